Background: an optimization exercise with open tools, aiming at small area, a short achievable clock period and few clock cycles. Do not read the settings as production practice.
Function was checked by simulation only, so behaviour that the tests miss may differ from the original.
Order is by start time. A run may have started before the one above it ended, and the first run may already hold edits.
Some runs may be left out. An edit can pass the tests and still lose a function that they never use.

==> flow/design.v <==
`timescale 1ns/100ps
`default_nettype none
module M1 (
		input logic clk,                  
        input logic reset,
        input logic M1_start,
        input logic [15:0] SRAM_read_data,
        output logic [17:0] M1_SRAM_Address,
        output logic [15:0] M1_SRAM_write_data,
        output logic M1_Status,
        output logic M1_SRAM_we_n
);
typedef enum logic [3:0] {
	M1_S_IDLE,
	M1_LI_0,
	M1_LI_1,
	M1_LI_2,
	M1_LI_3,
	M1_LI_4,
	M1_LI_5,
	M1_LI_6,
	M1_LI_7,
	M1_LI_8,
	M1_CC_0,
	M1_CC_1,
	M1_CC_2,
	M1_CC_3,
	M1_CC_4,
	M1_CC_5
} M1_state_type;
localparam
	Y_START_ADDRESS = 0,
	U_START_ADDRESS = 38400,
	V_START_ADDRESS = 57600,
	RGB_START_ADDRESS = 146944;
M1_state_type M1_state;
logic signed [31:0] R_Initial[1:0];
logic signed [31:0] G_Initial[1:0];
logic signed [31:0] B_Initial[1:0];
logic [7:0] r[1:0];
logic [7:0] g[1:0];
logic [7:0] b[1:0];
logic signed [31:0] Y_Register[1:0];
logic signed [31:0] U_Register;
logic signed [31:0] V_Register[1:0];
logic [47:0] U_Shift_Register;
logic [47:0] V_Shift_Register;
logic [7:0] U_buff;
logic [7:0] V_buff;
logic [17:0] Y_Counter, X_counter, Y_Address, U_Address, V_Address, RGB_Address;
logic signed [31:0] Product[3:0];
logic signed [31:0] Op0[3:0];
logic signed [31:0] Op1[3:0];
logic eol;
always @(posedge clk or negedge reset) begin
    if (~reset)begin
        M1_state <= M1_S_IDLE;
        M1_SRAM_we_n <= 1'b1;
        M1_Status <= 1'b0;
        M1_SRAM_Address <= 18'd0;
        M1_SRAM_write_data <= 16'd0;
        Y_Register[0] <= 16'd0;
        Y_Register[1] <= 16'd0;
        U_Register <= 16'd0;
        V_Register[0] <= 16'd0;
        V_Register[1] <= 16'd0;
        U_Shift_Register <= 48'd0;
        V_Shift_Register <= 48'd0;
        U_buff <= 8'd0;
        V_buff <= 8'd0;
        X_counter <= 18'd0;
        Y_Counter <= 18'd0;
        eol <= 1'b0;
        Op0[0] <= 32'd0;
        Op0[1] <= 32'd0;
        Op0[2] <= 32'd0;
        Op0[3] <= 32'd0;
        Op1[0] <= 32'd0;
        Op1[1] <= 32'd0;
        Op1[2] <= 32'd0;
        Op1[3] <= 32'd0;
        R_Initial[0] <= 32'd0;
        R_Initial[1] <= 32'd0;
        G_Initial[0] <= 32'd0;
        G_Initial[1] <= 32'd0;
        B_Initial[0] <= 32'd0;
        B_Initial[1] <= 32'd0;
        Y_Address <= Y_START_ADDRESS;
        U_Address <= U_START_ADDRESS;
        V_Address <= V_START_ADDRESS;
        RGB_Address <= RGB_START_ADDRESS;
        end else begin
            case(M1_state)
            M1_S_IDLE: begin
                M1_Status <= 1'b0;
                if(M1_start) begin
                    M1_state <= M1_LI_0;
                    M1_SRAM_we_n <= 1'b1;
						  M1_Status <= 1'b0;
						  Y_Register[0] <= 16'd0;
						  Y_Register[1] <= 16'd0;
						  U_Register <= 16'd0;
						  V_Register[0] <= 16'd0;
						  V_Register[1] <= 16'd0;
						  U_Shift_Register <= 48'd0;
						  V_Shift_Register <= 48'd0;
						  U_buff <= 8'd0;
						  V_buff <= 8'd0;
                            X_counter <= 18'd0;
                            Y_Counter <= 18'd0;
                            eol <= 1'b0;
                            Op0[0] <= 32'd0;
                            Op0[1] <= 32'd0;
                            Op0[2] <= 32'd0;
                            Op0[3] <= 32'd0;
                            Op1[0] <= 32'd0;
                            Op1[1] <= 32'd0;
                            Op1[2] <= 32'd0;
                            Op1[3] <= 32'd0;
                            R_Initial[0] <= 32'd0;
                            R_Initial[1] <= 32'd0;
                            G_Initial[0] <= 32'd0;
                            G_Initial[1] <= 32'd0;
                            B_Initial[0] <= 32'd0;
                            B_Initial[1] <= 32'd0;
						  Y_Address <= Y_START_ADDRESS;
						  U_Address <= U_START_ADDRESS;
						  V_Address <= V_START_ADDRESS;
						  RGB_Address <= RGB_START_ADDRESS;
                end
            end
        M1_LI_0: begin
            M1_SRAM_Address  <= Y_Address;
            Y_Address <= Y_Address + 1'b1;
            X_counter <= X_counter + 2'd2;
            Y_Counter <= Y_Counter + 1'd1;
            M1_state <= M1_LI_1;
        end
        M1_LI_1: begin
            M1_SRAM_Address  <= V_Address;
            V_Address <= V_Address + 1'b1;
            M1_state <= M1_LI_2;
        end
        M1_LI_2: begin
            M1_SRAM_Address  <= U_Address;
            U_Address <= U_Address + 1'b1;
            M1_state <= M1_LI_3;
        end
        M1_LI_3: begin
            M1_SRAM_Address  <= V_Address;
            V_Address <= V_Address + 1'b1;
            Op0[0] <= {24'd0, (SRAM_read_data[15:8] - 16)};
            Op1[0] <= 32'sd76284;
            Op0[1] <= {24'd0, (SRAM_read_data[7:0] - 16)};
            Op1[1] <= 32'sd76284;
            M1_state <= M1_LI_4;
        end
        M1_LI_4: begin
            M1_SRAM_Address  <= U_Address;
            U_Address <= U_Address + 1'b1;
            V_Shift_Register[47:40] <= SRAM_read_data[15:8];  
            V_Shift_Register[39:32] <= SRAM_read_data[15:8];  
            V_Shift_Register[31:24] <= SRAM_read_data[15:8];  
            V_Shift_Register[23:16] <= SRAM_read_data[7:0];   
            Y_Register[0] <= Product[0];
            Y_Register[1] <= Product[1];
            M1_state <= M1_LI_5;
        end
        M1_LI_5: begin
            U_Shift_Register[47:40] <= SRAM_read_data[15:8];  
            U_Shift_Register[39:32] <= SRAM_read_data[15:8];  
            U_Shift_Register[31:24] <= SRAM_read_data[15:8];  
            U_Shift_Register[23:16] <= SRAM_read_data[7:0];   
            Op0[0] <= {24'd0, V_Shift_Register[31:24] - 128};
            Op1[0] <= 32'sd104595;
            Op0[1] <= {24'd0, V_Shift_Register[31:24] - 128};
            Op1[1] <= -32'sd53281;
            Op0[2] <= {24'd0, V_Shift_Register[47:40]};
            Op1[2] <= 32'sd21;
            Op0[3] <= {24'd0, V_Shift_Register[39:32]};
            Op1[3] <= 32'sd52;
            X_counter <= X_counter + 2'd2;
            M1_state <= M1_LI_6;
        end
        M1_LI_6: begin
            V_Shift_Register[15:8] <= SRAM_read_data[15:8];
            V_Shift_Register[7:0] <= SRAM_read_data[7:0];
            Op0[0] <= {24'd0, U_Shift_Register[31:24] - 128};
            Op1[0] <= -32'sd25624;
            Op0[1] <= {24'd0, U_Shift_Register[31:24] - 128};
            Op1[1] <= 32'sd132251;
            Op0[2] <= {24'd0, U_Shift_Register[47:40]};
            Op1[2] <= 32'sd21;
            Op0[3] <= {24'd0, U_Shift_Register[39:32]};
            Op1[3] <= 32'sd52;
            R_Initial[0] <= Y_Register[0] + Product[0]; 
            V_Register[0] <= Product[1];
            V_Register[1] <= (Product[2] - Product[3]);
            M1_state <= M1_LI_7;
        end
        M1_LI_7: begin
            M1_SRAM_Address  <= Y_Address;
            Y_Address <= Y_Address + 1'b1;
            U_Shift_Register[15:8] <= SRAM_read_data[15:8] ;
            U_Shift_Register[7:0] <= SRAM_read_data[7:0];
            Op0[0] <= {24'd0, V_Shift_Register[31:24]};
            Op1[0] <= 32'sd159;
            Op0[1] <= {24'd0, V_Shift_Register[23:16]};
            Op1[1] <= 32'sd159;
            Op0[2] <= {24'd0, V_Shift_Register[15:8]};
            Op1[2] <= 32'sd52;
            Op0[3] <= {24'd0, V_Shift_Register[7:0]};
            Op1[3] <= 32'sd21;
            G_Initial[0] <= (Y_Register[0] + V_Register[0] + Product[0]);
            B_Initial[0] <= (Y_Register[0] + Product[1]);
            U_Register <= (Product[2] - Product[3]);
            M1_state <= M1_LI_8;
        end
        M1_LI_8: begin
            if (X_counter < 8'd162) begin
                M1_SRAM_Address  <= V_Address;
                V_Address <= V_Address + 1'b1;
            end
            Op0[0] <= {24'd0, U_Shift_Register[31:24]};
            Op1[0] <= 32'sd159;
            Op0[1] <= {24'd0, U_Shift_Register[23:16]};
            Op1[1] <= 32'sd159;
            Op0[2] <= {24'd0, U_Shift_Register[15:8]};
            Op1[2] <= 32'sd52;
            Op0[3] <= {24'd0, U_Shift_Register[7:0]};
            Op1[3] <= 32'sd21;
            V_Register[1] <= (((V_Register[1] + Product[0] + Product[1] - Product[2] + Product[3] + 8'd128) >>> 8) - 8'd128);
            M1_state <= M1_CC_0;
        end
        M1_CC_0: begin
            if (X_counter < 8'd160) begin
                if (eol == 1'b0) begin
                    M1_SRAM_Address  <= U_Address;
                    U_Address <= U_Address + 1'b1;
                end
            end
            Op0[0] <= {16'd0, (V_Register[1])};
            Op1[0] <= 32'sd104595;
            Op0[1] <= {16'd0, (V_Register[1])};
            Op1[1] <= -32'sd53281;
            U_Register <= (((U_Register + Product[0] + Product[1] - Product[2] + Product[3] + 8'd128) >>> 8) - 8'd128);
            V_Shift_Register <= V_Shift_Register << 8;
            U_Shift_Register <= U_Shift_Register << 8;
            M1_state <= M1_CC_1;
            if (Y_Counter > 240) begin
                M1_Status <= 1'b1;
            end
        end
        M1_CC_1: begin
            M1_SRAM_we_n <= 1'b0;
            M1_SRAM_Address  <= RGB_Address;
            RGB_Address <= RGB_Address + 1'b1;
            M1_SRAM_write_data <= {r[0], g[0]};
            Op0[0] <= {24'd0, (SRAM_read_data[15:8] - 16)};
            Op1[0] <= 32'sd76284;
            Op0[1] <= {24'd0, (SRAM_read_data[7:0] - 16)};
            Op1[1] <= 32'sd76284;
            Op0[2] <= {16'd0, (U_Register )};
            Op1[2] <= -32'sd25624;
            Op0[3] <= {16'd0, (U_Register )};
            Op1[3] <= 32'sd132251;
            R_Initial[1] <= Y_Register[1] + Product[0];
            G_Initial[1] <= Y_Register[1] + Product[1];
            if (eol == 1'b1) begin
                U_Shift_Register[7:0] <= U_buff;
                V_Shift_Register[7:0] <= V_buff;
            end
            M1_state <= M1_CC_2;
        end
        M1_CC_2: begin
            M1_SRAM_we_n <= 1'b0;
            M1_SRAM_Address  <= RGB_Address;
            RGB_Address <= RGB_Address + 1'b1;
            M1_SRAM_write_data <= {b[0], r[1]};
            Op0[0] <= {24'd0, V_Shift_Register[31:24]-128};
            Op1[0] <= 32'sd104595;
            Op0[1] <= {24'd0, V_Shift_Register[31:24]-128};
            Op1[1] <= -32'sd53281;
            Op0[2] <= {24'd0, V_Shift_Register[47:40]};
            Op1[2] <= 32'sd21;
            Op0[3] <= {24'd0, V_Shift_Register[39:32]};
            Op1[3] <= 32'sd52;
            G_Initial[1] <= G_Initial[1] + Product[2];
            B_Initial[1] <= Y_Register[1] + Product[3];
            Y_Register[0] <= Product[0];
            Y_Register[1] <= Product[1];
            if (eol == 1'b0) begin
                if (X_counter > 8'd159) begin
                    V_Shift_Register[7:0] <= V_Shift_Register[15:8];
                    V_buff <= V_Shift_Register[15:8];
                end else begin
                    V_Shift_Register[7:0] <= SRAM_read_data[15:8];
                    V_buff <= SRAM_read_data[7:0];   
                end
            end
            M1_state <= M1_CC_3;
        end
        M1_CC_3: begin
            M1_SRAM_we_n <= 1'b0;
            M1_SRAM_Address  <= RGB_Address;
            RGB_Address <= RGB_Address + 1'b1;
            M1_SRAM_write_data <= {g[1], b[1]};
            Op0[0] <= {24'd0, U_Shift_Register[31:24]-128};
            Op1[0] <= 32'sd132251;
            Op0[1] <= {24'd0, U_Shift_Register[31:24]-128};
            Op1[1] <= -32'sd25624;
            Op0[2] <= {24'd0, U_Shift_Register[47:40]};
            Op1[2] <= 32'sd21;
            Op0[3] <= {24'd0, U_Shift_Register[39:32]};
            Op1[3] <= 32'sd52;
            R_Initial[0] <= Y_Register[0] + Product[0]; 
            V_Register[0] <= Product[1];
            V_Register[1] <= (Product[2] - Product[3]);
            if (eol == 1'b0) begin
                if (X_counter > 8'd159) begin
                    U_Shift_Register[7:0] <= U_Shift_Register[15:8];
                    U_buff <= U_Shift_Register[15:8];
                end else begin
                    U_Shift_Register[7:0] <= SRAM_read_data[15:8];
                    U_buff <= SRAM_read_data[7:0];   
                end
            end
            M1_state <= M1_CC_4;
        end
        M1_CC_4: begin
            M1_SRAM_we_n <= 1'b1;
            if (X_counter < 8'd162) begin
                M1_SRAM_Address  <= Y_Address;
                Y_Address <= Y_Address + 1'b1;
            end
            eol <= ~eol;
            Op0[0] <= {24'd0, V_Shift_Register[31:24]};
            Op1[0] <= 32'sd159;
            Op0[1] <= {24'd0, V_Shift_Register[23:16]};
            Op1[1] <= 32'sd159;
            Op0[2] <= {24'd0, V_Shift_Register[15:8]};
            Op1[2] <= 32'sd52;
            Op0[3] <= {24'd0, V_Shift_Register[7:0]};
            Op1[3] <= 32'sd21;
            U_Register <= (Product[2] - Product[3]);
            G_Initial[0] <= (Y_Register[0] + V_Register[0] + Product[1]);
            B_Initial[0] <= (Y_Register[0] + Product[0]);
            X_counter <= X_counter + 1'd1;
            M1_state <= M1_CC_5;
        end
        M1_CC_5: begin
            M1_SRAM_we_n <= 1'b1;
            if (X_counter < 8'd160) begin
                if (eol == 1'b0) begin
                    M1_SRAM_Address  <= V_Address;
                    V_Address <= V_Address + 1'b1;
                end
            end
            Op0[0] <= {24'd0, U_Shift_Register[31:24]};
            Op1[0] <= 32'sd159;
            Op0[1] <= {24'd0, U_Shift_Register[23:16]};
            Op1[1] <= 32'sd159;
            Op0[2] <= {24'd0, U_Shift_Register[15:8]};
            Op1[2] <= 32'sd52;
            Op0[3] <= {24'd0, U_Shift_Register[7:0]};
            Op1[3] <= 32'sd21;
            V_Register[1] <= (((V_Register[1] + Product[0] + Product[1] - Product[2] + Product[3] + 8'd128) >>> 8) - 8'd128);
                if(X_counter > 163)begin
						  M1_SRAM_we_n <= 1'b1;
						  M1_Status <= 1'b0;
						  Y_Register[0] <= 16'd0;
						  Y_Register[1] <= 16'd0;
						  U_Register <= 16'd0;
						  V_Register[0] <= 16'd0;
						  V_Register[1] <= 16'd0;
						  U_Shift_Register <= 48'd0;
						  V_Shift_Register <= 48'd0;
						  U_buff <= 8'd0;
						  V_buff <= 8'd0;
						  X_counter <= 18'd0;
						  eol <= 1'b0;
                            Op0[0] <= 32'd0;
                            Op0[1] <= 32'd0;
                            Op0[2] <= 32'd0;
                            Op0[3] <= 32'd0;
                            Op1[0] <= 32'd0;
                            Op1[1] <= 32'd0;
                            Op1[2] <= 32'd0;
                            Op1[3] <= 32'd0;
                            R_Initial[0] <= 32'd0;
                            R_Initial[1] <= 32'd0;
                            G_Initial[0] <= 32'd0;
                            G_Initial[1] <= 32'd0;
                            B_Initial[0] <= 32'd0;
                            B_Initial[1] <= 32'd0;  
                    M1_state <= M1_LI_0;
                end else begin
                    M1_state <= M1_CC_0;
                end
        end
            endcase
        end       
end
assign Product[0] = Op0[0] * Op1[0];
assign Product[1] = Op0[1] * Op1[1];
assign Product[2] = Op0[2] * Op1[2];
assign Product[3] = Op0[3] * Op1[3];
assign r[0] = (R_Initial[0][31]) ? 8'd0 : (|R_Initial[0][30:24]) ? 8'd255 : R_Initial[0][23:16];
assign g[0] = (G_Initial[0][31]) ? 8'd0 : (|G_Initial[0][30:24]) ? 8'd255 : G_Initial[0][23:16];
assign b[0] = (B_Initial[0][31]) ? 8'd0 : (|B_Initial[0][30:24]) ? 8'd255 : B_Initial[0][23:16];
assign r[1] = (R_Initial[1][31]) ? 8'd0 : (|R_Initial[1][30:24]) ? 8'd255 : R_Initial[1][23:16];
assign g[1] = (G_Initial[1][31]) ? 8'd0 : (|G_Initial[1][30:24]) ? 8'd255 : G_Initial[1][23:16];
assign b[1] = (B_Initial[1][31]) ? 8'd0 : (|B_Initial[1][30:24]) ? 8'd255 : B_Initial[1][23:16];
endmodule
==> flow/run.sh <==
#!/bin/bash
# synth_recipe.tcl (not shown) runs the flow's synth.tcl, then flattens the netlist and writes it again
# the make line also repeats each setting of config.mk as NAME=value (left out here)
make -C /OpenROAD-flow-scripts/flow DESIGN_CONFIG=/design/flow/config.mk WORK_HOME=/design/flow/orfs CLKGATE_MAP_FILE= SYNTH_SCRIPT=/design/flow/synth_recipe.tcl finish
==> flow/config.mk <==
export PLATFORM = sky130hd
export DESIGN_NAME = M1
export DESIGN_NICKNAME = M1
export VERILOG_FILES = /design/flow/design.v
export SDC_FILE = /design/flow/constraint.sdc
export NUM_CORES = 4
export LEC_CHECK = 0
export CAP_MARGIN = 20
export CORE_MARGIN = 2
export CORE_UTILIZATION = 40
export SLEW_MARGIN = 20
==> flow/constraint.sdc <==
create_clock -name core_clock -period 13.0 [get_ports {clk}]
set_input_delay 2.6000 -clock core_clock [delete_from_list [all_inputs] [get_ports {clk}]]
set_output_delay 2.6000 -clock core_clock [all_outputs]
set_load 0.01 [all_outputs]
==> results by group, run 1 <==
Run status
  – Status: complete, no violations

Drt
  – Routed length per instance: between 20 and 25 um
  – Initial DRC count: between 7000 and 8000
  – Post-Route WL: between 300000 and 400000 um
  – Vias: 74301
  – DRC violations left: 0
  – DR pass1 iterations: 9
  – Vias per cell: between 5 and 6
  – Post-route ant nets: 0

Die
  – Starting Density: between 40% and 50%
  – Die area: about 240000 um2
  – Cell Rows: approximately 180
  – Die width: 491.0 um
  – Die Ht: between 400 and 500 um
  – IO Pins: 55
  – Core Footprint: between 200000 and 250000 um2

STA
  – Final setup margin: 0.6631 ns
  – RSZ-0062 raised after global routing: no
  – Final setup viols: 0
  – Setup TNS: 0 ns
  – Final-report hold violation count: 0
  – Worst slew pin tran: between 1 and 1.5 ns
  – Relative max-transition margin: around 23%
  – Fmax: 0.08106 GHz
  – Post-layout min period: around 12 ns
  – Fin Clk Skew: 0.07193 ns
  – Fin. max-slew vios: 0
  – Tcrit/Tclk final: a little over nine tenths

Synthesis
  – Area leader, netlist: fa_1
  – Synthesized area: between 90000 and 100000 um2
  – Post-synth ARST share: 100.0%
  – Top_reg_cell synth: dfrtp_1
  – Yosys Warn Count: 12
  – Dominant cell by count in the synthesized netlist: inv_1
  – Average cell area after synthesis: between 9 and 10 um2
  – Syn Inst Count: around 10000
  – Sequential share of the synthesized area: about 17%
  – Yosys cell types: a little under 90
  – Seq cells post-synth: ~660
  – Most frequent cells after synthesis: 1950 x inv_1, 1360 x fa_1, 1057 x ha_1, 861 x nand2_1, 647 x dfrtp_1
  – Synth top area cells: fa_1 29%, dfrtp_1 17%, ha_1 14%
  – Net Count, Synth: approximately 13000
  – Post-synth EDFFs: 0
  – Top cell type's share of synthesized area: between 20% and 30%

Layout
  – Layout cells sized above 1: 4.366%
  – Area growth from synthesis to layout: 8.426%
  – Layout net count: between 10000 and 15000
  – Non-filler cells, final: 13358

Clocking
  – Post-CTS sizing: 0
  – Post-CTS Setup Bufs: 0
  – # clock sinks: about 660
  – CTS Buf Count: 87
  – Worst-path clk slew: 0.06 ns
  – Hold Buf Count CTS: 0
  – Clock Latency Late Sink: 0.77 ns
  – H-tree depth: 3
  – CTS Buffer Depth: 3
  – CTS Root Buffer Type: clkbuf_16
  – CTS tree: done

Setup path
  – WP buf/inv: 9
  – Reg2Reg Depth: 39
  – CP arrival: ~13 ns
  – Most frequent CP cell: fa_1
  – CP top delay family: adder cells
  – CP Launch Type: register
  – CP Data Required Time: about 14 ns
  – Largest stage delay on the critical path: between 0.9 and 1 ns
  – CP endpoint kind: register
  – Critical path peak fanout: 17
  – Kind of critical path: register to register
  – Slowest cell on crit path: a2111oi_0
  – WP depth: 39

Placement
  – Placer congestion estimate: approximately 0.97
  – IO Port Bufs: 54
  – DP Cell Count: 13182
  – DPL Wire Length: ~260000 um
  – Dpl ws: ~0.58 ns

GRT
  – First-pass GRT wire length: roughly 500000 um
  – Overflow left after global routing: 0
  – Antenna violations before repair: 34
  – Gr usage total: 26.79%
  – Largest net degree at the start of global routing: 157
  – Vias in the first global route: 76019

Min path
  – Hold Path Depth: 1
  – HP Class: register to register

Flow run
  – Max Cap Viol: 0
-- cell usage in the layout, fill, tap and decap left out, types with 145 or more instances in the layout --
cell and instances:
buf_4 189, nand3_1 219, nand2_1 857, dfrtp_1 644, a221o_1 145, o21ai_0 382
nor2_1 327, xnor2_1 400, inv_1 1950, a21oi_1 364, fa_1 1360, a21o_1 150
xor2_1 228, and2_1 444, ha_1 1057
-- kinds of logic (layout without fill, tap and decap cells) --
| family | count (synthesis) | in the layout | share of synthesized area, % |
|---|---|---|---|
| fa+ha+maj | 2417 | 2417 | 42.65 |
| simple gates | 2300 | 2300 | 11.69 |
| buf+inv | 2300 | 2359 | 9.104 |
| compound gates | 1787 | 1787 | 12.79 |
| flops | 662 | 662 | 17.48 |
| xor+xnor | 639 | 639 | 5.960 |
| mux | 29 | 29 | 0.3245 |
| other cells | 0 | 15 | 0 |
-- metrics by stage --
step | util, % | hold slack [ns] | cell area [um2]
2_1_floorplan | - | 0.4432 | 94850
3_3_place_gp | 42.36 | 0.4601 | 99710
3_5_place_dp | 42.36 | 0.4651 | 99720
4_1_cts | 43.66 | 0.4814 | 102800
5_1_grt | 43.67 | 0.5004 | 102800
6_report | 43.69 | 0.4781 | 102800
-- worst paths after layout --
path | start | end | slack (ns)
setup / recovery | Op1[0][3] | V_Register[1][23] | 0.66
hold / removal | M1_SRAM_write_data[12] | M1_SRAM_write_data[12] | 0.48
setup reg to reg | Op1[0][3] | V_Register[1][23] | 0.66
hold reg to reg | M1_SRAM_write_data[12] | M1_SRAM_write_data[12] | 0.48
max in group asynchronous | reset | V_Register[1][24] | 8.79
min in group asynchronous | reset | V_Address[16] | 1.91
-- flip-flops by register name, indices dropped and copies added (netlist names), 25 cells and up --
register and count:
G_Initial 48, Y_Register 64, Op0 104, V_Shift_Register 48, Op1 25, U_Shift_Register 48
B_Initial 32, R_Initial 32, V_Register 64, U_Register 32
-- layer usage --
layer  global-route usage (%)  wire, um  vias to the layer above
li1                         -         -                    33076
met1                    37.32    139600                    37546
met2                    40.19    138700                     3096
met3                    6.675     29750                      541
met4                    9.749     13960                       42
met5                        0       272                        -
-- final cells by class --
cell class	instances	area (um2)
diodes	15	37.54
clock buffers	126	2524
clock inverters	35	546.8
fillers	22794	132600
inverters	1953	7331
multi-input cells	7172	69870
flip-flops and latches	662	16590
well taps	3150	3941
repair buffers	245	2004
Testbench counts, summed over its fixed seeds: cycles 1,395,426.
Power of run 1 is left out: the tool's default activity adds up to more than one toggle a clock period on the data nets, which glitch-free logic cannot reach.
==> inputs of run 2 (changes only) <==
==> flow/design.v (replaced) <==
`timescale 1ns/100ps
`default_nettype none
module M1 (
		input logic clk,
		input logic reset,
		input logic M1_start,
		input logic [15:0] SRAM_read_data,
		output logic [17:0] M1_SRAM_Address,
		output logic [15:0] M1_SRAM_write_data,
		output logic M1_Status,
		output logic M1_SRAM_we_n
);
localparam logic [1:0] S_IDLE = 2'd0, S_RUN = 2'd1, S_LEAD = 2'd2, S_DONE = 2'd3;
localparam logic [17:0] U_START_ADDRESS = 18'd38400, V_START_ADDRESS = 18'd57600,
                        RGB_START_ADDRESS = 18'd146944;
logic [1:0]  mode;
logic        dummy;       
logic [3:0]  ph;          
logic [6:0]  k;           
logic [15:0] yc;          
logic [14:0] wc;          
logic [17:0] ra;          
logic [7:0]  wu0, wu1, wu2, wu3, wu4, wu5, bufu;
logic [7:0]  wv0, wv1, wv2, wv3, wv4, wv5, bufv;
logic [15:0] py_r;
logic [9:0]  puf, pvf;    
logic [23:0] res;         
logic [7:0]  b0h;
wire run  = (mode == S_RUN);
wire lead = (mode == S_LEAD);
wire p0 = ph == 4'd0, p1 = ph == 4'd1, p2 = ph == 4'd2, p3 = ph == 4'd3, p4 = ph == 4'd4;
wire p5 = ph == 4'd5, p6 = ph == 4'd6, p7 = ph == 4'd7, p8 = ph == 4'd8, p9 = ph == 4'd9;
wire inrow = (k <= 7'd77);      
wire last_row = (yc >= 16'd38400);
wire rd_u = run ? p0 : (lead & (p0 | p4));
wire rd_v = run ? p9 : (lead & (p1 | p5 | p8));
wire rd_y = run & (p1 | p6);
wire wr   = run & ~dummy & (p2 | p3 | p4 | p5 | p7 | p8);
always_comb begin
	if (rd_y)      M1_SRAM_Address = {2'b00, yc};
	else if (rd_u) M1_SRAM_Address = U_START_ADDRESS + {3'd0, wc};
	else if (rd_v) M1_SRAM_Address = V_START_ADDRESS + {3'd0, wc};
	else           M1_SRAM_Address = ra;
end
assign M1_SRAM_we_n = ~wr;
assign M1_SRAM_write_data = (p2 | p5) ? res[23:8] : (p3 | p7) ? {b0h, res[23:16]} : res[15:0];
always_ff @(posedge clk or negedge reset) begin
	if (~reset) begin
		mode <= S_IDLE; dummy <= 1'b0; ph <= 4'd0; k <= 7'd0;
		yc <= 16'd0; wc <= 15'd0; ra <= RGB_START_ADDRESS; M1_Status <= 1'b0;
	end else begin
		case (mode)
		S_IDLE: if (M1_start) begin
			mode <= S_RUN; dummy <= 1'b1; ph <= 4'd6; k <= 7'd0;
			yc <= 16'd0; wc <= 15'd0; ra <= RGB_START_ADDRESS; M1_Status <= 1'b0;
		end
		S_RUN: begin
			if (rd_y) yc <= yc + 16'd1;
			if (p0 & inrow) wc <= wc + 15'd1;
			if (wr) ra <= ra + 18'd1;
			if (p7 & (k == 7'd79) & last_row) M1_Status <= 1'b1;
			if (p8 & (k == 7'd79) & last_row) mode <= S_DONE;
			if (p9) begin
				ph <= 4'd0;
				if (dummy | (k == 7'd79)) begin
					mode <= S_LEAD; dummy <= 1'b0; k <= 7'd0;
				end else k <= k + 7'd1;
			end else ph <= ph + 4'd1;
		end
		S_LEAD: begin
			if (p1 | p5) wc <= wc + 15'd1;
			if (p8) begin mode <= S_RUN; ph <= 4'd0; end
			else ph <= ph + 4'd1;
		end
		default: ;
		endcase
	end
end
wire shu     = run ? (p2 | p6) : (lead & (p2 | p3 | p4 | p5 | p6 | p7));
wire shu_bus = run ? (p2 & inrow) : (lead & (p2 | p6));
wire shu_buf = run ? (p6 & inrow) : (lead & (p5 | p7));
wire shv     = run ? (p1 | p6) : (lead & (p3 | p4 | p5 | p6 | p7 | p8));
wire shv_bus = run ? (p1 & inrow) : (lead & (p3 | p7));
wire shv_buf = run ? (p6 & inrow) : (lead & (p6 | p8));
wire [7:0] nu = shu_bus ? SRAM_read_data[15:8] : shu_buf ? bufu : wu5;
wire [7:0] nv = shv_bus ? SRAM_read_data[15:8] : shv_buf ? bufv : wv5;
always_ff @(posedge clk) begin
	if (shu) begin wu0 <= wu1; wu1 <= wu2; wu2 <= wu3; wu3 <= wu4; wu4 <= wu5; wu5 <= nu; end
	if (shu_bus) bufu <= SRAM_read_data[7:0];
	if (shv) begin wv0 <= wv1; wv1 <= wv2; wv2 <= wv3; wv3 <= wv4; wv4 <= wv5; wv5 <= nv; end
	if (shv_bus) bufv <= SRAM_read_data[7:0];
end
wire chv = p1 | p4;
wire [7:0] fa = chv ? wv0 : wu0;
wire [7:0] fb = chv ? wv1 : wu1;
wire [7:0] fc = chv ? wv2 : wu2;
wire [7:0] fd = chv ? wv3 : wu3;
wire [7:0] fe = chv ? wv4 : wu4;
wire [7:0] ff = chv ? wv5 : wu5;
    wire fs_1 = fa[5] ^ fa[3] ^ fa[1];
    wire fs_2 = (fa[5] & fa[3]) | (fa[5] & fa[1]) | (fa[3] & fa[1]);
    wire fs_3 = ff[5] ^ ff[3] ^ ff[1];
    wire fs_4 = (ff[5] & ff[3]) | (ff[5] & ff[1]) | (ff[3] & ff[1]);
    wire fs_5 = fa[6] ^ fa[4] ^ fa[2];
    wire fs_6 = (fa[6] & fa[4]) | (fa[6] & fa[2]) | (fa[4] & fa[2]);
    wire fs_7 = ff[6] ^ ff[4] ^ ff[2];
    wire fs_8 = (ff[6] & ff[4]) | (ff[6] & ff[2]) | (ff[4] & ff[2]);
    wire fs_9 = ~fb[4] ^ ~fb[2] ^ ~fb[1];
    wire fs_10 = (~fb[4] & ~fb[2]) | (~fb[4] & ~fb[1]) | (~fb[2] & ~fb[1]);
    wire fs_11 = fa[7] ^ fa[5] ^ fa[3];
    wire fs_12 = (fa[7] & fa[5]) | (fa[7] & fa[3]) | (fa[5] & fa[3]);
    wire fs_13 = ff[7] ^ ff[5] ^ ff[3];
    wire fs_14 = (ff[7] & ff[5]) | (ff[7] & ff[3]) | (ff[5] & ff[3]);
    wire fs_15 = ~fb[5] ^ ~fb[3] ^ ~fb[2];
    wire fs_16 = (~fb[5] & ~fb[3]) | (~fb[5] & ~fb[2]) | (~fb[3] & ~fb[2]);
    wire fs_17 = ~fe[5] ^ ~fe[3] ^ ~fe[2];
    wire fs_18 = (~fe[5] & ~fe[3]) | (~fe[5] & ~fe[2]) | (~fe[3] & ~fe[2]);
    wire fs_19 = ~fc[7] ^ fc[2];
    wire fs_20 = ~fc[7] & fc[2];
    wire fs_21 = fa[6] ^ fa[4] ^ ff[6];
    wire fs_22 = (fa[6] & fa[4]) | (fa[6] & ff[6]) | (fa[4] & ff[6]);
    wire fs_23 = ff[4] ^ ~fb[6] ^ ~fb[4];
    wire fs_24 = (ff[4] & ~fb[6]) | (ff[4] & ~fb[4]) | (~fb[6] & ~fb[4]);
    wire fs_25 = ~fb[3] ^ ~fe[6] ^ ~fe[4];
    wire fs_26 = (~fb[3] & ~fe[6]) | (~fb[3] & ~fe[4]) | (~fe[6] & ~fe[4]);
    wire fs_27 = fa[7] ^ fa[5] ^ ff[7];
    wire fs_28 = (fa[7] & fa[5]) | (fa[7] & ff[7]) | (fa[5] & ff[7]);
    wire fs_29 = ff[5] ^ ~fb[7] ^ ~fb[5];
    wire fs_30 = (ff[5] & ~fb[7]) | (ff[5] & ~fb[5]) | (~fb[7] & ~fb[5]);
    wire fs_31 = ~fb[4] ^ ~fe[7];
    wire fs_32 = ~fb[4] & ~fe[7];
    wire fs_33 = fa[6] ^ ff[6];
    wire fs_34 = fa[6] & ff[6];
    wire fs_35 = fa[4] ^ fa[2] ^ fa[0];
    wire fs_36 = (fa[4] & fa[2]) | (fa[4] & fa[0]) | (fa[2] & fa[0]);
    wire fs_37 = ff[4] ^ ff[2];
    wire fs_38 = ff[4] & ff[2];
    wire fs_39 = ~fb[3] ^ ~fb[1] ^ ~fb[0];
    wire fs_40 = (~fb[3] & ~fb[1]) | (~fb[3] & ~fb[0]) | (~fb[1] & ~fb[0]);
    wire fs_41 = ~fe[3] ^ ~fe[1] ^ ~fe[0];
    wire fs_42 = (~fe[3] & ~fe[1]) | (~fe[3] & ~fe[0]) | (~fe[1] & ~fe[0]);
    wire fs_43 = ~fc[5] ^ fc[0] ^ ~fd[5];
    wire fs_44 = (~fc[5] & fc[0]) | (~fc[5] & ~fd[5]) | (fc[0] & ~fd[5]);
    wire fs_45 = ~fe[4] ^ ~fe[2] ^ ~fe[1];
    wire fs_46 = (~fe[4] & ~fe[2]) | (~fe[4] & ~fe[1]) | (~fe[2] & ~fe[1]);
    wire fs_47 = ~fc[6] ^ fc[1] ^ ~fd[6];
    wire fs_48 = (~fc[6] & fc[1]) | (~fc[6] & ~fd[6]) | (fc[1] & ~fd[6]);
    wire fs_49 = ~(fd[1] ^ fs_2);
    wire fs_50 = fd[1] | fs_2;
    wire fs_51 = fs_4 ^ fs_5;
    wire fs_52 = fs_4 & fs_5;
    wire fs_53 = fc[0] ^ ~fd[7] ^ fd[2];
    wire fs_54 = (fc[0] & ~fd[7]) | (fc[0] & fd[2]) | (~fd[7] & fd[2]);
    wire fs_55 = ~(fd[0] ^ fs_6);
    wire fs_56 = fd[0] | fs_6;
    wire fs_57 = fs_8 ^ fs_10 ^ fs_11;
    wire fs_58 = (fs_8 & fs_10) | (fs_8 & fs_11) | (fs_10 & fs_11);
    wire fs_59 = fs_13 ^ fs_15 ^ fs_17;
    wire fs_60 = (fs_13 & fs_15) | (fs_13 & fs_17) | (fs_15 & fs_17);
    wire fs_61 = ~fe[3] ^ fc[3] ^ fc[1];
    wire fs_62 = (~fe[3] & fc[3]) | (~fe[3] & fc[1]) | (fc[3] & fc[1]);
    wire fs_63 = fd[3] ^ fd[1] ^ fs_12;
    wire fs_64 = (fd[3] & fd[1]) | (fd[3] & fs_12) | (fd[1] & fs_12);
    wire fs_65 = fs_14 ^ fs_16 ^ fs_18;
    wire fs_66 = (fs_14 & fs_16) | (fs_14 & fs_18) | (fs_16 & fs_18);
    wire fs_67 = fs_20 ^ fs_21 ^ fs_23;
    wire fs_68 = (fs_20 & fs_21) | (fs_20 & fs_23) | (fs_21 & fs_23);
    wire fs_69 = ~fe[5] ^ ~fe[4] ^ fc[4];
    wire fs_70 = (~fe[5] & ~fe[4]) | (~fe[5] & fc[4]) | (~fe[4] & fc[4]);
    wire fs_71 = fc[2] ^ fd[4] ^ fd[2];
    wire fs_72 = (fc[2] & fd[4]) | (fc[2] & fd[2]) | (fd[4] & fd[2]);
    wire fs_73 = ~(fs_22 ^ fs_24);
    wire fs_74 = fs_22 | fs_24;
    wire fs_75 = fs_26 ^ fs_27 ^ fs_29;
    wire fs_76 = (fs_26 & fs_27) | (fs_26 & fs_29) | (fs_27 & fs_29);
    wire fs_77 = ~fb[6] ^ ~fb[5] ^ ~fe[6];
    wire fs_78 = (~fb[6] & ~fb[5]) | (~fb[6] & ~fe[6]) | (~fb[5] & ~fe[6]);
    wire fs_79 = ~fe[5] ^ fc[5] ^ fc[3];
    wire fs_80 = (~fe[5] & fc[5]) | (~fe[5] & fc[3]) | (fc[5] & fc[3]);
    wire fs_81 = ~(fd[5] ^ fd[3]);
    wire fs_82 = fd[5] | fd[3];
    wire fs_83 = fs_28 ^ fs_30 ^ fs_32;
    wire fs_84 = (fs_28 & fs_30) | (fs_28 & fs_32) | (fs_30 & fs_32);
    wire fs_85 = fa[7] ^ ff[7] ^ ~fb[7];
    wire fs_86 = (fa[7] & ff[7]) | (fa[7] & ~fb[7]) | (ff[7] & ~fb[7]);
    wire fs_87 = ~fb[6] ^ ~fe[7] ^ ~fe[6];
    wire fs_88 = (~fb[6] & ~fe[7]) | (~fb[6] & ~fe[6]) | (~fe[7] & ~fe[6]);
    wire fs_89 = fc[6] ^ fc[4] ^ fd[6];
    wire fs_90 = (fc[6] & fc[4]) | (fc[6] & fd[6]) | (fc[4] & fd[6]);
    wire fs_91 = ~fb[7] ^ ~fe[7];
    wire fs_92 = ~fb[7] & ~fe[7];
    wire fs_93 = fa[2] ^ fa[0] ^ ff[2];
    wire fs_94 = (fa[2] & fa[0]) | (fa[2] & ff[2]) | (fa[0] & ff[2]);
    wire fs_95 = fa[3] ^ fa[1] ^ ff[3];
    wire fs_96 = (fa[3] & fa[1]) | (fa[3] & ff[3]) | (fa[1] & ff[3]);
    wire fs_97 = ff[1] ^ ~fb[1] ^ ~fe[1];
    wire fs_98 = (ff[1] & ~fb[1]) | (ff[1] & ~fe[1]) | (~fb[1] & ~fe[1]);
    wire fs_99 = ff[0] ^ ~fb[2] ^ ~fb[0];
    wire fs_100 = (ff[0] & ~fb[2]) | (ff[0] & ~fb[0]) | (~fb[2] & ~fb[0]);
    wire fs_101 = ~fe[2] ^ ~fe[0] ^ ~fc[4];
    wire fs_102 = (~fe[2] & ~fe[0]) | (~fe[2] & ~fc[4]) | (~fe[0] & ~fc[4]);
    wire fs_103 = ~fd[4] ^ fs_35;
    wire fs_104 = ~fd[4] & fs_35;
    wire fs_105 = ~(fd[0] ^ fs_1);
    wire fs_106 = fd[0] | fs_1;
    wire fs_107 = fs_3 ^ fs_36 ^ fs_38;
    wire fs_108 = (fs_3 & fs_36) | (fs_3 & fs_38) | (fs_36 & fs_38);
    wire fs_109 = fs_39 ^ fs_41 ^ fs_43;
    wire fs_110 = (fs_39 & fs_41) | (fs_39 & fs_43) | (fs_41 & fs_43);
    wire fs_111 = fs_7 ^ fs_9 ^ fs_40;
    wire fs_112 = (fs_7 & fs_9) | (fs_7 & fs_40) | (fs_9 & fs_40);
    wire fs_113 = fs_42 ^ fs_44 ^ fs_45;
    wire fs_114 = (fs_42 & fs_44) | (fs_42 & fs_45) | (fs_44 & fs_45);
    wire fs_115 = fs_47 ^ fs_49 ^ fs_51;
    wire fs_116 = (fs_47 & fs_49) | (fs_47 & fs_51) | (fs_49 & fs_51);
    wire fs_117 = fs_19 ^ fs_46 ^ fs_48;
    wire fs_118 = (fs_19 & fs_46) | (fs_19 & fs_48) | (fs_46 & fs_48);
    wire fs_119 = fs_50 ^ fs_52 ^ fs_53;
    wire fs_120 = (fs_50 & fs_52) | (fs_50 & fs_53) | (fs_52 & fs_53);
    wire fs_121 = fs_55 ^ fs_57 ^ fs_59;
    wire fs_122 = (fs_55 & fs_57) | (fs_55 & fs_59) | (fs_57 & fs_59);
    wire fs_123 = fs_25 ^ fs_54 ^ fs_56;
    wire fs_124 = (fs_25 & fs_54) | (fs_25 & fs_56) | (fs_54 & fs_56);
    wire fs_125 = fs_58 ^ fs_60 ^ fs_61;
    wire fs_126 = (fs_58 & fs_60) | (fs_58 & fs_61) | (fs_60 & fs_61);
    wire fs_127 = fs_63 ^ fs_65 ^ fs_67;
    wire fs_128 = (fs_63 & fs_65) | (fs_63 & fs_67) | (fs_65 & fs_67);
    wire fs_129 = fs_31 ^ fs_62 ^ fs_64;
    wire fs_130 = (fs_31 & fs_62) | (fs_31 & fs_64) | (fs_62 & fs_64);
    wire fs_131 = fs_66 ^ fs_68 ^ fs_69;
    wire fs_132 = (fs_66 & fs_68) | (fs_66 & fs_69) | (fs_68 & fs_69);
    wire fs_133 = fs_71 ^ fs_73 ^ fs_75;
    wire fs_134 = (fs_71 & fs_73) | (fs_71 & fs_75) | (fs_73 & fs_75);
    wire fs_135 = fs_33 ^ fs_70 ^ fs_72;
    wire fs_136 = (fs_33 & fs_70) | (fs_33 & fs_72) | (fs_70 & fs_72);
    wire fs_137 = fs_74 ^ fs_76 ^ fs_77;
    wire fs_138 = (fs_74 & fs_76) | (fs_74 & fs_77) | (fs_76 & fs_77);
    wire fs_139 = fs_79 ^ fs_81 ^ fs_83;
    wire fs_140 = (fs_79 & fs_81) | (fs_79 & fs_83) | (fs_81 & fs_83);
    wire fs_141 = fd[4] ^ fs_34 ^ fs_78;
    wire fs_142 = (fd[4] & fs_34) | (fd[4] & fs_78) | (fs_34 & fs_78);
    wire fs_143 = fs_80 ^ fs_82 ^ fs_84;
    wire fs_144 = (fs_80 & fs_82) | (fs_80 & fs_84) | (fs_82 & fs_84);
    wire fs_145 = fs_85 ^ fs_87 ^ fs_89;
    wire fs_146 = (fs_85 & fs_87) | (fs_85 & fs_89) | (fs_87 & fs_89);
    wire fs_147 = fc[7] ^ fc[5] ^ fd[7];
    wire fs_148 = (fc[7] & fc[5]) | (fc[7] & fd[7]) | (fc[5] & fd[7]);
    wire fs_149 = ~(fd[5] ^ fs_86);
    wire fs_150 = fd[5] | fs_86;
    wire fs_151 = fs_88 ^ fs_90 ^ fs_91;
    wire fs_152 = (fs_88 & fs_90) | (fs_88 & fs_91) | (fs_90 & fs_91);
    wire fs_153 = fa[1] ^ ff[1];
    wire fs_154 = fa[1] & ff[1];
    wire fs_155 = ff[0] ^ ~fb[0] ^ ~fe[0];
    wire fs_156 = (ff[0] & ~fb[0]) | (ff[0] & ~fe[0]) | (~fb[0] & ~fe[0]);
    wire fs_157 = ~fc[2] ^ ~fd[2];
    wire fs_158 = ~fc[2] & ~fd[2];
    wire fs_159 = ~(~fc[3] ^ ~fd[3]);
    wire fs_160 = ~fc[3] | ~fd[3];
    wire fs_161 = fs_94 ^ fs_95 ^ fs_97;
    wire fs_162 = (fs_94 & fs_95) | (fs_94 & fs_97) | (fs_95 & fs_97);
    wire fs_163 = fs_37 ^ fs_96 ^ fs_98;
    wire fs_164 = (fs_37 & fs_96) | (fs_37 & fs_98) | (fs_96 & fs_98);
    wire fs_165 = fs_99 ^ fs_101 ^ fs_103;
    wire fs_166 = (fs_99 & fs_101) | (fs_99 & fs_103) | (fs_101 & fs_103);
    wire fs_167 = fs_100 ^ fs_102 ^ fs_104;
    wire fs_168 = (fs_100 & fs_102) | (fs_100 & fs_104) | (fs_102 & fs_104);
    wire fs_169 = fs_105 ^ fs_107 ^ fs_109;
    wire fs_170 = (fs_105 & fs_107) | (fs_105 & fs_109) | (fs_107 & fs_109);
    wire fs_171 = fs_106 ^ fs_108 ^ fs_110;
    wire fs_172 = (fs_106 & fs_108) | (fs_106 & fs_110) | (fs_108 & fs_110);
    wire fs_173 = fs_111 ^ fs_113 ^ fs_115;
    wire fs_174 = (fs_111 & fs_113) | (fs_111 & fs_115) | (fs_113 & fs_115);
    wire fs_175 = fs_112 ^ fs_114 ^ fs_116;
    wire fs_176 = (fs_112 & fs_114) | (fs_112 & fs_116) | (fs_114 & fs_116);
    wire fs_177 = fs_117 ^ fs_119 ^ fs_121;
    wire fs_178 = (fs_117 & fs_119) | (fs_117 & fs_121) | (fs_119 & fs_121);
    wire fs_179 = fs_118 ^ fs_120 ^ fs_122;
    wire fs_180 = (fs_118 & fs_120) | (fs_118 & fs_122) | (fs_120 & fs_122);
    wire fs_181 = fs_123 ^ fs_125 ^ fs_127;
    wire fs_182 = (fs_123 & fs_125) | (fs_123 & fs_127) | (fs_125 & fs_127);
    wire fs_183 = fs_124 ^ fs_126 ^ fs_128;
    wire fs_184 = (fs_124 & fs_126) | (fs_124 & fs_128) | (fs_126 & fs_128);
    wire fs_185 = fs_129 ^ fs_131 ^ fs_133;
    wire fs_186 = (fs_129 & fs_131) | (fs_129 & fs_133) | (fs_131 & fs_133);
    wire fs_187 = fs_130 ^ fs_132 ^ fs_134;
    wire fs_188 = (fs_130 & fs_132) | (fs_130 & fs_134) | (fs_132 & fs_134);
    wire fs_189 = fs_135 ^ fs_137 ^ fs_139;
    wire fs_190 = (fs_135 & fs_137) | (fs_135 & fs_139) | (fs_137 & fs_139);
    wire fs_191 = fs_136 ^ fs_138 ^ fs_140;
    wire fs_192 = (fs_136 & fs_138) | (fs_136 & fs_140) | (fs_138 & fs_140);
    wire fs_193 = fs_141 ^ fs_143 ^ fs_145;
    wire fs_194 = (fs_141 & fs_143) | (fs_141 & fs_145) | (fs_143 & fs_145);
    wire fs_195 = fs_142 ^ fs_144 ^ fs_146;
    wire fs_196 = (fs_142 & fs_144) | (fs_142 & fs_146) | (fs_144 & fs_146);
    wire fs_197 = fs_147 ^ fs_149 ^ fs_151;
    wire fs_198 = (fs_147 & fs_149) | (fs_147 & fs_151) | (fs_149 & fs_151);
    wire fs_199 = fc[6] ^ fd[6] ^ fs_92;
    wire fs_200 = (fc[6] & fd[6]) | (fc[6] & fs_92) | (fd[6] & fs_92);
    wire fs_201 = fs_148 ^ fs_150 ^ fs_152;
    wire fs_202 = (fs_148 & fs_150) | (fs_148 & fs_152) | (fs_150 & fs_152);
    wire fs_203 = fa[0] ^ ff[0];
    wire fs_204 = fa[0] & ff[0];
    wire fs_205 = ~(~fc[1] ^ ~fd[1]);
    wire fs_206 = ~fc[1] | ~fd[1];
    wire fs_207 = fs_93 ^ fs_154 ^ fs_155;
    wire fs_208 = (fs_93 & fs_154) | (fs_93 & fs_155) | (fs_154 & fs_155);
    wire fs_209 = fs_156 ^ fs_158 ^ fs_159;
    wire fs_210 = (fs_156 & fs_158) | (fs_156 & fs_159) | (fs_158 & fs_159);
    wire fs_211 = fs_160 ^ fs_162 ^ fs_163;
    wire fs_212 = (fs_160 & fs_162) | (fs_160 & fs_163) | (fs_162 & fs_163);
    wire fs_213 = fs_164 ^ fs_166 ^ fs_167;
    wire fs_214 = (fs_164 & fs_166) | (fs_164 & fs_167) | (fs_166 & fs_167);
    wire fs_215 = fs_168 ^ fs_170 ^ fs_171;
    wire fs_216 = (fs_168 & fs_170) | (fs_168 & fs_171) | (fs_170 & fs_171);
    wire fs_217 = fs_172 ^ fs_174 ^ fs_175;
    wire fs_218 = (fs_172 & fs_174) | (fs_172 & fs_175) | (fs_174 & fs_175);
    wire fs_219 = fs_176 ^ fs_178 ^ fs_179;
    wire fs_220 = (fs_176 & fs_178) | (fs_176 & fs_179) | (fs_178 & fs_179);
    wire fs_221 = fs_180 ^ fs_182 ^ fs_183;
    wire fs_222 = (fs_180 & fs_182) | (fs_180 & fs_183) | (fs_182 & fs_183);
    wire fs_223 = fs_184 ^ fs_186 ^ fs_187;
    wire fs_224 = (fs_184 & fs_186) | (fs_184 & fs_187) | (fs_186 & fs_187);
    wire fs_225 = fs_188 ^ fs_190 ^ fs_191;
    wire fs_226 = (fs_188 & fs_190) | (fs_188 & fs_191) | (fs_190 & fs_191);
    wire fs_227 = fs_192 ^ fs_194 ^ fs_195;
    wire fs_228 = (fs_192 & fs_194) | (fs_192 & fs_195) | (fs_194 & fs_195);
    wire fs_229 = fs_196 ^ fs_198 ^ fs_199;
    wire fs_230 = (fs_196 & fs_198) | (fs_196 & fs_199) | (fs_198 & fs_199);
    wire fs_231 = fc[7] ^ fd[7] ^ fs_200;
    wire fs_232 = (fc[7] & fd[7]) | (fc[7] & fs_200) | (fd[7] & fs_200);
    wire fs_233 = ~fc[0] ^ ~fd[0];
    wire fs_234 = ~fc[0] & ~fd[0];
    wire fs_235 = fs_153 ^ fs_204 ^ fs_205;
    wire fs_236 = (fs_153 & fs_204) | (fs_153 & fs_205) | (fs_204 & fs_205);
    wire fs_237 = fs_157 ^ fs_206 ^ fs_207;
    wire fs_238 = (fs_157 & fs_206) | (fs_157 & fs_207) | (fs_206 & fs_207);
    wire fs_239 = fs_161 ^ fs_208 ^ fs_209;
    wire fs_240 = (fs_161 & fs_208) | (fs_161 & fs_209) | (fs_208 & fs_209);
    wire fs_241 = fs_165 ^ fs_210 ^ fs_211;
    wire fs_242 = (fs_165 & fs_210) | (fs_165 & fs_211) | (fs_210 & fs_211);
    wire fs_243 = fs_169 ^ fs_212 ^ fs_213;
    wire fs_244 = (fs_169 & fs_212) | (fs_169 & fs_213) | (fs_212 & fs_213);
    wire fs_245 = fs_173 ^ fs_214 ^ fs_215;
    wire fs_246 = (fs_173 & fs_214) | (fs_173 & fs_215) | (fs_214 & fs_215);
    wire fs_247 = fs_177 ^ fs_216 ^ fs_217;
    wire fs_248 = (fs_177 & fs_216) | (fs_177 & fs_217) | (fs_216 & fs_217);
    wire fs_249 = fs_181 ^ fs_218 ^ fs_219;
    wire fs_250 = (fs_181 & fs_218) | (fs_181 & fs_219) | (fs_218 & fs_219);
    wire fs_251 = fs_185 ^ fs_220 ^ fs_221;
    wire fs_252 = (fs_185 & fs_220) | (fs_185 & fs_221) | (fs_220 & fs_221);
    wire fs_253 = fs_189 ^ fs_222 ^ fs_223;
    wire fs_254 = (fs_189 & fs_222) | (fs_189 & fs_223) | (fs_222 & fs_223);
    wire fs_255 = fs_193 ^ fs_224 ^ fs_225;
    wire fs_256 = (fs_193 & fs_224) | (fs_193 & fs_225) | (fs_224 & fs_225);
    wire fs_257 = fs_197 ^ fs_226 ^ fs_227;
    wire fs_258 = (fs_197 & fs_226) | (fs_197 & fs_227) | (fs_226 & fs_227);
    wire fs_259 = fs_201 ^ fs_228 ^ fs_229;
    wire fs_260 = (fs_201 & fs_228) | (fs_201 & fs_229) | (fs_228 & fs_229);
    wire fs_261 = fs_202 ^ fs_230 ^ fs_231;
    wire fs_262 = (fs_202 & fs_230) | (fs_202 & fs_231) | (fs_230 & fs_231);
    wire fs_263 = ~fs_232;
    wire fs_264 = fs_232;
    wire [17:0] fs_ra = {1'b1, 1'b1, fs_262, fs_260, fs_258, fs_256, fs_254, fs_252, fs_250, fs_248, fs_246, fs_244, fs_242, fs_240, fs_238, fs_236, fs_234, fs_203};
    wire [17:0] fs_rb = {1'b0, fs_264, fs_263, fs_261, fs_259, fs_257, fs_255, fs_253, fs_251, fs_249, fs_247, fs_245, fs_243, fs_241, fs_239, fs_237, fs_235, fs_233};
    wire [17:0] fir_s = fs_ra + fs_rb;
    wire sr_1 = py[6] ^ py[4] ^ py[2];
    wire sr_2 = (py[6] & py[4]) | (py[6] & py[2]) | (py[4] & py[2]);
    wire sr_3 = py[7] ^ py[5] ^ py[3];
    wire sr_4 = (py[7] & py[5]) | (py[7] & py[3]) | (py[5] & py[3]);
    wire sr_5 = py[0] ^ ~pv[5];
    wire sr_6 = py[0] & ~pv[5];
    wire sr_7 = py[6] ^ py[4] ^ py[1];
    wire sr_8 = (py[6] & py[4]) | (py[6] & py[1]) | (py[4] & py[1]);
    wire sr_9 = ~pv[6] ^ pv[4];
    wire sr_10 = ~pv[6] & pv[4];
    wire sr_11 = py[7] ^ py[5] ^ py[2];
    wire sr_12 = (py[7] & py[5]) | (py[7] & py[2]) | (py[5] & py[2]);
    wire sr_13 = ~pv[7] ^ pv[5];
    wire sr_14 = ~pv[7] & pv[5];
    wire sr_15 = py[6] ^ py[3] ^ ~pv[8];
    wire sr_16 = (py[6] & py[3]) | (py[6] & ~pv[8]) | (py[3] & ~pv[8]);
    wire sr_17 = py[7] ^ py[4];
    wire sr_18 = py[7] & py[4];
    wire sr_19 = ~py[4] ^ ~pv[6];
    wire sr_20 = ~py[4] & ~pv[6];
    wire sr_21 = ~py[5] ^ ~pv[7] ^ pv[5];
    wire sr_22 = (~py[5] & ~pv[7]) | (~py[5] & pv[5]) | (~pv[7] & pv[5]);
    wire sr_23 = pv[3] ^ pv[0];
    wire sr_24 = pv[3] & pv[0];
    wire sr_25 = ~py[6] ^ ~pv[8] ^ pv[6];
    wire sr_26 = (~py[6] & ~pv[8]) | (~py[6] & pv[6]) | (~pv[8] & pv[6]);
    wire sr_27 = pv[4] ^ pv[1];
    wire sr_28 = pv[4] & pv[1];
    wire sr_29 = ~py[7] ^ py[0] ^ pv[7];
    wire sr_30 = (~py[7] & py[0]) | (~py[7] & pv[7]) | (py[0] & pv[7]);
    wire sr_31 = pv[5] ^ pv[2];
    wire sr_32 = pv[5] & pv[2];
    wire sr_33 = py[1] ^ pv[8] ^ pv[6];
    wire sr_34 = (py[1] & pv[8]) | (py[1] & pv[6]) | (pv[8] & pv[6]);
    wire sr_35 = py[2] ^ py[0] ^ pv[7];
    wire sr_36 = (py[2] & py[0]) | (py[2] & pv[7]) | (py[0] & pv[7]);
    wire sr_37 = pv[4] ^ ~pv[0];
    wire sr_38 = pv[4] & ~pv[0];
    wire sr_39 = py[3] ^ py[1] ^ pv[8];
    wire sr_40 = (py[3] & py[1]) | (py[3] & pv[8]) | (py[1] & pv[8]);
    wire sr_41 = ~(pv[5] ^ ~pv[1]);
    wire sr_42 = pv[5] | ~pv[1];
    wire sr_43 = py[4] ^ py[2] ^ py[0];
    wire sr_44 = (py[4] & py[2]) | (py[4] & py[0]) | (py[2] & py[0]);
    wire sr_45 = pv[6] ^ ~pv[2] ^ pv[0];
    wire sr_46 = (pv[6] & ~pv[2]) | (pv[6] & pv[0]) | (~pv[2] & pv[0]);
    wire sr_47 = py[5] ^ py[3] ^ py[1];
    wire sr_48 = (py[5] & py[3]) | (py[5] & py[1]) | (py[3] & py[1]);
    wire sr_49 = pv[7] ^ ~pv[3] ^ pv[1];
    wire sr_50 = (pv[7] & ~pv[3]) | (pv[7] & pv[1]) | (~pv[3] & pv[1]);
    wire sr_51 = pv[8] ^ ~pv[4] ^ pv[2];
    wire sr_52 = (pv[8] & ~pv[4]) | (pv[8] & pv[2]) | (~pv[4] & pv[2]);
    wire sr_53 = ~(~pv[0] ^ sr_1);
    wire sr_54 = ~pv[0] | sr_1;
    wire sr_55 = ~(pv[3] ^ ~pv[1]);
    wire sr_56 = pv[3] | ~pv[1];
    wire sr_57 = sr_2 ^ sr_3 ^ sr_5;
    wire sr_58 = (sr_2 & sr_3) | (sr_2 & sr_5) | (sr_3 & sr_5);
    wire sr_59 = ~pv[2] ^ pv[0] ^ sr_4;
    wire sr_60 = (~pv[2] & pv[0]) | (~pv[2] & sr_4) | (pv[0] & sr_4);
    wire sr_61 = sr_6 ^ sr_7 ^ sr_9;
    wire sr_62 = (sr_6 & sr_7) | (sr_6 & sr_9) | (sr_7 & sr_9);
    wire sr_63 = ~pv[3] ^ pv[1] ^ sr_8;
    wire sr_64 = (~pv[3] & pv[1]) | (~pv[3] & sr_8) | (pv[1] & sr_8);
    wire sr_65 = sr_10 ^ sr_11 ^ sr_13;
    wire sr_66 = (sr_10 & sr_11) | (sr_10 & sr_13) | (sr_11 & sr_13);
    wire sr_67 = pv[6] ^ ~pv[4] ^ pv[2];
    wire sr_68 = (pv[6] & ~pv[4]) | (pv[6] & pv[2]) | (~pv[4] & pv[2]);
    wire sr_69 = sr_12 ^ sr_14 ^ sr_15;
    wire sr_70 = (sr_12 & sr_14) | (sr_12 & sr_15) | (sr_14 & sr_15);
    wire sr_71 = pv[7] ^ ~pv[5] ^ pv[3];
    wire sr_72 = (pv[7] & ~pv[5]) | (pv[7] & pv[3]) | (~pv[5] & pv[3]);
    wire sr_73 = ~(sr_16 ^ sr_17);
    wire sr_74 = sr_16 | sr_17;
    wire sr_75 = py[5] ^ pv[8] ^ ~pv[6];
    wire sr_76 = (py[5] & pv[8]) | (py[5] & ~pv[6]) | (pv[8] & ~pv[6]);
    wire sr_77 = pv[4] ^ sr_18;
    wire sr_78 = pv[4] & sr_18;
    wire sr_79 = py[6] ^ ~pv[7];
    wire sr_80 = py[6] & ~pv[7];
    wire sr_81 = ~py[0] ^ ~pv[2];
    wire sr_82 = ~py[0] & ~pv[2];
    wire sr_83 = ~py[1] ^ ~pv[3];
    wire sr_84 = ~py[1] & ~pv[3];
    wire sr_85 = ~py[2] ^ ~pv[4] ^ pv[2];
    wire sr_86 = (~py[2] & ~pv[4]) | (~py[2] & pv[2]) | (~pv[4] & pv[2]);
    wire sr_87 = ~py[3] ^ ~pv[5] ^ pv[3];
    wire sr_88 = (~py[3] & ~pv[5]) | (~py[3] & pv[3]) | (~pv[5] & pv[3]);
    wire sr_89 = ~(pv[4] ^ pv[2]);
    wire sr_90 = pv[4] | pv[2];
    wire sr_91 = ~(sr_20 ^ sr_21);
    wire sr_92 = sr_20 | sr_21;
    wire sr_93 = sr_22 ^ sr_24 ^ sr_25;
    wire sr_94 = (sr_22 & sr_24) | (sr_22 & sr_25) | (sr_24 & sr_25);
    wire sr_95 = sr_26 ^ sr_28 ^ sr_29;
    wire sr_96 = (sr_26 & sr_28) | (sr_26 & sr_29) | (sr_28 & sr_29);
    wire sr_97 = pv[3] ^ sr_30 ^ sr_32;
    wire sr_98 = (pv[3] & sr_30) | (pv[3] & sr_32) | (sr_30 & sr_32);
    wire sr_99 = ~(sr_34 ^ sr_35);
    wire sr_100 = sr_34 | sr_35;
    wire sr_101 = sr_36 ^ sr_38 ^ sr_39;
    wire sr_102 = (sr_36 & sr_38) | (sr_36 & sr_39) | (sr_38 & sr_39);
    wire sr_103 = sr_40 ^ sr_42 ^ sr_43;
    wire sr_104 = (sr_40 & sr_42) | (sr_40 & sr_43) | (sr_42 & sr_43);
    wire sr_105 = sr_44 ^ sr_46 ^ sr_47;
    wire sr_106 = (sr_44 & sr_46) | (sr_44 & sr_47) | (sr_46 & sr_47);
    wire sr_107 = sr_48 ^ sr_50 ^ sr_51;
    wire sr_108 = (sr_48 & sr_50) | (sr_48 & sr_51) | (sr_50 & sr_51);
    wire sr_109 = sr_52 ^ sr_54 ^ sr_55;
    wire sr_110 = (sr_52 & sr_54) | (sr_52 & sr_55) | (sr_54 & sr_55);
    wire sr_111 = sr_56 ^ sr_58 ^ sr_59;
    wire sr_112 = (sr_56 & sr_58) | (sr_56 & sr_59) | (sr_58 & sr_59);
    wire sr_113 = sr_60 ^ sr_62 ^ sr_63;
    wire sr_114 = (sr_60 & sr_62) | (sr_60 & sr_63) | (sr_62 & sr_63);
    wire sr_115 = sr_64 ^ sr_66 ^ sr_67;
    wire sr_116 = (sr_64 & sr_66) | (sr_64 & sr_67) | (sr_66 & sr_67);
    wire sr_117 = sr_68 ^ sr_70 ^ sr_71;
    wire sr_118 = (sr_68 & sr_70) | (sr_68 & sr_71) | (sr_70 & sr_71);
    wire sr_119 = sr_72 ^ sr_74 ^ sr_75;
    wire sr_120 = (sr_72 & sr_74) | (sr_72 & sr_75) | (sr_74 & sr_75);
    wire sr_121 = pv[5] ^ sr_76 ^ sr_78;
    wire sr_122 = (pv[5] & sr_76) | (pv[5] & sr_78) | (sr_76 & sr_78);
    wire sr_123 = py[7] ^ ~pv[8] ^ pv[6];
    wire sr_124 = (py[7] & ~pv[8]) | (py[7] & pv[6]) | (~pv[8] & pv[6]);
    wire sr_125 = ~pv[0];
    wire sr_126 = pv[0];
    wire sr_127 = pv[1] ^ sr_82 ^ sr_83;
    wire sr_128 = (pv[1] & sr_82) | (pv[1] & sr_83) | (sr_82 & sr_83);
    wire sr_129 = pv[0] ^ sr_84 ^ sr_85;
    wire sr_130 = (pv[0] & sr_84) | (pv[0] & sr_85) | (sr_84 & sr_85);
    wire sr_131 = pv[1] ^ sr_86 ^ sr_87;
    wire sr_132 = (pv[1] & sr_86) | (pv[1] & sr_87) | (sr_86 & sr_87);
    wire sr_133 = sr_19 ^ sr_88 ^ sr_89;
    wire sr_134 = (sr_19 & sr_88) | (sr_19 & sr_89) | (sr_88 & sr_89);
    wire sr_135 = sr_23 ^ sr_90 ^ sr_91;
    wire sr_136 = (sr_23 & sr_90) | (sr_23 & sr_91) | (sr_90 & sr_91);
    wire sr_137 = sr_27 ^ sr_92 ^ sr_93;
    wire sr_138 = (sr_27 & sr_92) | (sr_27 & sr_93) | (sr_92 & sr_93);
    wire sr_139 = sr_31 ^ sr_94 ^ sr_95;
    wire sr_140 = (sr_31 & sr_94) | (sr_31 & sr_95) | (sr_94 & sr_95);
    wire sr_141 = sr_33 ^ sr_96 ^ sr_97;
    wire sr_142 = (sr_33 & sr_96) | (sr_33 & sr_97) | (sr_96 & sr_97);
    wire sr_143 = sr_37 ^ sr_98 ^ sr_99;
    wire sr_144 = (sr_37 & sr_98) | (sr_37 & sr_99) | (sr_98 & sr_99);
    wire sr_145 = sr_41 ^ sr_100 ^ sr_101;
    wire sr_146 = (sr_41 & sr_100) | (sr_41 & sr_101) | (sr_100 & sr_101);
    wire sr_147 = sr_45 ^ sr_102 ^ sr_103;
    wire sr_148 = (sr_45 & sr_102) | (sr_45 & sr_103) | (sr_102 & sr_103);
    wire sr_149 = sr_49 ^ sr_104 ^ sr_105;
    wire sr_150 = (sr_49 & sr_104) | (sr_49 & sr_105) | (sr_104 & sr_105);
    wire sr_151 = sr_53 ^ sr_106 ^ sr_107;
    wire sr_152 = (sr_53 & sr_106) | (sr_53 & sr_107) | (sr_106 & sr_107);
    wire sr_153 = sr_57 ^ sr_108 ^ sr_109;
    wire sr_154 = (sr_57 & sr_108) | (sr_57 & sr_109) | (sr_108 & sr_109);
    wire sr_155 = sr_61 ^ sr_110 ^ sr_111;
    wire sr_156 = (sr_61 & sr_110) | (sr_61 & sr_111) | (sr_110 & sr_111);
    wire sr_157 = sr_65 ^ sr_112 ^ sr_113;
    wire sr_158 = (sr_65 & sr_112) | (sr_65 & sr_113) | (sr_112 & sr_113);
    wire sr_159 = sr_69 ^ sr_114 ^ sr_115;
    wire sr_160 = (sr_69 & sr_114) | (sr_69 & sr_115) | (sr_114 & sr_115);
    wire sr_161 = sr_73 ^ sr_116 ^ sr_117;
    wire sr_162 = (sr_73 & sr_116) | (sr_73 & sr_117) | (sr_116 & sr_117);
    wire sr_163 = sr_77 ^ sr_118 ^ sr_119;
    wire sr_164 = (sr_77 & sr_118) | (sr_77 & sr_119) | (sr_118 & sr_119);
    wire sr_165 = sr_79 ^ sr_120 ^ sr_121;
    wire sr_166 = (sr_79 & sr_120) | (sr_79 & sr_121) | (sr_120 & sr_121);
    wire sr_167 = sr_80 ^ sr_122 ^ sr_123;
    wire sr_168 = (sr_80 & sr_122) | (sr_80 & sr_123) | (sr_122 & sr_123);
    wire sr_169 = pv[7] ^ sr_124;
    wire sr_170 = pv[7] & sr_124;
    wire sr_171 = ~pv[8];
    wire sr_172 = pv[8];
    wire [27:0] sr_ra = {1'b1, 1'b1, sr_170, sr_168, sr_166, sr_164, sr_162, sr_160, sr_158, sr_156, sr_154, sr_152, sr_150, sr_148, sr_146, sr_144, sr_142, sr_140, sr_138, sr_136, sr_134, sr_132, sr_130, sr_128, sr_126, sr_81, ~pv[1], ~pv[0]};
    wire [27:0] sr_rb = {1'b0, sr_172, sr_171, sr_169, sr_167, sr_165, sr_163, sr_161, sr_159, sr_157, sr_155, sr_153, sr_151, sr_149, sr_147, sr_145, sr_143, sr_141, sr_139, sr_137, sr_135, sr_133, sr_131, sr_129, sr_127, sr_125, 1'b0, 1'b1};
    wire [27:0] sum_r = sr_ra + sr_rb;
    wire sg_1 = py[7] ^ py[5];
    wire sg_2 = py[7] & py[5];
    wire sg_3 = py[6] ^ py[4];
    wire sg_4 = py[6] & py[4];
    wire sg_5 = py[7] ^ py[5];
    wire sg_6 = py[7] & py[5];
    wire sg_7 = py[2] ^ py[0];
    wire sg_8 = py[2] & py[0];
    wire sg_9 = py[3] ^ py[1];
    wire sg_10 = py[3] & py[1];
    wire sg_11 = py[4] ^ py[2] ^ py[0];
    wire sg_12 = (py[4] & py[2]) | (py[4] & py[0]) | (py[2] & py[0]);
    wire sg_13 = ~pu[8] ^ ~pu[3];
    wire sg_14 = ~pu[8] & ~pu[3];
    wire sg_15 = py[5] ^ py[3] ^ py[1];
    wire sg_16 = (py[5] & py[3]) | (py[5] & py[1]) | (py[3] & py[1]);
    wire sg_17 = ~pu[4] ^ pu[1];
    wire sg_18 = ~pu[4] & pu[1];
    wire sg_19 = py[6] ^ py[4] ^ py[2];
    wire sg_20 = (py[6] & py[4]) | (py[6] & py[2]) | (py[4] & py[2]);
    wire sg_21 = ~pu[5] ^ pu[2] ^ ~pu[0];
    wire sg_22 = (~pu[5] & pu[2]) | (~pu[5] & ~pu[0]) | (pu[2] & ~pu[0]);
    wire sg_23 = ~pv[3] ^ pv[1];
    wire sg_24 = ~pv[3] & pv[1];
    wire sg_25 = py[3] ^ py[0] ^ ~pu[6];
    wire sg_26 = (py[3] & py[0]) | (py[3] & ~pu[6]) | (py[0] & ~pu[6]);
    wire sg_27 = pu[3] ^ ~pu[1] ^ ~pv[4];
    wire sg_28 = (pu[3] & ~pu[1]) | (pu[3] & ~pv[4]) | (~pu[1] & ~pv[4]);
    wire sg_29 = pv[2] ^ ~pv[0] ^ sg_1;
    wire sg_30 = (pv[2] & ~pv[0]) | (pv[2] & sg_1) | (~pv[0] & sg_1);
    wire sg_31 = py[1] ^ ~pu[7] ^ pu[4];
    wire sg_32 = (py[1] & ~pu[7]) | (py[1] & pu[4]) | (~pu[7] & pu[4]);
    wire sg_33 = ~pu[2] ^ ~pv[5] ^ pv[3];
    wire sg_34 = (~pu[2] & ~pv[5]) | (~pu[2] & pv[3]) | (~pv[5] & pv[3]);
    wire sg_35 = ~pv[1] ^ sg_2 ^ sg_3;
    wire sg_36 = (~pv[1] & sg_2) | (~pv[1] & sg_3) | (sg_2 & sg_3);
    wire sg_37 = py[2] ^ ~pu[8] ^ pu[5];
    wire sg_38 = (py[2] & ~pu[8]) | (py[2] & pu[5]) | (~pu[8] & pu[5]);
    wire sg_39 = ~pu[3] ^ ~pv[6] ^ pv[4];
    wire sg_40 = (~pu[3] & ~pv[6]) | (~pu[3] & pv[4]) | (~pv[6] & pv[4]);
    wire sg_41 = ~pv[2] ^ sg_4 ^ sg_5;
    wire sg_42 = (~pv[2] & sg_4) | (~pv[2] & sg_5) | (sg_4 & sg_5);
    wire sg_43 = py[6] ^ py[3] ^ pu[6];
    wire sg_44 = (py[6] & py[3]) | (py[6] & pu[6]) | (py[3] & pu[6]);
    wire sg_45 = ~pu[4] ^ ~pv[7] ^ pv[5];
    wire sg_46 = (~pu[4] & ~pv[7]) | (~pu[4] & pv[5]) | (~pv[7] & pv[5]);
    wire sg_47 = ~pv[3] ^ sg_6;
    wire sg_48 = ~pv[3] & sg_6;
    wire sg_49 = py[7] ^ py[4] ^ pu[7];
    wire sg_50 = (py[7] & py[4]) | (py[7] & pu[7]) | (py[4] & pu[7]);
    wire sg_51 = ~pu[5] ^ ~pv[8] ^ pv[6];
    wire sg_52 = (~pu[5] & ~pv[8]) | (~pu[5] & pv[6]) | (~pv[8] & pv[6]);
    wire sg_53 = py[5] ^ pu[8] ^ ~pu[6];
    wire sg_54 = (py[5] & pu[8]) | (py[5] & ~pu[6]) | (pu[8] & ~pu[6]);
    wire sg_55 = ~py[3] ^ pu[2];
    wire sg_56 = ~py[3] & pu[2];
    wire sg_57 = ~py[4] ^ pu[3] ^ ~pu[1];
    wire sg_58 = (~py[4] & pu[3]) | (~py[4] & ~pu[1]) | (pu[3] & ~pu[1]);
    wire sg_59 = ~py[5] ^ pu[4] ^ ~pu[2];
    wire sg_60 = (~py[5] & pu[4]) | (~py[5] & ~pu[2]) | (pu[4] & ~pu[2]);
    wire sg_61 = ~py[6] ^ pu[5] ^ ~pu[3];
    wire sg_62 = (~py[6] & pu[5]) | (~py[6] & ~pu[3]) | (pu[5] & ~pu[3]);
    wire sg_63 = ~pv[8] ^ ~pv[3];
    wire sg_64 = ~pv[8] & ~pv[3];
    wire sg_65 = ~py[7] ^ py[0] ^ pu[6];
    wire sg_66 = (~py[7] & py[0]) | (~py[7] & pu[6]) | (py[0] & pu[6]);
    wire sg_67 = ~(~pu[4] ^ ~pv[4]);
    wire sg_68 = ~pu[4] | ~pv[4];
    wire sg_69 = py[1] ^ pu[7] ^ ~pu[5];
    wire sg_70 = (py[1] & pu[7]) | (py[1] & ~pu[5]) | (pu[7] & ~pu[5]);
    wire sg_71 = ~pu[0] ^ ~pv[5];
    wire sg_72 = ~pu[0] & ~pv[5];
    wire sg_73 = pu[8] ^ ~pu[6] ^ ~pu[1];
    wire sg_74 = (pu[8] & ~pu[6]) | (pu[8] & ~pu[1]) | (~pu[6] & ~pu[1]);
    wire sg_75 = ~(~pv[6] ^ sg_7);
    wire sg_76 = ~pv[6] | sg_7;
    wire sg_77 = ~pu[7] ^ ~pu[2] ^ ~pv[7];
    wire sg_78 = (~pu[7] & ~pu[2]) | (~pu[7] & ~pv[7]) | (~pu[2] & ~pv[7]);
    wire sg_79 = ~pv[0] ^ sg_8 ^ sg_9;
    wire sg_80 = (~pv[0] & sg_8) | (~pv[0] & sg_9) | (sg_8 & sg_9);
    wire sg_81 = pu[0] ^ ~pv[8] ^ ~pv[1];
    wire sg_82 = (pu[0] & ~pv[8]) | (pu[0] & ~pv[1]) | (~pv[8] & ~pv[1]);
    wire sg_83 = sg_10 ^ sg_11 ^ sg_13;
    wire sg_84 = (sg_10 & sg_11) | (sg_10 & sg_13) | (sg_11 & sg_13);
    wire sg_85 = ~pv[2] ^ pv[0] ^ sg_12;
    wire sg_86 = (~pv[2] & pv[0]) | (~pv[2] & sg_12) | (pv[0] & sg_12);
    wire sg_87 = sg_14 ^ sg_15 ^ sg_17;
    wire sg_88 = (sg_14 & sg_15) | (sg_14 & sg_17) | (sg_15 & sg_17);
    wire sg_89 = ~(sg_16 ^ sg_18);
    wire sg_90 = sg_16 | sg_18;
    wire sg_91 = sg_19 ^ sg_21 ^ sg_23;
    wire sg_92 = (sg_19 & sg_21) | (sg_19 & sg_23) | (sg_21 & sg_23);
    wire sg_93 = sg_20 ^ sg_22 ^ sg_24;
    wire sg_94 = (sg_20 & sg_22) | (sg_20 & sg_24) | (sg_22 & sg_24);
    wire sg_95 = sg_25 ^ sg_27 ^ sg_29;
    wire sg_96 = (sg_25 & sg_27) | (sg_25 & sg_29) | (sg_27 & sg_29);
    wire sg_97 = sg_26 ^ sg_28 ^ sg_30;
    wire sg_98 = (sg_26 & sg_28) | (sg_26 & sg_30) | (sg_28 & sg_30);
    wire sg_99 = sg_31 ^ sg_33 ^ sg_35;
    wire sg_100 = (sg_31 & sg_33) | (sg_31 & sg_35) | (sg_33 & sg_35);
    wire sg_101 = sg_32 ^ sg_34 ^ sg_36;
    wire sg_102 = (sg_32 & sg_34) | (sg_32 & sg_36) | (sg_34 & sg_36);
    wire sg_103 = sg_37 ^ sg_39 ^ sg_41;
    wire sg_104 = (sg_37 & sg_39) | (sg_37 & sg_41) | (sg_39 & sg_41);
    wire sg_105 = sg_38 ^ sg_40 ^ sg_42;
    wire sg_106 = (sg_38 & sg_40) | (sg_38 & sg_42) | (sg_40 & sg_42);
    wire sg_107 = sg_43 ^ sg_45 ^ sg_47;
    wire sg_108 = (sg_43 & sg_45) | (sg_43 & sg_47) | (sg_45 & sg_47);
    wire sg_109 = ~pv[4] ^ sg_44 ^ sg_46;
    wire sg_110 = (~pv[4] & sg_44) | (~pv[4] & sg_46) | (sg_44 & sg_46);
    wire sg_111 = sg_48 ^ sg_49 ^ sg_51;
    wire sg_112 = (sg_48 & sg_49) | (sg_48 & sg_51) | (sg_49 & sg_51);
    wire sg_113 = ~(pv[7] ^ ~pv[5]);
    wire sg_114 = pv[7] | ~pv[5];
    wire sg_115 = sg_50 ^ sg_52 ^ sg_53;
    wire sg_116 = (sg_50 & sg_52) | (sg_50 & sg_53) | (sg_52 & sg_53);
    wire sg_117 = py[6] ^ ~pu[7] ^ pv[8];
    wire sg_118 = (py[6] & ~pu[7]) | (py[6] & pv[8]) | (~pu[7] & pv[8]);
    wire sg_119 = ~(~pv[6] ^ sg_54);
    wire sg_120 = ~pv[6] | sg_54;
    wire sg_121 = py[7] ^ ~pu[8];
    wire sg_122 = py[7] & ~pu[8];
    wire sg_123 = ~pu[0] ^ ~pv[5];
    wire sg_124 = ~pu[0] & ~pv[5];
    wire sg_125 = ~pv[6] ^ ~pv[1] ^ sg_56;
    wire sg_126 = (~pv[6] & ~pv[1]) | (~pv[6] & sg_56) | (~pv[1] & sg_56);
    wire sg_127 = ~pv[7] ^ ~pv[2] ^ sg_58;
    wire sg_128 = (~pv[7] & ~pv[2]) | (~pv[7] & sg_58) | (~pv[2] & sg_58);
    wire sg_129 = ~(sg_60 ^ sg_61);
    wire sg_130 = sg_60 | sg_61;
    wire sg_131 = sg_62 ^ sg_64 ^ sg_65;
    wire sg_132 = (sg_62 & sg_64) | (sg_62 & sg_65) | (sg_64 & sg_65);
    wire sg_133 = sg_66 ^ sg_68 ^ sg_69;
    wire sg_134 = (sg_66 & sg_68) | (sg_66 & sg_69) | (sg_68 & sg_69);
    wire sg_135 = sg_70 ^ sg_72 ^ sg_73;
    wire sg_136 = (sg_70 & sg_72) | (sg_70 & sg_73) | (sg_72 & sg_73);
    wire sg_137 = sg_74 ^ sg_76 ^ sg_77;
    wire sg_138 = (sg_74 & sg_76) | (sg_74 & sg_77) | (sg_76 & sg_77);
    wire sg_139 = sg_78 ^ sg_80 ^ sg_81;
    wire sg_140 = (sg_78 & sg_80) | (sg_78 & sg_81) | (sg_80 & sg_81);
    wire sg_141 = sg_82 ^ sg_84 ^ sg_85;
    wire sg_142 = (sg_82 & sg_84) | (sg_82 & sg_85) | (sg_84 & sg_85);
    wire sg_143 = sg_86 ^ sg_88 ^ sg_89;
    wire sg_144 = (sg_86 & sg_88) | (sg_86 & sg_89) | (sg_88 & sg_89);
    wire sg_145 = sg_90 ^ sg_92 ^ sg_93;
    wire sg_146 = (sg_90 & sg_92) | (sg_90 & sg_93) | (sg_92 & sg_93);
    wire sg_147 = sg_94 ^ sg_96 ^ sg_97;
    wire sg_148 = (sg_94 & sg_96) | (sg_94 & sg_97) | (sg_96 & sg_97);
    wire sg_149 = sg_98 ^ sg_100 ^ sg_101;
    wire sg_150 = (sg_98 & sg_100) | (sg_98 & sg_101) | (sg_100 & sg_101);
    wire sg_151 = sg_102 ^ sg_104 ^ sg_105;
    wire sg_152 = (sg_102 & sg_104) | (sg_102 & sg_105) | (sg_104 & sg_105);
    wire sg_153 = sg_106 ^ sg_108 ^ sg_109;
    wire sg_154 = (sg_106 & sg_108) | (sg_106 & sg_109) | (sg_108 & sg_109);
    wire sg_155 = sg_110 ^ sg_112 ^ sg_113;
    wire sg_156 = (sg_110 & sg_112) | (sg_110 & sg_113) | (sg_112 & sg_113);
    wire sg_157 = sg_114 ^ sg_116 ^ sg_117;
    wire sg_158 = (sg_114 & sg_116) | (sg_114 & sg_117) | (sg_116 & sg_117);
    wire sg_159 = ~pv[7] ^ sg_118 ^ sg_120;
    wire sg_160 = (~pv[7] & sg_118) | (~pv[7] & sg_120) | (sg_118 & sg_120);
    wire sg_161 = ~~pv[8];
    wire sg_162 = ~pv[8];
    wire sg_163 = ~py[0] ^ ~pv[2];
    wire sg_164 = ~py[0] & ~pv[2];
    wire sg_165 = ~py[1] ^ pu[0] ^ ~pv[3];
    wire sg_166 = (~py[1] & pu[0]) | (~py[1] & ~pv[3]) | (pu[0] & ~pv[3]);
    wire sg_167 = ~py[2] ^ pu[1] ^ ~pv[4];
    wire sg_168 = (~py[2] & pu[1]) | (~py[2] & ~pv[4]) | (pu[1] & ~pv[4]);
    wire sg_169 = ~pv[0] ^ sg_55 ^ sg_123;
    wire sg_170 = (~pv[0] & sg_55) | (~pv[0] & sg_123) | (sg_55 & sg_123);
    wire sg_171 = sg_57 ^ sg_124 ^ sg_125;
    wire sg_172 = (sg_57 & sg_124) | (sg_57 & sg_125) | (sg_124 & sg_125);
    wire sg_173 = sg_59 ^ sg_126 ^ sg_127;
    wire sg_174 = (sg_59 & sg_126) | (sg_59 & sg_127) | (sg_126 & sg_127);
    wire sg_175 = sg_63 ^ sg_128 ^ sg_129;
    wire sg_176 = (sg_63 & sg_128) | (sg_63 & sg_129) | (sg_128 & sg_129);
    wire sg_177 = sg_67 ^ sg_130 ^ sg_131;
    wire sg_178 = (sg_67 & sg_130) | (sg_67 & sg_131) | (sg_130 & sg_131);
    wire sg_179 = sg_71 ^ sg_132 ^ sg_133;
    wire sg_180 = (sg_71 & sg_132) | (sg_71 & sg_133) | (sg_132 & sg_133);
    wire sg_181 = sg_75 ^ sg_134 ^ sg_135;
    wire sg_182 = (sg_75 & sg_134) | (sg_75 & sg_135) | (sg_134 & sg_135);
    wire sg_183 = sg_79 ^ sg_136 ^ sg_137;
    wire sg_184 = (sg_79 & sg_136) | (sg_79 & sg_137) | (sg_136 & sg_137);
    wire sg_185 = sg_83 ^ sg_138 ^ sg_139;
    wire sg_186 = (sg_83 & sg_138) | (sg_83 & sg_139) | (sg_138 & sg_139);
    wire sg_187 = sg_87 ^ sg_140 ^ sg_141;
    wire sg_188 = (sg_87 & sg_140) | (sg_87 & sg_141) | (sg_140 & sg_141);
    wire sg_189 = sg_91 ^ sg_142 ^ sg_143;
    wire sg_190 = (sg_91 & sg_142) | (sg_91 & sg_143) | (sg_142 & sg_143);
    wire sg_191 = sg_95 ^ sg_144 ^ sg_145;
    wire sg_192 = (sg_95 & sg_144) | (sg_95 & sg_145) | (sg_144 & sg_145);
    wire sg_193 = sg_99 ^ sg_146 ^ sg_147;
    wire sg_194 = (sg_99 & sg_146) | (sg_99 & sg_147) | (sg_146 & sg_147);
    wire sg_195 = sg_103 ^ sg_148 ^ sg_149;
    wire sg_196 = (sg_103 & sg_148) | (sg_103 & sg_149) | (sg_148 & sg_149);
    wire sg_197 = sg_107 ^ sg_150 ^ sg_151;
    wire sg_198 = (sg_107 & sg_150) | (sg_107 & sg_151) | (sg_150 & sg_151);
    wire sg_199 = sg_111 ^ sg_152 ^ sg_153;
    wire sg_200 = (sg_111 & sg_152) | (sg_111 & sg_153) | (sg_152 & sg_153);
    wire sg_201 = sg_115 ^ sg_154 ^ sg_155;
    wire sg_202 = (sg_115 & sg_154) | (sg_115 & sg_155) | (sg_154 & sg_155);
    wire sg_203 = sg_119 ^ sg_156 ^ sg_157;
    wire sg_204 = (sg_119 & sg_156) | (sg_119 & sg_157) | (sg_156 & sg_157);
    wire sg_205 = sg_121 ^ sg_158 ^ sg_159;
    wire sg_206 = (sg_121 & sg_158) | (sg_121 & sg_159) | (sg_158 & sg_159);
    wire sg_207 = sg_122 ^ sg_160 ^ sg_161;
    wire sg_208 = (sg_122 & sg_160) | (sg_122 & sg_161) | (sg_160 & sg_161);
    wire [27:0] sg_ra = {1'b1, 1'b1, sg_162, sg_206, sg_204, sg_202, sg_200, sg_198, sg_196, sg_194, sg_192, sg_190, sg_188, sg_186, sg_184, sg_182, sg_180, sg_178, sg_176, sg_174, sg_172, sg_170, sg_168, sg_166, sg_164, 1'b1, ~pv[1], ~pv[0]};
    wire [27:0] sg_rb = {1'b0, 1'b0, sg_208, sg_207, sg_205, sg_203, sg_201, sg_199, sg_197, sg_195, sg_193, sg_191, sg_189, sg_187, sg_185, sg_183, sg_181, sg_179, sg_177, sg_175, sg_173, sg_171, sg_169, sg_167, sg_165, sg_163, 1'b0, 1'b1};
    wire [27:0] sum_g = sg_ra + sg_rb;
    wire sb_1 = ~py[4] ^ ~pu[6];
    wire sb_2 = ~py[4] & ~pu[6];
    wire sb_3 = ~py[5] ^ ~pu[7] ^ ~pu[5];
    wire sb_4 = (~py[5] & ~pu[7]) | (~py[5] & ~pu[5]) | (~pu[7] & ~pu[5]);
    wire sb_5 = pu[2] ^ pu[0];
    wire sb_6 = pu[2] & pu[0];
    wire sb_7 = ~py[6] ^ ~pu[8] ^ ~pu[6];
    wire sb_8 = (~py[6] & ~pu[8]) | (~py[6] & ~pu[6]) | (~pu[8] & ~pu[6]);
    wire sb_9 = pu[3] ^ pu[1];
    wire sb_10 = pu[3] & pu[1];
    wire sb_11 = ~py[7] ^ py[0] ^ ~pu[7];
    wire sb_12 = (~py[7] & py[0]) | (~py[7] & ~pu[7]) | (py[0] & ~pu[7]);
    wire sb_13 = pu[4] ^ pu[2];
    wire sb_14 = pu[4] & pu[2];
    wire sb_15 = py[1] ^ ~pu[8] ^ pu[5];
    wire sb_16 = (py[1] & ~pu[8]) | (py[1] & pu[5]) | (~pu[8] & pu[5]);
    wire sb_17 = ~(pu[3] ^ pu[0]);
    wire sb_18 = pu[3] | pu[0];
    wire sb_19 = py[2] ^ py[0] ^ pu[6];
    wire sb_20 = (py[2] & py[0]) | (py[2] & pu[6]) | (py[0] & pu[6]);
    wire sb_21 = pu[4] ^ pu[1];
    wire sb_22 = pu[4] & pu[1];
    wire sb_23 = py[3] ^ py[1] ^ pu[7];
    wire sb_24 = (py[3] & py[1]) | (py[3] & pu[7]) | (py[1] & pu[7]);
    wire sb_25 = pu[5] ^ pu[2];
    wire sb_26 = pu[5] & pu[2];
    wire sb_27 = py[4] ^ py[2] ^ py[0];
    wire sb_28 = (py[4] & py[2]) | (py[4] & py[0]) | (py[2] & py[0]);
    wire sb_29 = pu[8] ^ pu[6] ^ pu[3];
    wire sb_30 = (pu[8] & pu[6]) | (pu[8] & pu[3]) | (pu[6] & pu[3]);
    wire sb_31 = py[5] ^ py[3] ^ py[1];
    wire sb_32 = (py[5] & py[3]) | (py[5] & py[1]) | (py[3] & py[1]);
    wire sb_33 = pu[7] ^ pu[4];
    wire sb_34 = pu[7] & pu[4];
    wire sb_35 = py[6] ^ py[4] ^ py[2];
    wire sb_36 = (py[6] & py[4]) | (py[6] & py[2]) | (py[4] & py[2]);
    wire sb_37 = pu[8] ^ pu[5];
    wire sb_38 = pu[8] & pu[5];
    wire sb_39 = py[7] ^ py[5] ^ py[3];
    wire sb_40 = (py[7] & py[5]) | (py[7] & py[3]) | (py[5] & py[3]);
    wire sb_41 = ~(py[0] ^ pu[6]);
    wire sb_42 = py[0] | pu[6];
    wire sb_43 = py[6] ^ py[4] ^ py[1];
    wire sb_44 = (py[6] & py[4]) | (py[6] & py[1]) | (py[4] & py[1]);
    wire sb_45 = ~(pu[7] ^ pu[0]);
    wire sb_46 = pu[7] | pu[0];
    wire sb_47 = py[7] ^ py[5] ^ py[2];
    wire sb_48 = (py[7] & py[5]) | (py[7] & py[2]) | (py[5] & py[2]);
    wire sb_49 = pu[8] ^ pu[1];
    wire sb_50 = pu[8] & pu[1];
    wire sb_51 = py[6] ^ py[3] ^ pu[2];
    wire sb_52 = (py[6] & py[3]) | (py[6] & pu[2]) | (py[3] & pu[2]);
    wire sb_53 = ~py[1] ^ ~pu[3];
    wire sb_54 = ~py[1] & ~pu[3];
    wire sb_55 = ~py[2] ^ ~pu[4];
    wire sb_56 = ~py[2] & ~pu[4];
    wire sb_57 = ~py[3] ^ ~pu[5] ^ ~pu[3];
    wire sb_58 = (~py[3] & ~pu[5]) | (~py[3] & ~pu[3]) | (~pu[5] & ~pu[3]);
    wire sb_59 = ~(~pu[4] ^ pu[1]);
    wire sb_60 = ~pu[4] | pu[1];
    wire sb_61 = ~(sb_2 ^ sb_3);
    wire sb_62 = sb_2 | sb_3;
    wire sb_63 = sb_4 ^ sb_6 ^ sb_7;
    wire sb_64 = (sb_4 & sb_6) | (sb_4 & sb_7) | (sb_6 & sb_7);
    wire sb_65 = sb_8 ^ sb_10 ^ sb_11;
    wire sb_66 = (sb_8 & sb_10) | (sb_8 & sb_11) | (sb_10 & sb_11);
    wire sb_67 = sb_12 ^ sb_14 ^ sb_15;
    wire sb_68 = (sb_12 & sb_14) | (sb_12 & sb_15) | (sb_14 & sb_15);
    wire sb_69 = sb_16 ^ sb_18 ^ sb_19;
    wire sb_70 = (sb_16 & sb_18) | (sb_16 & sb_19) | (sb_18 & sb_19);
    wire sb_71 = sb_20 ^ sb_22 ^ sb_23;
    wire sb_72 = (sb_20 & sb_22) | (sb_20 & sb_23) | (sb_22 & sb_23);
    wire sb_73 = sb_24 ^ sb_26 ^ sb_27;
    wire sb_74 = (sb_24 & sb_26) | (sb_24 & sb_27) | (sb_26 & sb_27);
    wire sb_75 = sb_28 ^ sb_30 ^ sb_31;
    wire sb_76 = (sb_28 & sb_30) | (sb_28 & sb_31) | (sb_30 & sb_31);
    wire sb_77 = sb_32 ^ sb_34 ^ sb_35;
    wire sb_78 = (sb_32 & sb_34) | (sb_32 & sb_35) | (sb_34 & sb_35);
    wire sb_79 = sb_36 ^ sb_38 ^ sb_39;
    wire sb_80 = (sb_36 & sb_38) | (sb_36 & sb_39) | (sb_38 & sb_39);
    wire sb_81 = sb_40 ^ sb_42 ^ sb_43;
    wire sb_82 = (sb_40 & sb_42) | (sb_40 & sb_43) | (sb_42 & sb_43);
    wire sb_83 = sb_44 ^ sb_46 ^ sb_47;
    wire sb_84 = (sb_44 & sb_46) | (sb_44 & sb_47) | (sb_46 & sb_47);
    wire sb_85 = ~(sb_48 ^ sb_50);
    wire sb_86 = sb_48 | sb_50;
    wire sb_87 = py[7] ^ py[4] ^ pu[3];
    wire sb_88 = (py[7] & py[4]) | (py[7] & pu[3]) | (py[4] & pu[3]);
    wire sb_89 = py[5] ^ pu[4];
    wire sb_90 = py[5] & pu[4];
    wire sb_91 = py[6] ^ pu[5];
    wire sb_92 = py[6] & pu[5];
    wire sb_93 = py[7] ^ pu[6];
    wire sb_94 = py[7] & pu[6];
    wire sb_95 = ~py[0] ^ ~pu[2];
    wire sb_96 = ~py[0] & ~pu[2];
    wire sb_97 = ~(~pu[1] ^ sb_53);
    wire sb_98 = ~pu[1] | sb_53;
    wire sb_99 = ~pu[2] ^ sb_54 ^ sb_55;
    wire sb_100 = (~pu[2] & sb_54) | (~pu[2] & sb_55) | (sb_54 & sb_55);
    wire sb_101 = pu[0] ^ sb_56 ^ sb_57;
    wire sb_102 = (pu[0] & sb_56) | (pu[0] & sb_57) | (sb_56 & sb_57);
    wire sb_103 = sb_1 ^ sb_58 ^ sb_59;
    wire sb_104 = (sb_1 & sb_58) | (sb_1 & sb_59) | (sb_58 & sb_59);
    wire sb_105 = sb_5 ^ sb_60 ^ sb_61;
    wire sb_106 = (sb_5 & sb_60) | (sb_5 & sb_61) | (sb_60 & sb_61);
    wire sb_107 = sb_9 ^ sb_62 ^ sb_63;
    wire sb_108 = (sb_9 & sb_62) | (sb_9 & sb_63) | (sb_62 & sb_63);
    wire sb_109 = sb_13 ^ sb_64 ^ sb_65;
    wire sb_110 = (sb_13 & sb_64) | (sb_13 & sb_65) | (sb_64 & sb_65);
    wire sb_111 = sb_17 ^ sb_66 ^ sb_67;
    wire sb_112 = (sb_17 & sb_66) | (sb_17 & sb_67) | (sb_66 & sb_67);
    wire sb_113 = sb_21 ^ sb_68 ^ sb_69;
    wire sb_114 = (sb_21 & sb_68) | (sb_21 & sb_69) | (sb_68 & sb_69);
    wire sb_115 = sb_25 ^ sb_70 ^ sb_71;
    wire sb_116 = (sb_25 & sb_70) | (sb_25 & sb_71) | (sb_70 & sb_71);
    wire sb_117 = sb_29 ^ sb_72 ^ sb_73;
    wire sb_118 = (sb_29 & sb_72) | (sb_29 & sb_73) | (sb_72 & sb_73);
    wire sb_119 = sb_33 ^ sb_74 ^ sb_75;
    wire sb_120 = (sb_33 & sb_74) | (sb_33 & sb_75) | (sb_74 & sb_75);
    wire sb_121 = sb_37 ^ sb_76 ^ sb_77;
    wire sb_122 = (sb_37 & sb_76) | (sb_37 & sb_77) | (sb_76 & sb_77);
    wire sb_123 = sb_41 ^ sb_78 ^ sb_79;
    wire sb_124 = (sb_41 & sb_78) | (sb_41 & sb_79) | (sb_78 & sb_79);
    wire sb_125 = sb_45 ^ sb_80 ^ sb_81;
    wire sb_126 = (sb_45 & sb_80) | (sb_45 & sb_81) | (sb_80 & sb_81);
    wire sb_127 = sb_49 ^ sb_82 ^ sb_83;
    wire sb_128 = (sb_49 & sb_82) | (sb_49 & sb_83) | (sb_82 & sb_83);
    wire sb_129 = sb_51 ^ sb_84 ^ sb_85;
    wire sb_130 = (sb_51 & sb_84) | (sb_51 & sb_85) | (sb_84 & sb_85);
    wire sb_131 = sb_52 ^ sb_86 ^ sb_87;
    wire sb_132 = (sb_52 & sb_86) | (sb_52 & sb_87) | (sb_86 & sb_87);
    wire sb_133 = ~(sb_88 ^ sb_89);
    wire sb_134 = sb_88 | sb_89;
    wire sb_135 = ~(sb_90 ^ sb_91);
    wire sb_136 = sb_90 | sb_91;
    wire sb_137 = ~(sb_92 ^ sb_93);
    wire sb_138 = sb_92 | sb_93;
    wire sb_139 = pu[7] ^ sb_94;
    wire sb_140 = pu[7] & sb_94;
    wire sb_141 = ~pu[8];
    wire sb_142 = pu[8];
    wire [27:0] sb_ra = {1'b1, 1'b1, sb_140, sb_138, sb_136, sb_134, sb_132, sb_130, sb_128, sb_126, sb_124, sb_122, sb_120, sb_118, sb_116, sb_114, sb_112, sb_110, sb_108, sb_106, sb_104, sb_102, sb_100, sb_98, sb_96, ~pu[0], ~pu[1], ~pu[0]};
    wire [27:0] sb_rb = {1'b0, sb_142, sb_141, sb_139, sb_137, sb_135, sb_133, sb_131, sb_129, sb_127, sb_125, sb_123, sb_121, sb_119, sb_117, sb_115, sb_113, sb_111, sb_109, sb_107, sb_105, sb_103, sb_101, sb_99, sb_97, sb_95, 1'b0, 1'b1};
    wire [27:0] sum_b = sb_ra + sb_rb;
always_ff @(posedge clk) begin
	if (run & (p0 | p3)) puf <= fir_s[17:8];
	if (run & (p1 | p4)) pvf <= fir_s[17:8];
	if (run & (p3 | p8)) py_r <= SRAM_read_data;
end
wire odd = p2 | p5;
wire [7:0] py = odd ? py_r[7:0] : py_r[15:8];
wire [8:0] pu = odd ? puf[8:0] : {1'b0, wu2};
wire [8:0] pv = odd ? pvf[8:0] : {1'b0, wv2};
wire qu = odd & puf[9];
wire qv = odd & pvf[9];
function automatic [7:0] clip(input [27:0] s);
	clip = s[27] ? 8'd0 : (|s[26:24]) ? 8'd255 : s[23:16];
endfunction
always_ff @(posedge clk) begin
	if (run & (p0 | p2 | p4 | p5))
		res <= {qv ? 8'd0 : clip(sum_r), (qu | qv) ? 8'd0 : clip(sum_g), qu ? 8'd0 : clip(sum_b)};
	if (run & (p1 | p5)) b0h <= res[7:0];
end
endmodule
==> run 2 against run 1 <==
Against the previous run:
- die area down 76%
- first-iteration DRC count down 88%
- highest routed layer unchanged
- critical endpoint is now puf[8]
- critical path type unchanged
- via count shrank 79%
- maximum frequency increased by 48%
- flip-flop and latch count fell by 418
- still clean on timing, DRC and antenna
- routed wire length decreased by 81%
- synthesized cell count is 78% lower
- utilization increased by 1.2 points
- non-clock buffer count fell by 156
- final cell count is 77% lower
- worst setup slack better by 4.0 ns
==> results by group, run 2 <==
Clocking
  – Post-CTS Setup Bufs: 0 (unchanged)
  – CTS Root Buffer Type: clkbuf_16
  – Post-CTS sizing: 0 (unchanged)
  – Clock Latency Late Sink: 0.58 ns (-0.19 ns)
  – CTS tree: done
  – # clock sinks: 244 (-63%)
  – CTS Buf Count: 26 (-70%)
  – Worst-path clk slew: 0.06 ns (about the same)
  – CTS Buffer Depth: 3 (unchanged)
  – H-tree depth: 1 (-2)
  – Hold Buf Count CTS: 0 (unchanged)

Drt
  – Vias: 15695 (-79%)
  – Post-Route WL: 59820 um (-81%)
  – Post-route ant nets: 0 (unchanged)
  – DR pass1 iterations: 5 (-4)
  – WL met3: 2944 um (-90%)
  – Routed length per instance: 19.64 um (-19%)
  – Initial DRC count: 934 (-88%)
  – Top Layer Used: met5
  – Vias per cell: 5.153 (-7.4%)
  – DRC violations left: 0 (unchanged)
  – Met1 WL: 25920 um (-81%)
  – Routed wl met2: 29340 um (-79%)

Synthesis
  – Most frequent cells after synthesis: 483 x inv_1, 263 x fa_1, 214 x ha_1, 180 x edfxtp_1, 147 x nand2_1
  – Sequential share of the synthesized area: 30.71% (+13 points)
  – Area leader, netlist: edfxtp_1
  – Dominant cell by count in the synthesized netlist: inv_1
  – Syn Inst Count: 2189 (-78%)
  – Average cell area after synthesis: 10.43 um2 (+11%)
  – Synthesized area: 22840 um2 (-76%)
  – Top_reg_cell synth: edfxtp_1
  – Yosys cell types: 71 (-20%)
  – Seq cells post-synth: 244 (-63%)
  – Post-synth EDFFs: 180 (+180)
  – Yosys Warn Count: 1 (-11)
  – Top cell type's share of synthesized area: 23.66% (-5.0 points)
  – Post-synth ARST share: 26.23% (-74 points)
  – Net Count, Synth: 2685 (-79%)
  – Synth top area cells: edfxtp_1 24%, fa_1 23%, ha_1 12%

Layout
  – Filler cell count: 5392 (-76%)
  – Max reg flops: 24 (-77%)
  – Most frequent cells in the layout: 483 x inv_1, 263 x fa_1, 214 x ha_1
  – Regs by FF count: res (24), ra (18)
  – Area growth from synthesis to layout: 10.83%
  – Largest Register: res
  – Layout cells sized above 1: 5.646% (+1.3 points)
  – Layout net count: 2761 (-78%)
  – Most common cell after layout, fill and taps aside: inv_1

STA
  – Setup TNS: 0 ns (unchanged)
  – Post-layout min period: 8.309 ns (-4.028 ns)
  – RSZ-0062 raised after global routing: no
  – Relative max-transition margin: 24.94% (+2.1 points)
  – Tcrit/Tclk final: 63.91% (-31 points)
  – Fin Clk Skew: 0.03417 ns (-0.03777 ns)
  – Final-report hold violation count: 0 (unchanged)
  – Final setup viols: 0 (unchanged)
  – Fin. max-slew vios: 0 (unchanged)
  – Fmax: 0.1204 GHz (+48%)
  – Worst slew pin tran: 1.114 ns (-0.04332 ns)

Min path
  – Hold_sp: wu3[6]
  – Hold EP: wu2[6]
  – HP Class: register to register
  – Hold Path Depth: 0 (-1)

Setup path
  – Largest stage delay on the critical path: 0.86 ns (-0.06 ns)
  – Reg2reg end: puf[8]
  – CP Launch Type: register
  – CP arrival: 8.59 ns (-4.34 ns)
  – Slowest cell on crit path: o21ai_0
  – Reg2Reg Depth: 25 (-36%)
  – Kind of critical path: register to register
  – CP Data Required Time: 13.29 ns (-0.31 ns)
  – Critical path peak fanout: 51 (+34)
  – Crit Reg-Reg Startpoint: ph[1]
  – Most frequent CP cell: fa_1
  – R2R setup slack: 4.69 ns (+4.03 ns)
  – CP endpoint kind: register

Die
  – Die Ht: 243.0 um (-51%)
  – Cell Rows: 87 (-51%)
  – IO Pins: 55 (unchanged)
  – Die area: 59030 um2 (-76%)
  – Core Footprint: 56390 um2 (-76%)
  – Die width: 243.0 um (-51%)
  – Starting Density: 40.51% (+0.21 points)

Run status
  – Status: complete, no violations

Placement
  – IO Port Bufs: 54 (unchanged)
  – DPL Wire Length: 48390 um (-82%)
  – Placer congestion estimate: 0.9429 (-2.7%)

GRT
  – Largest net degree at the start of global routing: 65 (-59%)
  – Overflow left after global routing: 0 (unchanged)
  – First-pass GRT wire length: 93720 um (-81%)
  – Gr usage total: 20.52% (-6.3 points)
  – Antenna violations before repair: 6 (-82%)
  – Vias in the first global route: 16521 (-78%)

Flow run
  – Max Cap Viol: 0 (unchanged)
run 2: final cells by class:
cell class | instances | area [um2] | area share, %
clock inverters | 18 | 176.4 | 0.6969
well taps | 756 | 945.9 | 3.737
multi-input cells | 1418 | 13880 | 54.82
flip-flops and latches | 244 | 7014 | 27.71
clock buffers | 30 | 665.6 | 2.629
inverters | 486 | 1824 | 7.206
diodes | 5 | 12.51 | 0.04943
repair buffers | 89 | 798.3 | 3.153
run 2: logic make-up after synthesis:
kind of cell	after synthesis	synth area share (%)
AO/OA/AOI/OAI	317	8.628
multiplexers	104	4.667
flip-flops	244	30.71
buffers and inverters	527	8.699
XOR/XNOR	101	3.873
AND/OR/NAND/NOR	412	8.343
adder cells (fa/ha/maj)	484	35.08
run 2: how the worst max path moves through the flow:
| stage | cells past startpoint | endpoint | slack, ns | startpoint |
|---|---|---|---|---|
| global route | 26 | puf[8] | 4.23 | ph[1] |
| detailed placement | 25 | pvf[8] | 4.76 | ph[1] |
| finish | 25 | puf[8] | 4.69 | ph[1] |
| floorplan | 26 | puf[8] | 5.73 | ph[1] |
| global placement | 25 | puf[8] | 4.97 | ph[1] |
| CTS | 25 | puf[8] | 4.73 | ph[1] |
run 2: through the flow:
| stage | utilization (%) | hold WS, ns | setup slack [ns] | std cells | cell area [um2] |
|---|---|---|---|---|---|
| floorplan | - | 0.4204 | 5.730 | 2189 | 22840 |
| global placement | 43.38 | 0.4264 | 4.974 | 2993 | 24460 |
| detailed placement | 43.38 | 0.4339 | 4.761 | 2993 | 24460 |
| CTS | 44.87 | 0.4484 | 4.728 | 3041 | 25300 |
| global route | 44.89 | 0.4606 | 4.232 | 3046 | 25310 |
| finish | 44.89 | 0.4474 | 4.691 | 3046 | 25310 |
run 2: worst max-delay path: cells and delay by family (launching register included):
kind	cells	cell delay (ns)
adder cells (fa/ha/maj)	8	3.59
AO/OA/AOI/OAI	5	1.43
buffers and inverters	5	0.95
multiplexers	1	0.63
AND/OR/NAND/NOR	4	0.60
flip-flops	1	0.43
XOR/XNOR	2	0.32
run 2: metal layers:
metal	vias to the layer above	global-route usage (%)
met5	-	0
met4	8	5.558
met3	97	2.908
met2	379	35.18
met1	7911	27.19
li1	7300	-
Testbench counts for the RTL of run 2, summed over its fixed seeds: cycles 1,164,978.
Power of run 2 is left out for the same reason.
==> run 3: too many edits to list; what changed since run 2 <==
flow/design.v: 917 -> 920 lines; modules unchanged: 0
  M1: edited, 915 -> 918 lines, shown in part
==> module M1, changes in run 3, first 45 of 1734 lines <==
@@ -16,58 +16,602 @@
 logic [3:0]  ph;          
 logic [6:0]  k;           
 logic [15:0] yc;          
-logic [14:0] wc;          
 logic [17:0] ra;          
+logic        chv;         
 logic [7:0]  wu0, wu1, wu2, wu3, wu4, wu5, bufu;
 logic [7:0]  wv0, wv1, wv2, wv3, wv4, wv5, bufv;
-logic [15:0] py_r;
-logic [9:0]  puf, pvf;    
+logic [7:0]  py, yl;
+logic [9:0]  pu, pv;      
 logic [23:0] res;         
-logic [7:0]  b0h;
 wire run  = (mode == S_RUN);
 wire lead = (mode == S_LEAD);
 wire p0 = ph == 4'd0, p1 = ph == 4'd1, p2 = ph == 4'd2, p3 = ph == 4'd3, p4 = ph == 4'd4;
 wire p5 = ph == 4'd5, p6 = ph == 4'd6, p7 = ph == 4'd7, p8 = ph == 4'd8, p9 = ph == 4'd9;
 wire inrow = (k <= 7'd77);      
+wire last_grp = (k == 7'd79);
 wire last_row = (yc >= 16'd38400);
-wire rd_u = run ? p0 : (lead & (p0 | p4));
-wire rd_v = run ? p9 : (lead & (p1 | p5 | p8));
-wire rd_y = run & (p1 | p6);
-wire wr   = run & ~dummy & (p2 | p3 | p4 | p5 | p7 | p8);
-always_comb begin
-	if (rd_y)      M1_SRAM_Address = {2'b00, yc};
-	else if (rd_u) M1_SRAM_Address = U_START_ADDRESS + {3'd0, wc};
-	else if (rd_v) M1_SRAM_Address = V_START_ADDRESS + {3'd0, wc};
-	else           M1_SRAM_Address = ra;
+wire to_lead = dummy | last_grp;
+wire sr_1 = py[6] ^ py[4] ^ py[2];
+wire sr_2 = (py[6] & py[4]) | (py[6] & py[2]) | (py[4] & py[2]);
+wire sr_3 = py[7] ^ py[5] ^ py[3];
+wire sr_4 = (py[7] & py[5]) | (py[7] & py[3]) | (py[5] & py[3]);
+wire sr_5 = py[0] ^ ~pv[5];
+wire sr_6 = py[0] & ~pv[5];
+wire sr_7 = py[6] ^ py[4] ^ py[1];
+wire sr_8 = (py[6] & py[4]) | (py[6] & py[1]) | (py[4] & py[1]);
+wire sr_9 = ~pv[6] ^ pv[4];
+wire sr_10 = ~pv[6] & pv[4];
+wire sr_11 = py[7] ^ py[5] ^ py[2];
+wire sr_12 = (py[7] & py[5]) | (py[7] & py[2]) | (py[5] & py[2]);
+wire sr_13 = ~pv[7] ^ pv[5];
==> run 3 against run 2 <==
Against the previous run:
- synthesized cell count rose by 2.7%
- non-clock buffer count down 19
- worst setup slack improved by 1.0 ns
- via count increased by 0.25%
- critical path type unchanged
- highest routed layer is now met4
==> results by group, run 3 <==
Setup path
  – CP Data Required Time: 13.30 ns (about the same)
  – Critical path peak fanout: 48 (-5.9%)
  – CP arrival: 7.57 ns (-1.02 ns)
  – R2R setup slack: 5.73 ns (+1.04 ns)
  – Crit Reg-Reg Startpoint: chv
  – Reg2Reg Depth: 21 (-16%)
  – CP Launch Type: register
  – Reg2reg end: pu[7]
  – Kind of critical path: register to register
  – CP endpoint kind: register

Placement
  – Placer congestion estimate: 0.9194 (-2.5%)
  – Cell Area, Placed: 24710 um2 (+1.0%)
  – Dpl ws: 5.699 ns (+0.9388 ns)
  – DPL Wire Length: 47220 um (-2.4%)
  – IO Port Bufs: 54 (unchanged)

Drt
  – DRC violations left: 0 (unchanged)
  – Met1 WL: 26250 um (+1.3%)
  – Post-Route WL: 58760 um (-1.8%)
  – Vias per cell: 5.105 (-0.92%)
  – Vias: 15735 (+0.25%)
  – WL met3: 2722 um (-7.5%)
  – Routed length per instance: 19.06 um (-2.9%)
  – Top Layer Used: met4
  – Post-route ant nets: 0 (unchanged)
  – Routed wl met2: 28090 um (-4.3%)
  – DR pass1 iterations: 5 (unchanged)
  – Initial DRC count: 979 (+4.8%)

GRT
  – First-pass GRT wire length: 93440 um (-0.29%)
  – Largest net degree at the start of global routing: 52 (-20%)
  – Vias in the first global route: 16646 (+0.76%)
  – Overflow left after global routing: 0 (unchanged)
  – Antenna violations before repair: 0 (-6)
  – Gr usage total: 20.02% (-0.50 points)

STA
  – Fin. max-slew vios: 0 (unchanged)
  – Fin Clk Skew: 0.01588 ns (-0.01828 ns)
  – Tcrit/Tclk final: 55.91% (-8.0 points)
  – Worst slew pin tran: 1.003 ns (-0.1108 ns)
  – Final setup margin: 5.732 ns (+1.041 ns)
  – Fmax: 0.1376 GHz (+14%)
  – Setup TNS: 0 ns (unchanged)
  – Final-report hold violation count: 0 (unchanged)
  – Post-layout min period: 7.268 ns (-1.041 ns)
  – RSZ-0062 raised after global routing: no
  – Relative max-transition margin: 33.04% (+8.1 points)
  – Final setup viols: 0 (unchanged)

Flow run
  – Max Cap Viol: 0 (unchanged)

Synthesis
  – Net Count, Synth: 2761 (+2.8%)
  – Post-synth EDFFs: 168 (-6.7%)
  – Dominant cell by count in the synthesized netlist: inv_1
  – Post-synth ARST share: 19.84% (-6.4 points)
  – Top cell type's share of synthesized area: 24.88% (+1.2 points)
  – Top_reg_cell synth: edfxtp_1
  – Synth top area cells: fa_1 25%, edfxtp_1 22%, ha_1 11%
  – Most frequent cells after synthesis: 500 x inv_1, 289 x fa_1, 204 x ha_1, 168 x edfxtp_1, 136 x nor2_1
  – Synthesized area: 23260 um2 (+1.8%)
  – Average cell area after synthesis: 10.34 um2 (-0.90%)
  – Syn Inst Count: 2249 (+2.7%)
  – Yosys Warn Count: 1 (unchanged)
  – Sequential share of the synthesized area: 30.49% (-0.22 points)
  – Area leader, netlist: fa_1
  – Yosys cell types: 78 (+9.9%)
  – Seq cells post-synth: 257 (+5.3%)

Clocking
  – Post-CTS sizing: 0 (unchanged)
  – H-tree depth: 1 (unchanged)
  – Hold Buf Count CTS: 0 (unchanged)
  – Post-CTS Setup Bufs: 0 (unchanged)
  – CTS Buf Count: 27 (+3.8%)
  – Clock Latency Late Sink: 0.55 ns (-0.03 ns)
  – Worst-path clk slew: 0.07 ns (about the same)
  – CTS Root Buffer Type: clkbuf_16
  – CTS Buffer Depth: 3 (unchanged)
  – CTS tree: done
  – # clock sinks: 257 (+5.3%)

Die
  – Core Footprint: 57590 um2 (+2.1%)
  – Die width: 245.1 um (+0.89%)
  – Die area: 60080 um2 (+1.8%)
  – Starting Density: 40.39% (-0.12 points)
  – Cell Rows: 88 (+1.1%)
  – Die Ht: 245.1 um (+0.89%)
  – IO Pins: 55 (unchanged)

Min path
  – HP Class: register to register
  – Hold EP: wu0[4]
  – Hold_sp: wu1[4]
  – Hold Path Depth: 0 (unchanged)

Layout
  – Area growth from synthesis to layout: 9.943%
  – Most frequent cells in the layout: 500 x inv_1, 289 x fa_1, 204 x ha_1
  – Max reg flops: 24 (unchanged)
  – Most common cell after layout, fill and taps aside: inv_1
  – Regs by FF count: res (24), M1_SRAM_Address (18), ra (18)
  – Diode count: 0 (-5)
  – Post-route cell area: 25570 um2 (+1.0%)
  – Largest Register: res
  – Layout cells sized above 1: 4.834% (-0.81 points)
  – Layout net count: 2810 (+1.8%)

Run status
  – Status: complete, no violations
-- run 3: changes by cell type after synthesis, sizes merged, moves of 14 or more --
cell	change
xnor2	-28
nor3	+23
nor2	+32
inv	+16
dfrtp	-14
dfxtp	+38
o21ai	-20
fa	+26
mux2i	-34
a21oi	+18
-- run 3: how the worst max path moves through the flow --
stage / from / to / slack [ns] / cells after the start
after floorplan: chv / pu[7] / 5.98 / 23
after global placement: chv / pv[7] / 5.77 / 20
after detailed placement: chv / pu[7] / 5.70 / 21
after CTS: chv / pu[7] / 5.70 / 21
after global routing: chv / pu[7] / 5.36 / 21
final: chv / pu[7] / 5.73 / 21
-- run 3: metal layers --
metal,up-vias,global-route usage [%]
li1,7416,-
met1,7858,27.09
met2,375,33.82
met3,86,2.449
met4,0,5.613
met5,-,0
-- run 3: worst max-delay path, cell delays in order, from the launching register on --
cell and delay, ns:
dfrtp_2 0.34, buf_4 0.65, mux2i_1 0.46, inv_1 0.12, fa_1 0.48, fa_1 0.55
inv_1 0.05, fa_1 0.43, fa_1 0.55, inv_1 0.06, fa_1 0.52, inv_1 0.05
fa_1 0.53, inv_1 0.04, ha_1 0.31, and3_1 0.19, a2111oi_0 0.42, nor3_1 0.19
a41oi_1 0.43, and2b_1 0.24, xnor2_1 0.09, mux2_2 0.26
-- run 3: stage by stage --
stage | cells | utilization, % | hold slack (ns)
after floorplan | 2249 | - | 0.4204
after global placement | 3034 | 42.90 | 0.4318
after detailed placement | 3034 | 42.90 | 0.4351
after CTS | 3082 | 44.40 | 0.4291
after global routing | 3082 | 44.40 | 0.4462
final | 3082 | 44.40 | 0.4329
-- run 3: cell families (layout without fill, tap and decap cells) --
| logic type | after synthesis | count (layout) | share of synthesized area (%) |
|---|---|---|---|
| xor+xnor | 78 | 78 | 2.938 |
| buf+inv | 550 | 618 | 8.926 |
| simple gates | 453 | 453 | 9.039 |
| fa+ha+maj | 494 | 494 | 35.90 |
| compound gates | 336 | 336 | 9.060 |
| mux | 81 | 81 | 3.653 |
| flops | 257 | 257 | 30.49 |
-- run 3: cell type report --
type | count | area [um2]
Clock buffer | 36 | 760.7
Inverter | 500 | 1877
Sequential cell | 257 | 7092
Clock inverter | 12 | 101.3
Multi-Input combinational cell | 1442 | 14120
Fill cell | 5441 | 32020
Timing Repair Buffer | 70 | 655.6
Tap cell | 765 | 957.2
Testbench counts for the RTL of run 3, summed over its fixed seeds: cycles 1,166,424.
Power of run 3 is not shown: the default activity estimate is doubtful for this run.
==> inputs of run 4 (changes only) <==
--- a/flow/config.mk
+++ b/flow/config.mk
@@ -7,5 +7,5 @@
 export LEC_CHECK = 0
 export CAP_MARGIN = 20
 export CORE_MARGIN = 2
-export CORE_UTILIZATION = 40
+export CORE_UTILIZATION = 60
 export SLEW_MARGIN = 20
==> run 4 against run 3 <==
Against the previous run:
- final cell count shrank 7.9%
- critical endpoint is now pv[7]
- hold slack gained 0.016 ns
- still clean
- synthesized cell count unchanged
- first-iteration DRC count is 22% higher
- synthesized area is the same
- critical path depth unchanged
- global-route usage up 9.6 points
- routed wire length fell by 2.4%
- utilization grew 22 points
- sequential share of layout area increased by 0.16 points
- clock skew hardly changed
- flip-flop and latch count is the same
==> results by group, run 4 <==
Run status
  – Status: complete, no violations

GRT
  – Antenna violations before repair: 1 (+1)
  – GR Util met1: 39.66% (+13 points)
  – Busiest layer in global routing: met2
  – Vias in the first global route: 16791 (+0.87%)
  – Gr usage total: 29.59% (+9.6 points)
  – Overflow left after global routing: 0 (unchanged)
  – Largest net degree at the start of global routing: 52 (unchanged)
  – Met2 Use GR: 50.47% (+17 points)
  – First-pass GRT wire length: 92160 um (-1.4%)
  – GR met3 Demand/Resource: 2.987% (+0.54 points)

Synthesis
  – Area leader, netlist: fa_1
  – Yosys Warn Count: 1 (unchanged)
  – Most frequent cells after synthesis: 500 x inv_1, 289 x fa_1, 204 x ha_1, 168 x edfxtp_1, 136 x nor2_1
  – Top_reg_cell synth: edfxtp_1
  – Seq cells post-synth: 257 (unchanged)
  – Dominant cell by count in the synthesized netlist: inv_1
  – Top cell type's share of synthesized area: 24.88% (unchanged)
  – Synthesized area: 23260 um2 (unchanged)
  – Post-synth ARST share: 19.84% (unchanged)
  – Synth top area cells: fa_1 25%, edfxtp_1 22%, ha_1 11%
  – Net Count, Synth: 2761 (unchanged)
  – Yosys cell types: 78 (unchanged)
  – Post-synth EDFFs: 168 (unchanged)
  – Average cell area after synthesis: 10.34 um2 (unchanged)
  – Syn Inst Count: 2249 (unchanged)
  – Sequential share of the synthesized area: 30.49% (unchanged)

Setup path
  – CP Launch Type: register
  – CP Data Required Time: 13.31 ns (about the same)
  – Slowest cell on crit path: buf_4
  – Most frequent CP cell: fa_1
  – Largest stage delay on the critical path: 0.64 ns (about the same)
  – CP arrival: 7.68 ns (+0.11 ns)
  – Critical path peak fanout: 48 (unchanged)
  – Critical path, cell by cell: buf_4 > mux2i_1 > inv_1 > fa_1 > inv_1 > fa_1 > fa_1 > fa_1 > inv_1 > fa_1 > inv_1 > fa_1 > inv_1 > ha_1 > and3_1 > a2111oi_0 > nor3_1 > a41oi_1 > and2b_1 > xnor2_1 > mux2_2
  – Kind of critical path: register to register
  – CP endpoint kind: register

Drt
  – Post-Route WL: 57360 um (-2.4%)
  – DRC violations left: 0 (unchanged)
  – Post-route ant nets: 0 (unchanged)
  – Vias per cell: 5.612 (+9.9%)
  – Vias: 15932 (+1.3%)
  – Routed length per instance: 20.21 um (+6.0%)
  – Initial DRC count: 1198 (+22%)
  – DR pass1 iterations: 7 (+2)

Layout
  – Regs by FF count: res (24), M1_SRAM_Address (18), ra (18)
  – Max reg flops: 24 (unchanged)
  – Diode count: 0 (unchanged)
  – Most common cell after layout, fill and taps aside: inv_1
  – Layout cells sized above 1: 5.256% (+0.42 points)
  – Largest Register: res
  – Most frequent cells in the layout: 500 x inv_1, 289 x fa_1, 204 x ha_1
  – Area growth from synthesis to layout: 9.307%
  – Layout net count: 2812 (+0.071%)
  – Filler cell count: 3128 (-43%)

Clocking
  – CTS Buffer Depth: 3 (unchanged)
  – CTS Root Buffer Type: clkbuf_16
  – Worst-path clk slew: 0.07 ns (about the same)
  – H-tree depth: 1 (unchanged)
  – Clock Latency Late Sink: 0.56 ns (about the same)
  – # clock sinks: 257 (unchanged)
  – Hold Buf Count CTS: 0 (unchanged)
  – Post-CTS sizing: 0 (unchanged)
  – CTS tree: done
  – CTS Buf Count: 27 (unchanged)
  – Post-CTS Setup Bufs: 0 (unchanged)

STA
  – Final-report hold violation count: 0 (unchanged)
  – Worst slew pin tran: 0.9079 ns (-0.09539 ns)
  – Tcrit/Tclk final: 56.69% (+0.78 points)
  – Fin Clk Skew: 0.01599 ns (+0.0001121 ns)
  – Post-layout min period: 7.369 ns (+0.1011 ns)
  – Setup TNS: 0 ns (unchanged)
  – Relative max-transition margin: 39.01% (+6.0 points)
  – RSZ-0062 raised after global routing: no
  – Fin. max-slew vios: 0 (unchanged)
  – Final setup viols: 0 (unchanged)
  – Final setup margin: 5.631 ns (-0.1011 ns)
  – Fmax: 0.1357 GHz (-1.4%)

Die
  – IO Pins: 55 (unchanged)
  – Core Footprint: 38470 um2 (-33%)
  – Starting Density: 60.46% (+20 points)
  – Die Ht: 200.9 um (-18%)
  – Die area: 40350 um2 (-33%)
  – Die width: 200.9 um (-18%)
  – Cell Rows: 72 (-18%)

Placement
  – Placer congestion estimate: 0.9266 (+0.78%)
  – DPL Wire Length: 45930 um (-2.7%)
  – Dpl ws: 5.665 ns (-0.03394 ns)
  – IO Port Bufs: 54 (unchanged)

Flow run
  – Max Cap Viol: 0 (unchanged)

Min path
  – HP Class: register to register
## run 4: cell type report
| type | count | area [um2] | share of cell area (%) |
|---|---|---|---|
| inverters | 500 | 1877 | 7.383 |
| repair buffers | 72 | 670.6 | 2.638 |
| well taps | 518 | 648.1 | 2.550 |
| clock buffers | 30 | 716.9 | 2.820 |
| flip-flops and latches | 257 | 7092 | 27.90 |
| multi-input cells | 1442 | 14130 | 55.58 |
| clock inverters | 20 | 287.8 | 1.132 |
## run 4: per-layer routing
layer	share of wire, %	wire length, um
met3	4.6	2622
met2	49	28260
met5	0.023	13
met4	3.8	2205
met1	42	24270
## run 4: worst max-delay path, delay by kind of cell (launching register included)
family | cells | cell delay, ns
simple gates | 3 | 1.09
fa+ha+maj | 7 | 3.37
compound gates | 2 | 0.42
buf+inv | 6 | 0.98
xor+xnor | 1 | 0.14
mux | 2 | 0.76
flops | 1 | 0.34
## run 4: stage by stage
step	utilization [%]	hold slack [ns]	instance area, um2	instances
6_report	66.08	0.4490	25420	2839
5_1_grt	66.08	0.4563	25420	2839
2_1_floorplan	-	0.4204	23260	2249
3_3_place_gp	63.46	0.4335	24410	2789
3_5_place_dp	63.46	0.4324	24410	2789
4_1_cts	66.07	0.4479	25410	2839
## run 4: path summary, 6_finish.rpt
path                       startpoint     end  slack, ns  cells after the start
max in group asynchronous       reset     chv      10.33                      2
setup reg to reg                  chv   pv[7]       5.63                     21
setup / recovery                  chv   pv[7]       5.63                     21
min in group asynchronous       reset   ra[0]       2.16                      2
hold / removal                 wu3[2]  wu2[2]       0.45                      0
hold reg to reg                wu3[2]  wu2[2]       0.45                      0
## run 4: kinds of logic after synthesis
logic type	count (synthesis)	share of synthesized area (%)
fa+ha+maj	494	35.90
buf+inv	550	8.926
flops	257	30.49
mux	81	3.653
simple gates	453	9.039
xor+xnor	78	2.938
compound gates	336	9.060
Power of run 4 is not shown: the default activity estimate is doubtful for this run.
==> inputs of run 5 (changes only) <==
==> flow/design.v (replaced) <==
`timescale 1ns/100ps
`default_nettype none
module M1 (
		input logic clk,
		input logic reset,
		input logic M1_start,
		input logic [15:0] SRAM_read_data,
		output logic [17:0] M1_SRAM_Address,
		output logic [15:0] M1_SRAM_write_data,
		output logic M1_Status,
		output logic M1_SRAM_we_n
);
localparam logic [1:0] S_IDLE = 2'd0, S_RUN = 2'd1, S_LEAD = 2'd2, S_DONE = 2'd3;
localparam logic [17:0] U_START_ADDRESS = 18'd38400, V_START_ADDRESS = 18'd57600,
                        RGB_START_ADDRESS = 18'd146944;
logic [1:0]  mode;
logic        dummy;       
logic        first;       
logic [3:0]  ph;          
logic [6:0]  k;           
logic [15:0] yc;          
logic [17:0] ra;          
logic        chv;         
logic [7:0]  wu0, wu1, wu2, wu3, wu4, wu5, bufu;
logic [7:0]  wv0, wv1, wv2, wv3, wv4, wv5, bufv;
logic [15:0] yw;          
logic [22:0] yt;          
logic [8:0]  pu, pv;      
logic        qu, qv;      
logic [8:0]  pa, pb, pc;  
logic [37:0] res;         
logic [7:0]  b0h;
wire run  = (mode == S_RUN);
wire lead = (mode == S_LEAD);
wire p0 = ph == 4'd0, p1 = ph == 4'd1, p2 = ph == 4'd2, p3 = ph == 4'd3, p4 = ph == 4'd4;
wire p5 = ph == 4'd5, p6 = ph == 4'd6, p7 = ph == 4'd7, p8 = ph == 4'd8, p9 = ph == 4'd9;
wire inrow = (k <= 7'd77);      
wire last_grp = (k == 7'd79);
wire tail = (k == 7'd80);
wire last_row = (yc >= 16'd38400);
wire to_lead = dummy | (last_grp & ~last_row);
wire ys_1 = ysel[7] ^ ysel[5];
wire ys_2 = ysel[7] & ysel[5];
wire ys_3 = ysel[6] ^ ysel[4];
wire ys_4 = ysel[6] & ysel[4];
wire ys_5 = ysel[7] ^ ysel[5];
wire ys_6 = ysel[7] & ysel[5];
wire ys_7 = ysel[4] ^ ysel[2];
wire ys_8 = ysel[4] & ysel[2];
wire ys_9 = ysel[5] ^ ysel[3] ^ ysel[1];
wire ys_10 = (ysel[5] & ysel[3]) | (ysel[5] & ysel[1]) | (ysel[3] & ysel[1]);
wire ys_11 = ysel[6] ^ ysel[4] ^ ysel[2];
wire ys_12 = (ysel[6] & ysel[4]) | (ysel[6] & ysel[2]) | (ysel[4] & ysel[2]);
wire ys_13 = ~(ysel[3] ^ ysel[0]);
wire ys_14 = ysel[3] | ysel[0];
wire ys_15 = ~(ysel[1] ^ ys_2);
wire ys_16 = ysel[1] | ys_2;
wire ys_17 = ~(ysel[2] ^ ys_4);
wire ys_18 = ysel[2] | ys_4;
wire ys_19 = ~(ysel[6] ^ ysel[3]);
wire ys_20 = ysel[6] | ysel[3];
wire ys_21 = ysel[7] ^ ysel[4];
wire ys_22 = ysel[7] & ysel[4];
wire ys_23 = ysel[2] ^ ysel[0];
wire ys_24 = ysel[2] & ysel[0];
wire ys_25 = ~(ysel[3] ^ ysel[1]);
wire ys_26 = ysel[3] | ysel[1];
wire ys_27 = ~(ysel[0] ^ ys_7);
wire ys_28 = ysel[0] | ys_7;
wire ys_29 = ~(ys_8 ^ ys_9);
wire ys_30 = ys_8 | ys_9;
wire ys_31 = ~(ys_10 ^ ys_11);
wire ys_32 = ys_10 | ys_11;
wire ys_33 = ys_1 ^ ys_12 ^ ys_13;
wire ys_34 = (ys_1 & ys_12) | (ys_1 & ys_13) | (ys_12 & ys_13);
wire ys_35 = ys_3 ^ ys_14 ^ ys_15;
wire ys_36 = (ys_3 & ys_14) | (ys_3 & ys_15) | (ys_14 & ys_15);
wire ys_37 = ys_5 ^ ys_16 ^ ys_17;
wire ys_38 = (ys_5 & ys_16) | (ys_5 & ys_17) | (ys_16 & ys_17);
wire ys_39 = ys_6 ^ ys_18 ^ ys_19;
wire ys_40 = (ys_6 & ys_18) | (ys_6 & ys_19) | (ys_18 & ys_19);
wire ys_41 = ~(ys_20 ^ ys_21);
wire ys_42 = ys_20 | ys_21;
wire ys_43 = ~(ysel[5] ^ ys_22);
wire ys_44 = ysel[5] | ys_22;
wire ys_45 = ~(ysel[6]);
wire ys_46 = ysel[6];
wire ys_47 = ~(ysel[7]);
wire ys_48 = ysel[7];
wire [24:0] ys_ra = {1'b1, ys_46, ys_44, ys_42, ys_40, ys_38, ys_36, ys_34, ys_32, ys_30, ys_28, ys_26, ys_24, 1'b1, ysel[1], ~ysel[7], ~ysel[6], ~ysel[5], ~ysel[4], ~ysel[3], ~ysel[2], ~ysel[1], ~ysel[0], 1'b0, 1'b0};
wire [24:0] ys_rb = {ys_48, ys_47, ys_45, ys_43, ys_41, ys_39, ys_37, ys_35, ys_33, ys_31, ys_29, ys_27, ys_25, ys_23, 1'b1, ysel[0], 1'b0, 1'b0, 1'b0, 1'b0, 1'b0, 1'b0, 1'b1, 1'b0, 1'b0};
wire [24:0] yt_s = ys_ra + ys_rb;
wire sr_1 = yt[4] ^ ~pv[6];
wire sr_2 = yt[4] & ~pv[6];
wire sr_3 = yt[5] ^ ~pv[7] ^ pv[5];
wire sr_4 = (yt[5] & ~pv[7]) | (yt[5] & pv[5]) | (~pv[7] & pv[5]);
wire sr_5 = pv[3] ^ pv[0];
wire sr_6 = pv[3] & pv[0];
wire sr_7 = yt[6] ^ ~pv[8] ^ pv[6];
wire sr_8 = (yt[6] & ~pv[8]) | (yt[6] & pv[6]) | (~pv[8] & pv[6]);
wire sr_9 = pv[4] ^ pv[1];
wire sr_10 = pv[4] & pv[1];
wire sr_11 = yt[7] ^ pv[7] ^ pv[5];
wire sr_12 = (yt[7] & pv[7]) | (yt[7] & pv[5]) | (pv[7] & pv[5]);
wire sr_13 = yt[8] ^ pv[8] ^ pv[6];
wire sr_14 = (yt[8] & pv[8]) | (yt[8] & pv[6]) | (pv[8] & pv[6]);
wire sr_15 = yt[9] ^ pv[7] ^ pv[4];
wire sr_16 = (yt[9] & pv[7]) | (yt[9] & pv[4]) | (pv[7] & pv[4]);
wire sr_17 = yt[10] ^ pv[8] ^ pv[5];
wire sr_18 = (yt[10] & pv[8]) | (yt[10] & pv[5]) | (pv[8] & pv[5]);
wire sr_19 = yt[11] ^ pv[6];
wire sr_20 = yt[11] & pv[6];
wire sr_21 = yt[12] ^ pv[7];
wire sr_22 = yt[12] & pv[7];
wire sr_23 = yt[13] ^ pv[8] ^ ~pv[4];
wire sr_24 = (yt[13] & pv[8]) | (yt[13] & ~pv[4]) | (pv[8] & ~pv[4]);
wire sr_25 = pv[2] ^ ~pv[0];
wire sr_26 = pv[2] & ~pv[0];
wire sr_27 = yt[14] ^ ~pv[5] ^ pv[3];
wire sr_28 = (yt[14] & ~pv[5]) | (yt[14] & pv[3]) | (~pv[5] & pv[3]);
wire sr_29 = ~(~pv[1]);
wire sr_30 = ~pv[1];
wire sr_31 = yt[15] ^ ~pv[6] ^ pv[4];
wire sr_32 = (yt[15] & ~pv[6]) | (yt[15] & pv[4]) | (~pv[6] & pv[4]);
wire sr_33 = ~pv[2] ^ pv[0];
wire sr_34 = ~pv[2] & pv[0];
wire sr_35 = yt[16] ^ ~pv[7] ^ pv[5];
wire sr_36 = (yt[16] & ~pv[7]) | (yt[16] & pv[5]) | (~pv[7] & pv[5]);
wire sr_37 = ~pv[3] ^ pv[1];
wire sr_38 = ~pv[3] & pv[1];
wire sr_39 = yt[17] ^ ~pv[8] ^ pv[6];
wire sr_40 = (yt[17] & ~pv[8]) | (yt[17] & pv[6]) | (~pv[8] & pv[6]);
wire sr_41 = ~pv[4] ^ pv[2];
wire sr_42 = ~pv[4] & pv[2];
wire sr_43 = yt[18] ^ pv[7] ^ ~pv[5];
wire sr_44 = (yt[18] & pv[7]) | (yt[18] & ~pv[5]) | (pv[7] & ~pv[5]);
wire sr_45 = ~(pv[3]);
wire sr_46 = pv[3];
wire sr_47 = yt[19] ^ pv[8] ^ ~pv[6];
wire sr_48 = (yt[19] & pv[8]) | (yt[19] & ~pv[6]) | (pv[8] & ~pv[6]);
wire sr_49 = yt[2] ^ ~pv[4];
wire sr_50 = yt[2] & ~pv[4];
wire sr_51 = yt[3] ^ ~pv[5] ^ pv[3];
wire sr_52 = (yt[3] & ~pv[5]) | (yt[3] & pv[3]) | (~pv[5] & pv[3]);
wire sr_53 = ~(pv[4] ^ pv[2]);
wire sr_54 = pv[4] | pv[2];
wire sr_55 = ~(sr_2 ^ sr_3);
wire sr_56 = sr_2 | sr_3;
wire sr_57 = sr_4 ^ sr_6 ^ sr_7;
wire sr_58 = (sr_4 & sr_6) | (sr_4 & sr_7) | (sr_6 & sr_7);
wire sr_59 = pv[2] ^ sr_8 ^ sr_10;
wire sr_60 = (pv[2] & sr_8) | (pv[2] & sr_10) | (sr_8 & sr_10);
wire sr_61 = ~(pv[3] ^ sr_12);
wire sr_62 = pv[3] | sr_12;
wire sr_63 = ~(~pv[0] ^ sr_14);
wire sr_64 = ~pv[0] | sr_14;
wire sr_65 = ~(~pv[1] ^ sr_16);
wire sr_66 = ~pv[1] | sr_16;
wire sr_67 = ~pv[2] ^ pv[0] ^ sr_18;
wire sr_68 = (~pv[2] & pv[0]) | (~pv[2] & sr_18) | (pv[0] & sr_18);
wire sr_69 = ~pv[3] ^ pv[1] ^ sr_20;
wire sr_70 = (~pv[3] & pv[1]) | (~pv[3] & sr_20) | (pv[1] & sr_20);
wire sr_71 = ~(sr_22 ^ sr_23);
wire sr_72 = sr_22 | sr_23;
wire sr_73 = sr_24 ^ sr_26 ^ sr_27;
wire sr_74 = (sr_24 & sr_26) | (sr_24 & sr_27) | (sr_26 & sr_27);
wire sr_75 = sr_28 ^ sr_30 ^ sr_31;
wire sr_76 = (sr_28 & sr_30) | (sr_28 & sr_31) | (sr_30 & sr_31);
wire sr_77 = sr_32 ^ sr_34 ^ sr_35;
wire sr_78 = (sr_32 & sr_34) | (sr_32 & sr_35) | (sr_34 & sr_35);
wire sr_79 = sr_36 ^ sr_38 ^ sr_39;
wire sr_80 = (sr_36 & sr_38) | (sr_36 & sr_39) | (sr_38 & sr_39);
wire sr_81 = sr_40 ^ sr_42 ^ sr_43;
wire sr_82 = (sr_40 & sr_42) | (sr_40 & sr_43) | (sr_42 & sr_43);
wire sr_83 = pv[4] ^ sr_44 ^ sr_46;
wire sr_84 = (pv[4] & sr_44) | (pv[4] & sr_46) | (sr_44 & sr_46);
wire sr_85 = yt[20] ^ ~pv[7] ^ pv[5];
wire sr_86 = (yt[20] & ~pv[7]) | (yt[20] & pv[5]) | (~pv[7] & pv[5]);
wire sr_87 = yt[21] ^ ~pv[8];
wire sr_88 = yt[21] & ~pv[8];
wire sr_89 = yt[0] ^ ~pv[2];
wire sr_90 = yt[0] & ~pv[2];
wire sr_91 = yt[1] ^ ~pv[3] ^ pv[1];
wire sr_92 = (yt[1] & ~pv[3]) | (yt[1] & pv[1]) | (~pv[3] & pv[1]);
wire sr_93 = pv[2] ^ pv[0] ^ sr_49;
wire sr_94 = (pv[2] & pv[0]) | (pv[2] & sr_49) | (pv[0] & sr_49);
wire sr_95 = pv[1] ^ sr_50 ^ sr_51;
wire sr_96 = (pv[1] & sr_50) | (pv[1] & sr_51) | (sr_50 & sr_51);
wire sr_97 = sr_1 ^ sr_52 ^ sr_53;
wire sr_98 = (sr_1 & sr_52) | (sr_1 & sr_53) | (sr_52 & sr_53);
wire sr_99 = sr_5 ^ sr_54 ^ sr_55;
wire sr_100 = (sr_5 & sr_54) | (sr_5 & sr_55) | (sr_54 & sr_55);
wire sr_101 = sr_9 ^ sr_56 ^ sr_57;
wire sr_102 = (sr_9 & sr_56) | (sr_9 & sr_57) | (sr_56 & sr_57);
wire sr_103 = sr_11 ^ sr_58 ^ sr_59;
wire sr_104 = (sr_11 & sr_58) | (sr_11 & sr_59) | (sr_58 & sr_59);
wire sr_105 = sr_13 ^ sr_60 ^ sr_61;
wire sr_106 = (sr_13 & sr_60) | (sr_13 & sr_61) | (sr_60 & sr_61);
wire sr_107 = sr_15 ^ sr_62 ^ sr_63;
wire sr_108 = (sr_15 & sr_62) | (sr_15 & sr_63) | (sr_62 & sr_63);
wire sr_109 = sr_17 ^ sr_64 ^ sr_65;
wire sr_110 = (sr_17 & sr_64) | (sr_17 & sr_65) | (sr_64 & sr_65);
wire sr_111 = sr_19 ^ sr_66 ^ sr_67;
wire sr_112 = (sr_19 & sr_66) | (sr_19 & sr_67) | (sr_66 & sr_67);
wire sr_113 = sr_21 ^ sr_68 ^ sr_69;
wire sr_114 = (sr_21 & sr_68) | (sr_21 & sr_69) | (sr_68 & sr_69);
wire sr_115 = sr_25 ^ sr_70 ^ sr_71;
wire sr_116 = (sr_25 & sr_70) | (sr_25 & sr_71) | (sr_70 & sr_71);
wire sr_117 = sr_29 ^ sr_72 ^ sr_73;
wire sr_118 = (sr_29 & sr_72) | (sr_29 & sr_73) | (sr_72 & sr_73);
wire sr_119 = sr_33 ^ sr_74 ^ sr_75;
wire sr_120 = (sr_33 & sr_74) | (sr_33 & sr_75) | (sr_74 & sr_75);
wire sr_121 = sr_37 ^ sr_76 ^ sr_77;
wire sr_122 = (sr_37 & sr_76) | (sr_37 & sr_77) | (sr_76 & sr_77);
wire sr_123 = sr_41 ^ sr_78 ^ sr_79;
wire sr_124 = (sr_41 & sr_78) | (sr_41 & sr_79) | (sr_78 & sr_79);
wire sr_125 = sr_45 ^ sr_80 ^ sr_81;
wire sr_126 = (sr_45 & sr_80) | (sr_45 & sr_81) | (sr_80 & sr_81);
wire sr_127 = sr_47 ^ sr_82 ^ sr_83;
wire sr_128 = (sr_47 & sr_82) | (sr_47 & sr_83) | (sr_82 & sr_83);
wire sr_129 = sr_48 ^ sr_84 ^ sr_85;
wire sr_130 = (sr_48 & sr_84) | (sr_48 & sr_85) | (sr_84 & sr_85);
wire sr_131 = pv[6] ^ sr_86 ^ sr_87;
wire sr_132 = (pv[6] & sr_86) | (pv[6] & sr_87) | (sr_86 & sr_87);
wire sr_133 = yt[22] ^ pv[7] ^ sr_88;
wire sr_134 = (yt[22] & pv[7]) | (yt[22] & sr_88) | (pv[7] & sr_88);
wire sr_135 = ~(pv[8]);
wire sr_136 = pv[8];
wire [27:0] sr_ra = {1'b1, 1'b1, sr_134, sr_132, sr_130, sr_128, sr_126, sr_124, sr_122, sr_120, sr_118, sr_116, sr_114, sr_112, sr_110, sr_108, sr_106, sr_104, sr_102, sr_100, sr_98, sr_96, sr_94, sr_92, sr_90, pv[0], ~pv[1], ~pv[0]};
wire [27:0] sr_rb = {1'b0, sr_136, sr_135, sr_133, sr_131, sr_129, sr_127, sr_125, sr_123, sr_121, sr_119, sr_117, sr_115, sr_113, sr_111, sr_109, sr_107, sr_105, sr_103, sr_101, sr_99, sr_97, sr_95, sr_93, sr_91, sr_89, 1'b0, 1'b1};
wire [27:0] sum_r = sr_ra + sr_rb;
wire sg_1 = yt[13] ^ ~pu[5];
wire sg_2 = yt[13] & ~pu[5];
wire sg_3 = yt[14] ^ ~pu[6] ^ pu[3];
wire sg_4 = (yt[14] & ~pu[6]) | (yt[14] & pu[3]) | (~pu[6] & pu[3]);
wire sg_5 = yt[15] ^ ~pu[7] ^ pu[4];
wire sg_6 = (yt[15] & ~pu[7]) | (yt[15] & pu[4]) | (~pu[7] & pu[4]);
wire sg_7 = yt[16] ^ ~pu[8] ^ pu[5];
wire sg_8 = (yt[16] & ~pu[8]) | (yt[16] & pu[5]) | (~pu[8] & pu[5]);
wire sg_9 = yt[17] ^ pu[6];
wire sg_10 = yt[17] & pu[6];
wire sg_11 = yt[18] ^ pu[7];
wire sg_12 = yt[18] & pu[7];
wire sg_13 = yt[19] ^ pu[8];
wire sg_14 = yt[19] & pu[8];
wire sg_15 = yt[3] ^ pu[2];
wire sg_16 = yt[3] & pu[2];
wire sg_17 = yt[4] ^ pu[3] ^ ~pu[1];
wire sg_18 = (yt[4] & pu[3]) | (yt[4] & ~pu[1]) | (pu[3] & ~pu[1]);
wire sg_19 = yt[5] ^ pu[4] ^ ~pu[2];
wire sg_20 = (yt[5] & pu[4]) | (yt[5] & ~pu[2]) | (pu[4] & ~pu[2]);
wire sg_21 = yt[6] ^ pu[5] ^ ~pu[3];
wire sg_22 = (yt[6] & pu[5]) | (yt[6] & ~pu[3]) | (pu[5] & ~pu[3]);
wire sg_23 = ~pv[8] ^ ~pv[3];
wire sg_24 = ~pv[8] & ~pv[3];
wire sg_25 = yt[7] ^ pu[6] ^ ~pu[4];
wire sg_26 = (yt[7] & pu[6]) | (yt[7] & ~pu[4]) | (pu[6] & ~pu[4]);
wire sg_27 = ~(~pv[4]);
wire sg_28 = ~pv[4];
wire sg_29 = yt[8] ^ pu[7] ^ ~pu[5];
wire sg_30 = (yt[8] & pu[7]) | (yt[8] & ~pu[5]) | (pu[7] & ~pu[5]);
wire sg_31 = ~(~pu[0] ^ ~pv[5]);
wire sg_32 = ~pu[0] | ~pv[5];
wire sg_33 = yt[9] ^ pu[8] ^ ~pu[6];
wire sg_34 = (yt[9] & pu[8]) | (yt[9] & ~pu[6]) | (pu[8] & ~pu[6]);
wire sg_35 = ~(~pu[1] ^ ~pv[6]);
wire sg_36 = ~pu[1] | ~pv[6];
wire sg_37 = yt[10] ^ ~pu[7] ^ ~pu[2];
wire sg_38 = (yt[10] & ~pu[7]) | (yt[10] & ~pu[2]) | (~pu[7] & ~pu[2]);
wire sg_39 = ~pv[7] ^ ~pv[0];
wire sg_40 = ~pv[7] & ~pv[0];
wire sg_41 = yt[11] ^ ~pu[8] ^ ~pu[3];
wire sg_42 = (yt[11] & ~pu[8]) | (yt[11] & ~pu[3]) | (~pu[8] & ~pu[3]);
wire sg_43 = pu[0] ^ ~pv[8] ^ ~pv[1];
wire sg_44 = (pu[0] & ~pv[8]) | (pu[0] & ~pv[1]) | (~pv[8] & ~pv[1]);
wire sg_45 = yt[12] ^ ~pu[4] ^ pu[1];
wire sg_46 = (yt[12] & ~pu[4]) | (yt[12] & pu[1]) | (~pu[4] & pu[1]);
wire sg_47 = ~pv[2] ^ pv[0];
wire sg_48 = ~pv[2] & pv[0];
wire sg_49 = pu[2] ^ ~pu[0] ^ ~pv[3];
wire sg_50 = (pu[2] & ~pu[0]) | (pu[2] & ~pv[3]) | (~pu[0] & ~pv[3]);
wire sg_51 = ~(pv[1] ^ sg_1);
wire sg_52 = pv[1] | sg_1;
wire sg_53 = ~pu[1] ^ ~pv[4] ^ pv[2];
wire sg_54 = (~pu[1] & ~pv[4]) | (~pu[1] & pv[2]) | (~pv[4] & pv[2]);
wire sg_55 = ~pv[0] ^ sg_2 ^ sg_3;
wire sg_56 = (~pv[0] & sg_2) | (~pv[0] & sg_3) | (sg_2 & sg_3);
wire sg_57 = ~pu[2] ^ ~pv[5] ^ pv[3];
wire sg_58 = (~pu[2] & ~pv[5]) | (~pu[2] & pv[3]) | (~pv[5] & pv[3]);
wire sg_59 = ~pv[1] ^ sg_4 ^ sg_5;
wire sg_60 = (~pv[1] & sg_4) | (~pv[1] & sg_5) | (sg_4 & sg_5);
wire sg_61 = ~pu[3] ^ ~pv[6] ^ pv[4];
wire sg_62 = (~pu[3] & ~pv[6]) | (~pu[3] & pv[4]) | (~pv[6] & pv[4]);
wire sg_63 = ~pv[2] ^ sg_6 ^ sg_7;
wire sg_64 = (~pv[2] & sg_6) | (~pv[2] & sg_7) | (sg_6 & sg_7);
wire sg_65 = ~pu[4] ^ ~pv[7] ^ pv[5];
wire sg_66 = (~pu[4] & ~pv[7]) | (~pu[4] & pv[5]) | (~pv[7] & pv[5]);
wire sg_67 = ~pv[3] ^ sg_8 ^ sg_9;
wire sg_68 = (~pv[3] & sg_8) | (~pv[3] & sg_9) | (sg_8 & sg_9);
wire sg_69 = ~pu[5] ^ ~pv[8] ^ pv[6];
wire sg_70 = (~pu[5] & ~pv[8]) | (~pu[5] & pv[6]) | (~pv[8] & pv[6]);
wire sg_71 = ~pv[4] ^ sg_10 ^ sg_11;
wire sg_72 = (~pv[4] & sg_10) | (~pv[4] & sg_11) | (sg_10 & sg_11);
wire sg_73 = ~pu[6] ^ pv[7] ^ ~pv[5];
wire sg_74 = (~pu[6] & pv[7]) | (~pu[6] & ~pv[5]) | (pv[7] & ~pv[5]);
wire sg_75 = ~(sg_12 ^ sg_13);
wire sg_76 = sg_12 | sg_13;
wire sg_77 = yt[20] ^ ~pu[7] ^ pv[8];
wire sg_78 = (yt[20] & ~pu[7]) | (yt[20] & pv[8]) | (~pu[7] & pv[8]);
wire sg_79 = ~(~pv[6] ^ sg_14);
wire sg_80 = ~pv[6] | sg_14;
wire sg_81 = yt[21] ^ ~pu[8];
wire sg_82 = yt[21] & ~pu[8];
wire sg_83 = ~pu[0] ^ ~pv[5];
wire sg_84 = ~pu[0] & ~pv[5];
wire sg_85 = ~pv[6] ^ ~pv[1] ^ sg_16;
wire sg_86 = (~pv[6] & ~pv[1]) | (~pv[6] & sg_16) | (~pv[1] & sg_16);
wire sg_87 = ~pv[7] ^ ~pv[2] ^ sg_18;
wire sg_88 = (~pv[7] & ~pv[2]) | (~pv[7] & sg_18) | (~pv[2] & sg_18);
wire sg_89 = ~(sg_20 ^ sg_21);
wire sg_90 = sg_20 | sg_21;
wire sg_91 = sg_22 ^ sg_24 ^ sg_25;
wire sg_92 = (sg_22 & sg_24) | (sg_22 & sg_25) | (sg_24 & sg_25);
wire sg_93 = sg_26 ^ sg_28 ^ sg_29;
wire sg_94 = (sg_26 & sg_28) | (sg_26 & sg_29) | (sg_28 & sg_29);
wire sg_95 = sg_30 ^ sg_32 ^ sg_33;
wire sg_96 = (sg_30 & sg_32) | (sg_30 & sg_33) | (sg_32 & sg_33);
wire sg_97 = sg_34 ^ sg_36 ^ sg_37;
wire sg_98 = (sg_34 & sg_36) | (sg_34 & sg_37) | (sg_36 & sg_37);
wire sg_99 = sg_38 ^ sg_40 ^ sg_41;
wire sg_100 = (sg_38 & sg_40) | (sg_38 & sg_41) | (sg_40 & sg_41);
wire sg_101 = sg_42 ^ sg_44 ^ sg_45;
wire sg_102 = (sg_42 & sg_44) | (sg_42 & sg_45) | (sg_44 & sg_45);
wire sg_103 = sg_46 ^ sg_48 ^ sg_49;
wire sg_104 = (sg_46 & sg_48) | (sg_46 & sg_49) | (sg_48 & sg_49);
wire sg_105 = sg_50 ^ sg_52 ^ sg_53;
wire sg_106 = (sg_50 & sg_52) | (sg_50 & sg_53) | (sg_52 & sg_53);
wire sg_107 = sg_54 ^ sg_56 ^ sg_57;
wire sg_108 = (sg_54 & sg_56) | (sg_54 & sg_57) | (sg_56 & sg_57);
wire sg_109 = sg_58 ^ sg_60 ^ sg_61;
wire sg_110 = (sg_58 & sg_60) | (sg_58 & sg_61) | (sg_60 & sg_61);
wire sg_111 = sg_62 ^ sg_64 ^ sg_65;
wire sg_112 = (sg_62 & sg_64) | (sg_62 & sg_65) | (sg_64 & sg_65);
wire sg_113 = sg_66 ^ sg_68 ^ sg_69;
wire sg_114 = (sg_66 & sg_68) | (sg_66 & sg_69) | (sg_68 & sg_69);
wire sg_115 = sg_70 ^ sg_72 ^ sg_73;
wire sg_116 = (sg_70 & sg_72) | (sg_70 & sg_73) | (sg_72 & sg_73);
wire sg_117 = sg_74 ^ sg_76 ^ sg_77;
wire sg_118 = (sg_74 & sg_76) | (sg_74 & sg_77) | (sg_76 & sg_77);
wire sg_119 = ~pv[7] ^ sg_78 ^ sg_80;
wire sg_120 = (~pv[7] & sg_78) | (~pv[7] & sg_80) | (sg_78 & sg_80);
wire sg_121 = ~(yt[22] ^ ~pv[8]);
wire sg_122 = yt[22] | ~pv[8];
wire sg_123 = yt[1] ^ pu[0];
wire sg_124 = yt[1] & pu[0];
wire sg_125 = yt[2] ^ pu[1] ^ ~pv[4];
wire sg_126 = (yt[2] & pu[1]) | (yt[2] & ~pv[4]) | (pu[1] & ~pv[4]);
wire sg_127 = ~pv[0] ^ sg_15 ^ sg_83;
wire sg_128 = (~pv[0] & sg_15) | (~pv[0] & sg_83) | (sg_15 & sg_83);
wire sg_129 = sg_17 ^ sg_84 ^ sg_85;
wire sg_130 = (sg_17 & sg_84) | (sg_17 & sg_85) | (sg_84 & sg_85);
wire sg_131 = sg_19 ^ sg_86 ^ sg_87;
wire sg_132 = (sg_19 & sg_86) | (sg_19 & sg_87) | (sg_86 & sg_87);
wire sg_133 = sg_23 ^ sg_88 ^ sg_89;
wire sg_134 = (sg_23 & sg_88) | (sg_23 & sg_89) | (sg_88 & sg_89);
wire sg_135 = sg_27 ^ sg_90 ^ sg_91;
wire sg_136 = (sg_27 & sg_90) | (sg_27 & sg_91) | (sg_90 & sg_91);
wire sg_137 = sg_31 ^ sg_92 ^ sg_93;
wire sg_138 = (sg_31 & sg_92) | (sg_31 & sg_93) | (sg_92 & sg_93);
wire sg_139 = sg_35 ^ sg_94 ^ sg_95;
wire sg_140 = (sg_35 & sg_94) | (sg_35 & sg_95) | (sg_94 & sg_95);
wire sg_141 = sg_39 ^ sg_96 ^ sg_97;
wire sg_142 = (sg_39 & sg_96) | (sg_39 & sg_97) | (sg_96 & sg_97);
wire sg_143 = sg_43 ^ sg_98 ^ sg_99;
wire sg_144 = (sg_43 & sg_98) | (sg_43 & sg_99) | (sg_98 & sg_99);
wire sg_145 = sg_47 ^ sg_100 ^ sg_101;
wire sg_146 = (sg_47 & sg_100) | (sg_47 & sg_101) | (sg_100 & sg_101);
wire sg_147 = sg_51 ^ sg_102 ^ sg_103;
wire sg_148 = (sg_51 & sg_102) | (sg_51 & sg_103) | (sg_102 & sg_103);
wire sg_149 = sg_55 ^ sg_104 ^ sg_105;
wire sg_150 = (sg_55 & sg_104) | (sg_55 & sg_105) | (sg_104 & sg_105);
wire sg_151 = sg_59 ^ sg_106 ^ sg_107;
wire sg_152 = (sg_59 & sg_106) | (sg_59 & sg_107) | (sg_106 & sg_107);
wire sg_153 = sg_63 ^ sg_108 ^ sg_109;
wire sg_154 = (sg_63 & sg_108) | (sg_63 & sg_109) | (sg_108 & sg_109);
wire sg_155 = sg_67 ^ sg_110 ^ sg_111;
wire sg_156 = (sg_67 & sg_110) | (sg_67 & sg_111) | (sg_110 & sg_111);
wire sg_157 = sg_71 ^ sg_112 ^ sg_113;
wire sg_158 = (sg_71 & sg_112) | (sg_71 & sg_113) | (sg_112 & sg_113);
wire sg_159 = sg_75 ^ sg_114 ^ sg_115;
wire sg_160 = (sg_75 & sg_114) | (sg_75 & sg_115) | (sg_114 & sg_115);
wire sg_161 = sg_79 ^ sg_116 ^ sg_117;
wire sg_162 = (sg_79 & sg_116) | (sg_79 & sg_117) | (sg_116 & sg_117);
wire sg_163 = sg_81 ^ sg_118 ^ sg_119;
wire sg_164 = (sg_81 & sg_118) | (sg_81 & sg_119) | (sg_118 & sg_119);
wire sg_165 = sg_82 ^ sg_120 ^ sg_121;
wire sg_166 = (sg_82 & sg_120) | (sg_82 & sg_121) | (sg_120 & sg_121);
wire [27:0] sg_ra = {1'b1, 1'b1, sg_122, sg_164, sg_162, sg_160, sg_158, sg_156, sg_154, sg_152, sg_150, sg_148, sg_146, sg_144, sg_142, sg_140, sg_138, sg_136, sg_134, sg_132, sg_130, sg_128, sg_126, sg_124, ~pv[3], yt[0], ~pv[1], ~pv[0]};
wire [27:0] sg_rb = {1'b0, 1'b0, sg_166, sg_165, sg_163, sg_161, sg_159, sg_157, sg_155, sg_153, sg_151, sg_149, sg_147, sg_145, sg_143, sg_141, sg_139, sg_137, sg_135, sg_133, sg_131, sg_129, sg_127, sg_125, sg_123, ~pv[2], 1'b0, 1'b1};
wire [27:0] sum_g = sg_ra + sg_rb;
wire sb_1 = yt[4] ^ ~pu[6];
wire sb_2 = yt[4] & ~pu[6];
wire sb_3 = yt[5] ^ ~pu[7] ^ ~pu[5];
wire sb_4 = (yt[5] & ~pu[7]) | (yt[5] & ~pu[5]) | (~pu[7] & ~pu[5]);
wire sb_5 = pu[2] ^ pu[0];
wire sb_6 = pu[2] & pu[0];
wire sb_7 = yt[6] ^ ~pu[8] ^ ~pu[6];
wire sb_8 = (yt[6] & ~pu[8]) | (yt[6] & ~pu[6]) | (~pu[8] & ~pu[6]);
wire sb_9 = pu[3] ^ pu[1];
wire sb_10 = pu[3] & pu[1];
wire sb_11 = yt[7] ^ ~pu[7] ^ pu[4];
wire sb_12 = (yt[7] & ~pu[7]) | (yt[7] & pu[4]) | (~pu[7] & pu[4]);
wire sb_13 = yt[8] ^ ~pu[8] ^ pu[5];
wire sb_14 = (yt[8] & ~pu[8]) | (yt[8] & pu[5]) | (~pu[8] & pu[5]);
wire sb_15 = yt[9] ^ pu[6] ^ pu[4];
wire sb_16 = (yt[9] & pu[6]) | (yt[9] & pu[4]) | (pu[6] & pu[4]);
wire sb_17 = yt[10] ^ pu[7];
wire sb_18 = yt[10] & pu[7];
wire sb_19 = yt[11] ^ pu[8];
wire sb_20 = yt[11] & pu[8];
wire sb_21 = yt[0] ^ ~pu[2];
wire sb_22 = yt[0] & ~pu[2];
wire sb_23 = yt[1] ^ ~pu[3];
wire sb_24 = yt[1] & ~pu[3];
wire sb_25 = yt[2] ^ ~pu[4];
wire sb_26 = yt[2] & ~pu[4];
wire sb_27 = yt[3] ^ ~pu[5] ^ ~pu[3];
wire sb_28 = (yt[3] & ~pu[5]) | (yt[3] & ~pu[3]) | (~pu[5] & ~pu[3]);
wire sb_29 = ~(~pu[4] ^ pu[1]);
wire sb_30 = ~pu[4] | pu[1];
wire sb_31 = ~(sb_2 ^ sb_3);
wire sb_32 = sb_2 | sb_3;
wire sb_33 = sb_4 ^ sb_6 ^ sb_7;
wire sb_34 = (sb_4 & sb_6) | (sb_4 & sb_7) | (sb_6 & sb_7);
wire sb_35 = pu[2] ^ sb_8 ^ sb_10;
wire sb_36 = (pu[2] & sb_8) | (pu[2] & sb_10) | (sb_8 & sb_10);
wire sb_37 = pu[3] ^ pu[0] ^ sb_12;
wire sb_38 = (pu[3] & pu[0]) | (pu[3] & sb_12) | (pu[0] & sb_12);
wire sb_39 = ~(pu[1] ^ sb_14);
wire sb_40 = pu[1] | sb_14;
wire sb_41 = pu[5] ^ pu[2] ^ sb_16;
wire sb_42 = (pu[5] & pu[2]) | (pu[5] & sb_16) | (pu[2] & sb_16);
wire sb_43 = pu[6] ^ pu[3] ^ sb_18;
wire sb_44 = (pu[6] & pu[3]) | (pu[6] & sb_18) | (pu[3] & sb_18);
wire sb_45 = yt[12] ^ pu[7] ^ pu[4];
wire sb_46 = (yt[12] & pu[7]) | (yt[12] & pu[4]) | (pu[7] & pu[4]);
wire sb_47 = yt[13] ^ pu[8];
wire sb_48 = yt[13] & pu[8];
wire sb_49 = yt[14] ^ pu[6];
wire sb_50 = yt[14] & pu[6];
wire sb_51 = yt[15] ^ pu[7] ^ pu[0];
wire sb_52 = (yt[15] & pu[7]) | (yt[15] & pu[0]) | (pu[7] & pu[0]);
wire sb_53 = yt[16] ^ pu[8];
wire sb_54 = yt[16] & pu[8];
wire sb_55 = yt[17] ^ pu[2];
wire sb_56 = yt[17] & pu[2];
wire sb_57 = ~(~pu[0]);
wire sb_58 = ~pu[0];
wire sb_59 = ~pu[1] ^ sb_22 ^ sb_23;
wire sb_60 = (~pu[1] & sb_22) | (~pu[1] & sb_23) | (sb_22 & sb_23);
wire sb_61 = ~pu[2] ^ sb_24 ^ sb_25;
wire sb_62 = (~pu[2] & sb_24) | (~pu[2] & sb_25) | (sb_24 & sb_25);
wire sb_63 = pu[0] ^ sb_26 ^ sb_27;
wire sb_64 = (pu[0] & sb_26) | (pu[0] & sb_27) | (sb_26 & sb_27);
wire sb_65 = sb_1 ^ sb_28 ^ sb_29;
wire sb_66 = (sb_1 & sb_28) | (sb_1 & sb_29) | (sb_28 & sb_29);
wire sb_67 = sb_5 ^ sb_30 ^ sb_31;
wire sb_68 = (sb_5 & sb_30) | (sb_5 & sb_31) | (sb_30 & sb_31);
wire sb_69 = sb_9 ^ sb_32 ^ sb_33;
wire sb_70 = (sb_9 & sb_32) | (sb_9 & sb_33) | (sb_32 & sb_33);
wire sb_71 = sb_11 ^ sb_34 ^ sb_35;
wire sb_72 = (sb_11 & sb_34) | (sb_11 & sb_35) | (sb_34 & sb_35);
wire sb_73 = sb_13 ^ sb_36 ^ sb_37;
wire sb_74 = (sb_13 & sb_36) | (sb_13 & sb_37) | (sb_36 & sb_37);
wire sb_75 = sb_15 ^ sb_38 ^ sb_39;
wire sb_76 = (sb_15 & sb_38) | (sb_15 & sb_39) | (sb_38 & sb_39);
wire sb_77 = sb_17 ^ sb_40 ^ sb_41;
wire sb_78 = (sb_17 & sb_40) | (sb_17 & sb_41) | (sb_40 & sb_41);
wire sb_79 = sb_19 ^ sb_42 ^ sb_43;
wire sb_80 = (sb_19 & sb_42) | (sb_19 & sb_43) | (sb_42 & sb_43);
wire sb_81 = sb_20 ^ sb_44 ^ sb_45;
wire sb_82 = (sb_20 & sb_44) | (sb_20 & sb_45) | (sb_44 & sb_45);
wire sb_83 = pu[5] ^ sb_46 ^ sb_47;
wire sb_84 = (pu[5] & sb_46) | (pu[5] & sb_47) | (sb_46 & sb_47);
wire sb_85 = ~(sb_48 ^ sb_49);
wire sb_86 = sb_48 | sb_49;
wire sb_87 = ~(sb_50 ^ sb_51);
wire sb_88 = sb_50 | sb_51;
wire sb_89 = pu[1] ^ sb_52 ^ sb_53;
wire sb_90 = (pu[1] & sb_52) | (pu[1] & sb_53) | (sb_52 & sb_53);
wire sb_91 = ~(sb_54 ^ sb_55);
wire sb_92 = sb_54 | sb_55;
wire sb_93 = yt[18] ^ pu[3] ^ sb_56;
wire sb_94 = (yt[18] & pu[3]) | (yt[18] & sb_56) | (pu[3] & sb_56);
wire sb_95 = ~(yt[19] ^ pu[4]);
wire sb_96 = yt[19] | pu[4];
wire sb_97 = ~(yt[20] ^ pu[5]);
wire sb_98 = yt[20] | pu[5];
wire sb_99 = ~(yt[21] ^ pu[6]);
wire sb_100 = yt[21] | pu[6];
wire sb_101 = yt[22] ^ pu[7];
wire sb_102 = yt[22] & pu[7];
wire sb_103 = ~(pu[8]);
wire sb_104 = pu[8];
wire [27:0] sb_ra = {1'b1, 1'b1, sb_102, sb_100, sb_98, sb_96, sb_94, sb_92, sb_90, sb_88, sb_86, sb_84, sb_82, sb_80, sb_78, sb_76, sb_74, sb_72, sb_70, sb_68, sb_66, sb_64, sb_62, sb_60, sb_58, sb_21, ~pu[1], ~pu[0]};
wire [27:0] sb_rb = {1'b0, sb_104, sb_103, sb_101, sb_99, sb_97, sb_95, sb_93, sb_91, sb_89, sb_87, sb_85, sb_83, sb_81, sb_79, sb_77, sb_75, sb_73, sb_71, sb_69, sb_67, sb_65, sb_63, sb_61, sb_59, sb_57, 1'b0, 1'b1};
wire [27:0] sum_b = sb_ra + sb_rb;
wire fs_1 = pa[7] ^ pa[5];
wire fs_2 = pa[7] & pa[5];
wire fs_3 = pa[8] ^ pa[6];
wire fs_4 = pa[8] & pa[6];
wire fs_5 = pa[4] ^ pa[2];
wire fs_6 = pa[4] & pa[2];
wire fs_7 = pa[5] ^ pa[3] ^ pa[1];
wire fs_8 = (pa[5] & pa[3]) | (pa[5] & pa[1]) | (pa[3] & pa[1]);
wire fs_9 = ~pb[3] ^ ~pb[1] ^ ~pb[0];
wire fs_10 = (~pb[3] & ~pb[1]) | (~pb[3] & ~pb[0]) | (~pb[1] & ~pb[0]);
wire fs_11 = pa[6] ^ pa[4] ^ pa[2];
wire fs_12 = (pa[6] & pa[4]) | (pa[6] & pa[2]) | (pa[4] & pa[2]);
wire fs_13 = ~pb[4] ^ ~pb[2] ^ ~pb[1];
wire fs_14 = (~pb[4] & ~pb[2]) | (~pb[4] & ~pb[1]) | (~pb[2] & ~pb[1]);
wire fs_15 = pa[3] ^ ~pb[5] ^ ~pb[3];
wire fs_16 = (pa[3] & ~pb[5]) | (pa[3] & ~pb[3]) | (~pb[5] & ~pb[3]);
wire fs_17 = ~pb[2] ^ ~pc[7] ^ pc[2];
wire fs_18 = (~pb[2] & ~pc[7]) | (~pb[2] & pc[2]) | (~pc[7] & pc[2]);
wire fs_19 = ~(pc[0]);
wire fs_20 = pc[0];
wire fs_21 = pa[4] ^ ~pb[6] ^ ~pb[4];
wire fs_22 = (pa[4] & ~pb[6]) | (pa[4] & ~pb[4]) | (~pb[6] & ~pb[4]);
wire fs_23 = ~pb[3] ^ ~pc[8] ^ pc[3];
wire fs_24 = (~pb[3] & ~pc[8]) | (~pb[3] & pc[3]) | (~pc[8] & pc[3]);
wire fs_25 = pc[1] ^ fs_2 ^ fs_3;
wire fs_26 = (pc[1] & fs_2) | (pc[1] & fs_3) | (fs_2 & fs_3);
wire fs_27 = pa[7] ^ pa[5] ^ ~pb[7];
wire fs_28 = (pa[7] & pa[5]) | (pa[7] & ~pb[7]) | (pa[5] & ~pb[7]);
wire fs_29 = ~pb[5] ^ ~pb[4] ^ pc[4];
wire fs_30 = (~pb[5] & ~pb[4]) | (~pb[5] & pc[4]) | (~pb[4] & pc[4]);
wire fs_31 = ~(pc[2] ^ fs_4);
wire fs_32 = pc[2] | fs_4;
wire fs_33 = pa[8] ^ pa[6] ^ ~pb[8];
wire fs_34 = (pa[8] & pa[6]) | (pa[8] & ~pb[8]) | (pa[6] & ~pb[8]);
wire fs_35 = ~pb[6] ^ ~pb[5] ^ pc[5];
wire fs_36 = (~pb[6] & ~pb[5]) | (~pb[6] & pc[5]) | (~pb[5] & pc[5]);
wire fs_37 = ~(pc[3]);
wire fs_38 = pc[3];
wire fs_39 = pa[7] ^ ~pb[7] ^ ~pb[6];
wire fs_40 = (pa[7] & ~pb[7]) | (pa[7] & ~pb[6]) | (~pb[7] & ~pb[6]);
wire fs_41 = pa[8] ^ ~pb[8];
wire fs_42 = pa[8] & ~pb[8];
wire fs_43 = pa[2] ^ pa[0];
wire fs_44 = pa[2] & pa[0];
wire fs_45 = pa[3] ^ pa[1];
wire fs_46 = pa[3] & pa[1];
wire fs_47 = pa[0] ^ ~pb[2] ^ ~pb[0];
wire fs_48 = (pa[0] & ~pb[2]) | (pa[0] & ~pb[0]) | (~pb[2] & ~pb[0]);
wire fs_49 = ~(~pc[4]);
wire fs_50 = ~pc[4];
wire fs_51 = ~(~pc[5] ^ pc[0]);
wire fs_52 = ~pc[5] | pc[0];
wire fs_53 = fs_6 ^ fs_7 ^ fs_9;
wire fs_54 = (fs_6 & fs_7) | (fs_6 & fs_9) | (fs_7 & fs_9);
wire fs_55 = ~pc[6] ^ pc[1] ^ fs_8;
wire fs_56 = (~pc[6] & pc[1]) | (~pc[6] & fs_8) | (pc[1] & fs_8);
wire fs_57 = fs_10 ^ fs_11 ^ fs_13;
wire fs_58 = (fs_10 & fs_11) | (fs_10 & fs_13) | (fs_11 & fs_13);
wire fs_59 = fs_1 ^ fs_12 ^ fs_14;
wire fs_60 = (fs_1 & fs_12) | (fs_1 & fs_14) | (fs_12 & fs_14);
wire fs_61 = fs_15 ^ fs_17 ^ fs_19;
wire fs_62 = (fs_15 & fs_17) | (fs_15 & fs_19) | (fs_17 & fs_19);
wire fs_63 = fs_16 ^ fs_18 ^ fs_20;
wire fs_64 = (fs_16 & fs_18) | (fs_16 & fs_20) | (fs_18 & fs_20);
wire fs_65 = fs_21 ^ fs_23 ^ fs_25;
wire fs_66 = (fs_21 & fs_23) | (fs_21 & fs_25) | (fs_23 & fs_25);
wire fs_67 = fs_22 ^ fs_24 ^ fs_26;
wire fs_68 = (fs_22 & fs_24) | (fs_22 & fs_26) | (fs_24 & fs_26);
wire fs_69 = fs_27 ^ fs_29 ^ fs_31;
wire fs_70 = (fs_27 & fs_29) | (fs_27 & fs_31) | (fs_29 & fs_31);
wire fs_71 = fs_28 ^ fs_30 ^ fs_32;
wire fs_72 = (fs_28 & fs_30) | (fs_28 & fs_32) | (fs_30 & fs_32);
wire fs_73 = fs_33 ^ fs_35 ^ fs_37;
wire fs_74 = (fs_33 & fs_35) | (fs_33 & fs_37) | (fs_35 & fs_37);
wire fs_75 = pc[6] ^ pc[4] ^ fs_34;
wire fs_76 = (pc[6] & pc[4]) | (pc[6] & fs_34) | (pc[4] & fs_34);
wire fs_77 = fs_36 ^ fs_38 ^ fs_39;
wire fs_78 = (fs_36 & fs_38) | (fs_36 & fs_39) | (fs_38 & fs_39);
wire fs_79 = ~pb[7] ^ pc[7] ^ pc[5];
wire fs_80 = (~pb[7] & pc[7]) | (~pb[7] & pc[5]) | (pc[7] & pc[5]);
wire fs_81 = ~(fs_40 ^ fs_41);
wire fs_82 = fs_40 | fs_41;
wire fs_83 = ~pb[8] ^ pc[8] ^ pc[6];
wire fs_84 = (~pb[8] & pc[8]) | (~pb[8] & pc[6]) | (pc[8] & pc[6]);
wire fs_85 = ~pb[0] ^ ~pc[2];
wire fs_86 = ~pb[0] & ~pc[2];
wire fs_87 = ~pb[1] ^ ~pc[3] ^ fs_44;
wire fs_88 = (~pb[1] & ~pc[3]) | (~pb[1] & fs_44) | (~pc[3] & fs_44);
wire fs_89 = fs_5 ^ fs_46 ^ fs_47;
wire fs_90 = (fs_5 & fs_46) | (fs_5 & fs_47) | (fs_46 & fs_47);
wire fs_91 = fs_48 ^ fs_50 ^ fs_51;
wire fs_92 = (fs_48 & fs_50) | (fs_48 & fs_51) | (fs_50 & fs_51);
wire fs_93 = fs_52 ^ fs_54 ^ fs_55;
wire fs_94 = (fs_52 & fs_54) | (fs_52 & fs_55) | (fs_54 & fs_55);
wire fs_95 = fs_56 ^ fs_58 ^ fs_59;
wire fs_96 = (fs_56 & fs_58) | (fs_56 & fs_59) | (fs_58 & fs_59);
wire fs_97 = fs_60 ^ fs_62 ^ fs_63;
wire fs_98 = (fs_60 & fs_62) | (fs_60 & fs_63) | (fs_62 & fs_63);
wire fs_99 = fs_64 ^ fs_66 ^ fs_67;
wire fs_100 = (fs_64 & fs_66) | (fs_64 & fs_67) | (fs_66 & fs_67);
wire fs_101 = fs_68 ^ fs_70 ^ fs_71;
wire fs_102 = (fs_68 & fs_70) | (fs_68 & fs_71) | (fs_70 & fs_71);
wire fs_103 = fs_72 ^ fs_74 ^ fs_75;
wire fs_104 = (fs_72 & fs_74) | (fs_72 & fs_75) | (fs_74 & fs_75);
wire fs_105 = fs_76 ^ fs_78 ^ fs_79;
wire fs_106 = (fs_76 & fs_78) | (fs_76 & fs_79) | (fs_78 & fs_79);
wire fs_107 = fs_42 ^ fs_80 ^ fs_82;
wire fs_108 = (fs_42 & fs_80) | (fs_42 & fs_82) | (fs_80 & fs_82);
wire fs_109 = pa[0] ^ ~pc[0];
wire fs_110 = pa[0] & ~pc[0];
wire fs_111 = pa[1] ^ ~pc[1];
wire fs_112 = pa[1] & ~pc[1];
wire fs_113 = ~(fs_43 ^ fs_85);
wire fs_114 = fs_43 | fs_85;
wire fs_115 = fs_45 ^ fs_86 ^ fs_87;
wire fs_116 = (fs_45 & fs_86) | (fs_45 & fs_87) | (fs_86 & fs_87);
wire fs_117 = fs_49 ^ fs_88 ^ fs_89;
wire fs_118 = (fs_49 & fs_88) | (fs_49 & fs_89) | (fs_88 & fs_89);
wire fs_119 = fs_53 ^ fs_90 ^ fs_91;
wire fs_120 = (fs_53 & fs_90) | (fs_53 & fs_91) | (fs_90 & fs_91);
wire fs_121 = fs_57 ^ fs_92 ^ fs_93;
wire fs_122 = (fs_57 & fs_92) | (fs_57 & fs_93) | (fs_92 & fs_93);
wire fs_123 = fs_61 ^ fs_94 ^ fs_95;
wire fs_124 = (fs_61 & fs_94) | (fs_61 & fs_95) | (fs_94 & fs_95);
wire fs_125 = fs_65 ^ fs_96 ^ fs_97;
wire fs_126 = (fs_65 & fs_96) | (fs_65 & fs_97) | (fs_96 & fs_97);
wire fs_127 = fs_69 ^ fs_98 ^ fs_99;
wire fs_128 = (fs_69 & fs_98) | (fs_69 & fs_99) | (fs_98 & fs_99);
wire fs_129 = fs_73 ^ fs_100 ^ fs_101;
wire fs_130 = (fs_73 & fs_100) | (fs_73 & fs_101) | (fs_100 & fs_101);
wire fs_131 = fs_77 ^ fs_102 ^ fs_103;
wire fs_132 = (fs_77 & fs_102) | (fs_77 & fs_103) | (fs_102 & fs_103);
wire fs_133 = fs_81 ^ fs_104 ^ fs_105;
wire fs_134 = (fs_81 & fs_104) | (fs_81 & fs_105) | (fs_104 & fs_105);
wire fs_135 = fs_83 ^ fs_106 ^ fs_107;
wire fs_136 = (fs_83 & fs_106) | (fs_83 & fs_107) | (fs_106 & fs_107);
wire fs_137 = pc[7] ^ fs_84 ^ fs_108;
wire fs_138 = (pc[7] & fs_84) | (pc[7] & fs_108) | (fs_84 & fs_108);
wire fs_139 = ~(pc[8]);
wire fs_140 = pc[8];
wire [17:0] fs_ra = {1'b1, 1'b1, fs_138, fs_136, fs_134, fs_132, fs_130, fs_128, fs_126, fs_124, fs_122, fs_120, fs_118, fs_116, fs_114, fs_112, fs_110, 1'b1};
wire [17:0] fs_rb = {1'b0, fs_140, fs_139, fs_137, fs_135, fs_133, fs_131, fs_129, fs_127, fs_125, fs_123, fs_121, fs_119, fs_117, fs_115, fs_113, fs_111, fs_109};
wire [17:0] fir_s = fs_ra + fs_rb;
function automatic [7:0] clip(input [11:0] s);
	clip = s[11] ? 8'd0 : (|s[10:8]) ? 8'd255 : s[7:0];
endfunction
wire rq_u = res[1], rq_v = res[0];
wire [7:0] c_r = rq_v ? 8'd0 : clip(res[37:26]);
wire [7:0] c_g = (rq_u | rq_v) ? 8'd0 : clip(res[25:14]);
wire [7:0] c_b = rq_u ? 8'd0 : clip(res[13:2]);
wire nx_rd_y = run & (p2 | p6);
wire nx_rd_u = (run & (p0 | (p9 & to_lead))) | (lead & p3);
wire nx_rd_v = (run & p1) | (lead & (p0 | p4));
wire nx_wr_cur  = run & ~dummy & ~tail & (p5 | p7 | p8);
wire nx_wr_prev = ~first & ((run & ((p9 & ~to_lead) | p3 | p4)) | (lead & p8));
wire nx_wr   = nx_wr_cur | nx_wr_prev;
wire [1:0] uv_d = lead ? {1'b0, p3 | p4} : (p9 ? 2'd0 : 2'd2);
wire [14:0] uvw = yc[15:1] + {13'd0, uv_d};
wire [17:0] nx_uva = (nx_rd_u ? U_START_ADDRESS : V_START_ADDRESS) + {3'd0, uvw};
always_ff @(posedge clk) begin
	if (nx_rd_y)                  M1_SRAM_Address <= {2'b00, yc};
	else if (nx_rd_u | nx_rd_v)   M1_SRAM_Address <= nx_uva;
	else                          M1_SRAM_Address <= ra;
	if (run & (p3 | p7))      M1_SRAM_write_data <= {b0h, c_r};
	else if (run & (p4 | p8)) M1_SRAM_write_data <= {c_g, c_b};
	else                  M1_SRAM_write_data <= {c_r, c_g};
end
always_ff @(posedge clk or negedge reset) begin
	if (~reset) begin
		mode <= S_IDLE; dummy <= 1'b0; first <= 1'b0; ph <= 4'd0; k <= 7'd0; chv <= 1'b0;
		yc <= 16'd0; ra <= RGB_START_ADDRESS; M1_Status <= 1'b0; M1_SRAM_we_n <= 1'b1;
	end else begin
		M1_SRAM_we_n <= ~nx_wr;
		chv <= run & (p3 | p7);
		case (mode)
		S_IDLE: if (M1_start) begin
			mode <= S_RUN; dummy <= 1'b1; first <= 1'b1; ph <= 4'd6; k <= 7'd0;
			yc <= 16'd0; ra <= RGB_START_ADDRESS; M1_Status <= 1'b0;
		end
		S_RUN: begin
			if (nx_rd_y) yc <= yc + 16'd1;
			if (nx_wr) ra <= ra + 18'd1;
			if (p5 & ~dummy) first <= 1'b0;
			if (p4 & tail) M1_Status <= 1'b1;
			if (p5 & tail) mode <= S_DONE;
			if (p9) begin
				ph <= 4'd0;
				if (to_lead) begin
					mode <= S_LEAD; dummy <= 1'b0; k <= 7'd0;
				end else k <= k + 7'd1;
			end else ph <= ph + 4'd1;
		end
		S_LEAD: begin
			if (nx_wr) ra <= ra + 18'd1;
			if (p8) begin mode <= S_RUN; ph <= 4'd0; end
			else ph <= ph + 4'd1;
		end
		default: ;
		endcase
	end
end
wire shu     = run ? (p3 | p9) : (lead & (p2 | p3 | p4 | p5 | p6 | p7));
wire shu_bus = run ? (p3 & inrow) : (lead & (p2 | p6));
wire shu_buf = run ? (p9 & inrow) : (lead & (p5 | p7));
wire shv     = run ? (p4 | p9) : (lead & (p3 | p4 | p5 | p6 | p7 | p8));
wire shv_bus = run ? (p4 & inrow) : (lead & (p3 | p7));
wire shv_buf = run ? (p9 & inrow) : (lead & (p6 | p8));
wire [7:0] nu = shu_bus ? SRAM_read_data[15:8] : shu_buf ? bufu : wu5;
wire [7:0] nv = shv_bus ? SRAM_read_data[15:8] : shv_buf ? bufv : wv5;
always_ff @(posedge clk) begin
	if (shu) begin wu0 <= wu1; wu1 <= wu2; wu2 <= wu3; wu3 <= wu4; wu4 <= wu5; wu5 <= nu; end
	if (shu_bus) bufu <= SRAM_read_data[7:0];
	if (shv) begin wv0 <= wv1; wv1 <= wv2; wv2 <= wv3; wv3 <= wv4; wv4 <= wv5; wv5 <= nv; end
	if (shv_bus) bufv <= SRAM_read_data[7:0];
end
wire [7:0] fa = chv ? wv0 : wu0;
wire [7:0] fb = chv ? wv1 : wu1;
wire [7:0] fc = chv ? wv2 : wu2;
wire [7:0] fd = chv ? wv3 : wu3;
wire [7:0] fe = chv ? wv4 : wu4;
wire [7:0] ff = chv ? wv5 : wu5;
always_ff @(posedge clk) begin
	pa <= {1'b0, fa} + {1'b0, ff};
	pb <= {1'b0, fb} + {1'b0, fe};
	pc <= {1'b0, fc} + {1'b0, fd};
end
wire ld_even = run & (p0 | p6);
wire [7:0] ysel = (p3 | p7) ? yw[15:8] : yw[7:0];
always_ff @(posedge clk) begin
	if (ld_even)            begin pu <= {1'b0, wu2}; qu <= 1'b0; end
	else if (run & (p4 | p8)) begin pu <= fir_s[16:8]; qu <= fir_s[17]; end
	if (ld_even)            begin pv <= {1'b0, wv2}; qv <= 1'b0; end
	else if (run & (p5 | p9)) begin pv <= fir_s[16:8]; qv <= fir_s[17]; end
	if (run & (p5 | p9)) yw <= SRAM_read_data;
	if (run & (p3 | p5 | p7 | p9)) yt <= yt_s[24:2];
	if (run & (p0 | p4 | p6 | p8)) res <= {sum_r[27:16], sum_g[27:16], sum_b[27:16], qu, qv};
	if (run & (p5 | p9)) b0h <= c_b;
end
endmodule
--- a/flow/config.mk
+++ b/flow/config.mk
@@ -7,5 +7,5 @@
 export LEC_CHECK = 0
 export CAP_MARGIN = 20
 export CORE_MARGIN = 2
-export CORE_UTILIZATION = 60
+export CORE_UTILIZATION = 50
 export SLEW_MARGIN = 20
==> run 5 against run 4 <==
Against the previous run:
- still clean on timing, DRC and antenna
- non-clock buffer count fell by 6
- synthesized area up 5.8%
- first-iteration DRC count down 9.9%
- register-to-register slack better by 2.3 ns
- sequential share of layout area rose by 5.3 points
- worst setup slack better by 2.3 ns
- count of clock-buffer cells in the layout rose by 15
- via count grew 2.6%
- synthesized cell count grew 2.4%
- clock skew grew 0.013 ns
- hold slack got worse by 0.0082 ns
- critical path depth decreased by 7
- critical path type unchanged
- largest cell class unchanged
- highest routed layer is now met4
==> results by group, run 5 <==
Run status
  – Status: complete, no violations

Clocking
  – CTS Buffer Depth: 3 (unchanged)
  – CTS Root Buffer Type: clkbuf_16
  – Post-CTS sizing: 0 (unchanged)
  – Hold Buf Count CTS: 0 (unchanged)
  – Clock Latency Late Sink: 0.57 ns (about the same)
  – CTS tree: done
  – Post-CTS Setup Bufs: 0 (unchanged)
  – H-tree depth: 2 (+1)
  – # clock sinks: 330 (+28%)
  – Worst-path clk slew: 0.06 ns (about the same)
  – CTS Buf Count: 39 (+44%)

Layout
  – Non-filler cells, final: 3055 (+7.6%)
  – Multi-input gate area in the final layout: 13750 um2 (-2.7%)
  – Largest Register: res
  – Filler cell count: 4263 (+36%)
  – Reg area: 9009 um2 (+27%)
  – Area growth from synthesis to layout: 10.26%
  – Layout net count: 2823 (+0.39%)
  – Most common cell after layout, fill and taps aside: inv_1
  – Post-Route Utilization: 55.64% (-10 points)
  – Max reg flops: 38 (+58%)
  – Layout cells sized above 1: 7.110% (+1.9 points)
  – Diode count: 0 (unchanged)
  – Most frequent cells in the layout: 445 x inv_1, 241 x ha_1, 213 x edfxtp_1
  – Regs by FF count: res (38), yt (23)

STA
  – Tcrit/Tclk final: 39.21% (-17 points)
  – Final setup margin: 7.903 ns (+2.272 ns)
  – Fin. max-slew vios: 0 (unchanged)
  – RSZ-0062 raised after global routing: no
  – Relative max-transition margin: 27.89% (-11 points)
  – Worst slew pin tran: 1.079 ns (+0.1714 ns)
  – Fmax: 0.1962 GHz (+45%)
  – Post-layout min period: 5.097 ns (-2.272 ns)
  – Final-report hold violation count: 0 (unchanged)
  – Setup TNS: 0 ns (unchanged)
  – Fin Clk Skew: 0.02947 ns (+0.01347 ns)
  – Final setup viols: 0 (unchanged)

Synthesis
  – Area leader, netlist: edfxtp_1
  – Synthesized area: 24600 um2 (+5.8%)
  – Most frequent cells after synthesis: 445 x inv_1, 241 x ha_1, 213 x edfxtp_1, 203 x fa_1, 154 x nand2_1
  – Post-synth EDFFs: 213 (+27%)
  – Dominant cell by count in the synthesized netlist: inv_1
  – Yosys Warn Count: 1 (unchanged)
  – Sequential share of the synthesized area: 36.62% (+6.1 points)
  – Top cell type's share of synthesized area: 26.00% (+1.1 points)
  – Yosys cell types: 82 (+5.1%)
  – Seq cells post-synth: 330 (+28%)
  – Synth top area cells: edfxtp_1 26%, fa_1 17%, ha_1 12%
  – Net Count, Synth: 2767 (+0.22%)
  – Syn Inst Count: 2304 (+2.4%)
  – Average cell area after synthesis: 10.68 um2 (+3.3%)
  – Top_reg_cell synth: edfxtp_1
  – Post-synth ARST share: 15.76% (-4.1 points)

Drt
  – Post-Route WL: 59320 um (+3.4%)
  – Vias per cell: 5.353 (-4.6%)
  – Routed length per instance: 19.42 um (-3.9%)
  – DRC violations left: 0 (unchanged)
  – Vias: 16354 (+2.6%)
  – Post-route ant nets: 0 (unchanged)
  – DR pass1 iterations: 5 (-2)
  – Initial DRC count: 1079 (-9.9%)

Die
  – IO Pins: 55 (unchanged)
  – Die Ht: 225.8 um (+12%)
  – Starting Density: 50.46% (-10 points)
  – Die width: 225.8 um (+12%)
  – Core Footprint: 48750 um2 (+27%)
  – Die area: 50990 um2 (+26%)
  – Cell Rows: 81 (+13%)

GRT
  – Antenna violations before repair: 0 (-1)
  – Vias in the first global route: 16893 (+0.61%)
  – Largest net degree at the start of global routing: 53 (+1.9%)
  – First-pass GRT wire length: 94880 um (+2.9%)
  – Overflow left after global routing: 0 (unchanged)
  – Gr usage total: 24.19% (-5.4 points)

Setup path
  – Critical path, cell by cell: inv_1 > fa_1 > fa_1 > fa_1 > inv_1 > ha_1 > a21oi_1 > o21ai_0 > a2111oi_0 > o211ai_1 > a31oi_1 > o21a_1 > or4b_1 > o311ai_1
  – Kind of critical path: register to register
  – Most frequent CP cell: fa_1
  – CP Data Required Time: 13.36 ns (+0.05 ns)
  – CP arrival: 5.46 ns (-2.22 ns)
  – Largest stage delay on the critical path: 0.81 ns (+0.17 ns)
  – Slowest cell on crit path: edfxtp_1
  – WP buf/inv: 2 (-4)
  – Critical path peak fanout: 10 (-79%)
  – CP top delay family: adder cells
  – CP Launch Type: register
  – CP endpoint kind: register

Placement
  – DP Cell Count: 2982 (+6.9%)
  – IO Port Bufs: 54 (unchanged)
  – Dpl ws: 7.868 ns (+2.203 ns)
  – Placer congestion estimate: 0.9277 (+0.12%)
  – DPL Wire Length: 46980 um (+2.3%)

Min path
  – HP Class: register to register

Flow run
  – Max Cap Viol: 0 (unchanged)
==> run 5: cell count changes after synthesis, moves of 19 or more <==
cell / delta
mux2i_1: -22
edfxtp_1: +45
inv_1: -55
ha_1: +37
fa_1: -86
o21ai_1: +29
dfxtp_1: +27
mux2_2: +38
xnor2_1: +26
nand2_1: +19
nor2_1: -40
==> run 5: path summary, 6_finish.rpt <==
| kind | start | endpoint | slack [ns] | depth (start not counted) |
|---|---|---|---|---|
| max | pv[5] | res[33] | 7.90 | 14 |
| min | wv3[7] | wv2[7] | 0.44 | 0 |
| max reg2reg | pv[5] | res[33] | 7.90 | 14 |
| min reg2reg | wv3[7] | wv2[7] | 0.44 | 0 |
| max in group asynchronous | reset | chv | 10.29 | 2 |
| min in group asynchronous | reset | ra[14] | 2.17 | 2 |
==> run 5: worst register-to-register path, stage by stage (launching register included) <==
cell	delay [ns]
edfxtp_1	0.81
inv_1	0.37
fa_1	0.51
fa_1	0.50
fa_1	0.49
inv_1	0.04
ha_1	0.32
a21oi_1	0.15
o21ai_0	0.09
a2111oi_0	0.41
o211ai_1	0.16
a31oi_1	0.30
o21a_1	0.22
or4b_1	0.45
o311ai_1	0.11
==> run 5: logic make-up (layout without fill, tap and decap cells) <==
family | Yosys count | in the layout | synth area share (%)
flops | 330 | 330 | 36.62
compound gates | 392 | 392 | 10.23
xor+xnor | 98 | 98 | 3.489
fa+ha+maj | 444 | 444 | 28.78
buf+inv | 498 | 585 | 7.736
simple gates | 445 | 445 | 8.850
mux | 97 | 97 | 4.298
==> run 5: metrics by stage <==
| step | hold WS, ns | cell area [um2] |
|---|---|---|
| after floorplan | 0.4081 | 24600 |
| after global placement | 0.4216 | 25870 |
| after detailed placement | 0.4299 | 25870 |
| after CTS | 0.4402 | 27110 |
| after global routing | 0.4524 | 27120 |
| final | 0.4408 | 27120 |
==> run 5: layer usage <==
| layer | GRT usage, % | part of all wire (%) | vias to the layer above |
|---|---|---|---|
| met2 | 39.16 | 46 | 319 |
| met4 | 5.512 | 1.8 | 0 |
| met3 | 2.875 | 3.6 | 70 |
| met5 | 0 | 0 | - |
| met1 | 34.93 | 48 | 8097 |
| li1 | - | - | 7868 |
==> run 5: area by class of cell <==
class	count	area share [%]
Multi-Input combinational cell	1476	50.68
Tap cell	664	3.063
Timing Repair Buffer	66	2.297
Clock inverter	27	0.8764
Sequential cell	330	33.21
Inverter	447	6.186
Clock buffer	45	3.681
Testbench counts for the RTL of run 5, summed over its fixed seeds: cycles 1,165,020.
Power of run 5 is not shown: the default activity estimate is doubtful for this run.
==> inputs of run 6 (changes only) <==
==> flow/design.v (replaced) <==
`timescale 1ns/100ps
`default_nettype none
module M1 (
		input logic clk,
		input logic reset,
		input logic M1_start,
		input logic [15:0] SRAM_read_data,
		output logic [17:0] M1_SRAM_Address,
		output logic [15:0] M1_SRAM_write_data,
		output logic M1_Status,
		output logic M1_SRAM_we_n
);
localparam logic [1:0] S_IDLE = 2'd0, S_RUN = 2'd1, S_LEAD = 2'd2, S_DONE = 2'd3;
localparam logic [17:0] U_START_ADDRESS = 18'd38400, V_START_ADDRESS = 18'd57600,
                        RGB_START_ADDRESS = 18'd146944;
logic [1:0]  mode;
logic        dummy;       
logic        first;       
logic [3:0]  ph;          
logic [6:0]  k;           
logic [15:0] yc;          
logic [17:0] ra;          
logic        chv;         
logic [7:0]  wu0, wu1, wu2, wu3, wu4, wu5, bufu;
logic [7:0]  wv0, wv1, wv2, wv3, wv4, wv5, bufv;
logic [15:0] yw;          
logic [22:0] yt;          
logic        start_r;
logic [8:0]  pu, pv;      
logic [10:0] pu3, pv3;    
logic [9:0]  ft;          
logic        qu, qv;      
logic [8:0]  pa, pb, pc;  
logic [37:0] res;         
logic [7:0]  b0h;
wire run  = (mode == S_RUN);
wire lead = (mode == S_LEAD);
wire p0 = ph == 4'd0, p1 = ph == 4'd1, p2 = ph == 4'd2, p3 = ph == 4'd3, p4 = ph == 4'd4;
wire p5 = ph == 4'd5, p6 = ph == 4'd6, p7 = ph == 4'd7, p8 = ph == 4'd8, p9 = ph == 4'd9;
wire inrow = (k <= 7'd77);      
wire last_grp = (k == 7'd79);
wire tail = (k == 7'd80);
wire last_row = (yc >= 16'd38400);
wire to_lead = dummy | (last_grp & ~last_row);
wire ys_1 = ysel[7] ^ ysel[5];
wire ys_2 = ysel[7] & ysel[5];
wire ys_3 = ysel[6] ^ ysel[4];
wire ys_4 = ysel[6] & ysel[4];
wire ys_5 = ysel[7] ^ ysel[5];
wire ys_6 = ysel[7] & ysel[5];
wire ys_7 = ysel[4] ^ ysel[2];
wire ys_8 = ysel[4] & ysel[2];
wire ys_9 = ysel[5] ^ ysel[3] ^ ysel[1];
wire ys_10 = (ysel[5] & ysel[3]) | (ysel[5] & ysel[1]) | (ysel[3] & ysel[1]);
wire ys_11 = ysel[6] ^ ysel[4] ^ ysel[2];
wire ys_12 = (ysel[6] & ysel[4]) | (ysel[6] & ysel[2]) | (ysel[4] & ysel[2]);
wire ys_13 = ~(ysel[3] ^ ysel[0]);
wire ys_14 = ysel[3] | ysel[0];
wire ys_15 = ~(ysel[1] ^ ys_2);
wire ys_16 = ysel[1] | ys_2;
wire ys_17 = ~(ysel[2] ^ ys_4);
wire ys_18 = ysel[2] | ys_4;
wire ys_19 = ~(ysel[6] ^ ysel[3]);
wire ys_20 = ysel[6] | ysel[3];
wire ys_21 = ysel[7] ^ ysel[4];
wire ys_22 = ysel[7] & ysel[4];
wire ys_23 = ysel[2] ^ ysel[0];
wire ys_24 = ysel[2] & ysel[0];
wire ys_25 = ~(ysel[3] ^ ysel[1]);
wire ys_26 = ysel[3] | ysel[1];
wire ys_27 = ~(ysel[0] ^ ys_7);
wire ys_28 = ysel[0] | ys_7;
wire ys_29 = ~(ys_8 ^ ys_9);
wire ys_30 = ys_8 | ys_9;
wire ys_31 = ~(ys_10 ^ ys_11);
wire ys_32 = ys_10 | ys_11;
wire ys_33 = ys_1 ^ ys_12 ^ ys_13;
wire ys_34 = (ys_1 & ys_12) | (ys_1 & ys_13) | (ys_12 & ys_13);
wire ys_35 = ys_3 ^ ys_14 ^ ys_15;
wire ys_36 = (ys_3 & ys_14) | (ys_3 & ys_15) | (ys_14 & ys_15);
wire ys_37 = ys_5 ^ ys_16 ^ ys_17;
wire ys_38 = (ys_5 & ys_16) | (ys_5 & ys_17) | (ys_16 & ys_17);
wire ys_39 = ys_6 ^ ys_18 ^ ys_19;
wire ys_40 = (ys_6 & ys_18) | (ys_6 & ys_19) | (ys_18 & ys_19);
wire ys_41 = ~(ys_20 ^ ys_21);
wire ys_42 = ys_20 | ys_21;
wire ys_43 = ~(ysel[5] ^ ys_22);
wire ys_44 = ysel[5] | ys_22;
wire ys_45 = ~(ysel[6]);
wire ys_46 = ysel[6];
wire ys_47 = ~(ysel[7]);
wire ys_48 = ysel[7];
wire [24:0] ys_ra = {1'b1, ys_46, ys_44, ys_42, ys_40, ys_38, ys_36, ys_34, ys_32, ys_30, ys_28, ys_26, ys_24, 1'b1, ysel[1], ~ysel[7], ~ysel[6], ~ysel[5], ~ysel[4], ~ysel[3], ~ysel[2], ~ysel[1], ~ysel[0], 1'b0, 1'b0};
wire [24:0] ys_rb = {ys_48, ys_47, ys_45, ys_43, ys_41, ys_39, ys_37, ys_35, ys_33, ys_31, ys_29, ys_27, ys_25, ys_23, 1'b1, ysel[0], 1'b0, 1'b0, 1'b0, 1'b0, 1'b0, 1'b0, 1'b1, 1'b0, 1'b0};
wire [24:0] yt_s = ys_ra + ys_rb;
wire sr_1 = yt[5] ^ pv[0];
wire sr_2 = yt[5] & pv[0];
wire sr_3 = yt[6] ^ pv[1];
wire sr_4 = yt[6] & pv[1];
wire sr_5 = yt[7] ^ pv[2] ^ pv[5];
wire sr_6 = (yt[7] & pv[2]) | (yt[7] & pv[5]) | (pv[2] & pv[5]);
wire sr_7 = yt[8] ^ pv[3] ^ pv[6];
wire sr_8 = (yt[8] & pv[3]) | (yt[8] & pv[6]) | (pv[3] & pv[6]);
wire sr_9 = yt[9] ^ pv3[0];
wire sr_10 = yt[9] & pv3[0];
wire sr_11 = yt[10] ^ pv3[1] ^ pv[5];
wire sr_12 = (yt[10] & pv3[1]) | (yt[10] & pv[5]) | (pv3[1] & pv[5]);
wire sr_13 = yt[4] ^ pv[2];
wire sr_14 = yt[4] & pv[2];
wire sr_15 = ~(pv[3] ^ pv3[7]);
wire sr_16 = pv[3] | pv3[7];
wire sr_17 = pv[4] ^ pv3[8] ^ sr_2;
wire sr_18 = (pv[4] & pv3[8]) | (pv[4] & sr_2) | (pv3[8] & sr_2);
wire sr_19 = ~(pv3[9] ^ sr_4);
wire sr_20 = pv3[9] | sr_4;
wire sr_21 = ~(pv3[10] ^ sr_6);
wire sr_22 = pv3[10] | sr_6;
wire sr_23 = pv[4] ^ pv[7] ^ sr_8;
wire sr_24 = (pv[4] & pv[7]) | (pv[4] & sr_8) | (pv[7] & sr_8);
wire sr_25 = ~(pv[8] ^ sr_10);
wire sr_26 = pv[8] | sr_10;
wire sr_27 = yt[11] ^ pv3[2] ^ pv[6];
wire sr_28 = (yt[11] & pv3[2]) | (yt[11] & pv[6]) | (pv3[2] & pv[6]);
wire sr_29 = yt[12] ^ pv3[3];
wire sr_30 = yt[12] & pv3[3];
wire sr_31 = yt[13] ^ pv3[0] ^ pv3[4];
wire sr_32 = (yt[13] & pv3[0]) | (yt[13] & pv3[4]) | (pv3[0] & pv3[4]);
wire sr_33 = yt[14] ^ pv3[1] ^ pv3[5];
wire sr_34 = (yt[14] & pv3[1]) | (yt[14] & pv3[5]) | (pv3[1] & pv3[5]);
wire sr_35 = yt[15] ^ pv3[2];
wire sr_36 = yt[15] & pv3[2];
wire sr_37 = yt[16] ^ pv3[3];
wire sr_38 = yt[16] & pv3[3];
wire sr_39 = yt[17] ^ pv3[4];
wire sr_40 = yt[17] & pv3[4];
wire sr_41 = yt[18] ^ pv3[5];
wire sr_42 = yt[18] & pv3[5];
wire sr_43 = yt[19] ^ pv3[6] ^ pv3[10];
wire sr_44 = (yt[19] & pv3[6]) | (yt[19] & pv3[10]) | (pv3[6] & pv3[10]);
wire sr_45 = yt[2] ^ pv[0];
wire sr_46 = yt[2] & pv[0];
wire sr_47 = yt[3] ^ pv[1] ^ pv3[5];
wire sr_48 = (yt[3] & pv[1]) | (yt[3] & pv3[5]) | (pv[1] & pv3[5]);
wire sr_49 = ~(pv3[6] ^ sr_13);
wire sr_50 = pv3[6] | sr_13;
wire sr_51 = sr_1 ^ sr_14 ^ sr_15;
wire sr_52 = (sr_1 & sr_14) | (sr_1 & sr_15) | (sr_14 & sr_15);
wire sr_53 = sr_3 ^ sr_16 ^ sr_17;
wire sr_54 = (sr_3 & sr_16) | (sr_3 & sr_17) | (sr_16 & sr_17);
wire sr_55 = sr_5 ^ sr_18 ^ sr_19;
wire sr_56 = (sr_5 & sr_18) | (sr_5 & sr_19) | (sr_18 & sr_19);
wire sr_57 = sr_7 ^ sr_20 ^ sr_21;
wire sr_58 = (sr_7 & sr_20) | (sr_7 & sr_21) | (sr_20 & sr_21);
wire sr_59 = sr_9 ^ sr_22 ^ sr_23;
wire sr_60 = (sr_9 & sr_22) | (sr_9 & sr_23) | (sr_22 & sr_23);
wire sr_61 = sr_11 ^ sr_24 ^ sr_25;
wire sr_62 = (sr_11 & sr_24) | (sr_11 & sr_25) | (sr_24 & sr_25);
wire sr_63 = sr_12 ^ sr_26 ^ sr_27;
wire sr_64 = (sr_12 & sr_26) | (sr_12 & sr_27) | (sr_26 & sr_27);
wire sr_65 = pv[7] ^ sr_28 ^ sr_29;
wire sr_66 = (pv[7] & sr_28) | (pv[7] & sr_29) | (sr_28 & sr_29);
wire sr_67 = pv[8] ^ sr_30 ^ sr_31;
wire sr_68 = (pv[8] & sr_30) | (pv[8] & sr_31) | (sr_30 & sr_31);
wire sr_69 = ~(sr_32 ^ sr_33);
wire sr_70 = sr_32 | sr_33;
wire sr_71 = pv3[6] ^ sr_34 ^ sr_35;
wire sr_72 = (pv3[6] & sr_34) | (pv3[6] & sr_35) | (sr_34 & sr_35);
wire sr_73 = pv3[7] ^ sr_36 ^ sr_37;
wire sr_74 = (pv3[7] & sr_36) | (pv3[7] & sr_37) | (sr_36 & sr_37);
wire sr_75 = pv3[8] ^ sr_38 ^ sr_39;
wire sr_76 = (pv3[8] & sr_38) | (pv3[8] & sr_39) | (sr_38 & sr_39);
wire sr_77 = pv3[9] ^ sr_40 ^ sr_41;
wire sr_78 = (pv3[9] & sr_40) | (pv3[9] & sr_41) | (sr_40 & sr_41);
wire sr_79 = ~(sr_42 ^ sr_43);
wire sr_80 = sr_42 | sr_43;
wire sr_81 = yt[20] ^ pv3[7] ^ sr_44;
wire sr_82 = (yt[20] & pv3[7]) | (yt[20] & sr_44) | (pv3[7] & sr_44);
wire sr_83 = yt[21] ^ pv3[8];
wire sr_84 = yt[21] & pv3[8];
wire sr_85 = ~(yt[22] ^ pv3[9]);
wire sr_86 = yt[22] | pv3[9];
wire sr_87 = ~(pv3[10]);
wire sr_88 = pv3[10];
wire [27:0] sr_ra = {1'b1, 1'b1, sr_86, sr_84, sr_82, sr_80, sr_78, sr_76, sr_74, sr_72, sr_70, sr_68, sr_66, sr_64, sr_62, sr_60, sr_58, sr_56, sr_54, sr_52, sr_50, sr_48, sr_46, pv3[4], yt[1], yt[0], pv3[1], pv3[0]};
wire [27:0] sr_rb = {1'b0, sr_88, sr_87, sr_85, sr_83, sr_81, sr_79, sr_77, sr_75, sr_73, sr_71, sr_69, sr_67, sr_65, sr_63, sr_61, sr_59, sr_57, sr_55, sr_53, sr_51, sr_49, sr_47, sr_45, pv3[3], pv3[2], 1'b0, 1'b0};
wire [27:0] sum_r = sr_ra + sr_rb;
wire sg_1 = yt[11] ^ ~pu3[0];
wire sg_2 = yt[11] & ~pu3[0];
wire sg_3 = yt[12] ^ ~pu3[1];
wire sg_4 = yt[12] & ~pu3[1];
wire sg_5 = yt[3] ^ ~pu3[2];
wire sg_6 = yt[3] & ~pu3[2];
wire sg_7 = yt[4] ^ ~pu3[3] ^ ~pv[1];
wire sg_8 = (yt[4] & ~pu3[3]) | (yt[4] & ~pv[1]) | (~pu3[3] & ~pv[1]);
wire sg_9 = yt[5] ^ ~pu3[4] ^ ~pv[2];
wire sg_10 = (yt[5] & ~pu3[4]) | (yt[5] & ~pv[2]) | (~pu3[4] & ~pv[2]);
wire sg_11 = yt[6] ^ ~pu3[5];
wire sg_12 = yt[6] & ~pu3[5];
wire sg_13 = yt[7] ^ ~pu3[6];
wire sg_14 = yt[7] & ~pu3[6];
wire sg_15 = yt[8] ^ ~pu[0] ^ ~pu3[7];
wire sg_16 = (yt[8] & ~pu[0]) | (yt[8] & ~pu3[7]) | (~pu[0] & ~pu3[7]);
wire sg_17 = yt[9] ^ ~pu[1] ^ ~pu3[8];
wire sg_18 = (yt[9] & ~pu[1]) | (yt[9] & ~pu3[8]) | (~pu[1] & ~pu3[8]);
wire sg_19 = yt[10] ^ ~pu[2] ^ ~pu3[9];
wire sg_20 = (yt[10] & ~pu[2]) | (yt[10] & ~pu3[9]) | (~pu[2] & ~pu3[9]);
wire sg_21 = ~pu[3] ^ ~pu3[10] ^ ~pv[1];
wire sg_22 = (~pu[3] & ~pu3[10]) | (~pu[3] & ~pv[1]) | (~pu3[10] & ~pv[1]);
wire sg_23 = ~(~pv[8]);
wire sg_24 = ~pv[8];
wire sg_25 = ~pu[4] ^ ~pv3[0] ^ ~pv[2];
wire sg_26 = (~pu[4] & ~pv3[0]) | (~pu[4] & ~pv[2]) | (~pv3[0] & ~pv[2]);
wire sg_27 = ~(sg_2 ^ sg_3);
wire sg_28 = sg_2 | sg_3;
wire sg_29 = yt[13] ^ ~pu3[2] ^ ~pu[5];
wire sg_30 = (yt[13] & ~pu3[2]) | (yt[13] & ~pu[5]) | (~pu3[2] & ~pu[5]);
wire sg_31 = ~pv3[1] ^ ~pv[3] ^ sg_4;
wire sg_32 = (~pv3[1] & ~pv[3]) | (~pv3[1] & sg_4) | (~pv[3] & sg_4);
wire sg_33 = yt[14] ^ ~pu3[3] ^ ~pu[6];
wire sg_34 = (yt[14] & ~pu3[3]) | (yt[14] & ~pu[6]) | (~pu3[3] & ~pu[6]);
wire sg_35 = ~(~pv3[2] ^ ~pv[4]);
wire sg_36 = ~pv3[2] | ~pv[4];
wire sg_37 = yt[15] ^ ~pu3[4] ^ ~pu[7];
wire sg_38 = (yt[15] & ~pu3[4]) | (yt[15] & ~pu[7]) | (~pu3[4] & ~pu[7]);
wire sg_39 = ~(~pv3[3] ^ ~pv[5]);
wire sg_40 = ~pv3[3] | ~pv[5];
wire sg_41 = yt[16] ^ ~pu3[5] ^ ~pu[8];
wire sg_42 = (yt[16] & ~pu3[5]) | (yt[16] & ~pu[8]) | (~pu3[5] & ~pu[8]);
wire sg_43 = ~(~pv3[4] ^ ~pv[6]);
wire sg_44 = ~pv3[4] | ~pv[6];
wire sg_45 = yt[17] ^ ~pu3[6] ^ ~pv3[5];
wire sg_46 = (yt[17] & ~pu3[6]) | (yt[17] & ~pv3[5]) | (~pu3[6] & ~pv3[5]);
wire sg_47 = ~(~pv[7]);
wire sg_48 = ~pv[7];
wire sg_49 = yt[18] ^ ~pu3[7] ^ ~pv3[6];
wire sg_50 = (yt[18] & ~pu3[7]) | (yt[18] & ~pv3[6]) | (~pu3[7] & ~pv3[6]);
wire sg_51 = ~(~pv[8]);
wire sg_52 = ~pv[8];
wire sg_53 = yt[19] ^ ~pu3[8];
wire sg_54 = yt[19] & ~pu3[8];
wire sg_55 = yt[20] ^ ~pu3[9];
wire sg_56 = yt[20] & ~pu3[9];
wire sg_57 = yt[1] ^ ~pu3[0];
wire sg_58 = yt[1] & ~pu3[0];
wire sg_59 = yt[2] ^ ~pu3[1];
wire sg_60 = yt[2] & ~pu3[1];
wire sg_61 = ~(~pv[0] ^ ~pv[5]);
wire sg_62 = ~pv[0] | ~pv[5];
wire sg_63 = ~(~pv[6] ^ sg_6);
wire sg_64 = ~pv[6] | sg_6;
wire sg_65 = ~(~pv[7] ^ sg_8);
wire sg_66 = ~pv[7] | sg_8;
wire sg_67 = ~pv[3] ^ ~pv[8] ^ sg_10;
wire sg_68 = (~pv[3] & ~pv[8]) | (~pv[3] & sg_10) | (~pv[8] & sg_10);
wire sg_69 = ~(~pv[4] ^ sg_12);
wire sg_70 = ~pv[4] | sg_12;
wire sg_71 = ~(~pv[5] ^ sg_14);
wire sg_72 = ~pv[5] | sg_14;
wire sg_73 = ~(~pv[6] ^ sg_16);
wire sg_74 = ~pv[6] | sg_16;
wire sg_75 = ~pv[0] ^ ~pv[7] ^ sg_18;
wire sg_76 = (~pv[0] & ~pv[7]) | (~pv[0] & sg_18) | (~pv[7] & sg_18);
wire sg_77 = sg_1 ^ sg_20 ^ sg_21;
wire sg_78 = (sg_1 & sg_20) | (sg_1 & sg_21) | (sg_20 & sg_21);
wire sg_79 = sg_22 ^ sg_24 ^ sg_25;
wire sg_80 = (sg_22 & sg_24) | (sg_22 & sg_25) | (sg_24 & sg_25);
wire sg_81 = sg_26 ^ sg_28 ^ sg_29;
wire sg_82 = (sg_26 & sg_28) | (sg_26 & sg_29) | (sg_28 & sg_29);
wire sg_83 = sg_30 ^ sg_32 ^ sg_33;
wire sg_84 = (sg_30 & sg_32) | (sg_30 & sg_33) | (sg_32 & sg_33);
wire sg_85 = sg_34 ^ sg_36 ^ sg_37;
wire sg_86 = (sg_34 & sg_36) | (sg_34 & sg_37) | (sg_36 & sg_37);
wire sg_87 = sg_38 ^ sg_40 ^ sg_41;
wire sg_88 = (sg_38 & sg_40) | (sg_38 & sg_41) | (sg_40 & sg_41);
wire sg_89 = sg_42 ^ sg_44 ^ sg_45;
wire sg_90 = (sg_42 & sg_44) | (sg_42 & sg_45) | (sg_44 & sg_45);
wire sg_91 = sg_46 ^ sg_48 ^ sg_49;
wire sg_92 = (sg_46 & sg_48) | (sg_46 & sg_49) | (sg_48 & sg_49);
wire sg_93 = ~pv3[7] ^ sg_50 ^ sg_52;
wire sg_94 = (~pv3[7] & sg_50) | (~pv3[7] & sg_52) | (sg_50 & sg_52);
wire sg_95 = ~(~pv3[8] ^ sg_54);
wire sg_96 = ~pv3[8] | sg_54;
wire sg_97 = yt[21] ^ ~pu3[10] ^ ~pv3[9];
wire sg_98 = (yt[21] & ~pu3[10]) | (yt[21] & ~pv3[9]) | (~pu3[10] & ~pv3[9]);
wire sg_99 = yt[22] ^ ~pv3[10];
wire sg_100 = yt[22] & ~pv3[10];
wire sg_101 = ~(~pv[3]);
wire sg_102 = ~pv[3];
wire sg_103 = ~pv[4] ^ sg_58 ^ sg_59;
wire sg_104 = (~pv[4] & sg_58) | (~pv[4] & sg_59) | (sg_58 & sg_59);
wire sg_105 = sg_5 ^ sg_60 ^ sg_61;
wire sg_106 = (sg_5 & sg_60) | (sg_5 & sg_61) | (sg_60 & sg_61);
wire sg_107 = sg_7 ^ sg_62 ^ sg_63;
wire sg_108 = (sg_7 & sg_62) | (sg_7 & sg_63) | (sg_62 & sg_63);
wire sg_109 = sg_9 ^ sg_64 ^ sg_65;
wire sg_110 = (sg_9 & sg_64) | (sg_9 & sg_65) | (sg_64 & sg_65);
wire sg_111 = sg_11 ^ sg_66 ^ sg_67;
wire sg_112 = (sg_11 & sg_66) | (sg_11 & sg_67) | (sg_66 & sg_67);
wire sg_113 = sg_13 ^ sg_68 ^ sg_69;
wire sg_114 = (sg_13 & sg_68) | (sg_13 & sg_69) | (sg_68 & sg_69);
wire sg_115 = sg_15 ^ sg_70 ^ sg_71;
wire sg_116 = (sg_15 & sg_70) | (sg_15 & sg_71) | (sg_70 & sg_71);
wire sg_117 = sg_17 ^ sg_72 ^ sg_73;
wire sg_118 = (sg_17 & sg_72) | (sg_17 & sg_73) | (sg_72 & sg_73);
wire sg_119 = sg_19 ^ sg_74 ^ sg_75;
wire sg_120 = (sg_19 & sg_74) | (sg_19 & sg_75) | (sg_74 & sg_75);
wire sg_121 = sg_23 ^ sg_76 ^ sg_77;
wire sg_122 = (sg_23 & sg_76) | (sg_23 & sg_77) | (sg_76 & sg_77);
wire sg_123 = sg_27 ^ sg_78 ^ sg_79;
wire sg_124 = (sg_27 & sg_78) | (sg_27 & sg_79) | (sg_78 & sg_79);
wire sg_125 = sg_31 ^ sg_80 ^ sg_81;
wire sg_126 = (sg_31 & sg_80) | (sg_31 & sg_81) | (sg_80 & sg_81);
wire sg_127 = sg_35 ^ sg_82 ^ sg_83;
wire sg_128 = (sg_35 & sg_82) | (sg_35 & sg_83) | (sg_82 & sg_83);
wire sg_129 = sg_39 ^ sg_84 ^ sg_85;
wire sg_130 = (sg_39 & sg_84) | (sg_39 & sg_85) | (sg_84 & sg_85);
wire sg_131 = sg_43 ^ sg_86 ^ sg_87;
wire sg_132 = (sg_43 & sg_86) | (sg_43 & sg_87) | (sg_86 & sg_87);
wire sg_133 = sg_47 ^ sg_88 ^ sg_89;
wire sg_134 = (sg_47 & sg_88) | (sg_47 & sg_89) | (sg_88 & sg_89);
wire sg_135 = sg_51 ^ sg_90 ^ sg_91;
wire sg_136 = (sg_51 & sg_90) | (sg_51 & sg_91) | (sg_90 & sg_91);
wire sg_137 = sg_53 ^ sg_92 ^ sg_93;
wire sg_138 = (sg_53 & sg_92) | (sg_53 & sg_93) | (sg_92 & sg_93);
wire sg_139 = sg_55 ^ sg_94 ^ sg_95;
wire sg_140 = (sg_55 & sg_94) | (sg_55 & sg_95) | (sg_94 & sg_95);
wire sg_141 = sg_56 ^ sg_96 ^ sg_97;
wire sg_142 = (sg_56 & sg_96) | (sg_56 & sg_97) | (sg_96 & sg_97);
wire sg_143 = ~(sg_98 ^ sg_99);
wire sg_144 = sg_98 | sg_99;
wire [27:0] sg_ra = {1'b1, 1'b1, sg_100, sg_142, sg_140, sg_138, sg_136, sg_134, sg_132, sg_130, sg_128, sg_126, sg_124, sg_122, sg_120, sg_118, sg_116, sg_114, sg_112, sg_110, sg_108, sg_106, sg_104, sg_102, sg_57, yt[0], ~pv[1], ~pv[0]};
wire [27:0] sg_rb = {1'b0, 1'b0, sg_144, sg_143, sg_141, sg_139, sg_137, sg_135, sg_133, sg_131, sg_129, sg_127, sg_125, sg_123, sg_121, sg_119, sg_117, sg_115, sg_113, sg_111, sg_109, sg_107, sg_105, sg_103, sg_101, ~pv[2], 1'b0, 1'b1};
wire [27:0] sum_g = sg_ra + sg_rb;
wire sb_1 = yt[5] ^ pu[0];
wire sb_2 = yt[5] & pu[0];
wire sb_3 = yt[6] ^ pu[1];
wire sb_4 = yt[6] & pu[1];
wire sb_5 = yt[7] ^ pu[2] ^ pu3[6];
wire sb_6 = (yt[7] & pu[2]) | (yt[7] & pu3[6]) | (pu[2] & pu3[6]);
wire sb_7 = yt[8] ^ pu[0] ^ pu[3];
wire sb_8 = (yt[8] & pu[0]) | (yt[8] & pu[3]) | (pu[0] & pu[3]);
wire sb_9 = yt[9] ^ pu[1];
wire sb_10 = yt[9] & pu[1];
wire sb_11 = yt[10] ^ pu[2] ^ pu[5];
wire sb_12 = (yt[10] & pu[2]) | (yt[10] & pu[5]) | (pu[2] & pu[5]);
wire sb_13 = yt[11] ^ pu[3];
wire sb_14 = yt[11] & pu[3];
wire sb_15 = yt[4] ^ pu3[3];
wire sb_16 = yt[4] & pu3[3];
wire sb_17 = ~(pu3[4] ^ pu3[7]);
wire sb_18 = pu3[4] | pu3[7];
wire sb_19 = pu3[5] ^ pu3[8] ^ sb_2;
wire sb_20 = (pu3[5] & pu3[8]) | (pu3[5] & sb_2) | (pu3[8] & sb_2);
wire sb_21 = ~(pu3[9] ^ sb_4);
wire sb_22 = pu3[9] | sb_4;
wire sb_23 = pu3[7] ^ pu3[10] ^ sb_6;
wire sb_24 = (pu3[7] & pu3[10]) | (pu3[7] & sb_6) | (pu3[10] & sb_6);
wire sb_25 = pu[4] ^ pu3[8] ^ sb_8;
wire sb_26 = (pu[4] & pu3[8]) | (pu[4] & sb_8) | (pu3[8] & sb_8);
wire sb_27 = ~(pu3[9] ^ sb_10);
wire sb_28 = pu3[9] | sb_10;
wire sb_29 = pu[6] ^ pu3[10] ^ sb_12;
wire sb_30 = (pu[6] & pu3[10]) | (pu[6] & sb_12) | (pu3[10] & sb_12);
wire sb_31 = yt[12] ^ pu[4] ^ pu[7];
wire sb_32 = (yt[12] & pu[4]) | (yt[12] & pu[7]) | (pu[4] & pu[7]);
wire sb_33 = yt[13] ^ pu[5];
wire sb_34 = yt[13] & pu[5];
wire sb_35 = yt[14] ^ pu[6];
wire sb_36 = yt[14] & pu[6];
wire sb_37 = yt[15] ^ pu[0] ^ pu[7];
wire sb_38 = (yt[15] & pu[0]) | (yt[15] & pu[7]) | (pu[0] & pu[7]);
wire sb_39 = yt[16] ^ pu[1];
wire sb_40 = yt[16] & pu[1];
wire sb_41 = yt[17] ^ pu[2];
wire sb_42 = yt[17] & pu[2];
wire sb_43 = yt[1] ^ pu3[0];
wire sb_44 = yt[1] & pu3[0];
wire sb_45 = yt[2] ^ pu3[1] ^ pu3[4];
wire sb_46 = (yt[2] & pu3[1]) | (yt[2] & pu3[4]) | (pu3[1] & pu3[4]);
wire sb_47 = yt[3] ^ pu3[2] ^ pu3[5];
wire sb_48 = (yt[3] & pu3[2]) | (yt[3] & pu3[5]) | (pu3[2] & pu3[5]);
wire sb_49 = ~(pu3[6] ^ sb_15);
wire sb_50 = pu3[6] | sb_15;
wire sb_51 = sb_1 ^ sb_16 ^ sb_17;
wire sb_52 = (sb_1 & sb_16) | (sb_1 & sb_17) | (sb_16 & sb_17);
wire sb_53 = sb_3 ^ sb_18 ^ sb_19;
wire sb_54 = (sb_3 & sb_18) | (sb_3 & sb_19) | (sb_18 & sb_19);
wire sb_55 = sb_5 ^ sb_20 ^ sb_21;
wire sb_56 = (sb_5 & sb_20) | (sb_5 & sb_21) | (sb_20 & sb_21);
wire sb_57 = sb_7 ^ sb_22 ^ sb_23;
wire sb_58 = (sb_7 & sb_22) | (sb_7 & sb_23) | (sb_22 & sb_23);
wire sb_59 = sb_9 ^ sb_24 ^ sb_25;
wire sb_60 = (sb_9 & sb_24) | (sb_9 & sb_25) | (sb_24 & sb_25);
wire sb_61 = sb_11 ^ sb_26 ^ sb_27;
wire sb_62 = (sb_11 & sb_26) | (sb_11 & sb_27) | (sb_26 & sb_27);
wire sb_63 = sb_13 ^ sb_28 ^ sb_29;
wire sb_64 = (sb_13 & sb_28) | (sb_13 & sb_29) | (sb_28 & sb_29);
wire sb_65 = sb_14 ^ sb_30 ^ sb_31;
wire sb_66 = (sb_14 & sb_30) | (sb_14 & sb_31) | (sb_30 & sb_31);
wire sb_67 = pu[8] ^ sb_32 ^ sb_33;
wire sb_68 = (pu[8] & sb_32) | (pu[8] & sb_33) | (sb_32 & sb_33);
wire sb_69 = ~(sb_34 ^ sb_35);
wire sb_70 = sb_34 | sb_35;
wire sb_71 = ~(sb_36 ^ sb_37);
wire sb_72 = sb_36 | sb_37;
wire sb_73 = pu[8] ^ sb_38 ^ sb_39;
wire sb_74 = (pu[8] & sb_38) | (pu[8] & sb_39) | (sb_38 & sb_39);
wire sb_75 = ~(sb_40 ^ sb_41);
wire sb_76 = sb_40 | sb_41;
wire sb_77 = yt[18] ^ pu[3] ^ sb_42;
wire sb_78 = (yt[18] & pu[3]) | (yt[18] & sb_42) | (pu[3] & sb_42);
wire sb_79 = ~(yt[19] ^ pu[4]);
wire sb_80 = yt[19] | pu[4];
wire sb_81 = ~(yt[20] ^ pu[5]);
wire sb_82 = yt[20] | pu[5];
wire sb_83 = ~(yt[21] ^ pu[6]);
wire sb_84 = yt[21] | pu[6];
wire sb_85 = yt[22] ^ pu[7];
wire sb_86 = yt[22] & pu[7];
wire sb_87 = ~(pu[8]);
wire sb_88 = pu[8];
wire [27:0] sb_ra = {1'b1, 1'b1, sb_86, sb_84, sb_82, sb_80, sb_78, sb_76, sb_74, sb_72, sb_70, sb_68, sb_66, sb_64, sb_62, sb_60, sb_58, sb_56, sb_54, sb_52, sb_50, sb_48, sb_46, sb_44, pu3[3], yt[0], pu3[1], pu3[0]};
wire [27:0] sb_rb = {1'b0, sb_88, sb_87, sb_85, sb_83, sb_81, sb_79, sb_77, sb_75, sb_73, sb_71, sb_69, sb_67, sb_65, sb_63, sb_61, sb_59, sb_57, sb_55, sb_53, sb_51, sb_49, sb_47, sb_45, sb_43, pu3[2], 1'b0, 1'b0};
wire [27:0] sum_b = sb_ra + sb_rb;
wire fs_1 = pa[7] ^ pa[5];
wire fs_2 = pa[7] & pa[5];
wire fs_3 = pa[8] ^ pa[6];
wire fs_4 = pa[8] & pa[6];
wire fs_5 = pa[4] ^ pa[2];
wire fs_6 = pa[4] & pa[2];
wire fs_7 = pa[5] ^ pa[3] ^ pa[1];
wire fs_8 = (pa[5] & pa[3]) | (pa[5] & pa[1]) | (pa[3] & pa[1]);
wire fs_9 = ~pb[3] ^ ~pb[1] ^ ~pb[0];
wire fs_10 = (~pb[3] & ~pb[1]) | (~pb[3] & ~pb[0]) | (~pb[1] & ~pb[0]);
wire fs_11 = pa[6] ^ pa[4] ^ pa[2];
wire fs_12 = (pa[6] & pa[4]) | (pa[6] & pa[2]) | (pa[4] & pa[2]);
wire fs_13 = ~pb[4] ^ ~pb[2] ^ ~pb[1];
wire fs_14 = (~pb[4] & ~pb[2]) | (~pb[4] & ~pb[1]) | (~pb[2] & ~pb[1]);
wire fs_15 = pa[3] ^ ~pb[5] ^ ~pb[3];
wire fs_16 = (pa[3] & ~pb[5]) | (pa[3] & ~pb[3]) | (~pb[5] & ~pb[3]);
wire fs_17 = ~pb[2] ^ ~pc[7] ^ pc[2];
wire fs_18 = (~pb[2] & ~pc[7]) | (~pb[2] & pc[2]) | (~pc[7] & pc[2]);
wire fs_19 = ~(pc[0]);
wire fs_20 = pc[0];
wire fs_21 = pa[4] ^ ~pb[6] ^ ~pb[4];
wire fs_22 = (pa[4] & ~pb[6]) | (pa[4] & ~pb[4]) | (~pb[6] & ~pb[4]);
wire fs_23 = ~pb[3] ^ ~pc[8] ^ pc[3];
wire fs_24 = (~pb[3] & ~pc[8]) | (~pb[3] & pc[3]) | (~pc[8] & pc[3]);
wire fs_25 = pc[1] ^ fs_2 ^ fs_3;
wire fs_26 = (pc[1] & fs_2) | (pc[1] & fs_3) | (fs_2 & fs_3);
wire fs_27 = pa[7] ^ pa[5] ^ ~pb[7];
wire fs_28 = (pa[7] & pa[5]) | (pa[7] & ~pb[7]) | (pa[5] & ~pb[7]);
wire fs_29 = ~pb[5] ^ ~pb[4] ^ pc[4];
wire fs_30 = (~pb[5] & ~pb[4]) | (~pb[5] & pc[4]) | (~pb[4] & pc[4]);
wire fs_31 = ~(pc[2] ^ fs_4);
wire fs_32 = pc[2] | fs_4;
wire fs_33 = pa[8] ^ pa[6] ^ ~pb[8];
wire fs_34 = (pa[8] & pa[6]) | (pa[8] & ~pb[8]) | (pa[6] & ~pb[8]);
wire fs_35 = ~pb[6] ^ ~pb[5] ^ pc[5];
wire fs_36 = (~pb[6] & ~pb[5]) | (~pb[6] & pc[5]) | (~pb[5] & pc[5]);
wire fs_37 = ~(pc[3]);
wire fs_38 = pc[3];
wire fs_39 = pa[7] ^ ~pb[7] ^ ~pb[6];
wire fs_40 = (pa[7] & ~pb[7]) | (pa[7] & ~pb[6]) | (~pb[7] & ~pb[6]);
wire fs_41 = pa[8] ^ ~pb[8];
wire fs_42 = pa[8] & ~pb[8];
wire fs_43 = pa[2] ^ pa[0];
wire fs_44 = pa[2] & pa[0];
wire fs_45 = pa[3] ^ pa[1];
wire fs_46 = pa[3] & pa[1];
wire fs_47 = pa[0] ^ ~pb[2] ^ ~pb[0];
wire fs_48 = (pa[0] & ~pb[2]) | (pa[0] & ~pb[0]) | (~pb[2] & ~pb[0]);
wire fs_49 = ~(~pc[4]);
wire fs_50 = ~pc[4];
wire fs_51 = ~(~pc[5] ^ pc[0]);
wire fs_52 = ~pc[5] | pc[0];
wire fs_53 = fs_6 ^ fs_7 ^ fs_9;
wire fs_54 = (fs_6 & fs_7) | (fs_6 & fs_9) | (fs_7 & fs_9);
wire fs_55 = ~pc[6] ^ pc[1] ^ fs_8;
wire fs_56 = (~pc[6] & pc[1]) | (~pc[6] & fs_8) | (pc[1] & fs_8);
wire fs_57 = fs_10 ^ fs_11 ^ fs_13;
wire fs_58 = (fs_10 & fs_11) | (fs_10 & fs_13) | (fs_11 & fs_13);
wire fs_59 = fs_1 ^ fs_12 ^ fs_14;
wire fs_60 = (fs_1 & fs_12) | (fs_1 & fs_14) | (fs_12 & fs_14);
wire fs_61 = fs_15 ^ fs_17 ^ fs_19;
wire fs_62 = (fs_15 & fs_17) | (fs_15 & fs_19) | (fs_17 & fs_19);
wire fs_63 = fs_16 ^ fs_18 ^ fs_20;
wire fs_64 = (fs_16 & fs_18) | (fs_16 & fs_20) | (fs_18 & fs_20);
wire fs_65 = fs_21 ^ fs_23 ^ fs_25;
wire fs_66 = (fs_21 & fs_23) | (fs_21 & fs_25) | (fs_23 & fs_25);
wire fs_67 = fs_22 ^ fs_24 ^ fs_26;
wire fs_68 = (fs_22 & fs_24) | (fs_22 & fs_26) | (fs_24 & fs_26);
wire fs_69 = fs_27 ^ fs_29 ^ fs_31;
wire fs_70 = (fs_27 & fs_29) | (fs_27 & fs_31) | (fs_29 & fs_31);
wire fs_71 = fs_28 ^ fs_30 ^ fs_32;
wire fs_72 = (fs_28 & fs_30) | (fs_28 & fs_32) | (fs_30 & fs_32);
wire fs_73 = fs_33 ^ fs_35 ^ fs_37;
wire fs_74 = (fs_33 & fs_35) | (fs_33 & fs_37) | (fs_35 & fs_37);
wire fs_75 = pc[6] ^ pc[4] ^ fs_34;
wire fs_76 = (pc[6] & pc[4]) | (pc[6] & fs_34) | (pc[4] & fs_34);
wire fs_77 = fs_36 ^ fs_38 ^ fs_39;
wire fs_78 = (fs_36 & fs_38) | (fs_36 & fs_39) | (fs_38 & fs_39);
wire fs_79 = ~pb[7] ^ pc[7] ^ pc[5];
wire fs_80 = (~pb[7] & pc[7]) | (~pb[7] & pc[5]) | (pc[7] & pc[5]);
wire fs_81 = ~(fs_40 ^ fs_41);
wire fs_82 = fs_40 | fs_41;
wire fs_83 = ~pb[8] ^ pc[8] ^ pc[6];
wire fs_84 = (~pb[8] & pc[8]) | (~pb[8] & pc[6]) | (pc[8] & pc[6]);
wire fs_85 = ~pb[0] ^ ~pc[2];
wire fs_86 = ~pb[0] & ~pc[2];
wire fs_87 = ~pb[1] ^ ~pc[3] ^ fs_44;
wire fs_88 = (~pb[1] & ~pc[3]) | (~pb[1] & fs_44) | (~pc[3] & fs_44);
wire fs_89 = fs_5 ^ fs_46 ^ fs_47;
wire fs_90 = (fs_5 & fs_46) | (fs_5 & fs_47) | (fs_46 & fs_47);
wire fs_91 = fs_48 ^ fs_50 ^ fs_51;
wire fs_92 = (fs_48 & fs_50) | (fs_48 & fs_51) | (fs_50 & fs_51);
wire fs_93 = fs_52 ^ fs_54 ^ fs_55;
wire fs_94 = (fs_52 & fs_54) | (fs_52 & fs_55) | (fs_54 & fs_55);
wire fs_95 = fs_56 ^ fs_58 ^ fs_59;
wire fs_96 = (fs_56 & fs_58) | (fs_56 & fs_59) | (fs_58 & fs_59);
wire fs_97 = fs_60 ^ fs_62 ^ fs_63;
wire fs_98 = (fs_60 & fs_62) | (fs_60 & fs_63) | (fs_62 & fs_63);
wire fs_99 = fs_64 ^ fs_66 ^ fs_67;
wire fs_100 = (fs_64 & fs_66) | (fs_64 & fs_67) | (fs_66 & fs_67);
wire fs_101 = fs_68 ^ fs_70 ^ fs_71;
wire fs_102 = (fs_68 & fs_70) | (fs_68 & fs_71) | (fs_70 & fs_71);
wire fs_103 = fs_72 ^ fs_74 ^ fs_75;
wire fs_104 = (fs_72 & fs_74) | (fs_72 & fs_75) | (fs_74 & fs_75);
wire fs_105 = fs_76 ^ fs_78 ^ fs_79;
wire fs_106 = (fs_76 & fs_78) | (fs_76 & fs_79) | (fs_78 & fs_79);
wire fs_107 = fs_42 ^ fs_80 ^ fs_82;
wire fs_108 = (fs_42 & fs_80) | (fs_42 & fs_82) | (fs_80 & fs_82);
wire fs_109 = pa[0] ^ ~pc[0];
wire fs_110 = pa[0] & ~pc[0];
wire fs_111 = pa[1] ^ ~pc[1];
wire fs_112 = pa[1] & ~pc[1];
wire fs_113 = ~(fs_43 ^ fs_85);
wire fs_114 = fs_43 | fs_85;
wire fs_115 = fs_45 ^ fs_86 ^ fs_87;
wire fs_116 = (fs_45 & fs_86) | (fs_45 & fs_87) | (fs_86 & fs_87);
wire fs_117 = fs_49 ^ fs_88 ^ fs_89;
wire fs_118 = (fs_49 & fs_88) | (fs_49 & fs_89) | (fs_88 & fs_89);
wire fs_119 = fs_53 ^ fs_90 ^ fs_91;
wire fs_120 = (fs_53 & fs_90) | (fs_53 & fs_91) | (fs_90 & fs_91);
wire fs_121 = fs_57 ^ fs_92 ^ fs_93;
wire fs_122 = (fs_57 & fs_92) | (fs_57 & fs_93) | (fs_92 & fs_93);
wire fs_123 = fs_61 ^ fs_94 ^ fs_95;
wire fs_124 = (fs_61 & fs_94) | (fs_61 & fs_95) | (fs_94 & fs_95);
wire fs_125 = fs_65 ^ fs_96 ^ fs_97;
wire fs_126 = (fs_65 & fs_96) | (fs_65 & fs_97) | (fs_96 & fs_97);
wire fs_127 = fs_69 ^ fs_98 ^ fs_99;
wire fs_128 = (fs_69 & fs_98) | (fs_69 & fs_99) | (fs_98 & fs_99);
wire fs_129 = fs_73 ^ fs_100 ^ fs_101;
wire fs_130 = (fs_73 & fs_100) | (fs_73 & fs_101) | (fs_100 & fs_101);
wire fs_131 = fs_77 ^ fs_102 ^ fs_103;
wire fs_132 = (fs_77 & fs_102) | (fs_77 & fs_103) | (fs_102 & fs_103);
wire fs_133 = fs_81 ^ fs_104 ^ fs_105;
wire fs_134 = (fs_81 & fs_104) | (fs_81 & fs_105) | (fs_104 & fs_105);
wire fs_135 = fs_83 ^ fs_106 ^ fs_107;
wire fs_136 = (fs_83 & fs_106) | (fs_83 & fs_107) | (fs_106 & fs_107);
wire fs_137 = pc[7] ^ fs_84 ^ fs_108;
wire fs_138 = (pc[7] & fs_84) | (pc[7] & fs_108) | (fs_84 & fs_108);
wire fs_139 = ~(pc[8]);
wire fs_140 = pc[8];
wire [17:0] fs_ra = {1'b1, 1'b1, fs_138, fs_136, fs_134, fs_132, fs_130, fs_128, fs_126, fs_124, fs_122, fs_120, fs_118, fs_116, fs_114, fs_112, fs_110, 1'b1};
wire [17:0] fs_rb = {1'b0, fs_140, fs_139, fs_137, fs_135, fs_133, fs_131, fs_129, fs_127, fs_125, fs_123, fs_121, fs_119, fs_117, fs_115, fs_113, fs_111, fs_109};
wire [17:0] fir_s = fs_ra + fs_rb;
function automatic [7:0] clip(input [11:0] s);
	clip = s[11] ? 8'd0 : (|s[10:8]) ? 8'd255 : s[7:0];
endfunction
wire rq_u = res[1], rq_v = res[0];
wire [7:0] c_r = rq_v ? 8'd0 : clip(res[37:26]);
wire [7:0] c_g = (rq_u | rq_v) ? 8'd0 : clip(res[25:14]);
wire [7:0] c_b = rq_u ? 8'd0 : clip(res[13:2]);
wire nx_rd_y = run & (p2 | p6);
wire nx_rd_u = (run & (p0 | (p9 & to_lead))) | (lead & p3);
wire nx_rd_v = (run & p1) | (lead & (p0 | p4));
wire nx_wr_cur  = run & ~dummy & ~tail & (p5 | p7 | p8);
wire nx_wr_prev = ~first & ((run & ((p9 & ~to_lead) | p3 | p4)) | (lead & p8));
wire nx_wr   = nx_wr_cur | nx_wr_prev;
wire [1:0] uv_d = lead ? {1'b0, p3 | p4} : (p9 ? 2'd0 : 2'd2);
wire [14:0] uvw = yc[15:1] + {13'd0, uv_d};
wire [17:0] nx_uva = (nx_rd_u ? U_START_ADDRESS : V_START_ADDRESS) + {3'd0, uvw};
always_ff @(posedge clk) begin
	if (nx_rd_y)                  M1_SRAM_Address <= {2'b00, yc};
	else if (nx_rd_u | nx_rd_v)   M1_SRAM_Address <= nx_uva;
	else                          M1_SRAM_Address <= ra;
	if (run & (p3 | p7))      M1_SRAM_write_data <= {b0h, c_r};
	else if (run & (p4 | p8)) M1_SRAM_write_data <= {c_g, c_b};
	else                  M1_SRAM_write_data <= {c_r, c_g};
end
always_ff @(posedge clk or negedge reset) begin
	if (~reset) begin
		start_r <= 1'b0;
		mode <= S_IDLE; dummy <= 1'b0; first <= 1'b0; ph <= 4'd0; k <= 7'd0; chv <= 1'b0;
		yc <= 16'd0; ra <= RGB_START_ADDRESS; M1_Status <= 1'b0; M1_SRAM_we_n <= 1'b1;
	end else begin
		M1_SRAM_we_n <= ~nx_wr;
		start_r <= M1_start;
		chv <= run & (p2 | p6);
		case (mode)
		S_IDLE: if (start_r) begin
			mode <= S_RUN; dummy <= 1'b1; first <= 1'b1; ph <= 4'd6; k <= 7'd0;
			yc <= 16'd0; ra <= RGB_START_ADDRESS; M1_Status <= 1'b0;
		end
		S_RUN: begin
			if (nx_rd_y) yc <= yc + 16'd1;
			if (nx_wr) ra <= ra + 18'd1;
			if (p5 & ~dummy) first <= 1'b0;
			if (p4 & tail) M1_Status <= 1'b1;
			if (p5 & tail) mode <= S_DONE;
			if (p9) begin
				ph <= 4'd0;
				if (to_lead) begin
					mode <= S_LEAD; dummy <= 1'b0; k <= 7'd0;
				end else k <= k + 7'd1;
			end else ph <= ph + 4'd1;
		end
		S_LEAD: begin
			if (nx_wr) ra <= ra + 18'd1;
			if (p8) begin mode <= S_RUN; ph <= 4'd0; end
			else ph <= ph + 4'd1;
		end
		default: ;
		endcase
	end
end
wire shu     = run ? (p3 | p9) : (lead & (p2 | p3 | p4 | p5 | p6 | p7));
wire shu_bus = run ? (p3 & inrow) : (lead & (p2 | p6));
wire shu_buf = run ? (p9 & inrow) : (lead & (p5 | p7));
wire shv     = run ? (p4 | p9) : (lead & (p3 | p4 | p5 | p6 | p7 | p8));
wire shv_bus = run ? (p4 & inrow) : (lead & (p3 | p7));
wire shv_buf = run ? (p9 & inrow) : (lead & (p6 | p8));
wire [7:0] nu = shu_bus ? SRAM_read_data[15:8] : shu_buf ? bufu : wu5;
wire [7:0] nv = shv_bus ? SRAM_read_data[15:8] : shv_buf ? bufv : wv5;
always_ff @(posedge clk) begin
	if (shu) begin wu0 <= wu1; wu1 <= wu2; wu2 <= wu3; wu3 <= wu4; wu4 <= wu5; wu5 <= nu; end
	if (shu_bus) bufu <= SRAM_read_data[7:0];
	if (shv) begin wv0 <= wv1; wv1 <= wv2; wv2 <= wv3; wv3 <= wv4; wv4 <= wv5; wv5 <= nv; end
	if (shv_bus) bufv <= SRAM_read_data[7:0];
end
wire [7:0] fa = chv ? wv0 : wu0;
wire [7:0] fb = chv ? wv1 : wu1;
wire [7:0] fc = chv ? wv2 : wu2;
wire [7:0] fd = chv ? wv3 : wu3;
wire [7:0] fe = chv ? wv4 : wu4;
wire [7:0] ff = chv ? wv5 : wu5;
always_ff @(posedge clk) begin
	pa <= {1'b0, fa} + {1'b0, ff};
	pb <= {1'b0, fb} + {1'b0, fe};
	pc <= {1'b0, fc} + {1'b0, fd};
end
wire ld_even = run & (p0 | p6);
wire [8:0] nu9 = ld_even ? {1'b0, wu2} : ft[8:0];
wire [8:0] nv9 = ld_even ? {1'b0, wv2} : ft[8:0];
wire [7:0] ysel = (p3 | p7) ? yw[15:8] : yw[7:0];
always_ff @(posedge clk) begin
	ft <= fir_s[17:8];
	if (ld_even | (run & (p4 | p8))) begin pu <= nu9; pu3 <= nu9 + {nu9, 1'b0}; qu <= ~ld_even & ft[9]; end
	if (ld_even | (run & (p5 | p9))) begin pv <= nv9; pv3 <= nv9 + {nv9, 1'b0}; qv <= ~ld_even & ft[9]; end
	if (run & (p5 | p9)) yw <= SRAM_read_data;
	if (run & (p3 | p5 | p7 | p9)) yt <= yt_s[24:2];
	if (run & (p0 | p4 | p6 | p8)) res <= {sum_r[27:16], sum_g[27:16], sum_b[27:16], qu, qv};
	if (run & (p5 | p9)) b0h <= c_b;
end
endmodule
==> run 6 against run 5 <==
Against the previous run:
- worst setup slack better by 0.21 ns
- non-clock buffer count is 2 lower
- clock skew increased by 0.0077 ns
- first-iteration DRC count down 19%
- utilization grew 0.66 points
- flip-flop and latch count rose by 31
- global-route usage decreased by 1.4 points
- final cell count decreased by 0.85%
==> results by group, run 6 <==
Drt
  – Routed length per instance: 18.39 um (-5.3%)
  – Vias: 15719 (-3.9%)
  – Post-route ant nets: 0 (unchanged)
  – DRC violations left: 0 (unchanged)
  – Vias per cell: 5.190 (-3.1%)
  – Post-Route WL: 55690 um (-6.1%)
  – DR pass1 iterations: 5 (unchanged)
  – Initial DRC count: 869 (-19%)

STA
  – RSZ-0062 raised after global routing: no
  – Worst slew pin tran: 1.105 ns (+0.02571 ns)
  – Tcrit/Tclk final: 37.60% (-1.6 points)
  – Fin. max-slew vios: 0 (unchanged)
  – Fmax: 0.2046 GHz (+4.3%)
  – Setup TNS: 0 ns (unchanged)
  – Hold WS: 0.4304 ns (-0.01039 ns)
  – Fin Clk Skew: 0.03713 ns (+0.007666 ns)
  – Final setup viols: 0 (unchanged)
  – Post-layout min period: 4.888 ns (-0.2091 ns)
  – Relative max-transition margin: 26.33% (-1.6 points)
  – Final-report hold violation count: 0 (unchanged)

Layout
  – Diode count: 0 (unchanged)
  – Regs by FF count: res (38), yt (23)
  – Most frequent cells in the layout: 431 x inv_1, 259 x ha_1, 237 x edfxtp_1
  – Post-Route Utilization: 56.30% (+0.66 points)
  – Area growth from synthesis to layout: 11.42%
  – Most common cell after layout, fill and taps aside: inv_1
  – Post-route cell area: 27450 um2 (+1.2%)
  – Largest Register: res
  – Layout net count: 2766 (-2.0%)
  – Max reg flops: 38 (unchanged)
  – Layout cells sized above 1: 7.611% (+0.50 points)

Synthesis
  – Adder-Cell Fraction of Synth Area: 25.91% (-2.9 points)
  – Post-synthesis xor/xnor area fraction: 4.302% (+0.81 points)
  – Mux cell area share after synthesis: 4.292% (-0.0059 points)
  – Post-Synth Simple-Gate Area: 7.888% (-0.96 points)
  – Combinational family with the most area after synthesis: adder cells
  – Most frequent cells after synthesis: 432 x inv_1, 259 x ha_1, 237 x edfxtp_1, 157 x fa_1, 117 x nand2_1
  – Dominant cell by count in the synthesized netlist: inv_1
  – Net Count, Synth: 2705 (-2.2%)
  – Post-synth EDFFs: 237 (+11%)
  – Syn Inst Count: 2270 (-1.5%)
  – Synth top area cells: edfxtp_1 29%, ha_1 13%, fa_1 13%
  – Top cell type's share of synthesized area: 28.89% (+2.9 points)
  – Post-synth ARST share: 14.68% (-1.1 points)
  – Area leader, netlist: edfxtp_1
  – Compound-Gate Fraction of Synth Area: 10.06% (-0.18 points)
  – Synthesized area: 24630 um2 (+0.14%)
  – Top_reg_cell synth: edfxtp_1
  – Sequential share of the synthesized area: 40.08% (+3.5 points)
  – Yosys Warn Count: 1 (unchanged)
  – Seq cells post-synth: 361 (+9.4%)
  – Yosys cell types: 75 (-8.5%)
  – Average cell area after synthesis: 10.85 um2 (+1.6%)

GRT
  – Gr usage total: 22.81% (-1.4 points)
  – Antenna violations before repair: 0 (unchanged)
  – Overflow left after global routing: 0 (unchanged)
  – Vias in the first global route: 16046 (-5.0%)
  – Largest net degree at the start of global routing: 54 (+1.9%)
  – First-pass GRT wire length: 88590 um (-6.6%)

Clocking
  – CTS tree: done
  – CTS Root Buffer Type: clkbuf_16
  – Clock Latency Late Sink: 0.60 ns (+0.03 ns)
  – # clock sinks: 361 (+9.4%)
  – CTS Buffer Depth: 3 (unchanged)
  – H-tree depth: 2 (unchanged)
  – Post-CTS Setup Bufs: 0 (unchanged)
  – CTS Buf Count: 42 (+7.7%)
  – Worst-path clk slew: 0.06 ns (about the same)
  – Hold Buf Count CTS: 0 (unchanged)
  – Post-CTS sizing: 0 (unchanged)

Die
  – Cell Rows: 81 (unchanged)
  – Core Footprint: 48750 um2 (unchanged)
  – Starting Density: 50.53% (+0.069 points)
  – Die area: 51060 um2 (+0.13%)
  – Die width: 226.0 um (about the same)
  – Die Ht: 226.0 um (about the same)
  – IO Pins: 55 (unchanged)

Placement
  – Placer congestion estimate: 0.9123 (-1.7%)
  – IO Port Bufs: 54 (unchanged)
  – DPL Wire Length: 44630 um (-5.0%)
  – Cell Area, Placed: 25900 um2 (+0.11%)

Flow run
  – Max Cap Viol: 0 (unchanged)

Setup path
  – Kind of critical path: register to register
  – Critical path peak fanout: 14 (+4)
  – CP endpoint kind: register
  – CP Launch Type: register
  – CP arrival: 5.22 ns (-0.24 ns)
  – CP Data Required Time: 13.33 ns (-0.03 ns)

Min path
  – HP Class: register to register

Run status
  – Status: complete, no violations
-- run 6: cell types whose count changed in the layout (fill, tap and decap cells not counted), moves of 24 or more --
cell	previous run	this run
fa_1	203	157
o21ai_0	66	108
o21ai_1	40	1
nand2_1	154	117
edfxtp_1	213	237
-- run 6: layout make-up --
type	count	area, um2
clock inverter	24	327.8
tap	664	830.8
fill	4182	21300
sequential	361	9874
multi-input combinational	1426	12960
inverter	436	1639
clock buffer	54	1200
timing repair buffer	64	618.1
-- run 6: worst paths after layout --
kind	start	end	slack [ns]	depth (start not counted)
max	ph[0]	yt[21]	8.11	18
min	qv	res[0]	0.43	0
max reg2reg	ph[0]	yt[21]	8.11	18
min reg2reg	qv	res[0]	0.43	0
max in group asynchronous	reset	chv	10.34	2
min in group asynchronous	reset	ra[8]	2.15	2
-- run 6: routing by layer --
metal / vias up / part of all wire, % / global-route usage, %
met3: 82 / 3.6 / 3.149
li1: 7764 / - / -
met1: 7595 / 46 / 30.68
met5: - / 0 / 0
met4: 0 / 2.7 / 6.623
met2: 278 / 48 / 38.54
-- run 6: kinds of logic after synthesis --
group / after synthesis
XOR/XNOR: 121
AND/OR/NAND/NOR: 403
adder cells (fa/ha/maj): 416
flip-flops: 361
AO/OA/AOI/OAI: 390
multiplexers: 96
buffers and inverters: 483
-- run 6: worst max-delay path: stages (launching register included) --
cell and delay [ns]:
dfrtp_1 0.41, ha_1 0.37, nor2b_1 0.18, buf_4 0.26
mux2i_1 0.46, inv_1 0.17, ha_1 0.27, inv_1 0.07
ha_1 0.23, fa_1 0.48, inv_1 0.04, ha_1 0.34
and3_1 0.21, o21ai_0 0.09, a21o_1 0.19, a31oi_1 0.24
a2111oi_0 0.16, a311o_1 0.35, xnor2_1 0.12
-- run 6: stage by stage --
| step | worst slack (ns) | std cells |
|---|---|---|
| finish | 8.112 | 3029 |
| global route | 7.812 | 3029 |
| global placement | 8.215 | 2950 |
| floorplan | 8.197 | 2270 |
| detailed placement | 8.122 | 2950 |
| CTS | 8.120 | 3028 |
Testbench counts for the RTL of run 6, summed over its fixed seeds: cycles 1,165,026.
Power of run 6 is left out: the tool's default activity adds up to more than one toggle a clock period on the data nets, which glitch-free logic cannot reach.
==> inputs of run 7 (changes only) <==
--- a/flow/design.v
+++ b/flow/design.v
@@ -28,10 +28,11 @@
 logic        start_r;
 logic [8:0]  pu, pv;      
 logic [10:0] pu3, pv3;    
-logic [9:0]  ft;          
+logic [20:0] ft;          
+logic        ysel_hi;
 logic        qu, qv;      
 logic [8:0]  pa, pb, pc;  
-logic [37:0] res;         
+logic [76:0] res;         
 logic [7:0]  b0h;
 wire run  = (mode == S_RUN);
 wire lead = (mode == S_LEAD);
@@ -183,7 +184,6 @@
 wire sr_88 = pv3[10];
 wire [27:0] sr_ra = {1'b1, 1'b1, sr_86, sr_84, sr_82, sr_80, sr_78, sr_76, sr_74, sr_72, sr_70, sr_68, sr_66, sr_64, sr_62, sr_60, sr_58, sr_56, sr_54, sr_52, sr_50, sr_48, sr_46, pv3[4], yt[1], yt[0], pv3[1], pv3[0]};
 wire [27:0] sr_rb = {1'b0, sr_88, sr_87, sr_85, sr_83, sr_81, sr_79, sr_77, sr_75, sr_73, sr_71, sr_69, sr_67, sr_65, sr_63, sr_61, sr_59, sr_57, sr_55, sr_53, sr_51, sr_49, sr_47, sr_45, pv3[3], pv3[2], 1'b0, 1'b0};
-wire [27:0] sum_r = sr_ra + sr_rb;
 wire sg_1 = yt[11] ^ ~pu3[0];
 wire sg_2 = yt[11] & ~pu3[0];
 wire sg_3 = yt[12] ^ ~pu3[1];
@@ -330,7 +330,6 @@
 wire sg_144 = sg_98 | sg_99;
 wire [27:0] sg_ra = {1'b1, 1'b1, sg_100, sg_142, sg_140, sg_138, sg_136, sg_134, sg_132, sg_130, sg_128, sg_126, sg_124, sg_122, sg_120, sg_118, sg_116, sg_114, sg_112, sg_110, sg_108, sg_106, sg_104, sg_102, sg_57, yt[0], ~pv[1], ~pv[0]};
 wire [27:0] sg_rb = {1'b0, 1'b0, sg_144, sg_143, sg_141, sg_139, sg_137, sg_135, sg_133, sg_131, sg_129, sg_127, sg_125, sg_123, sg_121, sg_119, sg_117, sg_115, sg_113, sg_111, sg_109, sg_107, sg_105, sg_103, sg_101, ~pv[2], 1'b0, 1'b1};
-wire [27:0] sum_g = sg_ra + sg_rb;
 wire sb_1 = yt[5] ^ pu[0];
 wire sb_2 = yt[5] & pu[0];
 wire sb_3 = yt[6] ^ pu[1];
@@ -421,7 +420,6 @@
 wire sb_88 = pu[8];
 wire [27:0] sb_ra = {1'b1, 1'b1, sb_86, sb_84, sb_82, sb_80, sb_78, sb_76, sb_74, sb_72, sb_70, sb_68, sb_66, sb_64, sb_62, sb_60, sb_58, sb_56, sb_54, sb_52, sb_50, sb_48, sb_46, sb_44, pu3[3], yt[0], pu3[1], pu3[0]};
 wire [27:0] sb_rb = {1'b0, sb_88, sb_87, sb_85, sb_83, sb_81, sb_79, sb_77, sb_75, sb_73, sb_71, sb_69, sb_67, sb_65, sb_63, sb_61, sb_59, sb_57, sb_55, sb_53, sb_51, sb_49, sb_47, sb_45, sb_43, pu3[2], 1'b0, 1'b0};
-wire [27:0] sum_b = sb_ra + sb_rb;
 wire fs_1 = pa[7] ^ pa[5];
 wire fs_2 = pa[7] & pa[5];
 wire fs_3 = pa[8] ^ pa[6];
@@ -564,14 +562,16 @@
 wire fs_140 = pc[8];
 wire [17:0] fs_ra = {1'b1, 1'b1, fs_138, fs_136, fs_134, fs_132, fs_130, fs_128, fs_126, fs_124, fs_122, fs_120, fs_118, fs_116, fs_114, fs_112, fs_110, 1'b1};
 wire [17:0] fs_rb = {1'b0, fs_140, fs_139, fs_137, fs_135, fs_133, fs_131, fs_129, fs_127, fs_125, fs_123, fs_121, fs_119, fs_117, fs_115, fs_113, fs_111, fs_109};
-wire [17:0] fir_s = fs_ra + fs_rb;
 function automatic [7:0] clip(input [11:0] s);
 	clip = s[11] ? 8'd0 : (|s[10:8]) ? 8'd255 : s[7:0];
 endfunction
 wire rq_u = res[1], rq_v = res[0];
-wire [7:0] c_r = rq_v ? 8'd0 : clip(res[37:26]);
-wire [7:0] c_g = (rq_u | rq_v) ? 8'd0 : clip(res[25:14]);
-wire [7:0] c_b = rq_u ? 8'd0 : clip(res[13:2]);
+wire [11:0] s_r = res[76:65] + res[64:53] + {11'd0, res[52]};
+wire [11:0] s_g = res[51:40] + res[39:28] + {11'd0, res[27]};
+wire [11:0] s_b = res[26:15] + res[14:3] + {11'd0, res[2]};
+wire [7:0] c_r = rq_v ? 8'd0 : clip(s_r);
+wire [7:0] c_g = (rq_u | rq_v) ? 8'd0 : clip(s_g);
+wire [7:0] c_b = rq_u ? 8'd0 : clip(s_b);
 wire nx_rd_y = run & (p2 | p6);
 wire nx_rd_u = (run & (p0 | (p9 & to_lead))) | (lead & p3);
 wire nx_rd_v = (run & p1) | (lead & (p0 | p4));
@@ -592,12 +592,13 @@
 always_ff @(posedge clk or negedge reset) begin
 	if (~reset) begin
 		start_r <= 1'b0;
-		mode <= S_IDLE; dummy <= 1'b0; first <= 1'b0; ph <= 4'd0; k <= 7'd0; chv <= 1'b0;
+		mode <= S_IDLE; dummy <= 1'b0; first <= 1'b0; ph <= 4'd0; k <= 7'd0; chv <= 1'b0; ysel_hi <= 1'b0;
 		yc <= 16'd0; ra <= RGB_START_ADDRESS; M1_Status <= 1'b0; M1_SRAM_we_n <= 1'b1;
 	end else begin
 		M1_SRAM_we_n <= ~nx_wr;
 		start_r <= M1_start;
 		chv <= run & (p2 | p6);
+		ysel_hi <= run & (p2 | p6);
 		case (mode)
 		S_IDLE: if (start_r) begin
 			mode <= S_RUN; dummy <= 1'b1; first <= 1'b1; ph <= 4'd6; k <= 7'd0;
@@ -651,16 +652,22 @@
 	pc <= {1'b0, fc} + {1'b0, fd};
 end
 wire ld_even = run & (p0 | p6);
-wire [8:0] nu9 = ld_even ? {1'b0, wu2} : ft[8:0];
-wire [8:0] nv9 = ld_even ? {1'b0, wv2} : ft[8:0];
-wire [7:0] ysel = (p3 | p7) ? yw[15:8] : yw[7:0];
+wire [8:0] nu9 = ld_even ? {1'b0, wu2} : fir_t[8:0];
+wire [8:0] nv9 = ld_even ? {1'b0, wv2} : fir_t[8:0];
+wire [7:0] ysel = ysel_hi ? yw[15:8] : yw[7:0];
+wire [8:0]  fs_lo = {1'b0, fs_ra[7:0]} + {1'b0, fs_rb[7:0]};
+wire [16:0] sr_lo = {1'b0, sr_ra[15:0]} + {1'b0, sr_rb[15:0]};
+wire [16:0] sg_lo = {1'b0, sg_ra[15:0]} + {1'b0, sg_rb[15:0]};
+wire [16:0] sb_lo = {1'b0, sb_ra[15:0]} + {1'b0, sb_rb[15:0]};
+wire [9:0]  fir_t = ft[20:11] + ft[10:1] + {9'd0, ft[0]};
 always_ff @(posedge clk) begin
-	ft <= fir_s[17:8];
-	if (ld_even | (run & (p4 | p8))) begin pu <= nu9; pu3 <= nu9 + {nu9, 1'b0}; qu <= ~ld_even & ft[9]; end
-	if (ld_even | (run & (p5 | p9))) begin pv <= nv9; pv3 <= nv9 + {nv9, 1'b0}; qv <= ~ld_even & ft[9]; end
+	ft <= {fs_ra[17:8], fs_rb[17:8], fs_lo[8]};
+	if (ld_even | (run & (p4 | p8))) begin pu <= nu9; pu3 <= nu9 + {nu9, 1'b0}; qu <= ~ld_even & fir_t[9]; end
+	if (ld_even | (run & (p5 | p9))) begin pv <= nv9; pv3 <= nv9 + {nv9, 1'b0}; qv <= ~ld_even & fir_t[9]; end
 	if (run & (p5 | p9)) yw <= SRAM_read_data;
 	if (run & (p3 | p5 | p7 | p9)) yt <= yt_s[24:2];
-	if (run & (p0 | p4 | p6 | p8)) res <= {sum_r[27:16], sum_g[27:16], sum_b[27:16], qu, qv};
+	if (run & (p0 | p4 | p6 | p8)) res <= {sr_ra[27:16], sr_rb[27:16], sr_lo[16], sg_ra[27:16], sg_rb[27:16], sg_lo[16],
+	                                          sb_ra[27:16], sb_rb[27:16], sb_lo[16], qu, qv};
 	if (run & (p5 | p9)) b0h <= c_b;
 end
 endmodule
==> run 7 against run 6 <==
Against the previous run:
- still clean
- sequential share of layout area rose by 2.5 points
- worst setup slack worse by 0.19 ns
- utilization up 0.14 points
- via count rose by 2.9%
- critical path depth decreased by 3
- register-to-register slack lost 0.19 ns
- highest routed layer unchanged
==> results by group, run 7 <==
Drt
  – Vias per cell: 5.317 (+2.5%)
  – Initial DRC count: 1034 (+19%)
  – Routed length per instance: 18.89 um (+2.7%)
  – Vias: 16170 (+2.9%)
  – DRC violations left: 0 (unchanged)
  – DR pass1 iterations: 6 (+1)
  – Post-Route WL: 57440 um (+3.1%)
  – Post-route ant nets: 0 (unchanged)

STA
  – Relative max-transition margin: 30.16% (+3.8 points)
  – Fin. max-slew vios: 0 (unchanged)
  – Final setup viols: 0 (unchanged)
  – Hold WS: 0.3845 ns (-0.04592 ns)
  – Setup TNS: 0 ns (unchanged)
  – Final-report hold violation count: 0 (unchanged)
  – Fmax: 0.1968 GHz (-3.8%)
  – Worst slew pin tran: 1.041 ns (-0.06368 ns)
  – RSZ-0062 raised after global routing: no
  – Tcrit/Tclk final: 39.08% (+1.5 points)
  – Fin Clk Skew: 0.02717 ns (-0.009970 ns)
  – Post-layout min period: 5.081 ns (+0.1931 ns)

Synthesis
  – Top_reg_cell synth: edfxtp_1
  – Synth top area cells: edfxtp_1 31%, fa_1 13%, ha_1 13%
  – Most frequent cells after synthesis: 419 x inv_1, 266 x edfxtp_1, 255 x ha_1, 166 x fa_1, 107 x o21ai_0
  – Average cell area after synthesis: 11.25 um2 (+3.7%)
  – Top cell type's share of synthesized area: 31.36% (+2.5 points)
  – Syn Inst Count: 2264 (-0.26%)
  – Seq cells post-synth: 398 (+10%)
  – Post-synth EDFFs: 266 (+12%)
  – Sequential share of the synthesized area: 42.81% (+2.7 points)
  – Yosys cell types: 80 (+6.7%)
  – Area leader, netlist: edfxtp_1
  – Dominant cell by count in the synthesized netlist: inv_1
  – Yosys Warn Count: 1 (unchanged)
  – Post-synth ARST share: 13.32% (-1.4 points)
  – Net Count, Synth: 2704 (-0.037%)
  – Synthesized area: 25470 um2 (+3.4%)

Setup path
  – Kind of critical path: register to register
  – R2R setup slack: 7.92 ns (-0.19 ns)
  – CP Launch Type: register
  – CP endpoint kind: register
  – CP Data Required Time: 13.30 ns (-0.03 ns)
  – Critical path peak fanout: 21 (+7)
  – CP arrival: 5.39 ns (+0.17 ns)

Clocking
  – Worst-path clk slew: 0.06 ns (about the same)
  – H-tree depth: 2 (unchanged)
  – CTS Buffer Depth: 3 (unchanged)
  – Clock Latency Late Sink: 0.57 ns (-0.03 ns)
  – Hold Buf Count CTS: 0 (unchanged)
  – # clock sinks: 398 (+10%)
  – Post-CTS Setup Bufs: 0 (unchanged)
  – CTS tree: done
  – CTS Buf Count: 44 (+4.8%)
  – CTS Root Buffer Type: clkbuf_16
  – Post-CTS sizing: 0 (unchanged)

Die
  – Die Ht: 229.7 um (+1.7%)
  – Die width: 229.7 um (+1.7%)
  – Starting Density: 50.67% (+0.14 points)
  – Cell Rows: 82 (+1.2%)
  – Die area: 52770 um2 (+3.4%)
  – Core Footprint: 50270 um2 (+3.1%)
  – IO Pins: 55 (unchanged)

GRT
  – Antenna violations before repair: 0 (unchanged)
  – Largest net degree at the start of global routing: 68 (+26%)
  – Gr usage total: 22.14% (-0.67 points)
  – Overflow left after global routing: 0 (unchanged)
  – Vias in the first global route: 16272 (+1.4%)
  – First-pass GRT wire length: 90670 um (+2.3%)

Min path
  – HP Class: register to register

Layout
  – Largest Register: res
  – Post-Route Utilization: 56.44% (+0.14 points)
  – Area growth from synthesis to layout: 11.40% (about the same)
  – Diode count: 0 (unchanged)
  – Post-route cell area: 28380 um2 (+3.4%)
  – Most common cell after layout, fill and taps aside: inv_1
  – Regs by FF count: res (67), yt (23)
  – Filler cell count: 4265 (+2.0%)
  – Most frequent cells in the layout: 418 x inv_1, 266 x edfxtp_1, 255 x ha_1
  – Max reg flops: 67 (+76%)
  – Layout net count: 2773 (+0.25%)
  – Layout cells sized above 1: 7.472% (-0.14 points)

Placement
  – Placer congestion estimate: 0.9190 (+0.73%)
  – DPL Wire Length: 45280 um (+1.5%)
  – IO Port Bufs: 54 (unchanged)
  – Cell Area, Placed: 26800 um2 (+3.5%)

Run status
  – Status: complete, no violations

Flow run
  – Max Cap Viol: 0 (unchanged)
==> run 7: layer usage <==
layer  track usage [%]  share of wire [%]
met5                 0                  0
met4             6.351                2.4
met3             3.646                4.2
met2             35.03                 46
met1             31.60                 47
==> run 7: final cells by class <==
class | count | area, um2 | share of cell area (%)
Clock buffer | 60 | 1256 | 4.427
Clock inverter | 22 | 300.3 | 1.058
Inverter | 419 | 1573 | 5.543
Multi-Input combinational cell | 1406 | 12880 | 45.40
Sequential cell | 398 | 10910 | 38.43
Tap cell | 672 | 840.8 | 2.963
Timing Repair Buffer | 64 | 618.1 | 2.178
==> run 7: logic make-up (layout without fill, tap and decap cells) <==
family,Yosys count,count (layout),share of synthesized area (%)
AO/OA/AOI/OAI,398,398,9.863
XOR/XNOR,105,105,3.610
adder cells (fa/ha/maj),421,421,25.57
buffers and inverters,460,565,6.881
flip-flops,398,398,42.81
multiplexers,84,84,3.595
AND/OR/NAND/NOR,398,398,7.672
==> run 7: path summary, 6_finish.rpt <==
path | start | endpoint | depth (start not counted)
max in group asynchronous | reset | ysel_hi | 2
setup reg to reg | mode[1] | pv3[10] | 15
hold reg to reg | pc[8] | ft[9] | 0
setup / recovery | mode[1] | pv3[10] | 15
hold / removal | pc[8] | ft[9] | 0
min in group asynchronous | reset | yc[13] | 2
==> run 7: per-stage QoR <==
step | cells | worst slack, ns
4_1_cts | 3040 | 7.935
2_1_floorplan | 2264 | 6.418
5_1_grt | 3041 | 7.442
3_3_place_gp | 2958 | 8.187
6_report | 3041 | 7.919
3_5_place_dp | 2958 | 8.008
==> run 7: critical path: stages (launching register included) <==
cell and delay, ns:
dfrtp_1 0.40, inv_1 0.08, ha_1 0.69, inv_1 0.50, nor2_1 0.48, and2_1 0.63, nor3_1 0.16, a21oi_1 0.32
inv_1 0.14, ha_1 0.29, a21o_1 0.17, a21oi_1 0.21, o21bai_1 0.10, a21oi_1 0.23, o21ai_0 0.19, a21o_1 0.20
Testbench counts for the RTL of run 7, summed over its fixed seeds: cycles 1,165,026.
Power of run 7 is left out for the same reason.
--- run 8: outline of the changes from run 7 ---
flow/design.v: 673 -> 758 lines; modules unchanged: 0
  M1: edited, 671 -> 756 lines, shown in part
==> module M1, changes in run 8, first 53 of 883 lines <==
@@ -25,9 +25,8 @@
 logic [22:0] yt;          
 logic        start_r;
 logic [8:0]  pu, pv;      
-logic [10:0] pu3, pv3;    
 logic [20:0] ft;          
-logic        ysel_hi;
+logic [7:0]  yb;          
 logic        qu, qv;      
 logic [8:0]  pa, pb, pc;  
 logic [76:0] res;         
@@ -41,34 +40,34 @@
 wire tail = (k == 7'd80);
 wire last_row = (yc >= 16'd38400);
 wire to_lead = dummy | (last_grp & ~last_row);
-wire ys_1 = ysel[7] ^ ysel[5];
-wire ys_2 = ysel[7] & ysel[5];
-wire ys_3 = ysel[6] ^ ysel[4];
-wire ys_4 = ysel[6] & ysel[4];
-wire ys_5 = ysel[7] ^ ysel[5];
-wire ys_6 = ysel[7] & ysel[5];
-wire ys_7 = ysel[4] ^ ysel[2];
-wire ys_8 = ysel[4] & ysel[2];
-wire ys_9 = ysel[5] ^ ysel[3] ^ ysel[1];
-wire ys_10 = (ysel[5] & ysel[3]) | (ysel[5] & ysel[1]) | (ysel[3] & ysel[1]);
-wire ys_11 = ysel[6] ^ ysel[4] ^ ysel[2];
-wire ys_12 = (ysel[6] & ysel[4]) | (ysel[6] & ysel[2]) | (ysel[4] & ysel[2]);
-wire ys_13 = ~(ysel[3] ^ ysel[0]);
-wire ys_14 = ysel[3] | ysel[0];
-wire ys_15 = ~(ysel[1] ^ ys_2);
-wire ys_16 = ysel[1] | ys_2;
-wire ys_17 = ~(ysel[2] ^ ys_4);
-wire ys_18 = ysel[2] | ys_4;
-wire ys_19 = ~(ysel[6] ^ ysel[3]);
-wire ys_20 = ysel[6] | ysel[3];
-wire ys_21 = ysel[7] ^ ysel[4];
-wire ys_22 = ysel[7] & ysel[4];
-wire ys_23 = ysel[2] ^ ysel[0];
-wire ys_24 = ysel[2] & ysel[0];
-wire ys_25 = ~(ysel[3] ^ ysel[1]);
-wire ys_26 = ysel[3] | ysel[1];
-wire ys_27 = ~(ysel[0] ^ ys_7);
-wire ys_28 = ysel[0] | ys_7;
+wire ys_1 = yb[7] ^ yb[5];
+wire ys_2 = yb[7] & yb[5];
+wire ys_3 = yb[6] ^ yb[4];
+wire ys_4 = yb[6] & yb[4];
+wire ys_5 = yb[7] ^ yb[5];
+wire ys_6 = yb[7] & yb[5];
+wire ys_7 = yb[4] ^ yb[2];
+wire ys_8 = yb[4] & yb[2];
+wire ys_9 = yb[5] ^ yb[3] ^ yb[1];
+wire ys_10 = (yb[5] & yb[3]) | (yb[5] & yb[1]) | (yb[3] & yb[1]);
==> run 8 against run 7 <==
Against the previous run:
- synthesized area up 0.21%
- still clean on timing, DRC and antenna
- clock skew down 0.0018 ns
- first-iteration DRC count down 15%
==> results by group, run 8 <==
GRT
  – Antenna violations before repair: 0 (unchanged)
  – First-pass GRT wire length: 92430 um (+1.9%)
  – Largest net degree at the start of global routing: 68 (unchanged)
  – Overflow left after global routing: 0 (unchanged)
  – Vias in the first global route: 16769 (+3.1%)
  – Gr usage total: 22.59% (+0.45 points)

Clocking
  – Post-CTS Setup Bufs: 0 (unchanged)
  – Clock Latency Late Sink: 0.58 ns (about the same)
  – H-tree depth: 2 (unchanged)
  – CTS Root Buffer Type: clkbuf_16
  – CTS Buffer Depth: 3 (unchanged)
  – CTS tree: done
  – Hold Buf Count CTS: 0 (unchanged)
  – CTS Buf Count: 43 (-2.3%)
  – Worst-path clk slew: 0.06 ns (about the same)
  – # clock sinks: 386 (-3.0%)
  – Post-CTS sizing: 0 (unchanged)

STA
  – Setup TNS: 0 ns (unchanged)
  – Final-report hold violation count: 0 (unchanged)
  – Worst slew pin tran: 0.9196 ns (-0.1218 ns)
  – Fin Clk Skew: 0.02538 ns (-0.001788 ns)
  – Final setup margin: 8.781 ns (+0.8616 ns)
  – Relative max-transition margin: 38.63% (+8.5 points)
  – Post-layout min period: 4.219 ns (-0.8616 ns)
  – Fin. max-slew vios: 0 (unchanged)
  – RSZ-0062 raised after global routing: no
  – Tcrit/Tclk final: 32.46% (-6.6 points)
  – Final setup viols: 0 (unchanged)
  – Fmax: 0.2370 GHz (+20%)

Setup path
  – CP Launch Type: register
  – CP top delay family: buffers and inverters
  – Critical path, cell by cell: clkdlybuf4s50_1
  – CP arrival: 1.62 ns (-3.77 ns)
  – Critical path peak fanout: 1 (-95%)
  – Slowest cell on crit path: clkdlybuf4s50_1
  – WP buf/inv: 1 (-2)
  – Kind of critical path: register to output port
  – R2R setup slack: 8.99 ns (+1.07 ns)
  – CP endpoint kind: output port
  – Largest stage delay on the critical path: 0.53 ns (-0.16 ns)
  – CP Data Required Time: 10.40 ns (-2.90 ns)

Drt
  – Routed length per instance: 18.82 um (-0.38%)
  – Initial DRC count: 880 (-15%)
  – Vias per cell: 5.250 (-1.3%)
  – DRC violations left: 0 (unchanged)
  – Vias: 16071 (-0.61%)
  – Post-Route WL: 57590 um (+0.28%)
  – DR pass1 iterations: 7 (+1)
  – Post-route ant nets: 0 (unchanged)

Synthesis
  – Net Count, Synth: 2753 (+1.8%)
  – Dominant cell by count in the synthesized netlist: inv_1
  – Sequential share of the synthesized area: 41.30% (-1.5 points)
  – Area leader, netlist: edfxtp_1
  – Most frequent cells after synthesis: 443 x inv_1, 254 x edfxtp_1, 233 x ha_1, 210 x fa_1, 173 x nand2_1
  – Synth top area cells: edfxtp_1 30%, fa_1 16%, ha_1 11%
  – Post-synth EDFFs: 254 (-4.5%)
  – Top_reg_cell synth: edfxtp_1
  – Syn Inst Count: 2291 (+1.2%)
  – Yosys Warn Count: 1 (unchanged)
  – Yosys cell types: 87 (+8.8%)
  – Top cell type's share of synthesized area: 29.88% (-1.5 points)
  – Seq cells post-synth: 386 (-3.0%)
  – Synthesized area: 25530 um2 (+0.21%)
  – Post-synth ARST share: 13.73% (+0.41 points)
  – Average cell area after synthesis: 11.14 um2 (-0.97%)

Layout
  – Area growth from synthesis to layout: 10.69%
  – Diode count: 0 (unchanged)
  – Most common cell after layout, fill and taps aside: inv_1
  – Regs by FF count: res (67), yt (23)
  – Most frequent cells in the layout: 443 x inv_1, 254 x edfxtp_1, 233 x ha_1
  – Max reg flops: 67 (unchanged)
  – Largest Register: res
  – Layout net count: 2818 (+1.6%)
  – Layout cells sized above 1: 6.656% (-0.82 points)

Min path
  – HP Class: register to register

Die
  – Die Ht: 230.0 um (+0.10%)
  – Cell Rows: 82 (unchanged)
  – Die width: 230.0 um (+0.10%)
  – Starting Density: 50.78% (+0.11 points)
  – IO Pins: 55 (unchanged)
  – Die area: 52880 um2 (+0.20%)
  – Core Footprint: 50270 um2 (unchanged)

Placement
  – IO Port Bufs: 54 (unchanged)
  – Dpl ws: 9.055 ns (+1.047 ns)
  – Placer congestion estimate: 0.8946 (-2.7%)
  – DPL Wire Length: 45650 um (+0.81%)

Run status
  – Status: complete, no violations

Flow run
  – Max Cap Viol: 0 (unchanged)
[run 8: cell count changes after synthesis, moves of 12 or more]
cell,before,now
a22oi_1,2,20
edfxtp_1,266,254
fa_1,166,210
ha_1,255,233
inv_1,419,443
nand2_1,104,173
o211ai_1,21,8
o21a_1,28,12
o21ai_0,107,95
o21ai_1,19,5
[run 8: path summary, 6_finish.rpt]
| kind | from | end | cells past startpoint |
|---|---|---|---|
| worst max-delay path | M1_SRAM_we_n | M1_SRAM_we_n | 1 |
| worst min-delay path | pc[8] | ft[9] | 0 |
| worst max register to register | mode[1] | M1_SRAM_Address[16] | 15 |
| worst min register to register | pc[8] | ft[9] | 0 |
| max in group asynchronous | reset | chv | 2 |
| min in group asynchronous | reset | ra[7] | 2 |
[run 8: layout make-up]
cell class	count	area, um2
Timing Repair Buffer	65	618.1
Inverter	446	1674
Tap cell	672	840.8
Clock buffer	55	1204
Sequential cell	386	10550
Multi-Input combinational cell	1414	13150
Clock inverter	23	226.5
Fill cell	4353	22020
[run 8: logic make-up after synthesis]
logic type	share of synthesized area [%]
buffers and inverters	7.288
and+or+nand+nor	8.744
adders and majority gates	27.89
DFF	41.30
AOI/OAI and AO/OA	8.887
xor gates and xnor gates	3.054
muxes	2.833
[run 8: layer usage]
metal  vias up  part of all wire [%]  track usage [%]
met5         -                     0                0
met4         0                   3.2            7.157
met3        85                   3.6            3.199
met2       282                    49            39.02
met1      7942                    44            29.41
li1       7762                     -                -
[run 8: stage by stage]
stage	utilization, %	area [um2]	std cells	hold WS, ns
final	56.20	28260	3061	0.4018
after global routing	56.20	28260	3061	0.4012
after CTS	56.19	28250	3060	0.3971
after detailed placement	53.34	26820	2982	0.3937
after global placement	53.34	26820	2982	0.3798
after floorplan	-	25530	2291	0.3640
Testbench counts for the RTL of run 8, summed over its fixed seeds: cycles 1,165,026.
Power of run 8 is left out for the same reason.
==> inputs of run 9 (changes only) <==
--- a/flow/design.v
+++ b/flow/design.v
@@ -10,33 +10,31 @@
 		output logic M1_Status,
 		output logic M1_SRAM_we_n
 );
-localparam logic [1:0] S_IDLE = 2'd0, S_RUN = 2'd1, S_LEAD = 2'd2, S_DONE = 2'd3;
 localparam logic [17:0] U_START_ADDRESS = 18'd38400, V_START_ADDRESS = 18'd57600,
                         RGB_START_ADDRESS = 18'd146944;
-logic [1:0]  mode;
+logic        run, lead, done;    
+logic [9:0]  pq;          
 logic        dummy;       
 logic        first;       
-logic [3:0]  ph;          
 logic [6:0]  k;           
 logic [15:0] yc;          
 logic [17:0] ra;          
 logic        chv;         
+logic        start_r;
 logic [7:0]  wu0, wu1, wu2, wu3, wu4, wu5, bufu;
 logic [7:0]  wv0, wv1, wv2, wv3, wv4, wv5, bufv;
-logic [15:0] yw;          
+logic [7:0]  yb;          
+logic [7:0]  yl;          
 logic [22:0] yt;          
-logic        start_r;
 logic [8:0]  pu, pv;      
-logic [20:0] ft;          
-logic [7:0]  yb;          
 logic        qu, qv;      
 logic [8:0]  pa, pb, pc;  
-logic [76:0] res;         
+logic [20:0] ft;          
+logic [70:0] res;         
 logic [7:0]  b0h;
-wire run  = (mode == S_RUN);
-wire lead = (mode == S_LEAD);
-wire p0 = ph == 4'd0, p1 = ph == 4'd1, p2 = ph == 4'd2, p3 = ph == 4'd3, p4 = ph == 4'd4;
-wire p5 = ph == 4'd5, p6 = ph == 4'd6, p7 = ph == 4'd7, p8 = ph == 4'd8, p9 = ph == 4'd9;
+wire idle = ~run & ~lead & ~done;
+wire p0 = pq[0], p1 = pq[1], p2 = pq[2], p3 = pq[3], p4 = pq[4];
+wire p5 = pq[5], p6 = pq[6], p7 = pq[7], p8 = pq[8], p9 = pq[9];
 wire inrow = (k <= 7'd77);      
 wire last_grp = (k == 7'd79);
 wire tail = (k == 7'd80);
@@ -229,8 +227,8 @@
 wire sr_134 = (yt[22] & pv[7]) | (yt[22] & sr_88) | (pv[7] & sr_88);
 wire sr_135 = ~(pv[8]);
 wire sr_136 = pv[8];
-wire [27:0] sr_ra = {1'b1, 1'b1, sr_134, sr_132, sr_130, sr_128, sr_126, sr_124, sr_122, sr_120, sr_118, sr_116, sr_114, sr_112, sr_110, sr_108, sr_106, sr_104, sr_102, sr_100, sr_98, sr_96, sr_94, sr_92, sr_90, pv[0], ~pv[1], ~pv[0]};
-wire [27:0] sr_rb = {1'b0, sr_136, sr_135, sr_133, sr_131, sr_129, sr_127, sr_125, sr_123, sr_121, sr_119, sr_117, sr_115, sr_113, sr_111, sr_109, sr_107, sr_105, sr_103, sr_101, sr_99, sr_97, sr_95, sr_93, sr_91, sr_89, 1'b0, 1'b1};
+wire [26:0] sr_ra = {1'b1, sr_134, sr_132, sr_130, sr_128, sr_126, sr_124, sr_122, sr_120, sr_118, sr_116, sr_114, sr_112, sr_110, sr_108, sr_106, sr_104, sr_102, sr_100, sr_98, sr_96, sr_94, sr_92, sr_90, pv[0], ~pv[1], ~pv[0]};
+wire [26:0] sr_rb = {sr_136, sr_135, sr_133, sr_131, sr_129, sr_127, sr_125, sr_123, sr_121, sr_119, sr_117, sr_115, sr_113, sr_111, sr_109, sr_107, sr_105, sr_103, sr_101, sr_99, sr_97, sr_95, sr_93, sr_91, sr_89, 1'b0, 1'b1};
 wire sg_1 = yt[13] ^ ~pu[5];
 wire sg_2 = yt[13] & ~pu[5];
 wire sg_3 = yt[14] ^ ~pu[6] ^ pu[3];
@@ -397,8 +395,8 @@
 wire sg_164 = (sg_81 & sg_118) | (sg_81 & sg_119) | (sg_118 & sg_119);
 wire sg_165 = sg_82 ^ sg_120 ^ sg_121;
 wire sg_166 = (sg_82 & sg_120) | (sg_82 & sg_121) | (sg_120 & sg_121);
-wire [27:0] sg_ra = {1'b1, 1'b1, sg_122, sg_164, sg_162, sg_160, sg_158, sg_156, sg_154, sg_152, sg_150, sg_148, sg_146, sg_144, sg_142, sg_140, sg_138, sg_136, sg_134, sg_132, sg_130, sg_128, sg_126, sg_124, ~pv[3], yt[0], ~pv[1], ~pv[0]};
-wire [27:0] sg_rb = {1'b0, 1'b0, sg_166, sg_165, sg_163, sg_161, sg_159, sg_157, sg_155, sg_153, sg_151, sg_149, sg_147, sg_145, sg_143, sg_141, sg_139, sg_137, sg_135, sg_133, sg_131, sg_129, sg_127, sg_125, sg_123, ~pv[2], 1'b0, 1'b1};
+wire [26:0] sg_ra = {1'b1, sg_122, sg_164, sg_162, sg_160, sg_158, sg_156, sg_154, sg_152, sg_150, sg_148, sg_146, sg_144, sg_142, sg_140, sg_138, sg_136, sg_134, sg_132, sg_130, sg_128, sg_126, sg_124, ~pv[3], yt[0], ~pv[1], ~pv[0]};
+wire [26:0] sg_rb = {1'b0, sg_166, sg_165, sg_163, sg_161, sg_159, sg_157, sg_155, sg_153, sg_151, sg_149, sg_147, sg_145, sg_143, sg_141, sg_139, sg_137, sg_135, sg_133, sg_131, sg_129, sg_127, sg_125, sg_123, ~pv[2], 1'b0, 1'b1};
 wire sb_1 = yt[4] ^ ~pu[6];
 wire sb_2 = yt[4] & ~pu[6];
 wire sb_3 = yt[5] ^ ~pu[7] ^ ~pu[5];
@@ -503,8 +501,8 @@
 wire sb_102 = yt[22] & pu[7];
 wire sb_103 = ~(pu[8]);
 wire sb_104 = pu[8];
-wire [27:0] sb_ra = {1'b1, 1'b1, sb_102, sb_100, sb_98, sb_96, sb_94, sb_92, sb_90, sb_88, sb_86, sb_84, sb_82, sb_80, sb_78, sb_76, sb_74, sb_72, sb_70, sb_68, sb_66, sb_64, sb_62, sb_60, sb_58, sb_21, ~pu[1], ~pu[0]};
-wire [27:0] sb_rb = {1'b0, sb_104, sb_103, sb_101, sb_99, sb_97, sb_95, sb_93, sb_91, sb_89, sb_87, sb_85, sb_83, sb_81, sb_79, sb_77, sb_75, sb_73, sb_71, sb_69, sb_67, sb_65, sb_63, sb_61, sb_59, sb_57, 1'b0, 1'b1};
+wire [26:0] sb_ra = {1'b1, sb_102, sb_100, sb_98, sb_96, sb_94, sb_92, sb_90, sb_88, sb_86, sb_84, sb_82, sb_80, sb_78, sb_76, sb_74, sb_72, sb_70, sb_68, sb_66, sb_64, sb_62, sb_60, sb_58, sb_21, ~pu[1], ~pu[0]};
+wire [26:0] sb_rb = {sb_104, sb_103, sb_101, sb_99, sb_97, sb_95, sb_93, sb_91, sb_89, sb_87, sb_85, sb_83, sb_81, sb_79, sb_77, sb_75, sb_73, sb_71, sb_69, sb_67, sb_65, sb_63, sb_61, sb_59, sb_57, 1'b0, 1'b1};
 wire fs_1 = pa[7] ^ pa[5];
 wire fs_2 = pa[7] & pa[5];
 wire fs_3 = pa[8] ^ pa[6];
@@ -647,13 +645,13 @@
 wire fs_140 = pc[8];
 wire [17:0] fs_ra = {1'b1, 1'b1, fs_138, fs_136, fs_134, fs_132, fs_130, fs_128, fs_126, fs_124, fs_122, fs_120, fs_118, fs_116, fs_114, fs_112, fs_110, 1'b1};
 wire [17:0] fs_rb = {1'b0, fs_140, fs_139, fs_137, fs_135, fs_133, fs_131, fs_129, fs_127, fs_125, fs_123, fs_121, fs_119, fs_117, fs_115, fs_113, fs_111, fs_109};
-function automatic [7:0] clip(input [11:0] s);
-	clip = s[11] ? 8'd0 : (|s[10:8]) ? 8'd255 : s[7:0];
+function automatic [7:0] clip(input [10:0] s);
+	clip = s[10] ? 8'd0 : (|s[9:8]) ? 8'd255 : s[7:0];
 endfunction
 wire rq_u = res[1], rq_v = res[0];
-wire [11:0] s_r = res[76:65] + res[64:53] + {11'd0, res[52]};
-wire [11:0] s_g = res[51:40] + res[39:28] + {11'd0, res[27]};
-wire [11:0] s_b = res[26:15] + res[14:3] + {11'd0, res[2]};
+wire [10:0] s_r = res[70:60] + res[59:49] + {10'd0, res[48]};
+wire [10:0] s_g = res[47:37] + res[36:26] + {10'd0, res[25]};
+wire [10:0] s_b = res[24:14] + res[13:3] + {10'd0, res[2]};
 wire [7:0] c_r = rq_v ? 8'd0 : clip(s_r);
 wire [7:0] c_g = (rq_u | rq_v) ? 8'd0 : clip(s_g);
 wire [7:0] c_b = rq_u ? 8'd0 : clip(s_b);
@@ -672,42 +670,38 @@
 	else                          M1_SRAM_Address <= ra;
 	if (run & (p3 | p7))      M1_SRAM_write_data <= {b0h, c_r};
 	else if (run & (p4 | p8)) M1_SRAM_write_data <= {c_g, c_b};
-	else                  M1_SRAM_write_data <= {c_r, c_g};
+	else                      M1_SRAM_write_data <= {c_r, c_g};
+	M1_SRAM_we_n <= ~nx_wr;
+	M1_Status <= (run & p4 & tail) | (done & M1_Status);
 end
 always_ff @(posedge clk or negedge reset) begin
 	if (~reset) begin
-		start_r <= 1'b0;
-		mode <= S_IDLE; dummy <= 1'b0; first <= 1'b0; ph <= 4'd0; k <= 7'd0; chv <= 1'b0;
-		yc <= 16'd0; ra <= RGB_START_ADDRESS; M1_Status <= 1'b0; M1_SRAM_we_n <= 1'b1;
+		start_r <= 1'b0; run <= 1'b0; lead <= 1'b0; done <= 1'b0; pq <= 10'd0;
+		dummy <= 1'b0; first <= 1'b0; k <= 7'd0; chv <= 1'b0;
+		yc <= 16'd0; ra <= RGB_START_ADDRESS;
 	end else begin
-		M1_SRAM_we_n <= ~nx_wr;
 		start_r <= M1_start;
 		chv <= run & (p2 | p6);
-		case (mode)
-		S_IDLE: if (start_r) begin
-			mode <= S_RUN; dummy <= 1'b1; first <= 1'b1; ph <= 4'd6; k <= 7'd0;
-			yc <= 16'd0; ra <= RGB_START_ADDRESS; M1_Status <= 1'b0;
-		end
-		S_RUN: begin
-			if (nx_rd_y) yc <= yc + 16'd1;
-			if (nx_wr) ra <= ra + 18'd1;
+		if (nx_rd_y) yc <= yc + 16'd1;
+		if (nx_wr) ra <= ra + 18'd1;
+		if (idle) begin
+			if (start_r) begin
+				run <= 1'b1; dummy <= 1'b1; first <= 1'b1; pq <= 10'b0001000000; k <= 7'd0;
+				yc <= 16'd0; ra <= RGB_START_ADDRESS;
+			end
+		end else if (run) begin
 			if (p5 & ~dummy) first <= 1'b0;
-			if (p4 & tail) M1_Status <= 1'b1;
-			if (p5 & tail) mode <= S_DONE;
+			if (p5 & tail) begin run <= 1'b0; done <= 1'b1; end
 			if (p9) begin
-				ph <= 4'd0;
 				if (to_lead) begin
-					mode <= S_LEAD; dummy <= 1'b0; k <= 7'd0;
+					run <= 1'b0; lead <= 1'b1; dummy <= 1'b0; k <= 7'd0;
 				end else k <= k + 7'd1;
-			end else ph <= ph + 4'd1;
-		end
-		S_LEAD: begin
-			if (nx_wr) ra <= ra + 18'd1;
-			if (p8) begin mode <= S_RUN; ph <= 4'd0; end
-			else ph <= ph + 4'd1;
+			end
+			pq <= {pq[8:0], pq[9]};
+		end else if (lead) begin
+			if (p8) begin lead <= 1'b0; run <= 1'b1; pq <= 10'd1; end
+			else pq <= {pq[8:0], pq[9]};
 		end
-		default: ;
-		endcase
 	end
 end
 wire shu     = run ? (p3 | p9) : (lead & (p2 | p3 | p4 | p5 | p6 | p7));
@@ -747,12 +741,11 @@
 	ft <= {fs_ra[17:8], fs_rb[17:8], fs_lo[8]};
 	if (ld_even | (run & (p4 | p8))) begin pu <= nu9; qu <= ~ld_even & fir_t[9]; end
 	if (ld_even | (run & (p5 | p9))) begin pv <= nv9; qv <= ~ld_even & fir_t[9]; end
-	if (run & (p2 | p6)) yb <= yw[15:8];
-	else if (run & (p4 | p8)) yb <= yw[7:0];
-	if (run & (p5 | p9)) yw <= SRAM_read_data;
+	if (run & (p5 | p9)) begin yb <= SRAM_read_data[15:8]; yl <= SRAM_read_data[7:0]; end
+	else if (run & (p4 | p8)) yb <= yl;
 	if (run & (p3 | p5 | p7 | p9)) yt <= yt_s[24:2];
-	if (run & (p0 | p4 | p6 | p8)) res <= {sr_ra[27:16], sr_rb[27:16], sr_lo[16], sg_ra[27:16], sg_rb[27:16], sg_lo[16],
-	                                          sb_ra[27:16], sb_rb[27:16], sb_lo[16], qu, qv};
+	if (run & (p0 | p4 | p6 | p8)) res <= {sr_ra[26:16], sr_rb[26:16], sr_lo[16], sg_ra[26:16], sg_rb[26:16], sg_lo[16],
+	                                          sb_ra[26:16], sb_rb[26:16], sb_lo[16], qu, qv};
 	if (run & (p5 | p9)) b0h <= c_b;
 end
 endmodule
==> run 9 against run 8 <==
Against the previous run:
- first-iteration DRC count shrank 18%
- maximum frequency grew 1.1%
- clock skew grew 0.017 ns
- die area shrank 1.6%
- synthesized area shrank 1.6%
- final cell count shrank 2.7%
- register-to-register slack gained 0.08 ns
==> results by group, run 9 <==
Run status
  – Status: complete, no violations

Synthesis
  – Syn Inst Count: 2196 (-4.1%)
  – Net Count, Synth: 2650 (-3.7%)
  – Post-synth EDFFs: 246 (-3.1%)
  – Dominant cell by count in the synthesized netlist: inv_1
  – Synthesized area: 25120 um2 (-1.6%)
  – Yosys cell types: 77 (-11%)
  – Post-synth ARST share: 15.06% (+1.3 points)
  – Average cell area after synthesis: 11.44 um2 (+2.7%)
  – Sequential share of the synthesized area: 41.66% (+0.36 points)
  – Most frequent cells after synthesis: 434 x inv_1, 246 x edfxtp_1, 225 x ha_1, 210 x fa_1, 114 x nor2_1
  – Seq cells post-synth: 385 (-0.26%)
  – Synth top area cells: edfxtp_1 29%, fa_1 17%, ha_1 11%
  – Top_reg_cell synth: edfxtp_1
  – Area leader, netlist: edfxtp_1
  – Yosys Warn Count: 1 (unchanged)
  – Top cell type's share of synthesized area: 29.40% (-0.48 points)

Setup path
  – CP top delay family: buffers and inverters
  – Reg2Reg Depth: 12 (-3)
  – CP arrival: 1.57 ns (-0.05 ns)
  – CP Data Required Time: 10.40 ns (about the same)
  – Largest stage delay on the critical path: 0.58 ns (+0.05 ns)
  – Critical path, cell by cell: clkdlybuf4s50_1
  – CP Launch Type: register
  – CP endpoint kind: output port
  – R2R setup slack: 9.07 ns (+0.08 ns)
  – Crit Reg-Reg Startpoint: pv[6]
  – Kind of critical path: register to output port
  – Critical path peak fanout: 1 (unchanged)
  – Reg2reg end: res[48]
  – WP buf/inv: 1 (unchanged)
  – Slowest cell on crit path: clkdlybuf4s50_1

Layout
  – Regs by FF count: res (67), yt (23)
  – Most frequent cells in the layout: 434 x inv_1, 246 x edfxtp_1, 225 x ha_1
  – Largest Register: res
  – Area growth from synthesis to layout: 11.57%
  – Layout net count: 2723 (-3.4%)
  – Non-filler cells, final: 2977 (-2.7%)
  – Filler cell count: 4330 (-0.53%)
  – Most common cell after layout, fill and taps aside: inv_1
  – Max reg flops: 67 (unchanged)
  – Layout cells sized above 1: 8.026% (+1.4 points)
  – Diode count: 0 (unchanged)

Clocking
  – CTS Buffer Depth: 3 (unchanged)
  – CTS tree: done
  – CTS Buf Count: 44 (+2.3%)
  – Post-CTS sizing: 0 (unchanged)
  – Clock Latency Late Sink: 0.59 ns (about the same)
  – Hold Buf Count CTS: 0 (unchanged)
  – H-tree depth: 2 (unchanged)
  – Worst-path clk slew: 0.06 ns (about the same)
  – # clock sinks: 385 (-0.26%)
  – CTS Root Buffer Type: clkbuf_16
  – Post-CTS Setup Bufs: 0 (unchanged)

STA
  – Fin Clk Skew: 0.04284 ns (+0.01746 ns)
  – RSZ-0062 raised after global routing: no
  – Final-report hold violation count: 0 (unchanged)
  – Relative max-transition margin: 24.43% (-14 points)
  – Final setup viols: 0 (unchanged)
  – Fin. max-slew vios: 0 (unchanged)
  – Tcrit/Tclk final: 32.10% (-0.36 points)
  – Fmax: 0.2397 GHz (+1.1%)
  – Post-layout min period: 4.173 ns (-0.04669 ns)
  – Worst slew pin tran: 1.134 ns (+0.2139 ns)
  – Setup TNS: 0 ns (unchanged)

Drt
  – Vias per cell: 5.252 (about the same)
  – DRC violations left: 0 (unchanged)
  – Vias: 15634 (-2.7%)
  – Post-Route WL: 57220 um (-0.64%)
  – DR pass1 iterations: 5 (-2)
  – Initial DRC count: 720 (-18%)
  – Post-route ant nets: 0 (unchanged)
  – Routed length per instance: 19.22 um (+2.2%)

Die
  – Die area: 52060 um2 (-1.6%)
  – Core Footprint: 49860 um2 (-0.82%)
  – IO Pins: 55 (unchanged)
  – Die Ht: 228.2 um (-0.78%)
  – Cell Rows: 82 (unchanged)
  – Die width: 228.2 um (-0.78%)
  – Starting Density: 50.39% (-0.39 points)

GRT
  – Antenna violations before repair: 0 (unchanged)
  – Largest net degree at the start of global routing: 68 (unchanged)
  – Vias in the first global route: 16473 (-1.8%)
  – Gr usage total: 22.52% (-0.069 points)
  – First-pass GRT wire length: 91060 um (-1.5%)
  – Overflow left after global routing: 0 (unchanged)

Flow run
  – Max Cap Viol: 0 (unchanged)

Placement
  – IO Port Bufs: 54 (unchanged)
  – DPL Wire Length: 44880 um (-1.7%)
  – Placer congestion estimate: 0.8757 (-2.1%)
  – DP Cell Count: 2894 (-3.0%)

Min path
  – Hold Path Depth: 0 (unchanged)
  – Hold_sp: pc[8]
  – Hold EP: ft[9]
  – HP Class: register to register
-- run 9: changes by cell type in the layout (fill, tap and decap cells not counted), sizes merged, moves of 9 or more --
| cell | before | now |
|---|---|---|
| a21oi | 91 | 81 |
| o21bai | 8 | 17 |
| a22oi | 20 | 2 |
| mux2 | 50 | 67 |
| a21o | 37 | 48 |
| nand2b | 25 | 15 |
| nor2 | 97 | 114 |
| o21a | 12 | 23 |
| nor2b | 25 | 15 |
| o21ai | 100 | 83 |
| nand2 | 174 | 98 |
-- run 9: worst max-delay path by stage --
| stage | startpoint | end | slack, ns | depth (start not counted) |
|---|---|---|---|---|
| floorplan | pu[2] | res[25] | 9.52 | 12 |
| global placement | pu[2] | res[25] | 9.08 | 12 |
| detailed placement | pu[2] | res[25] | 9.05 | 12 |
| CTS | M1_SRAM_Address[13] | M1_SRAM_Address[13] | 8.79 | 1 |
| global route | M1_SRAM_Address[13] | M1_SRAM_Address[13] | 8.80 | 1 |
| finish | M1_SRAM_Address[13] | M1_SRAM_Address[13] | 8.83 | 1 |
-- run 9: cells by family after synthesis --
kind of cell,after synthesis,share of synthesized area (%)
buffers and inverters,477,7.261
adders and majority gates,435,27.94
DFF,385,41.66
and+or+nand+nor,371,6.937
AOI/OAI and AO/OA,351,9.303
xor gates and xnor gates,98,3.416
muxes,79,3.481
-- run 9: metal layers --
metal / track usage [%] / up-vias / part of all wire [%]
li1: - / 7495 / -
met1: 28.46 / 7811 / 43
met2: 39.68 / 235 / 50
met3: 2.575 / 93 / 2.7
met4: 8.742 / 0 / 3.8
met5: 0 / - / 0
-- run 9: final cells by class --
type / count / area, um2 / share of cell area [%]
Timing Repair Buffer: 70 / 668.1 / 2.384
Tap cell: 672 / 840.8 / 3.000
Clock inverter: 30 / 427.9 / 1.527
Sequential cell: 385 / 10470 / 37.35
Multi-Input combinational cell: 1334 / 12840 / 45.82
Clock buffer: 52 / 1151 / 4.107
Inverter: 434 / 1629 / 5.812
-- run 9: stage by stage --
step | hold slack (ns) | instance area (um2) | worst slack (ns) | util, %
after floorplan | 0.3640 | 25120 | 9.521 | -
after global placement | 0.3846 | 26430 | 9.084 | 53.01
after detailed placement | 0.3907 | 26430 | 9.054 | 53.01
after CTS | 0.4061 | 28010 | 8.785 | 56.18
after global routing | 0.4219 | 28030 | 8.799 | 56.22
final | 0.4013 | 28030 | 8.827 | 56.22
Testbench counts for the RTL of run 9, summed over its fixed seeds: cycles 1,165,026.
Power of run 9 is left out for the same reason.
==> inputs of run 10 (changes only) <==
--- a/flow/config.mk
+++ b/flow/config.mk
@@ -7,5 +7,5 @@
 export LEC_CHECK = 0
 export CAP_MARGIN = 20
 export CORE_MARGIN = 2
-export CORE_UTILIZATION = 50
+export CORE_UTILIZATION = 65
 export SLEW_MARGIN = 20
==> run 10 against run 9 <==
Against the previous run:
- still clean
- global-route usage is 6.3 points higher
- hold slack better by 0.022 ns
- register-to-register slack better by 0.02 ns
- flip-flop and latch count did not move
- synthesized cell count unchanged
- critical path depth did not move
- final cell count is 5.4% lower
- sequential share of layout area rose by 0.46 points
- die area shrank 23%
- critical endpoint is now M1_Status
- largest cell class unchanged
==> results by group, run 10 <==
Synthesis
  – Top cell type's share of synthesized area: 29.40% (unchanged)
  – Synthesized area: 25120 um2 (unchanged)
  – Most frequent cells after synthesis: 434 x inv_1, 246 x edfxtp_1, 225 x ha_1, 210 x fa_1, 114 x nor2_1
  – Area leader, netlist: edfxtp_1
  – Average cell area after synthesis: 11.44 um2 (unchanged)
  – Synth top area cells: edfxtp_1 29%, fa_1 17%, ha_1 11%
  – Syn Inst Count: 2196 (unchanged)
  – Dominant cell by count in the synthesized netlist: inv_1
  – Post-synth ARST share: 15.06% (unchanged)
  – Seq cells post-synth: 385 (unchanged)
  – Post-synth EDFFs: 246 (unchanged)
  – Net Count, Synth: 2650 (unchanged)
  – Sequential share of the synthesized area: 41.66% (unchanged)
  – Top_reg_cell synth: edfxtp_1
  – Yosys cell types: 77 (unchanged)
  – Yosys Warn Count: 1 (unchanged)

Drt
  – Post-Route WL: 55630 um (-2.8%)
  – DRC violations left: 0 (unchanged)
  – Met1 WL: 25300 um (+2.3%)
  – Routed length per instance: 19.76 um (+2.8%)
  – Vias: 15931 (+1.9%)
  – WL met3: 4028 um (+170%)
  – Routed wl met2: 24940 um (-13%)
  – Top Layer Used: met4
  – DR pass1 iterations: 5 (unchanged)
  – Post-route ant nets: 0 (unchanged)
  – Initial DRC count: 1018 (+41%)
  – Vias per cell: 5.659 (+7.8%)

Setup path
  – Crit Reg-Reg Startpoint: pu[2]
  – CP top delay family: buffers and inverters
  – WP buf/inv: 1 (unchanged)
  – Critical path peak fanout: 2 (+1)
  – CP arrival: 1.53 ns (-0.04 ns)
  – Kind of critical path: register to output port
  – R2R setup slack: 9.09 ns (+0.02 ns)
  – Largest stage delay on the critical path: 0.57 ns (about the same)
  – Reg2reg end: res[25]
  – WP depth: 1 (unchanged)
  – CP endpoint kind: output port
  – Critical path, cell by cell: clkdlybuf4s50_1
  – CP endpoint: M1_Status
  – Slowest cell on crit path: clkdlybuf4s50_1
  – CP Data Required Time: 10.40 ns (about the same)
  – Reg2Reg Depth: 12 (unchanged)
  – CP startpoint: M1_Status
  – CP Launch Type: register

GRT
  – Antenna violations before repair: 0 (unchanged)
  – Gr usage total: 28.80% (+6.3 points)
  – Vias in the first global route: 16344 (-0.78%)
  – Largest net degree at the start of global routing: 68 (unchanged)
  – First-pass GRT wire length: 89090 um (-2.2%)
  – Overflow left after global routing: 0 (unchanged)

STA
  – Final-report hold violation count: 0 (unchanged)
  – Post-layout min period: 4.129 ns (-0.04315 ns)
  – Relative max-transition margin: 27.06% (+2.6 points)
  – Setup TNS: 0 ns (unchanged)
  – Fin Clk Skew: 0.03932 ns (-0.003521 ns)
  – Final setup viols: 0 (unchanged)
  – Fmax: 0.2422 GHz (+1.0%)
  – Fin. max-slew vios: 0 (unchanged)
  – Hold WS: 0.4234 ns (+0.02212 ns)
  – Tcrit/Tclk final: 31.76% (-0.33 points)
  – Worst slew pin tran: 1.094 ns (-0.03942 ns)
  – RSZ-0062 raised after global routing: no

Die
  – Cell Rows: 72 (-12%)
  – Die width: 200.6 um (-12%)
  – Die area: 40240 um2 (-23%)
  – Die Ht: 200.6 um (-12%)
  – Core Footprint: 38380 um2 (-23%)
  – Starting Density: 65.47% (+15 points)
  – IO Pins: 55 (unchanged)

Clocking
  – H-tree depth: 2 (unchanged)
  – CTS Buffer Depth: 3 (unchanged)
  – Post-CTS sizing: 0 (unchanged)
  – CTS Buf Count: 43 (-2.3%)
  – # clock sinks: 385 (unchanged)
  – Post-CTS Setup Bufs: 0 (unchanged)
  – Worst-path clk slew: 0.06 ns (about the same)
  – Hold Buf Count CTS: 0 (unchanged)
  – CTS tree: done
  – CTS Root Buffer Type: clkbuf_16
  – Clock Latency Late Sink: 0.59 ns (about the same)

Placement
  – Cell Area, Placed: 26210 um2 (-0.82%)
  – Placer congestion estimate: 0.9488 (+8.3%)
  – IO Port Bufs: 54 (unchanged)
  – DPL Wire Length: 43140 um (-3.9%)
  – DP Cell Count: 2737 (-5.4%)

Layout
  – Area growth from synthesis to layout: 10.21%
  – Most frequent cells in the layout: 434 x inv_1, 246 x edfxtp_1, 225 x ha_1
  – Post-route cell area: 27690 um2 (-1.2%)
  – Diode count: 0 (unchanged)
  – Most common cell after layout, fill and taps aside: inv_1
  – Regs by FF count: res (67), yt (23)
  – Largest Register: res
  – Layout net count: 2718 (-0.18%)
  – Max reg flops: 67 (unchanged)
  – Filler cell count: 2795 (-35%)
  – Layout cells sized above 1: 7.401% (-0.63 points)
  – Non-filler cells, final: 2815 (-5.4%)

Flow run
  – Max Cap Viol: 0 (unchanged)

Run status
  – Status: complete, no violations

Min path
  – HP Class: register to register
-- run 10: cell counts after synthesis --
Identical to the previous run, type by type.
-- run 10: stage by stage --
stage	setup WS (ns)	util (%)
final	8.871	72.15
after global routing	8.831	72.15
after CTS	8.842	72.15
after detailed placement	9.172	68.31
after global placement	9.222	68.31
after floorplan	9.521	-
-- run 10: how the worst min path moves through the flow --
stage | startpoint | end | slack, ns | cells after the start
floorplan | pc[8] | ft[9] | 0.36 | 0
CTS | qu | res[1] | 0.42 | 0
global route | qu | res[1] | 0.43 | 0
global placement | pc[8] | ft[9] | 0.38 | 0
finish | pc[8] | ft[9] | 0.42 | 0
detailed placement | pc[8] | ft[9] | 0.39 | 0
-- run 10: layout make-up --
| cell class | instances | area [um2] | share of cell area, % |
|---|---|---|---|
| Clock buffer | 52 | 1120 | 4.044 |
| Multi-Input combinational cell | 1334 | 12840 | 46.38 |
| Timing Repair Buffer | 66 | 625.6 | 2.259 |
| Tap cell | 518 | 648.1 | 2.341 |
| Sequential cell | 385 | 10470 | 37.81 |
| Clock inverter | 26 | 355.3 | 1.283 |
| Inverter | 434 | 1629 | 5.883 |
-- run 10: worst register-to-register path, cell delays in order, from the launching register on --
cell	delay, ns
edfxtp_1	0.55
inv_1	0.45
fa_1	0.50
inv_1	0.08
fa_1	0.42
fa_1	0.50
inv_1	0.04
ha_1	0.30
a21oi_1	0.13
nor2b_1	0.05
o21ai_0	0.19
nand2b_1	0.09
a221o_1	0.34
-- run 10: logic make-up after synthesis --
kind of cell	Yosys count	synth area share, %
flops	385	41.66
buf+inv	477	7.261
fa+ha+maj	435	27.94
compound gates	351	9.303
mux	79	3.481
xor+xnor	98	3.416
simple gates	371	6.937
-- run 10: per-layer routing --
| metal | up-vias | global-route usage (%) |
|---|---|---|
| li1 | 7497 | - |
| met1 | 7880 | 41.93 |
| met2 | 478 | 44.28 |
| met3 | 76 | 6.201 |
| met4 | 0 | 8.016 |
| met5 | - | 0 |
Power of run 10 is left out for the same reason.
==> inputs of run 11 (changes only) <==
--- a/flow/config.mk
+++ b/flow/config.mk
@@ -7,5 +7,6 @@
 export LEC_CHECK = 0
 export CAP_MARGIN = 20
 export CORE_MARGIN = 2
-export CORE_UTILIZATION = 65
+export CORE_UTILIZATION = 50
+export CTS_BUF_LIST = sky130_fd_sc_hd__clkbuf_8
 export SLEW_MARGIN = 20
==> run 11 against run 10 <==
Against the previous run:
- clock skew is 0.014 ns lower
- first-iteration DRC count is 24% lower
- worst setup slack worse by 0.089 ns
- synthesized area stayed put
- die area is 29% higher
==> results by group, run 11 <==
Synthesis
  – Post-synth ARST share: 15.06% (unchanged)
  – Dominant cell by count in the synthesized netlist: inv_1
  – Average cell area after synthesis: 11.44 um2 (unchanged)
  – Post-synth EDFFs: 246 (unchanged)
  – Compound-Gate Fraction of Synth Area: 9.303% (unchanged)
  – Top cell type's share of synthesized area: 29.40% (unchanged)
  – Most frequent cells after synthesis: 434 x inv_1, 246 x edfxtp_1, 225 x ha_1, 210 x fa_1, 114 x nor2_1
  – Adder-Cell Fraction of Synth Area: 27.94% (unchanged)
  – Sequential share of the synthesized area: 41.66% (unchanged)
  – Post-Synth Simple-Gate Area: 6.937% (unchanged)
  – Combinational family with the most area after synthesis: adder cells
  – Top_reg_cell synth: edfxtp_1
  – Synth top area cells: edfxtp_1 29%, fa_1 17%, ha_1 11%
  – Post-synthesis xor/xnor area fraction: 3.416% (unchanged)
  – Syn Inst Count: 2196 (unchanged)
  – Seq cells post-synth: 385 (unchanged)
  – Yosys cell types: 77 (unchanged)
  – Yosys Warn Count: 1 (unchanged)
  – Area leader, netlist: edfxtp_1
  – Mux cell area share after synthesis: 3.481% (unchanged)
  – Net Count, Synth: 2650 (unchanged)
  – Synthesized area: 25120 um2 (unchanged)

GRT
  – Overflow left after global routing: 0 (unchanged)
  – Vias in the first global route: 16706 (+2.2%)
  – Antenna violations before repair: 0 (unchanged)
  – Gr usage total: 22.70% (-6.1 points)
  – First-pass GRT wire length: 91530 um (+2.7%)
  – Largest net degree at the start of global routing: 68 (unchanged)

Setup path
  – Slowest cell on crit path: clkdlybuf4s50_1
  – Critical path peak fanout: 1 (-1)
  – Critical path, cell by cell: clkdlybuf4s50_1
  – CP endpoint kind: output port
  – Reg2reg end: res[48]
  – CP arrival: 1.62 ns (+0.09 ns)
  – Largest stage delay on the critical path: 0.57 ns (about the same)
  – Kind of critical path: register to output port
  – Crit Reg-Reg Startpoint: pv[6]
  – CP Launch Type: register
  – R2R setup slack: 9.05 ns (-0.04 ns)
  – Reg2Reg Depth: 12 (unchanged)
  – CP Data Required Time: 10.40 ns (about the same)
  – CP startpoint: M1_SRAM_Address[13]
  – CP top delay family: buffers and inverters
  – WP buf/inv: 1 (unchanged)

Clocking
  – # clock sinks: 385 (unchanged)
  – CTS Buffer Depth: 3 (unchanged)
  – CTS Root Buffer Type: clkbuf_8
  – Post-CTS sizing: 0 (unchanged)
  – Post-CTS Setup Bufs: 0 (unchanged)
  – Worst-path clk slew: 0.06 ns (about the same)
  – H-tree depth: 3 (+1)
  – Hold Buf Count CTS: 0 (unchanged)
  – CTS Buf Count: 70 (+63%)
  – Clock Latency Late Sink: 0.66 ns (+0.07 ns)
  – CTS tree: done

STA
  – Final setup viols: 0 (unchanged)
  – RSZ-0062 raised after global routing: no
  – Fin Clk Skew: 0.02523 ns (-0.01408 ns)
  – Final-report hold violation count: 0 (unchanged)
  – Worst slew pin tran: 1.106 ns (+0.01214 ns)
  – Relative max-transition margin: 26.25% (-0.81 points)
  – Fmax: 0.2371 GHz (-2.1%)
  – Fin. max-slew vios: 0 (unchanged)
  – Setup TNS: 0 ns (unchanged)
  – Tcrit/Tclk final: 32.45% (+0.68 points)
  – Post-layout min period: 4.218 ns (+0.08856 ns)
  – Final setup margin: 8.782 ns (-0.08856 ns)

Die
  – Die Ht: 228.2 um (+14%)
  – Die width: 228.2 um (+14%)
  – Core Footprint: 49860 um2 (+30%)
  – Cell Rows: 82 (+14%)
  – IO Pins: 55 (unchanged)
  – Die area: 52060 um2 (+29%)
  – Starting Density: 50.39% (-15 points)

Drt
  – Initial DRC count: 774 (-24%)
  – DR pass1 iterations: 7 (+2)
  – Post-Route WL: 57350 um (+3.1%)
  – DRC violations left: 0 (unchanged)
  – Vias per cell: 5.209 (-8.0%)
  – Post-route ant nets: 0 (unchanged)
  – Routed length per instance: 18.97 um (-4.0%)
  – Vias: 15752 (-1.1%)

Min path
  – Hold Path Depth: 0 (unchanged)
  – Hold EP: ft[9]
  – HP Class: register to register
  – Hold_sp: pc[8]

Layout
  – Area growth from synthesis to layout: 11.18%
  – Non-filler cells, final: 3024 (+7.4%)
  – Max reg flops: 67 (unchanged)
  – Filler cell count: 4371 (+56%)
  – Most frequent cells in the layout: 455 x inv_1, 246 x edfxtp_1, 225 x ha_1
  – Regs by FF count: res (67), yt (23)
  – Layout cells sized above 1: 9.103% (+1.7 points)
  – Post-Route Utilization: 56.02% (-16 points)
  – Layout net count: 2748 (+1.1%)
  – Most common cell after layout, fill and taps aside: inv_1
  – Largest Register: res

Placement
  – DPL Wire Length: 44880 um (+4.0%)
  – Dpl ws: 9.054 ns (-0.1183 ns)
  – DP Cell Count: 2894 (+5.7%)
  – Placer congestion estimate: 0.8757 (-7.7%)
  – IO Port Bufs: 54 (unchanged)

Flow run
  – Max Cap Viol: 0 (unchanged)

Run status
  – Status: complete, no violations
==> run 11: per-stage QoR <==
stage	cell area [um2]	hold slack [ns]
floorplan	25120	0.3640
global placement	26430	0.3846
detailed placement	26430	0.3907
CTS	27930	0.4078
global route	27930	0.4195
finish	27930	0.4035
==> run 11: cell type report <==
cell class              instances  area, um2  area share [%]
repair buffers                 69      648.1           2.320
clock buffers                  82       1129           4.040
diodes                          1      2.502        0.008959
flip-flops and latches        385      10470           37.48
well taps                     672      840.8           3.010
clock inverters                47      369.1           1.321
inverters                     434       1629           5.832
multi-input cells            1334      12840           45.99
==> run 11: how the worst max path moves through the flow <==
stage	depth (start not counted)	slack, ns	end
finish	1	8.78	M1_SRAM_Address[13]
global route	1	8.72	M1_SRAM_Address[13]
CTS	1	8.70	M1_SRAM_Address[13]
detailed placement	12	9.05	res[25]
global placement	12	9.08	res[25]
floorplan	12	9.52	res[25]
==> run 11: routing by layer <==
metal  vias to the layer above  GRT usage (%)  part of all wire (%)
met1                      7806          28.11                    43
met5                         -              0                     0
met3                       108          3.375                   3.2
met4                         0          9.763                   3.8
met2                       280          39.63                    50
li1                       7558              -                     -
==> run 11: cell families (layout without fill, tap and decap cells) <==
| logic type | Yosys count | after routing |
|---|---|---|
| buffers and inverters | 477 | 632 |
| adder cells (fa/ha/maj) | 435 | 435 |
| flip-flops | 385 | 385 |
| AND/OR/NAND/NOR | 371 | 371 |
| AO/OA/AOI/OAI | 351 | 351 |
| XOR/XNOR | 98 | 98 |
| multiplexers | 79 | 79 |
| other | 0 | 1 |
Power of run 11 is left out for the same reason.
==> inputs of run 12 (changes only) <==
--- a/flow/config.mk
+++ b/flow/config.mk
@@ -7,6 +7,5 @@
 export LEC_CHECK = 0
 export CAP_MARGIN = 20
 export CORE_MARGIN = 2
-export CORE_UTILIZATION = 50
-export CTS_BUF_LIST = sky130_fd_sc_hd__clkbuf_8
+export CORE_UTILIZATION = 75
 export SLEW_MARGIN = 20
==> run 12 against run 11 <==
Against the previous run:
- maximum frequency grew 3.3%
- synthesized cell count is the same
- critical endpoint is now M1_SRAM_Address[6]
- global-route usage grew 12 points
- routed wire length grew 0.63%
- worst setup slack gained 0.14 ns
- highest routed layer unchanged
- critical path type unchanged
- clock skew shrank 0.0070 ns
==> results by group, run 12 <==
Die
  – Die area: 34980 um2 (-33%)
  – Cell Rows: 67 (-18%)
  – Die width: 187.0 um (-18%)
  – Die Ht: 187.0 um (-18%)
  – IO Pins: 55 (unchanged)
  – Starting Density: 75.49% (+25 points)
  – Core Footprint: 33280 um2 (-33%)

Setup path
  – CP Data Required Time: 10.40 ns (about the same)
  – Slowest cell on crit path: clkdlybuf4s50_1
  – Critical path peak fanout: 1 (unchanged)
  – CP Launch Type: register
  – CP startpoint: M1_SRAM_Address[6]
  – CP top delay family: buffers and inverters
  – Crit Reg-Reg Startpoint: pu[6]
  – Kind of critical path: register to output port
  – CP endpoint kind: output port
  – Critical path, cell by cell: clkdlybuf4s50_1
  – WP buf/inv: 1 (unchanged)
  – CP arrival: 1.48 ns (-0.14 ns)
  – Largest stage delay on the critical path: 0.58 ns (about the same)

Clocking
  – CTS Buffer Depth: 3 (unchanged)
  – # clock sinks: 385 (unchanged)
  – Clock Latency Late Sink: 0.58 ns (-0.08 ns)
  – CTS Buf Count: 41 (-41%)
  – Post-CTS Setup Bufs: 0 (unchanged)
  – Post-CTS sizing: 0 (unchanged)
  – Hold Buf Count CTS: 0 (unchanged)
  – H-tree depth: 2 (-1)
  – Worst-path clk slew: 0.06 ns (about the same)
  – CTS tree: done
  – CTS Root Buffer Type: clkbuf_16

STA
  – Tcrit/Tclk final: 31.40% (-1.0 points)
  – Final setup viols: 0 (unchanged)
  – Fmax: 0.2450 GHz (+3.3%)
  – Fin. max-slew vios: 0 (unchanged)
  – Post-layout min period: 4.082 ns (-0.1360 ns)
  – Worst slew pin tran: 1.027 ns (-0.07951 ns)
  – RSZ-0062 raised after global routing: no
  – Fin Clk Skew: 0.01819 ns (-0.007042 ns)
  – Final-report hold violation count: 0 (unchanged)
  – Setup TNS: 0 ns (unchanged)
  – Relative max-transition margin: 31.25% (+5.0 points)

GRT
  – Vias in the first global route: 17051 (+2.1%)
  – Antenna violations before repair: 0 (unchanged)
  – Overflow left after global routing: 0 (unchanged)
  – Largest net degree at the start of global routing: 68 (unchanged)
  – Gr usage total: 34.48% (+12 points)
  – First-pass GRT wire length: 92960 um (+1.6%)

Synthesis
  – Post-synth ARST share: 15.06% (unchanged)
  – Area leader, netlist: edfxtp_1
  – Syn Inst Count: 2196 (unchanged)
  – Most frequent cells after synthesis: 434 x inv_1, 246 x edfxtp_1, 225 x ha_1, 210 x fa_1, 114 x nor2_1
  – Net Count, Synth: 2650 (unchanged)
  – Seq cells post-synth: 385 (unchanged)
  – Average cell area after synthesis: 11.44 um2 (unchanged)
  – Dominant cell by count in the synthesized netlist: inv_1
  – Sequential share of the synthesized area: 41.66% (unchanged)
  – Top cell type's share of synthesized area: 29.40% (unchanged)
  – Top_reg_cell synth: edfxtp_1
  – Synth top area cells: edfxtp_1 29%, fa_1 17%, ha_1 11%
  – Post-synth EDFFs: 246 (unchanged)
  – Yosys Warn Count: 1 (unchanged)
  – Synthesized area: 25120 um2 (unchanged)
  – Yosys cell types: 77 (unchanged)

Placement
  – DPL Wire Length: 43910 um (-2.2%)
  – IO Port Bufs: 54 (unchanged)
  – Placer congestion estimate: 0.9711 (+11%)

Drt
  – Vias per cell: 6.032 (+16%)
  – DRC violations left: 0 (unchanged)
  – Post-Route WL: 57720 um (+0.63%)
  – Initial DRC count: 1555 (+100%)
  – Vias: 16541 (+5.0%)
  – Routed length per instance: 21.05 um (+11%)
  – Post-route ant nets: 0 (unchanged)
  – DR pass1 iterations: 5 (-2)

Layout
  – Diode count: 0 (-1)
  – Layout cells sized above 1: 7.498% (-1.6 points)
  – Most common cell after layout, fill and taps aside: inv_1
  – Max reg flops: 67 (unchanged)
  – Largest Register: res
  – Area growth from synthesis to layout: 9.233%
  – Most frequent cells in the layout: 434 x inv_1, 246 x edfxtp_1, 225 x ha_1
  – Layout net count: 2715 (-1.2%)
  – Regs by FF count: res (67), yt (23)

Min path
  – Hold_sp: pc[8]
  – HP Class: register to register

Flow run
  – Max Cap Viol: 0 (unchanged)

Run status
  – Status: complete, no violations
run 12: layer usage:
metal	GRT usage, %	share of wire (%)	vias to the layer above
li1	-	-	7470
met1	48.29	42	8203
met2	54.69	47	718
met3	6.341	8.0	150
met4	12.88	3.6	0
met5	0	0	-
run 12: kinds of logic (layout without fill, tap and decap cells):
family | Yosys count | in the layout | share of synthesized area (%)
fa+ha+maj | 435 | 435 | 27.94
simple gates | 371 | 371 | 6.937
compound gates | 351 | 351 | 9.303
flops | 385 | 385 | 41.66
xor+xnor | 98 | 98 | 3.416
mux | 79 | 79 | 3.481
buf+inv | 477 | 575 | 7.261
run 12: per-stage QoR:
stage	cells	hold WS [ns]	util (%)	cell area, um2	worst slack, ns
after floorplan	2196	0.3640	-	25120	9.521
after CTS	2742	0.3986	82.44	27440	8.906
final	2742	0.4000	82.46	27440	8.918
after global placement	2666	0.3815	78.47	26120	9.291
after global routing	2742	0.4152	82.46	27440	8.894
after detailed placement	2666	0.3915	78.47	26120	9.196
run 12: layout make-up:
class	instances	area (um2)
Fill cell	1893	5837
Timing Repair Buffer	65	618.1
Multi-Input combinational cell	1334	12850
Clock buffer	48	1072
Sequential cell	385	10470
Tap cell	448	560.5
Clock inverter	28	247.7
Inverter	434	1629
run 12: final timing paths:
path,end,slack (ns),cells past startpoint
worst max-delay path,M1_SRAM_Address[6],8.92,1
worst max register to register,res[2],9.14,11
worst min-delay path,ft[9],0.40,0
worst min register to register,ft[9],0.40,0
max in group asynchronous,chv,10.29,2
min in group asynchronous,ra[15],2.17,2
Power of run 12 is left out for the same reason.
==> inputs of run 13 (changes only) <==
--- a/flow/design.v
+++ b/flow/design.v
@@ -676,32 +676,36 @@
 end
 always_ff @(posedge clk or negedge reset) begin
 	if (~reset) begin
-		start_r <= 1'b0; run <= 1'b0; lead <= 1'b0; done <= 1'b0; pq <= 10'd0;
-		dummy <= 1'b0; first <= 1'b0; k <= 7'd0; chv <= 1'b0;
-		yc <= 16'd0; ra <= RGB_START_ADDRESS;
+		start_r <= 1'b0; run <= 1'b0; lead <= 1'b0; done <= 1'b0;
 	end else begin
 		start_r <= M1_start;
-		chv <= run & (p2 | p6);
-		if (nx_rd_y) yc <= yc + 16'd1;
-		if (nx_wr) ra <= ra + 18'd1;
 		if (idle) begin
-			if (start_r) begin
-				run <= 1'b1; dummy <= 1'b1; first <= 1'b1; pq <= 10'b0001000000; k <= 7'd0;
-				yc <= 16'd0; ra <= RGB_START_ADDRESS;
-			end
+			if (start_r) run <= 1'b1;
 		end else if (run) begin
-			if (p5 & ~dummy) first <= 1'b0;
 			if (p5 & tail) begin run <= 1'b0; done <= 1'b1; end
-			if (p9) begin
-				if (to_lead) begin
-					run <= 1'b0; lead <= 1'b1; dummy <= 1'b0; k <= 7'd0;
-				end else k <= k + 7'd1;
-			end
-			pq <= {pq[8:0], pq[9]};
+			if (p9 & to_lead) begin run <= 1'b0; lead <= 1'b1; end
 		end else if (lead) begin
-			if (p8) begin lead <= 1'b0; run <= 1'b1; pq <= 10'd1; end
-			else pq <= {pq[8:0], pq[9]};
+			if (p8) begin lead <= 1'b0; run <= 1'b1; end
+		end
+	end
+end
+always_ff @(posedge clk) begin
+	chv <= run & (p2 | p6);
+	if (nx_rd_y) yc <= yc + 16'd1;
+	if (nx_wr) ra <= ra + 18'd1;
+	if (idle) begin
+		dummy <= 1'b1; first <= 1'b1; pq <= 10'b0001000000; k <= 7'd0;
+		yc <= 16'd0; ra <= RGB_START_ADDRESS;
+	end else if (run) begin
+		if (p5 & ~dummy) first <= 1'b0;
+		if (p9) begin
+			if (to_lead) begin dummy <= 1'b0; k <= 7'd0; end
+			else k <= k + 7'd1;
 		end
+		pq <= {pq[8:0], pq[9]};
+	end else if (lead) begin
+		if (p8) pq <= 10'd1;
+		else pq <= {pq[8:0], pq[9]};
 	end
 end
 wire shu     = run ? (p3 | p9) : (lead & (p2 | p3 | p4 | p5 | p6 | p7));
==> run 13 against run 12 <==
Against the previous run:
- cell area decreased by 1.2%
- first-iteration DRC count decreased by 15%
- worst setup slack improved by 0.037 ns
- routed wire length decreased by 0.77%
- utilization increased by 0.85 points
- critical path depth increased by 14
- clock skew increased by 0.0067 ns
- critical path type is now register to register
- largest cell class unchanged
==> results by group, run 13 <==
Clocking
  – Post-CTS Setup Bufs: 0 (unchanged)
  – # clock sinks: 385 (unchanged)
  – Clock Latency Late Sink: 0.55 ns (-0.03 ns)
  – Worst-path clk slew: 0.07 ns (about the same)
  – CTS Buf Count: 39 (-4.9%)
  – Hold Buf Count CTS: 0 (unchanged)
  – Post-CTS sizing: 0 (unchanged)
  – CTS Buffer Depth: 3 (unchanged)
  – CTS tree: done
  – H-tree depth: 2 (unchanged)
  – CTS Root Buffer Type: clkbuf_16

STA
  – Fin. max-slew vios: 0 (unchanged)
  – Final-report hold violation count: 0 (unchanged)
  – Worst slew pin tran: 0.8682 ns (-0.1585 ns)
  – Final setup margin: 8.955 ns (+0.03708 ns)
  – RSZ-0062 raised after global routing: no
  – Fin Clk Skew: 0.02493 ns (+0.006741 ns)
  – Post-layout min period: 4.045 ns (-0.03708 ns)
  – Fmax: 0.2472 GHz (+0.92%)
  – Setup TNS: 0 ns (unchanged)
  – Relative max-transition margin: 42.12% (+11 points)
  – Final setup viols: 0 (unchanged)
  – Tcrit/Tclk final: 31.11% (-0.29 points)

Layout
  – Layout net count: 2705 (-0.37%)
  – Largest Register: res
  – Layout cells sized above 1: 7.756% (+0.26 points)
  – Regs by FF count: res (67), yt (23)
  – Area growth from synthesis to layout: 9.469%
  – Diode count: 0 (unchanged)
  – Post-Route Utilization: 83.31% (+0.85 points)
  – Most common cell after layout, fill and taps aside: inv_1
  – Most frequent cells in the layout: 441 x inv_1, 246 x edfxtp_1, 225 x ha_1
  – Max reg flops: 67 (unchanged)

Synthesis
  – Post-synth ARST share: 1.039% (-14 points)
  – Net Count, Synth: 2641 (-0.34%)
  – Most frequent cells after synthesis: 441 x inv_1, 246 x edfxtp_1, 225 x ha_1, 210 x fa_1, 135 x dfxtp_1
  – Top cell type's share of synthesized area: 29.83% (+0.43 points)
  – Synth top area cells: edfxtp_1 30%, fa_1 17%, ha_1 11%
  – Post-synth EDFFs: 246 (unchanged)
  – Synthesized area: 24760 um2 (-1.4%)
  – Top_reg_cell synth: edfxtp_1
  – Syn Inst Count: 2187 (-0.41%)
  – Yosys cell types: 78 (+1.3%)
  – Area leader, netlist: edfxtp_1
  – Sequential share of the synthesized area: 41.15% (-0.51 points)
  – Average cell area after synthesis: 11.32 um2 (-1.0%)
  – Yosys Warn Count: 1 (unchanged)
  – Seq cells post-synth: 385 (unchanged)
  – Dominant cell by count in the synthesized netlist: inv_1

GRT
  – Antenna violations before repair: 0 (unchanged)
  – Vias in the first global route: 17035 (-0.094%)
  – Largest net degree at the start of global routing: 68 (unchanged)
  – Overflow left after global routing: 0 (unchanged)
  – First-pass GRT wire length: 89960 um (-3.2%)
  – Gr usage total: 34.53% (+0.055 points)

Die
  – Cell Rows: 66 (-1.5%)
  – Die area: 34490 um2 (-1.4%)
  – Die Ht: 185.7 um (-0.71%)
  – IO Pins: 55 (unchanged)
  – Starting Density: 76.11% (+0.62 points)
  – Die width: 185.7 um (-0.71%)
  – Core Footprint: 32540 um2 (-2.2%)

Setup path
  – CP Launch Type: register
  – CP arrival: 4.46 ns (+2.98 ns)
  – R2R setup slack: 8.96 ns (-0.18 ns)
  – Reg2Reg Depth: 15 (+4)
  – WP depth: 15 (+14)
  – Kind of critical path: register to register
  – Critical path peak fanout: 5 (+4)
  – WP buf/inv: 1 (unchanged)
  – CP top delay family: compound AO/OA/AOI/OAI gates
  – Slowest cell on crit path: o21ai_0
  – Critical path, cell by cell: ha_1 > or3b_1 > a211o_1 > and2_1 > o21ai_0 > inv_1 > ha_1 > and3_1 > a41oi_1 > o21bai_1 > a21oi_1 > o21bai_1 > xor2_1 > mux2i_1 > a21oi_1
  – CP endpoint: M1_SRAM_Address[13]
  – Crit Reg-Reg Startpoint: k[0]
  – Largest stage delay on the critical path: 0.57 ns (about the same)
  – CP Data Required Time: 13.41 ns (+3.01 ns)
  – CP startpoint: k[0]
  – Reg2reg end: M1_SRAM_Address[13]
  – CP endpoint kind: register

Drt
  – Post-route ant nets: 0 (unchanged)
  – Initial DRC count: 1326 (-15%)
  – DR pass1 iterations: 5 (unchanged)
  – Post-Route WL: 57270 um (-0.77%)
  – DRC violations left: 0 (unchanged)
  – Routed length per instance: 21.02 um (-0.11%)
  – Vias: 16312 (-1.4%)
  – Vias per cell: 5.988 (-0.73%)

Placement
  – DPL Wire Length: 43220 um (-1.6%)
  – IO Port Bufs: 54 (unchanged)
  – Dpl ws: 9.050 ns (-0.1461 ns)
  – Placer congestion estimate: 0.9345 (-3.8%)

Run status
  – Status: complete, no violations

Flow run
  – Max Cap Viol: 0 (unchanged)

Min path
  – HP Class: register to register
==> run 13: cell count changes after synthesis, moves of 12 or more <==
cell,change
dfxtp_1,+54
o21ai_1,+16
dfrtp_1,-48
xor2_1,-12
nor3_1,-19
==> run 13: metal layers <==
metal / track usage, % / vias up / routed length (um)
li1: - / 7414 / -
met1: 43.09 / 8041 / 22080
met2: 57.95 / 666 / 28270
met3: 5.498 / 191 / 3661
met4: 19.24 / 0 / 3260
met5: 0 / - / 0
==> run 13: area by class of cell <==
cell class	instances	area, um2
multi-input combinational	1315	12770
sequential	385	10190
fill	1797	5429
inverter	444	1667
clock buffer	57	1167
timing repair buffer	66	643.1
tap	442	553.0
clock inverter	15	120.1
==> run 13: cells by family (layout without fill, tap and decap cells) <==
group,Yosys count,after routing,share of synthesized area (%)
XOR/XNOR,87,87,3.077
multiplexers,80,80,3.572
adder cells (fa/ha/maj),435,435,28.35
flip-flops,385,385,41.15
AO/OA/AOI/OAI,344,344,9.151
AND/OR/NAND/NOR,369,369,7.271
buffers and inverters,487,582,7.433
==> run 13: per-stage QoR <==
| step | hold WS [ns] | cell area, um2 | cells |
|---|---|---|---|
| after floorplan | 0.3640 | 24760 | 2187 |
| final | 0.4022 | 27110 | 2724 |
| after global routing | 0.4131 | 27110 | 2724 |
| after global placement | 0.3791 | 25790 | 2651 |
| after detailed placement | 0.3968 | 25790 | 2651 |
| after CTS | 0.4016 | 27070 | 2723 |
==> run 13: worst register-to-register path: cells and delay by family, from the launching register on <==
family	cells	cell delay, ns
simple gates	3	0.78
xor+xnor	1	0.15
fa+ha+maj	2	0.53
flops	1	0.42
mux	1	0.13
buf+inv	1	0.19
compound gates	7	1.72
==> run 13: worst min path at each step <==
stage / cells past startpoint / end / slack, ns / start
after floorplan: 0 / ft[9] / 0.36 / pc[8]
after global placement: 0 / ft[9] / 0.38 / pc[8]
after detailed placement: 0 / ft[9] / 0.40 / pc[8]
after CTS: 0 / ft[9] / 0.40 / pc[8]
after global routing: 0 / ft[9] / 0.41 / pc[8]
final: 0 / ft[9] / 0.40 / pc[8]
Testbench counts for the RTL of run 13, summed over its fixed seeds: cycles 1,165,026.
Power of run 13 is left out for the same reason.
==> inputs of run 14 (changes only) <==
--- a/flow/config.mk
+++ b/flow/config.mk
@@ -8,4 +8,6 @@
 export CAP_MARGIN = 20
 export CORE_MARGIN = 2
 export CORE_UTILIZATION = 75
+export CTS_CLUSTER_DIAMETER = 100
+export CTS_CLUSTER_SIZE = 24
 export SLEW_MARGIN = 20
==> run 14 against run 13 <==
Against the previous run:
- die area stayed put
- maximum frequency hardly changed
- clock skew is 0.0049 ns lower
- sequential share of layout area is 0.97 points higher
- first-iteration DRC count is 5.1% lower
- critical path type is now register to output port
- synthesized cell count stayed put
- critical path depth is 14 lower
- synthesized area stayed put
- routed wire length is 4.8% lower
==> results by group, run 14 <==
Run status
  – Status: complete, no violations

Drt
  – Vias per cell: 5.925 (-1.1%)
  – Vias: 15927 (-2.4%)
  – Post-route ant nets: 0 (unchanged)
  – Routed length per instance: 20.29 um (-3.5%)
  – Initial DRC count: 1259 (-5.1%)
  – DR pass1 iterations: 5 (unchanged)
  – Post-Route WL: 54540 um (-4.8%)
  – DRC violations left: 0 (unchanged)

Die
  – IO Pins: 55 (unchanged)
  – Core Footprint: 32540 um2 (unchanged)
  – Cell Rows: 66 (unchanged)
  – Die width: 185.7 um (unchanged)
  – Die Ht: 185.7 um (unchanged)
  – Starting Density: 76.11% (unchanged)
  – Die area: 34490 um2 (unchanged)

Setup path
  – CP endpoint kind: output port
  – Reg2reg end: M1_SRAM_Address[13]
  – WP buf/inv: 1 (unchanged)
  – CP top delay family: buffers and inverters
  – CP Data Required Time: 10.40 ns (-3.01 ns)
  – CP Launch Type: register
  – WP depth: 1 (-14)
  – R2R setup slack: 8.98 ns (+0.02 ns)
  – Kind of critical path: register to output port
  – Slowest cell on crit path: clkdlybuf4s50_1
  – Critical path peak fanout: 2 (-3)
  – Crit Reg-Reg Startpoint: k[0]
  – Critical path, cell by cell: clkdlybuf4s50_1
  – Largest stage delay on the critical path: 0.55 ns (-0.02 ns)
  – Reg2Reg Depth: 15 (unchanged)
  – CP arrival: 1.45 ns (-3.01 ns)

Clocking
  – Worst-path clk slew: 0.10 ns (+0.03 ns)
  – CTS Root Buffer Type: clkbuf_16
  – # clock sinks: 385 (unchanged)
  – Post-CTS Setup Bufs: 0 (unchanged)
  – H-tree depth: 1 (-1)
  – CTS Buffer Depth: 3 (unchanged)
  – Hold Buf Count CTS: 0 (unchanged)
  – CTS Buf Count: 20 (-49%)
  – CTS tree: done
  – Clock Latency Late Sink: 0.54 ns (about the same)
  – Post-CTS sizing: 0 (unchanged)

GRT
  – Gr usage total: 32.78% (-1.8 points)
  – Largest net degree at the start of global routing: 68 (unchanged)
  – Overflow left after global routing: 0 (unchanged)
  – First-pass GRT wire length: 86150 um (-4.2%)
  – Vias in the first global route: 16403 (-3.7%)
  – Antenna violations before repair: 0 (unchanged)

Synthesis
  – Synthesized area: 24760 um2 (unchanged)
  – Seq cells post-synth: 385 (unchanged)
  – Syn Inst Count: 2187 (unchanged)
  – Mux cell area share after synthesis: 3.572% (unchanged)
  – Synth top area cells: edfxtp_1 30%, fa_1 17%, ha_1 11%
  – Top_reg_cell synth: edfxtp_1
  – Post-synth EDFFs: 246 (unchanged)
  – Net Count, Synth: 2641 (unchanged)
  – Post-synth ARST share: 1.039% (unchanged)
  – Compound-Gate Fraction of Synth Area: 9.151% (unchanged)
  – Most frequent cells after synthesis: 441 x inv_1, 246 x edfxtp_1, 225 x ha_1, 210 x fa_1, 135 x dfxtp_1
  – Yosys Warn Count: 1 (unchanged)
  – Combinational family with the most area after synthesis: adder cells
  – Dominant cell by count in the synthesized netlist: inv_1
  – Yosys cell types: 78 (unchanged)
  – Adder-Cell Fraction of Synth Area: 28.35% (unchanged)
  – Sequential share of the synthesized area: 41.15% (unchanged)
  – Post-synthesis xor/xnor area fraction: 3.077% (unchanged)
  – Top cell type's share of synthesized area: 29.83% (unchanged)
  – Average cell area after synthesis: 11.32 um2 (unchanged)
  – Post-Synth Simple-Gate Area: 7.271% (unchanged)
  – Area leader, netlist: edfxtp_1

Layout
  – Regs by FF count: res (67), yt (23)
  – Post-Route Utilization: 81.21% (-2.1 points)
  – Max reg flops: 67 (unchanged)
  – Layout cells sized above 1: 6.233% (-1.5 points)
  – Diode count: 0 (unchanged)
  – Most common cell after layout, fill and taps aside: inv_1
  – Area growth from synthesis to layout: 6.710%
  – Largest Register: res
  – Layout net count: 2686 (-0.70%)
  – Filler cell count: 1903 (+5.9%)
  – Most frequent cells in the layout: 441 x inv_1, 246 x edfxtp_1, 225 x ha_1

Placement
  – DPL Wire Length: 43220 um (unchanged)
  – IO Port Bufs: 54 (unchanged)
  – Placer congestion estimate: 0.9345 (unchanged)

STA
  – Final setup viols: 0 (unchanged)
  – Fmax: 0.2472 GHz (about the same)
  – Relative max-transition margin: 41.67% (-0.45 points)
  – RSZ-0062 raised after global routing: no
  – Tcrit/Tclk final: 31.12% (about the same)
  – Setup TNS: 0 ns (unchanged)
  – Final-report hold violation count: 0 (unchanged)
  – Fin Clk Skew: 0.02000 ns (-0.004930 ns)
  – Fin. max-slew vios: 0 (unchanged)
  – Post-layout min period: 4.046 ns (+0.0009200 ns)
  – Worst slew pin tran: 0.8741 ns (+0.005829 ns)

Flow run
  – Max Cap Viol: 0 (unchanged)

Min path
  – Hold Path Depth: 0 (unchanged)
  – HP Class: register to register
  – Hold_sp: pc[8]
  – Hold EP: ft[9]
## run 14: cell families (layout without fill, tap and decap cells)
logic type | after synthesis | in the layout
fa+ha+maj | 435 | 435
flops | 385 | 385
compound gates | 344 | 344
mux | 80 | 80
simple gates | 369 | 369
buf+inv | 487 | 546
xor+xnor | 87 | 87
## run 14: final cells by class
cell class | instances | area, um2 | share of cell area (%)
Timing Repair Buffer | 66 | 643.1 | 2.434
Tap cell | 442 | 553.0 | 2.093
Clock buffer | 32 | 545.5 | 2.064
Clock inverter | 4 | 58.81 | 0.2225
Inverter | 444 | 1667 | 6.307
Multi-Input combinational cell | 1315 | 12770 | 48.31
Sequential cell | 385 | 10190 | 38.57
## run 14: per-layer routing
metal | vias to the layer above | track usage (%) | part of all wire [%]
met5 | - | 0 | 0
met4 | 0 | 13.57 | 4.6
met3 | 145 | 3.835 | 6.2
met2 | 572 | 57.09 | 50
met1 | 7858 | 41.98 | 39
li1 | 7352 | - | -
## run 14: worst max path at each step
stage,start,slack [ns],end
2_1_floorplan,pu[2],9.61,res[25]
3_3_place_gp,k[0],9.32,M1_SRAM_Address[13]
3_5_place_dp,k[0],9.05,M1_SRAM_Address[13]
4_1_cts,M1_Status,8.93,M1_Status
5_1_grt,k[0],8.58,M1_SRAM_Address[13]
6_report,M1_Status,8.95,M1_Status
## run 14: per-stage QoR
stage / instance area, um2 / worst slack [ns] / hold WS (ns) / cells
5_1_grt: 26420 / 8.580 / 0.4164 / 2688
2_1_floorplan: 24760 / 9.608 / 0.3640 / 2187
6_report: 26420 / 8.954 / 0.4114 / 2688
3_3_place_gp: 25790 / 9.324 / 0.3791 / 2651
4_1_cts: 26390 / 8.931 / 0.4074 / 2687
3_5_place_dp: 25790 / 9.050 / 0.3968 / 2651
Power of run 14 is left out for the same reason.
==> inputs of run 15 (changes only) <==
--- a/flow/config.mk
+++ b/flow/config.mk
@@ -7,7 +7,7 @@
 export LEC_CHECK = 0
 export CAP_MARGIN = 20
 export CORE_MARGIN = 2
-export CORE_UTILIZATION = 75
-export CTS_CLUSTER_DIAMETER = 100
-export CTS_CLUSTER_SIZE = 24
+export CORE_UTILIZATION = 70
+export CTS_CLUSTER_DIAMETER = 90
+export CTS_CLUSTER_SIZE = 30
 export SLEW_MARGIN = 20
==> run 15 against run 14 <==
Against the previous run:
- still clean
- die area up 7.0%
- non-clock buffer count grew 1
- global-route usage down 2.6 points
- via count shrank 1.7%
- cell area barely moved
- maximum frequency increased by 0.27%
- critical path type unchanged
- critical endpoint unchanged
- highest routed layer unchanged
==> results by group, run 15 <==
Synthesis
  – Sequential share of the synthesized area: 41.15% (unchanged)
  – Area leader, netlist: edfxtp_1
  – Post-synth EDFFs: 246 (unchanged)
  – Yosys Warn Count: 1 (unchanged)
  – Post-synth ARST share: 1.039% (unchanged)
  – Yosys cell types: 78 (unchanged)
  – Synthesized area: 24760 um2 (unchanged)
  – Syn Inst Count: 2187 (unchanged)
  – Top_reg_cell synth: edfxtp_1
  – Net Count, Synth: 2641 (unchanged)
  – Dominant cell by count in the synthesized netlist: inv_1
  – Most frequent cells after synthesis: 441 x inv_1, 246 x edfxtp_1, 225 x ha_1, 210 x fa_1, 135 x dfxtp_1
  – Top cell type's share of synthesized area: 29.83% (unchanged)
  – Seq cells post-synth: 385 (unchanged)
  – Synth top area cells: edfxtp_1 30%, fa_1 17%, ha_1 11%
  – Average cell area after synthesis: 11.32 um2 (unchanged)

Clocking
  – Post-CTS sizing: 0 (unchanged)
  – CTS Root Buffer Type: clkbuf_16
  – Worst-path clk slew: 0.12 ns (+0.02 ns)
  – CTS tree: done
  – CTS Buffer Depth: 3 (unchanged)
  – Post-CTS Setup Bufs: 0 (unchanged)
  – # clock sinks: 385 (unchanged)
  – Clock Latency Late Sink: 0.55 ns (about the same)
  – Hold Buf Count CTS: 0 (unchanged)
  – H-tree depth: 1 (unchanged)
  – CTS Buf Count: 18 (-10%)

GRT
  – First-pass GRT wire length: 84750 um (-1.6%)
  – Antenna violations before repair: 1 (+1)
  – Vias in the first global route: 16133 (-1.6%)
  – Overflow left after global routing: 0 (unchanged)
  – Gr usage total: 30.13% (-2.6 points)
  – Largest net degree at the start of global routing: 68 (unchanged)

STA
  – Fin Clk Skew: 0.02684 ns (+0.006834 ns)
  – Fin. max-slew vios: 0 (unchanged)
  – Fmax: 0.2478 GHz (+0.27%)
  – Setup TNS: 0 ns (unchanged)
  – RSZ-0062 raised after global routing: no
  – Relative max-transition margin: 33.08% (-8.6 points)
  – Tcrit/Tclk final: 31.04% (-0.083 points)
  – Worst slew pin tran: 0.9991 ns (+0.1250 ns)
  – Final-report hold violation count: 0 (unchanged)
  – Final setup viols: 0 (unchanged)
  – Hold WS: 0.3954 ns (-0.01600 ns)
  – Post-layout min period: 4.035 ns (-0.01073 ns)

Drt
  – DRC violations left: 0 (unchanged)
  – Initial DRC count: 1133 (-10%)
  – Routed length per instance: 19.86 um (-2.1%)
  – Vias: 15660 (-1.7%)
  – Post-Route WL: 53590 um (-1.7%)
  – Vias per cell: 5.804 (-2.0%)
  – Post-route ant nets: 0 (unchanged)
  – DR pass1 iterations: 5 (unchanged)

Layout
  – Most frequent cells in the layout: 441 x inv_1, 246 x edfxtp_1, 225 x ha_1
  – Layout cells sized above 1: 6.242% (+0.0083 points)
  – Post-Route Utilization: 76.11% (-5.1 points)
  – Max reg flops: 67 (unchanged)
  – Largest Register: res
  – Diode count: 0 (unchanged)
  – Area growth from synthesis to layout: 6.690% (about the same)
  – Post-route cell area: 26420 um2 (about the same)
  – Most common cell after layout, fill and taps aside: inv_1
  – Layout net count: 2685 (-0.037%)
  – Regs by FF count: res (67), yt (23)

Setup path
  – Slowest cell on crit path: clkdlybuf4s50_1
  – CP Data Required Time: 10.40 ns (about the same)
  – Critical path peak fanout: 2 (unchanged)
  – WP buf/inv: 1 (unchanged)
  – CP arrival: 1.44 ns (about the same)
  – Critical path, cell by cell: clkdlybuf4s50_1
  – CP Launch Type: register
  – CP endpoint kind: output port
  – Largest stage delay on the critical path: 0.54 ns (about the same)
  – CP top delay family: buffers and inverters
  – Kind of critical path: register to output port

Placement
  – DPL Wire Length: 42210 um (-2.3%)
  – IO Port Bufs: 54 (unchanged)
  – Placer congestion estimate: 0.9452 (+1.1%)
  – Cell Area, Placed: 25820 um2 (+0.14%)

Die
  – IO Pins: 55 (unchanged)
  – Cell Rows: 68 (+3.0%)
  – Die Ht: 192.1 um (+3.4%)
  – Starting Density: 71.33% (-4.8 points)
  – Core Footprint: 34710 um2 (+6.7%)
  – Die area: 36890 um2 (+7.0%)
  – Die width: 192.1 um (+3.4%)

Run status
  – Status: complete, no violations

Min path
  – HP Class: register to register

Flow run
  – Max Cap Viol: 0 (unchanged)
-- run 15: cell counts after synthesis --
Identical to the previous run, type by type.
-- run 15: through the flow --
stage,worst slack (ns),cells
final,8.965,2698
after global routing,8.608,2698
after CTS,8.942,2697
after detailed placement,9.022,2665
after global placement,9.217,2663
after floorplan,9.608,2187
-- run 15: cell families (layout without fill, tap and decap cells) --
| family | Yosys count | after routing | synth area share (%) |
|---|---|---|---|
| AO/OA/AOI/OAI | 344 | 344 | 9.151 |
| XOR/XNOR | 87 | 87 | 3.077 |
| adder cells (fa/ha/maj) | 435 | 435 | 28.35 |
| buffers and inverters | 487 | 543 | 7.433 |
| flip-flops | 385 | 385 | 41.15 |
| multiplexers | 80 | 80 | 3.572 |
| AND/OR/NAND/NOR | 369 | 369 | 7.271 |
-- run 15: per-layer routing --
metal / global-route usage (%) / wire (um) / share of wire, %
met5: 0 / 0 / 0
met3: 3.380 / 2551 / 4.8
met2: 52.92 / 26820 / 50
met4: 10.10 / 1892 / 3.5
met1: 39.22 / 22330 / 42
-- run 15: worst paths after layout --
check | start | end | slack, ns | depth (start not counted)
worst max register to register | k[0] | M1_SRAM_Address[16] | 8.96 | 15
worst min-delay path | pc[8] | ft[9] | 0.40 | 0
worst max-delay path | M1_Status | M1_Status | 8.96 | 1
max in group asynchronous | reset | start_r | 10.56 | 1
min in group asynchronous | reset | run | 2.26 | 1
worst min register to register | pc[8] | ft[9] | 0.40 | 0
-- run 15: worst reg2reg max path, delay by kind of cell, from the launching register on --
kind                       cells  cell delay [ns]
adders and majority gates      2             0.54
AOI/OAI and AO/OA              8             1.89
and+or+nand+nor                4             0.90
DFF                            1             0.41
buffers and inverters          1             0.20
-- run 15: area by class of cell --
class | count | area, um2
fillers | 2328 | 8294
repair buffers | 67 | 654.4
inverters | 444 | 1667
well taps | 455 | 569.3
clock inverters | 5 | 77.57
clock buffers | 27 | 505.5
flip-flops and latches | 385 | 10190
multi-input cells | 1315 | 12750
Power of run 15 is left out for the same reason.
==> inputs of run 16 (changes only) <==
--- a/flow/design.v
+++ b/flow/design.v
@@ -35,11 +35,14 @@
 wire idle = ~run & ~lead & ~done;
 wire p0 = pq[0], p1 = pq[1], p2 = pq[2], p3 = pq[3], p4 = pq[4];
 wire p5 = pq[5], p6 = pq[6], p7 = pq[7], p8 = pq[8], p9 = pq[9];
-wire inrow = (k <= 7'd77);      
-wire last_grp = (k == 7'd79);
-wire tail = (k == 7'd80);
-wire last_row = (yc >= 16'd38400);
-wire to_lead = dummy | (last_grp & ~last_row);
+logic inrow;       
+logic tail;        
+logic to_lead;     
+always_ff @(posedge clk) begin
+	inrow <= (k <= 7'd77);
+	tail <= (k == 7'd80);
+	to_lead <= dummy | ((k == 7'd79) & (yc < 16'd38400));
+end
 wire ys_1 = yb[7] ^ yb[5];
 wire ys_2 = yb[7] & yb[5];
 wire ys_3 = yb[6] ^ yb[4];
--- a/flow/config.mk
+++ b/flow/config.mk
@@ -7,7 +7,7 @@
 export LEC_CHECK = 0
 export CAP_MARGIN = 20
 export CORE_MARGIN = 2
-export CORE_UTILIZATION = 70
-export CTS_CLUSTER_DIAMETER = 90
-export CTS_CLUSTER_SIZE = 30
+export CORE_UTILIZATION = 75
+export CTS_CLUSTER_DIAMETER = 100
+export CTS_CLUSTER_SIZE = 24
 export SLEW_MARGIN = 20
==> run 16 against run 15 <==
Against the previous run:
- synthesized area down 0.26%
- global-route usage is 1.5 points higher
- via count is 0.84% higher
- count of clock-buffer cells in the layout grew 6
- synthesized cell count barely moved
- critical endpoint is now M1_SRAM_Address[15]
- first-iteration DRC count rose by 17%
- worst setup slack lost 0.30 ns
- critical path depth is 11 higher
- clock skew decreased by 0.013 ns
- utilization rose by 5.2 points
- register-to-register slack worse by 0.30 ns
- cell area about the same
==> results by group, run 16 <==
Layout
  – Diode count: 0 (unchanged)
  – Regs by FF count: res (67), yt (23)
  – Layout cells sized above 1: 5.817% (-0.42 points)
  – Post-route cell area: 26390 um2 (about the same)
  – Max reg flops: 67 (unchanged)
  – Most frequent cells in the layout: 436 x inv_1, 246 x edfxtp_1, 224 x ha_1
  – Most common cell after layout, fill and taps aside: inv_1
  – Area growth from synthesis to layout: 6.870%
  – Layout net count: 2691 (+0.22%)
  – Largest Register: res

STA
  – Tcrit/Tclk final: 33.35% (+2.3 points)
  – Final-report hold violation count: 0 (unchanged)
  – Final setup viols: 0 (unchanged)
  – Fin. max-slew vios: 0 (unchanged)
  – Post-layout min period: 4.336 ns (+0.3005 ns)
  – RSZ-0062 raised after global routing: no
  – Hold WS: 0.3943 ns (-0.001155 ns)
  – Relative max-transition margin: 35.18% (+2.1 points)
  – Fin Clk Skew: 0.01335 ns (-0.01349 ns)
  – Setup TNS: 0 ns (unchanged)
  – Fmax: 0.2306 GHz (-6.9%)
  – Final setup margin: 8.664 ns (-0.3005 ns)
  – Worst slew pin tran: 0.9724 ns (-0.02672 ns)

Clocking
  – Clock Latency Late Sink: 0.54 ns (about the same)
  – CTS tree: done
  – H-tree depth: 1 (unchanged)
  – CTS Buf Count: 20 (+2)
  – Hold Buf Count CTS: 0 (unchanged)
  – CTS Buffer Depth: 3 (unchanged)
  – Post-CTS Setup Bufs: 0 (unchanged)
  – Worst-path clk slew: 0.10 ns (-0.02 ns)
  – # clock sinks: 388 (+0.78%)
  – Post-CTS sizing: 0 (unchanged)
  – CTS Root Buffer Type: clkbuf_16

Synthesis
  – Net Count, Synth: 2638 (-0.11%)
  – Most frequent cells after synthesis: 436 x inv_1, 246 x edfxtp_1, 224 x ha_1, 210 x fa_1, 138 x dfxtp_1
  – Synthesized area: 24700 um2 (-0.26%)
  – Dominant cell by count in the synthesized netlist: inv_1
  – Mux cell area share after synthesis: 3.334% (-0.24 points)
  – Post-Synth Simple-Gate Area: 7.331% (+0.060 points)
  – Sequential share of the synthesized area: 41.50% (+0.35 points)
  – Top_reg_cell synth: edfxtp_1
  – Seq cells post-synth: 388 (+0.78%)
  – Yosys Warn Count: 1 (unchanged)
  – Combinational family with the most area after synthesis: adder cells
  – Post-synth ARST share: 1.031% (-0.0080 points)
  – Top cell type's share of synthesized area: 29.91% (+0.079 points)
  – Syn Inst Count: 2185 (-0.091%)
  – Synth top area cells: edfxtp_1 30%, fa_1 17%, ha_1 11%
  – Yosys cell types: 81 (+3.8%)
  – Adder-Cell Fraction of Synth Area: 28.37% (about the same)
  – Post-synth EDFFs: 246 (unchanged)
  – Average cell area after synthesis: 11.30 um2 (-0.17%)
  – Compound-Gate Fraction of Synth Area: 8.805% (-0.35 points)
  – Post-synthesis xor/xnor area fraction: 3.369% (+0.29 points)
  – Area leader, netlist: edfxtp_1

Drt
  – Vias per cell: 5.862 (+0.99%)
  – Initial DRC count: 1321 (+17%)
  – Post-route ant nets: 0 (unchanged)
  – Post-Route WL: 52490 um (-2.1%)
  – Vias: 15792 (+0.84%)
  – DRC violations left: 0 (unchanged)
  – DR pass1 iterations: 7 (+2)
  – Routed length per instance: 19.48 um (-1.9%)

Min path
  – Hold Path Depth: 0 (unchanged)
  – HP Class: register to register

Die
  – Cell Rows: 66 (-2.9%)
  – Core Footprint: 32450 um2 (-6.5%)
  – Starting Density: 76.10% (+4.8 points)
  – Die area: 34400 um2 (-6.8%)
  – IO Pins: 55 (unchanged)
  – Die Ht: 185.5 um (-3.4%)
  – Die width: 185.5 um (-3.4%)

Setup path
  – Critical path peak fanout: 31 (+29)
  – CP endpoint kind: register
  – Reg2Reg Depth: 12 (-3)
  – CP arrival: 4.80 ns (+3.36 ns)
  – CP Data Required Time: 13.47 ns (+3.07 ns)
  – Kind of critical path: register to register
  – CP Launch Type: register

GRT
  – Antenna violations before repair: 0 (-1)
  – Largest net degree at the start of global routing: 68 (unchanged)
  – Gr usage total: 31.66% (+1.5 points)
  – Overflow left after global routing: 0 (unchanged)
  – First-pass GRT wire length: 82960 um (-2.1%)
  – Vias in the first global route: 15986 (-0.91%)

Placement
  – DPL Wire Length: 40790 um (-3.4%)
  – IO Port Bufs: 54 (unchanged)
  – Dpl ws: 8.792 ns (-0.2296 ns)
  – Cell Area, Placed: 25770 um2 (-0.19%)
  – Placer congestion estimate: 0.9273 (-1.9%)

Flow run
  – Max Cap Viol: 0 (unchanged)

Run status
  – Status: complete, no violations
-- run 16: final timing paths --
| kind | slack [ns] | startpoint | endpoint |
|---|---|---|---|
| worst max-delay path | 8.66 | run | M1_SRAM_Address[15] |
| min in group asynchronous | 2.29 | reset | start_r |
| worst min-delay path | 0.39 | pc[8] | ft[9] |
| worst max register to register | 8.66 | run | M1_SRAM_Address[15] |
| worst min register to register | 0.39 | pc[8] | ft[9] |
| max in group asynchronous | 10.50 | reset | done |
-- run 16: metrics by stage --
step	cells	util, %
3_5_place_dp	2657	79.42
4_1_cts	2693	81.27
2_1_floorplan	2185	-
5_1_grt	2694	81.33
6_report	2694	81.33
3_3_place_gp	2657	79.42
-- run 16: final cells by class --
class	instances	area, um2
clock inverter	3	30.03
multi-input combinational	1322	12690
inverter	438	1644
fill	1987	6060
clock buffer	33	570.5
sequential	388	10250
tap	442	553.0
timing repair buffer	68	653.1
-- run 16: logic make-up (layout without fill, tap and decap cells) --
logic type / Yosys count / after routing
mux: 74 / 74
fa+ha+maj: 434 / 434
buf+inv: 475 / 542
xor+xnor: 95 / 95
flops: 388 / 388
simple gates: 382 / 382
compound gates: 337 / 337
-- run 16: routing by layer --
layer	wire length [um]	GRT usage [%]	up-vias
met5	0	0	-
met4	2198	12.25	0
met3	2708	3.463	131
met2	26170	55.01	493
met1	21410	41.24	7796
li1	-	-	7372
-- run 16: worst max-delay path: stages, from the launching register on --
cell and delay [ns]:
dfrtp_1 0.99, clkinv_1 0.57, o21ai_0 0.77, inv_1 0.19, ha_1 0.35, nand4_1 0.12
o31a_1 0.18, o21bai_1 0.07, a21oi_1 0.22, o21bai_1 0.13, a21o_1 0.19, a211o_1 0.29
a31oi_1 0.19
Testbench counts for the RTL of run 16, summed over its fixed seeds: cycles 1,165,026.
Power of run 16 is left out for the same reason.
==> inputs of run 17 (changes only) <==
--- a/flow/config.mk
+++ b/flow/config.mk
@@ -5,9 +5,9 @@
 export SDC_FILE = /design/flow/constraint.sdc
 export NUM_CORES = 4
 export LEC_CHECK = 0
-export CAP_MARGIN = 20
+export CAP_MARGIN = 0
 export CORE_MARGIN = 2
 export CORE_UTILIZATION = 75
 export CTS_CLUSTER_DIAMETER = 100
 export CTS_CLUSTER_SIZE = 24
-export SLEW_MARGIN = 20
+export SLEW_MARGIN = 0
==> run 17 against run 16 <==
Against the previous run:
- routed wire length decreased by 0.18%
- critical path depth unchanged
- still clean on timing, DRC and antenna
- register-to-register slack about the same
- worst setup slack improved by 0.00096 ns
- sequential share of layout area about the same
- largest cell class unchanged
- via count increased by 0.15%
- clock skew decreased by 0.0012 ns
==> results by group, run 17 <==
Setup path
  – CP endpoint kind: register
  – Kind of critical path: register to register
  – CP Launch Type: register
  – Slowest cell on crit path: dfrtp_1
  – CP top delay family: compound AO/OA/AOI/OAI gates
  – Largest stage delay on the critical path: 1.01 ns (+0.02 ns)
  – CP arrival: 4.71 ns (-0.09 ns)
  – CP Data Required Time: 13.37 ns (-0.10 ns)
  – Critical path peak fanout: 31 (unchanged)
  – WP buf/inv: 2 (unchanged)
  – Critical path, cell by cell: clkinv_1 > o21ai_0 > inv_1 > ha_1 > nand4_1 > o31a_1 > o21bai_1 > a21oi_1 > o21bai_1 > a21o_1 > a211o_1 > a31oi_1
  – Most frequent CP cell: o21bai_1

Clocking
  – Clock Latency Late Sink: 0.54 ns (about the same)
  – CTS Root Buffer Type: clkbuf_16
  – CTS tree: done
  – CTS Buf Count: 20 (unchanged)
  – CTS Buffer Depth: 3 (unchanged)
  – Hold Buf Count CTS: 0 (unchanged)
  – Worst-path clk slew: 0.09 ns (about the same)
  – # clock sinks: 388 (unchanged)
  – Post-CTS sizing: 0 (unchanged)
  – H-tree depth: 1 (unchanged)
  – Post-CTS Setup Bufs: 0 (unchanged)

Die
  – Starting Density: 76.10% (unchanged)
  – Die width: 185.5 um (unchanged)
  – Die Ht: 185.5 um (unchanged)
  – IO Pins: 55 (unchanged)
  – Core Footprint: 32450 um2 (unchanged)
  – Cell Rows: 66 (unchanged)
  – Die area: 34400 um2 (unchanged)

Layout
  – Regs by FF count: res (67), yt (23)
  – Filler cell count: 1988 (+0.050%)
  – Layout cells sized above 1: 5.775% (-0.042 points)
  – Largest Register: res
  – Layout net count: 2690 (-0.037%)
  – Most frequent cells in the layout: 436 x inv_1, 246 x edfxtp_1, 224 x ha_1
  – Diode count: 0 (unchanged)
  – Most common cell after layout, fill and taps aside: inv_1
  – Max reg flops: 67 (unchanged)
  – Area growth from synthesis to layout: 6.788% (about the same)
  – Post-route cell area: 26370 um2 (about the same)
  – Non-filler cells, final: 2693 (-0.037%)

Synthesis
  – Synth top area cells: edfxtp_1 30%, fa_1 17%, ha_1 11%
  – Synthesized area: 24700 um2 (unchanged)
  – Syn Inst Count: 2185 (unchanged)
  – Most frequent cells after synthesis: 436 x inv_1, 246 x edfxtp_1, 224 x ha_1, 210 x fa_1, 138 x dfxtp_1
  – Average cell area after synthesis: 11.30 um2 (unchanged)
  – Top cell type's share of synthesized area: 29.91% (unchanged)
  – Seq cells post-synth: 388 (unchanged)
  – Post-synth ARST share: 1.031% (unchanged)
  – Compound-Gate Fraction of Synth Area: 8.805% (unchanged)
  – Mux cell area share after synthesis: 3.334% (unchanged)
  – Post-synth EDFFs: 246 (unchanged)
  – Dominant cell by count in the synthesized netlist: inv_1
  – Post-synthesis xor/xnor area fraction: 3.369% (unchanged)
  – Net Count, Synth: 2638 (unchanged)
  – Yosys cell types: 81 (unchanged)
  – Sequential share of the synthesized area: 41.50% (unchanged)
  – Top_reg_cell synth: edfxtp_1
  – Area leader, netlist: edfxtp_1
  – Yosys Warn Count: 1 (unchanged)
  – Combinational family with the most area after synthesis: adder cells
  – Adder-Cell Fraction of Synth Area: 28.37% (unchanged)
  – Post-Synth Simple-Gate Area: 7.331% (unchanged)

GRT
  – First-pass GRT wire length: 82960 um (unchanged)
  – Largest net degree at the start of global routing: 68 (unchanged)
  – Gr usage total: 31.66% (unchanged)
  – Overflow left after global routing: 0 (unchanged)
  – Antenna violations before repair: 0 (unchanged)
  – Vias in the first global route: 15986 (unchanged)

Drt
  – Initial DRC count: 1452 (+9.9%)
  – Vias: 15816 (+0.15%)
  – Post-route ant nets: 0 (unchanged)
  – Routed length per instance: 19.46 um (-0.14%)
  – Vias per cell: 5.873 (+0.19%)
  – DR pass1 iterations: 5 (-2)
  – DRC violations left: 0 (unchanged)
  – Post-Route WL: 52400 um (-0.18%)

Placement
  – DP Cell Count: 2657 (unchanged)
  – Cell Area, Placed: 25770 um2 (unchanged)
  – DPL Wire Length: 40790 um (unchanged)
  – Dpl ws: 8.792 ns (unchanged)
  – IO Port Bufs: 54 (unchanged)
  – Placer congestion estimate: 0.9273 (unchanged)

Min path
  – HP Class: register to register

STA
  – Tcrit/Tclk final: 33.34% (about the same)
  – Setup TNS: 0 ns (unchanged)
  – Fin Clk Skew: 0.01216 ns (-0.001189 ns)
  – Worst slew pin tran: 1.216 ns (+0.2436 ns)
  – RSZ-0062 raised after global routing: no
  – Post-layout min period: 4.335 ns (-0.0009600 ns)
  – Relative max-transition margin: 18.08% (-17 points)
  – Final setup viols: 0 (unchanged)
  – Fin. max-slew vios: 0 (unchanged)
  – Fmax: 0.2307 GHz (about the same)
  – Final setup margin: 8.665 ns (+0.0009600 ns)
  – Final-report hold violation count: 0 (unchanged)

Run status
  – Status: complete, no violations

Flow run
  – Max Cap Viol: 0 (unchanged)
## run 17: cell counts after synthesis
Identical to the previous run, type by type.
## run 17: final cells by class
cell class | instances | area, um2 | area share, %
Clock buffer | 33 | 570.5 | 2.163
Clock inverter | 3 | 30.03 | 0.1139
Inverter | 438 | 1644 | 6.234
Multi-Input combinational cell | 1322 | 12690 | 48.10
Sequential cell | 388 | 10250 | 38.87
Tap cell | 442 | 553.0 | 2.097
Timing Repair Buffer | 67 | 638.1 | 2.419
## run 17: cells by family (layout without fill, tap and decap cells)
group	count (synthesis)	after routing
buffers and inverters	475	541
adder cells (fa/ha/maj)	434	434
flip-flops	388	388
AND/OR/NAND/NOR	382	382
AO/OA/AOI/OAI	337	337
XOR/XNOR	95	95
multiplexers	74	74
## run 17: path summary, 6_finish.rpt
path                       startpoint             endpoint  slack (ns)  cells after the start
min                             pc[8]                ft[9]        0.39                      0
max reg2reg                       run  M1_SRAM_Address[15]        8.67                     12
max in group asynchronous       reset                 lead       10.50                      1
min in group asynchronous       reset              start_r        2.29                      1
max                               run  M1_SRAM_Address[15]        8.67                     12
min reg2reg                     pc[8]                ft[9]        0.39                      0
## run 17: metal layers
layer	GRT usage, %	part of all wire, %	up-vias
li1	-	-	7370
met1	41.24	41	7782
met2	55.01	50	519
met3	3.463	5.3	145
met4	12.25	4.3	0
met5	0	0	-
## run 17: metrics by stage
step           hold slack, ns  util [%]
5_1_grt                0.4145     81.27
3_3_place_gp           0.3757     79.42
2_1_floorplan          0.3640         -
3_5_place_dp           0.3801     79.42
6_report               0.3926     81.27
4_1_cts                0.3938     81.27
Power of run 17 is left out for the same reason.
==> inputs of run 18 (changes only) <==
==> flow/config.mk (replaced) <==
export PLATFORM = sky130hd
export DESIGN_NAME = M1
export DESIGN_NICKNAME = M1
export VERILOG_FILES = /design/flow/design.v
export SDC_FILE = /design/flow/constraint.sdc
export NUM_CORES = 4
export LEC_CHECK = 0
export CAP_MARGIN = 20
export CORE_MARGIN = 2
export CORE_UTILIZATION = 75
export CTS_CLUSTER_DIAMETER = 120
export CTS_CLUSTER_SIZE = 28
export SLEW_MARGIN = 20
==> run 18 against run 17 <==
Against the previous run:
- still clean on timing, DRC and antenna
- maximum frequency decreased by 0.19%
- worst setup slack got worse by 0.0083 ns
- first-iteration DRC count decreased by 11%
- sequential share of layout area increased by 0.055 points
- final cell count decreased by 0.11%
- largest cell class unchanged
==> results by group, run 18 <==
Run status
  – Status: complete, no violations

Die
  – Die area: 34400 um2 (unchanged)
  – Die Ht: 185.5 um (unchanged)
  – Cell Rows: 66 (unchanged)
  – Die width: 185.5 um (unchanged)
  – Core Footprint: 32450 um2 (unchanged)
  – IO Pins: 55 (unchanged)
  – Starting Density: 76.10% (unchanged)

Setup path
  – Largest stage delay on the critical path: 1.00 ns (about the same)
  – Slowest cell on crit path: dfrtp_1
  – CP endpoint kind: register
  – CP Data Required Time: 13.46 ns (+0.09 ns)
  – CP Launch Type: register
  – Critical path peak fanout: 31 (unchanged)
  – CP top delay family: compound AO/OA/AOI/OAI gates
  – Reg2reg end: M1_SRAM_Address[15]
  – Reg2Reg Depth: 12 (unchanged)
  – Most frequent CP cell: o21bai_1
  – WP depth: 12 (unchanged)
  – Kind of critical path: register to register
  – WP buf/inv: 2 (unchanged)
  – Crit Reg-Reg Startpoint: run
  – Critical path, cell by cell: clkinv_1 > o21ai_0 > inv_1 > ha_1 > nand4_1 > o31a_1 > o21bai_1 > a21oi_1 > o21bai_1 > a21o_1 > a211o_1 > a31oi_1
  – CP arrival: 4.81 ns (+0.10 ns)
  – CP startpoint: run
  – R2R setup slack: 8.66 ns (about the same)
  – CP endpoint: M1_SRAM_Address[15]

Placement
  – DP Cell Count: 2657 (unchanged)
  – DPL Wire Length: 40790 um (unchanged)
  – Dpl ws: 8.792 ns (unchanged)
  – IO Port Bufs: 54 (unchanged)
  – Placer congestion estimate: 0.9273 (unchanged)

GRT
  – Gr usage total: 31.35% (-0.31 points)
  – Met2 Use GR: 55.30% (+0.28 points)
  – Largest net degree at the start of global routing: 68 (unchanged)
  – Vias in the first global route: 15965 (-0.13%)
  – Antenna violations before repair: 0 (unchanged)
  – First-pass GRT wire length: 82410 um (-0.66%)
  – Overflow left after global routing: 0 (unchanged)
  – Busiest layer in global routing: met2
  – GR met3 Demand/Resource: 3.581% (+0.12 points)
  – GR Util met1: 40.75% (-0.48 points)

STA
  – Tcrit/Tclk final: 33.41% (+0.064 points)
  – Fin Clk Skew: 0.03117 ns (+0.01901 ns)
  – Final-report hold violation count: 0 (unchanged)
  – Fmax: 0.2303 GHz (-0.19%)
  – Final setup viols: 0 (unchanged)
  – Fin. max-slew vios: 0 (unchanged)
  – Worst slew pin tran: 0.9785 ns (-0.2375 ns)
  – Relative max-transition margin: 34.77% (+17 points)
  – Final setup margin: 8.657 ns (-0.008280 ns)
  – RSZ-0062 raised after global routing: no
  – Post-layout min period: 4.343 ns (+0.008280 ns)
  – Setup TNS: 0 ns (unchanged)

Layout
  – Most frequent cells in the layout: 436 x inv_1, 246 x edfxtp_1, 224 x ha_1
  – Non-filler cells, final: 2690 (-0.11%)
  – Area growth from synthesis to layout: 6.637%
  – Most common cell after layout, fill and taps aside: inv_1
  – Max reg flops: 67 (unchanged)
  – Largest Register: res
  – Regs by FF count: res (67), yt (23)
  – Layout net count: 2689 (-0.037%)
  – Layout cells sized above 1: 5.694% (-0.081 points)
  – Diode count: 0 (unchanged)

Drt
  – Initial DRC count: 1288 (-11%)
  – Routed length per instance: 19.37 um (-0.43%)
  – DR pass1 iterations: 5 (unchanged)
  – DRC violations left: 0 (unchanged)
  – Vias per cell: 5.894 (+0.35%)
  – Post-route ant nets: 0 (unchanged)
  – Post-Route WL: 52120 um (-0.54%)
  – Vias: 15854 (+0.24%)

Clocking
  – CTS tree: done
  – CTS Buffer Depth: 3 (unchanged)
  – Hold Buf Count CTS: 0 (unchanged)
  – Post-CTS sizing: 0 (unchanged)
  – Worst-path clk slew: 0.10 ns (about the same)
  – CTS Root Buffer Type: clkbuf_16
  – H-tree depth: 1 (unchanged)
  – # clock sinks: 388 (unchanged)
  – Post-CTS Setup Bufs: 0 (unchanged)
  – CTS Buf Count: 18 (-10%)
  – Clock Latency Late Sink: 0.54 ns (about the same)

Synthesis
  – Synthesized area: 24700 um2 (unchanged)
  – Most frequent cells after synthesis: 436 x inv_1, 246 x edfxtp_1, 224 x ha_1, 210 x fa_1, 138 x dfxtp_1
  – Yosys Warn Count: 1 (unchanged)
  – Seq cells post-synth: 388 (unchanged)
  – Top_reg_cell synth: edfxtp_1
  – Top cell type's share of synthesized area: 29.91% (unchanged)
  – Post-synth ARST share: 1.031% (unchanged)
  – Sequential share of the synthesized area: 41.50% (unchanged)
  – Synth top area cells: edfxtp_1 30%, fa_1 17%, ha_1 11%
  – Dominant cell by count in the synthesized netlist: inv_1
  – Area leader, netlist: edfxtp_1
  – Net Count, Synth: 2638 (unchanged)
  – Yosys cell types: 81 (unchanged)
  – Post-synth EDFFs: 246 (unchanged)
  – Average cell area after synthesis: 11.30 um2 (unchanged)
  – Syn Inst Count: 2185 (unchanged)

Min path
  – Hold_sp: pc[8]
  – HP Class: register to register

Flow run
  – Max Cap Viol: 0 (unchanged)
run 18: through the flow:
stage | hold slack, ns | instance area (um2) | util, %
6_report | 0.3966 | 26340 | 81.15
5_1_grt | 0.4078 | 26340 | 81.15
4_1_cts | 0.3974 | 26320 | 81.10
3_5_place_dp | 0.3801 | 25770 | 79.42
3_3_place_gp | 0.3757 | 25770 | 79.42
2_1_floorplan | 0.3640 | 24700 | -
run 18: final cells by class:
class	instances	area (um2)
Clock buffer	29	491.7
Clock inverter	3	55.05
Fill cell	1965	6117
Inverter	438	1644
Multi-Input combinational cell	1322	12690
Sequential cell	388	10250
Tap cell	442	553.0
Timing Repair Buffer	68	649.4
run 18: kinds of logic after synthesis:
| group | after synthesis | share of synthesized area (%) |
|---|---|---|
| compound gates | 337 | 8.805 |
| xor+xnor | 95 | 3.369 |
| fa+ha+maj | 434 | 28.37 |
| buf+inv | 475 | 7.290 |
| flops | 388 | 41.50 |
| mux | 74 | 3.334 |
| simple gates | 382 | 7.331 |
run 18: worst min path at each step:
stage | end | depth (start not counted)
floorplan | ft[9] | 0
global placement | ft[9] | 0
detailed placement | ft[9] | 0
CTS | ft[9] | 0
global route | ft[9] | 0
finish | ft[9] | 0
run 18: routing by layer:
metal	up-vias	wire, um
li1	7361	-
met1	7871	21090
met2	489	26500
met3	133	2772
met4	0	1751
met5	-	0
Power of run 18 is left out for the same reason.
==> inputs of run 19 (changes only) <==
--- a/flow/design.v
+++ b/flow/design.v
@@ -12,8 +12,9 @@
 );
 localparam logic [17:0] U_START_ADDRESS = 18'd38400, V_START_ADDRESS = 18'd57600,
                         RGB_START_ADDRESS = 18'd146944;
-logic        run, lead, done;    
+logic        idle, done;  
 logic [9:0]  pq;          
+logic [8:0]  lq;          
 logic        dummy;       
 logic        first;       
 logic [6:0]  k;           
@@ -32,7 +33,8 @@
 logic [20:0] ft;          
 logic [70:0] res;         
 logic [7:0]  b0h;
-wire idle = ~run & ~lead & ~done;
+wire l0 = lq[0], l1 = lq[1], l2 = lq[2], l3 = lq[3], l4 = lq[4];
+wire l5 = lq[5], l6 = lq[6], l7 = lq[7], l8 = lq[8];
 wire p0 = pq[0], p1 = pq[1], p2 = pq[2], p3 = pq[3], p4 = pq[4];
 wire p5 = pq[5], p6 = pq[6], p7 = pq[7], p8 = pq[8], p9 = pq[9];
 logic inrow;       
@@ -658,65 +660,62 @@
 wire [7:0] c_r = rq_v ? 8'd0 : clip(s_r);
 wire [7:0] c_g = (rq_u | rq_v) ? 8'd0 : clip(s_g);
 wire [7:0] c_b = rq_u ? 8'd0 : clip(s_b);
-wire nx_rd_y = run & (p2 | p6);
-wire nx_rd_u = (run & (p0 | (p9 & to_lead))) | (lead & p3);
-wire nx_rd_v = (run & p1) | (lead & (p0 | p4));
-wire nx_wr_cur  = run & ~dummy & ~tail & (p5 | p7 | p8);
-wire nx_wr_prev = ~first & ((run & ((p9 & ~to_lead) | p3 | p4)) | (lead & p8));
+wire nx_rd_y = p2 | p6;
+wire nx_rd_u = p0 | (p9 & to_lead) | l3;
+wire nx_rd_v = p1 | l0 | l4;
+wire nx_wr_cur  = ~dummy & ~tail & (p5 | p7 | p8);
+wire nx_wr_prev = ~first & ((p9 & ~to_lead) | p3 | p4 | l8);
 wire nx_wr   = nx_wr_cur | nx_wr_prev;
-wire [1:0] uv_d = lead ? {1'b0, p3 | p4} : (p9 ? 2'd0 : 2'd2);
+wire [1:0] uv_d = {p0 | p1, l3 | l4};
 wire [17:0] uv_base = (nx_rd_u ? U_START_ADDRESS : V_START_ADDRESS) + {16'd0, uv_d};
 wire [17:0] nx_uva = uv_base + {3'd0, yc[15:1]};
 always_ff @(posedge clk) begin
 	if (nx_rd_y)                  M1_SRAM_Address <= {2'b00, yc};
 	else if (nx_rd_u | nx_rd_v)   M1_SRAM_Address <= nx_uva;
 	else                          M1_SRAM_Address <= ra;
-	if (run & (p3 | p7))      M1_SRAM_write_data <= {b0h, c_r};
-	else if (run & (p4 | p8)) M1_SRAM_write_data <= {c_g, c_b};
+	if (p3 | p7)      M1_SRAM_write_data <= {b0h, c_r};
+	else if (p4 | p8) M1_SRAM_write_data <= {c_g, c_b};
 	else                      M1_SRAM_write_data <= {c_r, c_g};
 	M1_SRAM_we_n <= ~nx_wr;
-	M1_Status <= (run & p4 & tail) | (done & M1_Status);
+	M1_Status <= (p4 & tail) | (done & M1_Status);
 end
 always_ff @(posedge clk or negedge reset) begin
 	if (~reset) begin
-		start_r <= 1'b0; run <= 1'b0; lead <= 1'b0; done <= 1'b0;
+		start_r <= 1'b0; idle <= 1'b1; done <= 1'b0; pq <= 10'd0; lq <= 9'd0;
 	end else begin
 		start_r <= M1_start;
 		if (idle) begin
-			if (start_r) run <= 1'b1;
-		end else if (run) begin
-			if (p5 & tail) begin run <= 1'b0; done <= 1'b1; end
-			if (p9 & to_lead) begin run <= 1'b0; lead <= 1'b1; end
-		end else if (lead) begin
-			if (p8) begin lead <= 1'b0; run <= 1'b1; end
+			if (start_r) begin idle <= 1'b0; pq <= 10'b0001000000; end
+		end else begin
+			if (p9 & to_lead) pq <= 10'd0;
+			else if (p5 & tail) begin pq <= 10'd0; done <= 1'b1; end
+			else if (l8) pq <= 10'd1;
+			else pq <= {pq[8:0], pq[9]};
+			lq <= {lq[7:0], p9 & to_lead};
 		end
 	end
 end
 always_ff @(posedge clk) begin
-	chv <= run & (p2 | p6);
+	chv <= p2 | p6;
 	if (nx_rd_y) yc <= yc + 16'd1;
 	if (nx_wr) ra <= ra + 18'd1;
 	if (idle) begin
-		dummy <= 1'b1; first <= 1'b1; pq <= 10'b0001000000; k <= 7'd0;
+		dummy <= 1'b1; first <= 1'b1; k <= 7'd0;
 		yc <= 16'd0; ra <= RGB_START_ADDRESS;
-	end else if (run) begin
+	end else begin
 		if (p5 & ~dummy) first <= 1'b0;
 		if (p9) begin
 			if (to_lead) begin dummy <= 1'b0; k <= 7'd0; end
 			else k <= k + 7'd1;
 		end
-		pq <= {pq[8:0], pq[9]};
-	end else if (lead) begin
-		if (p8) pq <= 10'd1;
-		else pq <= {pq[8:0], pq[9]};
 	end
 end
-wire shu     = run ? (p3 | p9) : (lead & (p2 | p3 | p4 | p5 | p6 | p7));
-wire shu_bus = run ? (p3 & inrow) : (lead & (p2 | p6));
-wire shu_buf = run ? (p9 & inrow) : (lead & (p5 | p7));
-wire shv     = run ? (p4 | p9) : (lead & (p3 | p4 | p5 | p6 | p7 | p8));
-wire shv_bus = run ? (p4 & inrow) : (lead & (p3 | p7));
-wire shv_buf = run ? (p9 & inrow) : (lead & (p6 | p8));
+wire shu     = p3 | p9 | l2 | l3 | l4 | l5 | l6 | l7;
+wire shu_bus = (p3 & inrow) | l2 | l6;
+wire shu_buf = (p9 & inrow) | l5 | l7;
+wire shv     = p4 | p9 | l3 | l4 | l5 | l6 | l7 | l8;
+wire shv_bus = (p4 & inrow) | l3 | l7;
+wire shv_buf = (p9 & inrow) | l6 | l8;
 wire [7:0] nu = shu_bus ? SRAM_read_data[15:8] : shu_buf ? bufu : wu5;
 wire [7:0] nv = shv_bus ? SRAM_read_data[15:8] : shv_buf ? bufv : wv5;
 always_ff @(posedge clk) begin
@@ -736,7 +735,7 @@
 	pb <= {1'b0, fb} + {1'b0, fe};
 	pc <= {1'b0, fc} + {1'b0, fd};
 end
-wire ld_even = run & (p0 | p6);
+wire ld_even = p0 | p6;
 wire [8:0] nu9 = ld_even ? {1'b0, wu2} : fir_t[8:0];
 wire [8:0] nv9 = ld_even ? {1'b0, wv2} : fir_t[8:0];
 wire [8:0]  fs_lo = {1'b0, fs_ra[7:0]} + {1'b0, fs_rb[7:0]};
@@ -746,13 +745,13 @@
 wire [9:0]  fir_t = ft[20:11] + ft[10:1] + {9'd0, ft[0]};
 always_ff @(posedge clk) begin
 	ft <= {fs_ra[17:8], fs_rb[17:8], fs_lo[8]};
-	if (ld_even | (run & (p4 | p8))) begin pu <= nu9; qu <= ~ld_even & fir_t[9]; end
-	if (ld_even | (run & (p5 | p9))) begin pv <= nv9; qv <= ~ld_even & fir_t[9]; end
-	if (run & (p5 | p9)) begin yb <= SRAM_read_data[15:8]; yl <= SRAM_read_data[7:0]; end
-	else if (run & (p4 | p8)) yb <= yl;
-	if (run & (p3 | p5 | p7 | p9)) yt <= yt_s[24:2];
-	if (run & (p0 | p4 | p6 | p8)) res <= {sr_ra[26:16], sr_rb[26:16], sr_lo[16], sg_ra[26:16], sg_rb[26:16], sg_lo[16],
+	if (ld_even | p4 | p8) begin pu <= nu9; qu <= ~ld_even & fir_t[9]; end
+	if (ld_even | p5 | p9) begin pv <= nv9; qv <= ~ld_even & fir_t[9]; end
+	if (p5 | p9) begin yb <= SRAM_read_data[15:8]; yl <= SRAM_read_data[7:0]; end
+	else if (p4 | p8) yb <= yl;
+	if (p3 | p5 | p7 | p9) yt <= yt_s[24:2];
+	if (p0 | p4 | p6 | p8) res <= {sr_ra[26:16], sr_rb[26:16], sr_lo[16], sg_ra[26:16], sg_rb[26:16], sg_lo[16],
 	                                          sb_ra[26:16], sb_rb[26:16], sb_lo[16], qu, qv};
-	if (run & (p5 | p9)) b0h <= c_b;
+	if (p5 | p9) b0h <= c_b;
 end
 endmodule
--- a/flow/config.mk
+++ b/flow/config.mk
@@ -8,6 +8,6 @@
 export CAP_MARGIN = 20
 export CORE_MARGIN = 2
 export CORE_UTILIZATION = 75
-export CTS_CLUSTER_DIAMETER = 120
-export CTS_CLUSTER_SIZE = 28
+export CTS_CLUSTER_DIAMETER = 100
+export CTS_CLUSTER_SIZE = 24
 export SLEW_MARGIN = 20
==> run 19 against run 18 <==
Against the previous run:
- cell area is 0.70% higher
- sequential share of layout area grew 0.68 points
- flip-flop and latch count is 8 higher
==> results by group, run 19 <==
Synthesis
  – Yosys cell types: 66 (-19%)
  – Synthesized area: 24910 um2 (+0.85%)
  – Dominant cell by count in the synthesized netlist: inv_1
  – Post-synth ARST share: 5.556% (+4.5 points)
  – Net Count, Synth: 2631 (-0.27%)
  – Syn Inst Count: 2178 (-0.32%)
  – Synth top area cells: edfxtp_1 30%, fa_1 17%, ha_1 11%
  – Most frequent cells after synthesis: 424 x inv_1, 246 x edfxtp_1, 224 x ha_1, 210 x fa_1, 128 x dfxtp_1
  – Yosys Warn Count: 1 (unchanged)
  – Top_reg_cell synth: edfxtp_1
  – Post-synth EDFFs: 246 (unchanged)
  – Seq cells post-synth: 396 (+2.1%)
  – Average cell area after synthesis: 11.44 um2 (+1.2%)
  – Area leader, netlist: edfxtp_1
  – Top cell type's share of synthesized area: 29.66% (-0.25 points)
  – Sequential share of the synthesized area: 42.16% (+0.66 points)

Setup path
  – CP Launch Type: register
  – CP startpoint: M1_Status
  – CP top delay family: buffers and inverters
  – Crit Reg-Reg Startpoint: pv[6]
  – Reg2reg end: res[48]
  – CP Data Required Time: 10.40 ns (-3.06 ns)
  – WP depth: 1 (-11)
  – Kind of critical path: register to output port
  – WP buf/inv: 1 (-1)
  – Largest stage delay on the critical path: 0.53 ns (-0.47 ns)
  – Critical path, cell by cell: clkdlybuf4s50_1
  – CP endpoint: M1_Status
  – R2R setup slack: 9.03 ns (+0.37 ns)
  – CP arrival: 1.44 ns (-3.37 ns)
  – CP endpoint kind: output port
  – Slowest cell on crit path: clkdlybuf4s50_1
  – Reg2Reg Depth: 12 (unchanged)
  – Critical path peak fanout: 2 (-94%)

STA
  – Fmax: 0.2477 GHz (+7.6%)
  – Worst slew pin tran: 1.028 ns (+0.04924 ns)
  – Setup TNS: 0 ns (unchanged)
  – Fin. max-slew vios: 0 (unchanged)
  – Relative max-transition margin: 31.49% (-3.3 points)
  – Final setup viols: 0 (unchanged)
  – Post-layout min period: 4.037 ns (-0.3057 ns)
  – RSZ-0062 raised after global routing: no
  – Final-report hold violation count: 0 (unchanged)
  – Tcrit/Tclk final: 31.06% (-2.4 points)
  – Fin Clk Skew: 0.03250 ns (+0.001329 ns)

GRT
  – Busiest layer in global routing: met2
  – Antenna violations before repair: 0 (unchanged)
  – GR met3 Demand/Resource: 4.147% (+0.57 points)
  – Largest net degree at the start of global routing: 68 (unchanged)
  – Met2 Use GR: 56.85% (+1.5 points)
  – Vias in the first global route: 16357 (+2.5%)
  – GR Util met1: 40.64% (-0.11 points)
  – Gr usage total: 32.27% (+0.92 points)
  – First-pass GRT wire length: 85500 um (+3.7%)
  – Overflow left after global routing: 0 (unchanged)

Drt
  – Vias: 15762 (-0.58%)
  – DRC violations left: 0 (unchanged)
  – Post-Route WL: 53250 um (+2.2%)
  – Post-route ant nets: 0 (unchanged)
  – DR pass1 iterations: 5 (unchanged)
  – Vias per cell: 5.881 (-0.21%)
  – Initial DRC count: 1120 (-13%)
  – Routed length per instance: 19.87 um (+2.6%)

Die
  – Die area: 34680 um2 (+0.83%)
  – Die Ht: 186.2 um (+0.42%)
  – IO Pins: 55 (unchanged)
  – Starting Density: 76.36% (+0.26 points)
  – Core Footprint: 32620 um2 (+0.51%)
  – Cell Rows: 66 (unchanged)
  – Die width: 186.2 um (+0.42%)

Layout
  – Layout cells sized above 1: 6.077% (+0.38 points)
  – Multi-input gate area in the final layout: 12690 um2 (about the same)
  – Largest Register: res
  – Filler cell count: 1931 (-1.7%)
  – Most frequent cells in the layout: 424 x inv_1, 246 x edfxtp_1, 224 x ha_1
  – Layout net count: 2677 (-0.45%)
  – Diode count: 0 (unchanged)
  – Most common cell after layout, fill and taps aside: inv_1
  – Area growth from synthesis to layout: 6.475%
  – Reg area: 10500 um2 (+2.5%)
  – Regs by FF count: res (67), yt (23)
  – Max reg flops: 67 (unchanged)

Flow run
  – Max Cap Viol: 0 (unchanged)

Clocking
  – CTS Root Buffer Type: clkbuf_16
  – CTS Buf Count: 20 (+2)
  – Hold Buf Count CTS: 0 (unchanged)
  – CTS tree: done
  – CTS Buffer Depth: 3 (unchanged)
  – Clock Latency Late Sink: 0.56 ns (+0.02 ns)
  – Worst-path clk slew: 0.10 ns (about the same)
  – # clock sinks: 396 (+2.1%)
  – Post-CTS Setup Bufs: 0 (unchanged)
  – H-tree depth: 1 (unchanged)
  – Post-CTS sizing: 0 (unchanged)

Min path
  – HP Class: register to register

Run status
  – Status: complete, no violations

Placement
  – Placer congestion estimate: 0.9239 (-0.37%)
  – IO Port Bufs: 54 (unchanged)
  – DPL Wire Length: 41740 um (+2.3%)
## run 19: layout make-up
type | count | area share (%)
Clock inverter | 2 | 0.1227
Clock buffer | 34 | 2.085
Timing Repair Buffer | 61 | 2.236
Tap cell | 442 | 2.085
Inverter | 424 | 6.001
Multi-Input combinational cell | 1321 | 47.87
Sequential cell | 396 | 39.60
## run 19: worst min path at each step
stage | from | slack [ns] | cells after the start | to
6_report | pc[8] | 0.39 | 0 | ft[9]
5_1_grt | pc[8] | 0.41 | 0 | ft[9]
2_1_floorplan | pc[8] | 0.36 | 0 | ft[9]
3_3_place_gp | pc[8] | 0.38 | 0 | ft[9]
4_1_cts | pc[8] | 0.39 | 0 | ft[9]
3_5_place_dp | pc[8] | 0.38 | 0 | ft[9]
## run 19: cell families after synthesis
family | count (synthesis) | share of synthesized area [%]
buf+inv | 461 | 6.952
flops | 396 | 42.16
mux | 86 | 3.833
simple gates | 409 | 7.816
fa+ha+maj | 434 | 28.13
compound gates | 292 | 7.591
xor+xnor | 100 | 3.516
## run 19: through the flow
step	hold slack (ns)	utilization [%]	cells	instance area, um2	setup slack, ns
4_1_cts	0.3946	81.28	2680	26510	8.948
6_report	0.3949	81.30	2680	26520	8.963
5_1_grt	0.4080	81.30	2680	26520	8.847
2_1_floorplan	0.3640	-	2178	24910	9.444
3_3_place_gp	0.3819	79.48	2644	25930	9.154
3_5_place_dp	0.3818	79.48	2644	25930	9.073
## run 19: routing by layer
metal  vias up  part of all wire, %
met5         -                    0
met4         0                  4.5
met3       151                  5.3
met2       476                   51
met1      7808                   39
li1       7327                    -
Testbench counts for the RTL of run 19, summed over its fixed seeds: cycles 1,165,026.
Power of run 19 is not shown: the default activity estimate is doubtful for this run.
==> inputs of run 20 (changes only) <==
--- a/flow/config.mk
+++ b/flow/config.mk
@@ -7,7 +7,7 @@
 export LEC_CHECK = 0
 export CAP_MARGIN = 20
 export CORE_MARGIN = 2
-export CORE_UTILIZATION = 75
+export CORE_UTILIZATION = 80
 export CTS_CLUSTER_DIAMETER = 100
 export CTS_CLUSTER_SIZE = 24
 export SLEW_MARGIN = 20
==> run 20 against run 19 <==
Against the previous run:
- register-to-register slack improved by 0.02 ns
- count of clock-buffer cells in the layout stayed put
- synthesized area stayed put
- non-clock buffer count stayed put
- first-iteration DRC count increased by 19%
- worst setup slack improved by 0.0029 ns
- critical endpoint is now M1_SRAM_Address[13]
- still clean
- clock skew decreased by 0.0099 ns
- global-route usage increased by 3.8 points
==> results by group, run 20 <==
STA
  – Fin. max-slew vios: 0 (unchanged)
  – Fin Clk Skew: 0.02257 ns (-0.009930 ns)
  – Fmax: 0.2479 GHz (about the same)
  – Setup TNS: 0 ns (unchanged)
  – RSZ-0062 raised after global routing: no
  – Final-report hold violation count: 0 (unchanged)
  – Hold WS: 0.3925 ns (-0.002456 ns)
  – Relative max-transition margin: 32.71% (+1.2 points)
  – Post-layout min period: 4.034 ns (-0.002930 ns)
  – Tcrit/Tclk final: 31.03% (about the same)
  – Worst slew pin tran: 1.005 ns (-0.02300 ns)
  – Final setup viols: 0 (unchanged)
  – Final setup margin: 8.966 ns (+0.002930 ns)

Drt
  – Routed length per instance: 21.70 um (+9.2%)
  – Post-Route WL: 57210 um (+7.4%)
  – Vias per cell: 6.189 (+5.2%)
  – Vias: 16315 (+3.5%)
  – DRC violations left: 0 (unchanged)
  – Initial DRC count: 1333 (+19%)
  – Post-route ant nets: 0 (unchanged)
  – DR pass1 iterations: 6 (+1)

Setup path
  – CP Launch Type: register
  – Critical path, cell by cell: clkdlybuf4s50_1
  – CP arrival: 1.43 ns (about the same)
  – Slowest cell on crit path: clkdlybuf4s50_1
  – Reg2Reg Depth: 12 (unchanged)
  – Reg2reg end: res[48]
  – Critical path peak fanout: 1 (-1)
  – R2R setup slack: 9.05 ns (+0.02 ns)
  – CP Data Required Time: 10.40 ns (about the same)
  – CP top delay family: buffers and inverters
  – Largest stage delay on the critical path: 0.55 ns (+0.02 ns)
  – CP endpoint kind: output port
  – Kind of critical path: register to output port
  – Crit Reg-Reg Startpoint: pv[6]
  – WP buf/inv: 1 (unchanged)

Synthesis
  – Synth top area cells: edfxtp_1 30%, fa_1 17%, ha_1 11%
  – Net Count, Synth: 2631 (unchanged)
  – Post-synth EDFFs: 246 (unchanged)
  – Most frequent cells after synthesis: 424 x inv_1, 246 x edfxtp_1, 224 x ha_1, 210 x fa_1, 128 x dfxtp_1
  – Synthesized area: 24910 um2 (unchanged)
  – Sequential share of the synthesized area: 42.16% (unchanged)
  – Syn Inst Count: 2178 (unchanged)
  – Yosys cell types: 66 (unchanged)
  – Dominant cell by count in the synthesized netlist: inv_1
  – Post-synth ARST share: 5.556% (unchanged)
  – Seq cells post-synth: 396 (unchanged)
  – Average cell area after synthesis: 11.44 um2 (unchanged)
  – Area leader, netlist: edfxtp_1
  – Top cell type's share of synthesized area: 29.66% (unchanged)
  – Yosys Warn Count: 1 (unchanged)
  – Top_reg_cell synth: edfxtp_1

Die
  – Core Footprint: 30590 um2 (-6.2%)
  – Starting Density: 81.43% (+5.1 points)
  – Die width: 180.5 um (-3.1%)
  – Die Ht: 180.5 um (-3.1%)
  – Die area: 32560 um2 (-6.1%)
  – IO Pins: 55 (unchanged)
  – Cell Rows: 64 (-3.0%)

Clocking
  – CTS tree: done
  – CTS Buf Count: 21 (+5.0%)
  – CTS Buffer Depth: 3 (unchanged)
  – Hold Buf Count CTS: 0 (unchanged)
  – H-tree depth: 1 (unchanged)
  – Post-CTS Setup Bufs: 0 (unchanged)
  – CTS Root Buffer Type: clkbuf_16
  – Clock Latency Late Sink: 0.56 ns (about the same)
  – Post-CTS sizing: 0 (unchanged)
  – Worst-path clk slew: 0.09 ns (about the same)
  – # clock sinks: 396 (unchanged)

Placement
  – DPL Wire Length: 42840 um (+2.6%)
  – Placer congestion estimate: 0.9191 (-0.52%)
  – IO Port Bufs: 54 (unchanged)
  – Dpl ws: 9.095 ns (+0.02143 ns)

Min path
  – Hold EP: ft[9]
  – HP Class: register to register
  – Hold_sp: pc[8]
  – Hold Path Depth: 0 (unchanged)

GRT
  – First-pass GRT wire length: 91570 um (+7.1%)
  – Largest net degree at the start of global routing: 68 (unchanged)
  – Antenna violations before repair: 0 (unchanged)
  – Overflow left after global routing: 0 (unchanged)
  – Gr usage total: 36.07% (+3.8 points)
  – Vias in the first global route: 17408 (+6.4%)

Layout
  – Layout net count: 2678 (+0.037%)
  – Layout cells sized above 1: 6.161% (+0.084 points)
  – Max reg flops: 67 (unchanged)
  – Largest Register: res
  – Regs by FF count: res (67), yt (23)
  – Most common cell after layout, fill and taps aside: inv_1
  – Diode count: 0 (unchanged)
  – Most frequent cells in the layout: 424 x inv_1, 246 x edfxtp_1, 224 x ha_1
  – Filler cell count: 1501 (-22%)
  – Area growth from synthesis to layout: 6.390% (about the same)

Flow run
  – Max Cap Viol: 0 (unchanged)

Run status
  – Status: complete, no violations
## run 20: cell counts after synthesis
Identical to the previous run, type by type.
## run 20: layer usage
layer  up-vias  GRT usage, %  routed length, um
met4         0         15.00               2518
met2       748         64.05              29610
li1       7343             -                  -
met3       180         5.133               3789
met5         -             0                  0
met1      8044         44.59              21290
## run 20: worst max-delay path by stage
stage	cells past startpoint	endpoint	start	slack (ns)
6_report	1	M1_SRAM_Address[13]	M1_SRAM_Address[13]	8.97
3_3_place_gp	12	res[48]	pv[6]	9.16
3_5_place_dp	12	res[48]	pv[6]	9.09
5_1_grt	12	res[48]	pv[6]	8.86
4_1_cts	1	M1_SRAM_Address[13]	M1_SRAM_Address[13]	8.95
2_1_floorplan	12	res[48]	pv[6]	9.44
## run 20: layout make-up
| class | instances | area, um2 | share of cell area, % |
|---|---|---|---|
| Clock buffer | 34 | 574.3 | 2.167 |
| Clock inverter | 4 | 53.80 | 0.2030 |
| Inverter | 424 | 1592 | 6.006 |
| Multi-Input combinational cell | 1321 | 12690 | 47.88 |
| Sequential cell | 396 | 10500 | 39.63 |
| Tap cell | 396 | 495.5 | 1.870 |
| Timing Repair Buffer | 61 | 593.1 | 2.238 |
## run 20: cells by family after synthesis
kind of cell	Yosys count	share of synthesized area [%]
adders and majority gates	434	28.13
DFF	396	42.16
muxes	86	3.833
and+or+nand+nor	409	7.816
AOI/OAI and AO/OA	292	7.591
buffers and inverters	461	6.952
xor gates and xnor gates	100	3.516
## run 20: metrics by stage
| step | cells | cell area (um2) | utilization (%) |
|---|---|---|---|
| after floorplan | 2178 | 24910 | - |
| after global placement | 2598 | 25870 | 84.57 |
| after detailed placement | 2598 | 25870 | 84.57 |
| after CTS | 2636 | 26500 | 86.62 |
| after global routing | 2636 | 26500 | 86.63 |
| final | 2636 | 26500 | 86.63 |
Power of run 20 is not shown: the default activity estimate is doubtful for this run.
==> inputs of run 21 (changes only) <==
--- a/flow/config.mk
+++ b/flow/config.mk
@@ -7,7 +7,7 @@
 export LEC_CHECK = 0
 export CAP_MARGIN = 20
 export CORE_MARGIN = 2
-export CORE_UTILIZATION = 80
-export CTS_CLUSTER_DIAMETER = 100
-export CTS_CLUSTER_SIZE = 24
+export CORE_UTILIZATION = 75
+export CTS_CLUSTER_DIAMETER = 110
+export CTS_CLUSTER_SIZE = 28
 export SLEW_MARGIN = 20
==> run 21 against run 20 <==
Against the previous run:
- still clean
- worst setup slack better by 0.0014 ns
- maximum frequency about the same
- utilization down 5.5 points
- count of clock-buffer cells in the layout down 5
- sequential share of layout area up 0.056 points
- final cell count up 1.5%
- register-to-register slack about the same
- synthesized cell count unchanged
- synthesized area unchanged
- flip-flop and latch count unchanged
- clock skew up 0.0068 ns
- hold slack better by 0.00098 ns
- critical path type unchanged
- largest cell class unchanged
- highest routed layer unchanged
==> results by group, run 21 <==
Layout
  – Non-filler cells, final: 2676 (+1.5%)
  – Post-route cell area: 26460 um2 (-0.14%)
  – Most frequent cells in the layout: 424 x inv_1, 246 x edfxtp_1, 224 x ha_1
  – Reg area: 10500 um2 (unchanged)
  – Diode count: 0 (unchanged)
  – Multi-input gate area in the final layout: 12690 um2 (unchanged)
  – Max reg flops: 67 (unchanged)
  – Regs by FF count: res (67), yt (23)
  – Layout cells sized above 1: 5.998% (-0.16 points)
  – Largest Register: res
  – Most common cell after layout, fill and taps aside: inv_1
  – Layout net count: 2675 (-0.11%)
  – Area growth from synthesis to layout: 6.239%
  – Filler cell count: 1942 (+29%)

Clocking
  – Clock Latency Late Sink: 0.55 ns (about the same)
  – CTS tree: done
  – Hold Buf Count CTS: 0 (unchanged)
  – Post-CTS Setup Bufs: 0 (unchanged)
  – CTS Root Buffer Type: clkbuf_16
  – CTS Buf Count: 18 (-14%)
  – CTS Buffer Depth: 3 (unchanged)
  – # clock sinks: 396 (unchanged)
  – Worst-path clk slew: 0.11 ns (+0.02 ns)
  – Post-CTS sizing: 0 (unchanged)
  – H-tree depth: 1 (unchanged)

Drt
  – DRC violations left: 0 (unchanged)
  – Routed length per instance: 19.90 um (-8.3%)
  – Initial DRC count: 1082 (-19%)
  – DR pass1 iterations: 8 (+2)
  – Post-Route WL: 53240 um (-6.9%)
  – Vias per cell: 5.868 (-5.2%)
  – Vias: 15702 (-3.8%)
  – Post-route ant nets: 0 (unchanged)

STA
  – Fin. max-slew vios: 0 (unchanged)
  – Final-report hold violation count: 0 (unchanged)
  – Final setup viols: 0 (unchanged)
  – Fmax: 0.2480 GHz (about the same)
  – Tcrit/Tclk final: 31.02% (about the same)
  – Worst slew pin tran: 1.018 ns (+0.01299 ns)
  – Post-layout min period: 4.033 ns (-0.001420 ns)
  – Relative max-transition margin: 31.84% (-0.87 points)
  – RSZ-0062 raised after global routing: no
  – Setup TNS: 0 ns (unchanged)
  – Fin Clk Skew: 0.02933 ns (+0.006757 ns)

GRT
  – First-pass GRT wire length: 84750 um (-7.5%)
  – Largest net degree at the start of global routing: 68 (unchanged)
  – Gr usage total: 32.01% (-4.1 points)
  – Antenna violations before repair: 0 (unchanged)
  – Overflow left after global routing: 0 (unchanged)
  – Vias in the first global route: 16214 (-6.9%)

Flow run
  – Max Cap Viol: 0 (unchanged)

Setup path
  – Critical path peak fanout: 1 (unchanged)
  – CP top delay family: buffers and inverters
  – Slowest cell on crit path: clkdlybuf4s50_1
  – CP arrival: 1.43 ns (about the same)
  – CP Launch Type: register
  – Kind of critical path: register to output port
  – WP buf/inv: 1 (unchanged)
  – Critical path, cell by cell: clkdlybuf4s50_1
  – CP endpoint kind: output port
  – Largest stage delay on the critical path: 0.54 ns (about the same)
  – CP Data Required Time: 10.40 ns (about the same)

Placement
  – IO Port Bufs: 54 (unchanged)
  – Placer congestion estimate: 0.9239 (+0.52%)
  – DP Cell Count: 2644 (+1.8%)
  – DPL Wire Length: 41740 um (-2.6%)
  – Cell Area, Placed: 25930 um2 (+0.22%)

Synthesis
  – Most frequent cells after synthesis: 424 x inv_1, 246 x edfxtp_1, 224 x ha_1, 210 x fa_1, 128 x dfxtp_1
  – Area leader, netlist: edfxtp_1
  – Post-synth ARST share: 5.556% (unchanged)
  – Top cell type's share of synthesized area: 29.66% (unchanged)
  – Synth top area cells: edfxtp_1 30%, fa_1 17%, ha_1 11%
  – Synthesized area: 24910 um2 (unchanged)
  – Dominant cell by count in the synthesized netlist: inv_1
  – Average cell area after synthesis: 11.44 um2 (unchanged)
  – Post-synth EDFFs: 246 (unchanged)
  – Seq cells post-synth: 396 (unchanged)
  – Yosys cell types: 66 (unchanged)
  – Sequential share of the synthesized area: 42.16% (unchanged)
  – Yosys Warn Count: 1 (unchanged)
  – Top_reg_cell synth: edfxtp_1
  – Net Count, Synth: 2631 (unchanged)
  – Syn Inst Count: 2178 (unchanged)

Die
  – Core Footprint: 32620 um2 (+6.6%)
  – IO Pins: 55 (unchanged)
  – Cell Rows: 66 (+3.1%)
  – Die width: 186.2 um (+3.2%)
  – Die Ht: 186.2 um (+3.2%)
  – Starting Density: 76.36% (-5.1 points)
  – Die area: 34680 um2 (+6.5%)

Run status
  – Status: complete, no violations

Min path
  – HP Class: register to register
## run 21: layout make-up
type,count,area share (%)
inverter,424,6.014
clock buffer,29,1.858
multi-input combinational,1321,47.95
clock inverter,3,0.1560
sequential,396,39.69
timing repair buffer,61,2.241
tap,442,2.090
## run 21: cell families after synthesis
logic type / share of synthesized area, %
XOR/XNOR: 3.516
AO/OA/AOI/OAI: 7.591
multiplexers: 3.833
buffers and inverters: 6.952
adder cells (fa/ha/maj): 28.13
flip-flops: 42.16
AND/OR/NAND/NOR: 7.816
## run 21: worst paths after layout
path | start | endpoint | slack (ns) | cells after the start
max reg2reg | pv[6] | res[48] | 9.05 | 12
min | pc[8] | ft[9] | 0.39 | 0
max | M1_SRAM_Address[5] | M1_SRAM_Address[5] | 8.97 | 1
min in group asynchronous | reset | start_r | 2.55 | 1
max in group asynchronous | reset | lq[7] | 9.87 | 1
min reg2reg | pc[8] | ft[9] | 0.39 | 0
## run 21: layer usage
metal,global-route usage (%),routed length (um)
met1,40.47,21270
met2,56.36,26790
met4,13.73,2489
met5,0,0
met3,3.680,2696
## run 21: through the flow
stage	worst slack, ns	hold WS, ns	utilization [%]
after global placement	9.154	0.3819	79.48
after detailed placement	9.073	0.3818	79.48
after floorplan	9.444	0.3640	-
after CTS	8.949	0.3972	81.12
final	8.967	0.3935	81.12
after global routing	8.876	0.4097	81.12
Power of run 21 is not shown: the default activity estimate is doubtful for this run.
==> inputs of run 22 (changes only) <==
==> flow/config.mk (replaced) <==
export PLATFORM = sky130hd
export DESIGN_NAME = M1
export DESIGN_NICKNAME = M1
export VERILOG_FILES = /design/flow/design.v
export SDC_FILE = /design/flow/constraint.sdc
export NUM_CORES = 4
export LEC_CHECK = 0
export ABC_AREA = 1
export CAP_MARGIN = 20
export CORE_MARGIN = 2
export CORE_UTILIZATION = 75
export CTS_CLUSTER_DIAMETER = 100
export CTS_CLUSTER_SIZE = 24
export SLEW_MARGIN = 20
==> run 22 against run 21 <==
Against the previous run:
- still clean on timing, DRC and antenna
- cell area grew 4.1%
- flip-flop and latch count did not move
- utilization down 0.80 points
- synthesized area rose by 4.1%
- first-iteration DRC count is 39% higher
- final cell count grew 18%
- sequential share of layout area is 1.6 points lower
- critical endpoint is now M1_Status
==> results by group, run 22 <==
Run status
  – Status: complete, no violations

Die
  – IO Pins: 55 (unchanged)
  – Starting Density: 75.63% (-0.72 points)
  – Die area: 36080 um2 (+4.0%)
  – Core Footprint: 34290 um2 (+5.1%)
  – Cell Rows: 68 (+3.0%)
  – Die Ht: 190.0 um (+2.0%)
  – Die width: 190.0 um (+2.0%)

STA
  – Setup TNS: 0 ns (unchanged)
  – Tcrit/Tclk final: 30.98% (-0.042 points)
  – Final-report hold violation count: 0 (unchanged)
  – Fmax: 0.2483 GHz (+0.14%)
  – Hold WS: 0.4020 ns (+0.008496 ns)
  – Relative max-transition margin: 28.10% (-3.7 points)
  – Fin. max-slew vios: 0 (unchanged)
  – RSZ-0062 raised after global routing: no
  – Final setup viols: 0 (unchanged)
  – Fin Clk Skew: 0.02138 ns (-0.007955 ns)
  – Worst slew pin tran: 1.072 ns (+0.05416 ns)
  – Post-layout min period: 4.027 ns (-0.005440 ns)

Clocking
  – CTS Buf Count: 20 (+2)
  – CTS tree: done
  – # clock sinks: 396 (unchanged)
  – CTS Root Buffer Type: clkbuf_16
  – Post-CTS sizing: 0 (unchanged)
  – Worst-path clk slew: 0.09 ns (-0.02 ns)
  – Hold Buf Count CTS: 0 (unchanged)
  – CTS Buffer Depth: 3 (unchanged)
  – Post-CTS Setup Bufs: 0 (unchanged)
  – H-tree depth: 1 (unchanged)
  – Clock Latency Late Sink: 0.55 ns (about the same)

Layout
  – Max reg flops: 67 (unchanged)
  – Layout cells sized above 1: 3.682% (-2.3 points)
  – Area growth from synthesis to layout: 6.195% (about the same)
  – Largest Register: res
  – Regs by FF count: res (67), yt (23)
  – Diode count: 0 (unchanged)
  – Layout net count: 3157 (+18%)
  – Filler cell count: 2150 (+11%)
  – Most common cell after layout, fill and taps aside: inv_1
  – Most frequent cells in the layout: 591 x inv_1, 480 x nand2_1, 246 x edfxtp_1

Setup path
  – CP top delay family: buffers and inverters
  – Kind of critical path: register to output port
  – Reg2Reg Depth: 12 (unchanged)
  – WP buf/inv: 1 (unchanged)
  – Slowest cell on crit path: clkdlybuf4s50_1
  – Crit Reg-Reg Startpoint: pv[6]
  – Reg2reg end: res[48]
  – CP Data Required Time: 10.40 ns (about the same)
  – Critical path, cell by cell: clkdlybuf4s50_1
  – CP arrival: 1.43 ns (about the same)
  – Critical path peak fanout: 2 (+1)
  – R2R setup slack: 9.28 ns (+0.23 ns)
  – CP endpoint kind: output port
  – CP startpoint: M1_Status
  – CP Launch Type: register
  – Largest stage delay on the critical path: 0.54 ns (about the same)

Min path
  – Hold_sp: pc[8]
  – Hold Path Depth: 0 (unchanged)
  – Hold EP: ft[9]
  – HP Class: register to register

Synthesis
  – Most frequent cells after synthesis: 591 x inv_1, 481 x nand2_1, 246 x edfxtp_1, 224 x ha_1, 210 x fa_1
  – Syn Inst Count: 2651 (+22%)
  – Yosys Warn Count: 1 (unchanged)
  – Net Count, Synth: 3104 (+18%)
  – Synth top area cells: edfxtp_1 28%, fa_1 16%, ha_1 11%
  – Post-synth EDFFs: 246 (unchanged)
  – Sequential share of the synthesized area: 40.49% (-1.7 points)
  – Post-synth ARST share: 5.556% (unchanged)
  – Top cell type's share of synthesized area: 28.48% (-1.2 points)
  – Average cell area after synthesis: 9.783 um2 (-14%)
  – Dominant cell by count in the synthesized netlist: inv_1
  – Seq cells post-synth: 396 (unchanged)
  – Synthesized area: 25930 um2 (+4.1%)
  – Area leader, netlist: edfxtp_1
  – Top_reg_cell synth: edfxtp_1
  – Yosys cell types: 53 (-20%)

Flow run
  – Max Cap Viol: 0 (unchanged)

GRT
  – Largest net degree at the start of global routing: 68 (unchanged)
  – Gr usage total: 33.83% (+1.8 points)
  – First-pass GRT wire length: 94790 um (+12%)
  – Antenna violations before repair: 0 (unchanged)
  – Overflow left after global routing: 0 (unchanged)
  – Vias in the first global route: 18850 (+16%)

Drt
  – Routed length per instance: 18.67 um (-6.2%)
  – Post-Route WL: 59200 um (+11%)
  – DRC violations left: 0 (unchanged)
  – Vias per cell: 5.816 (-0.87%)
  – Initial DRC count: 1508 (+39%)
  – Vias: 18444 (+17%)
  – DR pass1 iterations: 5 (-3)
  – Post-route ant nets: 0 (unchanged)

Placement
  – IO Port Bufs: 54 (unchanged)
  – DPL Wire Length: 46710 um (+12%)
  – Placer congestion estimate: 0.9177 (-0.67%)
-- run 22: logic make-up after synthesis --
logic type	Yosys count	synth area share, %
buf+inv	634	9.312
compound gates	290	6.306
xor+xnor	60	2.026
mux	35	1.520
simple gates	802	13.33
fa+ha+maj	434	27.02
flops	396	40.49
-- run 22: stage by stage --
| step | util, % | worst slack (ns) | instances | cell area [um2] |
|---|---|---|---|---|
| after floorplan | - | 9.805 | 2651 | 25930 |
| after global placement | 78.65 | 9.292 | 3137 | 26970 |
| after detailed placement | 78.65 | 9.245 | 3137 | 26970 |
| after CTS | 80.32 | 8.963 | 3171 | 27540 |
| after global routing | 80.32 | 8.926 | 3171 | 27540 |
| final | 80.32 | 8.973 | 3171 | 27540 |
-- run 22: final cells by class --
cell class | count | area [um2] | area share, %
clock buffer | 31 | 541.8 | 1.967
clock inverter | 3 | 30.03 | 0.1090
inverter | 600 | 2253 | 8.182
multi-input combinational | 1621 | 13020 | 47.28
sequential | 396 | 10500 | 38.14
tap | 455 | 569.3 | 2.067
timing repair buffer | 65 | 623.1 | 2.263
-- run 22: worst max-delay path by stage --
stage	slack [ns]	end	cells past startpoint
CTS	8.96	M1_SRAM_write_data[11]	1
finish	8.97	M1_Status	1
floorplan	9.81	res[48]	12
detailed placement	9.24	pq[0]	1
global placement	9.29	pq[0]	1
global route	8.93	M1_Status	1
-- run 22: routing by layer --
| layer | share of wire, % | GRT usage [%] | wire [um] | vias up |
|---|---|---|---|---|
| met5 | 0 | 0 | 0 | - |
| met3 | 5.7 | 3.118 | 3387 | 180 |
| met1 | 37 | 40.46 | 21930 | 8939 |
| met2 | 51 | 60.96 | 30360 | 726 |
| li1 | - | - | - | 8599 |
| met4 | 5.9 | 17.80 | 3510 | 0 |
Power of run 22 is not shown: the default activity estimate is doubtful for this run.
==> inputs of run 23 (changes only) <==
--- a/flow/design.v
+++ b/flow/design.v
@@ -31,7 +31,7 @@
 logic        qu, qv;      
 logic [8:0]  pa, pb, pc;  
 logic [20:0] ft;          
-logic [70:0] res;         
+logic [37:0] res;         
 logic [7:0]  b0h;
 wire l0 = lq[0], l1 = lq[1], l2 = lq[2], l3 = lq[3], l4 = lq[4];
 wire l5 = lq[5], l6 = lq[6], l7 = lq[7], l8 = lq[8];
@@ -654,9 +654,9 @@
 	clip = s[10] ? 8'd0 : (|s[9:8]) ? 8'd255 : s[7:0];
 endfunction
 wire rq_u = res[1], rq_v = res[0];
-wire [10:0] s_r = res[70:60] + res[59:49] + {10'd0, res[48]};
-wire [10:0] s_g = res[47:37] + res[36:26] + {10'd0, res[25]};
-wire [10:0] s_b = res[24:14] + res[13:3] + {10'd0, res[2]};
+wire [10:0] s_r = res[37:27] + {10'd0, res[26]};
+wire [10:0] s_g = res[25:15] + {10'd0, res[14]};
+wire [10:0] s_b = res[13:3] + {10'd0, res[2]};
 wire [7:0] c_r = rq_v ? 8'd0 : clip(s_r);
 wire [7:0] c_g = (rq_u | rq_v) ? 8'd0 : clip(s_g);
 wire [7:0] c_b = rq_u ? 8'd0 : clip(s_b);
@@ -742,6 +742,9 @@
 wire [16:0] sr_lo = {1'b0, sr_ra[15:0]} + {1'b0, sr_rb[15:0]};
 wire [16:0] sg_lo = {1'b0, sg_ra[15:0]} + {1'b0, sg_rb[15:0]};
 wire [16:0] sb_lo = {1'b0, sb_ra[15:0]} + {1'b0, sb_rb[15:0]};
+wire [10:0] sr_hi = sr_ra[26:16] + sr_rb[26:16];
+wire [10:0] sg_hi = sg_ra[26:16] + sg_rb[26:16];
+wire [10:0] sb_hi = sb_ra[26:16] + sb_rb[26:16];
 wire [9:0]  fir_t = ft[20:11] + ft[10:1] + {9'd0, ft[0]};
 always_ff @(posedge clk) begin
 	ft <= {fs_ra[17:8], fs_rb[17:8], fs_lo[8]};
@@ -750,8 +753,7 @@
 	if (p5 | p9) begin yb <= SRAM_read_data[15:8]; yl <= SRAM_read_data[7:0]; end
 	else if (p4 | p8) yb <= yl;
 	if (p3 | p5 | p7 | p9) yt <= yt_s[24:2];
-	if (p0 | p4 | p6 | p8) res <= {sr_ra[26:16], sr_rb[26:16], sr_lo[16], sg_ra[26:16], sg_rb[26:16], sg_lo[16],
-	                                          sb_ra[26:16], sb_rb[26:16], sb_lo[16], qu, qv};
+	if (p0 | p4 | p6 | p8) res <= {sr_hi, sr_lo[16], sg_hi, sg_lo[16], sb_hi, sb_lo[16], qu, qv};
 	if (p5 | p9) b0h <= c_b;
 end
 endmodule
--- a/flow/config.mk
+++ b/flow/config.mk
@@ -5,7 +5,6 @@
 export SDC_FILE = /design/flow/constraint.sdc
 export NUM_CORES = 4
 export LEC_CHECK = 0
-export ABC_AREA = 1
 export CAP_MARGIN = 20
 export CORE_MARGIN = 2
 export CORE_UTILIZATION = 75
==> run 23 against run 22 <==
Against the previous run:
- still clean on timing, DRC and antenna
- clock skew up 0.0032 ns
- cell area decreased by 4.9%
- count of clock-buffer cells in the layout grew 1
- synthesized cell count is 16% lower
- synthesized area shrank 5.1%
- critical path depth grew 14
- register-to-register slack worse by 0.98 ns
- sequential share of layout area decreased by 1.3 points
- final cell count decreased by 14%
- die area down 5.0%
- hold slack improved by 0.015 ns
- critical path type is now register to register
==> results by group, run 23 <==
Run status
  – Status: complete, no violations

Layout
  – Max reg flops: 38 (-43%)
  – Diode count: 0 (unchanged)
  – Regs by FF count: res (38), yt (23)
  – Area growth from synthesis to layout: 6.418%
  – Layout cells sized above 1: 5.849% (+2.2 points)
  – Most common cell after layout, fill and taps aside: inv_1
  – Largest Register: res
  – Layout net count: 2720 (-14%)
  – Most frequent cells in the layout: 410 x inv_1, 233 x ha_1, 217 x edfxtp_1

Synthesis
  – Top_reg_cell synth: edfxtp_1
  – Syn Inst Count: 2216 (-16%)
  – Seq cells post-synth: 367 (-7.3%)
  – Post-synth EDFFs: 217 (-12%)
  – Sequential share of the synthesized area: 39.15% (-1.3 points)
  – Most frequent cells after synthesis: 410 x inv_1, 233 x ha_1, 217 x edfxtp_1, 207 x fa_1, 137 x nor2_1
  – Average cell area after synthesis: 11.10 um2 (+13%)
  – Yosys Warn Count: 1 (unchanged)
  – Synth top area cells: edfxtp_1 26%, fa_1 17%, ha_1 12%
  – Yosys cell types: 77 (+45%)
  – Dominant cell by count in the synthesized netlist: inv_1
  – Area leader, netlist: edfxtp_1
  – Synthesized area: 24600 um2 (-5.1%)
  – Post-synth ARST share: 5.995% (+0.44 points)
  – Net Count, Synth: 2675 (-14%)
  – Top cell type's share of synthesized area: 26.49% (-2.0 points)

Setup path
  – Reg2Reg Depth: 15 (+3)
  – Critical path, cell by cell: inv_1 > fa_1 > inv_1 > fa_1 > inv_1 > fa_1 > fa_1 > inv_1 > fa_1 > a21o_1 > a21oi_1 > nor2b_1 > o21ai_0 > a21oi_1 > xor2_1
  – CP endpoint: res[23]
  – Slowest cell on crit path: edfxtp_1
  – CP Launch Type: register
  – CP startpoint: pu[3]
  – Critical path peak fanout: 8 (+6)
  – Kind of critical path: register to register
  – R2R setup slack: 8.30 ns (-0.98 ns)
  – CP arrival: 4.99 ns (+3.56 ns)
  – Reg2reg end: res[23]
  – Largest stage delay on the critical path: 0.64 ns (+0.10 ns)
  – Most frequent CP cell: fa_1
  – Crit Reg-Reg Startpoint: pu[3]
  – CP Data Required Time: 13.29 ns (+2.89 ns)
  – CP endpoint kind: register

Clocking
  – Post-CTS sizing: 0 (unchanged)
  – CTS Buf Count: 19 (-5.0%)
  – H-tree depth: 1 (unchanged)
  – CTS tree: done
  – Clock Latency Late Sink: 0.55 ns (about the same)
  – Post-CTS Setup Bufs: 0 (unchanged)
  – CTS Root Buffer Type: clkbuf_16
  – # clock sinks: 367 (-7.3%)
  – CTS Buffer Depth: 3 (unchanged)
  – Worst-path clk slew: 0.11 ns (+0.02 ns)
  – Hold Buf Count CTS: 0 (unchanged)

Die
  – Die width: 185.1 um (-2.5%)
  – IO Pins: 55 (unchanged)
  – Core Footprint: 32450 um2 (-5.3%)
  – Die Ht: 185.1 um (-2.5%)
  – Die area: 34270 um2 (-5.0%)
  – Starting Density: 75.80% (+0.17 points)
  – Cell Rows: 66 (-2.9%)

STA
  – Hold WS: 0.4165 ns (+0.01454 ns)
  – Fin. max-slew vios: 0 (unchanged)
  – Tcrit/Tclk final: 36.18% (+5.2 points)
  – Setup TNS: 0 ns (unchanged)
  – RSZ-0062 raised after global routing: no
  – Final-report hold violation count: 0 (unchanged)
  – Post-layout min period: 4.703 ns (+0.6760 ns)
  – Fmax: 0.2126 GHz (-14%)
  – Fin Clk Skew: 0.02453 ns (+0.003154 ns)
  – Relative max-transition margin: 34.77% (+6.7 points)
  – Worst slew pin tran: 0.9760 ns (-0.09585 ns)
  – Final setup viols: 0 (unchanged)

GRT
  – Antenna violations before repair: 1 (+1)
  – Vias in the first global route: 16569 (-12%)
  – Gr usage total: 32.70% (-1.1 points)
  – First-pass GRT wire length: 85910 um (-9.4%)
  – Largest net degree at the start of global routing: 52 (-24%)
  – Overflow left after global routing: 0 (unchanged)

Drt
  – Post-route ant nets: 0 (unchanged)
  – Met1 WL: 22990 um (+4.8%)
  – Routed wl met2: 26110 um (-14%)
  – Initial DRC count: 1436 (-4.8%)
  – Vias per cell: 5.957 (+2.4%)
  – WL met3: 3395 um (+0.24%)
  – Routed length per instance: 19.87 um (+6.4%)
  – DR pass1 iterations: 5 (unchanged)
  – Top Layer Used: met5
  – DRC violations left: 0 (unchanged)
  – Post-Route WL: 53970 um (-8.8%)
  – Vias: 16180 (-12%)

Placement
  – Placer congestion estimate: 0.9642 (+5.1%)
  – DPL Wire Length: 42370 um (-9.3%)
  – IO Port Bufs: 54 (unchanged)

Flow run
  – Max Cap Viol: 0 (unchanged)

Min path
  – Hold Path Depth: 0 (unchanged)
  – HP Class: register to register
## run 23: cell types whose count changed in the layout (fill, tap and decap cells not counted), moves of 40 or more
cell     before  now
nor2_1       91  136
inv_1       591  410
a21oi_1     120   78
nand2_1     480  111
nand3_1     111   29
o21ai_0     100   60
xnor2_1      17   84
## run 23: kinds of logic (layout without fill, tap and decap cells)
logic type	count (synthesis)	in the layout	synth area share [%]
and+or+nand+nor	463	463	9.124
AOI/OAI and AO/OA	288	288	7.888
xor gates and xnor gates	123	123	4.379
DFF	367	367	39.15
adders and majority gates	440	440	28.69
muxes	87	87	3.916
buffers and inverters	448	506	6.851
## run 23: how the worst min path moves through the flow
stage               startpoint    end  slack, ns
floorplan                pc[8]  ft[9]       0.36
global placement         pc[8]  ft[9]       0.39
detailed placement       pc[8]  ft[9]       0.40
CTS                      pc[8]  ft[9]       0.42
global route             pc[8]  ft[9]       0.43
finish                   pc[8]  ft[9]       0.42
## run 23: layer usage
layer  global-route usage [%]  vias up
met5                        0        -
met4                    8.825        2
met3                    4.011      101
met2                    54.97      547
met1                    45.56     8023
li1                         -     7507
## run 23: final cells by class
cell class / instances / area, um2
Clock inverter: 2 / 25.02
Inverter: 411 / 1543
Timing Repair Buffer: 61 / 588.1
Clock buffer: 32 / 545.5
Tap cell: 442 / 553.0
Fill cell: 1997 / 6274
Sequential cell: 367 / 9632
Multi-Input combinational cell: 1401 / 13290
## run 23: through the flow
step                      utilization (%)  setup slack [ns]  instances  instance area, um2
after floorplan                         -             8.730       2216               24600
after global placement              78.92             8.475       2682               25610
after detailed placement            78.93             8.381       2682               25610
after CTS                           80.68             8.342       2716               26190
after global routing                80.67             8.046       2716               26180
final                               80.67             8.297       2716               26180
## run 23: critical path, delay by kind of cell, from the launching register on
family / cells / cell delay [ns]
adder cells (fa/ha/maj): 5 / 2.30
AO/OA/AOI/OAI: 4 / 0.77
flip-flops: 1 / 0.64
buffers and inverters: 4 / 0.48
XOR/XNOR: 1 / 0.16
AND/OR/NAND/NOR: 1 / 0.09
Testbench counts for the RTL of run 23, summed over its fixed seeds: cycles 1,165,026.
Power of run 23 is not shown: the default activity estimate is doubtful for this run.
==> inputs of run 24 (changes only) <==
--- a/flow/design.v
+++ b/flow/design.v
@@ -30,7 +30,7 @@
 logic [8:0]  pu, pv;      
 logic        qu, qv;      
 logic [8:0]  pa, pb, pc;  
-logic [20:0] ft;          
+logic [10:0] ft;          
 logic [37:0] res;         
 logic [7:0]  b0h;
 wire l0 = lq[0], l1 = lq[1], l2 = lq[2], l3 = lq[3], l4 = lq[4];
@@ -745,9 +745,10 @@
 wire [10:0] sr_hi = sr_ra[26:16] + sr_rb[26:16];
 wire [10:0] sg_hi = sg_ra[26:16] + sg_rb[26:16];
 wire [10:0] sb_hi = sb_ra[26:16] + sb_rb[26:16];
-wire [9:0]  fir_t = ft[20:11] + ft[10:1] + {9'd0, ft[0]};
+wire [9:0]  fir_t = ft[10:1] + {9'd0, ft[0]};
+wire [9:0]  fs_hi = fs_ra[17:8] + fs_rb[17:8];
 always_ff @(posedge clk) begin
-	ft <= {fs_ra[17:8], fs_rb[17:8], fs_lo[8]};
+	ft <= {fs_hi, fs_lo[8]};
 	if (ld_even | p4 | p8) begin pu <= nu9; qu <= ~ld_even & fir_t[9]; end
 	if (ld_even | p5 | p9) begin pv <= nv9; qv <= ~ld_even & fir_t[9]; end
 	if (p5 | p9) begin yb <= SRAM_read_data[15:8]; yl <= SRAM_read_data[7:0]; end
==> run 24 against run 23 <==
Against the previous run:
- routed wire length is 0.52% higher
- hold slack improved by 0.015 ns
- non-clock buffer count stayed put
- maximum frequency decreased by 5.4%
- flip-flop and latch count fell by 7
- synthesized area up 0.42%
- worst setup slack lost 0.27 ns
- clock skew shrank 0.011 ns
- global-route usage is 0.065 points lower
- final cell count grew 0.96%
- synthesized cell count up 1.0%
- still clean on timing, DRC and antenna
- die area grew 0.42%
==> results by group, run 24 <==
Setup path
  – Reg2Reg Depth: 15 (unchanged)
  – CP Launch Type: register
  – WP buf/inv: 4 (unchanged)
  – Kind of critical path: register to register
  – Slowest cell on crit path: edfxtp_1
  – CP top delay family: adder cells
  – Critical path peak fanout: 8 (unchanged)
  – CP Data Required Time: 13.37 ns (+0.08 ns)
  – CP endpoint kind: register
  – CP arrival: 5.33 ns (+0.34 ns)
  – Crit Reg-Reg Startpoint: pu[3]
  – Most frequent CP cell: fa_1
  – Largest stage delay on the critical path: 0.63 ns (about the same)
  – Reg2reg end: res[25]
  – R2R setup slack: 8.03 ns (-0.27 ns)
  – Critical path, cell by cell: inv_1 > fa_1 > inv_1 > fa_1 > inv_1 > fa_1 > fa_1 > inv_1 > fa_1 > a21o_1 > a21oi_1 > o21ai_0 > o41ai_1 > nor2_1 > a211oi_1

GRT
  – Antenna violations before repair: 0 (-1)
  – Gr usage total: 32.64% (-0.065 points)
  – Largest net degree at the start of global routing: 52 (unchanged)
  – Vias in the first global route: 16741 (+1.0%)
  – First-pass GRT wire length: 86500 um (+0.68%)
  – Overflow left after global routing: 0 (unchanged)

Synthesis
  – Dominant cell by count in the synthesized netlist: inv_1
  – Adder-Cell Fraction of Synth Area: 28.70% (about the same)
  – Syn Inst Count: 2239 (+1.0%)
  – Most frequent cells after synthesis: 414 x inv_1, 237 x ha_1, 217 x edfxtp_1, 206 x fa_1, 123 x nor2_1
  – Sequential share of the synthesized area: 38.41% (-0.73 points)
  – Mux cell area share after synthesis: 4.021% (+0.11 points)
  – Post-synthesis xor/xnor area fraction: 4.432% (+0.052 points)
  – Area leader, netlist: edfxtp_1
  – Average cell area after synthesis: 11.03 um2 (-0.61%)
  – Seq cells post-synth: 360 (-1.9%)
  – Yosys Warn Count: 1 (unchanged)
  – Compound-Gate Fraction of Synth Area: 8.569% (+0.68 points)
  – Net Count, Synth: 2701 (+0.97%)
  – Top cell type's share of synthesized area: 26.38% (-0.11 points)
  – Combinational family with the most area after synthesis: adder cells
  – Top_reg_cell synth: edfxtp_1
  – Post-Synth Simple-Gate Area: 9.025% (-0.099 points)
  – Synth top area cells: edfxtp_1 26%, fa_1 17%, ha_1 12%
  – Post-synth EDFFs: 217 (unchanged)
  – Yosys cell types: 75 (-2.6%)
  – Post-synth ARST share: 6.111% (+0.12 points)
  – Synthesized area: 24700 um2 (+0.42%)

STA
  – Relative max-transition margin: 34.94% (+0.17 points)
  – Fin. max-slew vios: 0 (unchanged)
  – Worst slew pin tran: 0.9729 ns (-0.003168 ns)
  – Fmax: 0.2012 GHz (-5.4%)
  – Final-report hold violation count: 0 (unchanged)
  – Fin Clk Skew: 0.01317 ns (-0.01136 ns)
  – Post-layout min period: 4.969 ns (+0.2660 ns)
  – Tcrit/Tclk final: 38.23% (+2.0 points)
  – Final setup viols: 0 (unchanged)
  – RSZ-0062 raised after global routing: no
  – Setup TNS: 0 ns (unchanged)
  – Hold WS: 0.4316 ns (+0.01509 ns)

Drt
  – Post-route ant nets: 0 (unchanged)
  – WL met3: 3759 um (+11%)
  – Routed wl met2: 26090 um (about the same)
  – Met1 WL: 22740 um (-1.1%)
  – DRC violations left: 0 (unchanged)
  – Initial DRC count: 1276 (-11%)
  – Routed length per instance: 19.79 um (-0.43%)
  – DR pass1 iterations: 5 (unchanged)
  – Vias per cell: 5.958 (about the same)
  – Vias: 16336 (+0.96%)
  – Top Layer Used: met4
  – Post-Route WL: 54250 um (+0.52%)

Placement
  – DP Cell Count: 2708 (+0.97%)
  – DPL Wire Length: 42840 um (+1.1%)
  – IO Port Bufs: 54 (unchanged)
  – Placer congestion estimate: 0.9745 (+1.1%)

Layout
  – Filler cell count: 1998 (+0.050%)
  – Layout cells sized above 1: 5.957% (+0.11 points)
  – Non-filler cells, final: 2742 (+0.96%)
  – Most frequent cells in the layout: 414 x inv_1, 237 x ha_1, 217 x edfxtp_1
  – Most common cell after layout, fill and taps aside: inv_1
  – Largest Register: res
  – Area growth from synthesis to layout: 6.376% (about the same)
  – Regs by FF count: res (38), yt (23)
  – Layout net count: 2749 (+1.1%)
  – Max reg flops: 38 (unchanged)
  – Diode count: 0 (unchanged)

Min path
  – HP Class: register to register
  – Hold Path Depth: 0 (unchanged)
  – Hold_sp: qv
  – Hold EP: res[0]

Clocking
  – Clock Latency Late Sink: 0.54 ns (about the same)
  – # clock sinks: 360 (-1.9%)
  – Post-CTS Setup Bufs: 0 (unchanged)
  – CTS Buffer Depth: 3 (unchanged)
  – H-tree depth: 1 (unchanged)
  – Post-CTS sizing: 0 (unchanged)
  – CTS Root Buffer Type: clkbuf_16
  – Worst-path clk slew: 0.10 ns (about the same)
  – Hold Buf Count CTS: 0 (unchanged)
  – CTS Buf Count: 19 (unchanged)
  – CTS tree: done

Flow run
  – Max Cap Viol: 0 (unchanged)

Die
  – Cell Rows: 66 (unchanged)
  – Starting Density: 76.12% (+0.32 points)
  – IO Pins: 55 (unchanged)
  – Core Footprint: 32450 um2 (unchanged)
  – Die width: 185.5 um (+0.21%)
  – Die Ht: 185.5 um (+0.21%)
  – Die area: 34410 um2 (+0.42%)

Run status
  – Status: complete, no violations
run 24: changes by cell type in the layout (fill, tap and decap cells not counted), moves of 7 or more:
cell | previous run | this run
dfxtp_1 | 127 | 120
nand2_1 | 111 | 122
nor2b_1 | 24 | 15
nor2_1 | 136 | 123
o21ai_0 | 60 | 78
o221ai_1 | 9 | 0
o21a_1 | 9 | 25
a31oi_1 | 11 | 4
run 24: how the worst max path moves through the flow:
stage / to / startpoint / slack [ns] / cells after the start
CTS: res[25] / pu[3] / 8.06 / 15
floorplan: res[25] / pu[3] / 8.51 / 15
detailed placement: res[25] / pu[3] / 8.09 / 15
finish: res[25] / pu[3] / 8.03 / 15
global route: res[25] / pu[3] / 7.67 / 15
global placement: res[25] / pu[3] / 8.19 / 15
run 24: area by class of cell:
class | instances | area (um2) | share of cell area (%)
multi-input combinational | 1430 | 13530 | 51.49
clock buffer | 31 | 520.5 | 1.981
inverter | 415 | 1558 | 5.927
clock inverter | 3 | 33.78 | 0.1285
timing repair buffer | 61 | 593.1 | 2.257
tap | 442 | 553.0 | 2.104
sequential | 360 | 9492 | 36.12
run 24: cell families after synthesis:
| group | count (synthesis) |
|---|---|
| muxes | 90 |
| DFF | 360 |
| AOI/OAI and AO/OA | 316 |
| adders and majority gates | 443 |
| and+or+nand+nor | 456 |
| buffers and inverters | 449 |
| xor gates and xnor gates | 125 |
run 24: stage by stage:
step	util [%]	setup slack [ns]	cell area [um2]
after CTS	80.98	8.061	26280
after global routing	80.98	7.667	26280
after floorplan	-	8.507	24700
after global placement	79.27	8.187	25730
after detailed placement	79.27	8.086	25730
final	80.98	8.031	26280
run 24: worst register-to-register path, stage by stage, from the launching register on:
cell and delay, ns:
edfxtp_1 0.63, inv_1 0.28, fa_1 0.56, inv_1 0.05, fa_1 0.36, inv_1 0.09, fa_1 0.43, fa_1 0.48
inv_1 0.07, fa_1 0.47, a21o_1 0.20, a21oi_1 0.19, o21ai_0 0.17, o41ai_1 0.45, nor2_1 0.12, a211oi_1 0.24
run 24: metal layers:
| layer | GRT usage (%) | vias up |
|---|---|---|
| li1 | - | 7621 |
| met1 | 44.40 | 8034 |
| met2 | 54.90 | 573 |
| met3 | 5.302 | 108 |
| met4 | 9.079 | 0 |
| met5 | 0 | - |
Testbench counts for the RTL of run 24, summed over its fixed seeds: cycles 1,165,026.
Power of run 24 is not shown: the default activity estimate is doubtful for this run.
==> inputs of run 25 (changes only) <==
--- a/flow/design.v
+++ b/flow/design.v
@@ -14,27 +14,26 @@
                         RGB_START_ADDRESS = 18'd146944;
 logic        idle, done;  
 logic [9:0]  pq;          
-logic [8:0]  lq;          
+logic [13:0] lq;          
 logic        dummy;       
 logic        first;       
 logic [6:0]  k;           
 logic [15:0] yc;          
 logic [17:0] ra;          
-logic        chv;         
 logic        start_r;
-logic [7:0]  wu0, wu1, wu2, wu3, wu4, wu5, bufu;
-logic [7:0]  wv0, wv1, wv2, wv3, wv4, wv5, bufv;
+logic [7:0]  w0, w1, w2, w3, w4, w5, w6, w7, w8, w9, w10, w11;   
+logic [7:0]  bufu, bufv;  
 logic [7:0]  yb;          
 logic [7:0]  yl;          
 logic [22:0] yt;          
 logic [8:0]  pu, pv;      
 logic        qu, qv;      
 logic [8:0]  pa, pb, pc;  
-logic [10:0] ft;          
-logic [37:0] res;         
+logic [20:0] ft;          
+logic [70:0] res;         
 logic [7:0]  b0h;
-wire l0 = lq[0], l1 = lq[1], l2 = lq[2], l3 = lq[3], l4 = lq[4];
-wire l5 = lq[5], l6 = lq[6], l7 = lq[7], l8 = lq[8];
+wire l0 = lq[0], l1 = lq[1], l2 = lq[2], l3 = lq[3], l4 = lq[4], l5 = lq[5], l6 = lq[6];
+wire l7 = lq[7], l8 = lq[8], l9 = lq[9], l10 = lq[10], l11 = lq[11], l12 = lq[12], l13 = lq[13];
 wire p0 = pq[0], p1 = pq[1], p2 = pq[2], p3 = pq[3], p4 = pq[4];
 wire p5 = pq[5], p6 = pq[6], p7 = pq[7], p8 = pq[8], p9 = pq[9];
 logic inrow;       
@@ -654,19 +653,19 @@
 	clip = s[10] ? 8'd0 : (|s[9:8]) ? 8'd255 : s[7:0];
 endfunction
 wire rq_u = res[1], rq_v = res[0];
-wire [10:0] s_r = res[37:27] + {10'd0, res[26]};
-wire [10:0] s_g = res[25:15] + {10'd0, res[14]};
-wire [10:0] s_b = res[13:3] + {10'd0, res[2]};
+wire [10:0] s_r = res[70:60] + res[59:49] + {10'd0, res[48]};
+wire [10:0] s_g = res[47:37] + res[36:26] + {10'd0, res[25]};
+wire [10:0] s_b = res[24:14] + res[13:3] + {10'd0, res[2]};
 wire [7:0] c_r = rq_v ? 8'd0 : clip(s_r);
 wire [7:0] c_g = (rq_u | rq_v) ? 8'd0 : clip(s_g);
 wire [7:0] c_b = rq_u ? 8'd0 : clip(s_b);
 wire nx_rd_y = p2 | p6;
-wire nx_rd_u = p0 | (p9 & to_lead) | l3;
-wire nx_rd_v = p1 | l0 | l4;
+wire nx_rd_u = p9 | l7 | l13;
+wire nx_rd_v = p1 | l0 | l8;
 wire nx_wr_cur  = ~dummy & ~tail & (p5 | p7 | p8);
-wire nx_wr_prev = ~first & ((p9 & ~to_lead) | p3 | p4 | l8);
+wire nx_wr_prev = ~first & (p0 | p3 | p4);
 wire nx_wr   = nx_wr_cur | nx_wr_prev;
-wire [1:0] uv_d = {p0 | p1, l3 | l4};
+wire [1:0] uv_d = {(p9 & ~to_lead) | p1 | l13, l7 | l8};
 wire [17:0] uv_base = (nx_rd_u ? U_START_ADDRESS : V_START_ADDRESS) + {16'd0, uv_d};
 wire [17:0] nx_uva = uv_base + {3'd0, yc[15:1]};
 always_ff @(posedge clk) begin
@@ -681,7 +680,7 @@
 end
 always_ff @(posedge clk or negedge reset) begin
 	if (~reset) begin
-		start_r <= 1'b0; idle <= 1'b1; done <= 1'b0; pq <= 10'd0; lq <= 9'd0;
+		start_r <= 1'b0; idle <= 1'b1; done <= 1'b0; pq <= 10'd0; lq <= 14'd0;
 	end else begin
 		start_r <= M1_start;
 		if (idle) begin
@@ -689,14 +688,13 @@
 		end else begin
 			if (p9 & to_lead) pq <= 10'd0;
 			else if (p5 & tail) begin pq <= 10'd0; done <= 1'b1; end
-			else if (l8) pq <= 10'd1;
+			else if (l13) pq <= 10'd1;
 			else pq <= {pq[8:0], pq[9]};
-			lq <= {lq[7:0], p9 & to_lead};
+			lq <= {lq[12:0], p9 & to_lead};
 		end
 	end
 end
 always_ff @(posedge clk) begin
-	chv <= p2 | p6;
 	if (nx_rd_y) yc <= yc + 16'd1;
 	if (nx_wr) ra <= ra + 18'd1;
 	if (idle) begin
@@ -710,51 +708,44 @@
 		end
 	end
 end
-wire shu     = p3 | p9 | l2 | l3 | l4 | l5 | l6 | l7;
-wire shu_bus = (p3 & inrow) | l2 | l6;
-wire shu_buf = (p9 & inrow) | l5 | l7;
-wire shv     = p4 | p9 | l3 | l4 | l5 | l6 | l7 | l8;
-wire shv_bus = (p4 & inrow) | l3 | l7;
-wire shv_buf = (p9 & inrow) | l6 | l8;
-wire [7:0] nu = shu_bus ? SRAM_read_data[15:8] : shu_buf ? bufu : wu5;
-wire [7:0] nv = shv_bus ? SRAM_read_data[15:8] : shv_buf ? bufv : wv5;
+wire ins_bu  = (p2 & inrow) | l2 | l10;      
+wire ins_bv  = (p4 & inrow) | l3 | l11;      
+wire ins_fu  = (p2 & ~inrow) | p6 | l8 | l12;
+wire ins_fv  = (p4 & ~inrow) | p8 | l9 | l13;
+wire ins_rep = l4 | l5 | l6 | l7;
+wire shw = ins_bu | ins_bv | ins_fu | ins_fv | ins_rep;
+wire [7:0] nw = (ins_bu | ins_bv) ? SRAM_read_data[15:8] : ins_fu ? bufu : ins_fv ? bufv : w10;
 always_ff @(posedge clk) begin
-	if (shu) begin wu0 <= wu1; wu1 <= wu2; wu2 <= wu3; wu3 <= wu4; wu4 <= wu5; wu5 <= nu; end
-	if (shu_bus) bufu <= SRAM_read_data[7:0];
-	if (shv) begin wv0 <= wv1; wv1 <= wv2; wv2 <= wv3; wv3 <= wv4; wv4 <= wv5; wv5 <= nv; end
-	if (shv_bus) bufv <= SRAM_read_data[7:0];
+	if (shw) begin
+		w0 <= w1; w1 <= w2; w2 <= w3; w3 <= w4; w4 <= w5; w5 <= w6;
+		w6 <= w7; w7 <= w8; w8 <= w9; w9 <= w10; w10 <= w11; w11 <= nw;
+	end
+	if (ins_bu) bufu <= SRAM_read_data[7:0];
+	if (ins_bv) bufv <= SRAM_read_data[7:0];
 end
-wire [7:0] fa = chv ? wv0 : wu0;
-wire [7:0] fb = chv ? wv1 : wu1;
-wire [7:0] fc = chv ? wv2 : wu2;
-wire [7:0] fd = chv ? wv3 : wu3;
-wire [7:0] fe = chv ? wv4 : wu4;
-wire [7:0] ff = chv ? wv5 : wu5;
 always_ff @(posedge clk) begin
-	pa <= {1'b0, fa} + {1'b0, ff};
-	pb <= {1'b0, fb} + {1'b0, fe};
-	pc <= {1'b0, fc} + {1'b0, fd};
+	pa <= {1'b0, w0} + {1'b0, w10};
+	pb <= {1'b0, w2} + {1'b0, w8};
+	pc <= {1'b0, w4} + {1'b0, w6};
 end
-wire ld_even = p0 | p6;
-wire [8:0] nu9 = ld_even ? {1'b0, wu2} : fir_t[8:0];
-wire [8:0] nv9 = ld_even ? {1'b0, wv2} : fir_t[8:0];
+wire ld_eu = p0 | p6;
+wire ld_ev = p3 | p7;
+wire [8:0] nu9 = ld_eu ? {1'b0, w4} : fir_t[8:0];
+wire [8:0] nv9 = ld_ev ? {1'b0, w4} : fir_t[8:0];
 wire [8:0]  fs_lo = {1'b0, fs_ra[7:0]} + {1'b0, fs_rb[7:0]};
 wire [16:0] sr_lo = {1'b0, sr_ra[15:0]} + {1'b0, sr_rb[15:0]};
 wire [16:0] sg_lo = {1'b0, sg_ra[15:0]} + {1'b0, sg_rb[15:0]};
 wire [16:0] sb_lo = {1'b0, sb_ra[15:0]} + {1'b0, sb_rb[15:0]};
-wire [10:0] sr_hi = sr_ra[26:16] + sr_rb[26:16];
-wire [10:0] sg_hi = sg_ra[26:16] + sg_rb[26:16];
-wire [10:0] sb_hi = sb_ra[26:16] + sb_rb[26:16];
-wire [9:0]  fir_t = ft[10:1] + {9'd0, ft[0]};
-wire [9:0]  fs_hi = fs_ra[17:8] + fs_rb[17:8];
+wire [9:0]  fir_t = ft[20:11] + ft[10:1] + {9'd0, ft[0]};
 always_ff @(posedge clk) begin
-	ft <= {fs_hi, fs_lo[8]};
-	if (ld_even | p4 | p8) begin pu <= nu9; qu <= ~ld_even & fir_t[9]; end
-	if (ld_even | p5 | p9) begin pv <= nv9; qv <= ~ld_even & fir_t[9]; end
+	ft <= {fs_ra[17:8], fs_rb[17:8], fs_lo[8]};
+	if (ld_eu | p4 | p8) begin pu <= nu9; qu <= ~ld_eu & fir_t[9]; end
+	if (ld_ev | p5 | p9) begin pv <= nv9; qv <= ~ld_ev & fir_t[9]; end
 	if (p5 | p9) begin yb <= SRAM_read_data[15:8]; yl <= SRAM_read_data[7:0]; end
 	else if (p4 | p8) yb <= yl;
 	if (p3 | p5 | p7 | p9) yt <= yt_s[24:2];
-	if (p0 | p4 | p6 | p8) res <= {sr_hi, sr_lo[16], sg_hi, sg_lo[16], sb_hi, sb_lo[16], qu, qv};
+	if (p0 | p4 | p6 | p8) res <= {sr_ra[26:16], sr_rb[26:16], sr_lo[16], sg_ra[26:16], sg_rb[26:16], sg_lo[16],
+	                                          sb_ra[26:16], sb_rb[26:16], sb_lo[16], qu, qv};
 	if (p5 | p9) b0h <= c_b;
 end
 endmodule
==> run 25 against run 24 <==
Against the previous run:
- still clean on timing, DRC and antenna
- die area down 0.19%
- cell area about the same
- first-iteration DRC count shrank 5.6%
- synthesized area is 0.19% lower
- critical endpoint is now M1_SRAM_Address[15]
==> results by group, run 25 <==
Placement
  – DPL Wire Length: 41720 um (-2.6%)
  – Placer congestion estimate: 0.9478 (-2.7%)
  – IO Port Bufs: 54 (unchanged)

Drt
  – Vias per cell: 5.910 (-0.79%)
  – Post-Route WL: 52880 um (-2.5%)
  – Routed length per instance: 19.81 um (+0.14%)
  – Initial DRC count: 1205 (-5.6%)
  – DRC violations left: 0 (unchanged)
  – DR pass1 iterations: 5 (unchanged)
  – Vias: 15775 (-3.4%)
  – Post-route ant nets: 0 (unchanged)

GRT
  – Largest net degree at the start of global routing: 80 (+54%)
  – Vias in the first global route: 16214 (-3.1%)
  – Overflow left after global routing: 0 (unchanged)
  – Gr usage total: 31.95% (-0.69 points)
  – First-pass GRT wire length: 83920 um (-3.0%)
  – Antenna violations before repair: 0 (unchanged)

STA
  – Setup TNS: 0 ns (unchanged)
  – Tcrit/Tclk final: 31.17% (-7.1 points)
  – RSZ-0062 raised after global routing: no
  – Worst slew pin tran: 1.122 ns (+0.1489 ns)
  – Fmax: 0.2468 GHz (+23%)
  – Fin Clk Skew: 0.01887 ns (+0.005700 ns)
  – Final-report hold violation count: 0 (unchanged)
  – Post-layout min period: 4.052 ns (-0.9170 ns)
  – Final setup viols: 0 (unchanged)
  – Fin. max-slew vios: 0 (unchanged)
  – Relative max-transition margin: 24.71% (-10 points)

Setup path
  – Slowest cell on crit path: clkdlybuf4s50_1
  – CP Data Required Time: 10.40 ns (-2.97 ns)
  – Reg2Reg Depth: 12 (-3)
  – CP arrival: 1.45 ns (-3.88 ns)
  – Reg2reg end: res[48]
  – CP Launch Type: register
  – WP buf/inv: 1 (-3)
  – Largest stage delay on the critical path: 0.56 ns (-0.07 ns)
  – CP endpoint kind: output port
  – CP top delay family: buffers and inverters
  – R2R setup slack: 9.11 ns (+1.08 ns)
  – Kind of critical path: register to output port
  – Crit Reg-Reg Startpoint: pv[6]
  – Critical path, cell by cell: clkdlybuf4s50_1
  – Critical path peak fanout: 1 (-7)

Die
  – Die width: 185.3 um (about the same)
  – IO Pins: 55 (unchanged)
  – Die area: 34340 um2 (-0.19%)
  – Starting Density: 75.98% (-0.15 points)
  – Die Ht: 185.3 um (about the same)
  – Cell Rows: 66 (unchanged)
  – Core Footprint: 32450 um2 (unchanged)

Min path
  – Hold Path Depth: 0 (unchanged)
  – Hold EP: w6[1]
  – Hold_sp: w7[1]
  – HP Class: register to register

Run status
  – Status: complete, no violations

Synthesis
  – Synthesized area: 24660 um2 (-0.19%)
  – Yosys Warn Count: 1 (unchanged)
  – Average cell area after synthesis: 11.39 um2 (+3.3%)
  – Sequential share of the synthesized area: 43.02% (+4.6 points)
  – Syn Inst Count: 2164 (-3.3%)
  – Net Count, Synth: 2617 (-3.1%)
  – Seq cells post-synth: 400 (+11%)
  – Yosys cell types: 68 (-9.3%)
  – Post-synth ARST share: 6.750% (+0.64 points)
  – Post-synth EDFFs: 246 (+13%)
  – Top cell type's share of synthesized area: 29.96% (+3.6 points)
  – Most frequent cells after synthesis: 426 x inv_1, 246 x edfxtp_1, 224 x ha_1, 210 x fa_1, 127 x dfxtp_1
  – Dominant cell by count in the synthesized netlist: inv_1
  – Synth top area cells: edfxtp_1 30%, fa_1 17%, ha_1 11%
  – Top_reg_cell synth: edfxtp_1
  – Area leader, netlist: edfxtp_1

Clocking
  – CTS Buf Count: 20 (+1)
  – CTS tree: done
  – CTS Buffer Depth: 3 (unchanged)
  – # clock sinks: 400 (+11%)
  – CTS Root Buffer Type: clkbuf_16
  – Hold Buf Count CTS: 0 (unchanged)
  – Worst-path clk slew: 0.10 ns (about the same)
  – Clock Latency Late Sink: 0.55 ns (about the same)
  – Post-CTS Setup Bufs: 0 (unchanged)
  – H-tree depth: 1 (unchanged)
  – Post-CTS sizing: 0 (unchanged)

Layout
  – Area growth from synthesis to layout: 6.525%
  – Layout net count: 2666 (-3.0%)
  – Filler cell count: 1957 (-2.1%)
  – Regs by FF count: res (67), yt (23)
  – Most common cell after layout, fill and taps aside: inv_1
  – Largest Register: res
  – Max reg flops: 67 (+76%)
  – Post-Route Utilization: 80.94% (about the same)
  – Layout cells sized above 1: 3.009% (-2.9 points)
  – Most frequent cells in the layout: 427 x inv_1, 246 x edfxtp_1, 224 x ha_1
  – Diode count: 0 (unchanged)

Flow run
  – Max Cap Viol: 0 (unchanged)
-- run 25: cell types whose count changed after synthesis, moves of 18 or more --
cell	previous run	this run
xnor2_1	83	52
mux2_2	74	22
nand2_1	122	104
o21ai_0	78	58
o21ai_1	0	35
edfxtp_1	217	246
-- run 25: routing by layer --
| layer | wire (um) | GRT usage, % |
|---|---|---|
| met1 | 21970 | 43.84 |
| met2 | 25550 | 53.66 |
| met3 | 3695 | 3.873 |
| met4 | 1661 | 10.48 |
| met5 | 0 | 0 |
-- run 25: worst max path at each step --
stage                                   start                  end  slack, ns  cells past startpoint
after floorplan                         pq[4]                w0[0]       9.25                      3
after global placement                  reset                pq[4]       9.07                      1
after detailed placement                reset                pq[3]       8.98                      1
after CTS                 M1_SRAM_Address[15]  M1_SRAM_Address[15]       8.94                      1
after global routing                    pv[6]              res[48]       8.92                     14
final                     M1_SRAM_Address[15]  M1_SRAM_Address[15]       8.95                      1
-- run 25: cells by family (layout without fill, tap and decap cells) --
| group | after synthesis | after routing | share of synthesized area, % |
|---|---|---|---|
| simple gates | 411 | 411 | 8.236 |
| flops | 400 | 400 | 43.02 |
| compound gates | 333 | 333 | 8.571 |
| xor+xnor | 93 | 93 | 3.303 |
| fa+ha+maj | 434 | 434 | 28.42 |
| mux | 33 | 33 | 1.451 |
| buf+inv | 460 | 523 | 7.008 |
-- run 25: cell type report --
| type | instances | area, um2 | area share (%) |
|---|---|---|---|
| Tap cell | 442 | 553.0 | 2.105 |
| Clock inverter | 3 | 28.78 | 0.1096 |
| Inverter | 426 | 1599 | 6.088 |
| Sequential cell | 400 | 10610 | 40.38 |
| Multi-Input combinational cell | 1304 | 12340 | 46.99 |
| Timing Repair Buffer | 61 | 588.1 | 2.239 |
| Clock buffer | 33 | 549.3 | 2.091 |
-- run 25: metrics by stage --
step           area, um2  hold slack (ns)  setup WS (ns)  instances
2_1_floorplan      24660           0.3640          9.254       2164
3_3_place_gp       25680           0.3875          9.068       2632
3_5_place_dp       25690           0.3928          8.980       2633
4_1_cts            26270           0.4124          8.941       2669
5_1_grt            26270           0.4248          8.923       2669
6_report           26270           0.4183          8.948       2669
Testbench counts for the RTL of run 25, summed over its fixed seeds: cycles 1,172,226.
Power of run 25 is not shown: the default activity estimate is doubtful for this run.
==> inputs of run 26 (changes only) <==
--- a/flow/design.v
+++ b/flow/design.v
@@ -14,15 +14,16 @@
                         RGB_START_ADDRESS = 18'd146944;
 logic        idle, done;  
 logic [9:0]  pq;          
-logic [13:0] lq;          
+logic [8:0]  lq;          
 logic        dummy;       
 logic        first;       
 logic [6:0]  k;           
 logic [15:0] yc;          
 logic [17:0] ra;          
+logic        chv;         
 logic        start_r;
-logic [7:0]  w0, w1, w2, w3, w4, w5, w6, w7, w8, w9, w10, w11;   
-logic [7:0]  bufu, bufv;  
+logic [7:0]  wu0, wu1, wu2, wu3, wu4, wu5, bufu;
+logic [7:0]  wv0, wv1, wv2, wv3, wv4, wv5, bufv;
 logic [7:0]  yb;          
 logic [7:0]  yl;          
 logic [22:0] yt;          
@@ -32,8 +33,8 @@
 logic [20:0] ft;          
 logic [70:0] res;         
 logic [7:0]  b0h;
-wire l0 = lq[0], l1 = lq[1], l2 = lq[2], l3 = lq[3], l4 = lq[4], l5 = lq[5], l6 = lq[6];
-wire l7 = lq[7], l8 = lq[8], l9 = lq[9], l10 = lq[10], l11 = lq[11], l12 = lq[12], l13 = lq[13];
+wire l0 = lq[0], l1 = lq[1], l2 = lq[2], l3 = lq[3], l4 = lq[4];
+wire l5 = lq[5], l6 = lq[6], l7 = lq[7], l8 = lq[8];
 wire p0 = pq[0], p1 = pq[1], p2 = pq[2], p3 = pq[3], p4 = pq[4];
 wire p5 = pq[5], p6 = pq[6], p7 = pq[7], p8 = pq[8], p9 = pq[9];
 logic inrow;       
@@ -659,13 +660,13 @@
 wire [7:0] c_r = rq_v ? 8'd0 : clip(s_r);
 wire [7:0] c_g = (rq_u | rq_v) ? 8'd0 : clip(s_g);
 wire [7:0] c_b = rq_u ? 8'd0 : clip(s_b);
-wire nx_rd_y = p2 | p6;
-wire nx_rd_u = p9 | l7 | l13;
-wire nx_rd_v = p1 | l0 | l8;
+wire nx_rd_y = p2 | (p6 & ~to_lead) | l5;
+wire nx_rd_u = p0 | (p9 & to_lead) | l3;
+wire nx_rd_v = p1 | l0 | l4;
 wire nx_wr_cur  = ~dummy & ~tail & (p5 | p7 | p8);
-wire nx_wr_prev = ~first & (p0 | p3 | p4);
+wire nx_wr_prev = ~first & ((p9 & ~to_lead) | p3 | p4 | l8);
 wire nx_wr   = nx_wr_cur | nx_wr_prev;
-wire [1:0] uv_d = {(p9 & ~to_lead) | p1 | l13, l7 | l8};
+wire [1:0] uv_d = {p0 | p1, l3 | l4};
 wire [17:0] uv_base = (nx_rd_u ? U_START_ADDRESS : V_START_ADDRESS) + {16'd0, uv_d};
 wire [17:0] nx_uva = uv_base + {3'd0, yc[15:1]};
 always_ff @(posedge clk) begin
@@ -680,7 +681,7 @@
 end
 always_ff @(posedge clk or negedge reset) begin
 	if (~reset) begin
-		start_r <= 1'b0; idle <= 1'b1; done <= 1'b0; pq <= 10'd0; lq <= 14'd0;
+		start_r <= 1'b0; idle <= 1'b1; done <= 1'b0; pq <= 10'd0; lq <= 9'd0;
 	end else begin
 		start_r <= M1_start;
 		if (idle) begin
@@ -688,13 +689,14 @@
 		end else begin
 			if (p9 & to_lead) pq <= 10'd0;
 			else if (p5 & tail) begin pq <= 10'd0; done <= 1'b1; end
-			else if (l13) pq <= 10'd1;
+			else if (l8) pq <= 10'd1;
 			else pq <= {pq[8:0], pq[9]};
-			lq <= {lq[12:0], p9 & to_lead};
+			lq <= {lq[7:0], p9 & to_lead};
 		end
 	end
 end
 always_ff @(posedge clk) begin
+	chv <= p2 | p6;
 	if (nx_rd_y) yc <= yc + 16'd1;
 	if (nx_wr) ra <= ra + 18'd1;
 	if (idle) begin
@@ -708,30 +710,34 @@
 		end
 	end
 end
-wire ins_bu  = (p2 & inrow) | l2 | l10;      
-wire ins_bv  = (p4 & inrow) | l3 | l11;      
-wire ins_fu  = (p2 & ~inrow) | p6 | l8 | l12;
-wire ins_fv  = (p4 & ~inrow) | p8 | l9 | l13;
-wire ins_rep = l4 | l5 | l6 | l7;
-wire shw = ins_bu | ins_bv | ins_fu | ins_fv | ins_rep;
-wire [7:0] nw = (ins_bu | ins_bv) ? SRAM_read_data[15:8] : ins_fu ? bufu : ins_fv ? bufv : w10;
+wire shu     = p3 | p9 | l2 | l3 | l4 | l5 | l6 | l7;
+wire shu_bus = (p3 & inrow) | l2 | l6;
+wire shu_buf = (p9 & inrow) | l5 | l7;
+wire shv     = p4 | p9 | l3 | l4 | l5 | l6 | l7 | l8;
+wire shv_bus = (p4 & inrow) | l3 | l7;
+wire shv_buf = (p9 & inrow) | l6 | l8;
+wire [7:0] nu = shu_bus ? SRAM_read_data[15:8] : shu_buf ? bufu : wu5;
+wire [7:0] nv = shv_bus ? SRAM_read_data[15:8] : shv_buf ? bufv : wv5;
 always_ff @(posedge clk) begin
-	if (shw) begin
-		w0 <= w1; w1 <= w2; w2 <= w3; w3 <= w4; w4 <= w5; w5 <= w6;
-		w6 <= w7; w7 <= w8; w8 <= w9; w9 <= w10; w10 <= w11; w11 <= nw;
-	end
-	if (ins_bu) bufu <= SRAM_read_data[7:0];
-	if (ins_bv) bufv <= SRAM_read_data[7:0];
+	if (shu) begin wu0 <= wu1; wu1 <= wu2; wu2 <= wu3; wu3 <= wu4; wu4 <= wu5; wu5 <= nu; end
+	if (shu_bus) bufu <= SRAM_read_data[7:0];
+	if (shv) begin wv0 <= wv1; wv1 <= wv2; wv2 <= wv3; wv3 <= wv4; wv4 <= wv5; wv5 <= nv; end
+	if (shv_bus) bufv <= SRAM_read_data[7:0];
 end
+wire [7:0] fa = chv ? wv0 : wu0;
+wire [7:0] fb = chv ? wv1 : wu1;
+wire [7:0] fc = chv ? wv2 : wu2;
+wire [7:0] fd = chv ? wv3 : wu3;
+wire [7:0] fe = chv ? wv4 : wu4;
+wire [7:0] ff = chv ? wv5 : wu5;
 always_ff @(posedge clk) begin
-	pa <= {1'b0, w0} + {1'b0, w10};
-	pb <= {1'b0, w2} + {1'b0, w8};
-	pc <= {1'b0, w4} + {1'b0, w6};
+	pa <= {1'b0, fa} + {1'b0, ff};
+	pb <= {1'b0, fb} + {1'b0, fe};
+	pc <= {1'b0, fc} + {1'b0, fd};
 end
-wire ld_eu = p0 | p6;
-wire ld_ev = p3 | p7;
-wire [8:0] nu9 = ld_eu ? {1'b0, w4} : fir_t[8:0];
-wire [8:0] nv9 = ld_ev ? {1'b0, w4} : fir_t[8:0];
+wire ld_even = p0 | p6;
+wire [8:0] nu9 = ld_even ? {1'b0, wu2} : fir_t[8:0];
+wire [8:0] nv9 = ld_even ? {1'b0, wv2} : fir_t[8:0];
 wire [8:0]  fs_lo = {1'b0, fs_ra[7:0]} + {1'b0, fs_rb[7:0]};
 wire [16:0] sr_lo = {1'b0, sr_ra[15:0]} + {1'b0, sr_rb[15:0]};
 wire [16:0] sg_lo = {1'b0, sg_ra[15:0]} + {1'b0, sg_rb[15:0]};
@@ -739,11 +745,11 @@
 wire [9:0]  fir_t = ft[20:11] + ft[10:1] + {9'd0, ft[0]};
 always_ff @(posedge clk) begin
 	ft <= {fs_ra[17:8], fs_rb[17:8], fs_lo[8]};
-	if (ld_eu | p4 | p8) begin pu <= nu9; qu <= ~ld_eu & fir_t[9]; end
-	if (ld_ev | p5 | p9) begin pv <= nv9; qv <= ~ld_ev & fir_t[9]; end
-	if (p5 | p9) begin yb <= SRAM_read_data[15:8]; yl <= SRAM_read_data[7:0]; end
+	if (ld_even | p4 | p8) begin pu <= nu9; qu <= ~ld_even & fir_t[9]; end
+	if (ld_even | p5 | p9) begin pv <= nv9; qv <= ~ld_even & fir_t[9]; end
+	if (p5 | (p9 & ~to_lead) | l8) begin yb <= SRAM_read_data[15:8]; yl <= SRAM_read_data[7:0]; end
 	else if (p4 | p8) yb <= yl;
-	if (p3 | p5 | p7 | p9) yt <= yt_s[24:2];
+	yt <= yt_s[24:2];
 	if (p0 | p4 | p6 | p8) res <= {sr_ra[26:16], sr_rb[26:16], sr_lo[16], sg_ra[26:16], sg_rb[26:16], sg_lo[16],
 	                                          sb_ra[26:16], sb_rb[26:16], sb_lo[16], qu, qv};
 	if (p5 | p9) b0h <= c_b;
==> run 26 against run 25 <==
Against the previous run:
- critical endpoint is now M1_SRAM_write_data[1]
- final cell count fell by 0.56%
- still clean on timing, DRC and antenna
- hold slack got worse by 0.018 ns
- utilization fell by 0.077 points
- synthesized area fell by 0.16%
- global-route usage barely moved
- register-to-register slack improved by 0.05 ns
- largest cell class unchanged
- cell area barely moved
- synthesized cell count fell by 0.69%
==> results by group, run 26 <==
STA
  – Final setup viols: 0 (unchanged)
  – Worst slew pin tran: 1.122 ns (-0.0001268 ns)
  – RSZ-0062 raised after global routing: no
  – Fin Clk Skew: 0.01811 ns (-0.0007575 ns)
  – Fin. max-slew vios: 0 (unchanged)
  – Final setup margin: 8.980 ns (+0.03232 ns)
  – Final-report hold violation count: 0 (unchanged)
  – Post-layout min period: 4.020 ns (-0.03232 ns)
  – Fmax: 0.2488 GHz (+0.80%)
  – Relative max-transition margin: 24.17% (-0.54 points)
  – Tcrit/Tclk final: 30.92% (-0.25 points)
  – Setup TNS: 0 ns (unchanged)

Layout
  – Largest Register: res
  – Filler cell count: 1950 (-0.36%)
  – Max reg flops: 67 (unchanged)
  – Most frequent cells in the layout: 427 x inv_1, 224 x ha_1, 223 x edfxtp_1
  – Regs by FF count: res (67), yt (23)
  – Layout net count: 2651 (-0.56%)
  – Layout cells sized above 1: 5.877% (+2.9 points)
  – Most common cell after layout, fill and taps aside: inv_1
  – Area growth from synthesis to layout: 6.597% (about the same)
  – Diode count: 0 (unchanged)

GRT
  – First-pass GRT wire length: 83350 um (-0.68%)
  – Vias in the first global route: 16171 (-0.27%)
  – Gr usage total: 31.93% (about the same)
  – Antenna violations before repair: 0 (unchanged)
  – GR Util met1: 39.60% (-4.2 points)
  – Busiest layer in global routing: met2
  – GR met3 Demand/Resource: 3.539% (-0.33 points)
  – Largest net degree at the start of global routing: 68 (-15%)
  – Overflow left after global routing: 0 (unchanged)
  – Met2 Use GR: 56.67% (+3.0 points)

Setup path
  – R2R setup slack: 9.16 ns (+0.05 ns)
  – CP top delay family: buffers and inverters
  – WP buf/inv: 1 (unchanged)
  – Largest stage delay on the critical path: 0.54 ns (-0.02 ns)
  – CP arrival: 1.42 ns (-0.03 ns)
  – Kind of critical path: register to output port
  – Slowest cell on crit path: clkdlybuf4s50_1
  – Critical path peak fanout: 1 (unchanged)
  – CP Data Required Time: 10.40 ns (about the same)
  – CP Launch Type: register
  – Critical path, cell by cell: clkdlybuf4s50_1
  – CP endpoint kind: output port

Die
  – IO Pins: 55 (unchanged)
  – Die width: 185.2 um (about the same)
  – Die Ht: 185.2 um (about the same)
  – Cell Rows: 66 (unchanged)
  – Core Footprint: 32450 um2 (unchanged)
  – Starting Density: 75.85% (-0.12 points)
  – Die area: 34290 um2 (-0.16%)

Placement
  – Dpl ws: 9.187 ns (+0.2070 ns)
  – IO Port Bufs: 54 (unchanged)
  – DPL Wire Length: 41450 um (-0.64%)
  – Placer congestion estimate: 0.9437 (-0.43%)

Flow run
  – Max Cap Viol: 0 (unchanged)

Clocking
  – CTS tree: done
  – H-tree depth: 1 (unchanged)
  – Worst-path clk slew: 0.10 ns (about the same)
  – Post-CTS sizing: 0 (unchanged)
  – CTS Buf Count: 20 (unchanged)
  – # clock sinks: 396 (-1.0%)
  – Clock Latency Late Sink: 0.55 ns (about the same)
  – CTS Root Buffer Type: clkbuf_16
  – Post-CTS Setup Bufs: 0 (unchanged)
  – Hold Buf Count CTS: 0 (unchanged)
  – CTS Buffer Depth: 3 (unchanged)

Min path
  – HP Class: register to register

Synthesis
  – Syn Inst Count: 2149 (-0.69%)
  – Net Count, Synth: 2602 (-0.57%)
  – Post-synth ARST share: 5.556% (-1.2 points)
  – Yosys cell types: 70 (+2.9%)
  – Most frequent cells after synthesis: 427 x inv_1, 224 x ha_1, 223 x edfxtp_1, 210 x fa_1, 151 x dfxtp_1
  – Area leader, netlist: edfxtp_1
  – Synth top area cells: edfxtp_1 27%, fa_1 17%, dfxtp_1 12%
  – Average cell area after synthesis: 11.46 um2 (+0.53%)
  – Top_reg_cell synth: edfxtp_1
  – Seq cells post-synth: 396 (-1.0%)
  – Sequential share of the synthesized area: 41.72% (-1.3 points)
  – Top cell type's share of synthesized area: 27.20% (-2.8 points)
  – Post-synth EDFFs: 223 (-9.3%)
  – Synthesized area: 24620 um2 (-0.16%)
  – Dominant cell by count in the synthesized netlist: inv_1
  – Yosys Warn Count: 1 (unchanged)

Drt
  – Vias: 15535 (-1.5%)
  – Routed length per instance: 19.86 um (+0.22%)
  – Post-Route WL: 52700 um (-0.34%)
  – Initial DRC count: 1073 (-11%)
  – DRC violations left: 0 (unchanged)
  – Post-route ant nets: 0 (unchanged)
  – DR pass1 iterations: 7 (+2)
  – Vias per cell: 5.853 (-0.96%)

Run status
  – Status: complete, no violations
==> run 26: worst paths after layout <==
path,start,end,cells after the start
worst min register to register,pc[8],ft[9],0
max in group asynchronous,reset,pq[4],1
worst min-delay path,pc[8],ft[9],0
min in group asynchronous,reset,start_r,1
worst max-delay path,M1_SRAM_write_data[1],M1_SRAM_write_data[1],1
worst max register to register,pu[5],res[25],10
==> run 26: cell type report <==
cell class / instances / area, um2 / area share, %
Multi-Input combinational cell: 1291 / 12610 / 48.06
Sequential cell: 396 / 10270 / 39.15
Timing Repair Buffer: 62 / 604.3 / 2.303
Clock buffer: 34 / 573.1 / 2.184
Inverter: 427 / 1603 / 6.108
Tap cell: 442 / 553.0 / 2.107
Clock inverter: 2 / 25.02 / 0.09536
==> run 26: routing by layer <==
layer,vias to the layer above,wire (um),share of wire [%]
met4,0,2577,4.9
met2,426,26760,51
met5,-,0,0
met1,7787,21100,40
met3,127,2258,4.3
li1,7195,-,-
==> run 26: logic make-up after synthesis <==
| family | synth area share (%) |
|---|---|
| flip-flops | 41.72 |
| XOR/XNOR | 3.736 |
| AO/OA/AOI/OAI | 7.954 |
| AND/OR/NAND/NOR | 7.294 |
| adder cells (fa/ha/maj) | 28.46 |
| multiplexers | 3.710 |
| buffers and inverters | 7.121 |
==> run 26: per-stage QoR <==
step / utilization, % / hold WS (ns) / instances / instance area (um2)
after floorplan: - / 0.3640 / 2149 / 24620
after global placement: 78.97 / 0.3811 / 2617 / 25630
after detailed placement: 78.97 / 0.3856 / 2617 / 25630
after CTS: 80.82 / 0.3995 / 2653 / 26230
after global routing: 80.86 / 0.4096 / 2654 / 26240
final: 80.86 / 0.4005 / 2654 / 26240
Testbench counts for the RTL of run 26, summed over its fixed seeds: cycles 1,165,026.
Power of run 26 is not shown: the default activity estimate is doubtful for this run.
==> inputs of run 27 (changes only) <==
--- a/flow/config.mk
+++ b/flow/config.mk
@@ -7,7 +7,7 @@
 export LEC_CHECK = 0
 export CAP_MARGIN = 20
 export CORE_MARGIN = 2
-export CORE_UTILIZATION = 75
+export CORE_UTILIZATION = 70
 export CTS_CLUSTER_DIAMETER = 100
 export CTS_CLUSTER_SIZE = 24
 export SLEW_MARGIN = 20
==> run 27 against run 26 <==
Against the previous run:
- clock skew shrank 0.0054 ns
- die area grew 7.0%
- critical path depth is the same
- flip-flop and latch count is the same
- final cell count grew 0.53%
- worst setup slack lost 0.0015 ns
- count of clock-buffer cells in the layout shrank 1
- utilization shrank 5.0 points
- cell area is essentially flat
==> results by group, run 27 <==
Synthesis
  – Yosys cell types: 70 (unchanged)
  – Post-synth ARST share: 5.556% (unchanged)
  – Most frequent cells after synthesis: 427 x inv_1, 224 x ha_1, 223 x edfxtp_1, 210 x fa_1, 151 x dfxtp_1
  – Yosys Warn Count: 1 (unchanged)
  – Synth top area cells: edfxtp_1 27%, fa_1 17%, dfxtp_1 12%
  – Average cell area after synthesis: 11.46 um2 (unchanged)
  – Sequential share of the synthesized area: 41.72% (unchanged)
  – Net Count, Synth: 2602 (unchanged)
  – Seq cells post-synth: 396 (unchanged)
  – Synthesized area: 24620 um2 (unchanged)
  – Top cell type's share of synthesized area: 27.20% (unchanged)
  – Area leader, netlist: edfxtp_1
  – Syn Inst Count: 2149 (unchanged)
  – Post-synth EDFFs: 223 (unchanged)
  – Top_reg_cell synth: edfxtp_1
  – Dominant cell by count in the synthesized netlist: inv_1

Clocking
  – CTS tree: done
  – CTS Buf Count: 20 (unchanged)
  – Worst-path clk slew: 0.09 ns (about the same)
  – Post-CTS sizing: 0 (unchanged)
  – Clock Latency Late Sink: 0.55 ns (about the same)
  – Post-CTS Setup Bufs: 0 (unchanged)
  – CTS Buffer Depth: 3 (unchanged)
  – Hold Buf Count CTS: 0 (unchanged)
  – CTS Root Buffer Type: clkbuf_16
  – H-tree depth: 1 (unchanged)
  – # clock sinks: 396 (unchanged)

Flow run
  – Max Cap Viol: 0 (unchanged)

Layout
  – Most common cell after layout, fill and taps aside: inv_1
  – Area growth from synthesis to layout: 6.678% (about the same)
  – Most frequent cells in the layout: 427 x inv_1, 224 x ha_1, 223 x edfxtp_1
  – Layout net count: 2652 (+0.038%)
  – Post-route cell area: 26260 um2 (about the same)
  – Filler cell count: 2318 (+19%)
  – Max reg flops: 67 (unchanged)
  – Regs by FF count: res (67), yt (23)
  – Layout cells sized above 1: 5.920% (+0.043 points)
  – Diode count: 0 (unchanged)
  – Largest Register: res

Die
  – Die Ht: 191.5 um (+3.4%)
  – IO Pins: 55 (unchanged)
  – Core Footprint: 34630 um2 (+6.7%)
  – Cell Rows: 68 (+3.0%)
  – Die width: 191.5 um (+3.4%)
  – Die area: 36680 um2 (+7.0%)
  – Starting Density: 71.09% (-4.8 points)

STA
  – Fin Clk Skew: 0.01270 ns (-0.005410 ns)
  – Worst slew pin tran: 1.100 ns (-0.02127 ns)
  – Final setup viols: 0 (unchanged)
  – RSZ-0062 raised after global routing: no
  – Post-layout min period: 4.022 ns (+0.001550 ns)
  – Setup TNS: 0 ns (unchanged)
  – Relative max-transition margin: 26.37% (+2.2 points)
  – Fin. max-slew vios: 0 (unchanged)
  – Hold WS: 0.3849 ns (-0.01558 ns)
  – Final-report hold violation count: 0 (unchanged)
  – Tcrit/Tclk final: 30.94% (about the same)
  – Fmax: 0.2487 GHz (about the same)

Setup path
  – Crit Reg-Reg Startpoint: pu[5]
  – R2R setup slack: 9.10 ns (-0.06 ns)
  – CP top delay family: buffers and inverters
  – WP buf/inv: 1 (unchanged)
  – Largest stage delay on the critical path: 0.53 ns (about the same)
  – CP startpoint: M1_Status
  – Critical path peak fanout: 2 (+1)
  – CP endpoint kind: output port
  – Reg2Reg Depth: 10 (unchanged)
  – CP Launch Type: register
  – CP endpoint: M1_Status
  – WP depth: 1 (unchanged)
  – CP Data Required Time: 10.40 ns (about the same)
  – Kind of critical path: register to output port
  – Slowest cell on crit path: clkdlybuf4s50_1
  – CP arrival: 1.42 ns (about the same)
  – Reg2reg end: res[25]
  – Critical path, cell by cell: clkdlybuf4s50_1

Placement
  – Placer congestion estimate: 0.9265 (-1.8%)
  – IO Port Bufs: 54 (unchanged)
  – DPL Wire Length: 40550 um (-2.2%)
  – Cell Area, Placed: 25650 um2 (about the same)

Drt
  – DR pass1 iterations: 6 (-1)
  – Post-route ant nets: 0 (unchanged)
  – Vias per cell: 5.729 (-2.1%)
  – Post-Route WL: 51730 um (-1.8%)
  – DRC violations left: 0 (unchanged)
  – Vias: 15284 (-1.6%)
  – Initial DRC count: 836 (-22%)
  – Routed length per instance: 19.39 um (-2.4%)

GRT
  – GR Util met1: 37.20% (-2.4 points)
  – Vias in the first global route: 15977 (-1.2%)
  – First-pass GRT wire length: 82590 um (-0.91%)
  – Largest net degree at the start of global routing: 68 (unchanged)
  – Met2 Use GR: 52.08% (-4.6 points)
  – Antenna violations before repair: 0 (unchanged)
  – Overflow left after global routing: 0 (unchanged)
  – Gr usage total: 29.24% (-2.7 points)
  – Busiest layer in global routing: met2
  – GR met3 Demand/Resource: 3.176% (-0.36 points)

Min path
  – HP Class: register to register
  – Hold_sp: pc[8]

Run status
  – Status: complete, no violations
## run 27: cell count changes in the layout (fill, tap and decap cells not counted), sizes merged
cell           delta
buf               +2
clkbuf            -1
bufinv            +1
clkdlybuf4s50     -1
## run 27: logic make-up (layout without fill, tap and decap cells)
| group | count (synthesis) | count (layout) | share of synthesized area, % |
|---|---|---|---|
| flops | 396 | 396 | 41.72 |
| simple gates | 375 | 375 | 7.294 |
| mux | 82 | 82 | 3.710 |
| compound gates | 295 | 295 | 7.954 |
| fa+ha+maj | 434 | 434 | 28.46 |
| xor+xnor | 105 | 105 | 3.736 |
| buf+inv | 462 | 526 | 7.121 |
## run 27: worst min-delay path by stage
stage	end	slack (ns)	cells after the start
final	ft[9]	0.38	0
after CTS	ft[9]	0.39	0
after global placement	ft[9]	0.38	0
after global routing	ft[9]	0.40	0
after detailed placement	ft[9]	0.38	0
after floorplan	ft[9]	0.36	0
## run 27: layer usage
layer / wire (um) / part of all wire [%]
met5: 0 / 0
met4: 1884 / 3.6
met3: 1971 / 3.8
met2: 26190 / 51
met1: 21680 / 42
## run 27: through the flow
step / setup WS (ns) / util, % / instances
after floorplan: 9.606 / - / 2149
after global placement: 9.180 / 74.08 / 2631
after detailed placement: 9.142 / 74.08 / 2631
after CTS: 8.954 / 75.83 / 2667
after global routing: 8.812 / 75.84 / 2668
final: 8.978 / 75.84 / 2668
## run 27: layout make-up
type / instances / area [um2] / share of cell area, %
clock buffer: 33 / 550.5 / 2.096
tap: 455 / 569.3 / 2.168
timing repair buffer: 63 / 603.1 / 2.296
multi-input combinational: 1291 / 12610 / 48.01
sequential: 396 / 10270 / 39.12
inverter: 427 / 1603 / 6.103
clock inverter: 3 / 55.05 / 0.2096
Power of run 27 is not shown: the default activity estimate is doubtful for this run.
==> inputs of run 28 (changes only) <==
--- a/flow/config.mk
+++ b/flow/config.mk
@@ -7,7 +7,7 @@
 export LEC_CHECK = 0
 export CAP_MARGIN = 20
 export CORE_MARGIN = 2
-export CORE_UTILIZATION = 70
+export CORE_UTILIZATION = 78
 export CTS_CLUSTER_DIAMETER = 100
 export CTS_CLUSTER_SIZE = 24
 export SLEW_MARGIN = 20
==> run 28 against run 27 <==
Against the previous run:
- flip-flop and latch count unchanged
- maximum frequency decreased by 0.22%
- still clean on timing, DRC and antenna
- via count increased by 1.7%
- clock skew increased by 0.015 ns
- synthesized cell count unchanged
- first-iteration DRC count increased by 63%
- cell area decreased by 0.28%
- critical path depth unchanged
- utilization increased by 7.8 points
==> results by group, run 28 <==
Run status
  – Status: complete, no violations

Layout
  – Non-filler cells, final: 2615 (-2.0%)
  – Largest Register: res
  – Diode count: 0 (unchanged)
  – Filler cell count: 1700 (-27%)
  – Post-Route Utilization: 83.64% (+7.8 points)
  – Layout cells sized above 1: 5.829% (-0.090 points)
  – Regs by FF count: res (67), yt (23)
  – Layout net count: 2652 (unchanged)
  – Max reg flops: 67 (unchanged)
  – Area growth from synthesis to layout: 6.384%
  – Most frequent cells in the layout: 427 x inv_1, 224 x ha_1, 223 x edfxtp_1
  – Most common cell after layout, fill and taps aside: inv_1

STA
  – Worst slew pin tran: 1.018 ns (-0.08280 ns)
  – Tcrit/Tclk final: 31.00% (+0.067 points)
  – Relative max-transition margin: 32.04% (+5.7 points)
  – RSZ-0062 raised after global routing: no
  – Setup TNS: 0 ns (unchanged)
  – Final setup viols: 0 (unchanged)
  – Post-layout min period: 4.030 ns (+0.008750 ns)
  – Fmax: 0.2481 GHz (-0.22%)
  – Final-report hold violation count: 0 (unchanged)
  – Fin Clk Skew: 0.02781 ns (+0.01511 ns)
  – Fin. max-slew vios: 0 (unchanged)
  – Hold WS: 0.3960 ns (+0.01110 ns)

Setup path
  – CP endpoint kind: output port
  – Critical path peak fanout: 1 (-1)
  – Slowest cell on crit path: clkdlybuf4s50_1
  – CP Data Required Time: 10.40 ns (about the same)
  – CP top delay family: buffers and inverters
  – Largest stage delay on the critical path: 0.53 ns (about the same)
  – Kind of critical path: register to output port
  – CP arrival: 1.43 ns (about the same)
  – R2R setup slack: 9.12 ns (+0.02 ns)
  – CP Launch Type: register
  – Critical path, cell by cell: clkdlybuf4s50_1
  – WP buf/inv: 1 (unchanged)

Synthesis
  – Top_reg_cell synth: edfxtp_1
  – Post-synth EDFFs: 223 (unchanged)
  – Seq cells post-synth: 396 (unchanged)
  – Area leader, netlist: edfxtp_1
  – Net Count, Synth: 2602 (unchanged)
  – Sequential share of the synthesized area: 41.72% (unchanged)
  – Yosys Warn Count: 1 (unchanged)
  – Average cell area after synthesis: 11.46 um2 (unchanged)
  – Synth top area cells: edfxtp_1 27%, fa_1 17%, dfxtp_1 12%
  – Yosys cell types: 70 (unchanged)
  – Most frequent cells after synthesis: 427 x inv_1, 224 x ha_1, 223 x edfxtp_1, 210 x fa_1, 151 x dfxtp_1
  – Post-synth ARST share: 5.556% (unchanged)
  – Syn Inst Count: 2149 (unchanged)
  – Dominant cell by count in the synthesized netlist: inv_1
  – Top cell type's share of synthesized area: 27.20% (unchanged)
  – Synthesized area: 24620 um2 (unchanged)

Drt
  – Post-Route WL: 53500 um (+3.4%)
  – Routed length per instance: 20.46 um (+5.5%)
  – DR pass1 iterations: 5 (-1)
  – Initial DRC count: 1361 (+63%)
  – Post-route ant nets: 0 (unchanged)
  – Vias: 15549 (+1.7%)
  – DRC violations left: 0 (unchanged)
  – Vias per cell: 5.946 (+3.8%)

Die
  – Core Footprint: 31310 um2 (-9.6%)
  – Starting Density: 78.62% (+7.5 points)
  – Die area: 33000 um2 (-10%)
  – Die Ht: 181.7 um (-5.2%)
  – Die width: 181.7 um (-5.2%)
  – IO Pins: 55 (unchanged)
  – Cell Rows: 65 (-4.4%)

Clocking
  – CTS Root Buffer Type: clkbuf_16
  – CTS Buffer Depth: 3 (unchanged)
  – # clock sinks: 396 (unchanged)
  – Clock Latency Late Sink: 0.55 ns (about the same)
  – Hold Buf Count CTS: 0 (unchanged)
  – CTS Buf Count: 20 (unchanged)
  – Post-CTS Setup Bufs: 0 (unchanged)
  – Worst-path clk slew: 0.10 ns (about the same)
  – CTS tree: done
  – Post-CTS sizing: 0 (unchanged)
  – H-tree depth: 1 (unchanged)

Min path
  – HP Class: register to register

GRT
  – Antenna violations before repair: 0 (unchanged)
  – First-pass GRT wire length: 85350 um (+3.3%)
  – Overflow left after global routing: 0 (unchanged)
  – Largest net degree at the start of global routing: 68 (unchanged)
  – Gr usage total: 33.56% (+4.3 points)
  – Vias in the first global route: 16417 (+2.8%)

Placement
  – Placer congestion estimate: 0.9366 (+1.1%)
  – IO Port Bufs: 54 (unchanged)
  – DPL Wire Length: 41370 um (+2.0%)
  – DP Cell Count: 2578 (-2.0%)

Flow run
  – Max Cap Viol: 0 (unchanged)
[run 28: logic make-up after synthesis]
group	count (synthesis)	share of synthesized area [%]
mux	82	3.710
flops	396	41.72
xor+xnor	105	3.736
compound gates	295	7.954
buf+inv	462	7.121
simple gates	375	7.294
fa+ha+maj	434	28.46
[run 28: final timing paths]
kind	from	endpoint	cells after the start
setup reg to reg	pv[6]	res[48]	12
max in group asynchronous	reset	pq[4]	1
min in group asynchronous	reset	start_r	1
hold reg to reg	pc[8]	ft[9]	0
hold / removal	pc[8]	ft[9]	0
setup / recovery	M1_SRAM_write_data[11]	M1_SRAM_write_data[11]	1
[run 28: final cells by class]
cell class | instances | area (um2) | area share [%]
repair buffers | 63 | 614.3 | 2.346
flip-flops and latches | 396 | 10270 | 39.22
multi-input cells | 1291 | 12610 | 48.15
clock inverters | 2 | 32.53 | 0.1242
inverters | 427 | 1603 | 6.120
clock buffers | 34 | 553.0 | 2.112
well taps | 402 | 503.0 | 1.921
[run 28: layer usage]
layer | vias up | global-route usage (%) | part of all wire (%)
li1 | 7199 | - | -
met1 | 7720 | 41.27 | 39
met2 | 496 | 60.72 | 52
met3 | 134 | 4.112 | 5.3
met4 | 0 | 13.33 | 4.2
met5 | - | 0 | 0
[run 28: metrics by stage]
| stage | cell area, um2 | worst slack [ns] |
|---|---|---|
| 2_1_floorplan | 24620 | 9.606 |
| 3_3_place_gp | 25590 | 9.197 |
| 3_5_place_dp | 25590 | 9.159 |
| 4_1_cts | 26170 | 8.934 |
| 5_1_grt | 26190 | 8.904 |
| 6_report | 26190 | 8.970 |
Power of run 28 is not shown: the default activity estimate is doubtful for this run.

[re-timing with driven ports]
The flow's constraints put no driver on any port. The routed layouts listed below were extracted and timed again, unchanged, in two steps. Step 1, drivers: a clkbuf_16 drives clk and a buf_2 each remaining input, both assumed. Step 2 adds t to the input delays and takes it off the output delays; t is the mean of the earliest and latest rising clock arrival at the registers after step 1. Input paths then give back, and output paths get back, about the clock's delay inside the block. a / b / c = ideal / step 1 / step 2; a / b = the first two.
run | t (ns) | setup WS [ns] | worst register clock-pin slew, ns
run 1 | 0.821 | 0.663 / 0.663 / 0.663 | 0.07 / 0.07
run 2 | 0.612 | 4.691 / 4.691 / 4.691 | 0.07 / 0.07
run 3 | 0.598 | 5.732 / 5.732 / 5.732 | 0.07 / 0.07
run 4 | 0.609 | 5.631 / 5.631 / 5.631 | 0.07 / 0.07
run 5 | 0.615 | 7.903 / 7.903 / 7.903 | 0.06 / 0.06
run 6 | 0.635 | 8.112 / 8.112 / 8.112 | 0.06 / 0.06
run 7 | 0.607 | 7.919 / 7.919 / 7.919 | 0.06 / 0.06
run 8 | 0.619 | 8.781 / 8.724 / 8.990 | 0.07 / 0.07
run 9 | 0.633 | 8.827 / 8.767 / 9.065 | 0.07 / 0.07
run 10 | 0.622 | 8.871 / 8.814 / 9.094 | 0.07 / 0.07
run 11 | 0.695 | 8.782 / 8.729 / 9.050 | 0.07 / 0.07
run 12 | 0.623 | 8.918 / 8.864 / 9.137 | 0.07 / 0.07
run 13 | 0.594 | 8.955 / 8.908 / 8.955 | 0.07 / 0.07
run 14 | 0.587 | 8.954 / 8.899 / 8.977 | 0.10 / 0.10
run 15 | 0.593 | 8.965 / 8.906 / 8.966 | 0.12 / 0.12
run 16 | 0.593 | 8.664 / 8.664 / 8.664 | 0.10 / 0.10
run 17 | 0.590 | 8.665 / 8.665 / 8.665 | 0.10 / 0.10
run 18 | 0.587 | 8.657 / 8.657 / 8.657 | 0.11 / 0.11
run 19 | 0.594 | 8.963 / 8.908 / 9.030 | 0.10 / 0.10
run 20 | 0.595 | 8.966 / 8.914 / 9.051 | 0.10 / 0.10
run 21 | 0.597 | 8.967 / 8.911 / 9.052 | 0.11 / 0.11
run 22 | 0.595 | 8.973 / 8.917 / 9.284 | 0.10 / 0.10
run 23 | 0.595 | 8.297 / 8.297 / 8.297 | 0.11 / 0.11
run 24 | 0.583 | 8.031 / 8.031 / 8.031 | 0.10 / 0.10
run 25 | 0.593 | 8.948 / 8.892 / 9.109 | 0.11 / 0.11
run 26 | 0.593 | 8.980 / 8.925 / 9.162 | 0.10 / 0.10
run 27 | 0.598 | 8.978 / 8.922 / 9.104 | 0.10 / 0.10
run 28 | 0.595 | 8.970 / 8.914 / 9.122 | 0.10 / 0.10
After both steps every run listed still meets setup and hold.
